Context: an optimization exercise on an open-source flow, tuned for small area, a short achievable clock period and few clock cycles per item. The choices shown serve that exercise and are no tape-out recipe. Where RTL was checked, it was by simulation tests only, not by an equivalence proof against the original. Order is by start time. A run may have started before the one above it ended, and the first run may already hold edits. Not every run is shown, and edits may drop behaviour that the tests do not exercise. The RTL of runs 2 to 10, 12, 14 to 18 and 27 to 35 was laid out without a check of its function.

**design/flow/config.mk**
```make
export PLATFORM = sky130hd
export DESIGN_NAME = DSP_CONV1D
export DESIGN_NICKNAME = DSP_CONV1D
export VERILOG_FILES = /design/flow/design.v
export SDC_FILE = /design/flow/constraint.sdc
export NUM_CORES = 8
export LEC_CHECK = 0
export CAP_MARGIN = 20
export CORE_MARGIN = 2
export CORE_UTILIZATION = 40
export SLEW_MARGIN = 20
```
**design/flow/run.sh**
```bash
#!/bin/bash
# synth_recipe.tcl (not shown) runs the flow's synth.tcl, then flattens the netlist and writes it again
# the make line also repeats each setting of config.mk as NAME=value (left out here)
make -C /OpenROAD-flow-scripts/flow DESIGN_CONFIG=/design/flow/config.mk WORK_HOME=/design/flow/orfs CLKGATE_MAP_FILE= SYNTH_SCRIPT=/design/flow/synth_recipe.tcl finish
```
**design/flow/design.v**
```verilog
module DSP_CONV1D #(
    parameter AXI_DATA_WIDTH = 32,
    parameter AXI_ADDR_WIDTH = 5,  
    parameter DSP_DATA_WIDTH = 32,
    parameter MAX_CONV_LEN = 256,
    parameter MAX_KERNEL_LEN = 32
)(
    input  s_axi_clk,
    input  s_axi_resetn,  
    input  [AXI_ADDR_WIDTH-1:0] s_axi_awaddr,
    input  s_axi_awvalid,
    output reg s_axi_awready,
    input  [AXI_DATA_WIDTH-1:0] s_axi_wdata,
    input  [AXI_DATA_WIDTH/8-1:0] s_axi_wstrb,
    input  s_axi_wvalid,
    output reg s_axi_wready,
    output reg  s_axi_bvalid,
    input  s_axi_bready,
    output reg [1:0] s_axi_bresp,
    input  [AXI_ADDR_WIDTH-1:0] s_axi_araddr,
    input  s_axi_arvalid,
    output reg s_axi_arready,
    output reg [AXI_DATA_WIDTH-1:0] s_axi_rdata,
    output reg [1:0] s_axi_rresp,
    output reg s_axi_rvalid,
    input  s_axi_rready,
    output interrupt_o,  
    output reg [DSP_DATA_WIDTH-1:0] dsp_mem_addr_o,
    input  [DSP_DATA_WIDTH-1:0] dsp_mem_rdata_i,
    output reg dsp_mem_req_o,
    input  dsp_mem_ack_i,
    output reg dsp_mem_we_o,
    output reg [DSP_DATA_WIDTH-1:0] dsp_mem_wdata_o
);
    localparam CTRL_REG_ADDR          = 5'h00;  
    localparam STATUS_REG_ADDR        = 5'h04;  
    localparam DATA_IN_ADDR_REG_ADDR  = 5'h08;  
    localparam KERNEL_ADDR_REG_ADDR   = 5'h0C;  
    localparam DATA_OUT_ADDR_REG_ADDR = 5'h10;  
    localparam DATA_LEN_REG_ADDR      = 5'h14;  
    localparam KERNEL_LEN_REG_ADDR    = 5'h18;  
    reg interrupt_enable_r;  
    reg busy_r;              
    reg done_r;              
    reg error_r;             
    reg [DSP_DATA_WIDTH-1:0] data_in_addr_r;
    reg [DSP_DATA_WIDTH-1:0] kernel_addr_r;
    reg [DSP_DATA_WIDTH-1:0] data_out_addr_r;
    reg [DSP_DATA_WIDTH-1:0] data_len_r;
    reg [DSP_DATA_WIDTH-1:0] kernel_len_r;
    localparam S_IDLE            = 4'd0;
    localparam S_BUSY_INIT       = 4'd1;
    localparam S_INIT_ACCUM      = 4'd2;
    localparam S_FETCH_KERNEL    = 4'd3;
    localparam S_WAIT_KERNEL_ACK = 4'd4;
    localparam S_FETCH_DATA      = 4'd5;
    localparam S_WAIT_DATA_ACK   = 4'd6;
    localparam S_EXEC_MAC        = 4'd7;
    localparam S_CHECK_MAC_LOOP  = 4'd8;
    localparam S_STORE_OUTPUT    = 4'd9;
    localparam S_WAIT_STORE_ACK  = 4'd10;
    localparam S_CHECK_OUTPUT_LOOP = 4'd11;
    localparam S_FINISH          = 4'd12;
    reg [3:0] current_state_r;
    reg [DSP_DATA_WIDTH-1:0] current_input_val_r;
    reg [DSP_DATA_WIDTH-1:0] current_kernel_val_r;
    reg [DSP_DATA_WIDTH-1:0] accumulator_r;
    wire [DSP_DATA_WIDTH-1:0] mac_mult_result_w = current_input_val_r * current_kernel_val_r;
    reg [$clog2(MAX_CONV_LEN+1)-1:0] output_idx_r;
    reg [$clog2(MAX_KERNEL_LEN+1)-1:0] kernel_idx_r;
    reg [DSP_DATA_WIDTH-1:0] current_data_read_addr_r;
    reg [DSP_DATA_WIDTH-1:0] current_kernel_read_addr_r;
    reg [DSP_DATA_WIDTH-1:0] current_output_write_addr_r;
    wire [DSP_DATA_WIDTH-1:0] len_diff_w = data_len_r - kernel_len_r;
    wire params_invalid_w = (kernel_len_r == 0) || (kernel_len_r > MAX_KERNEL_LEN) ||
                            (data_len_r < kernel_len_r) || (len_diff_w >= MAX_CONV_LEN);
    wire [DSP_DATA_WIDTH-1:0] calculated_output_len_w = len_diff_w + 1;
    assign interrupt_o = (done_r || error_r) && interrupt_enable_r;
    wire axi_write_fire_w = s_axi_awvalid && s_axi_awready && s_axi_wvalid && s_axi_wready;
    wire axi_read_fire_w  = s_axi_arvalid && s_axi_arready;
    wire start_cmd_w = axi_write_fire_w && (s_axi_awaddr == CTRL_REG_ADDR) && s_axi_wdata[0] &&
                       (current_state_r == S_IDLE);
    always @(posedge s_axi_clk or negedge s_axi_resetn) begin
        if (!s_axi_resetn) begin
            s_axi_awready <= 1'b0;
            s_axi_wready  <= 1'b0;
        end else begin
            if (axi_write_fire_w) begin  
                s_axi_awready <= 1'b0;
                s_axi_wready  <= 1'b0;
            end else if (!s_axi_bvalid || s_axi_bready) begin  
                s_axi_awready <= 1'b1;
                s_axi_wready  <= 1'b1;
            end
        end
    end
    always @(posedge s_axi_clk or negedge s_axi_resetn) begin
        if (!s_axi_resetn) begin
            interrupt_enable_r <= 1'b0;
            data_in_addr_r     <= 32'b0;
            kernel_addr_r      <= 32'b0;
            data_out_addr_r    <= 32'b0;
            data_len_r         <= 32'b0;
            kernel_len_r       <= 32'b0;
            s_axi_bvalid       <= 1'b0;
            s_axi_bresp        <= 2'b00;
        end else begin
            if (axi_write_fire_w) begin
                s_axi_bvalid <= 1'b1;        
                s_axi_bresp  <= 2'b00;       
                case (s_axi_awaddr)
                    CTRL_REG_ADDR:          interrupt_enable_r <= s_axi_wdata[1];
                    DATA_IN_ADDR_REG_ADDR:  data_in_addr_r  <= s_axi_wdata;
                    KERNEL_ADDR_REG_ADDR:   kernel_addr_r   <= s_axi_wdata;
                    DATA_OUT_ADDR_REG_ADDR: data_out_addr_r <= s_axi_wdata;
                    DATA_LEN_REG_ADDR:      data_len_r      <= s_axi_wdata;
                    KERNEL_LEN_REG_ADDR:    kernel_len_r    <= s_axi_wdata;
                    default: begin
                    end
                endcase
            end else if (s_axi_bready && s_axi_bvalid) begin
                s_axi_bvalid <= 1'b0;  
            end
        end
    end
    always @(posedge s_axi_clk or negedge s_axi_resetn) begin
        if (!s_axi_resetn) begin
            s_axi_arready <= 1'b0;
        end else begin
            if (axi_read_fire_w) begin  
                s_axi_arready <= 1'b0;
            end else if (!s_axi_rvalid || s_axi_rready) begin  
                s_axi_arready <= 1'b1;
            end
        end
    end
    always @(posedge s_axi_clk or negedge s_axi_resetn) begin
        if (!s_axi_resetn) begin
            s_axi_rvalid <= 1'b0;
            s_axi_rresp  <= 2'b00;
            s_axi_rdata  <= 32'b0;
        end else begin
            if (axi_read_fire_w) begin
                s_axi_rvalid <= 1'b1;
                s_axi_rresp  <= 2'b00;   
                case (s_axi_araddr)
                    CTRL_REG_ADDR:          s_axi_rdata <= {{(AXI_DATA_WIDTH-2){1'b0}}, interrupt_enable_r, 1'b0};
                    STATUS_REG_ADDR:        s_axi_rdata <= {{(AXI_DATA_WIDTH-3){1'b0}}, error_r, done_r, busy_r};
                    DATA_IN_ADDR_REG_ADDR:  s_axi_rdata <= data_in_addr_r;
                    KERNEL_ADDR_REG_ADDR:   s_axi_rdata <= kernel_addr_r;
                    DATA_OUT_ADDR_REG_ADDR: s_axi_rdata <= data_out_addr_r;
                    DATA_LEN_REG_ADDR:      s_axi_rdata <= data_len_r;
                    KERNEL_LEN_REG_ADDR:    s_axi_rdata <= kernel_len_r;
                    default:                s_axi_rdata <= 32'hDEADBEEF;  
                endcase
            end else if (s_axi_rready && s_axi_rvalid) begin
                s_axi_rvalid <= 1'b0;  
            end
        end
    end
    wire status_read_w = axi_read_fire_w && (s_axi_araddr == STATUS_REG_ADDR);
    always @(posedge s_axi_clk or negedge s_axi_resetn) begin
        if (!s_axi_resetn) begin
            busy_r  <= 1'b0;
            done_r  <= 1'b0;
            error_r <= 1'b0;
        end else begin
            if (start_cmd_w) begin
                busy_r  <= 1'b1;
                done_r  <= 1'b0;
                error_r <= 1'b0;
            end else begin
                if (current_state_r == S_FINISH) begin
                    done_r  <= 1'b1;
                    error_r <= params_invalid_w;
                    busy_r  <= 1'b0;
                end else if (status_read_w) begin
                    done_r  <= 1'b0;
                    error_r <= 1'b0;
                end
            end
        end
    end
    always @(posedge s_axi_clk or negedge s_axi_resetn) begin
        if (!s_axi_resetn) begin
            current_state_r <= S_IDLE;
        end else begin
            case (current_state_r)
                S_IDLE: begin
                    if (start_cmd_w)
                        current_state_r <= S_BUSY_INIT;
                end
                S_BUSY_INIT: begin
                    if (params_invalid_w) begin
                        current_state_r <= S_FINISH;  
                    end else begin
                        current_state_r <= S_INIT_ACCUM;
                    end
                end
                S_INIT_ACCUM:   current_state_r <= S_FETCH_KERNEL;
                S_FETCH_KERNEL: current_state_r <= S_WAIT_KERNEL_ACK;
                S_WAIT_KERNEL_ACK: begin
                    if (dsp_mem_ack_i)
                        current_state_r <= S_FETCH_DATA;
                end
                S_FETCH_DATA: current_state_r <= S_WAIT_DATA_ACK;
                S_WAIT_DATA_ACK: begin
                    if (dsp_mem_ack_i)
                        current_state_r <= S_EXEC_MAC;
                end
                S_EXEC_MAC: current_state_r <= S_CHECK_MAC_LOOP;
                S_CHECK_MAC_LOOP: begin
                    if (kernel_idx_r < kernel_len_r)
                        current_state_r <= S_FETCH_KERNEL;
                    else
                        current_state_r <= S_STORE_OUTPUT;
                end
                S_STORE_OUTPUT: current_state_r <= S_WAIT_STORE_ACK;
                S_WAIT_STORE_ACK: begin
                    if (dsp_mem_ack_i)
                        current_state_r <= S_CHECK_OUTPUT_LOOP;
                end
                S_CHECK_OUTPUT_LOOP: begin
                    if (output_idx_r < calculated_output_len_w)
                        current_state_r <= S_INIT_ACCUM;
                    else
                        current_state_r <= S_FINISH;
                end
                S_FINISH: current_state_r <= S_IDLE;
                default: current_state_r <= S_IDLE;
            endcase
        end
    end
    always @(posedge s_axi_clk) begin
        case (current_state_r)
            S_BUSY_INIT: begin
                output_idx_r <= 0;
                current_output_write_addr_r <= data_out_addr_r;
            end
            S_INIT_ACCUM: begin
                accumulator_r <= {DSP_DATA_WIDTH{1'b0}};
                kernel_idx_r <= 0;
                current_data_read_addr_r <= data_in_addr_r + output_idx_r;
                current_kernel_read_addr_r <= kernel_addr_r;
            end
            S_WAIT_KERNEL_ACK: begin
                if (dsp_mem_ack_i) begin
                    current_kernel_val_r <= dsp_mem_rdata_i;
                    current_kernel_read_addr_r <= current_kernel_read_addr_r + 1;  
                end
            end
            S_WAIT_DATA_ACK: begin
                if (dsp_mem_ack_i) begin
                    current_input_val_r <= dsp_mem_rdata_i;
                    current_data_read_addr_r <= current_data_read_addr_r + 1;  
                end
            end
            S_EXEC_MAC: begin
                accumulator_r <= accumulator_r + mac_mult_result_w;
                kernel_idx_r <= kernel_idx_r + 1;
            end
            S_WAIT_STORE_ACK: begin
                if (dsp_mem_ack_i) begin
                    output_idx_r <= output_idx_r + 1;
                    current_output_write_addr_r <= current_output_write_addr_r + 1;  
                end
            end
            default: begin
            end
        endcase
    end
    always @(*) begin
        dsp_mem_req_o   = 1'b0;
        dsp_mem_we_o    = 1'b0;
        dsp_mem_addr_o  = current_kernel_read_addr_r;
        dsp_mem_wdata_o = accumulator_r;
        case (current_state_r)
            S_FETCH_KERNEL, S_WAIT_KERNEL_ACK: begin
                dsp_mem_addr_o = current_kernel_read_addr_r;
                dsp_mem_req_o  = 1'b1;
            end
            S_FETCH_DATA, S_WAIT_DATA_ACK: begin
                dsp_mem_addr_o = current_data_read_addr_r;
                dsp_mem_req_o  = 1'b1;
            end
            S_STORE_OUTPUT, S_WAIT_STORE_ACK: begin
                dsp_mem_addr_o = current_output_write_addr_r;
                dsp_mem_req_o  = 1'b1;
                dsp_mem_we_o   = 1'b1;  
            end
            default: begin
            end
        endcase
    end
endmodule
```
**design/flow/constraint.sdc**
```tcl
create_clock -name core_clock -period 9.0 [get_ports {s_axi_clk}]
set_input_delay 1.8000 -clock core_clock [delete_from_list [all_inputs] [get_ports {s_axi_clk}]]
set_output_delay 1.8000 -clock core_clock [all_outputs]
set_load 0.01 [all_outputs]
```
==> results of run 1 <==
area by class of cell:
| type | instances | area [um^2] |
|---|---|---|
| fillers | 9437 | 53800 |
| diodes | 4 | 10.0 |
| inverters | 600 | 2250 |
| clock inverters | 21 | 188 |
| multi-input cells | 2900 | 25200 |
| well taps | 1287 | 1610 |
| clock buffers | 66 | 1340 |
| repair buffers | 251 | 2370 |
| flip-flops and latches | 411 | 11300 |
logic make-up (layout without fill, tap and decap cells):
kind of cell	count (synthesis)	after routing	synth area share, %
compound gates	586	586	9.82
xor+xnor	228	228	5.06
fa+ha+maj	624	624	28.1
buf+inv	799	938	7.69
flops	411	411	28.7
mux	151	151	4.28
other cells	1	8	0.00950
simple gates	1307	1307	16.3
state kept, by name, summed over array words and instances (netlist names), 6 cells and up:
register and cells:
current_output_write_addr_r 32, kernel_idx_r 6, current_kernel_read_addr_r 32, output_idx_r 9
data_len_r 32, accumulator_r 32, s_axi_rdata 32, current_input_val_r 32
kernel_len_r 32, data_in_addr_r 32, current_data_read_addr_r 32, kernel_addr_r 32
current_kernel_val_r 32, data_out_addr_r 32
final timing paths:
kind,endpoint,slack (ns),cells past startpoint
max in group asynchronous,data_len_r[3],6.27,2
setup reg to reg,accumulator_r[30],0.66,26
hold / removal,data_len_r[0],0.51,1
min in group asynchronous,kernel_addr_r[28],1.20,1
hold reg to reg,data_len_r[0],0.51,1
setup / recovery,accumulator_r[30],0.66,26
routing by layer:
metal | global-route usage, % | part of all wire, %
met1 | 30.1 | 41
met4 | 6.93 | 3.2
met3 | 5.51 | 8.0
met5 | 0 | 0.15
met2 | 39.2 | 48
metrics by stage:
stage          setup WS [ns]  cells
3_5_place_dp           0.702   5448
4_1_cts                0.668   5535
5_1_grt                0.281   5536
3_3_place_gp           0.721   5448
6_report               0.660   5540
2_1_floorplan           1.69   4110
cell usage in the layout (no fill, tap or decap), types with 49 or more instances in the layout:
master / netlist / routed
a22oi_1: 77 / 77
xnor2_1: 147 / 147
fa_1: 440 / 440
o21ai_0: 136 / 136
nor2_1: 195 / 188
clkdlybuf4s50_1: 0 / 184
nand2_1: 486 / 486
clkbuf_16: 0 / 49
inv_1: 599 / 599
a21oi_1: 132 / 132
dfrtp_1: 204 / 204
edfxtp_1: 207 / 207
nand3_1: 82 / 81
xor2_1: 81 / 81
ha_1: 184 / 184
mux2_2: 144 / 144
buf_4: 5 / 65
and2_1: 314 / 314
critical path, cell delays in order, from the launching register on:
cell and delay (ns):
edfxtp_1 1.08, and2_1 0.27, fa_1 0.45, fa_1 0.54, fa_1 0.54, inv_1 0.05
fa_1 0.47, inv_1 0.04, ha_1 0.28, ha_1 0.31, fa_1 0.54, inv_1 0.05
fa_1 0.53, inv_1 0.04, ha_1 0.35, o21a_1 0.20, a2111oi_0 0.44, buf_4 0.20
o41ai_1 0.08, buf_4 0.16, a41oi_1 0.41, a31oi_1 0.15, buf_4 0.18, a41o_1 0.25
o21a_1 0.18, o21a_1 0.16, nor3_1 0.17
==> impl_metrics.yaml, run 1 <==
timing:
  finClkSkew_ns: 0.0216
  hold_viol_final: 0
  rsz0062_at_grt: "no"
  whs_ns: 0.514
  relSlewSlack_pct: 25.3
  fin_crit_ns: 8.34
  setup_tns_ns: 0
  fin_crit_sh_pct: 92.7
  setup_viol: 0
  worst_slew_pin_slew_ns: 1.12
  drv_slew: 0
  fmax_mhz: 120
layout:
  final_core_util_pct: 45.1
  layout-drive-gt1-share_pct: 7.81
  nets: 4922
  stdcell_area_mm2: 0.0443
  area_delta_synth_final_pct: 12.2
setup_path:
  required_ns: 9.48
  start_kind: "flip-flop"
  arrival_ns: 8.82
  crit_start: "current_kernel_val_r[3]"
  path_max_fanout: 29
  end_kind: "flip-flop"
  crit_type: "flip-flop to flip-flop"
  reg2reg_from: "current_kernel_val_r[3]"
clock_tree:
  cts_buffer_depth: 3
  htree_levels: 2
  ctsResizeCount: 0
  path_clk_slew_ns: 0.06
  insertion_delay_ns: 0.64
  tritoncts: "built"
  cts_buffers: 48
  ctsRootBufferMaster: "clkbuf_16"
  cts_setup_buffers: 0
  cts_hold_buf: 0
  clock-sinks: 411
logic_synthesis:
  yosysSeqAreaShare_pct: 28.7
  ys_ff_latch: 411
  synth.top_cell.area_share_pct: 22.3
  synth_edf_count: 207
  synthFlopType: "edfxtp_1"
  avgSynthCellArea_um2: 9.61
  yosysMostFrequentCell: "inv_1"
  ys.warnings.count: 1
  async_flop_share_pct: 49.6
  synth_common_cells: "599 x inv_1, 486 x nand2_1, 440 x fa_1"
  syn_area_mm2: 0.0395
  synthTopCellsByArea: "fa_1 22%, edfxtp_1 16%, dfrtp_1 13%"
  ys_types: 93
  synth_largest_area_cell: "fa_1"
  syn-instance-count: 4107
global_route:
  gr-total-overflow: 0
  grt_pass1_wl_um: 182000
  grt_antenna_before_repair: 18
  grt_max_degree: 83
  grt_pass1_vias: 30500
  track_usage_pct: 23.4
placement:
  hpwl_um: 91900
  placed_area_mm2: 0.0427
  portBuffers: 185
  gp_congestion: 0.910
routing:
  ant_nets: 0
  firstDrtPassIters: 7
  vias: 29800
  wl_um: 117000
  first_iter_violations: 2274
  route.detailed.wl_per_inst_um: 21.2
  vias_per_cell: 5.38
  drc: 0
worst_hold_path:
  hold_path_class: "flip-flop to flip-flop"
  min_from: "data_len_r[0]"
run:
  drv_cap: 0
die:
  start_util_pct: 40.2
  die_w_um: 318
  fp-row-count: 115
  die_y_um: 318
  core-area_mm2: 0.0981
  dieArea_mm2: 0.101
  ios: 194
run_status:
  status: "no timing/DRC/antenna violations"
Testbench counts, summed over its fixed seeds: cycles 901,408, macs 128,917.
Power of run 1 is not shown: default switching activity piles up to over one toggle a cycle in this logic, so the estimate is an artifact.
--- run 2: outline of the changes from run 1 ---
design/flow/design.v: 295 -> 1906 lines; modules unchanged: 0
  DSP_CONV1D: edited, 295 -> 407 lines, not shown
  conv_mul_s1: new, 1431 lines, shown in part
  conv_mul_s2: new, 68 lines, not shown
==> module conv_mul_s1 as of run 2, first 61 of 1431 lines <==
module conv_mul_s1 (input [31:0] a, input [31:0] b, output [63:0] rows);
  wire p0_0 = a[0] & b[0];
  wire p0_1 = a[1] & b[0];
  wire p0_2 = a[2] & b[0];
  wire p0_3 = a[3] & b[0];
  wire p0_4 = a[4] & b[0];
  wire p0_5 = a[5] & b[0];
  wire p0_6 = a[6] & b[0];
  wire p0_7 = a[7] & b[0];
  wire p0_8 = a[8] & b[0];
  wire p0_9 = a[9] & b[0];
  wire p0_10 = a[10] & b[0];
  wire p0_11 = a[11] & b[0];
  wire p0_12 = a[12] & b[0];
  wire p0_13 = a[13] & b[0];
  wire p0_14 = a[14] & b[0];
  wire p0_15 = a[15] & b[0];
  wire p0_16 = a[16] & b[0];
  wire p0_17 = a[17] & b[0];
  wire p0_18 = a[18] & b[0];
  wire p0_19 = a[19] & b[0];
  wire p0_20 = a[20] & b[0];
  wire p0_21 = a[21] & b[0];
  wire p0_22 = a[22] & b[0];
  wire p0_23 = a[23] & b[0];
  wire p0_24 = a[24] & b[0];
  wire p0_25 = a[25] & b[0];
  wire p0_26 = a[26] & b[0];
  wire p0_27 = a[27] & b[0];
  wire p0_28 = a[28] & b[0];
  wire p0_29 = a[29] & b[0];
  wire p0_30 = a[30] & b[0];
  wire p0_31 = a[31] & b[0];
  wire p1_0 = a[0] & b[1];
  wire p1_1 = a[1] & b[1];
  wire p1_2 = a[2] & b[1];
  wire p1_3 = a[3] & b[1];
  wire p1_4 = a[4] & b[1];
  wire p1_5 = a[5] & b[1];
  wire p1_6 = a[6] & b[1];
  wire p1_7 = a[7] & b[1];
  wire p1_8 = a[8] & b[1];
  wire p1_9 = a[9] & b[1];
  wire p1_10 = a[10] & b[1];
  wire p1_11 = a[11] & b[1];
  wire p1_12 = a[12] & b[1];
  wire p1_13 = a[13] & b[1];
  wire p1_14 = a[14] & b[1];
  wire p1_15 = a[15] & b[1];
  wire p1_16 = a[16] & b[1];
  wire p1_17 = a[17] & b[1];
  wire p1_18 = a[18] & b[1];
  wire p1_19 = a[19] & b[1];
  wire p1_20 = a[20] & b[1];
  wire p1_21 = a[21] & b[1];
  wire p1_22 = a[22] & b[1];
  wire p1_23 = a[23] & b[1];
  wire p1_24 = a[24] & b[1];
  wire p1_25 = a[25] & b[1];
  wire p1_26 = a[26] & b[1];
  wire p1_27 = a[27] & b[1];
==> impl_metrics.yaml, run 2 <==
run_status:
  status: "no timing/DRC/antenna violations"
routing:
  vias: 39300
  drc: 0
  route.detailed.wl_per_inst_um: 21.7
  wl_um: 159000
  ant_nets: 0
  first_iter_violations: 3452
  firstDrtPassIters: 6
  vias_per_cell: 5.36
logic_synthesis:
  ys_types: 95
  avgSynthCellArea_um2: 11.1
  syn-instance-count: 5233
  yosysSeqAreaShare_pct: 44.9
  synthFlopType: "edfxtp_1"
  ys_ff_latch: 945
  synth_largest_area_cell: "edfxtp_1"
  ys.warnings.count: 3
  synthTopCellsByArea: "edfxtp_1 31%, fa_1 15%, dfrtp_1 10%"
  yosysMostFrequentCell: "inv_1"
  synth_edf_count: 591
  synth.top_cell.area_share_pct: 30.6
  syn_area_mm2: 0.0580
  async_flop_share_pct: 25.7
  synth_common_cells: "597 x inv_1, 591 x edfxtp_1, 486 x nand2_1"
layout:
  largest_register_ffs: 128
  area_delta_synth_final_pct: 12.7
  nets: 6025
  num-fill-cells: 13400
  fin_cells: 7347
  layout-drive-gt1-share_pct: 9.00
  antenna_cells: 0
  top_regs: "ring (128), dl (96), wq (96)"
  largest-register: "ring"
  final_cell_mix: "597 x inv_1, 591 x edfxtp_1, 485 x nand2_1"
  stdcell_area_mm2: 0.0653
  final_common_cell: "inv_1"
setup_path:
  crit_type: "flip-flop to flip-flop"
  reg2reg_from: "c_tap[0]"
  path_max_fanout: 34
  required_ns: 9.36
  reg2reg_depth: 16
  reg2reg_setup_slack_ns: 2.92
  arrival_ns: 6.44
  rr_endpoint: "r_nblk[6]"
  end_kind: "flip-flop"
  start_kind: "flip-flop"
timing:
  worst_slew_pin_slew_ns: 1.07
  setup_viol: 0
  relSlewSlack_pct: 26.6
  fin_crit_ns: 6.08
  hold_viol_final: 0
  fin_crit_sh_pct: 67.6
  whs_ns: 0.352
  drv_slew: 0
  rsz0062_at_grt: "no"
  fmax_mhz: 164
  setup_tns_ns: 0
  finClkSkew_ns: 0.0348
clock_tree:
  htree_levels: 3
  cts_buffers: 103
  ctsRootBufferMaster: "clkbuf_16"
  clock-sinks: 945
  ctsResizeCount: 0
  tritoncts: "built"
  cts_setup_buffers: 0
  cts_buffer_depth: 3
  insertion_delay_ns: 0.74
  path_clk_slew_ns: 0.06
  cts_hold_buf: 0
placement:
  dp_cells: 7154
  hpwl_um: 113000
  gp_congestion: 0.936
  placed_area_mm2: 0.0619
  portBuffers: 185
worst_hold_path:
  holdPathStages: 0
  min_from: "f0"
  hold_path_class: "flip-flop to flip-flop"
  holdPathEnd: "f1"
die:
  die_w_um: 385
  start_util_pct: 40.4
  ios: 194
  fp-row-count: 139
  dieArea_mm2: 0.148
  die_y_um: 385
  core-area_mm2: 0.144
global_route:
  gr-total-overflow: 0
  grt_pass1_wl_um: 243000
  grt_max_degree: 161
  track_usage_pct: 21.6
  grt_antenna_before_repair: 11
  grt_pass1_vias: 40100
run:
  drv_cap: 0
[run 2: area by class of cell]
type	instances	area, um^2	area share (%)
multi-input cells	3448	28800	44.1
flip-flops and latches	945	26100	39.9
clock inverters	51	477	0.730
clock buffers	142	2900	4.44
inverters	597	2240	3.43
repair buffers	261	2460	3.77
well taps	1903	2380	3.65
[run 2: through the flow]
stage	util (%)	setup slack, ns
detailed placement	43.1	2.84
global placement	43.1	2.89
global route	45.5	2.36
CTS	45.5	2.81
finish	45.5	2.92
floorplan	-	2.36
[run 2: metal layers]
metal,share of wire (%),up-vias,wire length [um],GRT usage [%]
li1,-,17900,-,-
met1,42,19800,67600,29.1
met2,48,1399,76100,36.2
met3,7.0,286,11100,3.27
met4,2.7,2,4320,6.34
met5,0.0082,-,13,0
[run 2: worst max-delay path: stages (launching register included)]
cell and delay (ns):
dfrtp_1 0.42, inv_1 0.07, ha_1 0.19, nand2_1 0.21
nand2b_2 0.58, o22ai_1 0.43, nand2_1 0.20, o21bai_1 0.53
inv_1 0.07, or2_2 0.34, fa_1 0.52, ha_1 0.22
nor3_1 0.18, o221ai_1 0.30, nor3_2 0.81, nand2_1 0.11
nand2_1 0.54
[run 2: cells by family after synthesis]
logic type / count (synthesis) / synth area share (%)
and+or+nand+nor: 1538 / 13.5
DFF: 945 / 44.9
buffers and inverters: 843 / 5.55
AOI/OAI and AO/OA: 780 / 8.53
adders and majority gates: 583 / 18.3
xor gates and xnor gates: 276 / 4.17
muxes: 267 / 5.05
other: 1 / 0.00647
[run 2: worst max-delay path by stage]
stage          startpoint   endpoint  cells past startpoint
3_5_place_dp     c_tap[0]  r_nblk[3]                     17
2_1_floorplan          v1   wq[1][0]                      2
3_3_place_gp     c_tap[0]  r_nblk[3]                     17
4_1_cts          c_tap[0]  r_nblk[3]                     17
5_1_grt          c_tap[0]  r_nblk[3]                     17
6_report         c_tap[0]  r_nblk[6]                     16
Power of run 2 is not shown: the default activity estimate is doubtful for this run.
==> run 3, diff against run 2 <==
--- a/design/flow/config.mk
+++ b/design/flow/config.mk
@@ -5,7 +5,9 @@
 export SDC_FILE = /design/flow/constraint.sdc
 export NUM_CORES = 8
 export LEC_CHECK = 0
+export ABC_CLOCK_PERIOD_IN_PS = 4000
 export CAP_MARGIN = 20
 export CORE_MARGIN = 2
 export CORE_UTILIZATION = 40
+export SETUP_SLACK_MARGIN = 5
 export SLEW_MARGIN = 20
==> impl_metrics.yaml, run 3 <==
logic_synthesis:
  synth_largest_area_cell: "edfxtp_1"
  synthTopCellsByArea: "edfxtp_1 31%, fa_1 15%, dfrtp_1 10%"
  synthFlopType: "edfxtp_1"
  syn-instance-count: 5233
  syn_area_mm2: 0.0580
  yosysMostFrequentCell: "inv_1"
  async_flop_share_pct: 25.7
  synth_edf_count: 591
  ys.warnings.count: 3
  avgSynthCellArea_um2: 11.1
  ys_types: 95
  ys_ff_latch: 945
  synth.top_cell.area_share_pct: 30.6
  yosysSeqAreaShare_pct: 44.9
  synth_common_cells: "597 x inv_1, 591 x edfxtp_1, 486 x nand2_1"
layout:
  largest-register: "ring"
  top_regs: "ring (128), dl (96), wq (96)"
  final_cell_mix: "591 x edfxtp_1, 548 x inv_1, 449 x nand2_1"
  largest_register_ffs: 128
  nets: 6283
  num-fill-cells: 12900
  layout-drive-gt1-share_pct: 20.9
  area_delta_synth_final_pct: 22.1
  final_common_cell: "edfxtp_1"
timing:
  rsz0062_at_grt: "yes"
  fin_crit_sh_pct: 57.5
  drv_slew: 0
  hold_viol_final: 0
  setup_tns_ns: 0
  finClkSkew_ns: 0.0468
  relSlewSlack_pct: 28.7
  fin_crit_ns: 5.18
  setup_viol: 0
  fmax_mhz: 193
  worst_slew_pin_slew_ns: 1.07
routing:
  first_iter_violations: 4042
  vias_per_cell: 5.44
  drc: 0
  firstDrtPassIters: 7
  route.detailed.wl_per_inst_um: 22.9
  ant_nets: 0
  wl_um: 174000
  vias: 41400
setup_path:
  cp_slowest_cell: "fa_2"
  start_kind: "flip-flop"
  crit_chain: "buf_12 -> nand2_4 -> fa_1 -> inv_1 -> fa_1 -> inv_1 -> fa_1 -> fa_1 -> inv_1 -> fa_2 -> inv_2 -> fa_2 -> fa_2 -> xnor2_2 -> xnor2_1 -> xnor2_1 -> xnor2_1 -> xnor2_1 -> xnor2_1 -> xnor2_1"
  path_delay_family: "adder cells"
  path_max_fanout: 4
  cp_common_cell: "xnor2_1"
  required_ns: 9.62
  crit_type: "flip-flop to flip-flop"
  crit_path_max_incr_delay_ns: 0.53
  end_kind: "flip-flop"
  crit_start: "k_q[1]"
  reg2reg_from: "k_q[1]"
  crit_buf_inv: 5
  arrival_ns: 5.79
placement:
  hpwl_um: 115000
  portBuffers: 185
  gp_congestion: 0.931
run_status:
  status: "no timing/DRC/antenna violations"
run:
  drv_cap: 0
clock_tree:
  path_clk_slew_ns: 0.06
  tritoncts: "built"
  clock-sinks: 945
  cts_buffer_depth: 3
  cts_hold_buf: 0
  ctsRootBufferMaster: "clkbuf_16"
  insertion_delay_ns: 0.77
  htree_levels: 3
  cts_buffers: 104
global_route:
  track_usage_pct: 23.3
  grt_max_degree: 164
  grt_pass1_wl_um: 259000
  grt_antenna_before_repair: 6
  gr-total-overflow: 0
  grt_pass1_vias: 41800
worst_hold_path:
  hold_path_class: "flip-flop to flip-flop"
  min_from: "f0"
die:
  die_y_um: 385
  fp-row-count: 139
  core-area_mm2: 0.144
  start_util_pct: 40.4
  die_w_um: 385
  dieArea_mm2: 0.148
  ios: 194
[run 3: worst paths after layout]
path                                       end  slack [ns]  cells past startpoint
hold / removal                              f1        0.36                      0
setup reg to reg                    rows_q[63]        3.82                     20
setup / recovery                    rows_q[63]        3.82                     20
hold reg to reg                             f1        0.36                      0
min in group asynchronous               done_r        1.03                      1
max in group asynchronous  data_out_addr_r[29]        6.54                      2
[run 3: layout make-up]
type                       count  area (um^2)  share of cell area (%)
multi-input combinational   3455        31200                    44.1
sequential                   945        26100                    36.8
timing repair buffer         511         5240                    7.41
clock buffer                 144         2940                    4.15
tap                         1903         2380                    3.36
inverter                     597         2250                    3.18
clock inverter                50          664                   0.938
antenna                        4         10.0                  0.0141
[run 3: kinds of logic (layout without fill, tap and decap cells)]
group,count (synthesis),after routing,synth area share (%)
simple gates,1538,1545,13.5
compound gates,780,780,8.53
flops,945,945,44.9
buf+inv,843,1302,5.55
xor+xnor,276,276,4.17
mux,267,267,5.05
fa+ha+maj,583,583,18.3
other cells,1,8,0.00647
[run 3: per-layer routing]
layer	part of all wire, %	vias up	wire (um)	track usage (%)
met5	0	-	0	0
li1	-	18400	-	-
met3	7.7	354	13500	3.96
met1	41	20900	71300	30.9
met2	48	1641	83400	38.5
met4	3.5	0	6140	8.07
[run 3: metrics by stage]
stage	hold WS (ns)	instance area, um^2	utilization (%)	setup slack [ns]	cells
after global routing	0.362	70800	49.3	3.64	7605
after CTS	0.359	69200	48.2	3.86	7544
final	0.357	70800	49.3	3.82	7609
after global placement	0.336	62400	43.5	3.51	7149
after detailed placement	0.346	62400	43.5	3.48	7149
after floorplan	0.331	58800	-	4.07	5236
[run 3: timing repair]
action,in CTS,in global routing
setup buffers,186,56
hold endpoints to repair,0,0
resized for setup,334,245
pin swaps,172,153
cloned,15,4
endpoints found under the setup margin,306,197
Power of run 3 is not shown: the default activity estimate is doubtful for this run.
## Run 4: large edit since run 3, in outline
design/flow/design.v: 1906 -> 1944 lines; modules unchanged: 0
  DSP_CONV1D: edited, 407 -> 420 lines, not shown
  conv_mul_s1: edited, 1431 -> 1207 lines, not shown
  conv_mul_s2: edited, 68 -> 317 lines, shown in part
==> module conv_mul_s2 as of run 4, first 28 of 317 lines <==
module conv_mul_s2 (input [191:0] rows, input [31:0] acc, output [31:0] q0, output [31:0] q1);
  wire u1 = rows[0] ^ rows[32];
  wire u2 = rows[0] & rows[32];
  wire u3 = rows[1] ^ rows[33] ^ rows[65];
  wire u4 = (rows[1] & rows[33]) | (rows[1] & rows[65]) | (rows[33] & rows[65]);
  wire u5 = rows[2] ^ rows[34] ^ rows[66];
  wire u6 = (rows[2] & rows[34]) | (rows[2] & rows[66]) | (rows[34] & rows[66]);
  wire u7 = rows[3] ^ rows[35] ^ rows[67];
  wire u8 = (rows[3] & rows[35]) | (rows[3] & rows[67]) | (rows[35] & rows[67]);
  wire u9 = rows[4] ^ rows[36] ^ rows[68];
  wire u10 = (rows[4] & rows[36]) | (rows[4] & rows[68]) | (rows[36] & rows[68]);
  wire u11 = rows[5] ^ rows[37] ^ rows[69];
  wire u12 = (rows[5] & rows[37]) | (rows[5] & rows[69]) | (rows[37] & rows[69]);
  wire u13 = rows[6] ^ rows[38] ^ rows[70];
  wire u14 = (rows[6] & rows[38]) | (rows[6] & rows[70]) | (rows[38] & rows[70]);
  wire u15 = rows[7] ^ rows[39] ^ rows[71];
  wire u16 = (rows[7] & rows[39]) | (rows[7] & rows[71]) | (rows[39] & rows[71]);
  wire u17 = rows[8] ^ rows[40] ^ rows[72];
  wire u18 = (rows[8] & rows[40]) | (rows[8] & rows[72]) | (rows[40] & rows[72]);
  wire u19 = rows[9] ^ rows[41] ^ rows[73];
  wire u20 = (rows[9] & rows[41]) | (rows[9] & rows[73]) | (rows[41] & rows[73]);
  wire u21 = rows[10] ^ rows[42] ^ rows[74];
  wire u22 = (rows[10] & rows[42]) | (rows[10] & rows[74]) | (rows[42] & rows[74]);
  wire u23 = rows[11] ^ rows[43] ^ rows[75];
  wire u24 = (rows[11] & rows[43]) | (rows[11] & rows[75]) | (rows[43] & rows[75]);
  wire u25 = rows[12] ^ rows[44] ^ rows[76];
  wire u26 = (rows[12] & rows[44]) | (rows[12] & rows[76]) | (rows[44] & rows[76]);
  wire u27 = rows[13] ^ rows[45] ^ rows[77];
--- a/design/flow/config.mk
+++ b/design/flow/config.mk
@@ -5,7 +5,7 @@
 export SDC_FILE = /design/flow/constraint.sdc
 export NUM_CORES = 8
 export LEC_CHECK = 0
-export ABC_CLOCK_PERIOD_IN_PS = 4000
+export ABC_CLOCK_PERIOD_IN_PS = 3000
 export CAP_MARGIN = 20
 export CORE_MARGIN = 2
 export CORE_UTILIZATION = 40
==> impl_metrics.yaml, run 4 <==
run_status:
  status: "no timing/DRC/antenna violations"
setup_path:
  rr_endpoint: "rows_q[190]"
  cp_common_cell: "fa_1"
  start_kind: "flip-flop"
  crit_chain: "buf_6 -> nand2_1 -> fa_1 -> inv_1 -> fa_1 -> inv_1 -> fa_1 -> inv_1 -> fa_1 -> fa_1"
  reg2reg_depth: 10
  end_kind: "flip-flop"
  cp_slowest_cell: "fa_1"
  crit_type: "flip-flop to flip-flop"
  arrival_ns: 4.47
  reg2reg_from: "k_q[1]"
  reg2reg_setup_slack_ns: 5.09
  path_max_fanout: 26
  crit_path_max_incr_delay_ns: 0.64
  crit_start: "k_q[1]"
  required_ns: 9.56
clock_tree:
  cts_buffer_depth: 3
  clock-sinks: 1032
  htree_levels: 3
  insertion_delay_ns: 0.73
  path_clk_slew_ns: 0.06
  cts_hold_buf: 0
  tritoncts: "built"
  cts_buffers: 109
  ctsRootBufferMaster: "clkbuf_16"
global_route:
  grt_max_degree: 114
  grt_pass1_vias: 35100
  track_usage_pct: 19.2
  grt_use_met2_pct: 32.1
  use_met1_pct: 25.6
  gr-total-overflow: 0
  grt_pass1_wl_um: 208000
  use_met3_pct: 2.67
  grt_antenna_before_repair: 7
  grt_busiest_layer: "met2"
logic_synthesis:
  async_flop_share_pct: 24.9
  synth_largest_area_cell: "edfxtp_1"
  yosysMostFrequentCell: "inv_1"
  synthFlopType: "edfxtp_1"
  ys_ff_latch: 1032
  synth_common_cells: "540 x inv_1, 525 x edfxtp_1, 440 x fa_1"
  yosysSeqAreaShare_pct: 49.4
  syn_area_mm2: 0.0551
  synth.top_cell.area_share_pct: 28.6
  ys.warnings.count: 3
  synthTopCellsByArea: "edfxtp_1 29%, fa_1 16%, dfrtp_1 12%"
  synth_edf_count: 525
  ys_types: 81
  syn-instance-count: 4607
  avgSynthCellArea_um2: 12.0
die:
  ios: 194
  dieArea_mm2: 0.141
  die_w_um: 375
  core-area_mm2: 0.137
  die_y_um: 375
  start_util_pct: 40.2
  fp-row-count: 136
routing:
  drc: 0
  first_iter_violations: 2267
  wl_um: 134000
  route.detailed.wl_per_inst_um: 20.0
  ant_nets: 0
  vias: 33900
  firstDrtPassIters: 7
  vias_per_cell: 5.09
placement:
  hpwl_um: 90900
  gp_congestion: 0.894
  placed_area_mm2: 0.0592
  portBuffers: 185
layout:
  final_core_util_pct: 46.1
  layout-drive-gt1-share_pct: 10.8
  final_common_cell: "inv_1"
  final_cell_mix: "536 x inv_1, 525 x edfxtp_1, 439 x fa_1"
  stdcell_area_mm2: 0.0633
  largest_register_ffs: 177
  area_delta_synth_final_pct: 14.8
  largest-register: "rows_q"
  nets: 5441
timing:
  worst_slew_pin_slew_ns: 1.01
  hold_viol_final: 0
  fin_crit_ns: 3.91
  whs_ns: 0.359
  setup_viol: 0
  setup_tns_ns: 0
  fin_crit_sh_pct: 43.5
  finClkSkew_ns: 0.0380
  drv_slew: 0
  relSlewSlack_pct: 32.3
  fmax_mhz: 255
  rsz0062_at_grt: "no"
worst_hold_path:
  hold_path_class: "flip-flop to flip-flop"
  holdPathEnd: "rw1"
  min_from: "rw0"
  holdPathStages: 0
run:
  drv_cap: 0
[run 4: changes by cell type in the layout (fill, tap and decap cells not counted), moves of 43 or more]
cell / change
xnor2_1: -43
buf_4: -155
nand2_1: -101
edfxtp_1: -66
buf_6: -56
fa_1: +76
mux2i_1: +56
dfxtp_1: +145
fa_2: -77
a22oi_1: -43
[run 4: worst max path at each step]
stage	slack [ns]	cells after the start	end
finish	5.09	10	rows_q[190]
global route	5.00	17	dsp_mem_addr_o[31]
CTS	5.01	16	dsp_mem_addr_o[31]
detailed placement	4.18	9	f_avail_q
global placement	4.17	9	f_avail_q
floorplan	3.66	14	f_roomy_q
[run 4: area by class of cell]
class | instances | area, um^2
fill | 12400 | 73900
clock inverter | 47 | 598
antenna | 3 | 7.51
inverter | 543 | 2050
multi-input combinational | 2840 | 25500
timing repair buffer | 255 | 2470
clock buffer | 159 | 3200
sequential | 1032 | 27200
tap | 1794 | 2240
[run 4: worst max-delay path: cells and delay by family, from the launching register on]
kind                       cells  cell delay, ns
and+or+nand+nor                1            0.11
buffers and inverters          4            0.44
adders and majority gates      5            2.71
DFF                            1            0.47
[run 4: cell families (layout without fill, tap and decap cells)]
family,after synthesis,in the layout,share of synthesized area [%]
XOR/XNOR,195,195,3.10
adder cells (fa/ha/maj),574,574,19.0
other,1,7,0.00680
AO/OA/AOI/OAI,549,549,6.11
buffers and inverters,738,1004,5.08
AND/OR/NAND/NOR,1194,1194,11.0
multiplexers,324,324,6.34
flip-flops,1032,1032,49.4
[run 4: per-layer routing]
layer	vias up	wire length, um
met5	-	27
met4	4	4210
met3	231	6140
met2	853	64600
met1	17200	58500
li1	15700	-
[run 4: repair_timing]
action,CTS,global route
gates resized for setup,17,17
cloned,2,0
buffers inserted,8,2
endpoints found under the hold margin,0,0
setup endpoints to repair,46,19
pin swaps,2,1
[run 4: through the flow]
step	cells	setup slack (ns)
2_1_floorplan	4610	3.66
3_3_place_gp	6451	4.17
3_5_place_dp	6451	4.18
4_1_cts	6667	5.01
5_1_grt	6673	5.00
6_report	6673	5.09
Power of run 4 is not shown: the default activity estimate is doubtful for this run.
==> run 5, diff against run 4 <==
--- a/design/flow/design.v
+++ b/design/flow/design.v
@@ -34,7 +34,7 @@
 );
     localparam P   = 4;    
     localparam LP  = 2;    
-    localparam R   = 6;    
+    localparam R   = 4;    
     localparam FD  = 3;    
     localparam WQD = 2;    
     localparam CTRL_REG_ADDR          = 5'h00;
@@ -418,7 +418,7 @@
     assign wq_din    = ring[0];
     assign wq_din_rw = rw1;
 endmodule
-module conv_mul_s1 (input [31:0] a, input [31:0] b, output [191:0] rows);
+module conv_mul_s1 (input [31:0] a, input [31:0] b, output [127:0] rows);
   wire p0_0 = a[0] & b[0];
   wire p0_1 = a[1] & b[0];
   wire p0_2 = a[2] & b[0];
@@ -1623,9 +1623,117 @@
   wire s674 = s519 ^ s521 ^ s523;
   wire s675 = s525 ^ s526 ^ s527;
   wire s676 = s528 ^ s529 ^ p31_0;
-  assign rows = {s676, s672, s666, s660, s654, s648, s642, s636, s630, s624, s618, s612, s606, s600, s594, s588, s582, s576, s570, s564, s558, s552, s546, p8_0, p7_0, p6_0, p5_0, 1'b0, 1'b0, 1'b0, 1'b0, 1'b0, s675, s670, s664, s658, s652, s646, s640, s634, s628, s622, s616, s610, s604, s598, s592, s586, s580, s574, s568, s562, s556, s550, s544, s540, p6_1, p5_1, p4_1, p4_0, 1'b0, 1'b0, 1'b0, 1'b0, s674, s668, s662, s656, s650, s644, s638, s632, s626, s620, s614, s608, s602, s596, s590, s584, s578, s572, s566, s560, s554, s548, s542, s538, p5_2, p4_2, p3_2, p3_1, p3_0, 1'b0, 1'b0, 1'b0, s673, s667, s661, s655, s649, s643, s637, s631, s625, s619, s613, s607, s601, s595, s589, s583, s577, s571, s565, s559, s553, s547, s541, s536, s534, p3_3, p2_3, p2_2, p2_1, p2_0, 1'b0, 1'b0, s671, s665, s659, s653, s647, s641, s635, s629, s623, s617, s611, s605, s599, s593, s587, s581, s575, s569, s563, s557, s551, s545, s539, s535, s532, p2_4, p1_4, p1_3, p1_2, p1_1, p1_0, 1'b0, s669, s663, s657, s651, s645, s639, s633, s627, s621, s615, s609, s603, s597, s591, s585, s579, s573, s567, s561, s555, s549, s543, s537, s533, s531, s530, p0_5, p0_4, p0_3, p0_2, p0_1, p0_0};
+  wire s677 = p0_4 ^ p1_3;
+  wire s678 = p0_4 & p1_3;
+  wire s679 = p0_5 ^ p1_4 ^ p2_3;
+  wire s680 = (p0_5 & p1_4) | (p0_5 & p2_3) | (p1_4 & p2_3);
+  wire s681 = p3_2 ^ p4_1;
+  wire s682 = p3_2 & p4_1;
+  wire s683 = s530 ^ p2_4 ^ p3_3;
+  wire s684 = (s530 & p2_4) | (s530 & p3_3) | (p2_4 & p3_3);
+  wire s685 = p4_2 ^ p5_1 ^ p6_0;
+  wire s686 = (p4_2 & p5_1) | (p4_2 & p6_0) | (p5_1 & p6_0);
+  wire s687 = s531 ^ s532 ^ s534;
+  wire s688 = (s531 & s532) | (s531 & s534) | (s532 & s534);
+  wire s689 = p5_2 ^ p6_1 ^ p7_0;
+  wire s690 = (p5_2 & p6_1) | (p5_2 & p7_0) | (p6_1 & p7_0);
+  wire s691 = s533 ^ s535 ^ s536;
+  wire s692 = (s533 & s535) | (s533 & s536) | (s535 & s536);
+  wire s693 = s538 ^ s540 ^ p8_0;
+  wire s694 = (s538 & s540) | (s538 & p8_0) | (s540 & p8_0);
+  wire s695 = s537 ^ s539 ^ s541;
+  wire s696 = (s537 & s539) | (s537 & s541) | (s539 & s541);
+  wire s697 = s542 ^ s544 ^ s546;
+  wire s698 = (s542 & s544) | (s542 & s546) | (s544 & s546);
+  wire s699 = s543 ^ s545 ^ s547;
+  wire s700 = (s543 & s545) | (s543 & s547) | (s545 & s547);
+  wire s701 = s548 ^ s550 ^ s552;
+  wire s702 = (s548 & s550) | (s548 & s552) | (s550 & s552);
+  wire s703 = s549 ^ s551 ^ s553;
+  wire s704 = (s549 & s551) | (s549 & s553) | (s551 & s553);
+  wire s705 = s554 ^ s556 ^ s558;
+  wire s706 = (s554 & s556) | (s554 & s558) | (s556 & s558);
+  wire s707 = s555 ^ s557 ^ s559;
+  wire s708 = (s555 & s557) | (s555 & s559) | (s557 & s559);
+  wire s709 = s560 ^ s562 ^ s564;
+  wire s710 = (s560 & s562) | (s560 & s564) | (s562 & s564);
+  wire s711 = s561 ^ s563 ^ s565;
+  wire s712 = (s561 & s563) | (s561 & s565) | (s563 & s565);
+  wire s713 = s566 ^ s568 ^ s570;
+  wire s714 = (s566 & s568) | (s566 & s570) | (s568 & s570);
+  wire s715 = s567 ^ s569 ^ s571;
+  wire s716 = (s567 & s569) | (s567 & s571) | (s569 & s571);
+  wire s717 = s572 ^ s574 ^ s576;
+  wire s718 = (s572 & s574) | (s572 & s576) | (s574 & s576);
+  wire s719 = s573 ^ s575 ^ s577;
+  wire s720 = (s573 & s575) | (s573 & s577) | (s575 & s577);
+  wire s721 = s578 ^ s580 ^ s582;
+  wire s722 = (s578 & s580) | (s578 & s582) | (s580 & s582);
+  wire s723 = s579 ^ s581 ^ s583;
+  wire s724 = (s579 & s581) | (s579 & s583) | (s581 & s583);
+  wire s725 = s584 ^ s586 ^ s588;
+  wire s726 = (s584 & s586) | (s584 & s588) | (s586 & s588);
+  wire s727 = s585 ^ s587 ^ s589;
+  wire s728 = (s585 & s587) | (s585 & s589) | (s587 & s589);
+  wire s729 = s590 ^ s592 ^ s594;
+  wire s730 = (s590 & s592) | (s590 & s594) | (s592 & s594);
+  wire s731 = s591 ^ s593 ^ s595;
+  wire s732 = (s591 & s593) | (s591 & s595) | (s593 & s595);
+  wire s733 = s596 ^ s598 ^ s600;
+  wire s734 = (s596 & s598) | (s596 & s600) | (s598 & s600);
+  wire s735 = s597 ^ s599 ^ s601;
+  wire s736 = (s597 & s599) | (s597 & s601) | (s599 & s601);
+  wire s737 = s602 ^ s604 ^ s606;
+  wire s738 = (s602 & s604) | (s602 & s606) | (s604 & s606);
+  wire s739 = s603 ^ s605 ^ s607;
+  wire s740 = (s603 & s605) | (s603 & s607) | (s605 & s607);
+  wire s741 = s608 ^ s610 ^ s612;
+  wire s742 = (s608 & s610) | (s608 & s612) | (s610 & s612);
+  wire s743 = s609 ^ s611 ^ s613;
+  wire s744 = (s609 & s611) | (s609 & s613) | (s611 & s613);
+  wire s745 = s614 ^ s616 ^ s618;
+  wire s746 = (s614 & s616) | (s614 & s618) | (s616 & s618);
+  wire s747 = s615 ^ s617 ^ s619;
+  wire s748 = (s615 & s617) | (s615 & s619) | (s617 & s619);
+  wire s749 = s620 ^ s622 ^ s624;
+  wire s750 = (s620 & s622) | (s620 & s624) | (s622 & s624);
+  wire s751 = s621 ^ s623 ^ s625;
+  wire s752 = (s621 & s623) | (s621 & s625) | (s623 & s625);
+  wire s753 = s626 ^ s628 ^ s630;
+  wire s754 = (s626 & s628) | (s626 & s630) | (s628 & s630);
+  wire s755 = s627 ^ s629 ^ s631;
+  wire s756 = (s627 & s629) | (s627 & s631) | (s629 & s631);
+  wire s757 = s632 ^ s634 ^ s636;
+  wire s758 = (s632 & s634) | (s632 & s636) | (s634 & s636);
+  wire s759 = s633 ^ s635 ^ s637;
+  wire s760 = (s633 & s635) | (s633 & s637) | (s635 & s637);
+  wire s761 = s638 ^ s640 ^ s642;
+  wire s762 = (s638 & s640) | (s638 & s642) | (s640 & s642);
+  wire s763 = s639 ^ s641 ^ s643;
+  wire s764 = (s639 & s641) | (s639 & s643) | (s641 & s643);
+  wire s765 = s644 ^ s646 ^ s648;
+  wire s766 = (s644 & s646) | (s644 & s648) | (s646 & s648);
+  wire s767 = s645 ^ s647 ^ s649;
+  wire s768 = (s645 & s647) | (s645 & s649) | (s647 & s649);
+  wire s769 = s650 ^ s652 ^ s654;
+  wire s770 = (s650 & s652) | (s650 & s654) | (s652 & s654);
+  wire s771 = s651 ^ s653 ^ s655;
+  wire s772 = (s651 & s653) | (s651 & s655) | (s653 & s655);
+  wire s773 = s656 ^ s658 ^ s660;
+  wire s774 = (s656 & s658) | (s656 & s660) | (s658 & s660);
+  wire s775 = s657 ^ s659 ^ s661;
+  wire s776 = (s657 & s659) | (s657 & s661) | (s659 & s661);
+  wire s777 = s662 ^ s664 ^ s666;
+  wire s778 = (s662 & s664) | (s662 & s666) | (s664 & s666);
+  wire s779 = s663 ^ s665 ^ s667;
+  wire s780 = (s663 & s665) | (s663 & s667) | (s665 & s667);
+  wire s781 = s668 ^ s670 ^ s672;
+  wire s782 = (s668 & s670) | (s668 & s672) | (s670 & s672);
+  wire s783 = s669 ^ s671 ^ s673;
+  wire s784 = s674 ^ s675 ^ s676;
+  assign rows = {s784, s781, s777, s773, s769, s765, s761, s757, s753, s749, s745, s741, s737, s733, s729, s725, s721, s717, s713, s709, s705, s701, s697, s693, s689, s685, p5_0, p4_0, p3_0, 1'b0, 1'b0, 1'b0, s783, s779, s775, s771, s767, s763, s759, s755, s751, s747, s743, s739, s735, s731, s727, s723, s719, s715, s711, s707, s703, s699, s695, s691, s687, s683, s681, p3_1, p2_1, p2_0, 1'b0, 1'b0, s782, s778, s774, s770, s766, s762, s758, s754, s750, s746, s742, s738, s734, s730, s726, s722, s718, s714, s710, s706, s702, s698, s694, s690, s686, s682, s679, p2_2, p1_2, p1_1, p1_0, 1'b0, s780, s776, s772, s768, s764, s760, s756, s752, s748, s744, s740, s736, s732, s728, s724, s720, s716, s712, s708, s704, s700, s696, s692, s688, s684, s680, s678, s677, p0_3, p0_2, p0_1, p0_0};
 endmodule
-module conv_mul_s2 (input [191:0] rows, input [31:0] acc, output [31:0] q0, output [31:0] q1);
+module conv_mul_s2 (input [127:0] rows, input [31:0] acc, output [31:0] q0, output [31:0] q1);
   wire u1 = rows[0] ^ rows[32];
   wire u2 = rows[0] & rows[32];
   wire u3 = rows[1] ^ rows[33] ^ rows[65];
@@ -1689,256 +1797,132 @@
   wire u61 = rows[30] ^ rows[62] ^ rows[94];
   wire u62 = (rows[30] & rows[62]) | (rows[30] & rows[94]) | (rows[62] & rows[94]);
   wire u63 = rows[31] ^ rows[63] ^ rows[95];
-  wire u64 = u1 ^ rows[64] ^ rows[96];
-  wire u65 = (u1 & rows[64]) | (u1 & rows[96]) | (rows[64] & rows[96]);
+  wire u64 = u1 ^ rows[64];
+  wire u65 = u1 & rows[64];
   wire u66 = u2 ^ u3 ^ rows[97];
   wire u67 = (u2 & u3) | (u2 & rows[97]) | (u3 & rows[97]);
-  wire u68 = rows[129] ^ rows[161];
-  wire u69 = rows[129] & rows[161];
-  wire u70 = u4 ^ u5 ^ rows[98];
-  wire u71 = (u4 & u5) | (u4 & rows[98]) | (u5 & rows[98]);
-  wire u72 = rows[130] ^ rows[162] ^ acc[2];
-  wire u73 = (rows[130] & rows[162]) | (rows[130] & acc[2]) | (rows[162] & acc[2]);
-  wire u74 = u6 ^ u7 ^ rows[99];
-  wire u75 = (u6 & u7) | (u6 & rows[99]) | (u7 & rows[99]);
-  wire u76 = rows[131] ^ rows[163] ^ acc[3];
-  wire u77 = (rows[131] & rows[163]) | (rows[131] & acc[3]) | (rows[163] & acc[3]);
-  wire u78 = u8 ^ u9 ^ rows[100];
-  wire u79 = (u8 & u9) | (u8 & rows[100]) | (u9 & rows[100]);
-  wire u80 = rows[132] ^ rows[164] ^ acc[4];
-  wire u81 = (rows[132] & rows[164]) | (rows[132] & acc[4]) | (rows[164] & acc[4]);
-  wire u82 = u10 ^ u11 ^ rows[101];
-  wire u83 = (u10 & u11) | (u10 & rows[101]) | (u11 & rows[101]);
-  wire u84 = rows[133] ^ rows[165] ^ acc[5];
-  wire u85 = (rows[133] & rows[165]) | (rows[133] & acc[5]) | (rows[165] & acc[5]);
-  wire u86 = u12 ^ u13 ^ rows[102];
-  wire u87 = (u12 & u13) | (u12 & rows[102]) | (u13 & rows[102]);
-  wire u88 = rows[134] ^ rows[166] ^ acc[6];
-  wire u89 = (rows[134] & rows[166]) | (rows[134] & acc[6]) | (rows[166] & acc[6]);
-  wire u90 = u14 ^ u15 ^ rows[103];
-  wire u91 = (u14 & u15) | (u14 & rows[103]) | (u15 & rows[103]);
-  wire u92 = rows[135] ^ rows[167] ^ acc[7];
-  wire u93 = (rows[135] & rows[167]) | (rows[135] & acc[7]) | (rows[167] & acc[7]);
-  wire u94 = u16 ^ u17 ^ rows[104];
-  wire u95 = (u16 & u17) | (u16 & rows[104]) | (u17 & rows[104]);
-  wire u96 = rows[136] ^ rows[168] ^ acc[8];
-  wire u97 = (rows[136] & rows[168]) | (rows[136] & acc[8]) | (rows[168] & acc[8]);
-  wire u98 = u18 ^ u19 ^ rows[105];
-  wire u99 = (u18 & u19) | (u18 & rows[105]) | (u19 & rows[105]);
-  wire u100 = rows[137] ^ rows[169] ^ acc[9];
-  wire u101 = (rows[137] & rows[169]) | (rows[137] & acc[9]) | (rows[169] & acc[9]);
-  wire u102 = u20 ^ u21 ^ rows[106];
-  wire u103 = (u20 & u21) | (u20 & rows[106]) | (u21 & rows[106]);
-  wire u104 = rows[138] ^ rows[170] ^ acc[10];
-  wire u105 = (rows[138] & rows[170]) | (rows[138] & acc[10]) | (rows[170] & acc[10]);
-  wire u106 = u22 ^ u23 ^ rows[107];
-  wire u107 = (u22 & u23) | (u22 & rows[107]) | (u23 & rows[107]);
-  wire u108 = rows[139] ^ rows[171] ^ acc[11];
-  wire u109 = (rows[139] & rows[171]) | (rows[139] & acc[11]) | (rows[171] & acc[11]);
-  wire u110 = u24 ^ u25 ^ rows[108];
-  wire u111 = (u24 & u25) | (u24 & rows[108]) | (u25 & rows[108]);
-  wire u112 = rows[140] ^ rows[172] ^ acc[12];
-  wire u113 = (rows[140] & rows[172]) | (rows[140] & acc[12]) | (rows[172] & acc[12]);
-  wire u114 = u26 ^ u27 ^ rows[109];
-  wire u115 = (u26 & u27) | (u26 & rows[109]) | (u27 & rows[109]);
-  wire u116 = rows[141] ^ rows[173] ^ acc[13];
-  wire u117 = (rows[141] & rows[173]) | (rows[141] & acc[13]) | (rows[173] & acc[13]);
-  wire u118 = u28 ^ u29 ^ rows[110];
-  wire u119 = (u28 & u29) | (u28 & rows[110]) | (u29 & rows[110]);
-  wire u120 = rows[142] ^ rows[174] ^ acc[14];
-  wire u121 = (rows[142] & rows[174]) | (rows[142] & acc[14]) | (rows[174] & acc[14]);
-  wire u122 = u30 ^ u31 ^ rows[111];
-  wire u123 = (u30 & u31) | (u30 & rows[111]) | (u31 & rows[111]);
-  wire u124 = rows[143] ^ rows[175] ^ acc[15];
-  wire u125 = (rows[143] & rows[175]) | (rows[143] & acc[15]) | (rows[175] & acc[15]);
-  wire u126 = u32 ^ u33 ^ rows[112];
-  wire u127 = (u32 & u33) | (u32 & rows[112]) | (u33 & rows[112]);
-  wire u128 = rows[144] ^ rows[176] ^ acc[16];
-  wire u129 = (rows[144] & rows[176]) | (rows[144] & acc[16]) | (rows[176] & acc[16]);
-  wire u130 = u34 ^ u35 ^ rows[113];
-  wire u131 = (u34 & u35) | (u34 & rows[113]) | (u35 & rows[113]);
-  wire u132 = rows[145] ^ rows[177] ^ acc[17];
-  wire u133 = (rows[145] & rows[177]) | (rows[145] & acc[17]) | (rows[177] & acc[17]);
-  wire u134 = u36 ^ u37 ^ rows[114];
-  wire u135 = (u36 & u37) | (u36 & rows[114]) | (u37 & rows[114]);
-  wire u136 = rows[146] ^ rows[178] ^ acc[18];
-  wire u137 = (rows[146] & rows[178]) | (rows[146] & acc[18]) | (rows[178] & acc[18]);
-  wire u138 = u38 ^ u39 ^ rows[115];
-  wire u139 = (u38 & u39) | (u38 & rows[115]) | (u39 & rows[115]);
-  wire u140 = rows[147] ^ rows[179] ^ acc[19];
-  wire u141 = (rows[147] & rows[179]) | (rows[147] & acc[19]) | (rows[179] & acc[19]);
-  wire u142 = u40 ^ u41 ^ rows[116];
-  wire u143 = (u40 & u41) | (u40 & rows[116]) | (u41 & rows[116]);
-  wire u144 = rows[148] ^ rows[180] ^ acc[20];
-  wire u145 = (rows[148] & rows[180]) | (rows[148] & acc[20]) | (rows[180] & acc[20]);
-  wire u146 = u42 ^ u43 ^ rows[117];
-  wire u147 = (u42 & u43) | (u42 & rows[117]) | (u43 & rows[117]);
-  wire u148 = rows[149] ^ rows[181] ^ acc[21];
-  wire u149 = (rows[149] & rows[181]) | (rows[149] & acc[21]) | (rows[181] & acc[21]);
-  wire u150 = u44 ^ u45 ^ rows[118];
-  wire u151 = (u44 & u45) | (u44 & rows[118]) | (u45 & rows[118]);
-  wire u152 = rows[150] ^ rows[182] ^ acc[22];
-  wire u153 = (rows[150] & rows[182]) | (rows[150] & acc[22]) | (rows[182] & acc[22]);
-  wire u154 = u46 ^ u47 ^ rows[119];
-  wire u155 = (u46 & u47) | (u46 & rows[119]) | (u47 & rows[119]);
-  wire u156 = rows[151] ^ rows[183] ^ acc[23];
-  wire u157 = (rows[151] & rows[183]) | (rows[151] & acc[23]) | (rows[183] & acc[23]);
-  wire u158 = u48 ^ u49 ^ rows[120];
-  wire u159 = (u48 & u49) | (u48 & rows[120]) | (u49 & rows[120]);
-  wire u160 = rows[152] ^ rows[184] ^ acc[24];
-  wire u161 = (rows[152] & rows[184]) | (rows[152] & acc[24]) | (rows[184] & acc[24]);
-  wire u162 = u50 ^ u51 ^ rows[121];
-  wire u163 = (u50 & u51) | (u50 & rows[121]) | (u51 & rows[121]);
-  wire u164 = rows[153] ^ rows[185] ^ acc[25];
-  wire u165 = (rows[153] & rows[185]) | (rows[153] & acc[25]) | (rows[185] & acc[25]);
-  wire u166 = u52 ^ u53 ^ rows[122];
-  wire u167 = (u52 & u53) | (u52 & rows[122]) | (u53 & rows[122]);
-  wire u168 = rows[154] ^ rows[186] ^ acc[26];
-  wire u169 = (rows[154] & rows[186]) | (rows[154] & acc[26]) | (rows[186] & acc[26]);
-  wire u170 = u54 ^ u55 ^ rows[123];
-  wire u171 = (u54 & u55) | (u54 & rows[123]) | (u55 & rows[123]);
-  wire u172 = rows[155] ^ rows[187] ^ acc[27];
-  wire u173 = (rows[155] & rows[187]) | (rows[155] & acc[27]) | (rows[187] & acc[27]);
-  wire u174 = u56 ^ u57 ^ rows[124];
-  wire u175 = (u56 & u57) | (u56 & rows[124]) | (u57 & rows[124]);
-  wire u176 = rows[156] ^ rows[188] ^ acc[28];
-  wire u177 = (rows[156] & rows[188]) | (rows[156] & acc[28]) | (rows[188] & acc[28]);
-  wire u178 = u58 ^ u59 ^ rows[125];
-  wire u179 = (u58 & u59) | (u58 & rows[125]) | (u59 & rows[125]);
-  wire u180 = rows[157] ^ rows[189] ^ acc[29];
-  wire u181 = (rows[157] & rows[189]) | (rows[157] & acc[29]) | (rows[189] & acc[29]);
-  wire u182 = u60 ^ u61 ^ rows[126];
-  wire u183 = (u60 & u61) | (u60 & rows[126]) | (u61 & rows[126]);
-  wire u184 = rows[158] ^ rows[190] ^ acc[30];
-  wire u185 = (rows[158] & rows[190]) | (rows[158] & acc[30]) | (rows[190] & acc[30]);
-  wire u186 = u62 ^ u63 ^ rows[127];
-  wire u187 = rows[159] ^ rows[191] ^ acc[31];
-  wire u188 = u64 ^ rows[128];
-  wire u189 = u64 & rows[128];
-  wire u190 = u65 ^ u66 ^ u68;
-  wire u191 = (u65 & u66) | (u65 & u68) | (u66 & u68);
-  wire u192 = u67 ^ u69 ^ u70;
-  wire u193 = (u67 & u69) | (u67 & u70) | (u69 & u70);
-  wire u194 = u71 ^ u73 ^ u74;
-  wire u195 = (u71 & u73) | (u71 & u74) | (u73 & u74);
-  wire u196 = u75 ^ u77 ^ u78;
-  wire u197 = (u75 & u77) | (u75 & u78) | (u77 & u78);
-  wire u198 = u79 ^ u81 ^ u82;
-  wire u199 = (u79 & u81) | (u79 & u82) | (u81 & u82);
-  wire u200 = u83 ^ u85 ^ u86;
-  wire u201 = (u83 & u85) | (u83 & u86) | (u85 & u86);
-  wire u202 = u87 ^ u89 ^ u90;
-  wire u203 = (u87 & u89) | (u87 & u90) | (u89 & u90);
-  wire u204 = u91 ^ u93 ^ u94;
-  wire u205 = (u91 & u93) | (u91 & u94) | (u93 & u94);
-  wire u206 = u95 ^ u97 ^ u98;
-  wire u207 = (u95 & u97) | (u95 & u98) | (u97 & u98);
-  wire u208 = u99 ^ u101 ^ u102;
-  wire u209 = (u99 & u101) | (u99 & u102) | (u101 & u102);
-  wire u210 = u103 ^ u105 ^ u106;
-  wire u211 = (u103 & u105) | (u103 & u106) | (u105 & u106);
-  wire u212 = u107 ^ u109 ^ u110;
-  wire u213 = (u107 & u109) | (u107 & u110) | (u109 & u110);
-  wire u214 = u111 ^ u113 ^ u114;
-  wire u215 = (u111 & u113) | (u111 & u114) | (u113 & u114);
-  wire u216 = u115 ^ u117 ^ u118;
-  wire u217 = (u115 & u117) | (u115 & u118) | (u117 & u118);
-  wire u218 = u119 ^ u121 ^ u122;
-  wire u219 = (u119 & u121) | (u119 & u122) | (u121 & u122);
-  wire u220 = u123 ^ u125 ^ u126;
-  wire u221 = (u123 & u125) | (u123 & u126) | (u125 & u126);
-  wire u222 = u127 ^ u129 ^ u130;
-  wire u223 = (u127 & u129) | (u127 & u130) | (u129 & u130);
-  wire u224 = u131 ^ u133 ^ u134;
-  wire u225 = (u131 & u133) | (u131 & u134) | (u133 & u134);
-  wire u226 = u135 ^ u137 ^ u138;
-  wire u227 = (u135 & u137) | (u135 & u138) | (u137 & u138);
-  wire u228 = u139 ^ u141 ^ u142;
-  wire u229 = (u139 & u141) | (u139 & u142) | (u141 & u142);
-  wire u230 = u143 ^ u145 ^ u146;
-  wire u231 = (u143 & u145) | (u143 & u146) | (u145 & u146);
-  wire u232 = u147 ^ u149 ^ u150;
-  wire u233 = (u147 & u149) | (u147 & u150) | (u149 & u150);
-  wire u234 = u151 ^ u153 ^ u154;
-  wire u235 = (u151 & u153) | (u151 & u154) | (u153 & u154);
-  wire u236 = u155 ^ u157 ^ u158;
-  wire u237 = (u155 & u157) | (u155 & u158) | (u157 & u158);
-  wire u238 = u159 ^ u161 ^ u162;
-  wire u239 = (u159 & u161) | (u159 & u162) | (u161 & u162);
-  wire u240 = u163 ^ u165 ^ u166;
-  wire u241 = (u163 & u165) | (u163 & u166) | (u165 & u166);
-  wire u242 = u167 ^ u169 ^ u170;
-  wire u243 = (u167 & u169) | (u167 & u170) | (u169 & u170);
-  wire u244 = u171 ^ u173 ^ u174;
-  wire u245 = (u171 & u173) | (u171 & u174) | (u173 & u174);
-  wire u246 = u175 ^ u177 ^ u178;
-  wire u247 = (u175 & u177) | (u175 & u178) | (u177 & u178);
-  wire u248 = u179 ^ u181 ^ u182;
-  wire u249 = (u179 & u181) | (u179 & u182) | (u181 & u182);
-  wire u250 = u183 ^ u185 ^ u186;
-  wire u251 = u188 ^ rows[160];
-  wire u252 = u188 & rows[160];
-  wire u253 = u189 ^ u190 ^ acc[1];
-  wire u254 = (u189 & u190) | (u189 & acc[1]) | (u190 & acc[1]);
-  wire u255 = u191 ^ u192 ^ u72;
-  wire u256 = (u191 & u192) | (u191 & u72) | (u192 & u72);
-  wire u257 = u193 ^ u194 ^ u76;
-  wire u258 = (u193 & u194) | (u193 & u76) | (u194 & u76);
-  wire u259 = u195 ^ u196 ^ u80;
-  wire u260 = (u195 & u196) | (u195 & u80) | (u196 & u80);
-  wire u261 = u197 ^ u198 ^ u84;
-  wire u262 = (u197 & u198) | (u197 & u84) | (u198 & u84);
-  wire u263 = u199 ^ u200 ^ u88;
-  wire u264 = (u199 & u200) | (u199 & u88) | (u200 & u88);
-  wire u265 = u201 ^ u202 ^ u92;
-  wire u266 = (u201 & u202) | (u201 & u92) | (u202 & u92);
-  wire u267 = u203 ^ u204 ^ u96;
-  wire u268 = (u203 & u204) | (u203 & u96) | (u204 & u96);
-  wire u269 = u205 ^ u206 ^ u100;
-  wire u270 = (u205 & u206) | (u205 & u100) | (u206 & u100);
-  wire u271 = u207 ^ u208 ^ u104;
-  wire u272 = (u207 & u208) | (u207 & u104) | (u208 & u104);
-  wire u273 = u209 ^ u210 ^ u108;
-  wire u274 = (u209 & u210) | (u209 & u108) | (u210 & u108);
-  wire u275 = u211 ^ u212 ^ u112;
-  wire u276 = (u211 & u212) | (u211 & u112) | (u212 & u112);
-  wire u277 = u213 ^ u214 ^ u116;
-  wire u278 = (u213 & u214) | (u213 & u116) | (u214 & u116);
-  wire u279 = u215 ^ u216 ^ u120;
-  wire u280 = (u215 & u216) | (u215 & u120) | (u216 & u120);
-  wire u281 = u217 ^ u218 ^ u124;
-  wire u282 = (u217 & u218) | (u217 & u124) | (u218 & u124);
-  wire u283 = u219 ^ u220 ^ u128;
-  wire u284 = (u219 & u220) | (u219 & u128) | (u220 & u128);
-  wire u285 = u221 ^ u222 ^ u132;
-  wire u286 = (u221 & u222) | (u221 & u132) | (u222 & u132);
-  wire u287 = u223 ^ u224 ^ u136;
-  wire u288 = (u223 & u224) | (u223 & u136) | (u224 & u136);
-  wire u289 = u225 ^ u226 ^ u140;
-  wire u290 = (u225 & u226) | (u225 & u140) | (u226 & u140);
-  wire u291 = u227 ^ u228 ^ u144;
-  wire u292 = (u227 & u228) | (u227 & u144) | (u228 & u144);
-  wire u293 = u229 ^ u230 ^ u148;
-  wire u294 = (u229 & u230) | (u229 & u148) | (u230 & u148);
-  wire u295 = u231 ^ u232 ^ u152;
-  wire u296 = (u231 & u232) | (u231 & u152) | (u232 & u152);
-  wire u297 = u233 ^ u234 ^ u156;
-  wire u298 = (u233 & u234) | (u233 & u156) | (u234 & u156);
-  wire u299 = u235 ^ u236 ^ u160;
-  wire u300 = (u235 & u236) | (u235 & u160) | (u236 & u160);
-  wire u301 = u237 ^ u238 ^ u164;
-  wire u302 = (u237 & u238) | (u237 & u164) | (u238 & u164);
-  wire u303 = u239 ^ u240 ^ u168;
-  wire u304 = (u239 & u240) | (u239 & u168) | (u240 & u168);
-  wire u305 = u241 ^ u242 ^ u172;
-  wire u306 = (u241 & u242) | (u241 & u172) | (u242 & u172);
-  wire u307 = u243 ^ u244 ^ u176;
-  wire u308 = (u243 & u244) | (u243 & u176) | (u244 & u176);
-  wire u309 = u245 ^ u246 ^ u180;
-  wire u310 = (u245 & u246) | (u245 & u180) | (u246 & u180);
-  wire u311 = u247 ^ u248 ^ u184;
-  wire u312 = (u247 & u248) | (u247 & u184) | (u248 & u184);
-  wire u313 = u249 ^ u250 ^ u187;
-  assign q0 = {u312, u310, u308, u306, u304, u302, u300, u298, u296, u294, u292, u290, u288, u286, u284, u282, u280, u278, u276, u274, u272, u270, u268, u266, u264, u262, u260, u258, u256, u254, u252, u251};
-  assign q1 = {u313, u311, u309, u307, u305, u303, u301, u299, u297, u295, u293, u291, u289, u287, u285, u283, u281, u279, u277, u275, u273, u271, u269, u267, u265, u263, u261, u259, u257, u255, u253, acc[0]};
+  wire u68 = u4 ^ u5 ^ rows[98];
+  wire u69 = (u4 & u5) | (u4 & rows[98]) | (u5 & rows[98]);
+  wire u70 = u6 ^ u7 ^ rows[99];
+  wire u71 = (u6 & u7) | (u6 & rows[99]) | (u7 & rows[99]);
+  wire u72 = u8 ^ u9 ^ rows[100];
+  wire u73 = (u8 & u9) | (u8 & rows[100]) | (u9 & rows[100]);
+  wire u74 = u10 ^ u11 ^ rows[101];
+  wire u75 = (u10 & u11) | (u10 & rows[101]) | (u11 & rows[101]);
+  wire u76 = u12 ^ u13 ^ rows[102];
+  wire u77 = (u12 & u13) | (u12 & rows[102]) | (u13 & rows[102]);
+  wire u78 = u14 ^ u15 ^ rows[103];
+  wire u79 = (u14 & u15) | (u14 & rows[103]) | (u15 & rows[103]);
+  wire u80 = u16 ^ u17 ^ rows[104];
+  wire u81 = (u16 & u17) | (u16 & rows[104]) | (u17 & rows[104]);
+  wire u82 = u18 ^ u19 ^ rows[105];
+  wire u83 = (u18 & u19) | (u18 & rows[105]) | (u19 & rows[105]);
+  wire u84 = u20 ^ u21 ^ rows[106];
+  wire u85 = (u20 & u21) | (u20 & rows[106]) | (u21 & rows[106]);
+  wire u86 = u22 ^ u23 ^ rows[107];
+  wire u87 = (u22 & u23) | (u22 & rows[107]) | (u23 & rows[107]);
+  wire u88 = u24 ^ u25 ^ rows[108];
+  wire u89 = (u24 & u25) | (u24 & rows[108]) | (u25 & rows[108]);
+  wire u90 = u26 ^ u27 ^ rows[109];
+  wire u91 = (u26 & u27) | (u26 & rows[109]) | (u27 & rows[109]);
+  wire u92 = u28 ^ u29 ^ rows[110];
+  wire u93 = (u28 & u29) | (u28 & rows[110]) | (u29 & rows[110]);
+  wire u94 = u30 ^ u31 ^ rows[111];
+  wire u95 = (u30 & u31) | (u30 & rows[111]) | (u31 & rows[111]);
+  wire u96 = u32 ^ u33 ^ rows[112];
+  wire u97 = (u32 & u33) | (u32 & rows[112]) | (u33 & rows[112]);
+  wire u98 = u34 ^ u35 ^ rows[113];
+  wire u99 = (u34 & u35) | (u34 & rows[113]) | (u35 & rows[113]);
+  wire u100 = u36 ^ u37 ^ rows[114];
+  wire u101 = (u36 & u37) | (u36 & rows[114]) | (u37 & rows[114]);
+  wire u102 = u38 ^ u39 ^ rows[115];
+  wire u103 = (u38 & u39) | (u38 & rows[115]) | (u39 & rows[115]);
+  wire u104 = u40 ^ u41 ^ rows[116];
+  wire u105 = (u40 & u41) | (u40 & rows[116]) | (u41 & rows[116]);
+  wire u106 = u42 ^ u43 ^ rows[117];
+  wire u107 = (u42 & u43) | (u42 & rows[117]) | (u43 & rows[117]);
+  wire u108 = u44 ^ u45 ^ rows[118];
+  wire u109 = (u44 & u45) | (u44 & rows[118]) | (u45 & rows[118]);
+  wire u110 = u46 ^ u47 ^ rows[119];
+  wire u111 = (u46 & u47) | (u46 & rows[119]) | (u47 & rows[119]);
+  wire u112 = u48 ^ u49 ^ rows[120];
+  wire u113 = (u48 & u49) | (u48 & rows[120]) | (u49 & rows[120]);
+  wire u114 = u50 ^ u51 ^ rows[121];
+  wire u115 = (u50 & u51) | (u50 & rows[121]) | (u51 & rows[121]);
+  wire u116 = u52 ^ u53 ^ rows[122];
+  wire u117 = (u52 & u53) | (u52 & rows[122]) | (u53 & rows[122]);
+  wire u118 = u54 ^ u55 ^ rows[123];
+  wire u119 = (u54 & u55) | (u54 & rows[123]) | (u55 & rows[123]);
+  wire u120 = u56 ^ u57 ^ rows[124];
+  wire u121 = (u56 & u57) | (u56 & rows[124]) | (u57 & rows[124]);
+  wire u122 = u58 ^ u59 ^ rows[125];
+  wire u123 = (u58 & u59) | (u58 & rows[125]) | (u59 & rows[125]);
+  wire u124 = u60 ^ u61 ^ rows[126];
+  wire u125 = (u60 & u61) | (u60 & rows[126]) | (u61 & rows[126]);
+  wire u126 = u62 ^ u63 ^ rows[127];
+  wire u127 = u64 ^ rows[96];
+  wire u128 = u64 & rows[96];
+  wire u129 = u65 ^ u66 ^ acc[1];
+  wire u130 = (u65 & u66) | (u65 & acc[1]) | (u66 & acc[1]);
+  wire u131 = u67 ^ u68 ^ acc[2];
+  wire u132 = (u67 & u68) | (u67 & acc[2]) | (u68 & acc[2]);
+  wire u133 = u69 ^ u70 ^ acc[3];
+  wire u134 = (u69 & u70) | (u69 & acc[3]) | (u70 & acc[3]);
+  wire u135 = u71 ^ u72 ^ acc[4];
+  wire u136 = (u71 & u72) | (u71 & acc[4]) | (u72 & acc[4]);
+  wire u137 = u73 ^ u74 ^ acc[5];
+  wire u138 = (u73 & u74) | (u73 & acc[5]) | (u74 & acc[5]);
+  wire u139 = u75 ^ u76 ^ acc[6];
+  wire u140 = (u75 & u76) | (u75 & acc[6]) | (u76 & acc[6]);
+  wire u141 = u77 ^ u78 ^ acc[7];
+  wire u142 = (u77 & u78) | (u77 & acc[7]) | (u78 & acc[7]);
+  wire u143 = u79 ^ u80 ^ acc[8];
+  wire u144 = (u79 & u80) | (u79 & acc[8]) | (u80 & acc[8]);
+  wire u145 = u81 ^ u82 ^ acc[9];
+  wire u146 = (u81 & u82) | (u81 & acc[9]) | (u82 & acc[9]);
+  wire u147 = u83 ^ u84 ^ acc[10];
+  wire u148 = (u83 & u84) | (u83 & acc[10]) | (u84 & acc[10]);
+  wire u149 = u85 ^ u86 ^ acc[11];
+  wire u150 = (u85 & u86) | (u85 & acc[11]) | (u86 & acc[11]);
+  wire u151 = u87 ^ u88 ^ acc[12];
+  wire u152 = (u87 & u88) | (u87 & acc[12]) | (u88 & acc[12]);
+  wire u153 = u89 ^ u90 ^ acc[13];
+  wire u154 = (u89 & u90) | (u89 & acc[13]) | (u90 & acc[13]);
+  wire u155 = u91 ^ u92 ^ acc[14];
+  wire u156 = (u91 & u92) | (u91 & acc[14]) | (u92 & acc[14]);
+  wire u157 = u93 ^ u94 ^ acc[15];
+  wire u158 = (u93 & u94) | (u93 & acc[15]) | (u94 & acc[15]);
+  wire u159 = u95 ^ u96 ^ acc[16];
+  wire u160 = (u95 & u96) | (u95 & acc[16]) | (u96 & acc[16]);
+  wire u161 = u97 ^ u98 ^ acc[17];
+  wire u162 = (u97 & u98) | (u97 & acc[17]) | (u98 & acc[17]);
+  wire u163 = u99 ^ u100 ^ acc[18];
+  wire u164 = (u99 & u100) | (u99 & acc[18]) | (u100 & acc[18]);
+  wire u165 = u101 ^ u102 ^ acc[19];
+  wire u166 = (u101 & u102) | (u101 & acc[19]) | (u102 & acc[19]);
+  wire u167 = u103 ^ u104 ^ acc[20];
+  wire u168 = (u103 & u104) | (u103 & acc[20]) | (u104 & acc[20]);
+  wire u169 = u105 ^ u106 ^ acc[21];
+  wire u170 = (u105 & u106) | (u105 & acc[21]) | (u106 & acc[21]);
+  wire u171 = u107 ^ u108 ^ acc[22];
+  wire u172 = (u107 & u108) | (u107 & acc[22]) | (u108 & acc[22]);
+  wire u173 = u109 ^ u110 ^ acc[23];
+  wire u174 = (u109 & u110) | (u109 & acc[23]) | (u110 & acc[23]);
+  wire u175 = u111 ^ u112 ^ acc[24];
+  wire u176 = (u111 & u112) | (u111 & acc[24]) | (u112 & acc[24]);
+  wire u177 = u113 ^ u114 ^ acc[25];
+  wire u178 = (u113 & u114) | (u113 & acc[25]) | (u114 & acc[25]);
+  wire u179 = u115 ^ u116 ^ acc[26];
+  wire u180 = (u115 & u116) | (u115 & acc[26]) | (u116 & acc[26]);
+  wire u181 = u117 ^ u118 ^ acc[27];
+  wire u182 = (u117 & u118) | (u117 & acc[27]) | (u118 & acc[27]);
+  wire u183 = u119 ^ u120 ^ acc[28];
+  wire u184 = (u119 & u120) | (u119 & acc[28]) | (u120 & acc[28]);
+  wire u185 = u121 ^ u122 ^ acc[29];
+  wire u186 = (u121 & u122) | (u121 & acc[29]) | (u122 & acc[29]);
+  wire u187 = u123 ^ u124 ^ acc[30];
+  wire u188 = (u123 & u124) | (u123 & acc[30]) | (u124 & acc[30]);
+  wire u189 = u125 ^ u126 ^ acc[31];
+  assign q0 = {u188, u186, u184, u182, u180, u178, u176, u174, u172, u170, u168, u166, u164, u162, u160, u158, u156, u154, u152, u150, u148, u146, u144, u142, u140, u138, u136, u134, u132, u130, u128, u127};
+  assign q1 = {u189, u187, u185, u183, u181, u179, u177, u175, u173, u171, u169, u167, u165, u163, u161, u159, u157, u155, u153, u151, u149, u147, u145, u143, u141, u139, u137, u135, u133, u131, u129, acc[0]};
 endmodule
==> impl_metrics.yaml, run 5 <==
setup_path:
  required_ns: 9.66
  end_kind: "flip-flop"
  start_kind: "input port"
  crit_chain: "dlygate4sd2_1 -> buf_4 -> nand2b_1 -> nor2_4 -> a221oi_1 -> o21ai_0 -> o21a_1"
  arrival_ns: 4.65
  path_max_fanout: 17
  crit_path_max_incr_delay_ns: 0.87
  path_delay_family: "buffers and inverters"
  cp_slowest_cell: "dlygate4sd2_1"
  crit_type: "input port to flip-flop"
  crit_buf_inv: 2
logic_synthesis:
  synth_largest_area_cell: "edfxtp_1"
  yosysSeqAreaShare_pct: 48.3
  ys_ff_latch: 977
  synth-xor-area-share_pct: 3.21
  synth-simple-area-share_pct: 11.0
  synthFlopType: "edfxtp_1"
  synth_compound_area_share_pct: 6.77
  synth.top_cell.area_share_pct: 29.2
  ys_types: 79
  synth_edf_count: 525
  syn_area_mm2: 0.0540
  avgSynthCellArea_um2: 12.0
  ys.warnings.count: 3
  synth_mux_area_share_pct: 6.25
  synthTopCellsByArea: "edfxtp_1 29%, fa_1 16%, dfrtp_1 12%"
  syn-instance-count: 4518
  async_flop_share_pct: 26.3
  synth_top_family_by_area: "adder cells"
  yosysMostFrequentCell: "inv_1"
  yosys.area_share.adder_pct: 19.3
  synth_common_cells: "526 x inv_1, 525 x edfxtp_1, 440 x fa_1"
layout:
  num-fill-cells: 12000
  layout-drive-gt1-share_pct: 12.7
  nets: 5383
  multiInputGateArea_mm2: 0.0257
  area_delta_synth_final_pct: 16.0
  largest-register: "rows_q"
  final_common_cell: "edfxtp_1"
  final_cell_mix: "525 x edfxtp_1, 514 x inv_1, 435 x fa_1"
  stdcell_area_mm2: 0.0627
  regArea_mm2: 0.0261
  largest_register_ffs: 122
global_route:
  grt_use_met2_pct: 33.2
  grt_antenna_before_repair: 9
  grt_busiest_layer: "met2"
  gr-total-overflow: 0
  use_met3_pct: 3.63
  grt_pass1_wl_um: 211000
  grt_max_degree: 158
  grt_pass1_vias: 34700
  track_usage_pct: 20.2
  use_met1_pct: 26.9
routing:
  route.detailed.wl_per_inst_um: 21.1
  vias_per_cell: 5.15
  wl_um: 139000
  drc: 0
  first_iter_violations: 2535
  ant_nets: 0
  firstDrtPassIters: 8
  vias: 33900
placement:
  portBuffers: 185
  gp_congestion: 0.886
  placed_area_mm2: 0.0581
  hpwl_um: 92600
timing:
  setup_tns_ns: 0
  worst_slew_pin_slew_ns: 1.29
  rsz0062_at_grt: "yes"
  hold_viol_final: 0
  finClkSkew_ns: 0.0704
  setup_viol: 0
  fin_crit_sh_pct: 44.3
  fmax_mhz: 251
  drv_slew: 0
  whs_ns: 0.352
  relSlewSlack_pct: 12.8
  fin_crit_ns: 3.99
clock_tree:
  insertion_delay_ns: 0.73
  ctsRootBufferMaster: "clkbuf_16"
  path_clk_slew_ns: 0.06
  cts_buffer_depth: 3
  tritoncts: "built"
  clock-sinks: 977
  htree_levels: 3
  cts_buffers: 106
die:
  start_util_pct: 40.4
  core-area_mm2: 0.134
  dieArea_mm2: 0.138
  die_w_um: 371
  fp-row-count: 134
  ios: 194
  die_y_um: 371
run_status:
  status: "no timing/DRC/antenna violations"
worst_hold_path:
  hold_path_class: "flip-flop to flip-flop"
run:
  drv_cap: 0
run 5: cell count changes after synthesis, sizes merged, moves of 19 or more:
cell   previous run  this run
a21oi           169       137
o21a             10        39
mux2i           123        90
dfxtp           250       195
a22oi            10        36
nor2            199       160
mux2            201       220
run 5: cell type report:
cell class / count / area share (%)
tap: 1768 / 3.53
multi-input combinational: 2823 / 41.0
antenna: 6 / 0.0240
sequential: 977 / 41.7
timing repair buffer: 292 / 4.79
inverter: 526 / 3.16
clock buffer: 143 / 4.68
clock inverter: 59 / 1.10
run 5: through the flow:
stage	util, %	instances	worst slack [ns]
after floorplan	-	4521	3.78
after global placement	43.4	6339	4.04
after detailed placement	43.4	6339	4.02
after CTS	46.6	6576	4.99
after global routing	46.8	6593	4.92
final	46.8	6594	5.01
run 5: cells by family after synthesis:
group / count (synthesis)
compound gates: 581
fa+ha+maj: 571
mux: 310
buf+inv: 722
xor+xnor: 198
simple gates: 1158
flops: 977
other cells: 1
run 5: timing repair:
action                     in CTS  in global routing
hold buffers                    0                  0
buffers inserted               27                 11
pin swaps                       9                 24
gates resized for setup        46                 53
setup endpoints to repair      72                 32
cloned                          8                  0
run 5: routing by layer:
| metal | share of wire [%] | up-vias | wire length (um) |
|---|---|---|---|
| met1 | 43 | 17300 | 60400 |
| met2 | 47 | 892 | 65900 |
| li1 | - | 15500 | - |
| met4 | 3.5 | 4 | 4920 |
| met3 | 5.5 | 279 | 7680 |
| met5 | 0.015 | - | 21 |
run 5: worst paths after layout:
check | start | endpoint | slack [ns] | cells after the start
worst max-delay path | s_axi_araddr[4] | s_axi_rdata[28] | 5.01 | 7
worst min-delay path | v0 | v1 | 0.35 | 0
worst max register to register | k_q[2] | rows_q[125] | 5.02 | 12
worst min register to register | v0 | v1 | 0.35 | 0
max in group asynchronous | s_axi_resetn | wq_ne_q | 6.41 | 2
min in group asynchronous | s_axi_resetn | s_axi_arready | 1.08 | 1
Power of run 5 is not shown: the default activity estimate is doubtful for this run.
--- run 6: outline of the changes from run 5 ---
design/flow/design.v: 1928 -> 1326 lines; modules unchanged: 0
  DSP_CONV1D: edited, 420 -> 431 lines, not shown
  conv_mul_s1: edited, 1315 -> 528 lines, shown in part
  conv_mul_s2: edited, 193 -> 317 lines, not shown
  conv_booth_enc: new, 50 lines
==> module conv_mul_s1 as of run 6, first 28 of 528 lines <==
module conv_mul_s1 (input [31:0] x, input [47:0] sel, output [191:0] rows);
  wire p0_0 = (sel[0] & x[0]) ^ sel[2];
  wire p0_1 = ~((sel[0] & x[1]) | (sel[1] & x[0])) ^ ~sel[2];
  wire p0_2 = ~((sel[0] & x[2]) | (sel[1] & x[1])) ^ ~sel[2];
  wire p0_3 = ~((sel[0] & x[3]) | (sel[1] & x[2])) ^ ~sel[2];
  wire p0_4 = ~((sel[0] & x[4]) | (sel[1] & x[3])) ^ ~sel[2];
  wire p0_5 = ~((sel[0] & x[5]) | (sel[1] & x[4])) ^ ~sel[2];
  wire p0_6 = ~((sel[0] & x[6]) | (sel[1] & x[5])) ^ ~sel[2];
  wire p0_7 = ~((sel[0] & x[7]) | (sel[1] & x[6])) ^ ~sel[2];
  wire p0_8 = ~((sel[0] & x[8]) | (sel[1] & x[7])) ^ ~sel[2];
  wire p0_9 = ~((sel[0] & x[9]) | (sel[1] & x[8])) ^ ~sel[2];
  wire p0_10 = ~((sel[0] & x[10]) | (sel[1] & x[9])) ^ ~sel[2];
  wire p0_11 = ~((sel[0] & x[11]) | (sel[1] & x[10])) ^ ~sel[2];
  wire p0_12 = ~((sel[0] & x[12]) | (sel[1] & x[11])) ^ ~sel[2];
  wire p0_13 = ~((sel[0] & x[13]) | (sel[1] & x[12])) ^ ~sel[2];
  wire p0_14 = ~((sel[0] & x[14]) | (sel[1] & x[13])) ^ ~sel[2];
  wire p0_15 = ~((sel[0] & x[15]) | (sel[1] & x[14])) ^ ~sel[2];
  wire p0_16 = ~((sel[0] & x[16]) | (sel[1] & x[15])) ^ ~sel[2];
  wire p0_17 = ~((sel[0] & x[17]) | (sel[1] & x[16])) ^ ~sel[2];
  wire p0_18 = ~((sel[0] & x[18]) | (sel[1] & x[17])) ^ ~sel[2];
  wire p0_19 = ~((sel[0] & x[19]) | (sel[1] & x[18])) ^ ~sel[2];
  wire p0_20 = ~((sel[0] & x[20]) | (sel[1] & x[19])) ^ ~sel[2];
  wire p0_21 = ~((sel[0] & x[21]) | (sel[1] & x[20])) ^ ~sel[2];
  wire p0_22 = ~((sel[0] & x[22]) | (sel[1] & x[21])) ^ ~sel[2];
  wire p0_23 = ~((sel[0] & x[23]) | (sel[1] & x[22])) ^ ~sel[2];
  wire p0_24 = ~((sel[0] & x[24]) | (sel[1] & x[23])) ^ ~sel[2];
  wire p0_25 = ~((sel[0] & x[25]) | (sel[1] & x[24])) ^ ~sel[2];
  wire p0_26 = ~((sel[0] & x[26]) | (sel[1] & x[25])) ^ ~sel[2];
==> module conv_booth_enc as of run 6 <==
module conv_booth_enc (input [31:0] k, output [47:0] sel);
  assign sel[0] = k[0] ^ 1'b0;
  assign sel[1] = (k[1] & ~k[0] & ~1'b0) | (~k[1] & k[0] & 1'b0);
  assign sel[2] = k[1];
  assign sel[3] = k[2] ^ k[1];
  assign sel[4] = (k[3] & ~k[2] & ~k[1]) | (~k[3] & k[2] & k[1]);
  assign sel[5] = k[3];
  assign sel[6] = k[4] ^ k[3];
  assign sel[7] = (k[5] & ~k[4] & ~k[3]) | (~k[5] & k[4] & k[3]);
  assign sel[8] = k[5];
  assign sel[9] = k[6] ^ k[5];
  assign sel[10] = (k[7] & ~k[6] & ~k[5]) | (~k[7] & k[6] & k[5]);
  assign sel[11] = k[7];
  assign sel[12] = k[8] ^ k[7];
  assign sel[13] = (k[9] & ~k[8] & ~k[7]) | (~k[9] & k[8] & k[7]);
  assign sel[14] = k[9];
  assign sel[15] = k[10] ^ k[9];
  assign sel[16] = (k[11] & ~k[10] & ~k[9]) | (~k[11] & k[10] & k[9]);
  assign sel[17] = k[11];
  assign sel[18] = k[12] ^ k[11];
  assign sel[19] = (k[13] & ~k[12] & ~k[11]) | (~k[13] & k[12] & k[11]);
  assign sel[20] = k[13];
  assign sel[21] = k[14] ^ k[13];
  assign sel[22] = (k[15] & ~k[14] & ~k[13]) | (~k[15] & k[14] & k[13]);
  assign sel[23] = k[15];
  assign sel[24] = k[16] ^ k[15];
  assign sel[25] = (k[17] & ~k[16] & ~k[15]) | (~k[17] & k[16] & k[15]);
  assign sel[26] = k[17];
  assign sel[27] = k[18] ^ k[17];
  assign sel[28] = (k[19] & ~k[18] & ~k[17]) | (~k[19] & k[18] & k[17]);
  assign sel[29] = k[19];
  assign sel[30] = k[20] ^ k[19];
  assign sel[31] = (k[21] & ~k[20] & ~k[19]) | (~k[21] & k[20] & k[19]);
  assign sel[32] = k[21];
  assign sel[33] = k[22] ^ k[21];
  assign sel[34] = (k[23] & ~k[22] & ~k[21]) | (~k[23] & k[22] & k[21]);
  assign sel[35] = k[23];
  assign sel[36] = k[24] ^ k[23];
  assign sel[37] = (k[25] & ~k[24] & ~k[23]) | (~k[25] & k[24] & k[23]);
  assign sel[38] = k[25];
  assign sel[39] = k[26] ^ k[25];
  assign sel[40] = (k[27] & ~k[26] & ~k[25]) | (~k[27] & k[26] & k[25]);
  assign sel[41] = k[27];
  assign sel[42] = k[28] ^ k[27];
  assign sel[43] = (k[29] & ~k[28] & ~k[27]) | (~k[29] & k[28] & k[27]);
  assign sel[44] = k[29];
  assign sel[45] = k[30] ^ k[29];
  assign sel[46] = (k[31] & ~k[30] & ~k[29]) | (~k[31] & k[30] & k[29]);
  assign sel[47] = k[31];
endmodule
==> impl_metrics.yaml, run 6 <==
timing:
  fin_crit_ns: 3.94
  finClkSkew_ns: 0.0779
  hold_viol_final: 0
  fmax_mhz: 254
  rsz0062_at_grt: "no"
  relSlewSlack_pct: 28.1
  drv_slew: 0
  whs_ns: 0.348
  setup_tns_ns: 0
  fin_crit_sh_pct: 43.8
  setup_viol: 0
  worst_slew_pin_slew_ns: 1.08
placement:
  hpwl_um: 86100
  gp_congestion: 0.824
  portBuffers: 185
clock_tree:
  cts_hold_buf: 0
  ctsRootBufferMaster: "clkbuf_16"
  cts_buffers: 114
  insertion_delay_ns: 0.78
  clock-sinks: 1095
  tritoncts: "built"
  path_clk_slew_ns: 0.06
  htree_levels: 3
  cts_buffer_depth: 3
logic_synthesis:
  syn_area_mm2: 0.0535
  synth_largest_area_cell: "edfxtp_1"
  synth.top_cell.area_share_pct: 33.9
  ys_ff_latch: 1095
  syn-instance-count: 4247
  yosysSeqAreaShare_pct: 54.7
  yosysMostFrequentCell: "edfxtp_1"
  avgSynthCellArea_um2: 12.6
  synthFlopType: "edfxtp_1"
  async_flop_share_pct: 23.7
  ys.warnings.count: 3
  ys_types: 89
  synth_common_cells: "603 x edfxtp_1, 351 x inv_1, 335 x xnor2_1"
  synthTopCellsByArea: "edfxtp_1 34%, dfrtp_1 12%, dfxtp_1 8.7%"
  synth_edf_count: 603
die:
  start_util_pct: 40.2
  die_y_um: 370
  core-area_mm2: 0.133
  ios: 194
  dieArea_mm2: 0.137
  fp-row-count: 134
  die_w_um: 370
layout:
  nets: 4810
  layout-drive-gt1-share_pct: 12.1
  largest_register_ffs: 167
  final_common_cell: "edfxtp_1"
  largest-register: "rows_q"
  num-fill-cells: 12000
  final_cell_mix: "603 x edfxtp_1, 350 x inv_1, 335 x xnor2_1"
  area_delta_synth_final_pct: 14.0
global_route:
  grt_pass1_wl_um: 202000
  grt_antenna_before_repair: 7
  track_usage_pct: 19.2
  gr-total-overflow: 0
  grt_max_degree: 82
  grt_pass1_vias: 33300
setup_path:
  arrival_ns: 2.14
  path_depth: 1
  required_ns: 7.20
  end_kind: "primary output"
  crit_chain: "clkdlybuf4s50_1"
  path_max_fanout: 5
  crit_type: "flip-flop to primary output"
  crit_buf_inv: 1
  crit_path_max_incr_delay_ns: 0.70
  path_delay_family: "flip-flops"
  start_kind: "flip-flop"
  reg2reg_depth: 13
  cp_slowest_cell: "dfrtp_1"
routing:
  vias_per_cell: 5.25
  vias: 32800
  ant_nets: 0
  first_iter_violations: 2744
  route.detailed.wl_per_inst_um: 21.0
  drc: 0
  wl_um: 131000
  firstDrtPassIters: 5
run_status:
  status: "no timing/DRC/antenna violations"
worst_hold_path:
  holdPathStages: 0
  hold_path_class: "flip-flop to flip-flop"
run:
  drv_cap: 0
## run 6: worst paths after layout
path | slack, ns | to | start
max in group asynchronous | 6.58 | data_out_addr_r[27] | s_axi_resetn
worst max-delay path | 5.06 | dsp_mem_req_o | dsp_mem_req_o
worst min-delay path | 0.35 | w1 | w0
worst min register to register | 0.35 | w1 | w0
worst max register to register | 5.32 | raddr_q[28] | r_k
min in group asynchronous | 1.01 | c_nblk[3] | s_axi_resetn
## run 6: cells by family after synthesis
kind of cell    share of synthesized area, %
compound gates                          8.99
xor+xnor                                7.89
fa+ha+maj                               11.1
buf+inv                                 4.32
flops                                   54.7
mux                                     6.83
other cells                          0.00701
simple gates                            6.12
## run 6: layout make-up
class,instances,area (um^2),area share (%)
sequential,1095,29300,48.0
multi-input combinational,2561,22100,36.2
clock buffer,147,3060,5.02
timing repair buffer,257,2410,3.95
tap,1768,2210,3.63
inverter,355,1340,2.20
clock inverter,66,632,1.04
antenna,2,5.00,0.00821
## run 6: what timing repair did
| item | CTS | global route |
|---|---|---|
| cloned | 1 | 0 |
| setup endpoints to repair | 50 | 10 |
| resized for setup | 4 | 1 |
| hold endpoints to repair | 0 | 0 |
| buffers inserted | 2 | 0 |
## run 6: worst reg2reg max path, stage by stage (launching register included)
cell      delay (ns)
dfxtp_2         0.80
mux2_2          0.32
ha_1            0.16
inv_1           0.05
fa_1            0.40
nor2b_1         0.12
o21ai_0         0.11
a21boi_1        0.30
o21bai_1        0.16
o21ai_1         0.20
buf_4           0.27
nand3_2         0.17
nor4_2          0.32
xnor2_1         0.11
## run 6: layer usage
| metal | global-route usage, % | share of wire (%) |
|---|---|---|
| met5 | 0 | 0.0061 |
| met4 | 5.89 | 2.6 |
| met3 | 3.15 | 5.7 |
| met2 | 29.8 | 45 |
| met1 | 27.7 | 47 |
## run 6: metrics by stage
| step | setup WS (ns) | std cells | util (%) | area, um^2 |
|---|---|---|---|---|
| 6_report | 5.06 | 6251 | 45.8 | 61000 |
| 5_1_grt | 5.03 | 6250 | 45.8 | 61000 |
| 4_1_cts | 5.03 | 6249 | 45.8 | 61000 |
| 3_5_place_dp | 3.81 | 6033 | 43.0 | 57200 |
| 3_3_place_gp | 3.87 | 6032 | 43.0 | 57200 |
| 2_1_floorplan | 4.65 | 4250 | - | 53500 |
Power of run 6 is not shown: the default activity estimate is doubtful for this run.
==> run 7, diff against run 6 <==
--- a/design/flow/design.v
+++ b/design/flow/design.v
@@ -34,7 +34,7 @@
 );
     localparam P   = 4;    
     localparam LP  = 2;    
-    localparam R   = 6;    
+    localparam R   = 4;    
     localparam FD  = 3;    
     localparam WQD = 2;    
     localparam CTRL_REG_ADDR          = 5'h00;
@@ -429,7 +429,7 @@
     assign wq_push   = v1 && w1;
     assign wq_din    = ring[0];
 endmodule
-module conv_mul_s1 (input [31:0] x, input [47:0] sel, output [191:0] rows);
+module conv_mul_s1 (input [31:0] x, input [47:0] sel, output [127:0] rows);
   wire p0_0 = (sel[0] & x[0]) ^ sel[2];
   wire p0_1 = ~((sel[0] & x[1]) | (sel[1] & x[0])) ^ ~sel[2];
   wire p0_2 = ~((sel[0] & x[2]) | (sel[1] & x[1])) ^ ~sel[2];
@@ -955,9 +955,107 @@
   wire s251 = s126 ^ s128 ^ s130;
   wire s252 = s132 ^ s133 ^ s134;
   wire s253 = s135 ^ s136 ^ p15_1;
-  assign rows = {s253, s249, s243, s237, s231, s225, s219, s213, s207, s201, s195, s189, s183, s177, s171, s165, s159, sel[23], p6_1, sel[20], p5_1, sel[17], 1'b0, sel[14], 1'b0, 1'b0, 1'b0, 1'b0, 1'b0, 1'b0, 1'b0, 1'b0, s252, s247, s241, s235, s229, s223, s217, s211, s205, s199, s193, s187, s181, s175, s169, s163, s157, s153, p5_3, p6_0, p4_3, p5_0, p4_1, p4_0, 1'b0, sel[11], 1'b0, 1'b0, 1'b0, 1'b0, 1'b0, 1'b0, s251, s245, s239, s233, s227, s221, s215, s209, s203, s197, s191, s185, s179, s173, s167, s161, s155, s151, s147, p5_2, p3_5, p4_2, p3_3, p3_2, p3_1, p3_0, 1'b0, sel[8], 1'b0, 1'b0, 1'b0, 1'b0, s250, s244, s238, s232, s226, s220, s214, s208, s202, s196, s190, s184, s178, s172, s166, s160, s154, s149, s145, s143, p2_7, p3_4, p2_5, p2_4, p2_3, p2_2, p2_1, p2_0, 1'b0, sel[5], 1'b0, 1'b0, s248, s242, s236, s230, s224, s218, s212, s206, s200, s194, s188, s182, s176, s170, s164, s158, s152, s148, s144, s141, s139, p2_6, p1_7, p1_6, p1_5, p1_4, p1_3, p1_2, p1_1, p1_0, 1'b0, sel[2], s246, s240, s234, s228, s222, s216, s210, s204, s198, s192, s186, s180, s174, s168, s162, s156, s150, s146, s142, s140, s138, s137, p0_9, p0_8, p0_7, p0_6, p0_5, p0_4, p0_3, p0_2, p0_1, p0_0};
+  wire s254 = p0_6 ^ p1_4;
+  wire s255 = p0_6 & p1_4;
+  wire s256 = p0_7 ^ p1_5;
+  wire s257 = p0_7 & p1_5;
+  wire s258 = p0_8 ^ p1_6 ^ p2_4;
+  wire s259 = (p0_8 & p1_6) | (p0_8 & p2_4) | (p1_6 & p2_4);
+  wire s260 = p3_2 ^ p4_0;
+  wire s261 = p3_2 & p4_0;
+  wire s262 = p0_9 ^ p1_7 ^ p2_5;
+  wire s263 = (p0_9 & p1_7) | (p0_9 & p2_5) | (p1_7 & p2_5);
+  wire s264 = p3_3 ^ p4_1;
+  wire s265 = p3_3 & p4_1;
+  wire s266 = s137 ^ p2_6 ^ p3_4;
+  wire s267 = (s137 & p2_6) | (s137 & p3_4) | (p2_6 & p3_4);
+  wire s268 = p4_2 ^ p5_0 ^ sel[17];
+  wire s269 = (p4_2 & p5_0) | (p4_2 & sel[17]) | (p5_0 & sel[17]);
+  wire s270 = s138 ^ s139 ^ p2_7;
+  wire s271 = (s138 & s139) | (s138 & p2_7) | (s139 & p2_7);
+  wire s272 = p3_5 ^ p4_3 ^ p5_1;
+  wire s273 = (p3_5 & p4_3) | (p3_5 & p5_1) | (p4_3 & p5_1);
+  wire s274 = s140 ^ s141 ^ s143;
+  wire s275 = (s140 & s141) | (s140 & s143) | (s141 & s143);
+  wire s276 = p5_2 ^ p6_0 ^ sel[20];
+  wire s277 = (p5_2 & p6_0) | (p5_2 & sel[20]) | (p6_0 & sel[20]);
+  wire s278 = s142 ^ s144 ^ s145;
+  wire s279 = (s142 & s144) | (s142 & s145) | (s144 & s145);
+  wire s280 = s147 ^ p5_3 ^ p6_1;
+  wire s281 = (s147 & p5_3) | (s147 & p6_1) | (p5_3 & p6_1);
+  wire s282 = s146 ^ s148 ^ s149;
+  wire s283 = (s146 & s148) | (s146 & s149) | (s148 & s149);
+  wire s284 = s151 ^ s153 ^ sel[23];
+  wire s285 = (s151 & s153) | (s151 & sel[23]) | (s153 & sel[23]);
+  wire s286 = s150 ^ s152 ^ s154;
+  wire s287 = (s150 & s152) | (s150 & s154) | (s152 & s154);
+  wire s288 = s155 ^ s157 ^ s159;
+  wire s289 = (s155 & s157) | (s155 & s159) | (s157 & s159);
+  wire s290 = s156 ^ s158 ^ s160;
+  wire s291 = (s156 & s158) | (s156 & s160) | (s158 & s160);
+  wire s292 = s161 ^ s163 ^ s165;
+  wire s293 = (s161 & s163) | (s161 & s165) | (s163 & s165);
+  wire s294 = s162 ^ s164 ^ s166;
+  wire s295 = (s162 & s164) | (s162 & s166) | (s164 & s166);
+  wire s296 = s167 ^ s169 ^ s171;
+  wire s297 = (s167 & s169) | (s167 & s171) | (s169 & s171);
+  wire s298 = s168 ^ s170 ^ s172;
+  wire s299 = (s168 & s170) | (s168 & s172) | (s170 & s172);
+  wire s300 = s173 ^ s175 ^ s177;
+  wire s301 = (s173 & s175) | (s173 & s177) | (s175 & s177);
+  wire s302 = s174 ^ s176 ^ s178;
+  wire s303 = (s174 & s176) | (s174 & s178) | (s176 & s178);
+  wire s304 = s179 ^ s181 ^ s183;
+  wire s305 = (s179 & s181) | (s179 & s183) | (s181 & s183);
+  wire s306 = s180 ^ s182 ^ s184;
+  wire s307 = (s180 & s182) | (s180 & s184) | (s182 & s184);
+  wire s308 = s185 ^ s187 ^ s189;
+  wire s309 = (s185 & s187) | (s185 & s189) | (s187 & s189);
+  wire s310 = s186 ^ s188 ^ s190;
+  wire s311 = (s186 & s188) | (s186 & s190) | (s188 & s190);
+  wire s312 = s191 ^ s193 ^ s195;
+  wire s313 = (s191 & s193) | (s191 & s195) | (s193 & s195);
+  wire s314 = s192 ^ s194 ^ s196;
+  wire s315 = (s192 & s194) | (s192 & s196) | (s194 & s196);
+  wire s316 = s197 ^ s199 ^ s201;
+  wire s317 = (s197 & s199) | (s197 & s201) | (s199 & s201);
+  wire s318 = s198 ^ s200 ^ s202;
+  wire s319 = (s198 & s200) | (s198 & s202) | (s200 & s202);
+  wire s320 = s203 ^ s205 ^ s207;
+  wire s321 = (s203 & s205) | (s203 & s207) | (s205 & s207);
+  wire s322 = s204 ^ s206 ^ s208;
+  wire s323 = (s204 & s206) | (s204 & s208) | (s206 & s208);
+  wire s324 = s209 ^ s211 ^ s213;
+  wire s325 = (s209 & s211) | (s209 & s213) | (s211 & s213);
+  wire s326 = s210 ^ s212 ^ s214;
+  wire s327 = (s210 & s212) | (s210 & s214) | (s212 & s214);
+  wire s328 = s215 ^ s217 ^ s219;
+  wire s329 = (s215 & s217) | (s215 & s219) | (s217 & s219);
+  wire s330 = s216 ^ s218 ^ s220;
+  wire s331 = (s216 & s218) | (s216 & s220) | (s218 & s220);
+  wire s332 = s221 ^ s223 ^ s225;
+  wire s333 = (s221 & s223) | (s221 & s225) | (s223 & s225);
+  wire s334 = s222 ^ s224 ^ s226;
+  wire s335 = (s222 & s224) | (s222 & s226) | (s224 & s226);
+  wire s336 = s227 ^ s229 ^ s231;
+  wire s337 = (s227 & s229) | (s227 & s231) | (s229 & s231);
+  wire s338 = s228 ^ s230 ^ s232;
+  wire s339 = (s228 & s230) | (s228 & s232) | (s230 & s232);
+  wire s340 = s233 ^ s235 ^ s237;
+  wire s341 = (s233 & s235) | (s233 & s237) | (s235 & s237);
+  wire s342 = s234 ^ s236 ^ s238;
+  wire s343 = (s234 & s236) | (s234 & s238) | (s236 & s238);
+  wire s344 = s239 ^ s241 ^ s243;
+  wire s345 = (s239 & s241) | (s239 & s243) | (s241 & s243);
+  wire s346 = s240 ^ s242 ^ s244;
+  wire s347 = (s240 & s242) | (s240 & s244) | (s242 & s244);
+  wire s348 = s245 ^ s247 ^ s249;
+  wire s349 = (s245 & s247) | (s245 & s249) | (s247 & s249);
+  wire s350 = s246 ^ s248 ^ s250;
+  wire s351 = s251 ^ s252 ^ s253;
+  assign rows = {s351, s348, s344, s340, s336, s332, s328, s324, s320, s316, s312, s308, s304, s300, s296, s292, s288, s284, s280, s276, s272, s268, s264, sel[14], p3_1, sel[11], 1'b0, sel[8], 1'b0, 1'b0, 1'b0, 1'b0, s350, s346, s342, s338, s334, s330, s326, s322, s318, s314, s310, s306, s302, s298, s294, s290, s286, s282, s278, s274, s270, s266, s262, s260, p2_3, p3_0, p2_1, p2_0, 1'b0, sel[5], 1'b0, 1'b0, s349, s345, s341, s337, s333, s329, s325, s321, s317, s313, s309, s305, s301, s297, s293, s289, s285, s281, s277, s273, s269, s265, s261, s258, s256, p2_2, p1_3, p1_2, p1_1, p1_0, 1'b0, sel[2], s347, s343, s339, s335, s331, s327, s323, s319, s315, s311, s307, s303, s299, s295, s291, s287, s283, s279, s275, s271, s267, s263, s259, s257, s255, s254, p0_5, p0_4, p0_3, p0_2, p0_1, p0_0};
 endmodule
-module conv_mul_s2 (input [191:0] rows, input [31:0] acc, output [31:0] q0, output [31:0] q1);
+module conv_mul_s2 (input [127:0] rows, input [31:0] acc, output [31:0] q0, output [31:0] q1);
   wire u1 = rows[0] ^ rows[32];
   wire u2 = rows[0] & rows[32];
   wire u3 = rows[1] ^ rows[33] ^ rows[65];
@@ -1021,258 +1119,134 @@
   wire u61 = rows[30] ^ rows[62] ^ rows[94];
   wire u62 = (rows[30] & rows[62]) | (rows[30] & rows[94]) | (rows[62] & rows[94]);
   wire u63 = rows[31] ^ rows[63] ^ rows[95];
-  wire u64 = u1 ^ rows[64] ^ rows[96];
-  wire u65 = (u1 & rows[64]) | (u1 & rows[96]) | (rows[64] & rows[96]);
+  wire u64 = u1 ^ rows[64];
+  wire u65 = u1 & rows[64];
   wire u66 = u2 ^ u3 ^ rows[97];
   wire u67 = (u2 & u3) | (u2 & rows[97]) | (u3 & rows[97]);
-  wire u68 = rows[129] ^ rows[161];
-  wire u69 = rows[129] & rows[161];
-  wire u70 = u4 ^ u5 ^ rows[98];
-  wire u71 = (u4 & u5) | (u4 & rows[98]) | (u5 & rows[98]);
-  wire u72 = rows[130] ^ rows[162] ^ acc[2];
-  wire u73 = (rows[130] & rows[162]) | (rows[130] & acc[2]) | (rows[162] & acc[2]);
-  wire u74 = u6 ^ u7 ^ rows[99];
-  wire u75 = (u6 & u7) | (u6 & rows[99]) | (u7 & rows[99]);
-  wire u76 = rows[131] ^ rows[163] ^ acc[3];
-  wire u77 = (rows[131] & rows[163]) | (rows[131] & acc[3]) | (rows[163] & acc[3]);
-  wire u78 = u8 ^ u9 ^ rows[100];
-  wire u79 = (u8 & u9) | (u8 & rows[100]) | (u9 & rows[100]);
-  wire u80 = rows[132] ^ rows[164] ^ acc[4];
-  wire u81 = (rows[132] & rows[164]) | (rows[132] & acc[4]) | (rows[164] & acc[4]);
-  wire u82 = u10 ^ u11 ^ rows[101];
-  wire u83 = (u10 & u11) | (u10 & rows[101]) | (u11 & rows[101]);
-  wire u84 = rows[133] ^ rows[165] ^ acc[5];
-  wire u85 = (rows[133] & rows[165]) | (rows[133] & acc[5]) | (rows[165] & acc[5]);
-  wire u86 = u12 ^ u13 ^ rows[102];
-  wire u87 = (u12 & u13) | (u12 & rows[102]) | (u13 & rows[102]);
-  wire u88 = rows[134] ^ rows[166] ^ acc[6];
-  wire u89 = (rows[134] & rows[166]) | (rows[134] & acc[6]) | (rows[166] & acc[6]);
-  wire u90 = u14 ^ u15 ^ rows[103];
-  wire u91 = (u14 & u15) | (u14 & rows[103]) | (u15 & rows[103]);
-  wire u92 = rows[135] ^ rows[167] ^ acc[7];
-  wire u93 = (rows[135] & rows[167]) | (rows[135] & acc[7]) | (rows[167] & acc[7]);
-  wire u94 = u16 ^ u17 ^ rows[104];
-  wire u95 = (u16 & u17) | (u16 & rows[104]) | (u17 & rows[104]);
-  wire u96 = rows[136] ^ rows[168] ^ acc[8];
-  wire u97 = (rows[136] & rows[168]) | (rows[136] & acc[8]) | (rows[168] & acc[8]);
-  wire u98 = u18 ^ u19 ^ rows[105];
-  wire u99 = (u18 & u19) | (u18 & rows[105]) | (u19 & rows[105]);
-  wire u100 = rows[137] ^ rows[169] ^ acc[9];
-  wire u101 = (rows[137] & rows[169]) | (rows[137] & acc[9]) | (rows[169] & acc[9]);
-  wire u102 = u20 ^ u21 ^ rows[106];
-  wire u103 = (u20 & u21) | (u20 & rows[106]) | (u21 & rows[106]);
-  wire u104 = rows[138] ^ rows[170] ^ acc[10];
-  wire u105 = (rows[138] & rows[170]) | (rows[138] & acc[10]) | (rows[170] & acc[10]);
-  wire u106 = u22 ^ u23 ^ rows[107];
-  wire u107 = (u22 & u23) | (u22 & rows[107]) | (u23 & rows[107]);
-  wire u108 = rows[139] ^ rows[171] ^ acc[11];
-  wire u109 = (rows[139] & rows[171]) | (rows[139] & acc[11]) | (rows[171] & acc[11]);
-  wire u110 = u24 ^ u25 ^ rows[108];
-  wire u111 = (u24 & u25) | (u24 & rows[108]) | (u25 & rows[108]);
-  wire u112 = rows[140] ^ rows[172] ^ acc[12];
-  wire u113 = (rows[140] & rows[172]) | (rows[140] & acc[12]) | (rows[172] & acc[12]);
-  wire u114 = u26 ^ u27 ^ rows[109];
-  wire u115 = (u26 & u27) | (u26 & rows[109]) | (u27 & rows[109]);
-  wire u116 = rows[141] ^ rows[173] ^ acc[13];
-  wire u117 = (rows[141] & rows[173]) | (rows[141] & acc[13]) | (rows[173] & acc[13]);
-  wire u118 = u28 ^ u29 ^ rows[110];
-  wire u119 = (u28 & u29) | (u28 & rows[110]) | (u29 & rows[110]);
-  wire u120 = rows[142] ^ rows[174] ^ acc[14];
-  wire u121 = (rows[142] & rows[174]) | (rows[142] & acc[14]) | (rows[174] & acc[14]);
-  wire u122 = u30 ^ u31 ^ rows[111];
-  wire u123 = (u30 & u31) | (u30 & rows[111]) | (u31 & rows[111]);
-  wire u124 = rows[143] ^ rows[175] ^ acc[15];
-  wire u125 = (rows[143] & rows[175]) | (rows[143] & acc[15]) | (rows[175] & acc[15]);
-  wire u126 = u32 ^ u33 ^ rows[112];
-  wire u127 = (u32 & u33) | (u32 & rows[112]) | (u33 & rows[112]);
-  wire u128 = rows[144] ^ rows[176] ^ acc[16];
-  wire u129 = (rows[144] & rows[176]) | (rows[144] & acc[16]) | (rows[176] & acc[16]);
-  wire u130 = u34 ^ u35 ^ rows[113];
-  wire u131 = (u34 & u35) | (u34 & rows[113]) | (u35 & rows[113]);
-  wire u132 = rows[145] ^ rows[177] ^ acc[17];
-  wire u133 = (rows[145] & rows[177]) | (rows[145] & acc[17]) | (rows[177] & acc[17]);
-  wire u134 = u36 ^ u37 ^ rows[114];
-  wire u135 = (u36 & u37) | (u36 & rows[114]) | (u37 & rows[114]);
-  wire u136 = rows[146] ^ rows[178] ^ acc[18];
-  wire u137 = (rows[146] & rows[178]) | (rows[146] & acc[18]) | (rows[178] & acc[18]);
-  wire u138 = u38 ^ u39 ^ rows[115];
-  wire u139 = (u38 & u39) | (u38 & rows[115]) | (u39 & rows[115]);
-  wire u140 = rows[147] ^ rows[179] ^ acc[19];
-  wire u141 = (rows[147] & rows[179]) | (rows[147] & acc[19]) | (rows[179] & acc[19]);
-  wire u142 = u40 ^ u41 ^ rows[116];
-  wire u143 = (u40 & u41) | (u40 & rows[116]) | (u41 & rows[116]);
-  wire u144 = rows[148] ^ rows[180] ^ acc[20];
-  wire u145 = (rows[148] & rows[180]) | (rows[148] & acc[20]) | (rows[180] & acc[20]);
-  wire u146 = u42 ^ u43 ^ rows[117];
-  wire u147 = (u42 & u43) | (u42 & rows[117]) | (u43 & rows[117]);
-  wire u148 = rows[149] ^ rows[181] ^ acc[21];
-  wire u149 = (rows[149] & rows[181]) | (rows[149] & acc[21]) | (rows[181] & acc[21]);
-  wire u150 = u44 ^ u45 ^ rows[118];
-  wire u151 = (u44 & u45) | (u44 & rows[118]) | (u45 & rows[118]);
-  wire u152 = rows[150] ^ rows[182] ^ acc[22];
-  wire u153 = (rows[150] & rows[182]) | (rows[150] & acc[22]) | (rows[182] & acc[22]);
-  wire u154 = u46 ^ u47 ^ rows[119];
-  wire u155 = (u46 & u47) | (u46 & rows[119]) | (u47 & rows[119]);
-  wire u156 = rows[151] ^ rows[183] ^ acc[23];
-  wire u157 = (rows[151] & rows[183]) | (rows[151] & acc[23]) | (rows[183] & acc[23]);
-  wire u158 = u48 ^ u49 ^ rows[120];
-  wire u159 = (u48 & u49) | (u48 & rows[120]) | (u49 & rows[120]);
-  wire u160 = rows[152] ^ rows[184] ^ acc[24];
-  wire u161 = (rows[152] & rows[184]) | (rows[152] & acc[24]) | (rows[184] & acc[24]);
-  wire u162 = u50 ^ u51 ^ rows[121];
-  wire u163 = (u50 & u51) | (u50 & rows[121]) | (u51 & rows[121]);
-  wire u164 = rows[153] ^ rows[185] ^ acc[25];
-  wire u165 = (rows[153] & rows[185]) | (rows[153] & acc[25]) | (rows[185] & acc[25]);
-  wire u166 = u52 ^ u53 ^ rows[122];
-  wire u167 = (u52 & u53) | (u52 & rows[122]) | (u53 & rows[122]);
-  wire u168 = rows[154] ^ rows[186] ^ acc[26];
-  wire u169 = (rows[154] & rows[186]) | (rows[154] & acc[26]) | (rows[186] & acc[26]);
-  wire u170 = u54 ^ u55 ^ rows[123];
-  wire u171 = (u54 & u55) | (u54 & rows[123]) | (u55 & rows[123]);
-  wire u172 = rows[155] ^ rows[187] ^ acc[27];
-  wire u173 = (rows[155] & rows[187]) | (rows[155] & acc[27]) | (rows[187] & acc[27]);
-  wire u174 = u56 ^ u57 ^ rows[124];
-  wire u175 = (u56 & u57) | (u56 & rows[124]) | (u57 & rows[124]);
-  wire u176 = rows[156] ^ rows[188] ^ acc[28];
-  wire u177 = (rows[156] & rows[188]) | (rows[156] & acc[28]) | (rows[188] & acc[28]);
-  wire u178 = u58 ^ u59 ^ rows[125];
-  wire u179 = (u58 & u59) | (u58 & rows[125]) | (u59 & rows[125]);
-  wire u180 = rows[157] ^ rows[189] ^ acc[29];
-  wire u181 = (rows[157] & rows[189]) | (rows[157] & acc[29]) | (rows[189] & acc[29]);
-  wire u182 = u60 ^ u61 ^ rows[126];
-  wire u183 = (u60 & u61) | (u60 & rows[126]) | (u61 & rows[126]);
-  wire u184 = rows[158] ^ rows[190] ^ acc[30];
-  wire u185 = (rows[158] & rows[190]) | (rows[158] & acc[30]) | (rows[190] & acc[30]);
-  wire u186 = u62 ^ u63 ^ rows[127];
-  wire u187 = rows[159] ^ rows[191] ^ acc[31];
-  wire u188 = u64 ^ rows[128];
-  wire u189 = u64 & rows[128];
-  wire u190 = u65 ^ u66 ^ u68;
-  wire u191 = (u65 & u66) | (u65 & u68) | (u66 & u68);
-  wire u192 = u67 ^ u69 ^ u70;
-  wire u193 = (u67 & u69) | (u67 & u70) | (u69 & u70);
-  wire u194 = u71 ^ u73 ^ u74;
-  wire u195 = (u71 & u73) | (u71 & u74) | (u73 & u74);
-  wire u196 = u75 ^ u77 ^ u78;
-  wire u197 = (u75 & u77) | (u75 & u78) | (u77 & u78);
-  wire u198 = u79 ^ u81 ^ u82;
-  wire u199 = (u79 & u81) | (u79 & u82) | (u81 & u82);
-  wire u200 = u83 ^ u85 ^ u86;
-  wire u201 = (u83 & u85) | (u83 & u86) | (u85 & u86);
-  wire u202 = u87 ^ u89 ^ u90;
-  wire u203 = (u87 & u89) | (u87 & u90) | (u89 & u90);
-  wire u204 = u91 ^ u93 ^ u94;
-  wire u205 = (u91 & u93) | (u91 & u94) | (u93 & u94);
-  wire u206 = u95 ^ u97 ^ u98;
-  wire u207 = (u95 & u97) | (u95 & u98) | (u97 & u98);
-  wire u208 = u99 ^ u101 ^ u102;
-  wire u209 = (u99 & u101) | (u99 & u102) | (u101 & u102);
-  wire u210 = u103 ^ u105 ^ u106;
-  wire u211 = (u103 & u105) | (u103 & u106) | (u105 & u106);
-  wire u212 = u107 ^ u109 ^ u110;
-  wire u213 = (u107 & u109) | (u107 & u110) | (u109 & u110);
-  wire u214 = u111 ^ u113 ^ u114;
-  wire u215 = (u111 & u113) | (u111 & u114) | (u113 & u114);
-  wire u216 = u115 ^ u117 ^ u118;
-  wire u217 = (u115 & u117) | (u115 & u118) | (u117 & u118);
-  wire u218 = u119 ^ u121 ^ u122;
-  wire u219 = (u119 & u121) | (u119 & u122) | (u121 & u122);
-  wire u220 = u123 ^ u125 ^ u126;
-  wire u221 = (u123 & u125) | (u123 & u126) | (u125 & u126);
-  wire u222 = u127 ^ u129 ^ u130;
-  wire u223 = (u127 & u129) | (u127 & u130) | (u129 & u130);
-  wire u224 = u131 ^ u133 ^ u134;
-  wire u225 = (u131 & u133) | (u131 & u134) | (u133 & u134);
-  wire u226 = u135 ^ u137 ^ u138;
-  wire u227 = (u135 & u137) | (u135 & u138) | (u137 & u138);
-  wire u228 = u139 ^ u141 ^ u142;
-  wire u229 = (u139 & u141) | (u139 & u142) | (u141 & u142);
-  wire u230 = u143 ^ u145 ^ u146;
-  wire u231 = (u143 & u145) | (u143 & u146) | (u145 & u146);
-  wire u232 = u147 ^ u149 ^ u150;
-  wire u233 = (u147 & u149) | (u147 & u150) | (u149 & u150);
-  wire u234 = u151 ^ u153 ^ u154;
-  wire u235 = (u151 & u153) | (u151 & u154) | (u153 & u154);
-  wire u236 = u155 ^ u157 ^ u158;
-  wire u237 = (u155 & u157) | (u155 & u158) | (u157 & u158);
-  wire u238 = u159 ^ u161 ^ u162;
-  wire u239 = (u159 & u161) | (u159 & u162) | (u161 & u162);
-  wire u240 = u163 ^ u165 ^ u166;
-  wire u241 = (u163 & u165) | (u163 & u166) | (u165 & u166);
-  wire u242 = u167 ^ u169 ^ u170;
-  wire u243 = (u167 & u169) | (u167 & u170) | (u169 & u170);
-  wire u244 = u171 ^ u173 ^ u174;
-  wire u245 = (u171 & u173) | (u171 & u174) | (u173 & u174);
-  wire u246 = u175 ^ u177 ^ u178;
-  wire u247 = (u175 & u177) | (u175 & u178) | (u177 & u178);
-  wire u248 = u179 ^ u181 ^ u182;
-  wire u249 = (u179 & u181) | (u179 & u182) | (u181 & u182);
-  wire u250 = u183 ^ u185 ^ u186;
-  wire u251 = u188 ^ rows[160];
-  wire u252 = u188 & rows[160];
-  wire u253 = u189 ^ u190 ^ acc[1];
-  wire u254 = (u189 & u190) | (u189 & acc[1]) | (u190 & acc[1]);
-  wire u255 = u191 ^ u192 ^ u72;
-  wire u256 = (u191 & u192) | (u191 & u72) | (u192 & u72);
-  wire u257 = u193 ^ u194 ^ u76;
-  wire u258 = (u193 & u194) | (u193 & u76) | (u194 & u76);
-  wire u259 = u195 ^ u196 ^ u80;
-  wire u260 = (u195 & u196) | (u195 & u80) | (u196 & u80);
-  wire u261 = u197 ^ u198 ^ u84;
-  wire u262 = (u197 & u198) | (u197 & u84) | (u198 & u84);
-  wire u263 = u199 ^ u200 ^ u88;
-  wire u264 = (u199 & u200) | (u199 & u88) | (u200 & u88);
-  wire u265 = u201 ^ u202 ^ u92;
-  wire u266 = (u201 & u202) | (u201 & u92) | (u202 & u92);
-  wire u267 = u203 ^ u204 ^ u96;
-  wire u268 = (u203 & u204) | (u203 & u96) | (u204 & u96);
-  wire u269 = u205 ^ u206 ^ u100;
-  wire u270 = (u205 & u206) | (u205 & u100) | (u206 & u100);
-  wire u271 = u207 ^ u208 ^ u104;
-  wire u272 = (u207 & u208) | (u207 & u104) | (u208 & u104);
-  wire u273 = u209 ^ u210 ^ u108;
-  wire u274 = (u209 & u210) | (u209 & u108) | (u210 & u108);
-  wire u275 = u211 ^ u212 ^ u112;
-  wire u276 = (u211 & u212) | (u211 & u112) | (u212 & u112);
-  wire u277 = u213 ^ u214 ^ u116;
-  wire u278 = (u213 & u214) | (u213 & u116) | (u214 & u116);
-  wire u279 = u215 ^ u216 ^ u120;
-  wire u280 = (u215 & u216) | (u215 & u120) | (u216 & u120);
-  wire u281 = u217 ^ u218 ^ u124;
-  wire u282 = (u217 & u218) | (u217 & u124) | (u218 & u124);
-  wire u283 = u219 ^ u220 ^ u128;
-  wire u284 = (u219 & u220) | (u219 & u128) | (u220 & u128);
-  wire u285 = u221 ^ u222 ^ u132;
-  wire u286 = (u221 & u222) | (u221 & u132) | (u222 & u132);
-  wire u287 = u223 ^ u224 ^ u136;
-  wire u288 = (u223 & u224) | (u223 & u136) | (u224 & u136);
-  wire u289 = u225 ^ u226 ^ u140;
-  wire u290 = (u225 & u226) | (u225 & u140) | (u226 & u140);
-  wire u291 = u227 ^ u228 ^ u144;
-  wire u292 = (u227 & u228) | (u227 & u144) | (u228 & u144);
-  wire u293 = u229 ^ u230 ^ u148;
-  wire u294 = (u229 & u230) | (u229 & u148) | (u230 & u148);
-  wire u295 = u231 ^ u232 ^ u152;
-  wire u296 = (u231 & u232) | (u231 & u152) | (u232 & u152);
-  wire u297 = u233 ^ u234 ^ u156;
-  wire u298 = (u233 & u234) | (u233 & u156) | (u234 & u156);
-  wire u299 = u235 ^ u236 ^ u160;
-  wire u300 = (u235 & u236) | (u235 & u160) | (u236 & u160);
-  wire u301 = u237 ^ u238 ^ u164;
-  wire u302 = (u237 & u238) | (u237 & u164) | (u238 & u164);
-  wire u303 = u239 ^ u240 ^ u168;
-  wire u304 = (u239 & u240) | (u239 & u168) | (u240 & u168);
-  wire u305 = u241 ^ u242 ^ u172;
-  wire u306 = (u241 & u242) | (u241 & u172) | (u242 & u172);
-  wire u307 = u243 ^ u244 ^ u176;
-  wire u308 = (u243 & u244) | (u243 & u176) | (u244 & u176);
-  wire u309 = u245 ^ u246 ^ u180;
-  wire u310 = (u245 & u246) | (u245 & u180) | (u246 & u180);
-  wire u311 = u247 ^ u248 ^ u184;
-  wire u312 = (u247 & u248) | (u247 & u184) | (u248 & u184);
-  wire u313 = u249 ^ u250 ^ u187;
-  assign q0 = {u312, u310, u308, u306, u304, u302, u300, u298, u296, u294, u292, u290, u288, u286, u284, u282, u280, u278, u276, u274, u272, u270, u268, u266, u264, u262, u260, u258, u256, u254, u252, u251};
-  assign q1 = {u313, u311, u309, u307, u305, u303, u301, u299, u297, u295, u293, u291, u289, u287, u285, u283, u281, u279, u277, u275, u273, u271, u269, u267, u265, u263, u261, u259, u257, u255, u253, acc[0]};
+  wire u68 = u4 ^ u5 ^ rows[98];
+  wire u69 = (u4 & u5) | (u4 & rows[98]) | (u5 & rows[98]);
+  wire u70 = u6 ^ u7 ^ rows[99];
+  wire u71 = (u6 & u7) | (u6 & rows[99]) | (u7 & rows[99]);
+  wire u72 = u8 ^ u9 ^ rows[100];
+  wire u73 = (u8 & u9) | (u8 & rows[100]) | (u9 & rows[100]);
+  wire u74 = u10 ^ u11 ^ rows[101];
+  wire u75 = (u10 & u11) | (u10 & rows[101]) | (u11 & rows[101]);
+  wire u76 = u12 ^ u13 ^ rows[102];
+  wire u77 = (u12 & u13) | (u12 & rows[102]) | (u13 & rows[102]);
+  wire u78 = u14 ^ u15 ^ rows[103];
+  wire u79 = (u14 & u15) | (u14 & rows[103]) | (u15 & rows[103]);
+  wire u80 = u16 ^ u17 ^ rows[104];
+  wire u81 = (u16 & u17) | (u16 & rows[104]) | (u17 & rows[104]);
+  wire u82 = u18 ^ u19 ^ rows[105];
+  wire u83 = (u18 & u19) | (u18 & rows[105]) | (u19 & rows[105]);
+  wire u84 = u20 ^ u21 ^ rows[106];
+  wire u85 = (u20 & u21) | (u20 & rows[106]) | (u21 & rows[106]);
+  wire u86 = u22 ^ u23 ^ rows[107];
+  wire u87 = (u22 & u23) | (u22 & rows[107]) | (u23 & rows[107]);
+  wire u88 = u24 ^ u25 ^ rows[108];
+  wire u89 = (u24 & u25) | (u24 & rows[108]) | (u25 & rows[108]);
+  wire u90 = u26 ^ u27 ^ rows[109];
+  wire u91 = (u26 & u27) | (u26 & rows[109]) | (u27 & rows[109]);
+  wire u92 = u28 ^ u29 ^ rows[110];
+  wire u93 = (u28 & u29) | (u28 & rows[110]) | (u29 & rows[110]);
+  wire u94 = u30 ^ u31 ^ rows[111];
+  wire u95 = (u30 & u31) | (u30 & rows[111]) | (u31 & rows[111]);
+  wire u96 = u32 ^ u33 ^ rows[112];
+  wire u97 = (u32 & u33) | (u32 & rows[112]) | (u33 & rows[112]);
+  wire u98 = u34 ^ u35 ^ rows[113];
+  wire u99 = (u34 & u35) | (u34 & rows[113]) | (u35 & rows[113]);
+  wire u100 = u36 ^ u37 ^ rows[114];
+  wire u101 = (u36 & u37) | (u36 & rows[114]) | (u37 & rows[114]);
+  wire u102 = u38 ^ u39 ^ rows[115];
+  wire u103 = (u38 & u39) | (u38 & rows[115]) | (u39 & rows[115]);
+  wire u104 = u40 ^ u41 ^ rows[116];
+  wire u105 = (u40 & u41) | (u40 & rows[116]) | (u41 & rows[116]);
+  wire u106 = u42 ^ u43 ^ rows[117];
+  wire u107 = (u42 & u43) | (u42 & rows[117]) | (u43 & rows[117]);
+  wire u108 = u44 ^ u45 ^ rows[118];
+  wire u109 = (u44 & u45) | (u44 & rows[118]) | (u45 & rows[118]);
+  wire u110 = u46 ^ u47 ^ rows[119];
+  wire u111 = (u46 & u47) | (u46 & rows[119]) | (u47 & rows[119]);
+  wire u112 = u48 ^ u49 ^ rows[120];
+  wire u113 = (u48 & u49) | (u48 & rows[120]) | (u49 & rows[120]);
+  wire u114 = u50 ^ u51 ^ rows[121];
+  wire u115 = (u50 & u51) | (u50 & rows[121]) | (u51 & rows[121]);
+  wire u116 = u52 ^ u53 ^ rows[122];
+  wire u117 = (u52 & u53) | (u52 & rows[122]) | (u53 & rows[122]);
+  wire u118 = u54 ^ u55 ^ rows[123];
+  wire u119 = (u54 & u55) | (u54 & rows[123]) | (u55 & rows[123]);
+  wire u120 = u56 ^ u57 ^ rows[124];
+  wire u121 = (u56 & u57) | (u56 & rows[124]) | (u57 & rows[124]);
+  wire u122 = u58 ^ u59 ^ rows[125];
+  wire u123 = (u58 & u59) | (u58 & rows[125]) | (u59 & rows[125]);
+  wire u124 = u60 ^ u61 ^ rows[126];
+  wire u125 = (u60 & u61) | (u60 & rows[126]) | (u61 & rows[126]);
+  wire u126 = u62 ^ u63 ^ rows[127];
+  wire u127 = u64 ^ rows[96];
+  wire u128 = u64 & rows[96];
+  wire u129 = u65 ^ u66 ^ acc[1];
+  wire u130 = (u65 & u66) | (u65 & acc[1]) | (u66 & acc[1]);
+  wire u131 = u67 ^ u68 ^ acc[2];
+  wire u132 = (u67 & u68) | (u67 & acc[2]) | (u68 & acc[2]);
+  wire u133 = u69 ^ u70 ^ acc[3];
+  wire u134 = (u69 & u70) | (u69 & acc[3]) | (u70 & acc[3]);
+  wire u135 = u71 ^ u72 ^ acc[4];
+  wire u136 = (u71 & u72) | (u71 & acc[4]) | (u72 & acc[4]);
+  wire u137 = u73 ^ u74 ^ acc[5];
+  wire u138 = (u73 & u74) | (u73 & acc[5]) | (u74 & acc[5]);
+  wire u139 = u75 ^ u76 ^ acc[6];
+  wire u140 = (u75 & u76) | (u75 & acc[6]) | (u76 & acc[6]);
+  wire u141 = u77 ^ u78 ^ acc[7];
+  wire u142 = (u77 & u78) | (u77 & acc[7]) | (u78 & acc[7]);
+  wire u143 = u79 ^ u80 ^ acc[8];
+  wire u144 = (u79 & u80) | (u79 & acc[8]) | (u80 & acc[8]);
+  wire u145 = u81 ^ u82 ^ acc[9];
+  wire u146 = (u81 & u82) | (u81 & acc[9]) | (u82 & acc[9]);
+  wire u147 = u83 ^ u84 ^ acc[10];
+  wire u148 = (u83 & u84) | (u83 & acc[10]) | (u84 & acc[10]);
+  wire u149 = u85 ^ u86 ^ acc[11];
+  wire u150 = (u85 & u86) | (u85 & acc[11]) | (u86 & acc[11]);
+  wire u151 = u87 ^ u88 ^ acc[12];
+  wire u152 = (u87 & u88) | (u87 & acc[12]) | (u88 & acc[12]);
+  wire u153 = u89 ^ u90 ^ acc[13];
+  wire u154 = (u89 & u90) | (u89 & acc[13]) | (u90 & acc[13]);
+  wire u155 = u91 ^ u92 ^ acc[14];
+  wire u156 = (u91 & u92) | (u91 & acc[14]) | (u92 & acc[14]);
+  wire u157 = u93 ^ u94 ^ acc[15];
+  wire u158 = (u93 & u94) | (u93 & acc[15]) | (u94 & acc[15]);
+  wire u159 = u95 ^ u96 ^ acc[16];
+  wire u160 = (u95 & u96) | (u95 & acc[16]) | (u96 & acc[16]);
+  wire u161 = u97 ^ u98 ^ acc[17];
+  wire u162 = (u97 & u98) | (u97 & acc[17]) | (u98 & acc[17]);
+  wire u163 = u99 ^ u100 ^ acc[18];
+  wire u164 = (u99 & u100) | (u99 & acc[18]) | (u100 & acc[18]);
+  wire u165 = u101 ^ u102 ^ acc[19];
+  wire u166 = (u101 & u102) | (u101 & acc[19]) | (u102 & acc[19]);
+  wire u167 = u103 ^ u104 ^ acc[20];
+  wire u168 = (u103 & u104) | (u103 & acc[20]) | (u104 & acc[20]);
+  wire u169 = u105 ^ u106 ^ acc[21];
+  wire u170 = (u105 & u106) | (u105 & acc[21]) | (u106 & acc[21]);
+  wire u171 = u107 ^ u108 ^ acc[22];
+  wire u172 = (u107 & u108) | (u107 & acc[22]) | (u108 & acc[22]);
+  wire u173 = u109 ^ u110 ^ acc[23];
+  wire u174 = (u109 & u110) | (u109 & acc[23]) | (u110 & acc[23]);
+  wire u175 = u111 ^ u112 ^ acc[24];
+  wire u176 = (u111 & u112) | (u111 & acc[24]) | (u112 & acc[24]);
+  wire u177 = u113 ^ u114 ^ acc[25];
+  wire u178 = (u113 & u114) | (u113 & acc[25]) | (u114 & acc[25]);
+  wire u179 = u115 ^ u116 ^ acc[26];
+  wire u180 = (u115 & u116) | (u115 & acc[26]) | (u116 & acc[26]);
+  wire u181 = u117 ^ u118 ^ acc[27];
+  wire u182 = (u117 & u118) | (u117 & acc[27]) | (u118 & acc[27]);
+  wire u183 = u119 ^ u120 ^ acc[28];
+  wire u184 = (u119 & u120) | (u119 & acc[28]) | (u120 & acc[28]);
+  wire u185 = u121 ^ u122 ^ acc[29];
+  wire u186 = (u121 & u122) | (u121 & acc[29]) | (u122 & acc[29]);
+  wire u187 = u123 ^ u124 ^ acc[30];
+  wire u188 = (u123 & u124) | (u123 & acc[30]) | (u124 & acc[30]);
+  wire u189 = u125 ^ u126 ^ acc[31];
+  assign q0 = {u188, u186, u184, u182, u180, u178, u176, u174, u172, u170, u168, u166, u164, u162, u160, u158, u156, u154, u152, u150, u148, u146, u144, u142, u140, u138, u136, u134, u132, u130, u128, u127};
+  assign q1 = {u189, u187, u185, u183, u181, u179, u177, u175, u173, u171, u169, u167, u165, u163, u161, u159, u157, u155, u153, u151, u149, u147, u145, u143, u141, u139, u137, u135, u133, u131, u129, acc[0]};
 endmodule
 module conv_booth_enc (input [31:0] k, output [47:0] sel);
   assign sel[0] = k[0] ^ 1'b0;
==> impl_metrics.yaml, run 7 <==
run_status:
  status: "no timing/DRC/antenna violations"
global_route:
  gr-total-overflow: 0
  grt_antenna_before_repair: 1
  grt_pass1_wl_um: 198000
  grt_pass1_vias: 32600
  track_usage_pct: 19.4
  grt_max_degree: 126
routing:
  vias: 32500
  firstDrtPassIters: 6
  drc: 0
  ant_nets: 0
  vias_per_cell: 5.31
  first_iter_violations: 3031
  wl_um: 130000
  route.detailed.wl_per_inst_um: 21.2
layout:
  nets: 4706
  antenna_cells: 0
  largest-register: "rows_q"
  layout-drive-gt1-share_pct: 12.0
  area_delta_synth_final_pct: 14.5
  fin_cells: 6124
  largest_register_ffs: 119
  final_common_cell: "edfxtp_1"
  final_cell_mix: "603 x edfxtp_1, 328 x inv_1, 306 x a22oi_1"
worst_hold_path:
  holdPathStages: 0
  hold_path_class: "flip-flop to flip-flop"
  min_from: "w0"
  holdPathEnd: "w1"
setup_path:
  rr_endpoint: "rows_q[124]"
  reg2reg_setup_slack_ns: 5.13
  end_kind: "flip-flop"
  crit_type: "flip-flop to flip-flop"
  required_ns: 9.58
  reg2reg_from: "ksel_q[13]"
  start_kind: "flip-flop"
  reg2reg_depth: 7
  arrival_ns: 4.45
  path_max_fanout: 23
placement:
  portBuffers: 185
  hpwl_um: 85500
  gp_congestion: 0.864
  dp_cells: 5911
clock_tree:
  ctsRootBufferMaster: "clkbuf_16"
  cts_buffer_depth: 3
  insertion_delay_ns: 0.76
  cts_hold_buf: 0
  tritoncts: "built"
  clock-sinks: 1047
  htree_levels: 3
  cts_buffers: 111
  path_clk_slew_ns: 0.06
logic_synthesis:
  avgSynthCellArea_um2: 12.5
  synthFlopType: "edfxtp_1"
  synth.top_cell.area_share_pct: 34.7
  ys.warnings.count: 3
  syn_area_mm2: 0.0521
  synth_common_cells: "603 x edfxtp_1, 330 x inv_1, 306 x a22oi_1"
  synth_edf_count: 603
  async_flop_share_pct: 24.7
  yosysMostFrequentCell: "edfxtp_1"
  ys_types: 70
  yosysSeqAreaShare_pct: 54.3
  syn-instance-count: 4160
  ys_ff_latch: 1047
  synth_largest_area_cell: "edfxtp_1"
  synthTopCellsByArea: "edfxtp_1 35%, dfrtp_1 12%, fa_1 8.6%"
timing:
  fin_crit_ns: 3.87
  rsz0062_at_grt: "no"
  worst_slew_pin_slew_ns: 1.15
  fin_crit_sh_pct: 43.0
  fmax_mhz: 258
  finClkSkew_ns: 0.0637
  hold_viol_final: 0
  relSlewSlack_pct: 23.3
  drv_slew: 0
  setup_viol: 0
  setup_tns_ns: 0
die:
  fp-row-count: 132
  core-area_mm2: 0.129
  die_y_um: 365
  ios: 194
  dieArea_mm2: 0.133
  start_util_pct: 40.3
  die_w_um: 365
run:
  drv_cap: 0
run 7: repair_timing:
| action | CTS | global route |
|---|---|---|
| setup buffers | 0 | 2 |
| gates cloned | 0 | 1 |
| resized for setup | 4 | 10 |
| setup endpoints to repair | 24 | 31 |
run 7: worst max path at each step:
stage	from	endpoint	slack (ns)	cells past startpoint
after floorplan	dsp_mem_ack_i	rx_idx[8]	4.93	9
after global placement	dsp_mem_ack_i	rx_idx[8]	4.07	11
after detailed placement	dsp_mem_ack_i	rx_idx[8]	4.05	11
after CTS	r_k	raddr_q[25]	4.99	12
after global routing	ksel_q[13]	rows_q[124]	5.02	7
final	ksel_q[13]	rows_q[124]	5.13	7
run 7: logic make-up after synthesis:
logic type | share of synthesized area [%]
flip-flops | 54.3
multiplexers | 6.60
XOR/XNOR | 7.91
other | 0.00719
adder cells (fa/ha/maj) | 11.2
buffers and inverters | 4.17
AND/OR/NAND/NOR | 5.89
AO/OA/AOI/OAI | 9.92
run 7: per-stage QoR:
step | util [%] | hold slack (ns) | area, um^2 | setup WS [ns]
finish | 46.1 | 0.316 | 59700 | 5.13
global route | 46.1 | 0.323 | 59700 | 5.02
CTS | 46.1 | 0.320 | 59600 | 4.99
detailed placement | 43.2 | 0.340 | 55900 | 4.05
global placement | 43.2 | 0.338 | 55900 | 4.07
floorplan | - | 0.331 | 52200 | 4.93
run 7: layer usage:
layer	routed length [um]	track usage, %	vias up
met3	8190	3.28	185
met5	0	0	-
met4	3170	5.29	0
li1	-	-	14900
met2	57300	29.1	1060
met1	61400	29.0	16300
run 7: cell type report:
cell class / instances / area (um^2)
fillers: 11700 / 69800
well taps: 1742 / 2180
inverters: 330 / 1240
flip-flops and latches: 1047 / 28300
multi-input cells: 2545 / 21900
repair buffers: 251 / 2390
clock buffers: 156 / 3120
clock inverters: 53 / 611
run 7: worst max-delay path, cell delays in order (launching register included):
cell and delay, ns:
edfxtp_1 1.11, a22oi_1 0.24, xor2_1 0.22, fa_1 0.53, fa_1 0.58, inv_1 0.06, fa_1 0.46, fa_1 0.52
Power of run 7 is not shown: the default activity estimate is doubtful for this run.
==> run 8, diff against run 7 <==
==> design/flow/flow/run.sh (new file) <==
#!/bin/bash
set -euo pipefail
bash standard.sh SETUP_SLACK_MARGIN=5.7 finish > standard_finish.log 2>&1
==> design/flow/standard.sh (new file) <==
#!/bin/bash
# synth_recipe.tcl (not shown) runs the flow's synth.tcl, then flattens the netlist and writes it again
# the make line also repeats each setting of config.mk as NAME=value (left out here)
make -C /OpenROAD-flow-scripts/flow DESIGN_CONFIG=/design/flow/config.mk WORK_HOME=/design/flow/orfs CLKGATE_MAP_FILE= SYNTH_SCRIPT=/design/flow/synth_recipe.tcl "${@:-finish}"
--- a/design/flow/config.mk
+++ b/design/flow/config.mk
@@ -9,5 +9,4 @@
 export CAP_MARGIN = 20
 export CORE_MARGIN = 2
 export CORE_UTILIZATION = 40
-export SETUP_SLACK_MARGIN = 5
 export SLEW_MARGIN = 20
removed: design/flow/run.sh
==> impl_metrics.yaml, run 8 <==
logic_synthesis:
  syn_area_mm2: 0.0521
  synthTopCellsByArea: "edfxtp_1 35%, dfrtp_1 12%, fa_1 8.6%"
  async_flop_share_pct: 24.7
  synthFlopType: "edfxtp_1"
  ys.warnings.count: 3
  synth.top_cell.area_share_pct: 34.7
  ys_ff_latch: 1047
  synth_largest_area_cell: "edfxtp_1"
  yosysSeqAreaShare_pct: 54.3
  syn-instance-count: 4160
  ys_types: 70
  synth_common_cells: "603 x edfxtp_1, 330 x inv_1, 306 x a22oi_1"
  yosysMostFrequentCell: "edfxtp_1"
  avgSynthCellArea_um2: 12.5
  synth_edf_count: 603
timing:
  drv_slew: 0
  fin_crit_ns: 3.30
  setup_viol: 0
  relSlewSlack_pct: 32.2
  fin_crit_sh_pct: 36.7
  setup_tns_ns: 0
  worst_slew_pin_slew_ns: 1.01
  fmax_mhz: 303
  rsz0062_at_grt: "yes"
  finClkSkew_ns: 0.0846
  hold_viol_final: 0
clock_tree:
  tritoncts: "built"
  clock-sinks: 1047
  cts_buffer_depth: 3
  cts_hold_buf: 0
  insertion_delay_ns: 0.76
  cts_buffers: 111
  path_clk_slew_ns: 0.06
  ctsRootBufferMaster: "clkbuf_16"
  htree_levels: 3
global_route:
  grt_pass1_wl_um: 203000
  grt_pass1_vias: 33000
  grt_antenna_before_repair: 15
  grt_max_degree: 115
  track_usage_pct: 20.1
  gr-total-overflow: 0
run:
  drv_cap: 0
setup_path:
  rr_endpoint: "rows_q[125]"
  reg2reg_from: "dl[2][24]"
  reg2reg_setup_slack_ns: 5.74
  crit_buf_inv: 1
  crit_chain: "o21a_1 -> buf_6"
  start_kind: "flip-flop"
  crit_type: "flip-flop to primary output"
  path_max_fanout: 2
  crit_path_max_incr_delay_ns: 0.38
  reg2reg_depth: 8
  arrival_ns: 1.50
  cp_slowest_cell: "dfrtp_1"
  end_kind: "primary output"
  path_delay_family: "flip-flops"
  required_ns: 7.20
layout:
  largest-register: "rows_q"
  layout-drive-gt1-share_pct: 16.5
  final_cell_mix: "603 x edfxtp_1, 325 x inv_1, 292 x a22oi_1"
  final_common_cell: "edfxtp_1"
  area_delta_synth_final_pct: 17.9
  largest_register_ffs: 119
  stdcell_area_mm2: 0.0615
  nets: 4812
routing:
  vias: 33100
  drc: 0
  wl_um: 136000
  firstDrtPassIters: 5
  first_iter_violations: 3033
  ant_nets: 0
  vias_per_cell: 5.30
  route.detailed.wl_per_inst_um: 21.8
die:
  die_y_um: 365
  ios: 194
  fp-row-count: 132
  core-area_mm2: 0.129
  dieArea_mm2: 0.133
  start_util_pct: 40.3
  die_w_um: 365
worst_hold_path:
  min_from: "inv_q"
  hold_path_class: "flip-flop to flip-flop"
  holdPathStages: 1
  holdPathEnd: "start_q"
placement:
  portBuffers: 185
  gp_congestion: 0.870
  placed_area_mm2: 0.0561
  hpwl_um: 87300
run_status:
  status: "no timing/DRC/antenna violations"
## run 8: timing repair
item	4_1_cts	5_1_grt
cloned	6	7
endpoints found under the setup margin	381	156
gates resized for setup	211	68
setup buffers	66	32
pin swaps	7	24
## run 8: final cells by class
type,instances,area (um^2)
Inverter,330,1250
Clock inverter,52,709
Timing Repair inverter,1,7.51
Tap cell,1742,2180
Antenna cell,8,20.0
Timing Repair Buffer,352,3350
Fill cell,11600,68000
Sequential cell,1047,28300
Multi-Input combinational cell,2549,22400
Clock buffer,160,3190
## run 8: worst max path at each step
stage / start / end / slack, ns / depth (start not counted)
after global routing: ksel_q[1] / rows_q[125] / 5.63 / 9
after floorplan: dsp_mem_ack_i / rx_idx[8] / 4.96 / 9
after detailed placement: s_axi_wvalid / kernel_addr_r[26] / 4.06 / 6
final: error_r / interrupt_o / 5.70 / 2
after CTS: dsp_mem_ack_i / wcredit_q / 5.58 / 11
after global placement: s_axi_wvalid / kernel_addr_r[15] / 4.11 / 6
## run 8: stage by stage
step	worst slack, ns	utilization (%)	cells	hold WS [ns]
floorplan	4.96	-	4163	0.331
global route	5.63	47.5	6239	0.353
CTS	5.58	46.9	6194	0.348
detailed placement	4.06	43.3	5910	0.336
finish	5.70	47.5	6241	0.345
global placement	4.11	43.3	5910	0.335
## run 8: kinds of logic (layout without fill, tap and decap cells)
| kind of cell | after synthesis | in the layout | synth area share, % |
|---|---|---|---|
| other | 1 | 12 | 0.00719 |
| buffers and inverters | 572 | 895 | 4.17 |
| and+or+nand+nor | 644 | 648 | 5.89 |
| AOI/OAI and AO/OA | 778 | 779 | 9.92 |
| muxes | 313 | 313 | 6.60 |
| adders and majority gates | 334 | 334 | 11.2 |
| DFF | 1047 | 1047 | 54.3 |
| xor gates and xnor gates | 471 | 471 | 7.91 |
## run 8: per-layer routing
| metal | track usage [%] | vias to the layer above | wire (um) |
|---|---|---|---|
| met3 | 3.50 | 240 | 9630 |
| li1 | - | 15100 | - |
| met2 | 30.5 | 1175 | 60100 |
| met5 | 0 | - | 36 |
| met4 | 6.83 | 6 | 4260 |
| met1 | 29.0 | 16500 | 62100 |
Power of run 8 is not shown: the default activity estimate is doubtful for this run.
==> run 9, diff against run 8 <==
--- a/design/flow/design.v
+++ b/design/flow/design.v
@@ -261,26 +261,19 @@
     reg [8:0]  r_nblk;     
     reg [7:0]  r_i;        
     reg [8:0]  rx_idx;     
-    reg [31:0] raddr_q;    
-    reg        rv_q;       
     wire [7:0] r_inext = (r_nblk == 9'd2) ? lasti_q : r_i + P;
     wire r_grpend = (r_fill == 1);
     wire r_blkend = r_grpend && (r_kidx == kl_q);
-    wire r_gen = r_act && (!rv_q || do_r);
-    wire [31:0] r_addr = (r_k ? kernel_addr_r : data_in_addr_r) + (r_k ? {26'd0, r_kidx} : {23'd0, rx_idx});
+    wire r_gen = do_r;
     always @(posedge s_axi_clk or negedge s_axi_resetn) begin
         if (!s_axi_resetn) begin
             r_act <= 1'b0;
-            rv_q  <= 1'b0;
         end else begin
             if (start_q) r_act <= 1'b1;
             else if (r_gen && !r_k && r_blkend && r_nblk == 9'd1) r_act <= 1'b0;
-            if (r_gen) rv_q <= 1'b1;
-            else if (do_r) rv_q <= 1'b0;
         end
     end
     always @(posedge s_axi_clk) begin
-        if (r_gen) raddr_q <= r_addr;
         if (start_q) begin
             r_k     <= 1'b1;
             r_kidx  <= 6'd0;
@@ -306,10 +299,12 @@
         end
     end
     wire m_free = !dsp_mem_req_o || dsp_mem_ack_i;
-    wire want_r = rv_q && (f_roomy_q || f_pop);
+    wire want_r = r_act && (f_roomy_q || f_pop);
     assign do_w = m_free && wq_ne_q;
     assign do_r = m_free && !wq_ne_q && want_r;
-    reg [31:0] waddr_q;    
+    reg [8:0]  w_idx;      
+    wire [31:0] base_sel = wq_ne_q ? data_out_addr_r : (r_k ? kernel_addr_r : data_in_addr_r);
+    wire [8:0]  idx_sel  = wq_ne_q ? w_idx : (r_k ? {3'b0, r_kidx} : rx_idx);
     always @(posedge s_axi_clk or negedge s_axi_resetn) begin
         if (!s_axi_resetn) begin
             dsp_mem_req_o <= 1'b0;
@@ -321,11 +316,11 @@
     end
     always @(posedge s_axi_clk) begin
         if (m_free) begin
-            dsp_mem_addr_o  <= wq_ne_q ? waddr_q : raddr_q;
+            dsp_mem_addr_o  <= base_sel + {23'd0, idx_sel};
             dsp_mem_wdata_o <= wq[wq_rp];
         end
-        if (start_q) waddr_q <= data_out_addr_r;
-        else if (do_w) waddr_q <= waddr_q + 32'd1;
+        if (start_q) w_idx <= 9'd0;
+        else if (do_w) w_idx <= w_idx + 9'd1;
     end
     reg st_kload, st_run, st_flush, st_drain;
     reg [5:0]    c_tap;
==> design/flow/run.sh (new file) <==
#!/bin/bash
# synth_recipe.tcl (not shown) runs the flow's synth.tcl, then flattens the netlist and writes it again
# the make line also repeats each setting of config.mk as NAME=value (left out here)
make -C /OpenROAD-flow-scripts/flow DESIGN_CONFIG=/design/flow/config.mk WORK_HOME=/design/flow/orfs CLKGATE_MAP_FILE= SYNTH_SCRIPT=/design/flow/synth_recipe.tcl finish
--- a/design/flow/config.mk
+++ b/design/flow/config.mk
@@ -9,4 +9,5 @@
 export CAP_MARGIN = 20
 export CORE_MARGIN = 2
 export CORE_UTILIZATION = 40
+export SETUP_SLACK_MARGIN = 5
 export SLEW_MARGIN = 20
removed: design/flow/flow/run.sh
removed: design/flow/standard.sh
==> impl_metrics.yaml, run 9 <==
timing:
  worst_slew_pin_slew_ns: 1.03
  finClkSkew_ns: 0.0444
  hold_viol_final: 0
  relSlewSlack_pct: 30.5
  setup_viol: 0
  drv_slew: 0
  setup_tns_ns: 0
  fin_crit_ns: 3.97
  rsz0062_at_grt: "yes"
  fin_crit_sh_pct: 44.1
  fmax_mhz: 252
clock_tree:
  htree_levels: 3
  cts_hold_buf: 0
  cts_buffers: 105
  ctsRootBufferMaster: "clkbuf_16"
  clock-sinks: 991
  insertion_delay_ns: 0.71
  cts_buffer_depth: 3
  tritoncts: "built"
  path_clk_slew_ns: 0.06
routing:
  vias_per_cell: 5.30
  wl_um: 120000
  firstDrtPassIters: 6
  drc: 0
  ant_nets: 0
  route.detailed.wl_per_inst_um: 20.5
  vias: 31000
  first_iter_violations: 2372
global_route:
  grt_antenna_before_repair: 6
  grt_pass1_wl_um: 188000
  grt_max_degree: 88
  gr-total-overflow: 0
  track_usage_pct: 19.1
  grt_pass1_vias: 32100
die:
  dieArea_mm2: 0.127
  ios: 194
  core-area_mm2: 0.123
  die_w_um: 356
  start_util_pct: 40.2
  fp-row-count: 129
  die_y_um: 356
logic_synthesis:
  synth_largest_area_cell: "edfxtp_1"
  async_flop_share_pct: 26.0
  ys_ff_latch: 991
  avgSynthCellArea_um2: 12.4
  syn-instance-count: 3985
  synth_common_cells: "539 x edfxtp_1, 309 x a22oi_1, 298 x inv_1"
  syn_area_mm2: 0.0496
  yosysSeqAreaShare_pct: 53.5
  synthFlopType: "edfxtp_1"
  ys_types: 75
  yosysMostFrequentCell: "edfxtp_1"
  synth.top_cell.area_share_pct: 32.6
  synth_edf_count: 539
  ys.warnings.count: 3
  synthTopCellsByArea: "edfxtp_1 33%, dfrtp_1 13%, fa_1 9.0%"
setup_path:
  path_max_fanout: 29
  crit_type: "input port to flip-flop"
  end_kind: "flip-flop"
  start_kind: "input port"
  arrival_ns: 4.63
  required_ns: 9.66
placement:
  portBuffers: 185
  hpwl_um: 79700
  gp_congestion: 0.867
layout:
  num-fill-cells: 11100
  final_cell_mix: "539 x edfxtp_1, 309 x a22oi_1, 296 x inv_1"
  largest_register_ffs: 119
  layout-drive-gt1-share_pct: 11.8
  largest-register: "rows_q"
  nets: 4531
  final_common_cell: "edfxtp_1"
  area_delta_synth_final_pct: 14.9
run:
  drv_cap: 0
run_status:
  status: "no timing/DRC/antenna violations"
worst_hold_path:
  hold_path_class: "flip-flop to flip-flop"
==> run 9: cell count changes after synthesis, moves of 14 or more <==
cell | previous run | this run
edfxtp_1 | 603 | 539
buf_1 | 55 | 39
inv_1 | 330 | 298
o21ai_0 | 147 | 129
nor2_1 | 157 | 183
mux2i_1 | 68 | 84
nand3_1 | 66 | 45
mux2_2 | 245 | 213
clkbuf_1 | 173 | 187
==> run 9: per-layer routing <==
metal / GRT usage (%) / wire length (um) / share of wire (%)
met5: 0 / 15 / 0.013
met4: 6.82 / 4120 / 3.4
met3: 3.10 / 5780 / 4.8
met2: 32.9 / 59500 / 50
met1: 24.2 / 50500 / 42
==> run 9: per-stage QoR <==
stage          instance area (um^2)  hold WS (ns)  utilization, %  setup slack (ns)  std cells
6_report                      57000         0.352            46.2              5.03       5844
5_1_grt                       57000         0.365            46.2              4.99       5843
4_1_cts                       56900         0.355            46.2              5.07       5839
3_5_place_dp                  53200         0.341            43.2              4.17       5639
3_3_place_gp                  53200         0.334            43.1              4.22       5638
2_1_floorplan                 49700         0.331               -              4.53       3988
==> run 9: critical path: stages <==
cell and delay [ns]:
clkdlybuf4s50_1 0.56, nor3_1 0.73, and2_2 0.87, a222oi_1 0.26, a21oi_1 0.28, a21o_1 0.11
==> run 9: logic make-up after synthesis <==
family / Yosys count / share of synthesized area (%)
mux: 297 / 6.53
fa+ha+maj: 335 / 11.8
flops: 991 / 53.5
compound gates: 731 / 9.83
other cells: 1 / 0.00756
buf+inv: 538 / 4.17
simple gates: 641 / 6.18
xor+xnor: 451 / 7.96
==> run 9: timing repair <==
item | 4_1_cts | 5_1_grt
cloned | 0 | 0
pin swaps | 1 | 1
buffers inserted | 0 | 1
setup endpoints to repair | 19 | 13
gates resized for setup | 10 | 3
==> run 9: final timing paths <==
kind                            startpoint            endpoint  slack, ns  depth (start not counted)
min in group asynchronous     s_axi_resetn       s_axi_awready       1.09                          1
hold reg to reg                         w0                  w1       0.35                          0
setup reg to reg                       r_k  dsp_mem_addr_o[31]       5.19                         14
setup / recovery           s_axi_araddr[1]     s_axi_rdata[14]       5.03                          6
max in group asynchronous     s_axi_resetn        s_axi_rvalid       6.52                          2
hold / removal                          w0                  w1       0.35                          0
==> run 9: final cells by class <==
class                   instances  area, um^2  share of cell area [%]
clock inverters                58         699                    1.23
repair buffers                253        2420                    4.24
flip-flops and latches        991       26500                    46.6
multi-input cells            2459       21200                    37.1
inverters                     300        1130                    1.98
clock buffers                 142        2980                    5.24
well taps                    1637        2050                    3.59
diodes                          4        10.0                  0.0176
Power of run 9 is not shown: the default activity estimate is doubtful for this run.
==> run 10, diff against run 9 <==
==> design/flow/flow/run.sh (new file) <==
#!/bin/bash
set -euo pipefail
bash standard.sh SETUP_SLACK_MARGIN=6 "BUFFER_PORTS_ARGS=-buffer_cell sky130_fd_sc_hd__buf_4" finish > standard_finish.log 2>&1
==> design/flow/standard.sh (new file) <==
#!/bin/bash
# synth_recipe.tcl (not shown) runs the flow's synth.tcl, then flattens the netlist and writes it again
# the make line also repeats each setting of config.mk as NAME=value (left out here)
make -C /OpenROAD-flow-scripts/flow DESIGN_CONFIG=/design/flow/config.mk WORK_HOME=/design/flow/orfs CLKGATE_MAP_FILE= SYNTH_SCRIPT=/design/flow/synth_recipe.tcl "${@:-finish}"
--- a/design/flow/config.mk
+++ b/design/flow/config.mk
@@ -9,5 +9,4 @@
 export CAP_MARGIN = 20
 export CORE_MARGIN = 2
 export CORE_UTILIZATION = 40
-export SETUP_SLACK_MARGIN = 5
 export SLEW_MARGIN = 20
removed: design/flow/run.sh
==> impl_metrics.yaml, run 10 <==
run_status:
  status: "no timing/DRC/antenna violations"
die:
  core-area_mm2: 0.123
  dieArea_mm2: 0.127
  die_w_um: 356
  start_util_pct: 40.2
  fp-row-count: 129
  ios: 194
  die_y_um: 356
timing:
  setup_viol: 0
  fin_crit_sh_pct: 36.9
  setup_tns_ns: 0
  worst_slew_pin_slew_ns: 1.05
  hold_viol_final: 0
  fmax_mhz: 301
  rsz0062_at_grt: "yes"
  drv_slew: 0
  relSlewSlack_pct: 29.7
  fin_crit_ns: 3.32
  finClkSkew_ns: 0.0838
  setup_slack_ns: 5.68
global_route:
  grt_pass1_vias: 32100
  gr-total-overflow: 0
  grt_antenna_before_repair: 5
  track_usage_pct: 19.4
  grt_pass1_wl_um: 191000
  grt_max_degree: 114
routing:
  route.detailed.wl_per_inst_um: 20.6
  first_iter_violations: 2523
  ant_nets: 0
  drc: 0
  vias_per_cell: 5.27
  firstDrtPassIters: 6
  vias: 31800
  wl_um: 124000
clock_tree:
  cts_buffers: 105
  ctsRootBufferMaster: "clkbuf_16"
  htree_levels: 3
  clock-sinks: 991
  cts_buffer_depth: 3
  insertion_delay_ns: 0.74
  tritoncts: "built"
  cts_hold_buf: 0
  path_clk_slew_ns: 0.06
placement:
  gp_congestion: 0.838
  hpwl_um: 78400
  portBuffers: 185
  place_ws_ns: 4.97
setup_path:
  required_ns: 9.53
  arrival_ns: 3.85
  reg2reg_from: "ksel_q[12]"
  reg2reg_setup_slack_ns: 5.68
  end_kind: "flip-flop"
  reg2reg_depth: 8
  crit_type: "flip-flop to flip-flop"
  start_kind: "flip-flop"
  path_max_fanout: 12
  rr_endpoint: "rows_q[125]"
layout:
  area_delta_synth_final_pct: 21.4
  layout-drive-gt1-share_pct: 23.7
  final_core_util_pct: 48.8
  largest_register_ffs: 119
  final_common_cell: "edfxtp_1"
  nets: 4712
  largest-register: "rows_q"
  final_cell_mix: "539 x edfxtp_1, 282 x inv_1, 267 x a22oi_1"
logic_synthesis:
  synth_largest_area_cell: "edfxtp_1"
  synth_edf_count: 539
  ys_ff_latch: 991
  avgSynthCellArea_um2: 12.4
  ys_types: 75
  synthTopCellsByArea: "edfxtp_1 33%, dfrtp_1 13%, fa_1 9.0%"
  synthFlopType: "edfxtp_1"
  synth_common_cells: "539 x edfxtp_1, 309 x a22oi_1, 298 x inv_1"
  yosysSeqAreaShare_pct: 53.5
  yosysMostFrequentCell: "edfxtp_1"
  synth.top_cell.area_share_pct: 32.6
  syn_area_mm2: 0.0496
  async_flop_share_pct: 26.0
  ys.warnings.count: 3
  syn-instance-count: 3985
worst_hold_path:
  holdPathEnd: "f1"
  holdPathStages: 0
  hold_path_class: "flip-flop to flip-flop"
  min_from: "f0"
run:
  drv_cap: 0
run 10: stage by stage:
| step | hold slack, ns | cells | cell area [um^2] |
|---|---|---|---|
| after floorplan | 0.331 | 3988 | 50800 |
| after global placement | 0.336 | 5627 | 53300 |
| after detailed placement | 0.340 | 5627 | 53300 |
| after CTS | 0.333 | 5979 | 59200 |
| after global routing | 0.334 | 6021 | 60200 |
| final | 0.323 | 6022 | 60200 |
run 10: layout make-up:
class | instances | area [um^2]
Multi-Input combinational cell | 2460 | 22500
Timing Repair Buffer | 433 | 4410
Fill cell | 10800 | 63100
Inverter | 300 | 1140
Tap cell | 1637 | 2050
Clock buffer | 139 | 2910
Sequential cell | 991 | 26600
Clock inverter | 60 | 593
Antenna cell | 2 | 5.00
run 10: worst max-delay path, cell delays in order (launching register included):
cell and delay [ns]:
edfxtp_1 0.44, buf_12 0.19, a22oi_2 0.16, xor2_1 0.24
fa_1 0.47, fa_1 0.59, inv_2 0.05, fa_2 0.54
fa_2 0.44
run 10: timing repair:
action | CTS | global route
setup buffers | 141 | 38
pin swaps | 56 | 83
setup endpoints to repair | 237 | 252
gates cloned | 12 | 2
resized for setup | 210 | 163
run 10: how the worst max path moves through the flow:
stage	startpoint	end	slack, ns	depth (start not counted)
5_1_grt	ksel_q[7]	rows_q[125]	5.63	9
4_1_cts	done_r	interrupt_o	5.64	2
6_report	ksel_q[12]	rows_q[125]	5.68	8
3_5_place_dp	s_axi_arvalid	s_axi_rdata[1]	4.97	6
2_1_floorplan	dsp_mem_ack_i	wcredit_q	4.69	11
3_3_place_gp	s_axi_arvalid	s_axi_rdata[1]	5.00	6
run 10: layer usage:
metal / vias to the layer above / track usage [%] / part of all wire, %
met5: - / 0 / 0.033
li1: 14600 / - / -
met2: 925 / 30.2 / 46
met3: 219 / 3.08 / 5.9
met1: 16000 / 27.6 / 45
met4: 6 / 6.78 / 3.0
run 10: kinds of logic (layout without fill, tap and decap cells):
| family | after synthesis | after routing | synth area share, % |
|---|---|---|---|
| fa+ha+maj | 335 | 335 | 11.8 |
| xor+xnor | 451 | 451 | 7.96 |
| buf+inv | 538 | 932 | 4.17 |
| compound gates | 731 | 731 | 9.83 |
| other cells | 1 | 6 | 0.00756 |
| simple gates | 641 | 642 | 6.18 |
| mux | 297 | 297 | 6.53 |
| flops | 991 | 991 | 53.5 |
Power of run 10 is not shown: the default activity estimate is doubtful for this run.
==> run 11, diff against run 10 <==
--- a/design/flow/design.v
+++ b/design/flow/design.v
@@ -34,7 +34,7 @@
 );
     localparam P   = 4;    
     localparam LP  = 2;    
-    localparam R   = 4;    
+    localparam R   = 6;    
     localparam FD  = 3;    
     localparam WQD = 2;    
     localparam CTRL_REG_ADDR          = 5'h00;
@@ -53,7 +53,8 @@
     reg [31:0] data_out_addr_r;
     reg [31:0] data_len_r;
     reg [31:0] kernel_len_r;
-    assign interrupt_o = (done_r || error_r) && interrupt_enable_r;
+    reg irq_q;       
+    assign interrupt_o = irq_q;
     wire axi_write_fire_w = s_axi_awvalid && s_axi_awready && s_axi_wvalid && s_axi_wready;
     wire axi_read_fire_w  = s_axi_arvalid && s_axi_arready;
     wire start_cmd_w = axi_write_fire_w && (s_axi_awaddr == CTRL_REG_ADDR) && s_axi_wdata[0] && !busy_r;
@@ -163,30 +164,41 @@
     reg errp_q;      
     reg start_q;     
     wire finish_w;
+    wire inten_n = (axi_write_fire_w && s_axi_awaddr == CTRL_REG_ADDR) ? s_axi_wdata[1] : interrupt_enable_r;
+    reg done_n, error_n;
+    always @(*) begin
+        done_n = done_r;
+        error_n = error_r;
+        if (start_cmd_w) begin
+            done_n = 1'b0;
+            error_n = 1'b0;
+        end else if (finish_w || errp_q) begin
+            done_n = 1'b1;
+            error_n = errp_q;
+        end else if (status_read_w) begin
+            done_n = 1'b0;
+            error_n = 1'b0;
+        end
+    end
     always @(posedge s_axi_clk or negedge s_axi_resetn) begin
         if (!s_axi_resetn) begin
             busy_r  <= 1'b0;
             done_r  <= 1'b0;
             error_r <= 1'b0;
+            irq_q   <= 1'b0;
             errp_q  <= 1'b0;
             start_q <= 1'b0;
         end else begin
             start_q <= start_cmd_w && !inv_q;
+            done_r  <= done_n;
+            error_r <= error_n;
+            irq_q   <= inten_n && (done_n || error_n);
             if (start_cmd_w) begin
                 busy_r  <= 1'b1;
-                done_r  <= 1'b0;
-                error_r <= 1'b0;
                 errp_q  <= inv_q;
-            end else begin
-                if (finish_w || errp_q) begin
-                    done_r  <= 1'b1;
-                    error_r <= errp_q;
-                    busy_r  <= 1'b0;
-                    errp_q  <= 1'b0;
-                end else if (status_read_w) begin
-                    done_r  <= 1'b0;
-                    error_r <= 1'b0;
-                end
+            end else if (finish_w || errp_q) begin
+                busy_r  <= 1'b0;
+                errp_q  <= 1'b0;
             end
         end
     end
@@ -305,6 +317,9 @@
     reg [8:0]  w_idx;      
     wire [31:0] base_sel = wq_ne_q ? data_out_addr_r : (r_k ? kernel_addr_r : data_in_addr_r);
     wire [8:0]  idx_sel  = wq_ne_q ? w_idx : (r_k ? {3'b0, r_kidx} : rx_idx);
+    wire [9:0]  addr_lo  = {1'b0, base_sel[8:0]} + {1'b0, idx_sel};
+    wire [22:0] base_inc = base_sel[31:9] + 23'd1;
+    wire [31:0] addr_nx  = {addr_lo[9] ? base_inc : base_sel[31:9], addr_lo[8:0]};
     always @(posedge s_axi_clk or negedge s_axi_resetn) begin
         if (!s_axi_resetn) begin
             dsp_mem_req_o <= 1'b0;
@@ -316,7 +331,7 @@
     end
     always @(posedge s_axi_clk) begin
         if (m_free) begin
-            dsp_mem_addr_o  <= base_sel + {23'd0, idx_sel};
+            dsp_mem_addr_o  <= addr_nx;
             dsp_mem_wdata_o <= wq[wq_rp];
         end
         if (start_q) w_idx <= 9'd0;
@@ -424,7 +439,7 @@
     assign wq_push   = v1 && w1;
     assign wq_din    = ring[0];
 endmodule
-module conv_mul_s1 (input [31:0] x, input [47:0] sel, output [127:0] rows);
+module conv_mul_s1 (input [31:0] x, input [47:0] sel, output [191:0] rows);
   wire p0_0 = (sel[0] & x[0]) ^ sel[2];
   wire p0_1 = ~((sel[0] & x[1]) | (sel[1] & x[0])) ^ ~sel[2];
   wire p0_2 = ~((sel[0] & x[2]) | (sel[1] & x[1])) ^ ~sel[2];
@@ -950,107 +965,9 @@
   wire s251 = s126 ^ s128 ^ s130;
   wire s252 = s132 ^ s133 ^ s134;
   wire s253 = s135 ^ s136 ^ p15_1;
-  wire s254 = p0_6 ^ p1_4;
-  wire s255 = p0_6 & p1_4;
-  wire s256 = p0_7 ^ p1_5;
-  wire s257 = p0_7 & p1_5;
-  wire s258 = p0_8 ^ p1_6 ^ p2_4;
-  wire s259 = (p0_8 & p1_6) | (p0_8 & p2_4) | (p1_6 & p2_4);
-  wire s260 = p3_2 ^ p4_0;
-  wire s261 = p3_2 & p4_0;
-  wire s262 = p0_9 ^ p1_7 ^ p2_5;
-  wire s263 = (p0_9 & p1_7) | (p0_9 & p2_5) | (p1_7 & p2_5);
-  wire s264 = p3_3 ^ p4_1;
-  wire s265 = p3_3 & p4_1;
-  wire s266 = s137 ^ p2_6 ^ p3_4;
-  wire s267 = (s137 & p2_6) | (s137 & p3_4) | (p2_6 & p3_4);
-  wire s268 = p4_2 ^ p5_0 ^ sel[17];
-  wire s269 = (p4_2 & p5_0) | (p4_2 & sel[17]) | (p5_0 & sel[17]);
-  wire s270 = s138 ^ s139 ^ p2_7;
-  wire s271 = (s138 & s139) | (s138 & p2_7) | (s139 & p2_7);
-  wire s272 = p3_5 ^ p4_3 ^ p5_1;
-  wire s273 = (p3_5 & p4_3) | (p3_5 & p5_1) | (p4_3 & p5_1);
-  wire s274 = s140 ^ s141 ^ s143;
-  wire s275 = (s140 & s141) | (s140 & s143) | (s141 & s143);
-  wire s276 = p5_2 ^ p6_0 ^ sel[20];
-  wire s277 = (p5_2 & p6_0) | (p5_2 & sel[20]) | (p6_0 & sel[20]);
-  wire s278 = s142 ^ s144 ^ s145;
-  wire s279 = (s142 & s144) | (s142 & s145) | (s144 & s145);
-  wire s280 = s147 ^ p5_3 ^ p6_1;
-  wire s281 = (s147 & p5_3) | (s147 & p6_1) | (p5_3 & p6_1);
-  wire s282 = s146 ^ s148 ^ s149;
-  wire s283 = (s146 & s148) | (s146 & s149) | (s148 & s149);
-  wire s284 = s151 ^ s153 ^ sel[23];
-  wire s285 = (s151 & s153) | (s151 & sel[23]) | (s153 & sel[23]);
-  wire s286 = s150 ^ s152 ^ s154;
-  wire s287 = (s150 & s152) | (s150 & s154) | (s152 & s154);
-  wire s288 = s155 ^ s157 ^ s159;
-  wire s289 = (s155 & s157) | (s155 & s159) | (s157 & s159);
-  wire s290 = s156 ^ s158 ^ s160;
-  wire s291 = (s156 & s158) | (s156 & s160) | (s158 & s160);
-  wire s292 = s161 ^ s163 ^ s165;
-  wire s293 = (s161 & s163) | (s161 & s165) | (s163 & s165);
-  wire s294 = s162 ^ s164 ^ s166;
-  wire s295 = (s162 & s164) | (s162 & s166) | (s164 & s166);
-  wire s296 = s167 ^ s169 ^ s171;
-  wire s297 = (s167 & s169) | (s167 & s171) | (s169 & s171);
-  wire s298 = s168 ^ s170 ^ s172;
-  wire s299 = (s168 & s170) | (s168 & s172) | (s170 & s172);
-  wire s300 = s173 ^ s175 ^ s177;
-  wire s301 = (s173 & s175) | (s173 & s177) | (s175 & s177);
-  wire s302 = s174 ^ s176 ^ s178;
-  wire s303 = (s174 & s176) | (s174 & s178) | (s176 & s178);
-  wire s304 = s179 ^ s181 ^ s183;
-  wire s305 = (s179 & s181) | (s179 & s183) | (s181 & s183);
-  wire s306 = s180 ^ s182 ^ s184;
-  wire s307 = (s180 & s182) | (s180 & s184) | (s182 & s184);
-  wire s308 = s185 ^ s187 ^ s189;
-  wire s309 = (s185 & s187) | (s185 & s189) | (s187 & s189);
-  wire s310 = s186 ^ s188 ^ s190;
-  wire s311 = (s186 & s188) | (s186 & s190) | (s188 & s190);
-  wire s312 = s191 ^ s193 ^ s195;
-  wire s313 = (s191 & s193) | (s191 & s195) | (s193 & s195);
-  wire s314 = s192 ^ s194 ^ s196;
-  wire s315 = (s192 & s194) | (s192 & s196) | (s194 & s196);
-  wire s316 = s197 ^ s199 ^ s201;
-  wire s317 = (s197 & s199) | (s197 & s201) | (s199 & s201);
-  wire s318 = s198 ^ s200 ^ s202;
-  wire s319 = (s198 & s200) | (s198 & s202) | (s200 & s202);
-  wire s320 = s203 ^ s205 ^ s207;
-  wire s321 = (s203 & s205) | (s203 & s207) | (s205 & s207);
-  wire s322 = s204 ^ s206 ^ s208;
-  wire s323 = (s204 & s206) | (s204 & s208) | (s206 & s208);
-  wire s324 = s209 ^ s211 ^ s213;
-  wire s325 = (s209 & s211) | (s209 & s213) | (s211 & s213);
-  wire s326 = s210 ^ s212 ^ s214;
-  wire s327 = (s210 & s212) | (s210 & s214) | (s212 & s214);
-  wire s328 = s215 ^ s217 ^ s219;
-  wire s329 = (s215 & s217) | (s215 & s219) | (s217 & s219);
-  wire s330 = s216 ^ s218 ^ s220;
-  wire s331 = (s216 & s218) | (s216 & s220) | (s218 & s220);
-  wire s332 = s221 ^ s223 ^ s225;
-  wire s333 = (s221 & s223) | (s221 & s225) | (s223 & s225);
-  wire s334 = s222 ^ s224 ^ s226;
-  wire s335 = (s222 & s224) | (s222 & s226) | (s224 & s226);
-  wire s336 = s227 ^ s229 ^ s231;
-  wire s337 = (s227 & s229) | (s227 & s231) | (s229 & s231);
-  wire s338 = s228 ^ s230 ^ s232;
-  wire s339 = (s228 & s230) | (s228 & s232) | (s230 & s232);
-  wire s340 = s233 ^ s235 ^ s237;
-  wire s341 = (s233 & s235) | (s233 & s237) | (s235 & s237);
-  wire s342 = s234 ^ s236 ^ s238;
-  wire s343 = (s234 & s236) | (s234 & s238) | (s236 & s238);
-  wire s344 = s239 ^ s241 ^ s243;
-  wire s345 = (s239 & s241) | (s239 & s243) | (s241 & s243);
-  wire s346 = s240 ^ s242 ^ s244;
-  wire s347 = (s240 & s242) | (s240 & s244) | (s242 & s244);
-  wire s348 = s245 ^ s247 ^ s249;
-  wire s349 = (s245 & s247) | (s245 & s249) | (s247 & s249);
-  wire s350 = s246 ^ s248 ^ s250;
-  wire s351 = s251 ^ s252 ^ s253;
-  assign rows = {s351, s348, s344, s340, s336, s332, s328, s324, s320, s316, s312, s308, s304, s300, s296, s292, s288, s284, s280, s276, s272, s268, s264, sel[14], p3_1, sel[11], 1'b0, sel[8], 1'b0, 1'b0, 1'b0, 1'b0, s350, s346, s342, s338, s334, s330, s326, s322, s318, s314, s310, s306, s302, s298, s294, s290, s286, s282, s278, s274, s270, s266, s262, s260, p2_3, p3_0, p2_1, p2_0, 1'b0, sel[5], 1'b0, 1'b0, s349, s345, s341, s337, s333, s329, s325, s321, s317, s313, s309, s305, s301, s297, s293, s289, s285, s281, s277, s273, s269, s265, s261, s258, s256, p2_2, p1_3, p1_2, p1_1, p1_0, 1'b0, sel[2], s347, s343, s339, s335, s331, s327, s323, s319, s315, s311, s307, s303, s299, s295, s291, s287, s283, s279, s275, s271, s267, s263, s259, s257, s255, s254, p0_5, p0_4, p0_3, p0_2, p0_1, p0_0};
+  assign rows = {s253, s249, s243, s237, s231, s225, s219, s213, s207, s201, s195, s189, s183, s177, s171, s165, s159, sel[23], p6_1, sel[20], p5_1, sel[17], 1'b0, sel[14], 1'b0, 1'b0, 1'b0, 1'b0, 1'b0, 1'b0, 1'b0, 1'b0, s252, s247, s241, s235, s229, s223, s217, s211, s205, s199, s193, s187, s181, s175, s169, s163, s157, s153, p5_3, p6_0, p4_3, p5_0, p4_1, p4_0, 1'b0, sel[11], 1'b0, 1'b0, 1'b0, 1'b0, 1'b0, 1'b0, s251, s245, s239, s233, s227, s221, s215, s209, s203, s197, s191, s185, s179, s173, s167, s161, s155, s151, s147, p5_2, p3_5, p4_2, p3_3, p3_2, p3_1, p3_0, 1'b0, sel[8], 1'b0, 1'b0, 1'b0, 1'b0, s250, s244, s238, s232, s226, s220, s214, s208, s202, s196, s190, s184, s178, s172, s166, s160, s154, s149, s145, s143, p2_7, p3_4, p2_5, p2_4, p2_3, p2_2, p2_1, p2_0, 1'b0, sel[5], 1'b0, 1'b0, s248, s242, s236, s230, s224, s218, s212, s206, s200, s194, s188, s182, s176, s170, s164, s158, s152, s148, s144, s141, s139, p2_6, p1_7, p1_6, p1_5, p1_4, p1_3, p1_2, p1_1, p1_0, 1'b0, sel[2], s246, s240, s234, s228, s222, s216, s210, s204, s198, s192, s186, s180, s174, s168, s162, s156, s150, s146, s142, s140, s138, s137, p0_9, p0_8, p0_7, p0_6, p0_5, p0_4, p0_3, p0_2, p0_1, p0_0};
 endmodule
-module conv_mul_s2 (input [127:0] rows, input [31:0] acc, output [31:0] q0, output [31:0] q1);
+module conv_mul_s2 (input [191:0] rows, input [31:0] acc, output [31:0] q0, output [31:0] q1);
   wire u1 = rows[0] ^ rows[32];
   wire u2 = rows[0] & rows[32];
   wire u3 = rows[1] ^ rows[33] ^ rows[65];
@@ -1114,134 +1031,258 @@
   wire u61 = rows[30] ^ rows[62] ^ rows[94];
   wire u62 = (rows[30] & rows[62]) | (rows[30] & rows[94]) | (rows[62] & rows[94]);
   wire u63 = rows[31] ^ rows[63] ^ rows[95];
-  wire u64 = u1 ^ rows[64];
-  wire u65 = u1 & rows[64];
+  wire u64 = u1 ^ rows[64] ^ rows[96];
+  wire u65 = (u1 & rows[64]) | (u1 & rows[96]) | (rows[64] & rows[96]);
   wire u66 = u2 ^ u3 ^ rows[97];
   wire u67 = (u2 & u3) | (u2 & rows[97]) | (u3 & rows[97]);
-  wire u68 = u4 ^ u5 ^ rows[98];
-  wire u69 = (u4 & u5) | (u4 & rows[98]) | (u5 & rows[98]);
-  wire u70 = u6 ^ u7 ^ rows[99];
-  wire u71 = (u6 & u7) | (u6 & rows[99]) | (u7 & rows[99]);
-  wire u72 = u8 ^ u9 ^ rows[100];
-  wire u73 = (u8 & u9) | (u8 & rows[100]) | (u9 & rows[100]);
-  wire u74 = u10 ^ u11 ^ rows[101];
-  wire u75 = (u10 & u11) | (u10 & rows[101]) | (u11 & rows[101]);
-  wire u76 = u12 ^ u13 ^ rows[102];
-  wire u77 = (u12 & u13) | (u12 & rows[102]) | (u13 & rows[102]);
-  wire u78 = u14 ^ u15 ^ rows[103];
-  wire u79 = (u14 & u15) | (u14 & rows[103]) | (u15 & rows[103]);
-  wire u80 = u16 ^ u17 ^ rows[104];
-  wire u81 = (u16 & u17) | (u16 & rows[104]) | (u17 & rows[104]);
-  wire u82 = u18 ^ u19 ^ rows[105];
-  wire u83 = (u18 & u19) | (u18 & rows[105]) | (u19 & rows[105]);
-  wire u84 = u20 ^ u21 ^ rows[106];
-  wire u85 = (u20 & u21) | (u20 & rows[106]) | (u21 & rows[106]);
-  wire u86 = u22 ^ u23 ^ rows[107];
-  wire u87 = (u22 & u23) | (u22 & rows[107]) | (u23 & rows[107]);
-  wire u88 = u24 ^ u25 ^ rows[108];
-  wire u89 = (u24 & u25) | (u24 & rows[108]) | (u25 & rows[108]);
-  wire u90 = u26 ^ u27 ^ rows[109];
-  wire u91 = (u26 & u27) | (u26 & rows[109]) | (u27 & rows[109]);
-  wire u92 = u28 ^ u29 ^ rows[110];
-  wire u93 = (u28 & u29) | (u28 & rows[110]) | (u29 & rows[110]);
-  wire u94 = u30 ^ u31 ^ rows[111];
-  wire u95 = (u30 & u31) | (u30 & rows[111]) | (u31 & rows[111]);
-  wire u96 = u32 ^ u33 ^ rows[112];
-  wire u97 = (u32 & u33) | (u32 & rows[112]) | (u33 & rows[112]);
-  wire u98 = u34 ^ u35 ^ rows[113];
-  wire u99 = (u34 & u35) | (u34 & rows[113]) | (u35 & rows[113]);
-  wire u100 = u36 ^ u37 ^ rows[114];
-  wire u101 = (u36 & u37) | (u36 & rows[114]) | (u37 & rows[114]);
-  wire u102 = u38 ^ u39 ^ rows[115];
-  wire u103 = (u38 & u39) | (u38 & rows[115]) | (u39 & rows[115]);
-  wire u104 = u40 ^ u41 ^ rows[116];
-  wire u105 = (u40 & u41) | (u40 & rows[116]) | (u41 & rows[116]);
-  wire u106 = u42 ^ u43 ^ rows[117];
-  wire u107 = (u42 & u43) | (u42 & rows[117]) | (u43 & rows[117]);
-  wire u108 = u44 ^ u45 ^ rows[118];
-  wire u109 = (u44 & u45) | (u44 & rows[118]) | (u45 & rows[118]);
-  wire u110 = u46 ^ u47 ^ rows[119];
-  wire u111 = (u46 & u47) | (u46 & rows[119]) | (u47 & rows[119]);
-  wire u112 = u48 ^ u49 ^ rows[120];
-  wire u113 = (u48 & u49) | (u48 & rows[120]) | (u49 & rows[120]);
-  wire u114 = u50 ^ u51 ^ rows[121];
-  wire u115 = (u50 & u51) | (u50 & rows[121]) | (u51 & rows[121]);
-  wire u116 = u52 ^ u53 ^ rows[122];
-  wire u117 = (u52 & u53) | (u52 & rows[122]) | (u53 & rows[122]);
-  wire u118 = u54 ^ u55 ^ rows[123];
-  wire u119 = (u54 & u55) | (u54 & rows[123]) | (u55 & rows[123]);
-  wire u120 = u56 ^ u57 ^ rows[124];
-  wire u121 = (u56 & u57) | (u56 & rows[124]) | (u57 & rows[124]);
-  wire u122 = u58 ^ u59 ^ rows[125];
-  wire u123 = (u58 & u59) | (u58 & rows[125]) | (u59 & rows[125]);
-  wire u124 = u60 ^ u61 ^ rows[126];
-  wire u125 = (u60 & u61) | (u60 & rows[126]) | (u61 & rows[126]);
-  wire u126 = u62 ^ u63 ^ rows[127];
-  wire u127 = u64 ^ rows[96];
-  wire u128 = u64 & rows[96];
-  wire u129 = u65 ^ u66 ^ acc[1];
-  wire u130 = (u65 & u66) | (u65 & acc[1]) | (u66 & acc[1]);
-  wire u131 = u67 ^ u68 ^ acc[2];
-  wire u132 = (u67 & u68) | (u67 & acc[2]) | (u68 & acc[2]);
-  wire u133 = u69 ^ u70 ^ acc[3];
-  wire u134 = (u69 & u70) | (u69 & acc[3]) | (u70 & acc[3]);
-  wire u135 = u71 ^ u72 ^ acc[4];
-  wire u136 = (u71 & u72) | (u71 & acc[4]) | (u72 & acc[4]);
-  wire u137 = u73 ^ u74 ^ acc[5];
-  wire u138 = (u73 & u74) | (u73 & acc[5]) | (u74 & acc[5]);
-  wire u139 = u75 ^ u76 ^ acc[6];
-  wire u140 = (u75 & u76) | (u75 & acc[6]) | (u76 & acc[6]);
-  wire u141 = u77 ^ u78 ^ acc[7];
-  wire u142 = (u77 & u78) | (u77 & acc[7]) | (u78 & acc[7]);
-  wire u143 = u79 ^ u80 ^ acc[8];
-  wire u144 = (u79 & u80) | (u79 & acc[8]) | (u80 & acc[8]);
-  wire u145 = u81 ^ u82 ^ acc[9];
-  wire u146 = (u81 & u82) | (u81 & acc[9]) | (u82 & acc[9]);
-  wire u147 = u83 ^ u84 ^ acc[10];
-  wire u148 = (u83 & u84) | (u83 & acc[10]) | (u84 & acc[10]);
-  wire u149 = u85 ^ u86 ^ acc[11];
-  wire u150 = (u85 & u86) | (u85 & acc[11]) | (u86 & acc[11]);
-  wire u151 = u87 ^ u88 ^ acc[12];
-  wire u152 = (u87 & u88) | (u87 & acc[12]) | (u88 & acc[12]);
-  wire u153 = u89 ^ u90 ^ acc[13];
-  wire u154 = (u89 & u90) | (u89 & acc[13]) | (u90 & acc[13]);
-  wire u155 = u91 ^ u92 ^ acc[14];
-  wire u156 = (u91 & u92) | (u91 & acc[14]) | (u92 & acc[14]);
-  wire u157 = u93 ^ u94 ^ acc[15];
-  wire u158 = (u93 & u94) | (u93 & acc[15]) | (u94 & acc[15]);
-  wire u159 = u95 ^ u96 ^ acc[16];
-  wire u160 = (u95 & u96) | (u95 & acc[16]) | (u96 & acc[16]);
-  wire u161 = u97 ^ u98 ^ acc[17];
-  wire u162 = (u97 & u98) | (u97 & acc[17]) | (u98 & acc[17]);
-  wire u163 = u99 ^ u100 ^ acc[18];
-  wire u164 = (u99 & u100) | (u99 & acc[18]) | (u100 & acc[18]);
-  wire u165 = u101 ^ u102 ^ acc[19];
-  wire u166 = (u101 & u102) | (u101 & acc[19]) | (u102 & acc[19]);
-  wire u167 = u103 ^ u104 ^ acc[20];
-  wire u168 = (u103 & u104) | (u103 & acc[20]) | (u104 & acc[20]);
-  wire u169 = u105 ^ u106 ^ acc[21];
-  wire u170 = (u105 & u106) | (u105 & acc[21]) | (u106 & acc[21]);
-  wire u171 = u107 ^ u108 ^ acc[22];
-  wire u172 = (u107 & u108) | (u107 & acc[22]) | (u108 & acc[22]);
-  wire u173 = u109 ^ u110 ^ acc[23];
-  wire u174 = (u109 & u110) | (u109 & acc[23]) | (u110 & acc[23]);
-  wire u175 = u111 ^ u112 ^ acc[24];
-  wire u176 = (u111 & u112) | (u111 & acc[24]) | (u112 & acc[24]);
-  wire u177 = u113 ^ u114 ^ acc[25];
-  wire u178 = (u113 & u114) | (u113 & acc[25]) | (u114 & acc[25]);
-  wire u179 = u115 ^ u116 ^ acc[26];
-  wire u180 = (u115 & u116) | (u115 & acc[26]) | (u116 & acc[26]);
-  wire u181 = u117 ^ u118 ^ acc[27];
-  wire u182 = (u117 & u118) | (u117 & acc[27]) | (u118 & acc[27]);
-  wire u183 = u119 ^ u120 ^ acc[28];
-  wire u184 = (u119 & u120) | (u119 & acc[28]) | (u120 & acc[28]);
-  wire u185 = u121 ^ u122 ^ acc[29];
-  wire u186 = (u121 & u122) | (u121 & acc[29]) | (u122 & acc[29]);
-  wire u187 = u123 ^ u124 ^ acc[30];
-  wire u188 = (u123 & u124) | (u123 & acc[30]) | (u124 & acc[30]);
-  wire u189 = u125 ^ u126 ^ acc[31];
-  assign q0 = {u188, u186, u184, u182, u180, u178, u176, u174, u172, u170, u168, u166, u164, u162, u160, u158, u156, u154, u152, u150, u148, u146, u144, u142, u140, u138, u136, u134, u132, u130, u128, u127};
-  assign q1 = {u189, u187, u185, u183, u181, u179, u177, u175, u173, u171, u169, u167, u165, u163, u161, u159, u157, u155, u153, u151, u149, u147, u145, u143, u141, u139, u137, u135, u133, u131, u129, acc[0]};
+  wire u68 = rows[129] ^ rows[161];
+  wire u69 = rows[129] & rows[161];
+  wire u70 = u4 ^ u5 ^ rows[98];
+  wire u71 = (u4 & u5) | (u4 & rows[98]) | (u5 & rows[98]);
+  wire u72 = rows[130] ^ rows[162] ^ acc[2];
+  wire u73 = (rows[130] & rows[162]) | (rows[130] & acc[2]) | (rows[162] & acc[2]);
+  wire u74 = u6 ^ u7 ^ rows[99];
+  wire u75 = (u6 & u7) | (u6 & rows[99]) | (u7 & rows[99]);
+  wire u76 = rows[131] ^ rows[163] ^ acc[3];
+  wire u77 = (rows[131] & rows[163]) | (rows[131] & acc[3]) | (rows[163] & acc[3]);
+  wire u78 = u8 ^ u9 ^ rows[100];
+  wire u79 = (u8 & u9) | (u8 & rows[100]) | (u9 & rows[100]);
+  wire u80 = rows[132] ^ rows[164] ^ acc[4];
+  wire u81 = (rows[132] & rows[164]) | (rows[132] & acc[4]) | (rows[164] & acc[4]);
+  wire u82 = u10 ^ u11 ^ rows[101];
+  wire u83 = (u10 & u11) | (u10 & rows[101]) | (u11 & rows[101]);
+  wire u84 = rows[133] ^ rows[165] ^ acc[5];
+  wire u85 = (rows[133] & rows[165]) | (rows[133] & acc[5]) | (rows[165] & acc[5]);
+  wire u86 = u12 ^ u13 ^ rows[102];
+  wire u87 = (u12 & u13) | (u12 & rows[102]) | (u13 & rows[102]);
+  wire u88 = rows[134] ^ rows[166] ^ acc[6];
+  wire u89 = (rows[134] & rows[166]) | (rows[134] & acc[6]) | (rows[166] & acc[6]);
+  wire u90 = u14 ^ u15 ^ rows[103];
+  wire u91 = (u14 & u15) | (u14 & rows[103]) | (u15 & rows[103]);
+  wire u92 = rows[135] ^ rows[167] ^ acc[7];
+  wire u93 = (rows[135] & rows[167]) | (rows[135] & acc[7]) | (rows[167] & acc[7]);
+  wire u94 = u16 ^ u17 ^ rows[104];
+  wire u95 = (u16 & u17) | (u16 & rows[104]) | (u17 & rows[104]);
+  wire u96 = rows[136] ^ rows[168] ^ acc[8];
+  wire u97 = (rows[136] & rows[168]) | (rows[136] & acc[8]) | (rows[168] & acc[8]);
+  wire u98 = u18 ^ u19 ^ rows[105];
+  wire u99 = (u18 & u19) | (u18 & rows[105]) | (u19 & rows[105]);
+  wire u100 = rows[137] ^ rows[169] ^ acc[9];
+  wire u101 = (rows[137] & rows[169]) | (rows[137] & acc[9]) | (rows[169] & acc[9]);
+  wire u102 = u20 ^ u21 ^ rows[106];
+  wire u103 = (u20 & u21) | (u20 & rows[106]) | (u21 & rows[106]);
+  wire u104 = rows[138] ^ rows[170] ^ acc[10];
+  wire u105 = (rows[138] & rows[170]) | (rows[138] & acc[10]) | (rows[170] & acc[10]);
+  wire u106 = u22 ^ u23 ^ rows[107];
+  wire u107 = (u22 & u23) | (u22 & rows[107]) | (u23 & rows[107]);
+  wire u108 = rows[139] ^ rows[171] ^ acc[11];
+  wire u109 = (rows[139] & rows[171]) | (rows[139] & acc[11]) | (rows[171] & acc[11]);
+  wire u110 = u24 ^ u25 ^ rows[108];
+  wire u111 = (u24 & u25) | (u24 & rows[108]) | (u25 & rows[108]);
+  wire u112 = rows[140] ^ rows[172] ^ acc[12];
+  wire u113 = (rows[140] & rows[172]) | (rows[140] & acc[12]) | (rows[172] & acc[12]);
+  wire u114 = u26 ^ u27 ^ rows[109];
+  wire u115 = (u26 & u27) | (u26 & rows[109]) | (u27 & rows[109]);
+  wire u116 = rows[141] ^ rows[173] ^ acc[13];
+  wire u117 = (rows[141] & rows[173]) | (rows[141] & acc[13]) | (rows[173] & acc[13]);
+  wire u118 = u28 ^ u29 ^ rows[110];
+  wire u119 = (u28 & u29) | (u28 & rows[110]) | (u29 & rows[110]);
+  wire u120 = rows[142] ^ rows[174] ^ acc[14];
+  wire u121 = (rows[142] & rows[174]) | (rows[142] & acc[14]) | (rows[174] & acc[14]);
+  wire u122 = u30 ^ u31 ^ rows[111];
+  wire u123 = (u30 & u31) | (u30 & rows[111]) | (u31 & rows[111]);
+  wire u124 = rows[143] ^ rows[175] ^ acc[15];
+  wire u125 = (rows[143] & rows[175]) | (rows[143] & acc[15]) | (rows[175] & acc[15]);
+  wire u126 = u32 ^ u33 ^ rows[112];
+  wire u127 = (u32 & u33) | (u32 & rows[112]) | (u33 & rows[112]);
+  wire u128 = rows[144] ^ rows[176] ^ acc[16];
+  wire u129 = (rows[144] & rows[176]) | (rows[144] & acc[16]) | (rows[176] & acc[16]);
+  wire u130 = u34 ^ u35 ^ rows[113];
+  wire u131 = (u34 & u35) | (u34 & rows[113]) | (u35 & rows[113]);
+  wire u132 = rows[145] ^ rows[177] ^ acc[17];
+  wire u133 = (rows[145] & rows[177]) | (rows[145] & acc[17]) | (rows[177] & acc[17]);
+  wire u134 = u36 ^ u37 ^ rows[114];
+  wire u135 = (u36 & u37) | (u36 & rows[114]) | (u37 & rows[114]);
+  wire u136 = rows[146] ^ rows[178] ^ acc[18];
+  wire u137 = (rows[146] & rows[178]) | (rows[146] & acc[18]) | (rows[178] & acc[18]);
+  wire u138 = u38 ^ u39 ^ rows[115];
+  wire u139 = (u38 & u39) | (u38 & rows[115]) | (u39 & rows[115]);
+  wire u140 = rows[147] ^ rows[179] ^ acc[19];
+  wire u141 = (rows[147] & rows[179]) | (rows[147] & acc[19]) | (rows[179] & acc[19]);
+  wire u142 = u40 ^ u41 ^ rows[116];
+  wire u143 = (u40 & u41) | (u40 & rows[116]) | (u41 & rows[116]);
+  wire u144 = rows[148] ^ rows[180] ^ acc[20];
+  wire u145 = (rows[148] & rows[180]) | (rows[148] & acc[20]) | (rows[180] & acc[20]);
+  wire u146 = u42 ^ u43 ^ rows[117];
+  wire u147 = (u42 & u43) | (u42 & rows[117]) | (u43 & rows[117]);
+  wire u148 = rows[149] ^ rows[181] ^ acc[21];
+  wire u149 = (rows[149] & rows[181]) | (rows[149] & acc[21]) | (rows[181] & acc[21]);
+  wire u150 = u44 ^ u45 ^ rows[118];
+  wire u151 = (u44 & u45) | (u44 & rows[118]) | (u45 & rows[118]);
+  wire u152 = rows[150] ^ rows[182] ^ acc[22];
+  wire u153 = (rows[150] & rows[182]) | (rows[150] & acc[22]) | (rows[182] & acc[22]);
+  wire u154 = u46 ^ u47 ^ rows[119];
+  wire u155 = (u46 & u47) | (u46 & rows[119]) | (u47 & rows[119]);
+  wire u156 = rows[151] ^ rows[183] ^ acc[23];
+  wire u157 = (rows[151] & rows[183]) | (rows[151] & acc[23]) | (rows[183] & acc[23]);
+  wire u158 = u48 ^ u49 ^ rows[120];
+  wire u159 = (u48 & u49) | (u48 & rows[120]) | (u49 & rows[120]);
+  wire u160 = rows[152] ^ rows[184] ^ acc[24];
+  wire u161 = (rows[152] & rows[184]) | (rows[152] & acc[24]) | (rows[184] & acc[24]);
+  wire u162 = u50 ^ u51 ^ rows[121];
+  wire u163 = (u50 & u51) | (u50 & rows[121]) | (u51 & rows[121]);
+  wire u164 = rows[153] ^ rows[185] ^ acc[25];
+  wire u165 = (rows[153] & rows[185]) | (rows[153] & acc[25]) | (rows[185] & acc[25]);
+  wire u166 = u52 ^ u53 ^ rows[122];
+  wire u167 = (u52 & u53) | (u52 & rows[122]) | (u53 & rows[122]);
+  wire u168 = rows[154] ^ rows[186] ^ acc[26];
+  wire u169 = (rows[154] & rows[186]) | (rows[154] & acc[26]) | (rows[186] & acc[26]);
+  wire u170 = u54 ^ u55 ^ rows[123];
+  wire u171 = (u54 & u55) | (u54 & rows[123]) | (u55 & rows[123]);
+  wire u172 = rows[155] ^ rows[187] ^ acc[27];
+  wire u173 = (rows[155] & rows[187]) | (rows[155] & acc[27]) | (rows[187] & acc[27]);
+  wire u174 = u56 ^ u57 ^ rows[124];
+  wire u175 = (u56 & u57) | (u56 & rows[124]) | (u57 & rows[124]);
+  wire u176 = rows[156] ^ rows[188] ^ acc[28];
+  wire u177 = (rows[156] & rows[188]) | (rows[156] & acc[28]) | (rows[188] & acc[28]);
+  wire u178 = u58 ^ u59 ^ rows[125];
+  wire u179 = (u58 & u59) | (u58 & rows[125]) | (u59 & rows[125]);
+  wire u180 = rows[157] ^ rows[189] ^ acc[29];
+  wire u181 = (rows[157] & rows[189]) | (rows[157] & acc[29]) | (rows[189] & acc[29]);
+  wire u182 = u60 ^ u61 ^ rows[126];
+  wire u183 = (u60 & u61) | (u60 & rows[126]) | (u61 & rows[126]);
+  wire u184 = rows[158] ^ rows[190] ^ acc[30];
+  wire u185 = (rows[158] & rows[190]) | (rows[158] & acc[30]) | (rows[190] & acc[30]);
+  wire u186 = u62 ^ u63 ^ rows[127];
+  wire u187 = rows[159] ^ rows[191] ^ acc[31];
+  wire u188 = u64 ^ rows[128];
+  wire u189 = u64 & rows[128];
+  wire u190 = u65 ^ u66 ^ u68;
+  wire u191 = (u65 & u66) | (u65 & u68) | (u66 & u68);
+  wire u192 = u67 ^ u69 ^ u70;
+  wire u193 = (u67 & u69) | (u67 & u70) | (u69 & u70);
+  wire u194 = u71 ^ u73 ^ u74;
+  wire u195 = (u71 & u73) | (u71 & u74) | (u73 & u74);
+  wire u196 = u75 ^ u77 ^ u78;
+  wire u197 = (u75 & u77) | (u75 & u78) | (u77 & u78);
+  wire u198 = u79 ^ u81 ^ u82;
+  wire u199 = (u79 & u81) | (u79 & u82) | (u81 & u82);
+  wire u200 = u83 ^ u85 ^ u86;
+  wire u201 = (u83 & u85) | (u83 & u86) | (u85 & u86);
+  wire u202 = u87 ^ u89 ^ u90;
+  wire u203 = (u87 & u89) | (u87 & u90) | (u89 & u90);
+  wire u204 = u91 ^ u93 ^ u94;
+  wire u205 = (u91 & u93) | (u91 & u94) | (u93 & u94);
+  wire u206 = u95 ^ u97 ^ u98;
+  wire u207 = (u95 & u97) | (u95 & u98) | (u97 & u98);
+  wire u208 = u99 ^ u101 ^ u102;
+  wire u209 = (u99 & u101) | (u99 & u102) | (u101 & u102);
+  wire u210 = u103 ^ u105 ^ u106;
+  wire u211 = (u103 & u105) | (u103 & u106) | (u105 & u106);
+  wire u212 = u107 ^ u109 ^ u110;
+  wire u213 = (u107 & u109) | (u107 & u110) | (u109 & u110);
+  wire u214 = u111 ^ u113 ^ u114;
+  wire u215 = (u111 & u113) | (u111 & u114) | (u113 & u114);
+  wire u216 = u115 ^ u117 ^ u118;
+  wire u217 = (u115 & u117) | (u115 & u118) | (u117 & u118);
+  wire u218 = u119 ^ u121 ^ u122;
+  wire u219 = (u119 & u121) | (u119 & u122) | (u121 & u122);
+  wire u220 = u123 ^ u125 ^ u126;
+  wire u221 = (u123 & u125) | (u123 & u126) | (u125 & u126);
+  wire u222 = u127 ^ u129 ^ u130;
+  wire u223 = (u127 & u129) | (u127 & u130) | (u129 & u130);
+  wire u224 = u131 ^ u133 ^ u134;
+  wire u225 = (u131 & u133) | (u131 & u134) | (u133 & u134);
+  wire u226 = u135 ^ u137 ^ u138;
+  wire u227 = (u135 & u137) | (u135 & u138) | (u137 & u138);
+  wire u228 = u139 ^ u141 ^ u142;
+  wire u229 = (u139 & u141) | (u139 & u142) | (u141 & u142);
+  wire u230 = u143 ^ u145 ^ u146;
+  wire u231 = (u143 & u145) | (u143 & u146) | (u145 & u146);
+  wire u232 = u147 ^ u149 ^ u150;
+  wire u233 = (u147 & u149) | (u147 & u150) | (u149 & u150);
+  wire u234 = u151 ^ u153 ^ u154;
+  wire u235 = (u151 & u153) | (u151 & u154) | (u153 & u154);
+  wire u236 = u155 ^ u157 ^ u158;
+  wire u237 = (u155 & u157) | (u155 & u158) | (u157 & u158);
+  wire u238 = u159 ^ u161 ^ u162;
+  wire u239 = (u159 & u161) | (u159 & u162) | (u161 & u162);
+  wire u240 = u163 ^ u165 ^ u166;
+  wire u241 = (u163 & u165) | (u163 & u166) | (u165 & u166);
+  wire u242 = u167 ^ u169 ^ u170;
+  wire u243 = (u167 & u169) | (u167 & u170) | (u169 & u170);
+  wire u244 = u171 ^ u173 ^ u174;
+  wire u245 = (u171 & u173) | (u171 & u174) | (u173 & u174);
+  wire u246 = u175 ^ u177 ^ u178;
+  wire u247 = (u175 & u177) | (u175 & u178) | (u177 & u178);
+  wire u248 = u179 ^ u181 ^ u182;
+  wire u249 = (u179 & u181) | (u179 & u182) | (u181 & u182);
+  wire u250 = u183 ^ u185 ^ u186;
+  wire u251 = u188 ^ rows[160];
+  wire u252 = u188 & rows[160];
+  wire u253 = u189 ^ u190 ^ acc[1];
+  wire u254 = (u189 & u190) | (u189 & acc[1]) | (u190 & acc[1]);
+  wire u255 = u191 ^ u192 ^ u72;
+  wire u256 = (u191 & u192) | (u191 & u72) | (u192 & u72);
+  wire u257 = u193 ^ u194 ^ u76;
+  wire u258 = (u193 & u194) | (u193 & u76) | (u194 & u76);
+  wire u259 = u195 ^ u196 ^ u80;
+  wire u260 = (u195 & u196) | (u195 & u80) | (u196 & u80);
+  wire u261 = u197 ^ u198 ^ u84;
+  wire u262 = (u197 & u198) | (u197 & u84) | (u198 & u84);
+  wire u263 = u199 ^ u200 ^ u88;
+  wire u264 = (u199 & u200) | (u199 & u88) | (u200 & u88);
+  wire u265 = u201 ^ u202 ^ u92;
+  wire u266 = (u201 & u202) | (u201 & u92) | (u202 & u92);
+  wire u267 = u203 ^ u204 ^ u96;
+  wire u268 = (u203 & u204) | (u203 & u96) | (u204 & u96);
+  wire u269 = u205 ^ u206 ^ u100;
+  wire u270 = (u205 & u206) | (u205 & u100) | (u206 & u100);
+  wire u271 = u207 ^ u208 ^ u104;
+  wire u272 = (u207 & u208) | (u207 & u104) | (u208 & u104);
+  wire u273 = u209 ^ u210 ^ u108;
+  wire u274 = (u209 & u210) | (u209 & u108) | (u210 & u108);
+  wire u275 = u211 ^ u212 ^ u112;
+  wire u276 = (u211 & u212) | (u211 & u112) | (u212 & u112);
+  wire u277 = u213 ^ u214 ^ u116;
+  wire u278 = (u213 & u214) | (u213 & u116) | (u214 & u116);
+  wire u279 = u215 ^ u216 ^ u120;
+  wire u280 = (u215 & u216) | (u215 & u120) | (u216 & u120);
+  wire u281 = u217 ^ u218 ^ u124;
+  wire u282 = (u217 & u218) | (u217 & u124) | (u218 & u124);
+  wire u283 = u219 ^ u220 ^ u128;
+  wire u284 = (u219 & u220) | (u219 & u128) | (u220 & u128);
+  wire u285 = u221 ^ u222 ^ u132;
+  wire u286 = (u221 & u222) | (u221 & u132) | (u222 & u132);
+  wire u287 = u223 ^ u224 ^ u136;
+  wire u288 = (u223 & u224) | (u223 & u136) | (u224 & u136);
+  wire u289 = u225 ^ u226 ^ u140;
+  wire u290 = (u225 & u226) | (u225 & u140) | (u226 & u140);
+  wire u291 = u227 ^ u228 ^ u144;
+  wire u292 = (u227 & u228) | (u227 & u144) | (u228 & u144);
+  wire u293 = u229 ^ u230 ^ u148;
+  wire u294 = (u229 & u230) | (u229 & u148) | (u230 & u148);
+  wire u295 = u231 ^ u232 ^ u152;
+  wire u296 = (u231 & u232) | (u231 & u152) | (u232 & u152);
+  wire u297 = u233 ^ u234 ^ u156;
+  wire u298 = (u233 & u234) | (u233 & u156) | (u234 & u156);
+  wire u299 = u235 ^ u236 ^ u160;
+  wire u300 = (u235 & u236) | (u235 & u160) | (u236 & u160);
+  wire u301 = u237 ^ u238 ^ u164;
+  wire u302 = (u237 & u238) | (u237 & u164) | (u238 & u164);
+  wire u303 = u239 ^ u240 ^ u168;
+  wire u304 = (u239 & u240) | (u239 & u168) | (u240 & u168);
+  wire u305 = u241 ^ u242 ^ u172;
+  wire u306 = (u241 & u242) | (u241 & u172) | (u242 & u172);
+  wire u307 = u243 ^ u244 ^ u176;
+  wire u308 = (u243 & u244) | (u243 & u176) | (u244 & u176);
+  wire u309 = u245 ^ u246 ^ u180;
+  wire u310 = (u245 & u246) | (u245 & u180) | (u246 & u180);
+  wire u311 = u247 ^ u248 ^ u184;
+  wire u312 = (u247 & u248) | (u247 & u184) | (u248 & u184);
+  wire u313 = u249 ^ u250 ^ u187;
+  assign q0 = {u312, u310, u308, u306, u304, u302, u300, u298, u296, u294, u292, u290, u288, u286, u284, u282, u280, u278, u276, u274, u272, u270, u268, u266, u264, u262, u260, u258, u256, u254, u252, u251};
+  assign q1 = {u313, u311, u309, u307, u305, u303, u301, u299, u297, u295, u293, u291, u289, u287, u285, u283, u281, u279, u277, u275, u273, u271, u269, u267, u265, u263, u261, u259, u257, u255, u253, acc[0]};
 endmodule
 module conv_booth_enc (input [31:0] k, output [47:0] sel);
   assign sel[0] = k[0] ^ 1'b0;
==> design/flow/flow/run.sh (replaced) <==
#!/bin/bash
set -euo pipefail
bash standard.sh SETUP_SLACK_MARGIN=6.4 "BUFFER_PORTS_ARGS=-buffer_cell sky130_fd_sc_hd__buf_4" finish > standard_finish.log 2>&1
==> impl_metrics.yaml, run 11 <==
worst_hold_path:
  hold_path_class: "flip-flop to flip-flop"
die:
  core-area_mm2: 0.127
  dieArea_mm2: 0.131
  die_y_um: 361
  die_w_um: 361
  fp-row-count: 131
  ios: 194
  start_util_pct: 40.1
setup_path:
  reg2reg_depth: 10
  path_depth: 10
  endpoint: "dsp_mem_addr_o[20]"
  crit_buf_inv: 3
  rr_endpoint: "dsp_mem_addr_o[20]"
  cp_common_cell: "buf_4"
  start_kind: "flip-flop"
  arrival_ns: 3.63
  reg2reg_setup_slack_ns: 5.81
  path_delay_family: "simple AND/OR/NAND/NOR gates"
  end_kind: "flip-flop"
  required_ns: 9.44
  crit_type: "flip-flop to flip-flop"
  path_max_fanout: 36
  crit_chain: "buf_4 -> bufbuf_16 -> nand2_1 -> o21ai_0 -> ha_1 -> a41oi_4 -> or4_4 -> buf_4 -> nor2_4 -> xor2_1"
  crit_start: "wq_ne_q"
  cp_slowest_cell: "or4_4"
  reg2reg_from: "wq_ne_q"
  crit_path_max_incr_delay_ns: 0.68
clock_tree:
  insertion_delay_ns: 0.72
  path_clk_slew_ns: 0.06
  clock-sinks: 1040
  htree_levels: 3
  tritoncts: "built"
  ctsRootBufferMaster: "clkbuf_16"
  cts_buffer_depth: 3
  cts_buffers: 113
timing:
  setup_viol: 0
  hold_viol_final: 0
  fin_crit_sh_pct: 35.5
  fmax_mhz: 313
  worst_slew_pin_slew_ns: 0.993
  rsz0062_at_grt: "yes"
  relSlewSlack_pct: 33.6
  finClkSkew_ns: 0.0275
  setup_tns_ns: 0
  drv_slew: 0
  fin_crit_ns: 3.19
routing:
  drc: 0
  route.detailed.wl_per_inst_um: 21.4
  ant_nets: 0
  vias: 32900
  wl_um: 133000
  first_iter_violations: 2421
  vias_per_cell: 5.31
  firstDrtPassIters: 6
layout:
  layout-drive-gt1-share_pct: 26.9
  area_delta_synth_final_pct: 22.2
  antenna_cells: 0
  final_cell_mix: "539 x edfxtp_1, 317 x xnor2_1, 281 x inv_1"
  nets: 4859
  final_core_util_pct: 49.1
  largest_register_ffs: 167
  final_common_cell: "edfxtp_1"
  largest-register: "rows_q"
global_route:
  grt_max_degree: 159
  grt_pass1_wl_um: 203000
  grt_antenna_before_repair: 2
  grt_pass1_vias: 33600
  track_usage_pct: 20.2
  gr-total-overflow: 0
logic_synthesis:
  syn_area_mm2: 0.0511
  synthFlopType: "edfxtp_1"
  syn-instance-count: 4096
  ys.warnings.count: 3
  synth_common_cells: "539 x edfxtp_1, 355 x inv_1, 324 x xnor2_1"
  synth.top_cell.area_share_pct: 31.7
  yosysMostFrequentCell: "edfxtp_1"
  yosysSeqAreaShare_pct: 53.9
  ys_types: 77
  synth_largest_area_cell: "edfxtp_1"
  avgSynthCellArea_um2: 12.5
  async_flop_share_pct: 24.9
  synthTopCellsByArea: "edfxtp_1 32%, dfrtp_1 13%, dfxtp_1 9.5%"
  synth_edf_count: 539
  ys_ff_latch: 1040
placement:
  portBuffers: 185
  gp_congestion: 0.822
  hpwl_um: 81400
run:
  drv_cap: 0
run_status:
  status: "no timing/DRC/antenna violations"
==> run 11: cell count changes after synthesis, sizes merged, moves of 27 or more <==
| cell | before | now |
|---|---|---|
| a221oi | 3 | 30 |
| a22oi | 309 | 281 |
| dfxtp | 194 | 242 |
| inv | 299 | 355 |
| nor2 | 184 | 144 |
| o21ai | 136 | 172 |
| xnor2 | 269 | 324 |
| xor2 | 182 | 122 |
==> run 11: per-layer routing <==
| metal | GRT usage (%) | vias up | wire (um) |
|---|---|---|---|
| met5 | 0 | - | 23 |
| met4 | 6.54 | 4 | 4230 |
| met3 | 3.55 | 274 | 7620 |
| met2 | 34.4 | 1008 | 65200 |
| met1 | 26.1 | 16600 | 55400 |
| li1 | - | 15000 | - |
==> run 11: timing repair <==
action	CTS	global route
endpoints found under the setup margin	485	602
hold buffers	0	0
buffers inserted	152	44
resized for setup	309	221
endpoints found under the hold margin	0	0
pin swaps	102	75
cloned	21	3
==> run 11: area by class of cell <==
type                            count  area, um^2
Clock buffer                      167        3240
Clock inverter                     45         413
Fill cell                       11000       64800
Inverter                          355        1350
Multi-Input combinational cell   2459       22800
Sequential cell                  1040       27600
Tap cell                         1662        2080
Timing Repair Buffer              462        4890
==> run 11: cells by family after synthesis <==
| logic type | count (synthesis) | share of synthesized area (%) |
|---|---|---|
| other | 1 | 0.00734 |
| muxes | 329 | 7.05 |
| buffers and inverters | 604 | 4.52 |
| xor gates and xnor gates | 446 | 7.65 |
| DFF | 1040 | 53.9 |
| AOI/OAI and AO/OA | 725 | 9.44 |
| adders and majority gates | 342 | 11.7 |
| and+or+nand+nor | 609 | 5.76 |
==> run 11: per-stage QoR <==
step	cell area [um^2]	worst slack, ns	cells	hold slack (ns)
3_5_place_dp	54800	4.35	5758	0.335
5_1_grt	62400	5.66	6190	0.354
6_report	62400	5.81	6190	0.345
2_1_floorplan	52200	5.13	4099	0.331
3_3_place_gp	54800	4.42	5757	0.333
4_1_cts	61300	5.74	6143	0.348
==> run 11: how the worst min path moves through the flow <==
stage | slack [ns] | depth (start not counted) | end | startpoint
final | 0.35 | 0 | w1 | w0
after global routing | 0.35 | 0 | f1 | f0
after CTS | 0.35 | 0 | w1 | w0
after detailed placement | 0.33 | 0 | w1 | w0
after global placement | 0.33 | 0 | w1 | w0
after floorplan | 0.33 | 0 | f1 | f0
Testbench counts for the RTL of run 11, summed over its fixed seeds: cycles 143,289, macs 128,917.
Power of run 11 is not shown: the default activity estimate is doubtful for this run.
## Run 12: large edit since run 11, in outline
design/flow/design.v: 1336 -> 1619 lines; modules unchanged: 1
  DSP_CONV1D: edited, 441 -> 498 lines, not shown
  conv_mul_s1: edited, 528 -> 626 lines, not shown
  conv_mul_s2: edited, 317 -> 377 lines, shown in part
  conv_cpa: new, 68 lines, not shown
==> module conv_mul_s2 as of run 12, first 29 of 377 lines <==
module conv_mul_s2 (input [255:0] rows, input [31:0] acc, output [95:0] q);
  wire u1 = rows[0] ^ rows[32] ^ rows[64];
  wire u2 = (rows[0] & rows[32]) | (rows[0] & rows[64]) | (rows[32] & rows[64]);
  wire u3 = rows[96] ^ rows[128];
  wire u4 = rows[96] & rows[128];
  wire u5 = rows[1] ^ rows[33] ^ rows[65];
  wire u6 = (rows[1] & rows[33]) | (rows[1] & rows[65]) | (rows[33] & rows[65]);
  wire u7 = rows[97] ^ rows[129] ^ rows[161];
  wire u8 = (rows[97] & rows[129]) | (rows[97] & rows[161]) | (rows[129] & rows[161]);
  wire u9 = rows[193] ^ rows[225];
  wire u10 = rows[193] & rows[225];
  wire u11 = rows[2] ^ rows[34] ^ rows[66];
  wire u12 = (rows[2] & rows[34]) | (rows[2] & rows[66]) | (rows[34] & rows[66]);
  wire u13 = rows[98] ^ rows[130] ^ rows[162];
  wire u14 = (rows[98] & rows[130]) | (rows[98] & rows[162]) | (rows[130] & rows[162]);
  wire u15 = rows[194] ^ rows[226] ^ acc[2];
  wire u16 = (rows[194] & rows[226]) | (rows[194] & acc[2]) | (rows[226] & acc[2]);
  wire u17 = rows[3] ^ rows[35] ^ rows[67];
  wire u18 = (rows[3] & rows[35]) | (rows[3] & rows[67]) | (rows[35] & rows[67]);
  wire u19 = rows[99] ^ rows[131] ^ rows[163];
  wire u20 = (rows[99] & rows[131]) | (rows[99] & rows[163]) | (rows[131] & rows[163]);
  wire u21 = rows[195] ^ rows[227] ^ acc[3];
  wire u22 = (rows[195] & rows[227]) | (rows[195] & acc[3]) | (rows[227] & acc[3]);
  wire u23 = rows[4] ^ rows[36] ^ rows[68];
  wire u24 = (rows[4] & rows[36]) | (rows[4] & rows[68]) | (rows[36] & rows[68]);
  wire u25 = rows[100] ^ rows[132] ^ rows[164];
  wire u26 = (rows[100] & rows[132]) | (rows[100] & rows[164]) | (rows[132] & rows[164]);
  wire u27 = rows[196] ^ rows[228] ^ acc[4];
  wire u28 = (rows[196] & rows[228]) | (rows[196] & acc[4]) | (rows[228] & acc[4]);
==> design/flow/flow/run.sh (replaced) <==
#!/bin/bash
set -euo pipefail
bash standard.sh SETUP_SLACK_MARGIN=6 "BUFFER_PORTS_ARGS=-buffer_cell sky130_fd_sc_hd__buf_4" finish > standard_finish.log 2>&1
==> impl_metrics.yaml, run 12 <==
setup_path:
  arrival_ns: 4.37
  cp_slowest_cell: "a221o_1"
  start_kind: "flip-flop"
  path_max_fanout: 5
  crit_type: "flip-flop to flip-flop"
  path_delay_family: "compound AO/OA/AOI/OAI gates"
  crit_buf_inv: 6
  crit_path_max_incr_delay_ns: 0.38
  required_ns: 9.73
  end_kind: "flip-flop"
  crit_chain: "nand3_4 -> nor2_4 -> and3_4 -> xor2_2 -> ha_1 -> nand3b_1 -> o211ai_1 -> a211o_1 -> a221o_1 -> nor3b_2 -> buf_4 -> buf_6 -> buf_6 -> buf_6 -> buf_6 -> buf_6 -> o21ai_4 -> a211o_1 -> a31o_1 -> nor2_1"
  cp_common_cell: "buf_6"
layout:
  nets: 6903
  largest_register_ffs: 238
  final_common_cell: "edfxtp_1"
  layout-drive-gt1-share_pct: 24.1
  fin_cells: 8790
  area_delta_synth_final_pct: 20.7
  top_regs: "rows_q (238), dl (160), ring (160)"
  largest-register: "rows_q"
  final_cell_mix: "835 x edfxtp_1, 429 x a22oi_1, 422 x fa_1"
logic_synthesis:
  synthFlopType: "edfxtp_1"
  synthTopCellsByArea: "edfxtp_1 34%, fa_1 13%, dfxtp_1 9.2%"
  yosysSeqAreaShare_pct: 51.6
  yosysMostFrequentCell: "edfxtp_1"
  synth_common_cells: "835 x edfxtp_1, 520 x a22oi_1, 473 x fa_1"
  synth_edf_count: 835
  syn_area_mm2: 0.0748
  ys_types: 85
  ys_ff_latch: 1444
  ys.warnings.count: 3
  async_flop_share_pct: 18.3
  synth.top_cell.area_share_pct: 33.5
  syn-instance-count: 5794
  synth_largest_area_cell: "edfxtp_1"
  avgSynthCellArea_um2: 12.9
die:
  core-area_mm2: 0.186
  start_util_pct: 40.3
  fp-row-count: 158
  ios: 194
  dieArea_mm2: 0.190
  die_y_um: 436
  die_w_um: 436
timing:
  setup_tns_ns: 0
  drv_slew: 0
  setup_viol: 0
  fmax_mhz: 275
  fin_crit_ns: 3.64
  hold_viol_final: 0
  fin_crit_sh_pct: 40.4
  worst_slew_pin_slew_ns: 1.05
  relSlewSlack_pct: 29.3
  finClkSkew_ns: 0.0495
  rsz0062_at_grt: "yes"
clock_tree:
  path_clk_slew_ns: 0.06
  insertion_delay_ns: 0.80
  tritoncts: "built"
  cts_buffer_depth: 3
  cts_buffers: 157
  cts_hold_buf: 0
  ctsRootBufferMaster: "clkbuf_16"
  clock-sinks: 1444
  htree_levels: 4
run_status:
  status: "no timing/DRC/antenna violations"
routing:
  wl_um: 210000
  drc: 0
  firstDrtPassIters: 8
  route.detailed.wl_per_inst_um: 23.9
  vias: 47900
  vias_per_cell: 5.45
  ant_nets: 0
  first_iter_violations: 4408
global_route:
  grt_pass1_vias: 49600
  grt_pass1_wl_um: 315000
  grt_antenna_before_repair: 10
  track_usage_pct: 21.8
  gr-total-overflow: 0
  grt_max_degree: 157
worst_hold_path:
  hold_path_class: "flip-flop to flip-flop"
placement:
  portBuffers: 185
  dp_cells: 8164
  gp_congestion: 0.910
  hpwl_um: 133000
run:
  drv_cap: 0
[run 12: cell types whose count changed after synthesis, moves of 52 or more]
cell and delta:
inv_1 -75, nor2_1 +102, a22oi_1 +239, xor2_1 +240, dfxtp_1 +103, a21oi_1 +77
mux2i_1 +52, edfxtp_1 +296, xnor2_1 +115, fa_1 +248, clkbuf_1 +110
[run 12: cells by family (layout without fill, tap and decap cells)]
logic type                 after synthesis  in the layout  share of synthesized area, %
buffers and inverters                  674           1181                          3.45
xor gates and xnor gates               801            801                          9.38
DFF                                   1444           1444                          51.6
AOI/OAI and AO/OA                     1037           1038                          9.30
other                                    1              5                       0.00502
and+or+nand+nor                        810            814                          5.19
muxes                                  387            387                          5.60
adders and majority gates              640            640                          15.5
[run 12: worst paths after layout]
check / start / end / slack [ns] / depth (start not counted)
max: nm1_q[2] / skip_q[1] / 5.36 / 20
min: w0 / w1 / 0.35 / 0
max reg2reg: nm1_q[2] / skip_q[1] / 5.36 / 20
min reg2reg: w0 / w1 / 0.35 / 0
max in group asynchronous: s_axi_resetn / data_len_r[3] / 6.29 / 2
min in group asynchronous: s_axi_resetn / data_out_addr_r[27] / 1.13 / 1
[run 12: layout make-up]
cell class,instances,area (um^2)
fillers,16100,95300
clock buffers,204,4390
repair inverters,1,7.51
repair buffers,609,6230
multi-input cells,3684,35800
inverters,280,1060
diodes,1,2.50
clock inverters,87,1050
flip-flops and latches,1444,38600
well taps,2480,3100
[run 12: stage by stage]
stage | hold WS, ns | setup slack (ns) | util (%) | area [um^2]
after floorplan | 0.331 | 4.48 | - | 75300
after global placement | 0.338 | 4.04 | 42.5 | 78900
after detailed placement | 0.335 | 3.99 | 42.5 | 78900
after CTS | 0.349 | 5.43 | 47.6 | 88400
after global routing | 0.369 | 5.17 | 48.6 | 90300
final | 0.348 | 5.36 | 48.6 | 90300
[run 12: layer usage]
layer / wire length, um / vias up / global-route usage, %
met4: 7850 / 8 / 8.25
met3: 15800 / 395 / 4.24
met2: 95600 / 1872 / 33.7
li1: - / 21200 / -
met5: 54 / - / 0
met1: 91100 / 24500 / 30.5
[run 12: what timing repair did]
item	in CTS	in global routing
setup buffers	227	81
endpoints found under the setup margin	635	325
endpoints found under the hold margin	0	0
cloned	22	4
pin swaps	191	172
gates resized for setup	406	270
Power of run 12 is not shown: the default activity estimate is doubtful for this run.
==> run 13, diff against run 12 <==
==> design/flow/design.v: back to that of run 11 <==
==> impl_metrics.yaml, run 13 <==
run_status:
  status: "no timing/DRC/antenna violations"
logic_synthesis:
  yosysMostFrequentCell: "edfxtp_1"
  ys_ff_latch: 1040
  avgSynthCellArea_um2: 12.5
  async_flop_share_pct: 24.9
  synthTopCellsByArea: "edfxtp_1 32%, dfrtp_1 13%, dfxtp_1 9.5%"
  synth.top_cell.area_share_pct: 31.7
  synth_largest_area_cell: "edfxtp_1"
  synth_edf_count: 539
  synthFlopType: "edfxtp_1"
  ys_types: 77
  yosysSeqAreaShare_pct: 53.9
  ys.warnings.count: 3
  syn_area_mm2: 0.0511
  syn-instance-count: 4096
  synth_common_cells: "539 x edfxtp_1, 355 x inv_1, 324 x xnor2_1"
timing:
  finClkSkew_ns: 0.0526
  fin_crit_ns: 3.20
  fmax_mhz: 313
  worst_slew_pin_slew_ns: 1.02
  setup_viol: 0
  fin_crit_sh_pct: 35.5
  drv_slew: 0
  rsz0062_at_grt: "yes"
  relSlewSlack_pct: 31.2
  setup_tns_ns: 0
  hold_viol_final: 0
setup_path:
  start_kind: "flip-flop"
  reg2reg_from: "r_k"
  end_kind: "flip-flop"
  crit_type: "flip-flop to flip-flop"
  reg2reg_depth: 13
  required_ns: 9.43
  endpoint: "dsp_mem_addr_o[16]"
  arrival_ns: 3.63
  rr_endpoint: "dsp_mem_addr_o[16]"
  crit_start: "r_k"
  path_max_fanout: 7
  reg2reg_setup_slack_ns: 5.80
routing:
  ant_nets: 0
  drc: 0
  vias: 32200
  route.detailed.wl_per_inst_um: 21.1
  first_iter_violations: 2456
  wl_um: 128000
  firstDrtPassIters: 6
  vias_per_cell: 5.30
placement:
  portBuffers: 185
  hpwl_um: 82700
  gp_congestion: 0.817
run:
  drv_cap: 0
global_route:
  track_usage_pct: 19.6
  grt_antenna_before_repair: 0
  grt_pass1_wl_um: 197000
  gr-total-overflow: 0
  grt_max_degree: 120
  grt_pass1_vias: 32500
layout:
  area_delta_synth_final_pct: 17.5
  largest_register_ffs: 167
  final_cell_mix: "539 x edfxtp_1, 351 x inv_1, 323 x xnor2_1"
  final_common_cell: "edfxtp_1"
  antenna_cells: 0
  layout-drive-gt1-share_pct: 19.4
  nets: 4736
  largest-register: "rows_q"
  regArea_mm2: 0.0275
  num-fill-cells: 11300
  multiInputGateArea_mm2: 0.0220
clock_tree:
  tritoncts: "built"
  cts_hold_buf: 0
  insertion_delay_ns: 0.73
  ctsRootBufferMaster: "clkbuf_16"
  path_clk_slew_ns: 0.06
  cts_buffer_depth: 3
  htree_levels: 3
  cts_buffers: 111
  clock-sinks: 1040
worst_hold_path:
  hold_path_class: "flip-flop to flip-flop"
die:
  start_util_pct: 40.1
  fp-row-count: 131
  ios: 194
  dieArea_mm2: 0.131
  core-area_mm2: 0.127
  die_w_um: 361
  die_y_um: 361
==> run 13: cell count changes in the layout (fill, tap and decap cells not counted), moves of 90 or more <==
cell	delta
a22oi_1	-149
dfxtp_1	-91
buf_4	-161
nor2_1	-96
xnor2_1	-96
inv_1	+97
edfxtp_1	-296
a22oi_2	-90
fa_1	-197
xor2_1	-222
==> run 13: cell type report <==
| class | count | share of cell area, % |
|---|---|---|
| inverter | 355 | 2.23 |
| tap | 1662 | 3.47 |
| sequential | 1040 | 45.9 |
| multi-input combinational | 2458 | 36.7 |
| timing repair buffer | 342 | 5.35 |
| clock inverter | 62 | 1.16 |
| clock buffer | 149 | 5.19 |
==> run 13: what timing repair did <==
item | CTS | global route
pin swaps | 12 | 13
gates resized for setup | 121 | 49
setup endpoints to repair | 267 | 344
buffers inserted | 54 | 37
cloned | 6 | 0
==> run 13: metal layers <==
layer | GRT usage, % | part of all wire [%]
met5 | 0 | 0
met4 | 6.50 | 3.2
met2 | 32.2 | 48
met3 | 2.67 | 4.5
met1 | 26.6 | 45
==> run 13: cell families after synthesis <==
| group | synth area share [%] |
|---|---|
| AOI/OAI and AO/OA | 9.44 |
| xor gates and xnor gates | 7.65 |
| adders and majority gates | 11.7 |
| buffers and inverters | 4.52 |
| DFF | 53.9 |
| muxes | 7.05 |
| other | 0.00734 |
| and+or+nand+nor | 5.76 |
==> run 13: worst max-delay path, stage by stage (launching register included) <==
cell	delay (ns)
dfxtp_4	0.43
buf_16	0.16
mux2i_1	0.20
o21a_2	0.19
inv_2	0.06
ha_4	0.25
a21o_1	0.12
a21oi_2	0.06
o21ai_2	0.21
a41oi_4	0.23
or4_4	0.69
buf_12	0.18
nor2_4	0.07
xnor2_1	0.06
==> run 13: worst min path at each step <==
| stage | from | end | cells past startpoint |
|---|---|---|---|
| after global placement | w0 | w1 | 0 |
| final | w0 | w1 | 0 |
| after global routing | f0 | f1 | 0 |
| after floorplan | f0 | f1 | 0 |
| after CTS | w0 | w1 | 0 |
| after detailed placement | w0 | w1 | 0 |
==> run 13: stage by stage <==
| stage | hold slack (ns) | cells | utilization (%) | worst slack, ns | instance area [um^2] |
|---|---|---|---|---|---|
| 3_5_place_dp | 0.335 | 5760 | 43.0 | 4.22 | 54700 |
| 5_1_grt | 0.358 | 6068 | 47.2 | 5.65 | 60000 |
| 4_1_cts | 0.349 | 6031 | 46.8 | 5.75 | 59500 |
| 3_3_place_gp | 0.333 | 5759 | 43.0 | 4.19 | 54700 |
| 6_report | 0.347 | 6068 | 47.2 | 5.80 | 60000 |
| 2_1_floorplan | 0.331 | 4099 | - | 5.13 | 51900 |
Testbench counts for the RTL of run 13, summed over its fixed seeds: cycles 143,289, macs 128,917.
Power of run 13 is not shown: the default activity estimate is doubtful for this run.
==> run 14, diff against run 13 <==
--- a/design/flow/design.v
+++ b/design/flow/design.v
@@ -343,8 +343,7 @@
     reg [8:0]    c_nblk;
     reg          c_first;    
     reg          t0, tl, s0, sl;    
-    reg [31:0] a_q;          
-    reg [47:0] ksel_q;       
+    reg [31:0] k_q;          
     reg [31:0] dl [0:P-2];   
     wire need_f = t0 || s0 || sl;
     wire wr_op  = t0 && !c_first;
@@ -356,14 +355,13 @@
     assign w0_n = (iss_run && wr_op) || (iss_flush && flush_wr);
     wire [31:0] x_in = (t0 || sl) ? f_head : dl[0];
     wire [47:0] ksel_w;
-    conv_booth_enc u_enc (.k(f_head), .sel(ksel_w));
+    conv_booth_enc u_enc (.k(k_q), .sel(ksel_w));
     wire drained = !v0 && !v1 && !wq_ne_q && !dsp_mem_req_o;
     assign finish_w = st_drain && drained;
     integer di;
     always @(posedge s_axi_clk) begin
-        if (iss_kload || (iss_run && s0 && !t0)) ksel_q <= ksel_w;
+        if (iss_kload || (iss_run && s0 && !t0)) k_q <= f_head;
         if (iss_run) begin
-            a_q <= x_in;
             for (di = 0; di < P-2; di = di + 1) dl[di] <= dl[di+1];
             dl[P-2] <= x_in;
         end
@@ -420,7 +418,7 @@
     end
     wire [R*32-1:0] rows_w;
     reg  [R*32-1:0] rows_q;
-    conv_mul_s1 u_s1 (.x(a_q), .sel(ksel_q), .rows(rows_w));
+    conv_mul_s1 u_s1 (.x(dl[P-2]), .sel(ksel_w), .rows(rows_w));
     always @(posedge s_axi_clk) rows_q <= rows_w;
     reg  [31:0] ring [0:P-2];
     reg  [31:0] rcs0, rcs1;
==> impl_metrics.yaml, run 14 <==
run_status:
  status: "no timing/DRC/antenna violations"
routing:
  first_iter_violations: 3941
  ant_nets: 0
  vias_per_cell: 5.58
  wl_um: 159000
  route.detailed.wl_per_inst_um: 21.5
  vias: 41300
  firstDrtPassIters: 6
  drc: 0
logic_synthesis:
  yosysSeqAreaShare_pct: 48.5
  synthTopCellsByArea: "edfxtp_1 28%, dfrtp_1 12%, dfxtp_1 8.7%"
  ys_types: 90
  syn_area_mm2: 0.0557
  synthFlopType: "edfxtp_1"
  avgSynthCellArea_um2: 10.5
  synth.top_cell.area_share_pct: 28.2
  synth_edf_count: 523
  syn-instance-count: 5299
  ys_ff_latch: 1024
  yosysMostFrequentCell: "edfxtp_1"
  async_flop_share_pct: 25.3
  ys.warnings.count: 5
  synth_common_cells: "523 x edfxtp_1, 459 x nand2_1, 450 x nor2_1"
  synth_largest_area_cell: "edfxtp_1"
layout:
  layout-drive-gt1-share_pct: 20.6
  nets: 5937
  final_cell_mix: "523 x edfxtp_1, 443 x nand2_1, 431 x nor2_1"
  area_delta_synth_final_pct: 20.7
  final_common_cell: "edfxtp_1"
  largest-register: "rows_q"
  largest_register_ffs: 167
die:
  fp-row-count: 136
  core-area_mm2: 0.138
  dieArea_mm2: 0.142
  ios: 194
  start_util_pct: 40.4
  die_w_um: 377
  die_y_um: 377
setup_path:
  required_ns: 9.46
  reg2reg_depth: 13
  crit_path_max_incr_delay_ns: 0.42
  crit_start: "r_k"
  cp_slowest_cell: "dfxtp_4"
  crit_type: "flip-flop to flip-flop"
  arrival_ns: 3.76
  crit_chain: "buf_6 -> mux2i_2 -> o21a_1 -> inv_1 -> ha_1 -> a21o_1 -> a21oi_2 -> o21ai_2 -> a2111oi_4 -> o31a_4 -> nor3_4 -> and4bb_1 -> xnor2_1"
  reg2reg_from: "r_k"
  start_kind: "flip-flop"
  path_max_fanout: 8
  end_kind: "flip-flop"
  reg2reg_setup_slack_ns: 5.70
timing:
  relSlewSlack_pct: 30.1
  setup_viol: 0
  fin_crit_ns: 3.30
  worst_slew_pin_slew_ns: 1.05
  setup_tns_ns: 0
  fmax_mhz: 303
  fin_crit_sh_pct: 36.7
  drv_slew: 0
  rsz0062_at_grt: "yes"
  hold_viol_final: 0
  finClkSkew_ns: 0.0601
run:
  drv_cap: 0
clock_tree:
  cts_buffers: 111
  cts_buffer_depth: 3
  clock-sinks: 1024
  htree_levels: 3
  cts_hold_buf: 0
  ctsRootBufferMaster: "clkbuf_16"
  tritoncts: "built"
  insertion_delay_ns: 0.74
  path_clk_slew_ns: 0.06
worst_hold_path:
  holdPathStages: 0
  hold_path_class: "flip-flop to flip-flop"
  min_from: "f0"
global_route:
  gr-total-overflow: 0
  grt_max_degree: 154
  grt_pass1_wl_um: 238000
  track_usage_pct: 21.6
  grt_pass1_vias: 39600
  grt_antenna_before_repair: 1
placement:
  portBuffers: 185
  hpwl_um: 98700
  gp_congestion: 0.870
==> run 14: cell count changes after synthesis, sizes merged, moves of 178 or more <==
cell   before  now
xnor2     324  146
a22oi     281   64
nand2     196  459
nor2      144  450
a21oi     105  368
o21ai     172  374
==> run 14: critical path: cells and delay by family, from the launching register on <==
family / cells / cell delay, ns
AOI/OAI and AO/OA: 6 / 1.39
xor gates and xnor gates: 1 / 0.13
adders and majority gates: 1 / 0.26
buffers and inverters: 2 / 0.22
DFF: 1 / 0.42
muxes: 1 / 0.23
and+or+nand+nor: 2 / 0.34
==> run 14: cells by family (layout without fill, tap and decap cells) <==
logic type,after synthesis,in the layout,share of synthesized area (%)
compound gates,1281,1281,14.3
simple gates,1202,1204,9.46
flops,1024,1024,48.5
buf+inv,814,1114,5.60
fa+ha+maj,405,405,11.9
mux,334,334,6.52
xor+xnor,238,238,3.74
other cells,1,6,0.00673
==> run 14: per-layer routing <==
layer	GRT usage [%]	routed length, um
met5	0	63
met4	9.62	8340
met3	3.62	11100
met2	35.2	74100
met1	28.3	65300
==> run 14: through the flow <==
step                area (um^2)  worst slack [ns]  hold slack [ns]  util, %  std cells
finish                    67200              5.70            0.347     48.8       7400
global route              67200              5.59            0.361     48.7       7398
CTS                       65900              5.76            0.349     47.8       7330
detailed placement        59100              4.39            0.336     42.9       6955
global placement          59100              4.42            0.335     42.9       6955
floorplan                 56700              4.74            0.331        -       5302
==> run 14: layout make-up <==
class | count | area, um^2
Timing Repair inverter | 2 | 18.8
Inverter | 402 | 1590
Sequential cell | 1024 | 27000
Multi-Input combinational cell | 3466 | 27100
Fill cell | 12300 | 70600
Tap cell | 1794 | 2240
Clock inverter | 54 | 563
Timing Repair Buffer | 501 | 5530
Antenna cell | 2 | 5.00
Clock buffer | 155 | 3100
==> run 14: repair_timing <==
action,in CTS,in global routing
resized for setup,310,175
gates cloned,28,13
buffers inserted,138,54
pin swaps,45,75
endpoints found under the setup margin,387,282
==> run 14: path summary, 6_finish.rpt <==
path,end
worst max register to register,dsp_mem_addr_o[22]
worst max-delay path,dsp_mem_addr_o[22]
max in group asynchronous,kernel_addr_r[28]
worst min-delay path,f1
min in group asynchronous,data_in_addr_r[6]
worst min register to register,f1
Power of run 14 is not shown: the default activity estimate is doubtful for this run.
==> run 15, diff against run 14 <==
--- a/design/flow/config.mk
+++ b/design/flow/config.mk
@@ -5,7 +5,7 @@
 export SDC_FILE = /design/flow/constraint.sdc
 export NUM_CORES = 8
 export LEC_CHECK = 0
-export ABC_CLOCK_PERIOD_IN_PS = 3000
+export ABC_AREA = 1
 export CAP_MARGIN = 20
 export CORE_MARGIN = 2
 export CORE_UTILIZATION = 40
==> impl_metrics.yaml, run 15 <==
run_status:
  status: "no timing/DRC/antenna violations"
timing:
  drv_slew: 0
  setup_tns_ns: 0
  relSlewSlack_pct: 24.3
  hold_viol_final: 0
  fin_crit_sh_pct: 36.1
  fmax_mhz: 308
  fin_crit_ns: 3.25
  worst_slew_pin_slew_ns: 1.12
  rsz0062_at_grt: "yes"
  finClkSkew_ns: 0.0443
  setup_viol: 0
clock_tree:
  ctsRootBufferMaster: "clkbuf_16"
  tritoncts: "built"
  path_clk_slew_ns: 0.06
  cts_buffer_depth: 3
  clock-sinks: 1024
  cts_buffers: 110
  insertion_delay_ns: 0.76
  htree_levels: 3
run:
  drv_cap: 0
logic_synthesis:
  synth_compound_area_share_pct: 8.69
  synth.top_cell.area_share_pct: 30.6
  synth_common_cells: "1040 x nand2_1, 662 x inv_1, 523 x edfxtp_1"
  ys.warnings.count: 5
  yosysSeqAreaShare_pct: 52.7
  synth-xor-area-share_pct: 6.90
  syn-instance-count: 5073
  async_flop_share_pct: 25.3
  ys_types: 64
  synthTopCellsByArea: "edfxtp_1 31%, dfrtp_1 13%, dfxtp_1 9.4%"
  synth_top_family_by_area: "simple AND/OR/NAND/NOR gates"
  ys_ff_latch: 1024
  yosys.area_share.adder_pct: 11.7
  avgSynthCellArea_um2: 10.1
  syn_area_mm2: 0.0513
  synthFlopType: "edfxtp_1"
  yosysMostFrequentCell: "nand2_1"
  synth_edf_count: 523
  synth_largest_area_cell: "edfxtp_1"
  synth_mux_area_share_pct: 0.0220
  synth-simple-area-share_pct: 13.0
setup_path:
  arrival_ns: 1.45
  crit_buf_inv: 1
  crit_path_max_incr_delay_ns: 0.54
  cp_slowest_cell: "dfrtp_4"
  crit_type: "flip-flop to primary output"
  crit_chain: "buf_6"
  start_kind: "flip-flop"
  end_kind: "primary output"
  path_delay_family: "flip-flops"
  required_ns: 7.20
  path_max_fanout: 2
  reg2reg_setup_slack_ns: 5.77
routing:
  vias: 36800
  firstDrtPassIters: 6
  route.detailed.wl_per_inst_um: 19.8
  vias_per_cell: 5.17
  drc: 0
  ant_nets: 0
  wl_um: 141000
  first_iter_violations: 3271
die:
  fp-row-count: 131
  dieArea_mm2: 0.131
  ios: 194
  core-area_mm2: 0.127
  die_w_um: 362
  die_y_um: 362
  start_util_pct: 40.3
layout:
  layout-drive-gt1-share_pct: 15.3
  fin_cells: 7114
  largest_register_ffs: 167
  largest-register: "rows_q"
  area_delta_synth_final_pct: 20.0
  stdcell_area_mm2: 0.0615
  final_cell_mix: "997 x nand2_1, 632 x inv_1, 523 x edfxtp_1"
  nets: 5785
  final_common_cell: "nand2_1"
global_route:
  gr-total-overflow: 0
  grt_max_degree: 152
  grt_antenna_before_repair: 2
  grt_pass1_wl_um: 217000
  grt_pass1_vias: 36800
  track_usage_pct: 21.5
placement:
  dp_cells: 6752
  hpwl_um: 90900
  gp_congestion: 0.908
  placed_area_mm2: 0.0545
  portBuffers: 185
worst_hold_path:
  hold_path_class: "flip-flop to flip-flop"
==> run 15: changes by cell type after synthesis, sizes merged, moves of 69 or more <==
cell    previous run  this run
nand2            459      1047
inv              402       680
xor2              92       343
a21oi            368       120
mux2             229         1
clkbuf           304       140
o22ai             91       245
nor2             450       311
nand3             51       157
mux2i            105         0
a221oi           106         2
a211oi           109        21
xnor2            146        61
o21ai            374       305
==> run 15: cell type report <==
type	count	area (um^2)
diodes	1	2.50
clock buffers	145	3130
clock inverters	62	912
fillers	11400	65800
inverters	692	2730
multi-input cells	3152	21900
flip-flops and latches	1024	27000
well taps	1662	2080
repair buffers	371	3730
repair inverters	5	31.3
==> run 15: timing repair <==
item	CTS	global route
hold buffers	0	0
setup endpoints to repair	331	175
pin swaps	65	59
cloned	25	3
gates resized for setup	278	118
buffers inserted	84	42
==> run 15: logic make-up (layout without fill, tap and decap cells) <==
logic type	after synthesis	in the layout
AO/OA/AOI/OAI	767	767
flip-flops	1024	1024
other	1	5
adder cells (fa/ha/maj)	343	343
XOR/XNOR	404	404
AND/OR/NAND/NOR	1622	1633
buffers and inverters	911	1275
multiplexers	1	1
==> run 15: final timing paths <==
check	cells past startpoint	from	endpoint
max	1	dsp_mem_req_o	dsp_mem_req_o
min	0	f0	f1
max reg2reg	11	k_q[7]	rows_q[156]
min reg2reg	0	f0	f1
max in group asynchronous	2	s_axi_resetn	s_axi_rdata[6]
min in group asynchronous	1	s_axi_resetn	s_axi_rdata[25]
==> run 15: per-layer routing <==
| metal | part of all wire [%] | vias to the layer above | GRT usage (%) |
|---|---|---|---|
| met5 | 0 | - | 0 |
| met4 | 3.9 | 0 | 8.70 |
| met3 | 7.5 | 307 | 3.91 |
| met2 | 45 | 1292 | 33.6 |
| met1 | 43 | 18000 | 29.4 |
| li1 | - | 17200 | - |
==> run 15: through the flow <==
stage               util, %  worst slack [ns]  hold slack, ns
floorplan                 -              5.30           0.331
global placement       42.7              4.65           0.336
detailed placement     42.8              4.69           0.335
CTS                    47.6              5.72           0.352
global route           48.3              5.71           0.364
finish                 48.3              5.75           0.353
Power of run 15 is not shown: the default activity estimate is doubtful for this run.
==> run 16, diff against run 15 <==
--- a/design/flow/design.v
+++ b/design/flow/design.v
@@ -343,7 +343,7 @@
     reg [8:0]    c_nblk;
     reg          c_first;    
     reg          t0, tl, s0, sl;    
-    reg [31:0] k_q;          
+    reg [47:0] ksel_q;       
     reg [31:0] dl [0:P-2];   
     wire need_f = t0 || s0 || sl;
     wire wr_op  = t0 && !c_first;
@@ -355,12 +355,12 @@
     assign w0_n = (iss_run && wr_op) || (iss_flush && flush_wr);
     wire [31:0] x_in = (t0 || sl) ? f_head : dl[0];
     wire [47:0] ksel_w;
-    conv_booth_enc u_enc (.k(k_q), .sel(ksel_w));
+    conv_booth_enc u_enc (.k(f_head), .sel(ksel_w));
     wire drained = !v0 && !v1 && !wq_ne_q && !dsp_mem_req_o;
     assign finish_w = st_drain && drained;
     integer di;
     always @(posedge s_axi_clk) begin
-        if (iss_kload || (iss_run && s0 && !t0)) k_q <= f_head;
+        if (iss_kload || (iss_run && s0 && !t0)) ksel_q <= ksel_w;
         if (iss_run) begin
             for (di = 0; di < P-2; di = di + 1) dl[di] <= dl[di+1];
             dl[P-2] <= x_in;
@@ -418,7 +418,7 @@
     end
     wire [R*32-1:0] rows_w;
     reg  [R*32-1:0] rows_q;
-    conv_mul_s1 u_s1 (.x(dl[P-2]), .sel(ksel_w), .rows(rows_w));
+    conv_mul_s1 u_s1 (.x(dl[P-2]), .sel(ksel_q), .rows(rows_w));
     always @(posedge s_axi_clk) rows_q <= rows_w;
     reg  [31:0] ring [0:P-2];
     reg  [31:0] rcs0, rcs1;
--- a/design/flow/config.mk
+++ b/design/flow/config.mk
@@ -5,7 +5,7 @@
 export SDC_FILE = /design/flow/constraint.sdc
 export NUM_CORES = 8
 export LEC_CHECK = 0
-export ABC_AREA = 1
+export ABC_CLOCK_PERIOD_IN_PS = 3000
 export CAP_MARGIN = 20
 export CORE_MARGIN = 2
 export CORE_UTILIZATION = 40
==> impl_metrics.yaml, run 16 <==
run_status:
  status: "no timing/DRC/antenna violations"
routing:
  top_layer: "met5"
  routed-wl-met3_um: 7280
  firstDrtPassIters: 6
  met1_length_um: 56800
  route.detailed.wl_per_inst_um: 20.5
  drc: 0
  vias: 31700
  first_iter_violations: 2712
  wl_um: 124000
  ant_nets: 0
  wl_met2_um: 56400
  vias_per_cell: 5.26
layout:
  largest_register_ffs: 167
  regArea_mm2: 0.0275
  num-fill-cells: 11100
  largest-register: "rows_q"
  multiInputGateArea_mm2: 0.0217
  nets: 4717
  layout-drive-gt1-share_pct: 19.0
  final_cell_mix: "539 x edfxtp_1, 357 x inv_1, 328 x xnor2_1"
  final_core_util_pct: 47.4
  final_common_cell: "edfxtp_1"
  area_delta_synth_final_pct: 17.5
clock_tree:
  clock-sinks: 1040
  tritoncts: "built"
  insertion_delay_ns: 0.75
  htree_levels: 3
  ctsRootBufferMaster: "clkbuf_16"
  path_clk_slew_ns: 0.06
  cts_buffers: 109
  cts_buffer_depth: 3
  cts_hold_buf: 0
placement:
  hpwl_um: 79000
  gp_congestion: 0.810
  portBuffers: 185
run:
  drv_cap: 0
timing:
  worst_slew_pin_slew_ns: 1.00
  fin_crit_ns: 3.16
  relSlewSlack_pct: 33.1
  hold_viol_final: 0
  setup_tns_ns: 0
  setup_viol: 0
  finClkSkew_ns: 0.0812
  fmax_mhz: 317
  rsz0062_at_grt: "yes"
  drv_slew: 0
  fin_crit_sh_pct: 35.1
setup_path:
  cp_slowest_cell: "dfrtp_2"
  end_kind: "primary output"
  rr_endpoint: "dsp_mem_addr_o[29]"
  required_ns: 7.20
  crit_start: "s_axi_rdata[30]"
  crit_path_max_incr_delay_ns: 0.46
  path_max_fanout: 2
  crit_type: "flip-flop to primary output"
  start_kind: "flip-flop"
  reg2reg_depth: 16
  reg2reg_setup_slack_ns: 5.94
  path_delay_family: "flip-flops"
  crit_chain: "buf_6"
  crit_buf_inv: 1
  reg2reg_from: "wq_ne_q"
  arrival_ns: 1.36
logic_synthesis:
  ys.warnings.count: 5
  synthTopCellsByArea: "edfxtp_1 32%, dfrtp_1 13%, dfxtp_1 9.6%"
  yosysMostFrequentCell: "edfxtp_1"
  synthFlopType: "edfxtp_1"
  yosysSeqAreaShare_pct: 54.3
  avgSynthCellArea_um2: 12.5
  synth_edf_count: 539
  syn_area_mm2: 0.0507
  syn-instance-count: 4063
  ys_types: 85
  synth.top_cell.area_share_pct: 31.9
  synth_common_cells: "539 x edfxtp_1, 361 x inv_1, 328 x xnor2_1"
  synth_largest_area_cell: "edfxtp_1"
  async_flop_share_pct: 24.9
  ys_ff_latch: 1040
global_route:
  grt_pass1_vias: 32200
  grt_pass1_wl_um: 192000
  grt_max_degree: 159
  track_usage_pct: 19.1
  gr-total-overflow: 0
  grt_antenna_before_repair: 6
worst_hold_path:
  min_from: "w0"
  hold_path_class: "flip-flop to flip-flop"
  holdPathEnd: "w1"
  holdPathStages: 0
die:
  die_w_um: 360
  ios: 194
  fp-row-count: 130
  die_y_um: 360
  dieArea_mm2: 0.130
  start_util_pct: 40.3
  core-area_mm2: 0.126
[run 16: changes by cell type after synthesis, moves of 81 or more]
cell,change
nand2_1,-845
inv_1,-301
a22oi_1,+281
xnor2_1,+267
o22ai_1,-244
xor2_1,-221
mux2_2,+193
o21ai_0,-163
nor2_1,-112
nand3_1,-109
mux2i_1,+81
[run 16: how the worst max path moves through the flow]
stage                              end  slack, ns  cells past startpoint
floorplan                    wcredit_q       4.61                     11
global placement    dsp_mem_addr_o[14]       4.13                     13
detailed placement  dsp_mem_addr_o[15]       4.12                     13
CTS                    s_axi_rdata[30]       5.79                      1
global route        dsp_mem_addr_o[15]       5.80                     14
finish                 s_axi_rdata[30]       5.84                      1
[run 16: routing by layer]
| layer | vias up | track usage, % |
|---|---|---|
| met5 | - | 0 |
| met4 | 4 | 6.17 |
| met3 | 187 | 3.10 |
| met2 | 962 | 29.6 |
| met1 | 15900 | 27.4 |
| li1 | 14600 | - |
[run 16: metrics by stage]
| step | hold slack, ns | std cells | area, um^2 | setup WS (ns) |
|---|---|---|---|---|
| 3_3_place_gp | 0.339 | 5725 | 54300 | 4.13 |
| 4_1_cts | 0.357 | 6000 | 59000 | 5.79 |
| 3_5_place_dp | 0.337 | 5726 | 54300 | 4.12 |
| 6_report | 0.354 | 6038 | 59600 | 5.84 |
| 2_1_floorplan | 0.331 | 4066 | 51500 | 4.61 |
| 5_1_grt | 0.365 | 6037 | 59600 | 5.80 |
[run 16: cell families after synthesis]
group	Yosys count	synth area share [%]
compound gates	721	9.68
xor+xnor	450	7.78
fa+ha+maj	342	11.8
buf+inv	599	4.55
flops	1040	54.3
mux	286	6.15
other cells	1	0.00740
simple gates	624	5.77
[run 16: final cells by class]
type                       instances  area share, %
sequential                      1040           46.2
multi-input combinational       2428           36.5
timing repair buffer             346           5.35
clock buffer                     136           4.94
tap                             1650           3.47
inverter                         363           2.30
clock inverter                    71           1.19
antenna                            3         0.0126
timing repair inverter             1        0.00840
[run 16: what timing repair did]
item                                    in CTS  in global routing
gates cloned                                 4                  2
pin swaps                                   21                 22
setup buffers                               63                 32
endpoints found under the setup margin     157                273
resized for setup                          112                 66
Power of run 16 is not shown: the default activity estimate is doubtful for this run.
==> run 17, diff against run 16 <==
--- a/design/flow/design.v
+++ b/design/flow/design.v
@@ -312,11 +312,12 @@
     end
     wire m_free = !dsp_mem_req_o || dsp_mem_ack_i;
     wire want_r = r_act && (f_roomy_q || f_pop);
-    assign do_w = m_free && wq_ne_q;
-    assign do_r = m_free && !wq_ne_q && want_r;
+    wire wsel = wq_ne_q && !(want_r && f_cnt < 2);    
+    assign do_w = m_free && wsel;
+    assign do_r = m_free && !wsel && want_r;
     reg [8:0]  w_idx;      
-    wire [31:0] base_sel = wq_ne_q ? data_out_addr_r : (r_k ? kernel_addr_r : data_in_addr_r);
-    wire [8:0]  idx_sel  = wq_ne_q ? w_idx : (r_k ? {3'b0, r_kidx} : rx_idx);
+    wire [31:0] base_sel = wsel ? data_out_addr_r : (r_k ? kernel_addr_r : data_in_addr_r);
+    wire [8:0]  idx_sel  = wsel ? w_idx : (r_k ? {3'b0, r_kidx} : rx_idx);
     wire [9:0]  addr_lo  = {1'b0, base_sel[8:0]} + {1'b0, idx_sel};
     wire [22:0] base_inc = base_sel[31:9] + 23'd1;
     wire [31:0] addr_nx  = {addr_lo[9] ? base_inc : base_sel[31:9], addr_lo[8:0]};
@@ -326,7 +327,7 @@
             dsp_mem_we_o  <= 1'b0;
         end else if (m_free) begin
             dsp_mem_req_o <= wq_ne_q || want_r;
-            dsp_mem_we_o  <= wq_ne_q;
+            dsp_mem_we_o  <= wsel;
         end
     end
     always @(posedge s_axi_clk) begin
--- a/design/flow/config.mk
+++ b/design/flow/config.mk
@@ -8,5 +8,5 @@
 export ABC_CLOCK_PERIOD_IN_PS = 3000
 export CAP_MARGIN = 20
 export CORE_MARGIN = 2
-export CORE_UTILIZATION = 40
+export CORE_UTILIZATION = 55
 export SLEW_MARGIN = 20
==> impl_metrics.yaml, run 17 <==
clock_tree:
  htree_levels: 3
  cts_buffers: 108
  insertion_delay_ns: 0.69
  cts_hold_buf: 0
  path_clk_slew_ns: 0.07
  cts_buffer_depth: 3
  ctsRootBufferMaster: "clkbuf_16"
  clock-sinks: 1040
  tritoncts: "built"
layout:
  final_common_cell: "edfxtp_1"
  final_cell_mix: "539 x edfxtp_1, 332 x xnor2_1, 278 x a22oi_1"
  nets: 4731
  largest-register: "rows_q"
  largest_register_ffs: 167
  stdcell_area_mm2: 0.0594
  final_core_util_pct: 64.9
  fin_cells: 5586
  layout-drive-gt1-share_pct: 20.3
  area_delta_synth_final_pct: 17.1
timing:
  fin_crit_sh_pct: 42.9
  fin_crit_ns: 3.86
  finClkSkew_ns: 0.0341
  rsz0062_at_grt: "yes"
  hold_viol_final: 0
  setup_viol: 0
  setup_tns_ns: 0
  drv_slew: 0
  relSlewSlack_pct: 31.3
  worst_slew_pin_slew_ns: 1.03
  fmax_mhz: 259
routing:
  firstDrtPassIters: 8
  drc: 0
  wl_um: 129000
  vias: 32700
  ant_nets: 0
  first_iter_violations: 2927
  vias_per_cell: 5.85
  route.detailed.wl_per_inst_um: 23.1
setup_path:
  crit_type: "flip-flop to flip-flop"
  crit_path_max_incr_delay_ns: 0.53
  start_kind: "flip-flop"
  required_ns: 9.42
  cp_slowest_cell: "or4b_1"
  path_max_fanout: 6
  arrival_ns: 4.28
  crit_chain: "nor3b_2 -> o41a_1 -> a21o_4 -> buf_12 -> buf_8 -> nand2_2 -> o21ai_2 -> ha_4 -> o21ai_2 -> o211ai_1 -> a41o_1 -> buf_12 -> nand2_8 -> nor2_4 -> nand2_1 -> or4b_1 -> xnor2_1"
  end_kind: "flip-flop"
global_route:
  use_met1_pct: 39.7
  grt_pass1_wl_um: 198000
  gr-total-overflow: 0
  grt_use_met2_pct: 41.8
  grt_antenna_before_repair: 2
  grt_max_degree: 148
  grt_busiest_layer: "met2"
  use_met3_pct: 4.37
  track_usage_pct: 27.2
  grt_pass1_vias: 33500
logic_synthesis:
  synth_compound_area_share_pct: 9.41
  syn-instance-count: 4050
  synth_largest_area_cell: "edfxtp_1"
  avgSynthCellArea_um2: 12.5
  synth-xor-area-share_pct: 7.99
  syn_area_mm2: 0.0508
  synth_mux_area_share_pct: 6.35
  ys_ff_latch: 1040
  synth.top_cell.area_share_pct: 31.9
  synthFlopType: "edfxtp_1"
  synth-simple-area-share_pct: 6.36
  ys.warnings.count: 5
  synth_edf_count: 539
  ys_types: 78
  yosys.area_share.adder_pct: 11.7
  yosysMostFrequentCell: "edfxtp_1"
  synth_top_family_by_area: "adder cells"
  synth_common_cells: "539 x edfxtp_1, 335 x xnor2_1, 281 x inv_1"
  yosysSeqAreaShare_pct: 54.2
  synthTopCellsByArea: "edfxtp_1 32%, dfrtp_1 13%, dfxtp_1 9.5%"
  async_flop_share_pct: 24.9
die:
  ios: 194
  dieArea_mm2: 0.0948
  start_util_pct: 55.5
  fp-row-count: 111
  die_w_um: 308
  core-area_mm2: 0.0915
  die_y_um: 308
placement:
  portBuffers: 185
  gp_congestion: 0.872
  dp_cells: 5244
  hpwl_um: 83800
  placed_area_mm2: 0.0538
run_status:
  status: "no timing/DRC/antenna violations"
worst_hold_path:
  hold_path_class: "flip-flop to flip-flop"
run:
  drv_cap: 0
[run 17: kinds of logic (layout without fill, tap and decap cells)]
| logic type | after synthesis | count (layout) |
|---|---|---|
| mux | 297 | 297 |
| compound gates | 707 | 707 |
| buf+inv | 526 | 868 |
| flops | 1040 | 1040 |
| fa+ha+maj | 341 | 341 |
| simple gates | 675 | 678 |
| other cells | 1 | 6 |
| xor+xnor | 463 | 463 |
[run 17: metal layers]
layer | vias to the layer above | wire length (um)
met3 | 266 | 8020
met4 | 0 | 3930
met1 | 16400 | 58900
li1 | 14800 | -
met2 | 1171 | 58000
met5 | - | 0
[run 17: final timing paths]
kind	startpoint	depth (start not counted)	to	slack, ns
max	t0	17	dsp_mem_addr_o[31]	5.14
min reg2reg	w0	0	w1	0.35
min in group asynchronous	s_axi_resetn	1	c_nblk[4]	1.14
max reg2reg	t0	17	dsp_mem_addr_o[31]	5.14
min	w0	0	w1	0.35
max in group asynchronous	s_axi_resetn	2	kernel_len_r[1]	6.28
[run 17: per-stage QoR]
| step | setup slack [ns] | hold slack (ns) |
|---|---|---|
| finish | 5.14 | 0.350 |
| detailed placement | 4.17 | 0.339 |
| floorplan | 4.57 | 0.331 |
| CTS | 5.16 | 0.352 |
| global route | 5.06 | 0.354 |
| global placement | 4.27 | 0.336 |
[run 17: layout make-up]
| cell class | instances | area [um^2] |
|---|---|---|
| fill | 6866 | 32100 |
| sequential | 1040 | 27500 |
| multi-input combinational | 2490 | 22200 |
| timing repair buffer | 381 | 3500 |
| clock buffer | 135 | 2890 |
| tap | 1186 | 1480 |
| inverter | 283 | 1070 |
| clock inverter | 69 | 776 |
| antenna | 2 | 5.00 |
[run 17: critical path, delay by kind of cell (launching register included)]
family,cells,cell delay (ns)
AOI/OAI and AO/OA,6,1.29
xor gates and xnor gates,1,0.14
adders and majority gates,1,0.28
buffers and inverters,3,0.42
DFF,1,0.43
and+or+nand+nor,6,1.05
[run 17: what timing repair did]
action | 4_1_cts | 5_1_grt
pin swaps | 27 | 41
endpoints found under the setup margin | 331 | 215
cloned | 4 | 2
resized for setup | 160 | 81
buffers inserted | 63 | 67
endpoints found under the hold margin | 0 | 0
Power of run 17 is not shown: the default activity estimate is doubtful for this run.
==> run 18, diff against run 17 <==
--- a/design/flow/config.mk
+++ b/design/flow/config.mk
@@ -8,5 +8,5 @@
 export ABC_CLOCK_PERIOD_IN_PS = 3000
 export CAP_MARGIN = 20
 export CORE_MARGIN = 2
-export CORE_UTILIZATION = 55
+export CORE_UTILIZATION = 65
 export SLEW_MARGIN = 20
==> impl_metrics.yaml, run 18 <==
die:
  die_y_um: 283
  die_w_um: 283
  fp-row-count: 102
  core-area_mm2: 0.0773
  start_util_pct: 65.7
  ios: 194
  dieArea_mm2: 0.0804
global_route:
  grt_busiest_layer: "met2"
  use_met3_pct: 5.18
  grt_max_degree: 123
  grt_antenna_before_repair: 1
  gr-total-overflow: 0
  grt_pass1_wl_um: 195000
  track_usage_pct: 31.1
  grt_pass1_vias: 34100
  use_met1_pct: 44.8
  grt_use_met2_pct: 48.3
setup_path:
  required_ns: 9.39
  path_max_fanout: 6
  end_kind: "flip-flop"
  start_kind: "flip-flop"
  crit_type: "flip-flop to flip-flop"
  arrival_ns: 4.29
timing:
  setup_tns_ns: 0
  rsz0062_at_grt: "yes"
  hold_viol_final: 0
  fmax_mhz: 257
  fin_crit_sh_pct: 43.3
  setup_viol: 0
  fin_crit_ns: 3.90
  drv_slew: 0
  worst_slew_pin_slew_ns: 1.21
  relSlewSlack_pct: 17.2
  whs_ns: 0.354
  finClkSkew_ns: 0.0150
logic_synthesis:
  ys.warnings.count: 5
  ys_ff_latch: 1040
  synthTopCellsByArea: "edfxtp_1 32%, dfrtp_1 13%, dfxtp_1 9.5%"
  synthFlopType: "edfxtp_1"
  syn-instance-count: 4050
  yosysMostFrequentCell: "edfxtp_1"
  avgSynthCellArea_um2: 12.5
  syn_area_mm2: 0.0508
  synth_edf_count: 539
  synth_common_cells: "539 x edfxtp_1, 335 x xnor2_1, 281 x inv_1"
  ys_types: 78
  synth.top_cell.area_share_pct: 31.9
  yosysSeqAreaShare_pct: 54.2
  synth_largest_area_cell: "edfxtp_1"
  async_flop_share_pct: 24.9
placement:
  portBuffers: 185
  gp_congestion: 0.870
  hpwl_um: 80500
  placed_area_mm2: 0.0536
layout:
  largest-register: "rows_q"
  stdcell_area_mm2: 0.0593
  layout-drive-gt1-share_pct: 20.6
  largest_register_ffs: 167
  area_delta_synth_final_pct: 16.8
  final_common_cell: "edfxtp_1"
  num-fill-cells: 4793
  final_cell_mix: "539 x edfxtp_1, 327 x xnor2_1, 277 x inv_1"
  multiInputGateArea_mm2: 0.0223
  regArea_mm2: 0.0275
  nets: 4726
clock_tree:
  cts_hold_buf: 0
  cts_buffer_depth: 3
  clock-sinks: 1040
  cts_buffers: 104
  path_clk_slew_ns: 0.06
  insertion_delay_ns: 0.66
  htree_levels: 3
  ctsRootBufferMaster: "clkbuf_16"
  tritoncts: "built"
routing:
  vias: 33200
  ant_nets: 0
  first_iter_violations: 3120
  drc: 0
  route.detailed.wl_per_inst_um: 23.2
  vias_per_cell: 6.11
  wl_um: 126000
  firstDrtPassIters: 7
run:
  drv_cap: 0
worst_hold_path:
  hold_path_class: "flip-flop to flip-flop"
run_status:
  status: "no timing/DRC/antenna violations"
==> run 18: cell count changes in the layout (fill, tap and decap cells not counted), sizes merged, moves of 2 or more <==
cell | before | now
buf | 381 | 379
clkinv | 45 | 27
clkbuf | 135 | 156
bufinv | 16 | 5
==> run 18: per-layer routing <==
metal | wire length, um | up-vias
li1 | - | 14700
met5 | 0 | -
met1 | 53200 | 16600
met2 | 57900 | 1508
met3 | 10600 | 281
met4 | 4450 | 0
==> run 18: final timing paths <==
| path | to | start | slack (ns) | cells past startpoint |
|---|---|---|---|---|
| setup / recovery | dsp_mem_addr_o[27] | wcredit_q | 5.10 | 17 |
| hold / removal | f1 | f0 | 0.35 | 0 |
| setup reg to reg | dsp_mem_addr_o[27] | wcredit_q | 5.10 | 17 |
| hold reg to reg | f1 | f0 | 0.35 | 0 |
| max in group asynchronous | data_in_addr_r[12] | s_axi_resetn | 6.41 | 2 |
| min in group asynchronous | start_q | s_axi_resetn | 1.21 | 1 |
==> run 18: area by class of cell <==
type | instances | area share, %
antenna | 1 | 0.00422
clock buffer | 154 | 5.34
clock inverter | 41 | 0.612
inverter | 283 | 1.80
multi-input combinational | 2489 | 37.6
sequential | 1040 | 46.4
tap | 1040 | 2.19
timing repair buffer | 381 | 6.05
==> run 18: worst max-delay path, cell delays in order, from the launching register on <==
cell	delay, ns
dfstp_2	0.57
nor3b_4	0.06
o41a_1	0.38
a21o_4	0.32
buf_12	0.16
buf_16	0.13
o21ai_2	0.11
ha_1	0.19
o21ai_2	0.07
o211ai_1	0.27
a41o_1	0.28
buf_12	0.15
nand2_8	0.05
buf_6	0.14
nor3b_4	0.33
nand2_1	0.11
xnor2_1	0.20
mux2i_1	0.10
==> run 18: cell families after synthesis <==
family          after synthesis  share of synthesized area, %
simple gates                675                          6.36
other cells                   1                       0.00739
compound gates              707                          9.41
mux                         297                          6.35
flops                      1040                          54.2
buf+inv                     526                          3.96
fa+ha+maj                   341                          11.7
xor+xnor                    463                          7.99
==> run 18: what timing repair did <==
action | 4_1_cts | 5_1_grt
endpoints found under the setup margin | 314 | 186
endpoints found under the hold margin | 0 | 0
buffers inserted | 55 | 74
cloned | 7 | 3
pin swaps | 36 | 49
gates resized for setup | 159 | 104
==> run 18: per-stage QoR <==
stage          setup slack (ns)  cells  utilization (%)
2_1_floorplan              4.57   4053                -
3_3_place_gp               4.33   5093             69.2
3_5_place_dp               4.23   5094             69.3
4_1_cts                    5.05   5351             75.3
5_1_grt                    4.98   5429             76.7
6_report                   5.10   5429             76.7
Power of run 18 is not shown: the default activity estimate is doubtful for this run.
==> run 19, diff against run 18 <==
--- a/design/flow/design.v
+++ b/design/flow/design.v
@@ -33,7 +33,7 @@
     output reg [DSP_DATA_WIDTH-1:0] dsp_mem_wdata_o
 );
     localparam P   = 4;    
-    localparam LP  = 2;    
+    localparam SW  = (P > 2) ? $clog2(P) : 1;    
     localparam R   = 6;    
     localparam FD  = 3;    
     localparam WQD = 2;    
@@ -148,9 +148,7 @@
     reg [5:0]  kl_q;         
     reg [8:0]  dlm1_q;       
     reg [7:0]  lasti_q;      
-    reg [8:0]  nblk_q;       
     reg        small_q;      
-    reg [LP-1:0] skip_q;     
     always @(posedge s_axi_clk) begin
         inv_q   <= kz_w || kbig_w || nlt_w || nbig_w;
         nm1_q   <= data_len_r[7:0] - {2'b0, kl6_w};
@@ -158,8 +156,6 @@
         dlm1_q  <= data_len_r[8:0] - 9'd1;
         small_q <= (nm1_q < P - 1);
         lasti_q <= (nm1_q < P - 1) ? 8'd0 : (nm1_q + 8'd1 - P);
-        nblk_q  <= {1'b0, nm1_q >> LP} + 9'd1;
-        skip_q  <= (P - 1) - nm1_q[LP-1:0];
     end
     reg errp_q;      
     reg start_q;     
@@ -246,7 +242,6 @@
     reg           v0, f0, w0;    
     reg           v1, f1, w1;
     reg  [WPW+1:0] w_pend;
-    wire [WPW+1:0] w_pend_n = w_pend + w0_n - do_w;
     always @(posedge s_axi_clk) begin
         if (wq_push) wq[wq_wp] <= wq_din;
     end
@@ -262,18 +257,21 @@
                 2'b01: begin wq_cnt <= wq_cnt - 1'b1; wq_ne_q <= (wq_cnt != 1); end
                 default: ;
             endcase
-            w_pend <= w_pend_n;
-            wcredit_q <= (w_pend_n < WQD);
+            case ({w0_n, do_w})
+                2'b10: begin w_pend <= w_pend + 1'b1; wcredit_q <= (w_pend < WQD - 1); end
+                2'b01: begin w_pend <= w_pend - 1'b1; wcredit_q <= 1'b1; end
+                default: ;
+            endcase
         end
     end
     reg        r_act;      
     reg        r_k;        
-    reg [LP:0] r_fill;     
+    reg [SW:0] r_fill;     
     reg [5:0]  r_kidx;     
-    reg [8:0]  r_nblk;     
     reg [7:0]  r_i;        
     reg [8:0]  rx_idx;     
-    wire [7:0] r_inext = (r_nblk == 9'd2) ? lasti_q : r_i + P;
+    wire [7:0] r_inext = (r_i + P >= lasti_q) ? lasti_q : r_i + P;
+    wire r_last = (r_i == lasti_q);
     wire r_grpend = (r_fill == 1);
     wire r_blkend = r_grpend && (r_kidx == kl_q);
     wire r_gen = do_r;
@@ -282,14 +280,13 @@
             r_act <= 1'b0;
         end else begin
             if (start_q) r_act <= 1'b1;
-            else if (r_gen && !r_k && r_blkend && r_nblk == 9'd1) r_act <= 1'b0;
+            else if (r_gen && !r_k && r_blkend && r_last) r_act <= 1'b0;
         end
     end
     always @(posedge s_axi_clk) begin
         if (start_q) begin
             r_k     <= 1'b1;
             r_kidx  <= 6'd0;
-            r_nblk  <= nblk_q;
             r_i     <= 8'd0;
             rx_idx  <= 9'd0;
         end else if (r_gen) begin
@@ -303,7 +300,6 @@
                 if (r_grpend) r_k <= 1'b1;
                 if (r_blkend) begin                  
                     r_kidx  <= 6'd0;
-                    r_nblk  <= r_nblk - 9'd1;
                     r_i     <= r_inext;
                     rx_idx  <= {1'b0, r_inext};
                 end
@@ -312,15 +308,15 @@
     end
     wire m_free = !dsp_mem_req_o || dsp_mem_ack_i;
     wire want_r = r_act && (f_roomy_q || f_pop);
-    wire wsel = wq_ne_q && !(want_r && f_cnt < 2);    
+    wire wsel = wq_ne_q && !(r_act && f_roomy_q && f_cnt < 2);
     assign do_w = m_free && wsel;
     assign do_r = m_free && !wsel && want_r;
     reg [8:0]  w_idx;      
-    wire [31:0] base_sel = wsel ? data_out_addr_r : (r_k ? kernel_addr_r : data_in_addr_r);
-    wire [8:0]  idx_sel  = wsel ? w_idx : (r_k ? {3'b0, r_kidx} : rx_idx);
-    wire [9:0]  addr_lo  = {1'b0, base_sel[8:0]} + {1'b0, idx_sel};
-    wire [22:0] base_inc = base_sel[31:9] + 23'd1;
-    wire [31:0] addr_nx  = {addr_lo[9] ? base_inc : base_sel[31:9], addr_lo[8:0]};
+    wire [31:0] rbase   = r_k ? kernel_addr_r : data_in_addr_r;
+    wire [8:0]  ridx    = r_k ? {3'b0, r_kidx} : rx_idx;
+    wire [31:0] raddr_w = rbase + {23'd0, ridx};
+    wire [31:0] waddr_w = data_out_addr_r + {23'd0, w_idx};
+    wire [31:0] addr_nx = wsel ? waddr_w : raddr_w;
     always @(posedge s_axi_clk or negedge s_axi_resetn) begin
         if (!s_axi_resetn) begin
             dsp_mem_req_o <= 1'b0;
@@ -340,8 +336,9 @@
     end
     reg st_kload, st_run, st_flush, st_drain;
     reg [5:0]    c_tap;
-    reg [LP-1:0] c_slot;
-    reg [8:0]    c_nblk;
+    reg [SW-1:0] c_slot;
+    reg [7:0]    c_i;        
+    reg [SW-1:0] skip_q;     
     reg          c_first;    
     reg          t0, tl, s0, sl;    
     reg [47:0] ksel_q;       
@@ -349,7 +346,7 @@
     wire need_f = t0 || s0 || sl;
     wire wr_op  = t0 && !c_first;
     wire iss_run = st_run && (!need_f || f_avail_q) && (!wr_op || wcredit_q);
-    wire flush_wr = small_q ? ({1'b0, c_slot} <= nm1_q[LP:0]) : (c_slot >= skip_q);
+    wire flush_wr = small_q ? (c_slot <= nm1_q) : (c_slot >= skip_q);
     wire iss_flush = st_flush && (!flush_wr || wcredit_q);
     wire iss_kload = st_kload && f_avail_q;
     assign f_pop = iss_kload || (iss_run && need_f);
@@ -370,7 +367,7 @@
     always @(posedge s_axi_clk or negedge s_axi_resetn) begin
         if (!s_axi_resetn) begin
             st_kload <= 1'b0; st_run <= 1'b0; st_flush <= 1'b0; st_drain <= 1'b0;
-            c_tap <= 6'd0; c_slot <= 0; c_nblk <= 9'd0; c_first <= 1'b0;
+            c_tap <= 6'd0; c_slot <= 0; c_i <= 8'd0; skip_q <= 0; c_first <= 1'b0;
             t0 <= 1'b0; tl <= 1'b0; s0 <= 1'b0; sl <= 1'b0;
             v0 <= 1'b0; f0 <= 1'b0; w0 <= 1'b0;
             v1 <= 1'b0; f1 <= 1'b0; w1 <= 1'b0;
@@ -381,7 +378,8 @@
             w0 <= w0_n;
             if (start_q) begin
                 st_kload <= 1'b1;
-                c_nblk <= nblk_q;
+                c_i <= 8'd0;
+                skip_q <= 0;
                 c_first <= 1'b1;
                 c_tap <= 6'd0; c_slot <= 0;
                 t0 <= 1'b1; tl <= (kl_q == 6'd1); s0 <= 1'b1; sl <= 1'b0;
@@ -391,7 +389,7 @@
                 st_run <= 1'b1;
             end
             if (iss_run || iss_flush) begin
-                c_slot <= c_slot + 1'b1;
+                c_slot <= sl ? 0 : c_slot + 1'b1;
                 s0 <= sl;
                 sl <= (c_slot == P-2);
             end
@@ -404,9 +402,10 @@
                     t0 <= 1'b1;
                     tl <= (kl_q == 6'd1);
                     c_first <= 1'b0;
-                    c_nblk <= c_nblk - 9'd1;
+                    c_i <= (c_i + P >= lasti_q) ? lasti_q : c_i + P;
+                    if (c_i != lasti_q) skip_q <= c_i + P - lasti_q;
                     st_run <= 1'b0;
-                    if (c_nblk == 9'd1) st_flush <= 1'b1;
+                    if (c_i == lasti_q) st_flush <= 1'b1;
                     else st_kload <= 1'b1;
                 end
             end
--- a/design/flow/config.mk
+++ b/design/flow/config.mk
@@ -8,5 +8,5 @@
 export ABC_CLOCK_PERIOD_IN_PS = 3000
 export CAP_MARGIN = 20
 export CORE_MARGIN = 2
-export CORE_UTILIZATION = 65
+export CORE_UTILIZATION = 40
 export SLEW_MARGIN = 20
==> impl_metrics.yaml, run 19 <==
timing:
  worst_slew_pin_slew_ns: 1.08
  setup_tns_ns: 0
  fmax_mhz: 316
  fin_crit_sh_pct: 35.1
  finClkSkew_ns: 0.0573
  drv_slew: 0
  rsz0062_at_grt: "yes"
  hold_viol_final: 0
  fin_crit_ns: 3.16
  relSlewSlack_pct: 28.2
  setup_slack_ns: 5.84
  setup_viol: 0
clock_tree:
  ctsRootBufferMaster: "clkbuf_16"
  path_clk_slew_ns: 0.06
  clock-sinks: 1023
  tritoncts: "built"
  cts_buffers: 112
  htree_levels: 3
  cts_buffer_depth: 3
  insertion_delay_ns: 0.74
setup_path:
  rr_endpoint: "dsp_mem_addr_o[8]"
  end_kind: "primary output"
  start_kind: "flip-flop"
  path_delay_family: "flip-flops"
  arrival_ns: 1.36
  required_ns: 7.20
  crit_chain: "buf_6"
  crit_type: "flip-flop to primary output"
  cp_slowest_cell: "dfrtp_2"
  reg2reg_setup_slack_ns: 5.92
  crit_buf_inv: 1
  crit_path_max_incr_delay_ns: 0.47
  crit_start: "s_axi_rdata[0]"
  reg2reg_from: "r_k"
  path_max_fanout: 2
  reg2reg_depth: 13
layout:
  area_delta_synth_final_pct: 17.6
  largest_register_ffs: 167
  final_common_cell: "edfxtp_1"
  final_core_util_pct: 47.5
  regArea_mm2: 0.0271
  largest-register: "rows_q"
  stdcell_area_mm2: 0.0607
  layout-drive-gt1-share_pct: 19.6
  multiInputGateArea_mm2: 0.0232
  num-fill-cells: 11400
  final_cell_mix: "530 x edfxtp_1, 354 x inv_1, 331 x xnor2_1"
  nets: 4842
routing:
  wl_met2_um: 57900
  first_iter_violations: 3018
  top_layer: "met5"
  routed-wl-met3_um: 8780
  route.detailed.wl_per_inst_um: 21.4
  drc: 0
  vias: 33200
  met1_length_um: 61000
  wl_um: 132000
  vias_per_cell: 5.40
  ant_nets: 0
  firstDrtPassIters: 9
placement:
  place_ws_ns: 4.97
  hpwl_um: 84500
  gp_congestion: 0.866
  placed_area_mm2: 0.0552
  portBuffers: 185
logic_synthesis:
  ys_types: 87
  syn-instance-count: 4178
  yosysSeqAreaShare_pct: 52.5
  async_flop_share_pct: 25.4
  ys_ff_latch: 1023
  synthTopCellsByArea: "edfxtp_1 31%, dfrtp_1 13%, dfxtp_1 9.0%"
  synth_edf_count: 530
  yosysMostFrequentCell: "edfxtp_1"
  ys.warnings.count: 5
  synthFlopType: "edfxtp_1"
  synth_common_cells: "530 x edfxtp_1, 358 x inv_1, 336 x xnor2_1"
  synth_largest_area_cell: "edfxtp_1"
  syn_area_mm2: 0.0516
  synth.top_cell.area_share_pct: 30.8
  avgSynthCellArea_um2: 12.4
die:
  ios: 194
  start_util_pct: 40.4
  dieArea_mm2: 0.132
  die_y_um: 363
  die_w_um: 363
  fp-row-count: 131
  core-area_mm2: 0.128
global_route:
  track_usage_pct: 19.8
  grt_pass1_vias: 33400
  grt_max_degree: 140
  grt_pass1_wl_um: 202000
  gr-total-overflow: 0
  grt_antenna_before_repair: 3
run_status:
  status: "no timing/DRC/antenna violations"
worst_hold_path:
  min_from: "w0"
  hold_path_class: "flip-flop to flip-flop"
  holdPathEnd: "w1"
  holdPathStages: 0
run:
  drv_cap: 0
==> run 19: cell count changes in the layout (fill, tap and decap cells not counted), moves of 12 or more <==
cell	delta
a21o_1	+21
a21oi_1	+13
buf_4	-29
clkinv_2	+12
dfxtp_1	-14
ha_1	+22
inv_1	+77
mux2i_1	-19
nor2_1	-31
xor2_1	+17
==> run 19: per-layer routing <==
metal / vias up / track usage (%)
met5: - / 0
met4: 6 / 6.60
met3: 259 / 3.20
met2: 1150 / 29.9
met1: 16700 / 29.0
li1: 15100 / -
==> run 19: per-stage QoR <==
| stage | hold slack (ns) | std cells |
|---|---|---|
| after floorplan | 0.331 | 4181 |
| after global placement | 0.335 | 5846 |
| after detailed placement | 0.336 | 5846 |
| after CTS | 0.351 | 6105 |
| after global routing | 0.357 | 6150 |
| final | 0.348 | 6151 |
==> run 19: cell type report <==
cell class | count | area share, %
diodes | 1 | 0.00412
clock buffers | 139 | 4.96
clock inverters | 68 | 1.28
inverters | 358 | 2.22
multi-input cells | 2558 | 38.3
flip-flops and latches | 1023 | 44.7
well taps | 1662 | 3.42
repair buffers | 342 | 5.19
==> run 19: kinds of logic after synthesis <==
| family | Yosys count | synth area share, % |
|---|---|---|
| AO/OA/AOI/OAI | 743 | 9.92 |
| XOR/XNOR | 481 | 8.16 |
| adder cells (fa/ha/maj) | 361 | 12.0 |
| buffers and inverters | 600 | 4.50 |
| flip-flops | 1023 | 52.5 |
| multiplexers | 300 | 6.37 |
| other | 1 | 0.00727 |
| AND/OR/NAND/NOR | 669 | 6.52 |
==> run 19: worst max-delay path by stage <==
stage | endpoint | depth (start not counted)
after floorplan | fifo[1][0] | 2
after global placement | dsp_mem_addr_o[28] | 12
after detailed placement | dsp_mem_addr_o[28] | 12
after CTS | s_axi_rdata[0] | 1
after global routing | s_axi_rdata[0] | 1
final | s_axi_rdata[0] | 1
==> run 19: what timing repair did <==
item | in CTS | in global routing
setup endpoints to repair | 175 | 220
gates resized for setup | 117 | 97
setup buffers | 50 | 44
pin swaps | 8 | 26
cloned | 2 | 0
hold buffers | 0 | 0
Testbench counts for the RTL of run 19, summed over its fixed seeds: cycles 141,951, macs 128,917.
Power of run 19 is not shown: the default activity estimate is doubtful for this run.
==> run 20, diff against run 19 <==
==> design/flow/flow/run.sh (replaced) <==
#!/bin/bash
set -euo pipefail
bash standard.sh SETUP_SLACK_MARGIN=5.6 "BUFFER_PORTS_ARGS=-buffer_cell sky130_fd_sc_hd__buf_4" finish > standard_finish.log 2>&1
==> impl_metrics.yaml, run 20 <==
run_status:
  status: "no timing/DRC/antenna violations"
clock_tree:
  insertion_delay_ns: 0.73
  cts_hold_buf: 0
  path_clk_slew_ns: 0.06
  ctsRootBufferMaster: "clkbuf_16"
  htree_levels: 3
  cts_buffers: 110
  cts_buffer_depth: 3
  clock-sinks: 1023
  tritoncts: "built"
setup_path:
  end_kind: "flip-flop"
  cp_slowest_cell: "nor2_1"
  crit_chain: "buf_16 -> mux2_2 -> ha_1 -> a21o_1 -> a21o_1 -> nor2_1 -> a2111oi_0 -> xor2_1 -> mux2i_1 -> mux2i_1"
  start_kind: "flip-flop"
  required_ns: 9.46
  reg2reg_from: "r_k"
  path_max_fanout: 16
  crit_path_max_incr_delay_ns: 0.57
  crit_start: "r_k"
  arrival_ns: 3.80
  crit_type: "flip-flop to flip-flop"
logic_synthesis:
  synth_edf_count: 530
  yosysSeqAreaShare_pct: 52.5
  synthTopCellsByArea: "edfxtp_1 31%, dfrtp_1 13%, dfxtp_1 9.0%"
  ys_ff_latch: 1023
  syn_area_mm2: 0.0516
  synth_common_cells: "530 x edfxtp_1, 358 x inv_1, 336 x xnor2_1"
  synth_mux_area_share_pct: 6.37
  synth_largest_area_cell: "edfxtp_1"
  async_flop_share_pct: 25.4
  synth.top_cell.area_share_pct: 30.8
  synth_compound_area_share_pct: 9.92
  ys.warnings.count: 5
  synth-simple-area-share_pct: 6.52
  synth-xor-area-share_pct: 8.16
  synth_top_family_by_area: "adder cells"
  ys_types: 87
  yosysMostFrequentCell: "edfxtp_1"
  avgSynthCellArea_um2: 12.4
  synthFlopType: "edfxtp_1"
  yosys.area_share.adder_pct: 12.0
  syn-instance-count: 4178
die:
  ios: 194
  die_y_um: 363
  start_util_pct: 40.4
  fp-row-count: 131
  core-area_mm2: 0.128
  die_w_um: 363
  dieArea_mm2: 0.132
routing:
  first_iter_violations: 2671
  vias: 32300
  ant_nets: 0
  vias_per_cell: 5.31
  wl_um: 124000
  route.detailed.wl_per_inst_um: 20.5
  firstDrtPassIters: 9
  drc: 0
placement:
  hpwl_um: 83600
  gp_congestion: 0.842
  place_ws_ns: 4.93
  portBuffers: 185
layout:
  final_common_cell: "edfxtp_1"
  layout-drive-gt1-share_pct: 16.2
  area_delta_synth_final_pct: 13.9
  final_core_util_pct: 46.0
  largest-register: "rows_q"
  largest_register_ffs: 167
  final_cell_mix: "530 x edfxtp_1, 357 x inv_1, 336 x xnor2_1"
  nets: 4762
global_route:
  grt_pass1_vias: 32300
  grt_max_degree: 146
  gr-total-overflow: 0
  track_usage_pct: 19.0
  grt_antenna_before_repair: 2
  grt_pass1_wl_um: 195000
timing:
  setup_slack_ns: 5.66
  setup_tns_ns: 0
  setup_viol: 0
  relSlewSlack_pct: 27.3
  drv_slew: 0
  fin_crit_sh_pct: 37.1
  fmax_mhz: 299
  finClkSkew_ns: 0.0563
  whs_ns: 0.330
  hold_viol_final: 0
  fin_crit_ns: 3.34
  worst_slew_pin_slew_ns: 1.09
  rsz0062_at_grt: "yes"
worst_hold_path:
  min_from: "w0"
  hold_path_class: "flip-flop to flip-flop"
run:
  drv_cap: 0
[run 20: cell count changes in the layout (fill, tap and decap cells not counted), moves of 6 or more]
cell,change
ha_4,-9
nor2_2,-6
mux2_2,+62
dfrtp_2,-8
clkinv_2,-7
o21ai_1,-7
clkbuf_8,+12
nor2_1,+6
ha_1,+10
dfrtp_1,+8
buf_4,+38
mux2_4,-62
o21ai_0,+13
buf_6,-109
[run 20: cell type report]
| class | count | area [um^2] |
|---|---|---|
| Antenna cell | 4 | 10.0 |
| Clock buffer | 146 | 3090 |
| Clock inverter | 60 | 682 |
| Fill cell | 11500 | 69000 |
| Inverter | 358 | 1350 |
| Multi-Input combinational cell | 2558 | 22400 |
| Sequential cell | 1023 | 27100 |
| Tap cell | 1662 | 2080 |
| Timing Repair Buffer | 264 | 2080 |
[run 20: per-stage QoR]
step | std cells | instance area [um^2]
6_report | 6075 | 58800
5_1_grt | 6071 | 58800
4_1_cts | 6064 | 58700
3_5_place_dp | 5852 | 54800
3_3_place_gp | 5852 | 54800
2_1_floorplan | 4181 | 51700
[run 20: final timing paths]
kind / slack (ns) / to / depth (start not counted)
worst max-delay path: 5.66 / dsp_mem_addr_o[26] / 10
worst min-delay path: 0.33 / w1 / 0
worst max register to register: 5.66 / dsp_mem_addr_o[26] / 10
worst min register to register: 0.33 / w1 / 0
max in group asynchronous: 6.38 / v1 / 2
min in group asynchronous: 1.16 / s_axi_rdata[16] / 1
[run 20: timing repair]
action,in CTS,in global routing
setup buffers,4,6
gates resized for setup,6,13
gates cloned,2,0
pin swaps,1,1
setup endpoints to repair,25,21
[run 20: routing by layer]
metal	GRT usage, %	part of all wire [%]
met1	27.7	48
met4	5.18	2.4
met2	29.4	45
met5	0	0.0088
met3	2.95	5.2
[run 20: cells by family (layout without fill, tap and decap cells)]
kind of cell    Yosys count  in the layout
compound gates          743            743
xor+xnor                481            481
fa+ha+maj               361            361
buf+inv                 600            828
flops                  1023           1023
mux                     300            300
other cells               1              8
simple gates            669            669
[run 20: critical path: cells and delay by family, from the launching register on]
kind / cells / cell delay (ns)
fa+ha+maj: 1 / 0.33
buf+inv: 1 / 0.18
flops: 1 / 0.44
xor+xnor: 1 / 0.19
compound gates: 3 / 0.67
mux: 3 / 0.68
simple gates: 1 / 0.57
Power of run 20 is not shown: the default activity estimate is doubtful for this run.
==> run 21, diff against run 20 <==
==> design/flow/flow/run.sh (replaced) <==
#!/bin/bash
set -euo pipefail
bash standard.sh SETUP_SLACK_MARGIN=5.4 "BUFFER_PORTS_ARGS=-buffer_cell sky130_fd_sc_hd__buf_4" finish > standard_finish.log 2>&1
==> impl_metrics.yaml, run 21 <==
layout:
  layout-drive-gt1-share_pct: 15.8
  final_cell_mix: "530 x edfxtp_1, 357 x inv_1, 336 x xnor2_1"
  antenna_cells: 0
  area_delta_synth_final_pct: 14.1
  largest_register_ffs: 167
  final_common_cell: "edfxtp_1"
  nets: 4754
  stdcell_area_mm2: 0.0589
  largest-register: "rows_q"
  final_core_util_pct: 46.0
  num-fill-cells: 11600
setup_path:
  crit_type: "flip-flop to flip-flop"
  crit_buf_inv: 1
  required_ns: 9.48
  path_delay_family: "compound AO/OA/AOI/OAI gates"
  end_kind: "flip-flop"
  arrival_ns: 3.99
  cp_slowest_cell: "o21bai_1"
  crit_chain: "buf_16 -> mux2_2 -> ha_1 -> a21o_1 -> a21o_1 -> o21bai_1 -> a21oi_1 -> nand2_1 -> xor2_1 -> a21oi_1"
  start_kind: "flip-flop"
  path_max_fanout: 31
  crit_path_max_incr_delay_ns: 0.83
die:
  fp-row-count: 131
  die_y_um: 363
  die_w_um: 363
  dieArea_mm2: 0.132
  ios: 194
  start_util_pct: 40.4
  core-area_mm2: 0.128
logic_synthesis:
  async_flop_share_pct: 25.4
  yosysSeqAreaShare_pct: 52.5
  synth_common_cells: "530 x edfxtp_1, 358 x inv_1, 336 x xnor2_1"
  syn_area_mm2: 0.0516
  yosysMostFrequentCell: "edfxtp_1"
  synth_largest_area_cell: "edfxtp_1"
  synth_edf_count: 530
  ys.warnings.count: 5
  synthTopCellsByArea: "edfxtp_1 31%, dfrtp_1 13%, dfxtp_1 9.0%"
  ys_ff_latch: 1023
  avgSynthCellArea_um2: 12.4
  synth.top_cell.area_share_pct: 30.8
  syn-instance-count: 4178
  synthFlopType: "edfxtp_1"
  ys_types: 87
routing:
  vias: 32500
  first_iter_violations: 2764
  drc: 0
  vias_per_cell: 5.35
  firstDrtPassIters: 6
  wl_um: 125000
  route.detailed.wl_per_inst_um: 20.7
  ant_nets: 0
clock_tree:
  clock-sinks: 1023
  insertion_delay_ns: 0.75
  tritoncts: "built"
  path_clk_slew_ns: 0.06
  cts_buffers: 111
  htree_levels: 3
  ctsRootBufferMaster: "clkbuf_16"
  cts_buffer_depth: 3
  cts_hold_buf: 0
global_route:
  grt_antenna_before_repair: 3
  grt_pass1_wl_um: 196000
  grt_pass1_vias: 32500
  track_usage_pct: 19.1
  gr-total-overflow: 0
  grt_max_degree: 158
placement:
  gp_congestion: 0.844
  hpwl_um: 84500
  place_ws_ns: 4.84
  placed_area_mm2: 0.0548
  portBuffers: 185
run:
  drv_cap: 0
timing:
  setup_tns_ns: 0
  worst_slew_pin_slew_ns: 1.11
  setup_slack_ns: 5.49
  fmax_mhz: 285
  hold_viol_final: 0
  fin_crit_sh_pct: 39.0
  rsz0062_at_grt: "yes"
  finClkSkew_ns: 0.0562
  setup_viol: 0
  drv_slew: 0
  fin_crit_ns: 3.51
  relSlewSlack_pct: 25.0
worst_hold_path:
  hold_path_class: "flip-flop to flip-flop"
run_status:
  status: "no timing/DRC/antenna violations"
run 21: cell counts after synthesis:
No cell type changed its count.
run 21: worst register-to-register path, cell delays in order, from the launching register on:
cell      delay (ns)
dfxtp_4         0.44
buf_16          0.24
mux2_2          0.41
ha_1            0.33
a21o_1          0.20
a21o_1          0.20
o21bai_1        0.83
a21oi_1         0.21
nand2_1         0.14
xor2_1          0.19
a21oi_1         0.10
run 21: what timing repair did:
item	CTS	global route
buffers inserted	3	0
gates resized for setup	7	11
setup endpoints to repair	24	22
gates cloned	1	0
pin swaps	1	0
run 21: area by class of cell:
cell class / instances / area (um^2) / area share, %
inverters: 358 / 1350 / 2.29
repair buffers: 255 / 2000 / 3.39
multi-input cells: 2558 / 22400 / 38.0
clock inverters: 60 / 756 / 1.28
clock buffers: 152 / 3200 / 5.44
well taps: 1662 / 2080 / 3.53
flip-flops and latches: 1023 / 27100 / 46.0
run 21: per-layer routing:
layer | routed length [um] | global-route usage, % | up-vias
met5 | 34 | 0 | -
met4 | 2590 | 4.78 | 6
met3 | 7350 | 3.22 | 180
met2 | 56300 | 29.3 | 1014
met1 | 59200 | 28.1 | 16300
li1 | - | - | 15000
run 21: stage by stage:
step / hold slack [ns] / instances
floorplan: 0.331 / 4181
global placement: 0.336 / 5851
detailed placement: 0.340 / 5852
CTS: 0.300 / 6068
global route: 0.315 / 6068
finish: 0.302 / 6068
run 21: worst paths after layout:
path / from / depth (start not counted) / slack, ns / end
setup / recovery: r_k / 10 / 5.49 / dsp_mem_addr_o[14]
hold / removal: f0 / 0 / 0.30 / f1
setup reg to reg: r_k / 10 / 5.49 / dsp_mem_addr_o[14]
hold reg to reg: f0 / 0 / 0.30 / f1
max in group asynchronous: s_axi_resetn / 2 / 6.37 / f_rp[0]
min in group asynchronous: s_axi_resetn / 1 / 1.09 / data_len_r[16]
run 21: kinds of logic (layout without fill, tap and decap cells):
group	count (synthesis)	after routing	synth area share, %
DFF	1023	1023	52.5
buffers and inverters	600	825	4.50
AOI/OAI and AO/OA	743	743	9.92
other	1	4	0.00727
and+or+nand+nor	669	669	6.52
xor gates and xnor gates	481	481	8.16
muxes	300	300	6.37
adders and majority gates	361	361	12.0
Power of run 21 is not shown: the default activity estimate is doubtful for this run.
==> run 22, diff against run 21 <==
==> design/flow/flow/run.sh (replaced) <==
#!/bin/bash
set -euo pipefail
bash standard.sh SETUP_SLACK_MARGIN=5.8 "BUFFER_PORTS_ARGS=-buffer_cell sky130_fd_sc_hd__buf_4" finish > standard_finish.log 2>&1
--- a/design/flow/config.mk
+++ b/design/flow/config.mk
@@ -6,7 +6,7 @@
 export NUM_CORES = 8
 export LEC_CHECK = 0
 export ABC_CLOCK_PERIOD_IN_PS = 3000
-export CAP_MARGIN = 20
+export CAP_MARGIN = 0
 export CORE_MARGIN = 2
 export CORE_UTILIZATION = 40
-export SLEW_MARGIN = 20
+export SLEW_MARGIN = 0
==> impl_metrics.yaml, run 22 <==
timing:
  setup_slack_ns: 5.81
  finClkSkew_ns: 0.0882
  setup_viol: 0
  fin_crit_ns: 3.19
  setup_tns_ns: 0
  hold_viol_final: 0
  worst_slew_pin_slew_ns: 1.13
  fmax_mhz: 314
  drv_slew: 0
  relSlewSlack_pct: 24.7
  rsz0062_at_grt: "yes"
  fin_crit_sh_pct: 35.4
die:
  core-area_mm2: 0.128
  ios: 194
  start_util_pct: 40.4
  fp-row-count: 131
  dieArea_mm2: 0.132
  die_w_um: 363
  die_y_um: 363
routing:
  ant_nets: 0
  route.detailed.wl_per_inst_um: 20.6
  first_iter_violations: 2849
  firstDrtPassIters: 7
  wl_um: 125000
  vias_per_cell: 5.34
  vias: 32400
  drc: 0
global_route:
  grt_max_degree: 96
  grt_pass1_wl_um: 195000
  grt_antenna_before_repair: 4
  gr-total-overflow: 0
  grt_pass1_vias: 32300
  track_usage_pct: 19.0
layout:
  area_delta_synth_final_pct: 14.3
  layout-drive-gt1-share_pct: 16.5
  antenna_cells: 0
  final_common_cell: "edfxtp_1"
  final_core_util_pct: 46.1
  final_cell_mix: "530 x edfxtp_1, 355 x inv_1, 335 x xnor2_1"
  nets: 4761
  largest-register: "rows_q"
  largest_register_ffs: 167
run_status:
  status: "no timing/DRC/antenna violations"
setup_path:
  path_max_fanout: 2
  cp_slowest_cell: "dfrtp_2"
  path_delay_family: "flip-flops"
  crit_type: "flip-flop to primary output"
  crit_chain: "buf_6"
  crit_path_max_incr_delay_ns: 0.48
  end_kind: "primary output"
  required_ns: 7.20
  crit_buf_inv: 1
  start_kind: "flip-flop"
  arrival_ns: 1.39
logic_synthesis:
  ys_types: 87
  synth_edf_count: 530
  syn_area_mm2: 0.0516
  avgSynthCellArea_um2: 12.4
  synthTopCellsByArea: "edfxtp_1 31%, dfrtp_1 13%, dfxtp_1 9.0%"
  synth.top_cell.area_share_pct: 30.8
  async_flop_share_pct: 25.4
  synth_common_cells: "530 x edfxtp_1, 358 x inv_1, 336 x xnor2_1"
  synthFlopType: "edfxtp_1"
  syn-instance-count: 4178
  synth_largest_area_cell: "edfxtp_1"
  yosysMostFrequentCell: "edfxtp_1"
  ys.warnings.count: 5
  yosysSeqAreaShare_pct: 52.5
  ys_ff_latch: 1023
clock_tree:
  tritoncts: "built"
  insertion_delay_ns: 0.76
  path_clk_slew_ns: 0.06
  cts_buffer_depth: 3
  htree_levels: 3
  cts_buffers: 109
  clock-sinks: 1023
  ctsRootBufferMaster: "clkbuf_16"
placement:
  place_ws_ns: 4.79
  gp_congestion: 0.852
  hpwl_um: 83900
  portBuffers: 185
run:
  drv_cap: 0
worst_hold_path:
  hold_path_class: "flip-flop to flip-flop"
## run 22: metrics by stage
stage	instance area [um^2]	hold slack, ns	std cells
6_report	59000	0.347	6070
5_1_grt	59000	0.368	6070
4_1_cts	58800	0.349	6067
3_3_place_gp	54900	0.337	5850
3_5_place_dp	54900	0.336	5850
2_1_floorplan	51900	0.331	4181
## run 22: what timing repair did
action                                  4_1_cts  5_1_grt
gates cloned                                  2        0
buffers inserted                             10        3
endpoints found under the setup margin       78       97
hold buffers                                  0        0
pin swaps                                     1        4
gates resized for setup                      29       24
## run 22: final timing paths
kind,start,to,cells after the start,slack (ns)
worst max-delay path,s_axi_rdata[0],s_axi_rdata[0],1,5.81
worst min register to register,w0,w1,0,0.35
max in group asynchronous,s_axi_resetn,f_rp[1],3,6.11
min in group asynchronous,s_axi_resetn,data_len_r[18],1,1.08
worst min-delay path,w0,w1,0,0.35
worst max register to register,dl[2][13],rows_q[158],6,5.92
## run 22: cell families after synthesis
| kind of cell | after synthesis | synth area share [%] |
|---|---|---|
| flops | 1023 | 52.5 |
| buf+inv | 600 | 4.50 |
| fa+ha+maj | 361 | 12.0 |
| simple gates | 669 | 6.52 |
| mux | 300 | 6.37 |
| compound gates | 743 | 9.92 |
| xor+xnor | 481 | 8.16 |
| other cells | 1 | 0.00727 |
## run 22: final cells by class
type / instances / area [um^2]
inverter: 358 / 1350
clock buffer: 151 / 3110
sequential: 1023 / 27100
timing repair buffer: 264 / 2130
tap: 1662 / 2080
multi-input combinational: 2558 / 22600
clock inverter: 54 / 599
fill: 11500 / 68900
## run 22: per-layer routing
layer | up-vias | share of wire (%) | GRT usage (%)
met2 | 941 | 45 | 29.0
met4 | 6 | 2.6 | 5.64
met1 | 16300 | 47 | 27.6
met3 | 188 | 6.2 | 3.46
met5 | - | 0.029 | 0
li1 | 15000 | - | -
Power of run 22 is not shown: the default activity estimate is doubtful for this run.
==> run 23, diff against run 22 <==
--- a/design/flow/config.mk
+++ b/design/flow/config.mk
@@ -6,7 +6,8 @@
 export NUM_CORES = 8
 export LEC_CHECK = 0
 export ABC_CLOCK_PERIOD_IN_PS = 3000
-export CAP_MARGIN = 0
+export CAP_MARGIN = 20
 export CORE_MARGIN = 2
 export CORE_UTILIZATION = 40
-export SLEW_MARGIN = 0
+export SLEW_MARGIN = 20
+export TNS_END_PERCENT = 30
==> impl_metrics.yaml, run 23 <==
logic_synthesis:
  synth-xor-area-share_pct: 8.16
  synthTopCellsByArea: "edfxtp_1 31%, dfrtp_1 13%, dfxtp_1 9.0%"
  synth_largest_area_cell: "edfxtp_1"
  ys_types: 87
  synth_compound_area_share_pct: 9.92
  yosysSeqAreaShare_pct: 52.5
  avgSynthCellArea_um2: 12.4
  synth.top_cell.area_share_pct: 30.8
  ys_ff_latch: 1023
  ys.warnings.count: 5
  async_flop_share_pct: 25.4
  synth_common_cells: "530 x edfxtp_1, 358 x inv_1, 336 x xnor2_1"
  yosysMostFrequentCell: "edfxtp_1"
  synth_top_family_by_area: "adder cells"
  synth_mux_area_share_pct: 6.37
  synth-simple-area-share_pct: 6.52
  syn_area_mm2: 0.0516
  synthFlopType: "edfxtp_1"
  syn-instance-count: 4178
  yosys.area_share.adder_pct: 12.0
  synth_edf_count: 530
global_route:
  grt_antenna_before_repair: 3
  track_usage_pct: 19.3
  grt_max_degree: 137
  grt_pass1_vias: 32700
  grt_pass1_wl_um: 197000
  gr-total-overflow: 0
placement:
  hpwl_um: 83900
  portBuffers: 185
  gp_congestion: 0.847
  placed_area_mm2: 0.0547
routing:
  ant_nets: 0
  vias: 32600
  first_iter_violations: 2891
  wl_um: 127000
  drc: 0
  vias_per_cell: 5.35
  firstDrtPassIters: 8
  route.detailed.wl_per_inst_um: 20.9
die:
  start_util_pct: 40.4
  fp-row-count: 131
  core-area_mm2: 0.128
  die_w_um: 363
  die_y_um: 363
  dieArea_mm2: 0.132
  ios: 194
layout:
  final_core_util_pct: 46.4
  area_delta_synth_final_pct: 15.1
  largest-register: "rows_q"
  final_cell_mix: "530 x edfxtp_1, 357 x inv_1, 335 x xnor2_1"
  antenna_cells: 0
  largest_register_ffs: 167
  num-fill-cells: 11500
  final_common_cell: "edfxtp_1"
  nets: 4771
  stdcell_area_mm2: 0.0594
  layout-drive-gt1-share_pct: 16.8
clock_tree:
  insertion_delay_ns: 0.76
  cts_buffer_depth: 3
  ctsRootBufferMaster: "clkbuf_16"
  path_clk_slew_ns: 0.06
  cts_hold_buf: 0
  cts_buffers: 111
  tritoncts: "built"
  clock-sinks: 1023
  htree_levels: 3
timing:
  rsz0062_at_grt: "yes"
  fin_crit_ns: 3.22
  worst_slew_pin_slew_ns: 1.08
  setup_tns_ns: 0
  drv_slew: 0
  relSlewSlack_pct: 27.7
  hold_viol_final: 0
  fin_crit_sh_pct: 35.8
  finClkSkew_ns: 0.0680
  setup_viol: 0
  fmax_mhz: 310
setup_path:
  required_ns: 9.57
  crit_chain: "buf_4 -> nor2b_1 -> buf_4 -> nor4b_4 -> and2_1 -> nor2b_1 -> mux2i_1 -> nor2_1"
  crit_buf_inv: 2
  end_kind: "flip-flop"
  path_delay_family: "simple AND/OR/NAND/NOR gates"
  crit_type: "input port to flip-flop"
  crit_path_max_incr_delay_ns: 0.62
  path_max_fanout: 14
  arrival_ns: 3.80
  start_kind: "input port"
  cp_slowest_cell: "and2_1"
run_status:
  status: "no timing/DRC/antenna violations"
run:
  drv_cap: 0
worst_hold_path:
  hold_path_class: "flip-flop to flip-flop"
## run 23: logic make-up after synthesis
kind of cell | after synthesis
flip-flops | 1023
AO/OA/AOI/OAI | 743
AND/OR/NAND/NOR | 669
buffers and inverters | 600
XOR/XNOR | 481
adder cells (fa/ha/maj) | 361
multiplexers | 300
other | 1
## run 23: repair_timing
action | in CTS | in global routing
gates cloned | 3 | 1
endpoints found under the setup margin | 60 | 78
resized for setup | 25 | 45
endpoints found under the hold margin | 0 | 0
pin swaps | 2 | 11
buffers inserted | 4 | 10
## run 23: final timing paths
kind                                from            endpoint  slack (ns)  cells past startpoint
setup / recovery           dsp_mem_ack_i              r_i[1]        5.78                      8
hold / removal                        f0                  f1        0.35                      0
setup reg to reg                     r_k  dsp_mem_addr_o[30]        5.84                     12
hold reg to reg                       f0                  f1        0.35                      0
max in group asynchronous   s_axi_resetn                  v1        6.92                      2
min in group asynchronous   s_axi_resetn     s_axi_rdata[16]        0.90                      1
## run 23: worst reg2reg max path: cells and delay by family, from the launching register on
family / cells / cell delay, ns
compound gates: 4 / 0.96
xor+xnor: 1 / 0.16
fa+ha+maj: 1 / 0.30
buf+inv: 3 / 0.42
flops: 1 / 0.41
mux: 2 / 0.62
simple gates: 1 / 0.09
## run 23: area by class of cell
type	count	area, um^2	share of cell area (%)
Multi-Input combinational cell	2559	22600	38.1
Tap cell	1662	2080	3.50
Clock buffer	136	3020	5.08
Clock inverter	74	1020	1.72
Inverter	358	1350	2.27
Timing Repair Buffer	271	2200	3.70
Sequential cell	1023	27100	45.6
## run 23: per-stage QoR
step | hold slack [ns] | cells | worst slack (ns)
floorplan | 0.331 | 4181 | 5.43
global placement | 0.334 | 5852 | 4.93
detailed placement | 0.335 | 5852 | 4.91
CTS | 0.349 | 6069 | 5.70
global route | 0.351 | 6083 | 5.68
finish | 0.348 | 6083 | 5.78
## run 23: per-layer routing
metal | GRT usage (%) | wire [um] | vias to the layer above | share of wire, %
met1 | 28.0 | 58900 | 16400 | 46
met2 | 29.6 | 56800 | 1017 | 45
met4 | 5.32 | 3130 | 2 | 2.5
li1 | - | - | 15000 | -
met3 | 3.38 | 8070 | 206 | 6.4
met5 | 0 | 13 | - | 0.010
Power of run 23 is not shown: the default activity estimate is doubtful for this run.
==> run 24, diff against run 23 <==
==> design/flow/config.mk (replaced) <==
export PLATFORM = sky130hd
export DESIGN_NAME = DSP_CONV1D
export DESIGN_NICKNAME = DSP_CONV1D
export VERILOG_FILES = /design/flow/design.v
export SDC_FILE = /design/flow/constraint.sdc
export NUM_CORES = 8
export LEC_CHECK = 0
export ABC_CLOCK_PERIOD_IN_PS = 2500
export CAP_MARGIN = 20
export CORE_MARGIN = 2
export CORE_UTILIZATION = 40
export SLEW_MARGIN = 20
==> impl_metrics.yaml, run 24 <==
routing:
  drc: 0
  vias_per_cell: 5.33
  first_iter_violations: 2657
  wl_um: 126000
  route.detailed.wl_per_inst_um: 20.7
  vias: 32400
  ant_nets: 0
  firstDrtPassIters: 8
logic_synthesis:
  yosysSeqAreaShare_pct: 52.5
  syn-instance-count: 4178
  ys_ff_latch: 1023
  synthTopCellsByArea: "edfxtp_1 31%, dfrtp_1 13%, dfxtp_1 9.0%"
  async_flop_share_pct: 25.4
  synthFlopType: "edfxtp_1"
  ys.warnings.count: 5
  synth_largest_area_cell: "edfxtp_1"
  synth_common_cells: "530 x edfxtp_1, 358 x inv_1, 336 x xnor2_1"
  yosysMostFrequentCell: "edfxtp_1"
  synth_edf_count: 530
  avgSynthCellArea_um2: 12.4
  ys_types: 87
  synth.top_cell.area_share_pct: 30.8
  syn_area_mm2: 0.0516
setup_path:
  reg2reg_setup_slack_ns: 5.91
  arrival_ns: 1.38
  crit_buf_inv: 1
  start_kind: "flip-flop"
  crit_chain: "buf_6"
  path_max_fanout: 2
  crit_type: "flip-flop to primary output"
  cp_slowest_cell: "dfrtp_2"
  crit_path_max_incr_delay_ns: 0.48
  end_kind: "primary output"
  required_ns: 7.20
  path_delay_family: "flip-flops"
global_route:
  gr-total-overflow: 0
  grt_max_degree: 96
  grt_pass1_wl_um: 195000
  grt_pass1_vias: 32200
  track_usage_pct: 19.0
  grt_antenna_before_repair: 5
run_status:
  status: "no timing/DRC/antenna violations"
timing:
  fin_crit_ns: 3.18
  rsz0062_at_grt: "yes"
  setup_viol: 0
  setup_slack_ns: 5.82
  drv_slew: 0
  worst_slew_pin_slew_ns: 1.10
  hold_viol_final: 0
  relSlewSlack_pct: 26.9
  finClkSkew_ns: 0.0689
  fmax_mhz: 314
  setup_tns_ns: 0
  fin_crit_sh_pct: 35.4
layout:
  antenna_cells: 0
  final_core_util_pct: 46.1
  multiInputGateArea_mm2: 0.0226
  num-fill-cells: 11500
  nets: 4762
  area_delta_synth_final_pct: 14.1
  final_cell_mix: "530 x edfxtp_1, 355 x inv_1, 335 x xnor2_1"
  largest_register_ffs: 167
  final_common_cell: "edfxtp_1"
  layout-drive-gt1-share_pct: 16.6
  largest-register: "rows_q"
  regArea_mm2: 0.0271
run:
  drv_cap: 0
die:
  start_util_pct: 40.4
  core-area_mm2: 0.128
  die_w_um: 363
  die_y_um: 363
  ios: 194
  fp-row-count: 131
  dieArea_mm2: 0.132
worst_hold_path:
  hold_path_class: "flip-flop to flip-flop"
placement:
  place_ws_ns: 4.79
  portBuffers: 185
  hpwl_um: 84000
  gp_congestion: 0.852
clock_tree:
  insertion_delay_ns: 0.75
  cts_buffer_depth: 3
  htree_levels: 3
  cts_buffers: 108
  tritoncts: "built"
  path_clk_slew_ns: 0.06
  ctsRootBufferMaster: "clkbuf_16"
  clock-sinks: 1023
  cts_hold_buf: 0
## run 24: cell count changes in the layout (fill, tap and decap cells not counted), moves of 4 or more
cell	previous run	this run
clkbuf_1	16	21
clkinv_1	17	21
clkbuf_8	4	14
bufinv_16	20	5
buf_6	1	10
buf_4	260	249
clkbuf_16	116	109
dfrtp_2	2	8
dfrtp_1	255	249
## run 24: metrics by stage
| step | hold slack [ns] | area (um^2) | instances |
|---|---|---|---|
| after CTS | 0.365 | 58700 | 6065 |
| after floorplan | 0.331 | 51900 | 4181 |
| final | 0.364 | 58900 | 6072 |
| after global routing | 0.372 | 58900 | 6072 |
| after global placement | 0.337 | 54900 | 5850 |
| after detailed placement | 0.336 | 54900 | 5850 |
## run 24: worst paths after layout
path,from,end,cells after the start
hold reg to reg,f0,f1,0
setup reg to reg,r_k,dsp_mem_addr_o[8],10
max in group asynchronous,s_axi_resetn,f_rp[0],3
hold / removal,f0,f1,0
min in group asynchronous,s_axi_resetn,data_len_r[18],1
setup / recovery,s_axi_rdata[0],s_axi_rdata[0],1
## run 24: logic make-up (layout without fill, tap and decap cells)
group,after synthesis,count (layout),share of synthesized area (%)
AOI/OAI and AO/OA,743,743,9.92
xor gates and xnor gates,481,481,8.16
adders and majority gates,361,361,12.0
buffers and inverters,600,829,4.50
DFF,1023,1023,52.5
muxes,300,300,6.37
other,1,4,0.00727
and+or+nand+nor,669,669,6.52
## run 24: final cells by class
class,instances,area share [%]
Clock inverter,61,0.960
Inverter,358,2.29
Timing Repair Buffer,266,3.64
Multi-Input combinational cell,2558,38.4
Clock buffer,144,5.09
Tap cell,1662,3.53
Sequential cell,1023,46.0
## run 24: worst register-to-register path, stage by stage, from the launching register on
cell	delay, ns
dfxtp_4	0.38
buf_16	0.17
mux2_2	0.39
ha_1	0.33
o21a_2	0.27
a21boi_4	0.16
o21ai_4	0.33
a21boi_0	0.20
o21ai_0	0.22
a21oi_1	0.09
nor3_1	0.36
## run 24: layer usage
layer  share of wire, %  global-route usage, %  routed length (um)  up-vias
li1                   -                      -                   -    15000
met1                 47                   27.6               59000    16300
met2                 44                   29.1               55900      938
met3                5.9                   3.23                7370      202
met4                2.7                   5.86                3370        8
met5              0.037                      0                  47        -
## run 24: what timing repair did
action	in CTS	in global routing
pin swaps	1	5
resized for setup	27	23
setup buffers	8	6
endpoints found under the setup margin	70	90
gates cloned	2	0
Power of run 24 is not shown: the default activity estimate is doubtful for this run.
==> run 25, diff against run 24 <==
--- a/design/flow/config.mk
+++ b/design/flow/config.mk
@@ -5,7 +5,7 @@
 export SDC_FILE = /design/flow/constraint.sdc
 export NUM_CORES = 8
 export LEC_CHECK = 0
-export ABC_CLOCK_PERIOD_IN_PS = 2500
+export ABC_CLOCK_PERIOD_IN_PS = 4000
 export CAP_MARGIN = 20
 export CORE_MARGIN = 2
 export CORE_UTILIZATION = 40
==> impl_metrics.yaml, run 25 <==
setup_path:
  crit_type: "flip-flop to primary output"
  crit_chain: "buf_6"
  crit_path_max_incr_delay_ns: 0.48
  required_ns: 7.20
  path_max_fanout: 2
  crit_buf_inv: 1
  arrival_ns: 1.38
  end_kind: "primary output"
  start_kind: "flip-flop"
  cp_slowest_cell: "dfrtp_2"
  path_delay_family: "flip-flops"
die:
  dieArea_mm2: 0.132
  die_w_um: 363
  die_y_um: 363
  ios: 194
  core-area_mm2: 0.128
  start_util_pct: 40.4
  fp-row-count: 131
run_status:
  status: "no timing/DRC/antenna violations"
routing:
  drc: 0
  wl_um: 126000
  firstDrtPassIters: 8
  first_iter_violations: 2657
  vias: 32400
  ant_nets: 0
  vias_per_cell: 5.33
  route.detailed.wl_per_inst_um: 20.7
global_route:
  use_met3_pct: 3.23
  grt_use_met2_pct: 29.1
  grt_max_degree: 96
  use_met1_pct: 27.6
  grt_busiest_layer: "met2"
  grt_antenna_before_repair: 5
  gr-total-overflow: 0
  grt_pass1_wl_um: 195000
  grt_pass1_vias: 32200
  track_usage_pct: 19.0
clock_tree:
  cts_hold_buf: 0
  ctsRootBufferMaster: "clkbuf_16"
  tritoncts: "built"
  cts_buffers: 108
  insertion_delay_ns: 0.75
  htree_levels: 3
  clock-sinks: 1023
  cts_buffer_depth: 3
  path_clk_slew_ns: 0.06
timing:
  fmax_mhz: 314
  setup_tns_ns: 0
  drv_slew: 0
  finClkSkew_ns: 0.0689
  fin_crit_ns: 3.18
  setup_slack_ns: 5.82
  worst_slew_pin_slew_ns: 1.10
  setup_viol: 0
  relSlewSlack_pct: 26.9
  whs_ns: 0.364
  rsz0062_at_grt: "yes"
  fin_crit_sh_pct: 35.4
  hold_viol_final: 0
logic_synthesis:
  synth_common_cells: "530 x edfxtp_1, 358 x inv_1, 336 x xnor2_1"
  synth_edf_count: 530
  ys.warnings.count: 5
  ys_ff_latch: 1023
  synth.top_cell.area_share_pct: 30.8
  yosysMostFrequentCell: "edfxtp_1"
  ys_types: 87
  synthTopCellsByArea: "edfxtp_1 31%, dfrtp_1 13%, dfxtp_1 9.0%"
  syn-instance-count: 4178
  avgSynthCellArea_um2: 12.4
  synthFlopType: "edfxtp_1"
  yosysSeqAreaShare_pct: 52.5
  async_flop_share_pct: 25.4
  syn_area_mm2: 0.0516
  synth_largest_area_cell: "edfxtp_1"
layout:
  area_delta_synth_final_pct: 14.1
  nets: 4762
  final_common_cell: "edfxtp_1"
  largest-register: "rows_q"
  layout-drive-gt1-share_pct: 16.6
  fin_cells: 6072
  final_cell_mix: "530 x edfxtp_1, 355 x inv_1, 335 x xnor2_1"
  antenna_cells: 0
  largest_register_ffs: 167
placement:
  portBuffers: 185
  dp_cells: 5850
  place_ws_ns: 4.79
  hpwl_um: 84000
  gp_congestion: 0.852
worst_hold_path:
  hold_path_class: "flip-flop to flip-flop"
run:
  drv_cap: 0
[run 25: cell counts after synthesis]
Identical to the previous run, type by type.
[run 25: what timing repair did]
action | in CTS | in global routing
buffers inserted | 8 | 6
pin swaps | 1 | 5
gates resized for setup | 27 | 23
cloned | 2 | 0
setup endpoints to repair | 70 | 90
[run 25: through the flow]
step / area, um^2 / utilization (%)
finish: 58900 / 46.1
global route: 58900 / 46.1
CTS: 58700 / 45.9
detailed placement: 54900 / 42.9
global placement: 54900 / 42.9
floorplan: 51900 / -
[run 25: layer usage]
layer	share of wire [%]	vias to the layer above	wire, um
met3	5.9	202	7370
li1	-	15000	-
met1	47	16300	59000
met4	2.7	8	3370
met2	44	938	55900
met5	0.037	-	47
[run 25: path summary, 6_finish.rpt]
| kind | startpoint | to | slack (ns) | cells past startpoint |
|---|---|---|---|---|
| setup / recovery | s_axi_rdata[0] | s_axi_rdata[0] | 5.82 | 1 |
| hold reg to reg | f0 | f1 | 0.36 | 0 |
| max in group asynchronous | s_axi_resetn | f_rp[0] | 6.10 | 3 |
| setup reg to reg | r_k | dsp_mem_addr_o[8] | 5.91 | 10 |
| hold / removal | f0 | f1 | 0.36 | 0 |
| min in group asynchronous | s_axi_resetn | data_len_r[18] | 1.08 | 1 |
[run 25: kinds of logic (layout without fill, tap and decap cells)]
kind of cell | Yosys count | count (layout) | share of synthesized area, %
AO/OA/AOI/OAI | 743 | 743 | 9.92
XOR/XNOR | 481 | 481 | 8.16
adder cells (fa/ha/maj) | 361 | 361 | 12.0
buffers and inverters | 600 | 829 | 4.50
flip-flops | 1023 | 1023 | 52.5
multiplexers | 300 | 300 | 6.37
other | 1 | 4 | 0.00727
AND/OR/NAND/NOR | 669 | 669 | 6.52
[run 25: layout make-up]
cell class / count / area (um^2)
clock buffer: 144 / 3000
clock inverter: 61 / 566
fill: 11500 / 69000
inverter: 358 / 1350
multi-input combinational: 2558 / 22600
sequential: 1023 / 27100
tap: 1662 / 2080
timing repair buffer: 266 / 2140
Power of run 25 is not shown: the default activity estimate is doubtful for this run.
==> run 26, diff against run 25 <==
--- a/design/flow/config.mk
+++ b/design/flow/config.mk
@@ -5,7 +5,7 @@
 export SDC_FILE = /design/flow/constraint.sdc
 export NUM_CORES = 8
 export LEC_CHECK = 0
-export ABC_CLOCK_PERIOD_IN_PS = 4000
+export ABC_CLOCK_PERIOD_IN_PS = 3000
 export CAP_MARGIN = 20
 export CORE_MARGIN = 2
 export CORE_UTILIZATION = 40
==> impl_metrics.yaml, run 26 <==
run_status:
  status: "no timing/DRC/antenna violations"
logic_synthesis:
  ys.warnings.count: 5
  yosysSeqAreaShare_pct: 52.5
  yosysMostFrequentCell: "edfxtp_1"
  ys_types: 87
  synth_largest_area_cell: "edfxtp_1"
  synthFlopType: "edfxtp_1"
  syn_area_mm2: 0.0516
  avgSynthCellArea_um2: 12.4
  synth_common_cells: "530 x edfxtp_1, 358 x inv_1, 336 x xnor2_1"
  synthTopCellsByArea: "edfxtp_1 31%, dfrtp_1 13%, dfxtp_1 9.0%"
  synth_edf_count: 530
  async_flop_share_pct: 25.4
  synth.top_cell.area_share_pct: 30.8
  ys_ff_latch: 1023
  syn-instance-count: 4178
timing:
  worst_slew_pin_slew_ns: 1.10
  hold_viol_final: 0
  setup_viol: 0
  setup_tns_ns: 0
  relSlewSlack_pct: 26.9
  fmax_mhz: 314
  fin_crit_sh_pct: 35.4
  fin_crit_ns: 3.18
  drv_slew: 0
  finClkSkew_ns: 0.0689
  rsz0062_at_grt: "yes"
setup_path:
  path_max_fanout: 2
  required_ns: 7.20
  start_kind: "flip-flop"
  cp_slowest_cell: "dfrtp_2"
  path_delay_family: "flip-flops"
  crit_path_max_incr_delay_ns: 0.48
  crit_type: "flip-flop to primary output"
  end_kind: "primary output"
  crit_chain: "buf_6"
  crit_buf_inv: 1
  arrival_ns: 1.38
global_route:
  gr-total-overflow: 0
  grt_max_degree: 96
  grt_pass1_vias: 32200
  grt_pass1_wl_um: 195000
  track_usage_pct: 19.0
  grt_antenna_before_repair: 5
clock_tree:
  cts_buffer_depth: 3
  ctsRootBufferMaster: "clkbuf_16"
  cts_hold_buf: 0
  tritoncts: "built"
  insertion_delay_ns: 0.75
  clock-sinks: 1023
  path_clk_slew_ns: 0.06
  htree_levels: 3
  cts_buffers: 108
placement:
  portBuffers: 185
  hpwl_um: 84000
  gp_congestion: 0.852
die:
  start_util_pct: 40.4
  die_w_um: 363
  die_y_um: 363
  ios: 194
  dieArea_mm2: 0.132
  fp-row-count: 131
  core-area_mm2: 0.128
layout:
  antenna_cells: 0
  final_cell_mix: "530 x edfxtp_1, 355 x inv_1, 335 x xnor2_1"
  area_delta_synth_final_pct: 14.1
  num-fill-cells: 11500
  final_common_cell: "edfxtp_1"
  nets: 4762
  layout-drive-gt1-share_pct: 16.6
  largest-register: "rows_q"
  largest_register_ffs: 167
routing:
  vias_per_cell: 5.33
  wl_um: 126000
  ant_nets: 0
  route.detailed.wl_per_inst_um: 20.7
  drc: 0
  first_iter_violations: 2657
  vias: 32400
  firstDrtPassIters: 8
worst_hold_path:
  hold_path_class: "flip-flop to flip-flop"
run:
  drv_cap: 0
==> run 26: cell counts in the layout (fill, tap and decap cells not counted) <==
Identical to the previous run, type by type.
==> run 26: cells by family (layout without fill, tap and decap cells) <==
group / Yosys count / after routing / share of synthesized area, %
other cells: 1 / 4 / 0.00727
fa+ha+maj: 361 / 361 / 12.0
mux: 300 / 300 / 6.37
buf+inv: 600 / 829 / 4.50
flops: 1023 / 1023 / 52.5
simple gates: 669 / 669 / 6.52
compound gates: 743 / 743 / 9.92
xor+xnor: 481 / 481 / 8.16
==> run 26: repair_timing <==
action,4_1_cts,5_1_grt
cloned,2,0
endpoints found under the setup margin,70,90
pin swaps,1,5
resized for setup,27,23
buffers inserted,8,6
==> run 26: final timing paths <==
check	endpoint	start	slack, ns	cells after the start
hold reg to reg	f1	f0	0.36	0
max in group asynchronous	f_rp[0]	s_axi_resetn	6.10	3
hold / removal	f1	f0	0.36	0
setup / recovery	s_axi_rdata[0]	s_axi_rdata[0]	5.82	1
setup reg to reg	dsp_mem_addr_o[8]	r_k	5.91	10
min in group asynchronous	data_len_r[18]	s_axi_resetn	1.08	1
==> run 26: layer usage <==
layer | share of wire, % | vias to the layer above | global-route usage (%)
li1 | - | 15000 | -
met2 | 44 | 938 | 29.1
met4 | 2.7 | 8 | 5.86
met3 | 5.9 | 202 | 3.23
met1 | 47 | 16300 | 27.6
met5 | 0.037 | - | 0
==> run 26: layout make-up <==
type,instances,area (um^2),share of cell area [%]
multi-input cells,2558,22600,38.4
flip-flops and latches,1023,27100,46.0
inverters,358,1350,2.29
well taps,1662,2080,3.53
clock inverters,61,566,0.960
clock buffers,144,3000,5.09
repair buffers,266,2140,3.64
==> run 26: per-stage QoR <==
step / cell area (um^2) / worst slack, ns / util, % / cells / hold slack [ns]
after detailed placement: 54900 / 4.79 / 42.9 / 5850 / 0.336
after floorplan: 51900 / 5.55 / - / 4181 / 0.331
after global placement: 54900 / 4.82 / 42.9 / 5850 / 0.337
after global routing: 58900 / 5.78 / 46.1 / 6072 / 0.372
after CTS: 58700 / 5.78 / 45.9 / 6065 / 0.365
final: 58900 / 5.82 / 46.1 / 6072 / 0.364
Power of run 26 is not shown: the default activity estimate is doubtful for this run.
==> run 27: too many edits to list; what changed since run 26 <==
design/flow/design.v: 1334 -> 1620 lines; modules unchanged: 1
  DSP_CONV1D: edited, 439 -> 499 lines, not shown
  conv_mul_s1: edited, 528 -> 626 lines, not shown
  conv_mul_s2: edited, 317 -> 377 lines, shown in part
  conv_cpa: new, 68 lines, not shown
==> module conv_mul_s2 as of run 27, first 29 of 377 lines <==
module conv_mul_s2 (input [255:0] rows, input [31:0] acc, output [95:0] q);
  wire u1 = rows[0] ^ rows[32] ^ rows[64];
  wire u2 = (rows[0] & rows[32]) | (rows[0] & rows[64]) | (rows[32] & rows[64]);
  wire u3 = rows[96] ^ rows[128];
  wire u4 = rows[96] & rows[128];
  wire u5 = rows[1] ^ rows[33] ^ rows[65];
  wire u6 = (rows[1] & rows[33]) | (rows[1] & rows[65]) | (rows[33] & rows[65]);
  wire u7 = rows[97] ^ rows[129] ^ rows[161];
  wire u8 = (rows[97] & rows[129]) | (rows[97] & rows[161]) | (rows[129] & rows[161]);
  wire u9 = rows[193] ^ rows[225];
  wire u10 = rows[193] & rows[225];
  wire u11 = rows[2] ^ rows[34] ^ rows[66];
  wire u12 = (rows[2] & rows[34]) | (rows[2] & rows[66]) | (rows[34] & rows[66]);
  wire u13 = rows[98] ^ rows[130] ^ rows[162];
  wire u14 = (rows[98] & rows[130]) | (rows[98] & rows[162]) | (rows[130] & rows[162]);
  wire u15 = rows[194] ^ rows[226] ^ acc[2];
  wire u16 = (rows[194] & rows[226]) | (rows[194] & acc[2]) | (rows[226] & acc[2]);
  wire u17 = rows[3] ^ rows[35] ^ rows[67];
  wire u18 = (rows[3] & rows[35]) | (rows[3] & rows[67]) | (rows[35] & rows[67]);
  wire u19 = rows[99] ^ rows[131] ^ rows[163];
  wire u20 = (rows[99] & rows[131]) | (rows[99] & rows[163]) | (rows[131] & rows[163]);
  wire u21 = rows[195] ^ rows[227] ^ acc[3];
  wire u22 = (rows[195] & rows[227]) | (rows[195] & acc[3]) | (rows[227] & acc[3]);
  wire u23 = rows[4] ^ rows[36] ^ rows[68];
  wire u24 = (rows[4] & rows[36]) | (rows[4] & rows[68]) | (rows[36] & rows[68]);
  wire u25 = rows[100] ^ rows[132] ^ rows[164];
  wire u26 = (rows[100] & rows[132]) | (rows[100] & rows[164]) | (rows[132] & rows[164]);
  wire u27 = rows[196] ^ rows[228] ^ acc[4];
  wire u28 = (rows[196] & rows[228]) | (rows[196] & acc[4]) | (rows[228] & acc[4]);
==> impl_metrics.yaml, run 27 <==
timing:
  drv_slew: 0
  fin_crit_ns: 3.35
  rsz0062_at_grt: "yes"
  finClkSkew_ns: 0.0307
  setup_tns_ns: 0
  fmax_mhz: 299
  setup_viol: 0
  worst_slew_pin_slew_ns: 1.15
  hold_viol_final: 0
  fin_crit_sh_pct: 37.2
  relSlewSlack_pct: 23.0
placement:
  placed_area_mm2: 0.0820
  gp_congestion: 0.929
  hpwl_um: 138000
  portBuffers: 185
  dp_cells: 8468
global_route:
  grt_pass1_wl_um: 319000
  track_usage_pct: 21.4
  grt_max_degree: 145
  grt_antenna_before_repair: 22
  grt_pass1_vias: 50800
  gr-total-overflow: 0
clock_tree:
  path_clk_slew_ns: 0.06
  tritoncts: "built"
  clock-sinks: 1540
  insertion_delay_ns: 0.82
  ctsRootBufferMaster: "clkbuf_16"
  cts_hold_buf: 0
  cts_buffer_depth: 3
  cts_buffers: 164
  htree_levels: 4
worst_hold_path:
  hold_path_class: "flip-flop to flip-flop"
  holdPathStages: 0
  min_from: "f0"
  holdPathEnd: "f1"
setup_path:
  crit_buf_inv: 2
  required_ns: 9.72
  crit_path_max_incr_delay_ns: 0.64
  start_kind: "flip-flop"
  end_kind: "flip-flop"
  crit_type: "flip-flop to flip-flop"
  cp_slowest_cell: "fa_2"
  crit_chain: "buf_6 -> a22oi_2 -> xor2_1 -> fa_1 -> fa_2 -> fa_1 -> inv_2 -> fa_2"
  arrival_ns: 4.06
  path_max_fanout: 4
  reg2reg_from: "ksa_q[0]"
  path_delay_family: "adder cells"
  reg2reg_setup_slack_ns: 5.65
  reg2reg_depth: 8
  rr_endpoint: "rows_q[126]"
routing:
  firstDrtPassIters: 6
  ant_nets: 0
  first_iter_violations: 4528
  wl_um: 214000
  vias: 49500
  vias_per_cell: 5.47
  route.detailed.wl_per_inst_um: 23.7
  top_layer: "met5"
  wl_met2_um: 95500
  drc: 0
  met1_length_um: 92500
  routed-wl-met3_um: 16100
logic_synthesis:
  yosysMostFrequentCell: "edfxtp_1"
  syn_area_mm2: 0.0779
  async_flop_share_pct: 17.3
  synth_common_cells: "931 x edfxtp_1, 544 x a22oi_1, 473 x fa_1"
  ys_ff_latch: 1540
  synthFlopType: "edfxtp_1"
  synth.top_cell.area_share_pct: 35.9
  ys.warnings.count: 5
  avgSynthCellArea_um2: 12.9
  syn-instance-count: 6048
  synth_largest_area_cell: "edfxtp_1"
  synthTopCellsByArea: "edfxtp_1 36%, fa_1 12%, dfxtp_1 8.8%"
  ys_types: 88
  yosysSeqAreaShare_pct: 53.3
  synth_edf_count: 931
layout:
  layout-drive-gt1-share_pct: 19.4
  final_cell_mix: "931 x edfxtp_1, 492 x a22oi_1, 449 x fa_1"
  multiInputGateArea_mm2: 0.0351
  fin_cells: 9050
  stdcell_area_mm2: 0.0919
  largest-register: "rows_q"
  area_delta_synth_final_pct: 18.0
  largest_register_ffs: 238
  final_common_cell: "edfxtp_1"
  num-fill-cells: 16900
  regArea_mm2: 0.0415
  nets: 7098
  top_regs: "rows_q (238), dl (224), ring (224)"
run_status:
  status: "no timing/DRC/antenna violations"
die:
  fp-row-count: 161
  die_y_um: 445
  core-area_mm2: 0.193
  dieArea_mm2: 0.198
  start_util_pct: 40.4
  ios: 194
  die_w_um: 445
run:
  drv_cap: 0
## run 27: cell types whose count changed after synthesis, sizes merged, moves of 108 or more
cell	previous run	this run
xor2	145	355
nand2	204	448
a22oi	274	544
clkbuf	173	312
dfxtp	233	342
edfxtp	530	931
xnor2	336	444
fa	225	473
## run 27: metrics by stage
step / hold WS (ns) / utilization (%) / worst slack [ns]
after global placement: 0.336 / 42.5 / 4.33
after CTS: 0.353 / 47.0 / 5.67
after detailed placement: 0.342 / 42.5 / 4.28
after global routing: 0.358 / 47.6 / 5.62
after floorplan: 0.331 / - / 4.77
final: 0.351 / 47.6 / 5.65
## run 27: worst max path at each step
| stage | start | to | slack [ns] | depth (start not counted) |
|---|---|---|---|---|
| 2_1_floorplan | dsp_mem_ack_i | f_res[2] | 4.77 | 12 |
| 3_3_place_gp | dsp_mem_ack_i | f_res[2] | 4.33 | 13 |
| 3_5_place_dp | dsp_mem_ack_i | f_res[2] | 4.28 | 13 |
| 4_1_cts | dsp_mem_addr_o[28] | dsp_mem_addr_o[28] | 5.67 | 1 |
| 5_1_grt | ksa_q[0] | rows_q[124] | 5.62 | 8 |
| 6_report | ksa_q[0] | rows_q[126] | 5.65 | 8 |
## run 27: cell type report
class                           instances  share of cell area (%)
Multi-Input combinational cell       3829                    38.2
Tap cell                             2526                    3.44
Clock inverter                         83                    1.08
Sequential cell                      1540                    45.2
Timing Repair inverter                  1                 0.00817
Clock buffer                          222                    4.97
Timing Repair Buffer                  543                    5.88
Inverter                              290                    1.19
Antenna cell                           16                  0.0436
## run 27: what timing repair did
action / CTS / global route
pin swaps: 87 / 117
resized for setup: 237 / 161
endpoints found under the setup margin: 478 / 401
gates cloned: 15 / 5
buffers inserted: 191 / 50
## run 27: logic make-up (layout without fill, tap and decap cells)
| kind of cell | Yosys count | in the layout | share of synthesized area, % |
|---|---|---|---|
| mux | 290 | 290 | 4.06 |
| compound gates | 1077 | 1078 | 9.41 |
| flops | 1540 | 1540 | 53.3 |
| simple gates | 1012 | 1015 | 6.03 |
| other cells | 1 | 20 | 0.00481 |
| xor+xnor | 799 | 799 | 8.98 |
| buf+inv | 686 | 1139 | 3.36 |
| fa+ha+maj | 643 | 643 | 14.9 |
## run 27: layer usage
layer  global-route usage (%)  vias to the layer above
li1                         -                    22000
met1                     29.5                    25100
met2                     32.5                     1976
met3                     4.23                      477
met4                     9.87                        4
met5                        0                        -
Power of run 27 is not shown: the default activity estimate is doubtful for this run.
--- run 28: outline of the changes from run 27 ---
design/flow/design.v: 1620 -> 1768 lines; modules unchanged: 2
  DSP_CONV1D: edited, 499 -> 499 lines
  conv_mul_s1: edited, 626 -> 528 lines, not shown
  conv_mul_s2: edited, 377 -> 623 lines, shown in part
==> module DSP_CONV1D, changes in run 28 <==
@@ -33,7 +33,7 @@
     output reg [DSP_DATA_WIDTH-1:0] dsp_mem_wdata_o
 );
     localparam P   = 8;    
-    localparam R   = 4;    
+    localparam R   = 6;    
     localparam CSR = 3;    
     localparam FD  = 3;    
     localparam WQD = 2;    
==> module conv_mul_s2, changes in run 28, first 29 of 990 lines <==
@@ -1,377 +1,623 @@
-module conv_mul_s2 (input [255:0] rows, input [31:0] acc, output [95:0] q);
+module conv_mul_s2 (input [383:0] rows, input [31:0] acc, output [95:0] q);
   wire u1 = rows[0] ^ rows[32] ^ rows[64];
   wire u2 = (rows[0] & rows[32]) | (rows[0] & rows[64]) | (rows[32] & rows[64]);
-  wire u3 = rows[96] ^ rows[128];
-  wire u4 = rows[96] & rows[128];
+  wire u3 = rows[96] ^ rows[128] ^ rows[160];
+  wire u4 = (rows[96] & rows[128]) | (rows[96] & rows[160]) | (rows[128] & rows[160]);
   wire u5 = rows[1] ^ rows[33] ^ rows[65];
   wire u6 = (rows[1] & rows[33]) | (rows[1] & rows[65]) | (rows[33] & rows[65]);
   wire u7 = rows[97] ^ rows[129] ^ rows[161];
   wire u8 = (rows[97] & rows[129]) | (rows[97] & rows[161]) | (rows[129] & rows[161]);
-  wire u9 = rows[193] ^ rows[225];
-  wire u10 = rows[193] & rows[225];
+  wire u9 = rows[193] ^ rows[225] ^ rows[257];
+  wire u10 = (rows[193] & rows[225]) | (rows[193] & rows[257]) | (rows[225] & rows[257]);
   wire u11 = rows[2] ^ rows[34] ^ rows[66];
   wire u12 = (rows[2] & rows[34]) | (rows[2] & rows[66]) | (rows[34] & rows[66]);
   wire u13 = rows[98] ^ rows[130] ^ rows[162];
   wire u14 = (rows[98] & rows[130]) | (rows[98] & rows[162]) | (rows[130] & rows[162]);
-  wire u15 = rows[194] ^ rows[226] ^ acc[2];
-  wire u16 = (rows[194] & rows[226]) | (rows[194] & acc[2]) | (rows[226] & acc[2]);
-  wire u17 = rows[3] ^ rows[35] ^ rows[67];
-  wire u18 = (rows[3] & rows[35]) | (rows[3] & rows[67]) | (rows[35] & rows[67]);
-  wire u19 = rows[99] ^ rows[131] ^ rows[163];
-  wire u20 = (rows[99] & rows[131]) | (rows[99] & rows[163]) | (rows[131] & rows[163]);
-  wire u21 = rows[195] ^ rows[227] ^ acc[3];
-  wire u22 = (rows[195] & rows[227]) | (rows[195] & acc[3]) | (rows[227] & acc[3]);
==> impl_metrics.yaml, run 28 <==
die:
  start_util_pct: 40.2
  fp-row-count: 164
  dieArea_mm2: 0.205
  ios: 194
  core-area_mm2: 0.200
  die_y_um: 452
  die_w_um: 452
timing:
  whs_ns: 0.342
  fmax_mhz: 300
  setup_viol: 0
  setup_tns_ns: 0
  rsz0062_at_grt: "yes"
  worst_slew_pin_slew_ns: 1.17
  relSlewSlack_pct: 21.9
  drv_slew: 0
  fin_crit_ns: 3.33
  hold_viol_final: 0
  fin_crit_sh_pct: 37.0
  finClkSkew_ns: 0.0451
logic_synthesis:
  synth_compound_area_share_pct: 8.88
  ys_ff_latch: 1637
  synth-simple-area-share_pct: 5.47
  synth.top_cell.area_share_pct: 34.8
  syn-instance-count: 6225
  ys.warnings.count: 5
  synthTopCellsByArea: "edfxtp_1 35%, fa_1 12%, dfxtp_1 11%"
  ys_types: 90
  avgSynthCellArea_um2: 12.9
  synth_largest_area_cell: "edfxtp_1"
  synth_common_cells: "932 x edfxtp_1, 565 x xnor2_1, 534 x a22oi_1"
  syn_area_mm2: 0.0804
  synth-xor-area-share_pct: 8.76
  synth_edf_count: 932
  yosysSeqAreaShare_pct: 54.0
  synth_mux_area_share_pct: 4.18
  synthFlopType: "edfxtp_1"
  yosys.area_share.adder_pct: 14.7
  async_flop_share_pct: 16.3
  synth_top_family_by_area: "adder cells"
  yosysMostFrequentCell: "edfxtp_1"
placement:
  hpwl_um: 141000
  placed_area_mm2: 0.0848
  portBuffers: 185
  gp_congestion: 0.870
clock_tree:
  htree_levels: 4
  path_clk_slew_ns: 0.06
  ctsRootBufferMaster: "clkbuf_16"
  cts_buffer_depth: 3
  insertion_delay_ns: 0.84
  clock-sinks: 1637
  cts_buffers: 177
  tritoncts: "built"
routing:
  vias: 49600
  route.detailed.wl_per_inst_um: 22.9
  ant_nets: 0
  wl_um: 211000
  drc: 0
  vias_per_cell: 5.39
  first_iter_violations: 4591
  firstDrtPassIters: 6
global_route:
  grt_max_degree: 159
  grt_pass1_vias: 50600
  gr-total-overflow: 0
  track_usage_pct: 20.2
  grt_pass1_wl_um: 315000
  grt_antenna_before_repair: 13
layout:
  stdcell_area_mm2: 0.0925
  area_delta_synth_final_pct: 15.0
  final_cell_mix: "932 x edfxtp_1, 565 x xnor2_1, 534 x a22oi_1"
  top_regs: "rows_q (334), dl (224), ring (224)"
  largest_register_ffs: 334
  layout-drive-gt1-share_pct: 15.6
  num-fill-cells: 17800
  final_common_cell: "edfxtp_1"
  final_core_util_pct: 46.3
  largest-register: "rows_q"
  nets: 7123
setup_path:
  rr_endpoint: "ring[6][28]"
  arrival_ns: 3.87
  reg2reg_from: "rcs[13]"
  crit_start: "rcs[13]"
  crit_type: "flip-flop to flip-flop"
  reg2reg_setup_slack_ns: 5.67
  path_max_fanout: 3
  end_kind: "flip-flop"
  start_kind: "flip-flop"
  required_ns: 9.54
  endpoint: "ring[6][28]"
  reg2reg_depth: 11
run:
  drv_cap: 0
worst_hold_path:
  holdPathStages: 0
  hold_path_class: "flip-flop to flip-flop"
run_status:
  status: "no timing/DRC/antenna violations"
run 28: how the worst min path moves through the flow:
stage | from | endpoint | slack, ns
4_1_cts | f0 | f1 | 0.35
5_1_grt | f0 | f1 | 0.36
6_report | f0 | f1 | 0.34
3_3_place_gp | w0 | w1 | 0.34
3_5_place_dp | f0 | f1 | 0.33
2_1_floorplan | f0 | f1 | 0.33
run 28: routing by layer:
metal	GRT usage (%)	part of all wire, %	vias to the layer above
li1	-	-	22000
met1	28.9	44	25100
met2	30.5	44	2019
met3	3.69	7.4	468
met4	7.90	3.8	8
met5	0	0.024	-
run 28: kinds of logic after synthesis:
| kind of cell | Yosys count |
|---|---|
| DFF | 1637 |
| adders and majority gates | 658 |
| AOI/OAI and AO/OA | 1032 |
| muxes | 310 |
| other | 1 |
| xor gates and xnor gates | 804 |
| buffers and inverters | 841 |
| and+or+nand+nor | 942 |
run 28: layout make-up:
cell class | instances | area [um^2] | share of cell area, %
antenna | 5 | 12.5 | 0.0135
clock buffer | 245 | 4990 | 5.39
clock inverter | 85 | 877 | 0.949
inverter | 440 | 1660 | 1.79
multi-input combinational | 3752 | 34700 | 37.6
sequential | 1637 | 43500 | 47.0
tap | 2656 | 3320 | 3.59
timing repair buffer | 370 | 3400 | 3.68
timing repair inverter | 1 | 5.00 | 0.00541
run 28: repair_timing:
action                                  CTS  global route
buffers inserted                         37            39
cloned                                    3             2
hold buffers                              0             0
gates resized for setup                 143            93
endpoints found under the setup margin  331           300
pin swaps                                22            38
hold endpoints to repair                  0             0
run 28: through the flow:
step | std cells | worst slack, ns
floorplan | 6228 | 5.00
global placement | 8772 | 4.72
detailed placement | 8773 | 4.63
CTS | 9143 | 5.59
global route | 9190 | 5.52
finish | 9191 | 5.67
run 28: worst max-delay path, stage by stage, from the launching register on:
cell and delay [ns]:
edfxtp_1 0.39, fa_1 0.59, ha_4 0.21, a21o_1 0.17, a211o_1 0.24, o211ai_1 0.28, o21ai_4 0.13, a221o_1 0.38
nor4_2 0.18, o21bai_1 0.13, a31oi_1 0.26, xnor2_1 0.10
Power of run 28 is not shown: the default activity estimate is doubtful for this run.
--- run 29: outline of the changes from run 28 ---
design/flow/design.v: 1768 -> 1673 lines; modules unchanged: 2
  DSP_CONV1D: edited, 499 -> 552 lines, not shown
  conv_mul_s1: edited, 528 -> 626 lines, not shown
  conv_mul_s2: edited, 623 -> 377 lines, shown in part
==> module conv_mul_s2, changes in run 29, first 30 of 990 lines <==
@@ -1,623 +1,377 @@
-module conv_mul_s2 (input [383:0] rows, input [31:0] acc, output [95:0] q);
+module conv_mul_s2 (input [255:0] rows, input [31:0] acc, output [95:0] q);
   wire u1 = rows[0] ^ rows[32] ^ rows[64];
   wire u2 = (rows[0] & rows[32]) | (rows[0] & rows[64]) | (rows[32] & rows[64]);
-  wire u3 = rows[96] ^ rows[128] ^ rows[160];
-  wire u4 = (rows[96] & rows[128]) | (rows[96] & rows[160]) | (rows[128] & rows[160]);
+  wire u3 = rows[96] ^ rows[128];
+  wire u4 = rows[96] & rows[128];
   wire u5 = rows[1] ^ rows[33] ^ rows[65];
   wire u6 = (rows[1] & rows[33]) | (rows[1] & rows[65]) | (rows[33] & rows[65]);
   wire u7 = rows[97] ^ rows[129] ^ rows[161];
   wire u8 = (rows[97] & rows[129]) | (rows[97] & rows[161]) | (rows[129] & rows[161]);
-  wire u9 = rows[193] ^ rows[225] ^ rows[257];
-  wire u10 = (rows[193] & rows[225]) | (rows[193] & rows[257]) | (rows[225] & rows[257]);
+  wire u9 = rows[193] ^ rows[225];
+  wire u10 = rows[193] & rows[225];
   wire u11 = rows[2] ^ rows[34] ^ rows[66];
   wire u12 = (rows[2] & rows[34]) | (rows[2] & rows[66]) | (rows[34] & rows[66]);
   wire u13 = rows[98] ^ rows[130] ^ rows[162];
   wire u14 = (rows[98] & rows[130]) | (rows[98] & rows[162]) | (rows[130] & rows[162]);
-  wire u15 = rows[194] ^ rows[226] ^ rows[258];
-  wire u16 = (rows[194] & rows[226]) | (rows[194] & rows[258]) | (rows[226] & rows[258]);
-  wire u17 = rows[290] ^ rows[322];
-  wire u18 = rows[290] & rows[322];
-  wire u19 = rows[3] ^ rows[35] ^ rows[67];
-  wire u20 = (rows[3] & rows[35]) | (rows[3] & rows[67]) | (rows[35] & rows[67]);
-  wire u21 = rows[99] ^ rows[131] ^ rows[163];
-  wire u22 = (rows[99] & rows[131]) | (rows[99] & rows[163]) | (rows[131] & rows[163]);
-  wire u23 = rows[195] ^ rows[227] ^ rows[259];
==> impl_metrics.yaml, run 29 <==
logic_synthesis:
  synthFlopType: "edfxtp_1"
  synth-xor-area-share_pct: 8.46
  synth_edf_count: 1064
  ys_types: 96
  ys_ff_latch: 1695
  syn-instance-count: 6579
  async_flop_share_pct: 16.7
  synth_common_cells: "1064 x edfxtp_1, 566 x a22oi_1, 475 x fa_1"
  ys.warnings.count: 5
  synthTopCellsByArea: "edfxtp_1 38%, fa_1 11%, dfrtp_1 8.2%"
  synth-simple-area-share_pct: 5.94
  synth.top_cell.area_share_pct: 37.5
  yosys.area_share.adder_pct: 13.7
  synth_top_family_by_area: "adder cells"
  syn_area_mm2: 0.0851
  yosysSeqAreaShare_pct: 54.1
  synth_compound_area_share_pct: 10.4
  synth_mux_area_share_pct: 4.15
  yosysMostFrequentCell: "edfxtp_1"
  avgSynthCellArea_um2: 12.9
  synth_largest_area_cell: "edfxtp_1"
routing:
  route.detailed.wl_per_inst_um: 23.7
  firstDrtPassIters: 6
  first_iter_violations: 5400
  drc: 0
  vias_per_cell: 5.51
  wl_um: 234000
  vias: 54300
  ant_nets: 0
timing:
  worst_slew_pin_slew_ns: 1.10
  setup_viol: 0
  hold_viol_final: 0
  fin_crit_sh_pct: 36.9
  fmax_mhz: 301
  relSlewSlack_pct: 25.9
  whs_ns: 0.352
  rsz0062_at_grt: "yes"
  finClkSkew_ns: 0.0739
  fin_crit_ns: 3.32
  setup_tns_ns: 0
  drv_slew: 0
global_route:
  grt_pass1_wl_um: 350000
  grt_max_degree: 182
  gr-total-overflow: 0
  grt_antenna_before_repair: 9
  grt_pass1_vias: 55300
  track_usage_pct: 21.2
clock_tree:
  tritoncts: "built"
  ctsRootBufferMaster: "clkbuf_16"
  cts_buffer_depth: 3
  clock-sinks: 1695
  cts_buffers: 180
  insertion_delay_ns: 0.85
  path_clk_slew_ns: 0.06
  cts_hold_buf: 0
  htree_levels: 4
layout:
  nets: 7610
  largest_register_ffs: 238
  final_cell_mix: "1064 x edfxtp_1, 521 x a22oi_1, 452 x fa_1"
  multiInputGateArea_mm2: 0.0377
  largest-register: "rows_q"
  final_common_cell: "edfxtp_1"
  top_regs: "rows_q (238), dl (224), ring (224)"
  layout-drive-gt1-share_pct: 18.5
  area_delta_synth_final_pct: 17.3
  num-fill-cells: 18600
  regArea_mm2: 0.0460
  fin_cells: 9850
placement:
  portBuffers: 185
  dp_cells: 9259
  hpwl_um: 151000
  gp_congestion: 0.893
setup_path:
  path_delay_family: "flip-flops"
  arrival_ns: 1.52
  end_kind: "primary output"
  crit_chain: "buf_6"
  required_ns: 7.20
  start_kind: "flip-flop"
  path_max_fanout: 1
  crit_buf_inv: 1
  cp_slowest_cell: "edfxtp_1"
  crit_path_max_incr_delay_ns: 0.52
  crit_type: "flip-flop to primary output"
run_status:
  status: "no timing/DRC/antenna violations"
die:
  ios: 194
  die_y_um: 465
  start_util_pct: 40.2
  core-area_mm2: 0.212
  die_w_um: 465
  fp-row-count: 169
  dieArea_mm2: 0.216
worst_hold_path:
  hold_path_class: "flip-flop to flip-flop"
run:
  drv_cap: 0
run 29: changes by cell type in the layout (fill, tap and decap cells not counted), sizes merged, moves of 30 or more:
cell    delta
edfxtp   +132
a21oi     +83
xnor2    -118
xor2     +136
a22oi     +32
buf      +160
dfxtp     -90
nor2      +30
a22o      +36
inv      -150
o21ai     +65
run 29: logic make-up (layout without fill, tap and decap cells):
family,after synthesis,after routing
multiplexers,327,327
AND/OR/NAND/NOR,1046,1050
buffers and inverters,740,1179
adder cells (fa/ha/maj),648,648
other,1,7
AO/OA/AOI/OAI,1300,1301
XOR/XNOR,822,822
flip-flops,1695,1695
run 29: routing by layer:
layer,global-route usage [%],share of wire (%)
met5,0,0
met4,7.58,3.5
met2,32.9,46
met3,4.26,7.5
met1,29.6,43
run 29: what timing repair did:
item	in CTS	in global routing
setup buffers	154	79
cloned	15	7
gates resized for setup	266	162
endpoints found under the setup margin	458	465
pin swaps	69	109
run 29: final timing paths:
kind / startpoint / slack [ns] / endpoint / cells past startpoint
worst min-delay path: f0 / 0.35 / f1 / 0
max in group asynchronous: s_axi_resetn / 6.29 / data_in_addr_r[17] / 2
worst min register to register: f0 / 0.35 / f1 / 0
worst max register to register: ksa_q[1] / 5.68 / rows_q[123] / 9
worst max-delay path: dsp_mem_addr_o[7] / 5.68 / dsp_mem_addr_o[7] / 1
min in group asynchronous: s_axi_resetn / 1.01 / c_i[4] / 1
run 29: final cells by class:
type	instances	area share, %
Sequential cell	1695	46.1
Multi-Input combinational cell	4152	37.7
Timing Repair Buffer	544	5.49
Clock buffer	252	5.07
Tap cell	2821	3.53
Inverter	303	1.16
Clock inverter	80	0.887
Antenna cell	3	0.00752
run 29: through the flow:
stage / cell area, um^2 / setup slack (ns) / util, %
floorplan: 85400 / 4.38 / -
global placement: 89500 / 4.55 / 42.3
finish: 99900 / 5.68 / 47.1
CTS: 98400 / 5.60 / 46.4
global route: 99900 / 5.59 / 47.1
detailed placement: 89500 / 4.52 / 42.3
Power of run 29 is not shown: the default activity estimate is doubtful for this run.
==> run 30, diff against run 29 <==
--- a/design/flow/design.v
+++ b/design/flow/design.v
@@ -35,8 +35,8 @@
     localparam P   = 8;    
     localparam R   = 4;    
     localparam CSR = 3;    
-    localparam FD  = 3;    
-    localparam WQD = 6;    
+    localparam FD  = 2;    
+    localparam WQD = 8;    
     localparam CTRL_REG_ADDR          = 5'h00;
     localparam STATUS_REG_ADDR        = 5'h04;
     localparam DATA_IN_ADDR_REG_ADDR  = 5'h08;
==> impl_metrics.yaml, run 30 <==
logic_synthesis:
  synth.top_cell.area_share_pct: 38.1
  yosysSeqAreaShare_pct: 54.3
  avgSynthCellArea_um2: 13.4
  syn-instance-count: 6430
  synthFlopType: "edfxtp_1"
  ys.warnings.count: 5
  synthTopCellsByArea: "edfxtp_1 38%, fa_1 11%, dfxtp_1 8.1%"
  yosysMostFrequentCell: "edfxtp_1"
  async_flop_share_pct: 16.2
  synth_common_cells: "1096 x edfxtp_1, 518 x a22oi_1, 474 x fa_1"
  synth_edf_count: 1096
  ys_ff_latch: 1723
  synth_largest_area_cell: "edfxtp_1"
  ys_types: 100
  syn_area_mm2: 0.0864
die:
  start_util_pct: 40.2
  die_w_um: 469
  dieArea_mm2: 0.220
  core-area_mm2: 0.215
  ios: 194
  fp-row-count: 170
  die_y_um: 469
timing:
  setup_tns_ns: 0
  drv_slew: 0
  finClkSkew_ns: 0.0780
  fin_crit_ns: 3.33
  fin_crit_sh_pct: 37.0
  setup_slack_ns: 5.67
  setup_viol: 0
  worst_slew_pin_slew_ns: 1.05
  hold_viol_final: 0
  rsz0062_at_grt: "yes"
  fmax_mhz: 301
  relSlewSlack_pct: 29.8
setup_path:
  arrival_ns: 1.53
  crit_path_max_incr_delay_ns: 0.51
  start_kind: "flip-flop"
  required_ns: 7.20
  end_kind: "primary output"
  crit_chain: "buf_6"
  path_max_fanout: 1
  crit_buf_inv: 1
  crit_type: "flip-flop to primary output"
  cp_slowest_cell: "edfxtp_1"
  path_delay_family: "flip-flops"
routing:
  met1_length_um: 102000
  route.detailed.wl_per_inst_um: 24.3
  wl_met2_um: 107000
  ant_nets: 0
  firstDrtPassIters: 5
  drc: 0
  vias: 54200
  routed-wl-met3_um: 18700
  top_layer: "met5"
  wl_um: 238000
  vias_per_cell: 5.53
  first_iter_violations: 5111
global_route:
  grt_max_degree: 176
  grt_antenna_before_repair: 7
  gr-total-overflow: 0
  track_usage_pct: 21.2
  grt_pass1_vias: 55900
  grt_pass1_wl_um: 352000
run:
  drv_cap: 0
layout:
  final_common_cell: "edfxtp_1"
  layout-drive-gt1-share_pct: 21.5
  largest_register_ffs: 256
  top_regs: "wq (256), rows_q (238)"
  largest-register: "wq"
  nets: 7526
  area_delta_synth_final_pct: 18.7
  final_cell_mix: "1096 x edfxtp_1, 470 x a22oi_1, 463 x fa_1"
placement:
  place_ws_ns: 3.99
  portBuffers: 185
  gp_congestion: 0.872
  hpwl_um: 149000
clock_tree:
  htree_levels: 4
  cts_buffer_depth: 3
  insertion_delay_ns: 0.86
  clock-sinks: 1723
  tritoncts: "built"
  ctsRootBufferMaster: "clkbuf_16"
  cts_buffers: 180
  path_clk_slew_ns: 0.06
run_status:
  status: "no timing/DRC/antenna violations"
worst_hold_path:
  hold_path_class: "flip-flop to flip-flop"
[run 30: timing repair]
item,in CTS,in global routing
pin swaps,64,140
cloned,13,12
buffers inserted,183,92
endpoints found under the setup margin,601,311
hold buffers,0,0
gates resized for setup,299,224
[run 30: cell type report]
cell class	count	area (um^2)
Tap cell	2838	3550
Clock buffer	239	5040
Antenna cell	4	10.0
Sequential cell	1723	46900
Multi-Input combinational cell	3992	38500
Fill cell	18500	112000
Clock inverter	101	1290
Timing Repair Buffer	593	6130
Inverter	300	1140
[run 30: logic make-up after synthesis]
logic type	count (synthesis)	share of synthesized area (%)
AOI/OAI and AO/OA	1136	9.04
xor gates and xnor gates	830	8.42
adders and majority gates	650	13.5
buffers and inverters	721	3.22
DFF	1723	54.3
muxes	416	6.10
other	1	0.00434
and+or+nand+nor	953	5.42
[run 30: final timing paths]
check / startpoint / endpoint / slack, ns / cells past startpoint
setup / recovery: dsp_mem_addr_o[6] / dsp_mem_addr_o[6] / 5.67 / 1
hold / removal: w0 / w1 / 0.32 / 0
setup reg to reg: rcs[18] / ring[6][31] / 5.72 / 10
hold reg to reg: w0 / w1 / 0.32 / 0
max in group asynchronous: s_axi_resetn / wq_rp[0] / 6.39 / 2
min in group asynchronous: s_axi_resetn / error_r / 1.04 / 1
[run 30: layer usage]
layer	up-vias	global-route usage, %
li1	23700	-
met1	27700	28.9
met2	2154	32.8
met3	549	4.12
met4	6	9.40
met5	-	0
[run 30: stage by stage]
stage	instance area (um^2)	utilization, %	hold slack (ns)	cells
6_report	103000	47.8	0.321	9790
3_3_place_gp	90800	42.3	0.336	9142
5_1_grt	103000	47.8	0.323	9789
3_5_place_dp	90900	42.4	0.348	9145
4_1_cts	100000	46.8	0.316	9681
2_1_floorplan	86700	-	0.331	6433
Power of run 30 is not shown: the default activity estimate is doubtful for this run.
--- run 31: outline of the changes from run 30 ---
design/flow/design.v: 1673 -> 1824 lines; modules unchanged: 2
  DSP_CONV1D: edited, 552 -> 555 lines
  conv_mul_s1: edited, 626 -> 528 lines, not shown
  conv_mul_s2: edited, 377 -> 623 lines, shown in part
==> module DSP_CONV1D, changes in run 31 <==
@@ -33,10 +33,10 @@
     output reg [DSP_DATA_WIDTH-1:0] dsp_mem_wdata_o
 );
     localparam P   = 8;    
-    localparam R   = 4;    
+    localparam R   = 6;    
     localparam CSR = 3;    
-    localparam FD  = 2;    
-    localparam WQD = 8;    
+    localparam FD  = 3;    
+    localparam WQD = 6;    
     localparam CTRL_REG_ADDR          = 5'h00;
     localparam STATUS_REG_ADDR        = 5'h04;
     localparam DATA_IN_ADDR_REG_ADDR  = 5'h08;
@@ -532,18 +532,21 @@
     conv_mul_s1 u_s1a (.x(a_q), .sel(ksa_q), .rows(rows_a));
     conv_mul_s1 u_s1b (.x(dl[0]), .sel(ksb_q), .rows(rows_b));
     always @(posedge s_axi_clk) rows_q <= {rows_b, rows_a};
-    reg  [31:0] ring [0:P-2];
-    reg  [CSR*32-1:0] rcs;
+    reg  [31:0] ring [0:P-3];
+    reg  [CSR*32-1:0] rcs;         
+    reg  [63:0] rcs2;              
+    wire [31:0] r3a = rcs[31:0], r3b = rcs[63:32], r3c = rcs[95:64];
+    wire [31:0] r2s = r3a ^ r3b ^ r3c;
+    wire [31:0] r2c = (r3a & r3b) | (r3a & r3c) | (r3b & r3c);
     wire [31:0] acc_in = f1 ? 32'd0 : ring[0];
     wire [CSR*32-1:0] q_w;
-    wire [31:0] rcs_sum;
     conv_mul_s2 u_s2 (.rows(rows_q), .acc(acc_in), .q(q_w));
-    conv_cpa u_cpa (.q(rcs), .sum(rcs_sum));
     integer ri;
     always @(posedge s_axi_clk) begin
         if (v1) begin
-            for (ri = 0; ri < P-2; ri = ri + 1) ring[ri] <= ring[ri+1];
-            ring[P-2] <= rcs_sum;
+            for (ri = 0; ri < P-3; ri = ri + 1) ring[ri] <= ring[ri+1];
+            ring[P-3] <= rcs2[31:0] + rcs2[63:32];
+            rcs2 <= {r2c[30:0], 1'b0, r2s};
             rcs <= q_w;
         end
     end
==> module conv_mul_s2, changes in run 31, first 29 of 990 lines <==
@@ -1,377 +1,623 @@
-module conv_mul_s2 (input [255:0] rows, input [31:0] acc, output [95:0] q);
+module conv_mul_s2 (input [383:0] rows, input [31:0] acc, output [95:0] q);
   wire u1 = rows[0] ^ rows[32] ^ rows[64];
   wire u2 = (rows[0] & rows[32]) | (rows[0] & rows[64]) | (rows[32] & rows[64]);
-  wire u3 = rows[96] ^ rows[128];
-  wire u4 = rows[96] & rows[128];
+  wire u3 = rows[96] ^ rows[128] ^ rows[160];
+  wire u4 = (rows[96] & rows[128]) | (rows[96] & rows[160]) | (rows[128] & rows[160]);
   wire u5 = rows[1] ^ rows[33] ^ rows[65];
   wire u6 = (rows[1] & rows[33]) | (rows[1] & rows[65]) | (rows[33] & rows[65]);
   wire u7 = rows[97] ^ rows[129] ^ rows[161];
   wire u8 = (rows[97] & rows[129]) | (rows[97] & rows[161]) | (rows[129] & rows[161]);
-  wire u9 = rows[193] ^ rows[225];
-  wire u10 = rows[193] & rows[225];
+  wire u9 = rows[193] ^ rows[225] ^ rows[257];
+  wire u10 = (rows[193] & rows[225]) | (rows[193] & rows[257]) | (rows[225] & rows[257]);
   wire u11 = rows[2] ^ rows[34] ^ rows[66];
   wire u12 = (rows[2] & rows[34]) | (rows[2] & rows[66]) | (rows[34] & rows[66]);
   wire u13 = rows[98] ^ rows[130] ^ rows[162];
   wire u14 = (rows[98] & rows[130]) | (rows[98] & rows[162]) | (rows[130] & rows[162]);
-  wire u15 = rows[194] ^ rows[226] ^ acc[2];
-  wire u16 = (rows[194] & rows[226]) | (rows[194] & acc[2]) | (rows[226] & acc[2]);
-  wire u17 = rows[3] ^ rows[35] ^ rows[67];
-  wire u18 = (rows[3] & rows[35]) | (rows[3] & rows[67]) | (rows[35] & rows[67]);
-  wire u19 = rows[99] ^ rows[131] ^ rows[163];
-  wire u20 = (rows[99] & rows[131]) | (rows[99] & rows[163]) | (rows[131] & rows[163]);
-  wire u21 = rows[195] ^ rows[227] ^ acc[3];
-  wire u22 = (rows[195] & rows[227]) | (rows[195] & acc[3]) | (rows[227] & acc[3]);
==> impl_metrics.yaml, run 31 <==
routing:
  drc: 0
  wl_um: 229000
  first_iter_violations: 4807
  firstDrtPassIters: 6
  vias_per_cell: 5.39
  route.detailed.wl_per_inst_um: 23.0
  vias: 53500
  ant_nets: 0
timing:
  drv_slew: 0
  relSlewSlack_pct: 22.6
  fmax_mhz: 300
  rsz0062_at_grt: "yes"
  fin_crit_sh_pct: 37.0
  worst_slew_pin_slew_ns: 1.16
  fin_crit_ns: 3.33
  setup_viol: 0
  setup_tns_ns: 0
  hold_viol_final: 0
  finClkSkew_ns: 0.0421
die:
  fp-row-count: 172
  start_util_pct: 40.2
  die_w_um: 474
  core-area_mm2: 0.220
  dieArea_mm2: 0.224
  ios: 194
  die_y_um: 474
worst_hold_path:
  hold_path_class: "flip-flop to flip-flop"
  holdPathStages: 0
logic_synthesis:
  ys_types: 99
  ys_ff_latch: 1823
  synthFlopType: "edfxtp_1"
  synth_edf_count: 1096
  syn-instance-count: 6751
  synthTopCellsByArea: "edfxtp_1 37%, fa_1 11%, dfxtp_1 10%"
  syn_area_mm2: 0.0882
  ys.warnings.count: 5
  synth.top_cell.area_share_pct: 37.3
  synth_common_cells: "1096 x edfxtp_1, 594 x xnor2_1, 564 x a22oi_1"
  yosysSeqAreaShare_pct: 55.4
  avgSynthCellArea_um2: 13.1
  synth_largest_area_cell: "edfxtp_1"
  yosysMostFrequentCell: "edfxtp_1"
  async_flop_share_pct: 15.5
setup_path:
  crit_start: "dsp_mem_addr_o[8]"
  arrival_ns: 1.53
  path_depth: 1
  start_kind: "flip-flop"
  crit_path_max_incr_delay_ns: 0.51
  reg2reg_setup_slack_ns: 5.80
  crit_type: "flip-flop to primary output"
  required_ns: 7.20
  crit_chain: "buf_6"
  path_max_fanout: 1
  reg2reg_from: "r_ph[0]"
  endpoint: "dsp_mem_addr_o[8]"
  path_delay_family: "flip-flops"
  cp_slowest_cell: "edfxtp_1"
  end_kind: "primary output"
  crit_buf_inv: 1
  reg2reg_depth: 17
  rr_endpoint: "dsp_mem_addr_o[30]"
clock_tree:
  tritoncts: "built"
  cts_hold_buf: 0
  cts_buffers: 192
  path_clk_slew_ns: 0.06
  htree_levels: 4
  clock-sinks: 1823
  ctsRootBufferMaster: "clkbuf_16"
  cts_buffer_depth: 3
  insertion_delay_ns: 0.84
global_route:
  gr-total-overflow: 0
  grt_pass1_vias: 54800
  grt_max_degree: 198
  grt_pass1_wl_um: 344000
  grt_antenna_before_repair: 6
  track_usage_pct: 20.2
layout:
  largest-register: "rows_q"
  top_regs: "rows_q (334), dl (224)"
  nets: 7642
  layout-drive-gt1-share_pct: 14.7
  largest_register_ffs: 334
  final_cell_mix: "1096 x edfxtp_1, 594 x xnor2_1, 564 x a22oi_1"
  area_delta_synth_final_pct: 14.5
  final_common_cell: "edfxtp_1"
  num-fill-cells: 19500
placement:
  hpwl_um: 152000
  portBuffers: 185
  gp_congestion: 0.899
run_status:
  status: "no timing/DRC/antenna violations"
run:
  drv_cap: 0
-- run 31: cell count changes in the layout (fill, tap and decap cells not counted), moves of 44 or more --
cell and delta:
xnor2_1 +154, mux2_2 -44, nand2_1 -61, nor2_1 +101
dfxtp_1 +96, mux4_2 -64, inv_1 +142, xor2_1 -125
a21oi_1 +66, a22oi_1 +94, a22oi_2 -48, buf_4 -131
-- run 31: cell type report --
class | count | area [um^2] | area share, %
timing repair buffer | 371 | 3560 | 3.53
tap | 2871 | 3590 | 3.56
inverter | 435 | 1630 | 1.62
clock inverter | 93 | 1070 | 1.06
sequential | 1823 | 48900 | 48.4
multi-input combinational | 4066 | 36700 | 36.3
clock buffer | 269 | 5520 | 5.47
antenna | 3 | 7.51 | 0.00743
-- run 31: what timing repair did --
item	in CTS	in global routing
pin swaps	21	33
cloned	5	2
buffers inserted	44	25
setup endpoints to repair	544	221
resized for setup	166	87
-- run 31: how the worst min path moves through the flow --
stage	from	endpoint	slack (ns)
floorplan	f0	f1	0.33
global route	w0	w1	0.39
global placement	f0	f1	0.34
detailed placement	f0	f1	0.37
finish	w0	w1	0.37
CTS	w0	w1	0.38
-- run 31: through the flow --
stage                     hold slack [ns]  instance area, um^2  cells  setup slack [ns]  utilization [%]
final                               0.374               101000   9931              5.67             46.0
after global routing                0.386               101000   9930              5.62             46.0
after CTS                           0.376               100000   9900              5.60             45.7
after detailed placement            0.365                92600   9489              4.19             42.2
after global placement              0.340                92600   9488              4.25             42.2
after floorplan                     0.331                88300   6754              4.12                -
-- run 31: metal layers --
metal,up-vias,part of all wire (%),GRT usage [%]
met5,-,0.0070,0
met4,2,3.6,7.85
met3,395,6.3,3.25
met2,1842,46,31.8
met1,27200,44,28.0
li1,24000,-,-
-- run 31: kinds of logic after synthesis --
logic type,count (synthesis),synth area share (%)
flops,1823,55.4
compound gates,1230,9.49
simple gates,991,5.35
buf+inv,865,3.74
xor+xnor,836,8.30
fa+ha+maj,667,13.6
mux,338,4.12
other cells,1,0.00425
Power of run 31 is not shown: the default activity estimate is doubtful for this run.
==> run 32, diff against run 31 <==
--- a/design/flow/design.v
+++ b/design/flow/design.v
@@ -360,9 +360,9 @@
     assign do_w = m_free && wsel;
     assign do_r = m_free && !wsel && want_r;
     reg [8:0]  w_idx;      
-    wire [31:0] rbase   = (r_ph != 2'd2) ? kernel_addr_r : data_in_addr_r;
-    wire [8:0]  ridx    = (r_ph != 2'd2) ? {3'b0, r_kidx} : rx_idx;
-    wire [31:0] raddr_w = rbase + {23'd0, ridx};
+    wire [31:0] kaddr_w = kernel_addr_r + {26'd0, r_kidx};
+    wire [31:0] xaddr_w = data_in_addr_r + {23'd0, rx_idx};
+    wire [31:0] raddr_w = (r_ph != 2'd2) ? kaddr_w : xaddr_w;
     wire [31:0] waddr_w = data_out_addr_r + {23'd0, w_idx};
     wire [31:0] addr_nx = wsel ? waddr_w : raddr_w;
     always @(posedge s_axi_clk or negedge s_axi_resetn) begin
==> impl_metrics.yaml, run 32 <==
run_status:
  status: "no timing/DRC/antenna violations"
worst_hold_path:
  hold_path_class: "flip-flop to flip-flop"
  holdPathStages: 0
  holdPathEnd: "dl[4][27]"
  min_from: "dl[3][27]"
routing:
  drc: 0
  vias: 53900
  wl_um: 232000
  ant_nets: 0
  route.detailed.wl_per_inst_um: 23.1
  first_iter_violations: 5052
  vias_per_cell: 5.38
  firstDrtPassIters: 6
timing:
  rsz0062_at_grt: "yes"
  drv_slew: 0
  finClkSkew_ns: 0.0931
  fmax_mhz: 295
  whs_ns: 0.355
  fin_crit_sh_pct: 37.7
  relSlewSlack_pct: 24.3
  setup_slack_ns: 5.61
  setup_tns_ns: 0
  fin_crit_ns: 3.39
  hold_viol_final: 0
  setup_viol: 0
  worst_slew_pin_slew_ns: 1.14
die:
  die_y_um: 475
  fp-row-count: 172
  start_util_pct: 40.3
  die_w_um: 475
  core-area_mm2: 0.220
  ios: 194
  dieArea_mm2: 0.225
logic_synthesis:
  synthFlopType: "edfxtp_1"
  synthTopCellsByArea: "edfxtp_1 37%, fa_1 11%, dfxtp_1 10%"
  ys_ff_latch: 1823
  syn_area_mm2: 0.0887
  yosysSeqAreaShare_pct: 55.1
  synth.top_cell.area_share_pct: 37.1
  yosysMostFrequentCell: "edfxtp_1"
  async_flop_share_pct: 15.5
  synth_edf_count: 1096
  ys.warnings.count: 5
  synth_largest_area_cell: "edfxtp_1"
  syn-instance-count: 6767
  avgSynthCellArea_um2: 13.1
  synth_common_cells: "1096 x edfxtp_1, 601 x xnor2_1, 530 x a22oi_1"
  ys_types: 94
global_route:
  use_met1_pct: 28.7
  use_met3_pct: 3.40
  gr-total-overflow: 0
  grt_pass1_vias: 55100
  grt_max_degree: 154
  track_usage_pct: 20.5
  grt_pass1_wl_um: 349000
  grt_use_met2_pct: 31.9
  grt_antenna_before_repair: 11
  grt_busiest_layer: "met2"
placement:
  hpwl_um: 156000
  place_ws_ns: 5.05
  portBuffers: 185
  gp_congestion: 0.875
  dp_cells: 9600
setup_path:
  path_delay_family: "flip-flops"
  rr_endpoint: "w_pend[4]"
  path_max_fanout: 1
  crit_type: "flip-flop to primary output"
  crit_buf_inv: 1
  arrival_ns: 1.59
  reg2reg_depth: 15
  reg2reg_setup_slack_ns: 5.76
  crit_path_max_incr_delay_ns: 0.54
  reg2reg_from: "wq_cnt[1]"
  crit_chain: "buf_6"
  required_ns: 7.20
  cp_slowest_cell: "edfxtp_1"
  crit_start: "dsp_mem_addr_o[0]"
  end_kind: "primary output"
  start_kind: "flip-flop"
clock_tree:
  cts_buffer_depth: 3
  path_clk_slew_ns: 0.06
  cts_hold_buf: 0
  htree_levels: 4
  ctsRootBufferMaster: "clkbuf_16"
  cts_buffers: 190
  insertion_delay_ns: 0.87
  clock-sinks: 1823
  tritoncts: "built"
layout:
  final_common_cell: "edfxtp_1"
  fin_cells: 10000
  top_regs: "rows_q (334), dl (224)"
  multiInputGateArea_mm2: 0.0370
  largest-register: "rows_q"
  largest_register_ffs: 334
  num-fill-cells: 19700
  final_cell_mix: "1096 x edfxtp_1, 601 x xnor2_1, 530 x a22oi_1"
  area_delta_synth_final_pct: 14.2
  regArea_mm2: 0.0489
  nets: 7667
  layout-drive-gt1-share_pct: 14.5
run:
  drv_cap: 0
-- run 32: cell count changes in the layout (fill, tap and decap cells not counted), moves of 11 or more --
cell,delta
a21oi_1,+39
a22o_1,-34
a22oi_1,-34
and3_1,+21
inv_1,+20
mux2i_1,-48
mux4_2,+32
nand2_1,+18
nand2_2,-11
nand3_1,-15
nand4_1,+15
nor2_1,-21
o21ai_0,-30
-- run 32: layout make-up --
cell class	count	share of cell area, %
antenna	1	0.00247
tap	2958	3.66
multi-input combinational	4069	36.6
inverter	453	1.68
clock buffer	259	5.26
timing repair buffer	370	3.35
clock inverter	94	1.15
sequential	1823	48.3
-- run 32: metal layers --
metal	wire length [um]	part of all wire, %
met3	14500	6.3
met4	9000	3.9
met1	103000	44
met2	105000	45
met5	74	0.032
-- run 32: what timing repair did --
item,CTS,global route
pin swaps,9,24
cloned,3,0
endpoints found under the setup margin,499,333
buffers inserted,21,48
endpoints found under the hold margin,0,0
resized for setup,135,62
-- run 32: how the worst max path moves through the flow --
stage,to,slack (ns),cells past startpoint
after floorplan,wq[5][0],3.73,2
after global placement,s_axi_rdata[26],5.09,6
after detailed placement,s_axi_rdata[21],5.05,6
after CTS,dsp_mem_addr_o[0],5.55,1
after global routing,dsp_mem_addr_o[0],5.56,1
final,dsp_mem_addr_o[0],5.61,1
-- run 32: logic make-up (layout without fill, tap and decap cells) --
family,after synthesis,count (layout),synth area share [%]
compound gates,1222,1223,9.32
buf+inv,880,1176,3.79
mux,318,318,4.32
other cells,1,5,0.00423
flops,1823,1823,55.1
fa+ha+maj,674,674,13.6
simple gates,997,998,5.41
xor+xnor,852,852,8.42
-- run 32: stage by stage --
stage,cell area (um^2),util (%)
2_1_floorplan,89000,-
3_3_place_gp,93300,42.4
3_5_place_dp,93400,42.4
4_1_cts,101000,45.7
5_1_grt,101000,46.0
6_report,101000,46.0
Power of run 32 is not shown: the default activity estimate is doubtful for this run.
--- run 33: outline of the changes from run 32 ---
design/flow/design.v: 1824 -> 1334 lines; modules unchanged: 2
  DSP_CONV1D: edited, 555 -> 439 lines, not shown
  conv_mul_s2: edited, 623 -> 317 lines, shown in part
  removed: conv_cpa
==> module conv_mul_s2 as of run 33, first 28 of 317 lines <==
module conv_mul_s2 (input [191:0] rows, input [31:0] acc, output [31:0] q0, output [31:0] q1);
  wire u1 = rows[0] ^ rows[32];
  wire u2 = rows[0] & rows[32];
  wire u3 = rows[1] ^ rows[33] ^ rows[65];
  wire u4 = (rows[1] & rows[33]) | (rows[1] & rows[65]) | (rows[33] & rows[65]);
  wire u5 = rows[2] ^ rows[34] ^ rows[66];
  wire u6 = (rows[2] & rows[34]) | (rows[2] & rows[66]) | (rows[34] & rows[66]);
  wire u7 = rows[3] ^ rows[35] ^ rows[67];
  wire u8 = (rows[3] & rows[35]) | (rows[3] & rows[67]) | (rows[35] & rows[67]);
  wire u9 = rows[4] ^ rows[36] ^ rows[68];
  wire u10 = (rows[4] & rows[36]) | (rows[4] & rows[68]) | (rows[36] & rows[68]);
  wire u11 = rows[5] ^ rows[37] ^ rows[69];
  wire u12 = (rows[5] & rows[37]) | (rows[5] & rows[69]) | (rows[37] & rows[69]);
  wire u13 = rows[6] ^ rows[38] ^ rows[70];
  wire u14 = (rows[6] & rows[38]) | (rows[6] & rows[70]) | (rows[38] & rows[70]);
  wire u15 = rows[7] ^ rows[39] ^ rows[71];
  wire u16 = (rows[7] & rows[39]) | (rows[7] & rows[71]) | (rows[39] & rows[71]);
  wire u17 = rows[8] ^ rows[40] ^ rows[72];
  wire u18 = (rows[8] & rows[40]) | (rows[8] & rows[72]) | (rows[40] & rows[72]);
  wire u19 = rows[9] ^ rows[41] ^ rows[73];
  wire u20 = (rows[9] & rows[41]) | (rows[9] & rows[73]) | (rows[41] & rows[73]);
  wire u21 = rows[10] ^ rows[42] ^ rows[74];
  wire u22 = (rows[10] & rows[42]) | (rows[10] & rows[74]) | (rows[42] & rows[74]);
  wire u23 = rows[11] ^ rows[43] ^ rows[75];
  wire u24 = (rows[11] & rows[43]) | (rows[11] & rows[75]) | (rows[43] & rows[75]);
  wire u25 = rows[12] ^ rows[44] ^ rows[76];
  wire u26 = (rows[12] & rows[44]) | (rows[12] & rows[76]) | (rows[44] & rows[76]);
  wire u27 = rows[13] ^ rows[45] ^ rows[77];
==> impl_metrics.yaml, run 33 <==
clock_tree:
  ctsRootBufferMaster: "clkbuf_16"
  cts_buffer_depth: 3
  cts_buffers: 109
  tritoncts: "built"
  htree_levels: 3
  cts_hold_buf: 0
  insertion_delay_ns: 0.74
  clock-sinks: 1023
  path_clk_slew_ns: 0.06
logic_synthesis:
  synthFlopType: "edfxtp_1"
  yosys.area_share.adder_pct: 12.0
  synth-xor-area-share_pct: 8.47
  synth_largest_area_cell: "edfxtp_1"
  synth.top_cell.area_share_pct: 30.4
  synthTopCellsByArea: "edfxtp_1 30%, dfrtp_1 12%, dfxtp_1 8.9%"
  yosysMostFrequentCell: "edfxtp_1"
  synth_edf_count: 530
  ys.warnings.count: 5
  syn_area_mm2: 0.0524
  synth_compound_area_share_pct: 10.2
  ys_ff_latch: 1023
  async_flop_share_pct: 25.4
  synth_top_family_by_area: "adder cells"
  avgSynthCellArea_um2: 12.0
  syn-instance-count: 4364
  synth_mux_area_share_pct: 5.88
  yosysSeqAreaShare_pct: 51.7
  ys_types: 89
  synth_common_cells: "530 x edfxtp_1, 363 x inv_1, 343 x xnor2_1"
  synth-simple-area-share_pct: 7.18
routing:
  first_iter_violations: 2928
  met1_length_um: 62000
  wl_met2_um: 58400
  ant_nets: 0
  vias: 33800
  top_layer: "met4"
  route.detailed.wl_per_inst_um: 20.8
  vias_per_cell: 5.34
  routed-wl-met3_um: 7880
  drc: 0
  firstDrtPassIters: 5
  wl_um: 132000
layout:
  largest_register_ffs: 167
  nets: 4949
  largest-register: "rows_q"
  layout-drive-gt1-share_pct: 15.1
  final_common_cell: "edfxtp_1"
  area_delta_synth_final_pct: 13.9
  final_cell_mix: "530 x edfxtp_1, 362 x inv_1, 343 x xnor2_1"
die:
  dieArea_mm2: 0.134
  start_util_pct: 40.4
  fp-row-count: 132
  die_y_um: 366
  die_w_um: 366
  ios: 194
  core-area_mm2: 0.130
timing:
  setup_viol: 0
  finClkSkew_ns: 0.0640
  worst_slew_pin_slew_ns: 1.06
  relSlewSlack_pct: 29.5
  setup_tns_ns: 0
  hold_viol_final: 0
  drv_slew: 0
  rsz0062_at_grt: "yes"
  fin_crit_ns: 3.18
  fin_crit_sh_pct: 35.4
  fmax_mhz: 314
global_route:
  grt_antenna_before_repair: 2
  grt_pass1_vias: 33600
  grt_max_degree: 152
  gr-total-overflow: 0
  grt_pass1_wl_um: 205000
  track_usage_pct: 19.5
setup_path:
  crit_buf_inv: 1
  crit_start: "s_axi_rdata[1]"
  cp_slowest_cell: "dfrtp_2"
  crit_type: "flip-flop to primary output"
  reg2reg_from: "ksel_q[19]"
  arrival_ns: 1.38
  path_delay_family: "flip-flops"
  crit_path_max_incr_delay_ns: 0.49
  required_ns: 7.20
  end_kind: "primary output"
  crit_chain: "buf_6"
  path_max_fanout: 2
  start_kind: "flip-flop"
placement:
  hpwl_um: 89500
  portBuffers: 185
  gp_congestion: 0.888
run_status:
  status: "no timing/DRC/antenna violations"
worst_hold_path:
  hold_path_class: "flip-flop to flip-flop"
  min_from: "f0"
run:
  drv_cap: 0
[run 33: path summary, 6_finish.rpt]
kind / end / slack (ns) / cells past startpoint
max: s_axi_rdata[1] / 5.82 / 1
min: f1 / 0.35 / 0
max reg2reg: rows_q[158] / 5.86 / 6
min reg2reg: f1 / 0.35 / 0
max in group asynchronous: v1 / 6.46 / 2
min in group asynchronous: kernel_len_r[22] / 1.08 / 1
[run 33: timing repair]
action | 4_1_cts | 5_1_grt
setup endpoints to repair | 68 | 44
setup buffers | 8 | 11
pin swaps | 1 | 2
cloned | 1 | 0
gates resized for setup | 24 | 11
[run 33: logic make-up (layout without fill, tap and decap cells)]
group           count (synthesis)  in the layout
compound gates                801            801
xor+xnor                      507            507
fa+ha+maj                     368            368
buf+inv                       617            842
flops                        1023           1023
mux                           282            282
other cells                     1              6
simple gates                  765            765
[run 33: routing by layer]
| metal | vias to the layer above | track usage, % |
|---|---|---|
| met5 | - | 0 |
| met3 | 219 | 3.17 |
| li1 | 15600 | - |
| met4 | 0 | 5.52 |
| met1 | 17000 | 28.8 |
| met2 | 1064 | 29.7 |
[run 33: final cells by class]
type	instances	area, um^2
Antenna cell	2	5.00
Clock inverter	70	712
Inverter	363	1370
Multi-Input combinational cell	2727	23200
Timing Repair Buffer	270	2110
Clock buffer	138	2980
Timing Repair inverter	1	5.00
Sequential cell	1023	27100
Fill cell	11800	70100
Tap cell	1742	2180
[run 33: per-stage QoR]
| stage | utilization [%] | hold WS (ns) | cell area (um^2) | std cells | worst slack (ns) |
|---|---|---|---|---|---|
| detailed placement | 42.9 | 0.344 | 55700 | 6106 | 4.76 |
| floorplan | - | 0.331 | 52600 | 4367 | 5.20 |
| global placement | 42.9 | 0.338 | 55700 | 6106 | 4.83 |
| global route | 46.0 | 0.362 | 59700 | 6334 | 5.76 |
| finish | 46.0 | 0.354 | 59700 | 6336 | 5.82 |
| CTS | 45.9 | 0.357 | 59600 | 6323 | 5.76 |
Power of run 33 is not shown: the default activity estimate is doubtful for this run.
==> run 34, diff against run 33 <==
==> design/flow/design.v: back to that of run 31 <==
==> design/flow/flow/run.sh (replaced) <==
#!/bin/bash
set -euo pipefail
bash standard.sh SETUP_SLACK_MARGIN=6.2 "BUFFER_PORTS_ARGS=-buffer_cell sky130_fd_sc_hd__buf_4" finish > standard_finish.log 2>&1
==> impl_metrics.yaml, run 34 <==
setup_path:
  path_max_fanout: 1
  arrival_ns: 1.53
  cp_slowest_cell: "edfxtp_1"
  path_depth: 1
  path_delay_family: "flip-flops"
  start_kind: "flip-flop"
  crit_type: "flip-flop to primary output"
  crit_path_max_incr_delay_ns: 0.51
  required_ns: 7.20
  reg2reg_depth: 16
  end_kind: "primary output"
  reg2reg_setup_slack_ns: 5.86
  crit_chain: "buf_6"
  crit_buf_inv: 1
die:
  core-area_mm2: 0.220
  die_w_um: 474
  start_util_pct: 40.2
  ios: 194
  fp-row-count: 172
  die_y_um: 474
  dieArea_mm2: 0.224
placement:
  portBuffers: 185
  gp_congestion: 0.899
  hpwl_um: 152000
layout:
  layout-drive-gt1-share_pct: 19.5
  largest_register_ffs: 334
  num-fill-cells: 19200
  largest-register: "rows_q"
  final_core_util_pct: 47.7
  final_common_cell: "edfxtp_1"
  top_regs: "rows_q (334), dl (224)"
  area_delta_synth_final_pct: 18.7
  final_cell_mix: "1096 x edfxtp_1, 588 x xnor2_1, 548 x a22oi_1"
  nets: 7879
logic_synthesis:
  synth_common_cells: "1096 x edfxtp_1, 594 x xnor2_1, 564 x a22oi_1"
  synthFlopType: "edfxtp_1"
  synth.top_cell.area_share_pct: 37.3
  synth_largest_area_cell: "edfxtp_1"
  yosysSeqAreaShare_pct: 55.4
  syn_area_mm2: 0.0882
  ys_ff_latch: 1823
  ys_types: 99
  avgSynthCellArea_um2: 13.1
  synth_edf_count: 1096
  syn-instance-count: 6751
  synthTopCellsByArea: "edfxtp_1 37%, fa_1 11%, dfxtp_1 10%"
  async_flop_share_pct: 15.5
  ys.warnings.count: 5
  yosysMostFrequentCell: "edfxtp_1"
clock_tree:
  htree_levels: 4
  insertion_delay_ns: 0.85
  cts_buffer_depth: 3
  tritoncts: "built"
  cts_buffers: 192
  path_clk_slew_ns: 0.06
  cts_hold_buf: 0
  clock-sinks: 1823
  ctsRootBufferMaster: "clkbuf_16"
timing:
  rsz0062_at_grt: "yes"
  worst_slew_pin_slew_ns: 1.15
  hold_viol_final: 0
  relSlewSlack_pct: 22.6
  fin_crit_sh_pct: 37.0
  setup_tns_ns: 0
  fin_crit_ns: 3.33
  setup_viol: 0
  fmax_mhz: 300
  drv_slew: 0
  whs_ns: 0.383
  finClkSkew_ns: 0.0398
global_route:
  grt_max_degree: 198
  track_usage_pct: 20.9
  grt_pass1_wl_um: 354000
  gr-total-overflow: 0
  grt_pass1_vias: 56100
  grt_antenna_before_repair: 6
routing:
  vias: 55100
  route.detailed.wl_per_inst_um: 23.5
  drc: 0
  wl_um: 239000
  ant_nets: 0
  vias_per_cell: 5.42
  firstDrtPassIters: 8
  first_iter_violations: 5084
run_status:
  status: "no timing/DRC/antenna violations"
worst_hold_path:
  holdPathStages: 0
  hold_path_class: "flip-flop to flip-flop"
run:
  drv_cap: 0
[run 34: per-layer routing]
metal / wire length (um) / vias to the layer above / part of all wire, % / GRT usage (%)
li1: - / 24500 / - / -
met1: 104000 / 28200 / 43 / 28.9
met2: 111000 / 2033 / 46 / 32.9
met3: 16200 / 420 / 6.8 / 3.42
met4: 8660 / 2 / 3.6 / 7.96
met5: 16 / - / 0.0067 / 0
[run 34: layout make-up]
class | count | area (um^2) | area share [%]
Tap cell | 2871 | 3590 | 3.43
Clock buffer | 269 | 5520 | 5.27
Timing Repair Buffer | 604 | 6140 | 5.87
Inverter | 435 | 1650 | 1.57
Multi-Input combinational cell | 4070 | 37800 | 36.1
Antenna cell | 2 | 5.00 | 0.00478
Clock inverter | 93 | 1070 | 1.02
Sequential cell | 1823 | 48900 | 46.7
[run 34: stage by stage]
stage,std cells,cell area [um^2],worst slack [ns]
final,10200,105000,5.67
after global routing,10200,105000,5.62
after CTS,10000,103000,5.60
after detailed placement,9489,92600,4.19
after global placement,9488,92600,4.25
after floorplan,6754,88300,4.12
[run 34: repair_timing]
action	4_1_cts	5_1_grt
setup endpoints to repair	907	438
cloned	14	9
pin swaps	79	129
setup buffers	179	111
gates resized for setup	362	240
[run 34: path summary, 6_finish.rpt]
kind	from	to
worst max-delay path	dsp_mem_addr_o[6]	dsp_mem_addr_o[6]
worst min-delay path	w0	w1
worst max register to register	r_ph[1]	dsp_mem_addr_o[24]
worst min register to register	w0	w1
max in group asynchronous	s_axi_resetn	kernel_addr_r[26]
min in group asynchronous	s_axi_resetn	error_r
[run 34: cell families after synthesis]
group                      after synthesis  synth area share [%]
xor gates and xnor gates               836                  8.30
AOI/OAI and AO/OA                     1230                  9.49
and+or+nand+nor                        991                  5.35
muxes                                  338                  4.12
buffers and inverters                  865                  3.74
DFF                                   1823                  55.4
other                                    1               0.00425
adders and majority gates              667                  13.6
Power of run 34 is not shown: the default activity estimate is doubtful for this run.
==> run 35, diff against run 34 <==
--- a/design/flow/design.v
+++ b/design/flow/design.v
@@ -359,12 +359,11 @@
     wire wsel = wq_ne_q && (!r_poss || wq_cnt >= WQD - 1);
     assign do_w = m_free && wsel;
     assign do_r = m_free && !wsel && want_r;
-    reg [8:0]  w_idx;      
-    wire [31:0] rbase   = (r_ph != 2'd2) ? kernel_addr_r : data_in_addr_r;
-    wire [8:0]  ridx    = (r_ph != 2'd2) ? {3'b0, r_kidx} : rx_idx;
-    wire [31:0] raddr_w = rbase + {23'd0, ridx};
-    wire [31:0] waddr_w = data_out_addr_r + {23'd0, w_idx};
-    wire [31:0] addr_nx = wsel ? waddr_w : raddr_w;
+    wire [31:0] kaddr_w = kernel_addr_r + {26'd0, r_kidx};
+    wire [31:0] xaddr_w = data_in_addr_r + {23'd0, rx_idx};
+    wire [31:0] raddr_w = (r_ph != 2'd2) ? kaddr_w : xaddr_w;
+    reg  [31:0] waddr_q;    
+    wire [31:0] addr_nx = wsel ? waddr_q : raddr_w;
     always @(posedge s_axi_clk or negedge s_axi_resetn) begin
         if (!s_axi_resetn) begin
             dsp_mem_req_o <= 1'b0;
@@ -380,8 +379,8 @@
             dsp_mem_wdata_o <= wq[wq_rp];
             cur_dst <= (wsel || r_ph == 2'd2) ? 2'd0 : {r_ph[0], !r_ph[0]};
         end
-        if (start_q) w_idx <= 9'd0;
-        else if (do_w) w_idx <= w_idx + 9'd1;
+        if (start_q) waddr_q <= data_out_addr_r;
+        else if (do_w) waddr_q <= waddr_q + 32'd1;
     end
     wire k_push = dsp_mem_req_o && dsp_mem_ack_i && !dsp_mem_we_o && (cur_dst != 2'd0);
     wire k_fake = r_act && r_kfake && (kq_res != 2'd2);
==> design/flow/flow/run.sh (replaced) <==
#!/bin/bash
set -euo pipefail
bash standard.sh SETUP_SLACK_MARGIN=5.8 "BUFFER_PORTS_ARGS=-buffer_cell sky130_fd_sc_hd__buf_4" finish > standard_finish.log 2>&1
==> impl_metrics.yaml, run 35 <==
layout:
  num-fill-cells: 19900
  largest_register_ffs: 334
  layout-drive-gt1-share_pct: 13.6
  final_common_cell: "edfxtp_1"
  fin_cells: 10200
  largest-register: "rows_q"
  area_delta_synth_final_pct: 14.0
  top_regs: "rows_q (334), dl (224)"
  nets: 7830
  final_cell_mix: "1128 x edfxtp_1, 591 x xnor2_1, 566 x a22oi_1"
placement:
  dp_cells: 9788
  hpwl_um: 158000
  portBuffers: 185
  gp_congestion: 0.872
worst_hold_path:
  min_from: "w0"
  hold_path_class: "flip-flop to flip-flop"
run:
  drv_cap: 0
logic_synthesis:
  ys.warnings.count: 5
  ys_ff_latch: 1846
  syn-instance-count: 6943
  synthTopCellsByArea: "edfxtp_1 38%, fa_1 11%, dfxtp_1 9.7%"
  synthFlopType: "edfxtp_1"
  yosysSeqAreaShare_pct: 55.6
  synth.top_cell.area_share_pct: 37.9
  synth_edf_count: 1128
  syn_area_mm2: 0.0894
  avgSynthCellArea_um2: 12.9
  synth_largest_area_cell: "edfxtp_1"
  yosysMostFrequentCell: "edfxtp_1"
  ys_types: 85
  synth_common_cells: "1128 x edfxtp_1, 591 x xnor2_1, 568 x a22oi_1"
  async_flop_share_pct: 15.3
setup_path:
  start_kind: "flip-flop"
  crit_type: "flip-flop to flip-flop"
  reg2reg_depth: 16
  endpoint: "w_pend[4]"
  crit_start: "c_slot[0]"
  reg2reg_from: "c_slot[0]"
  required_ns: 9.71
  end_kind: "flip-flop"
  path_max_fanout: 4
  arrival_ns: 4.07
  rr_endpoint: "w_pend[4]"
  reg2reg_setup_slack_ns: 5.64
routing:
  route.detailed.wl_per_inst_um: 23.2
  vias: 55500
  firstDrtPassIters: 7
  ant_nets: 0
  wl_um: 237000
  first_iter_violations: 5434
  vias_per_cell: 5.42
  drc: 0
clock_tree:
  insertion_delay_ns: 0.86
  htree_levels: 4
  ctsRootBufferMaster: "clkbuf_16"
  path_clk_slew_ns: 0.06
  tritoncts: "built"
  cts_buffer_depth: 3
  cts_buffers: 193
  clock-sinks: 1846
timing:
  fmax_mhz: 297
  setup_tns_ns: 0
  finClkSkew_ns: 0.0721
  hold_viol_final: 0
  drv_slew: 0
  worst_slew_pin_slew_ns: 1.16
  fin_crit_sh_pct: 37.4
  setup_viol: 0
  relSlewSlack_pct: 22.6
  fin_crit_ns: 3.36
  rsz0062_at_grt: "yes"
die:
  start_util_pct: 40.2
  dieArea_mm2: 0.227
  core-area_mm2: 0.222
  die_y_um: 477
  ios: 194
  die_w_um: 477
  fp-row-count: 173
global_route:
  gr-total-overflow: 0
  grt_pass1_vias: 56300
  grt_pass1_wl_um: 357000
  grt_antenna_before_repair: 6
  track_usage_pct: 20.6
  grt_max_degree: 186
run_status:
  status: "no timing/DRC/antenna violations"
-- run 35: final cells by class --
class	count	area [um^2]	share of cell area [%]
clock inverter	119	1070	1.06
multi-input combinational	4225	37000	36.4
timing repair buffer	378	3400	3.33
clock buffer	247	5280	5.18
antenna	4	10.0	0.00983
sequential	1846	49700	48.8
inverter	436	1640	1.61
tap	2975	3720	3.65
-- run 35: cells by family (layout without fill, tap and decap cells) --
family / count (synthesis) / count (layout) / share of synthesized area (%)
multiplexers: 265 / 265 / 3.21
AND/OR/NAND/NOR: 1130 / 1133 / 5.93
other: 1 / 8 / 0.00420
buffers and inverters: 879 / 1180 / 3.74
flip-flops: 1846 / 1846 / 55.6
AO/OA/AOI/OAI: 1302 / 1303 / 9.80
adder cells (fa/ha/maj): 664 / 664 / 13.3
XOR/XNOR: 856 / 856 / 8.39
-- run 35: worst max-delay path, stage by stage, from the launching register on --
cell	delay [ns]
dfrtp_1	0.39
inv_2	0.09
ha_4	0.20
nand2b_4	0.13
a21o_1	0.17
a21o_1	0.18
a211oi_4	0.29
o31ai_2	0.10
or3_1	0.31
o21a_1	0.17
ha_4	0.21
fa_2	0.34
a21o_1	0.17
a21oi_2	0.15
xor2_1	0.16
nor2_1	0.07
xor2_1	0.13
-- run 35: metrics by stage --
step | util [%] | instance area (um^2) | hold WS [ns] | setup slack [ns]
after detailed placement | 42.4 | 94100 | 0.339 | 4.84
after CTS | 45.6 | 101000 | 0.357 | 5.60
after floorplan | - | 89600 | 0.331 | 4.11
after global placement | 42.3 | 94000 | 0.340 | 4.86
final | 45.9 | 102000 | 0.354 | 5.64
after global routing | 45.9 | 102000 | 0.358 | 5.53
-- run 35: worst min-delay path by stage --
| stage | to | slack, ns | depth (start not counted) |
|---|---|---|---|
| after global routing | w1 | 0.36 | 0 |
| after floorplan | f1 | 0.33 | 0 |
| after detailed placement | w1 | 0.34 | 0 |
| after CTS | w1 | 0.36 | 0 |
| after global placement | f1 | 0.34 | 0 |
| final | w1 | 0.35 | 0 |
-- run 35: timing repair --
action / CTS / global route
pin swaps: 18 / 19
setup buffers: 24 / 43
gates resized for setup: 128 / 67
gates cloned: 3 / 1
hold buffers: 0 / 0
endpoints found under the setup margin: 359 / 169
-- run 35: layer usage --
| layer | global-route usage (%) | wire length, um |
|---|---|---|
| met5 | 0 | 211 |
| met4 | 8.09 | 9690 |
| met3 | 3.29 | 15500 |
| met2 | 32.1 | 108000 |
| met1 | 28.9 | 104000 |
Power of run 35 is not shown: the default activity estimate is doubtful for this run.

-- separate check: timing with driven ports --
In the flow no input, the clock included, has a driving cell. The finished layouts below were timed again as built, in two steps.
Step 1: set_driving_cell puts a clkbuf_16 on s_axi_clk and a buf_2 on each other input, an assumption about the parent block.
Step 2 also shifts input and output timing later by t, the mid clock arrival at the registers, as if the neighbouring blocks saw the same clock.
Slacks: ideal ports / drivers / drivers and shift; pairs: ideal ports / drivers.
| run | t (ns) | setup WS [ns] | hold WS [ns] | worst register clock-pin slew, ns | worst data-port slew with drivers (ns) |
|---|---|---|---|---|---|
| run 1 | 0.692 | 0.660 / 0.660 / 0.660 | 0.514 / 0.514 / 0.514 | 0.06 / 0.06 | 0.14 |
| run 2 | 0.798 | 2.916 / 2.916 / 2.916 | 0.352 / 0.352 / 0.352 | 0.07 / 0.07 | 0.11 |
| run 3 | 0.806 | 3.823 / 3.823 / 3.823 | 0.357 / 0.357 / 0.357 | 0.07 / 0.07 | 0.10 |
| run 4 | 0.790 | 5.085 / 5.085 / 4.509 | 0.359 / 0.359 / 0.359 | 0.07 / 0.07 | 0.14 |
| run 5 | 0.764 | 5.015 / 5.019 / 4.302 | 0.352 / 0.352 / 0.352 | 0.07 / 0.07 | 0.16 |
| run 6 | 0.824 | 5.058 / 4.978 / 4.355 | 0.348 / 0.348 / 0.348 | 0.07 / 0.07 | 0.14 |
| run 7 | 0.800 | 5.130 / 5.067 / 4.395 | 0.316 / 0.316 / 0.316 | 0.06 / 0.06 | 0.07 |
| run 8 | 0.790 | 5.698 / 5.628 / 4.963 | 0.345 / 0.345 / 0.345 | 0.07 / 0.07 | 0.18 |
| run 9 | 0.757 | 5.031 / 5.065 / 4.308 | 0.352 / 0.352 / 0.352 | 0.07 / 0.07 | 0.11 |
| run 10 | 0.772 | 5.676 / 5.611 / 5.188 | 0.323 / 0.323 / 0.323 | 0.06 / 0.06 | 0.13 |
| run 11 | 0.784 | 5.808 / 5.755 / 5.381 | 0.345 / 0.345 / 0.345 | 0.07 / 0.07 | 0.10 |
| run 12 | 0.876 | 5.363 / 5.363 / 5.213 | 0.348 / 0.348 / 0.348 | 0.08 / 0.08 | 0.13 |
| run 13 | 0.787 | 5.804 / 5.785 / 5.305 | 0.347 / 0.347 / 0.347 | 0.08 / 0.08 | 0.14 |
| run 14 | 0.794 | 5.699 / 5.699 / 5.262 | 0.347 / 0.347 / 0.347 | 0.07 / 0.07 | 0.10 |
| run 15 | 0.810 | 5.751 / 5.679 / 5.314 | 0.353 / 0.353 / 0.353 | 0.07 / 0.07 | 0.07 |
| run 16 | 0.776 | 5.845 / 5.775 / 5.274 | 0.354 / 0.354 / 0.354 | 0.07 / 0.07 | 0.14 |
| run 17 | 0.744 | 5.141 / 5.141 / 5.141 | 0.350 / 0.350 / 0.350 | 0.07 / 0.07 | 0.11 |
| run 18 | 0.724 | 5.102 / 5.102 / 5.102 | 0.354 / 0.354 / 0.354 | 0.07 / 0.07 | 0.11 |
| run 19 | 0.780 | 5.838 / 5.769 / 5.277 | 0.348 / 0.348 / 0.348 | 0.06 / 0.06 | 0.14 |
| run 20 | 0.789 | 5.660 / 5.660 / 5.039 | 0.330 / 0.330 / 0.330 | 0.07 / 0.07 | 0.14 |
| run 21 | 0.796 | 5.487 / 5.487 / 4.804 | 0.302 / 0.302 / 0.302 | 0.07 / 0.07 | 0.13 |
| run 22 | 0.785 | 5.812 / 5.745 / 5.241 | 0.347 / 0.347 / 0.347 | 0.07 / 0.07 | 0.14 |
| run 23 | 0.796 | 5.776 / 5.702 / 4.906 | 0.348 / 0.348 / 0.348 | 0.07 / 0.07 | 0.14 |
| run 24 | 0.784 | 5.817 / 5.750 / 5.214 | 0.364 / 0.364 / 0.364 | 0.06 / 0.06 | 0.17 |
| run 25 | 0.784 | 5.817 / 5.750 / 5.214 | 0.364 / 0.364 / 0.364 | 0.06 / 0.06 | 0.17 |
| run 26 | 0.784 | 5.817 / 5.750 / 5.214 | 0.364 / 0.364 / 0.364 | 0.06 / 0.06 | 0.17 |
| run 27 | 0.895 | 5.653 / 5.637 / 5.074 | 0.351 / 0.351 / 0.351 | 0.07 / 0.07 | 0.18 |
| run 28 | 0.910 | 5.667 / 5.618 / 5.013 | 0.342 / 0.342 / 0.342 | 0.07 / 0.07 | 0.17 |
| run 29 | 0.907 | 5.675 / 5.585 / 5.029 | 0.352 / 0.352 / 0.352 | 0.07 / 0.07 | 0.06 |
| run 30 | 0.917 | 5.673 / 5.578 / 4.832 | 0.321 / 0.321 / 0.321 | 0.06 / 0.06 | 0.13 |
| run 31 | 0.911 | 5.669 / 5.579 / 5.018 | 0.374 / 0.374 / 0.374 | 0.07 / 0.07 | 0.12 |
| run 32 | 0.922 | 5.611 / 5.518 / 5.069 | 0.355 / 0.355 / 0.355 | 0.07 / 0.07 | 0.13 |
| run 33 | 0.789 | 5.817 / 5.739 / 5.156 | 0.354 / 0.354 / 0.354 | 0.07 / 0.07 | 0.15 |
| run 34 | 0.922 | 5.668 / 5.576 / 5.221 | 0.383 / 0.383 / 0.383 | 0.07 / 0.07 | 0.14 |
| run 35 | 0.914 | 5.637 / 5.580 / 5.093 | 0.354 / 0.354 / 0.354 | 0.07 / 0.07 | 0.13 |
After both steps every run listed still meets setup and hold. For run 23, which loses most, drivers alone change the setup slack by -0.074 ns; drivers and shift together by -0.870 ns.
